Source: an optimization exercise on an open RTL-to-GDS flow (aim: small area and a short achievable clock period). Production flows keep margins and buffers that such runs may drop.
Only simulation tests tie the RTL to the original design; equivalence was not proved.
Runs are listed by start time; runs that overlapped did not see each other's results, and the first one shown may already differ from the original design.
The series may have gaps, and a smaller design here may also do less where the tests do not look.

==> flow/design.v <==
module custom_isa_extensions (
    input wire clk,
    input wire resetn,
    input wire is_custom_instruction,
    input wire is_vconv_instruction,
    input wire is_relu_instruction,
    input wire is_madd_instruction,
    input wire is_gemm_instruction,
    input wire [31:0] rs1_data,
    input wire [31:0] rs2_data,
    input wire [31:0] rs3_data,
    input wire instruction_valid,
    output reg instruction_ready,
    output reg [31:0] result_data,
    input wire [31:0] mem_addr,
    input wire [31:0] mem_wdata,
    output reg [31:0] mem_rdata,
    input wire [3:0] mem_wstrb,
    input wire mem_valid,
    output reg mem_ready,
    input wire mem_we
);
    typedef enum logic [2:0] {
        IDLE,
        DECODE,
        EXECUTE_VCONV,
        EXECUTE_RELU,
        EXECUTE_MADD,
        EXECUTE_GEMM,
        COMPLETE
    } state_t;
    state_t current_state, next_state;
    reg [7:0] execution_counter;
    reg [31:0] temp_result;
    reg [15:0] vconv_accumulator [0:7];
    reg [3:0] vconv_index;
    reg [31:0] relu_input;
    reg [63:0] madd_product;
    reg [15:0] gemm_accumulator [0:15];
    reg [3:0] gemm_row, gemm_col;
    always @(posedge clk) begin
        if (!resetn) begin
            current_state <= IDLE;
        end else begin
            current_state <= next_state;
        end
    end
    always @(*) begin
        next_state = current_state;
        case (current_state)
            IDLE: begin
                if (instruction_valid && is_custom_instruction) begin
                    next_state = DECODE;
                end
            end
            DECODE: begin
                if (is_vconv_instruction) begin
                    next_state = EXECUTE_VCONV;
                end else if (is_relu_instruction) begin
                    next_state = EXECUTE_RELU;
                end else if (is_madd_instruction) begin
                    next_state = EXECUTE_MADD;
                end else if (is_gemm_instruction) begin
                    next_state = EXECUTE_GEMM;
                end else begin
                    next_state = IDLE;
                end
            end
            EXECUTE_VCONV: begin
                if (execution_counter >= 8'd15) begin  
                    next_state = COMPLETE;
                end
            end
            EXECUTE_RELU: begin
                if (execution_counter >= 8'd3) begin  
                    next_state = COMPLETE;
                end
            end
            EXECUTE_MADD: begin
                if (execution_counter >= 8'd7) begin  
                    next_state = COMPLETE;
                end
            end
            EXECUTE_GEMM: begin
                if (execution_counter >= 8'd31) begin  
                    next_state = COMPLETE;
                end
            end
            COMPLETE: begin
                next_state = IDLE;
            end
            default: begin
                next_state = IDLE;
            end
        endcase
    end
    always @(posedge clk) begin
        if (!resetn) begin
            instruction_ready <= 1'b0;
            result_data <= 32'h0;
            execution_counter <= 8'h0;
            temp_result <= 32'h0;
            for (int i = 0; i < 8; i++) begin
                vconv_accumulator[i] <= 16'h0;
            end
            for (int i = 0; i < 16; i++) begin
                gemm_accumulator[i] <= 16'h0;
            end
            vconv_index <= 4'h0;
            gemm_row <= 4'h0;
            gemm_col <= 4'h0;
        end else begin
            case (current_state)
                IDLE: begin
                    instruction_ready <= 1'b1;
                    execution_counter <= 8'h0;
                    result_data <= 32'h0;
                end
                DECODE: begin
                    instruction_ready <= 1'b0;
                    execution_counter <= 8'h0;
                end
                EXECUTE_VCONV: begin
                    execution_counter <= execution_counter + 1;
                    if (execution_counter < 8) begin
                        if (vconv_index < 4'd8)
                            vconv_accumulator[vconv_index[2:0]] <= vconv_accumulator[vconv_index[2:0]] +
                                                                  rs1_data[15:0] * rs2_data[15:0];
                        vconv_index <= vconv_index + 1;
                    end else begin
                        temp_result <= temp_result + {16'h0, vconv_accumulator[execution_counter - 8]};
                    end
                    if (execution_counter == 8'd15) begin
                        result_data <= temp_result;
                    end
                end
                EXECUTE_RELU: begin
                    execution_counter <= execution_counter + 1;
                    case (execution_counter)
                        8'd0: begin
                            relu_input <= rs1_data;
                        end
                        8'd1: begin
                            if (relu_input[31] == 1'b1) begin
                                temp_result <= 32'h0;  
                            end else begin
                                temp_result <= relu_input;  
                            end
                        end
                        8'd2: begin
                            result_data <= temp_result;
                        end
                        8'd3: begin
                            result_data <= temp_result;
                        end
                    endcase
                end
                EXECUTE_MADD: begin
                    execution_counter <= execution_counter + 1;
                    case (execution_counter)
                        8'd0: begin
                            madd_product <= rs1_data * rs2_data;
                        end
                        8'd1, 8'd2, 8'd3: begin
                            madd_product <= madd_product;
                        end
                        8'd4: begin
                            temp_result <= madd_product[31:0] + rs3_data;
                        end
                        8'd5, 8'd6: begin
                            temp_result <= temp_result;
                        end
                        8'd7: begin
                            result_data <= temp_result;
                        end
                    endcase
                end
                EXECUTE_GEMM: begin
                    execution_counter <= execution_counter + 1;
                    if (execution_counter < 16) begin
                        gemm_accumulator[gemm_row * 4 + gemm_col] <= 
                            gemm_accumulator[gemm_row * 4 + gemm_col] + 
                            rs1_data[15:0] * rs2_data[15:0];
                        if (gemm_col == 3) begin
                            gemm_col <= 0;
                            if (gemm_row == 3) begin
                                gemm_row <= 0;
                            end else begin
                                gemm_row <= gemm_row + 1;
                            end
                        end else begin
                            gemm_col <= gemm_col + 1;
                        end
                    end else begin
                        temp_result <= temp_result + {16'h0, gemm_accumulator[execution_counter - 16]};
                        if (execution_counter == 8'd31) begin
                            result_data <= temp_result;
                        end
                    end
                end
                COMPLETE: begin
                    instruction_ready <= 1'b1;
                end
                default: begin
                    instruction_ready <= 1'b0;
                    result_data <= 32'h0;
                end
            endcase
        end
    end
    always @(posedge clk) begin
        if (!resetn) begin
            mem_ready <= 1'b1;
            mem_rdata <= 32'h0;
        end else begin
            if (mem_valid) begin
                if (mem_we) begin
                    mem_ready <= 1'b1;
                end else begin
                    mem_rdata <= {mem_addr[7:0], mem_addr[15:8], mem_addr[23:16], mem_addr[31:24]};
                    mem_ready <= 1'b1;
                end
            end else begin
                mem_ready <= 1'b1;
            end
        end
    end
endmodule
==> flow/run.sh <==
#!/bin/bash
# synth_recipe.tcl (not shown) runs the flow's synth.tcl, then flattens the netlist and writes it again
# the make line also repeats each setting of config.mk as NAME=value (left out here)
make -C /OpenROAD-flow-scripts/flow DESIGN_CONFIG=/design/flow/config.mk WORK_HOME=/design/flow/orfs CLKGATE_MAP_FILE= SYNTH_SCRIPT=/design/flow/synth_recipe.tcl finish
==> flow/config.mk <==
export PLATFORM = sky130hd
export DESIGN_NAME = custom_isa_extensions
export DESIGN_NICKNAME = custom_isa_extensions
export VERILOG_FILES = /design/flow/design.v
export SDC_FILE = /design/flow/constraint.sdc
export NUM_CORES = 4
export LEC_CHECK = 0
export CAP_MARGIN = 20
export CORE_MARGIN = 2
export CORE_UTILIZATION = 40
export SLEW_MARGIN = 20
==> flow/constraint.sdc <==
create_clock -name core_clock -period 9.0 [get_ports {clk}]
set_input_delay 1.8000 -clock core_clock [delete_from_list [all_inputs] [get_ports {clk}]]
set_output_delay 1.8000 -clock core_clock [all_outputs]
set_load 0.01 [all_outputs]
==> flow_summary.ini, run 1 <==
[run_status]
status = complete, no violations

[route]
via_per_inst = 5.438
dr_total_vias = 35510
drcViolationCount = 0
routed_wl_microns = 147100
drt_iter0_drc = 3226
drtAntennaViolNets = 0
drt-pass1-iter-count = 6
wl_per_cell_microns = 22.53

[timing]
hold_violations = 0
setup_viol_count_final = 0
max_slew.worst_pin.slew_ns = 1.115
slew_headroom = 0.2543
holdWs_ns = 0.4482
max_freq_mhz = 116.9
fin_crit_sh = 0.9504
slew_viol_final = 0
finClkSkew_ns = 0.03822
period_minus_slack_ns = 8.554
rsz0062_at_grt = false

[critical_path]
path_common_cell = fa_1
crit_required_ns = 9.35
r2r_setup_slack_ns = 3.20
cp-end-kind = flop
cp_slowest_stage_delay_ns = 0.63
worstSetupPathType = input pin to flop
critPathLaunchType = input pin
r2r_end = temp_result[31]
slowest_stage = clkdlybuf4s50_1
worstPathArrival_ns = 8.90
crit_chain = clkdlybuf4s50_1, buf_4, and2_1, fa_1, fa_1, fa_1, inv_1, fa_1, inv_1, fa_1, fa_1, fa_1, fa_1, ha_1, a21o_1, a21o_1, a21oi_1, o21ai_0, o2111a_1, nand3_1, a31oi_1, mux2i_1, nand2_1
cp_max_fo = 5
rr_worst_depth = 15

[floorplan]
dieArea_sq_mm = 0.1274
ios = 240
die_x_microns = 356.9
floorplan.rows = 129
fp.dieH_microns = 356.9
design.core.area_sq_mm = 0.1236
start_util = 0.4030

[yosys]
synth.area.top_cells = edfxtp_1 27%, fa_1 20%, mux4_2 10%, ha_1 6.4%, dfxtp_1 5.1%
synth_flop_cell = edfxtp_1
synth_seq_cells = 575
syn_area_sq_mm = 0.04982
netlist_instances = 4606
synth_nets = 5528
synth_edf_count = 448
synth.top_cell.area_share = 0.2700
synth.distinct_cells = 94
synth.largest_area_cell = edfxtp_1
syn_area_per_cell_sq_um = 10.82
ys_warn_count = 1
synth_async_sr_flop_share = 0
yosysSeqAreaShare = 0.3210

[worst_hold_path]
holdCritStartpoint = result_data[9]
hp-class = flop to flop
min_delay_path_depth = 2
min_to = result_data[9]

[global_routing]
grt_overflow = 0
antenna_found_initial = 13
grt_pass1_vias = 36330
grt_start_max_net_pins = 85
grtUsageTotal = 0.2328
grt_first_pass_wirelength_microns = 223800

[cts]
post-cts-setup-buffers = 0
cts_hold_buf = 0
cts_tree = done
clk_root_buffer_cell = clkbuf_16
clk_path_buf_depth = 3
numCtsBuffers = 66
cts_resized = 0
cts_max_level = 3
clk_pin_slew_ns = 0.05
clock_sinks = 575
clock_latency_ns = 0.63

[place]
hpwl_microns = 108300
io_buffer_count = 202
place.gp.congestion = 0.8851
place_inst = 6412
place_area_sq_mm = 0.05491

[cells_and_area]
nets = 5765
fin_util = 0.4612
drive_gt1_frac = 0.1243
postLayoutCellArea_sq_mm = 0.05702
area_delta_synth_final_pct = 14.46
final_cells = 6530

[job]
drv_cap = 0
[placed cells by master, fill, tap and decap left out, types with 16 or more instances in the layout]
| cell type | instances |
|---|---|
| a211oi_1 | 16 |
| a21boi_0 | 41 |
| a21boi_1 | 22 |
| a21o_1 | 39 |
| a21oi_1 | 113 |
| a31oi_1 | 24 |
| and2_1 | 321 |
| and3_1 | 19 |
| buf_12 | 27 |
| buf_4 | 194 |
| clkbuf_16 | 68 |
| clkdlybuf4s50_1 | 201 |
| dfxtp_1 | 123 |
| edfxtp_1 | 448 |
| fa_1 | 492 |
| ha_1 | 255 |
| inv_1 | 595 |
| mux2i_1 | 30 |
| mux4_2 | 224 |
| nand2_1 | 439 |
| nand3_1 | 71 |
| nor2_1 | 488 |
| nor2b_1 | 17 |
| nor3_1 | 33 |
| o21a_1 | 29 |
| o21ai_0 | 83 |
| xnor2_1 | 140 |
| xor2_1 | 48 |
[Yosys cell counts, types with 27 or more instances]
| library cell | n |
|---|---|
| a21boi_0 | 41 |
| a21o_1 | 39 |
| a21oi_1 | 114 |
| and2_1 | 321 |
| buf_1 | 29 |
| buf_2 | 27 |
| clkbuf_1 | 188 |
| dfxtp_1 | 127 |
| edfxtp_1 | 448 |
| fa_1 | 492 |
| ha_1 | 256 |
| inv_1 | 595 |
| mux2i_1 | 30 |
| mux4_2 | 224 |
| nand2_1 | 440 |
| nand3_1 | 71 |
| nor2_1 | 491 |
| nor3_1 | 34 |
| o21a_1 | 29 |
| o21ai_0 | 83 |
| xnor2_1 | 142 |
| xor2_1 | 49 |
[cell type report]
cell class                 instances  area (sq um)
inverter                         597          2241
timing repair buffer             422          4009
clock buffer                      89          1834
tap                             1637          2048
multi-input combinational       3181         30610
antenna                            2         5.005
clock inverter                    27         269.0
fill                           11480         66610
sequential                       575         16010
[worst max-delay path: cells and delay by family]
family,cells,cell delay [ns]
AO/OA/AOI/OAI,6,1.18
adder cells (fa/ha/maj),9,4.34
buffers and inverters,4,1.02
multiplexers,1,0.22
AND/OR/NAND/NOR,3,0.35
[how the worst max path moves through the flow]
stage | from | endpoint | slack (ns)
after floorplan | rs2_data[2] | madd_product[30] | 0.75
after global placement | rs2_data[9] | madd_product[31] | -0.12
after detailed placement | rs2_data[9] | madd_product[30] | -0.19
after CTS | rs2_data[9] | madd_product[27] | 0.45
after global routing | rs2_data[9] | madd_product[27] | 0.1
final | rs1_data[14] | madd_product[30] | 0.45
[sequential cells by signal, summed over array words and instances (netlist names), 3 cells and up, named ones only]
signal	cells
gemm_accumulator	256
current_state	3
madd_product	32
gemm_row	4
vconv_index	4
relu_input	32
vconv_accumulator	128
mem_rdata	32
execution_counter	8
temp_result	32
result_data	32
gemm_col	4
[cell families (layout without fill, tap and decap cells)]
kind of cell / after synthesis / count (layout) / synth area share
mux: 268 / 268 / 0.1104
fa+ha+maj: 748 / 748 / 0.2620
xor+xnor: 195 / 195 / 0.03538
buf+inv: 850 / 1135 / 0.06592
simple gates: 1473 / 1473 / 0.1374
other cells: 1 / 3 / 0.00007527
compound gates: 496 / 496 / 0.06778
flops: 575 / 575 / 0.3210
[per-stage QoR]
stage,worst slack (ns),TNS (ns)
2_1_floorplan,0.7456,0
3_3_place_gp,-0.1168,-0.9691
3_5_place_dp,-0.1928,-2.108
4_1_cts,0.4476,0
5_1_grt,0.09736,0
6_report,0.4464,0
[routing by layer]
layer  wire (microns)  GRT usage
met1            62950     0.3287
met5              116          0
met4             3677    0.05798
met2            67330     0.3692
met3            13020    0.04561
Power of run 1 is not shown: default switching activity piles up to over one toggle a cycle in this logic, so the estimate is an artifact.
==> run 2, diff against run 1 <==
==> flow/design.v (replaced) <==
module custom_isa_extensions (
    input wire clk,
    input wire resetn,
    input wire is_custom_instruction,
    input wire is_vconv_instruction,
    input wire is_relu_instruction,
    input wire is_madd_instruction,
    input wire is_gemm_instruction,
    input wire [31:0] rs1_data,
    input wire [31:0] rs2_data,
    input wire [31:0] rs3_data,
    input wire instruction_valid,
    output reg instruction_ready,
    output reg [31:0] result_data,
    input wire [31:0] mem_addr,
    input wire [31:0] mem_wdata,
    output reg [31:0] mem_rdata,
    input wire [3:0] mem_wstrb,
    input wire mem_valid,
    output wire mem_ready,
    input wire mem_we
);
    reg s_idle, s_dec, s_vc, s_relu, s_madd, s_gemm, s_comp;
    reg [4:0] cnt;               
    reg [31:0] temp;
    reg vph;                     
    reg fresh_v, fresh_g;        
    reg [15:0] vr [0:7];         
    reg [15:0] gr [0:15];        
    reg [15:0] xr, yr;           
    reg [15:0] sr, cr;           
    reg [15:0] hr;               
    wire s_exec    = s_vc | s_relu | s_madd | s_gemm;
    wire vc_last   = s_vc   & (cnt[3:0] == 4'd15);
    wire relu_last = s_relu & (cnt[1:0] == 2'd3);
    wire madd_last = s_madd & (cnt[2:0] == 3'd7);
    wire gemm_last = s_gemm & (cnt == 5'd31);
    wire go        = instruction_valid & is_custom_instruction;
    wire m0 = s_madd & (cnt[2:0] == 3'd0);
    wire m1 = s_madd & (cnt[2:0] == 3'd1);
    wire m2 = s_madd & (cnt[2:0] == 3'd2);
    wire m3 = s_madd & (cnt[2:0] == 3'd3);
    wire m4 = s_madd & (cnt[2:0] == 3'd4);
    wire m5 = s_madd & (cnt[2:0] == 3'd5);
    wire m6 = s_madd & (cnt[2:0] == 3'd6);
    always @(posedge clk) begin
        if (!resetn) begin
            s_idle <= 1'b1;
            s_dec  <= 1'b0;
            s_vc   <= 1'b0;
            s_relu <= 1'b0;
            s_madd <= 1'b0;
            s_gemm <= 1'b0;
            s_comp <= 1'b0;
        end else begin
            s_idle <= (s_idle & ~go) | s_comp |
                      (s_dec & ~(is_vconv_instruction | is_relu_instruction |
                                 is_madd_instruction | is_gemm_instruction));
            s_dec  <= s_idle & go;
            s_vc   <= (s_dec & is_vconv_instruction) | (s_vc & ~vc_last);
            s_relu <= (s_dec & ~is_vconv_instruction & is_relu_instruction) |
                      (s_relu & ~relu_last);
            s_madd <= (s_dec & ~is_vconv_instruction & ~is_relu_instruction &
                       is_madd_instruction) | (s_madd & ~madd_last);
            s_gemm <= (s_dec & ~is_vconv_instruction & ~is_relu_instruction &
                       ~is_madd_instruction & is_gemm_instruction) |
                      (s_gemm & ~gemm_last);
            s_comp <= vc_last | relu_last | madd_last | gemm_last;
        end
    end
    always @(posedge clk) begin
        if (!resetn || !s_exec)
            cnt <= 5'd0;
        else
            cnt <= cnt + 5'd1;
    end
    always @(posedge clk) begin
        if (!(s_madd && cnt != 5'd0)) begin
            xr <= rs1_data[15:0];
            yr <= rs2_data[15:0];
        end
    end
    wire [15:0] ma = m2        ? temp[31:16] :
                     (m3 | m5) ? {8'd0, xr[15:8]} :
                     (m4 | m6) ? {8'd0, xr[7:0]} : xr;
    wire [15:0] mb = m1        ? temp[15:0] :
                     (m3 | m6) ? {8'd0, yr[15:8]} :
                     (m4 | m5) ? {8'd0, yr[7:0]} : yr;
    wire [15:0] cs_s, cs_c;
    wire cs_p0_0 = ma[0] & mb[0];
    wire cs_p0_1 = ma[0] & mb[1];
    wire cs_p0_2 = ma[0] & mb[2];
    wire cs_p0_3 = ma[0] & mb[3];
    wire cs_p0_4 = ma[0] & mb[4];
    wire cs_p0_5 = ma[0] & mb[5];
    wire cs_p0_6 = ma[0] & mb[6];
    wire cs_p0_7 = ma[0] & mb[7];
    wire cs_p0_8 = ma[0] & mb[8];
    wire cs_p0_9 = ma[0] & mb[9];
    wire cs_p0_10 = ma[0] & mb[10];
    wire cs_p0_11 = ma[0] & mb[11];
    wire cs_p0_12 = ma[0] & mb[12];
    wire cs_p0_13 = ma[0] & mb[13];
    wire cs_p0_14 = ma[0] & mb[14];
    wire cs_p0_15 = ma[0] & mb[15];
    wire cs_p1_0 = ma[1] & mb[0];
    wire cs_p1_1 = ma[1] & mb[1];
    wire cs_p1_2 = ma[1] & mb[2];
    wire cs_p1_3 = ma[1] & mb[3];
    wire cs_p1_4 = ma[1] & mb[4];
    wire cs_p1_5 = ma[1] & mb[5];
    wire cs_p1_6 = ma[1] & mb[6];
    wire cs_p1_7 = ma[1] & mb[7];
    wire cs_p1_8 = ma[1] & mb[8];
    wire cs_p1_9 = ma[1] & mb[9];
    wire cs_p1_10 = ma[1] & mb[10];
    wire cs_p1_11 = ma[1] & mb[11];
    wire cs_p1_12 = ma[1] & mb[12];
    wire cs_p1_13 = ma[1] & mb[13];
    wire cs_p1_14 = ma[1] & mb[14];
    wire cs_p2_0 = ma[2] & mb[0];
    wire cs_p2_1 = ma[2] & mb[1];
    wire cs_p2_2 = ma[2] & mb[2];
    wire cs_p2_3 = ma[2] & mb[3];
    wire cs_p2_4 = ma[2] & mb[4];
    wire cs_p2_5 = ma[2] & mb[5];
    wire cs_p2_6 = ma[2] & mb[6];
    wire cs_p2_7 = ma[2] & mb[7];
    wire cs_p2_8 = ma[2] & mb[8];
    wire cs_p2_9 = ma[2] & mb[9];
    wire cs_p2_10 = ma[2] & mb[10];
    wire cs_p2_11 = ma[2] & mb[11];
    wire cs_p2_12 = ma[2] & mb[12];
    wire cs_p2_13 = ma[2] & mb[13];
    wire cs_p3_0 = ma[3] & mb[0];
    wire cs_p3_1 = ma[3] & mb[1];
    wire cs_p3_2 = ma[3] & mb[2];
    wire cs_p3_3 = ma[3] & mb[3];
    wire cs_p3_4 = ma[3] & mb[4];
    wire cs_p3_5 = ma[3] & mb[5];
    wire cs_p3_6 = ma[3] & mb[6];
    wire cs_p3_7 = ma[3] & mb[7];
    wire cs_p3_8 = ma[3] & mb[8];
    wire cs_p3_9 = ma[3] & mb[9];
    wire cs_p3_10 = ma[3] & mb[10];
    wire cs_p3_11 = ma[3] & mb[11];
    wire cs_p3_12 = ma[3] & mb[12];
    wire cs_p4_0 = ma[4] & mb[0];
    wire cs_p4_1 = ma[4] & mb[1];
    wire cs_p4_2 = ma[4] & mb[2];
    wire cs_p4_3 = ma[4] & mb[3];
    wire cs_p4_4 = ma[4] & mb[4];
    wire cs_p4_5 = ma[4] & mb[5];
    wire cs_p4_6 = ma[4] & mb[6];
    wire cs_p4_7 = ma[4] & mb[7];
    wire cs_p4_8 = ma[4] & mb[8];
    wire cs_p4_9 = ma[4] & mb[9];
    wire cs_p4_10 = ma[4] & mb[10];
    wire cs_p4_11 = ma[4] & mb[11];
    wire cs_p5_0 = ma[5] & mb[0];
    wire cs_p5_1 = ma[5] & mb[1];
    wire cs_p5_2 = ma[5] & mb[2];
    wire cs_p5_3 = ma[5] & mb[3];
    wire cs_p5_4 = ma[5] & mb[4];
    wire cs_p5_5 = ma[5] & mb[5];
    wire cs_p5_6 = ma[5] & mb[6];
    wire cs_p5_7 = ma[5] & mb[7];
    wire cs_p5_8 = ma[5] & mb[8];
    wire cs_p5_9 = ma[5] & mb[9];
    wire cs_p5_10 = ma[5] & mb[10];
    wire cs_p6_0 = ma[6] & mb[0];
    wire cs_p6_1 = ma[6] & mb[1];
    wire cs_p6_2 = ma[6] & mb[2];
    wire cs_p6_3 = ma[6] & mb[3];
    wire cs_p6_4 = ma[6] & mb[4];
    wire cs_p6_5 = ma[6] & mb[5];
    wire cs_p6_6 = ma[6] & mb[6];
    wire cs_p6_7 = ma[6] & mb[7];
    wire cs_p6_8 = ma[6] & mb[8];
    wire cs_p6_9 = ma[6] & mb[9];
    wire cs_p7_0 = ma[7] & mb[0];
    wire cs_p7_1 = ma[7] & mb[1];
    wire cs_p7_2 = ma[7] & mb[2];
    wire cs_p7_3 = ma[7] & mb[3];
    wire cs_p7_4 = ma[7] & mb[4];
    wire cs_p7_5 = ma[7] & mb[5];
    wire cs_p7_6 = ma[7] & mb[6];
    wire cs_p7_7 = ma[7] & mb[7];
    wire cs_p7_8 = ma[7] & mb[8];
    wire cs_p8_0 = ma[8] & mb[0];
    wire cs_p8_1 = ma[8] & mb[1];
    wire cs_p8_2 = ma[8] & mb[2];
    wire cs_p8_3 = ma[8] & mb[3];
    wire cs_p8_4 = ma[8] & mb[4];
    wire cs_p8_5 = ma[8] & mb[5];
    wire cs_p8_6 = ma[8] & mb[6];
    wire cs_p8_7 = ma[8] & mb[7];
    wire cs_p9_0 = ma[9] & mb[0];
    wire cs_p9_1 = ma[9] & mb[1];
    wire cs_p9_2 = ma[9] & mb[2];
    wire cs_p9_3 = ma[9] & mb[3];
    wire cs_p9_4 = ma[9] & mb[4];
    wire cs_p9_5 = ma[9] & mb[5];
    wire cs_p9_6 = ma[9] & mb[6];
    wire cs_p10_0 = ma[10] & mb[0];
    wire cs_p10_1 = ma[10] & mb[1];
    wire cs_p10_2 = ma[10] & mb[2];
    wire cs_p10_3 = ma[10] & mb[3];
    wire cs_p10_4 = ma[10] & mb[4];
    wire cs_p10_5 = ma[10] & mb[5];
    wire cs_p11_0 = ma[11] & mb[0];
    wire cs_p11_1 = ma[11] & mb[1];
    wire cs_p11_2 = ma[11] & mb[2];
    wire cs_p11_3 = ma[11] & mb[3];
    wire cs_p11_4 = ma[11] & mb[4];
    wire cs_p12_0 = ma[12] & mb[0];
    wire cs_p12_1 = ma[12] & mb[1];
    wire cs_p12_2 = ma[12] & mb[2];
    wire cs_p12_3 = ma[12] & mb[3];
    wire cs_p13_0 = ma[13] & mb[0];
    wire cs_p13_1 = ma[13] & mb[1];
    wire cs_p13_2 = ma[13] & mb[2];
    wire cs_p14_0 = ma[14] & mb[0];
    wire cs_p14_1 = ma[14] & mb[1];
    wire cs_p15_0 = ma[15] & mb[0];
    wire cs_s0 = cs_p0_13 ^ cs_p1_12;
    wire cs_c0 = cs_p0_13 & cs_p1_12;
    wire cs_s1 = cs_p0_14 ^ cs_p1_13 ^ cs_p2_12;
    wire cs_c1 = (cs_p0_14 & cs_p1_13) | (cs_p0_14 & cs_p2_12) | (cs_p1_13 & cs_p2_12);
    wire cs_s2 = cs_p3_11 ^ cs_p4_10;
    wire cs_c2 = cs_p3_11 & cs_p4_10;
    wire cs_s3 = cs_p0_15 ^ cs_p1_14 ^ cs_p2_13;
    wire cs_s4 = cs_p3_12 ^ cs_p4_11 ^ cs_p5_10;
    wire cs_s5 = cs_p6_9 ^ cs_p7_8;
    wire cs_s6 = cs_p0_9 ^ cs_p1_8;
    wire cs_c6 = cs_p0_9 & cs_p1_8;
    wire cs_s7 = cs_p0_10 ^ cs_p1_9 ^ cs_p2_8;
    wire cs_c7 = (cs_p0_10 & cs_p1_9) | (cs_p0_10 & cs_p2_8) | (cs_p1_9 & cs_p2_8);
    wire cs_s8 = cs_p3_7 ^ cs_p4_6;
    wire cs_c8 = cs_p3_7 & cs_p4_6;
    wire cs_s9 = cs_p0_11 ^ cs_p1_10 ^ cs_p2_9;
    wire cs_c9 = (cs_p0_11 & cs_p1_10) | (cs_p0_11 & cs_p2_9) | (cs_p1_10 & cs_p2_9);
    wire cs_s10 = cs_p3_8 ^ cs_p4_7 ^ cs_p5_6;
    wire cs_c10 = (cs_p3_8 & cs_p4_7) | (cs_p3_8 & cs_p5_6) | (cs_p4_7 & cs_p5_6);
    wire cs_s11 = cs_p6_5 ^ cs_p7_4;
    wire cs_c11 = cs_p6_5 & cs_p7_4;
    wire cs_s12 = cs_p0_12 ^ cs_p1_11 ^ cs_p2_10;
    wire cs_c12 = (cs_p0_12 & cs_p1_11) | (cs_p0_12 & cs_p2_10) | (cs_p1_11 & cs_p2_10);
    wire cs_s13 = cs_p3_9 ^ cs_p4_8 ^ cs_p5_7;
    wire cs_c13 = (cs_p3_9 & cs_p4_8) | (cs_p3_9 & cs_p5_7) | (cs_p4_8 & cs_p5_7);
    wire cs_s14 = cs_p6_6 ^ cs_p7_5 ^ cs_p8_4;
    wire cs_c14 = (cs_p6_6 & cs_p7_5) | (cs_p6_6 & cs_p8_4) | (cs_p7_5 & cs_p8_4);
    wire cs_s15 = cs_p9_3 ^ cs_p10_2;
    wire cs_c15 = cs_p9_3 & cs_p10_2;
    wire cs_s16 = cs_s0 ^ cs_p2_11 ^ cs_p3_10;
    wire cs_c16 = (cs_s0 & cs_p2_11) | (cs_s0 & cs_p3_10) | (cs_p2_11 & cs_p3_10);
    wire cs_s17 = cs_p4_9 ^ cs_p5_8 ^ cs_p6_7;
    wire cs_c17 = (cs_p4_9 & cs_p5_8) | (cs_p4_9 & cs_p6_7) | (cs_p5_8 & cs_p6_7);
    wire cs_s18 = cs_p7_6 ^ cs_p8_5 ^ cs_p9_4;
    wire cs_c18 = (cs_p7_6 & cs_p8_5) | (cs_p7_6 & cs_p9_4) | (cs_p8_5 & cs_p9_4);
    wire cs_s19 = cs_p10_3 ^ cs_p11_2 ^ cs_p12_1;
    wire cs_c19 = (cs_p10_3 & cs_p11_2) | (cs_p10_3 & cs_p12_1) | (cs_p11_2 & cs_p12_1);
    wire cs_s20 = cs_c0 ^ cs_s1 ^ cs_s2;
    wire cs_c20 = (cs_c0 & cs_s1) | (cs_c0 & cs_s2) | (cs_s1 & cs_s2);
    wire cs_s21 = cs_p5_9 ^ cs_p6_8 ^ cs_p7_7;
    wire cs_c21 = (cs_p5_9 & cs_p6_8) | (cs_p5_9 & cs_p7_7) | (cs_p6_8 & cs_p7_7);
    wire cs_s22 = cs_p8_6 ^ cs_p9_5 ^ cs_p10_4;
    wire cs_c22 = (cs_p8_6 & cs_p9_5) | (cs_p8_6 & cs_p10_4) | (cs_p9_5 & cs_p10_4);
    wire cs_s23 = cs_p11_3 ^ cs_p12_2 ^ cs_p13_1;
    wire cs_c23 = (cs_p11_3 & cs_p12_2) | (cs_p11_3 & cs_p13_1) | (cs_p12_2 & cs_p13_1);
    wire cs_s24 = cs_c1 ^ cs_c2 ^ cs_s3;
    wire cs_s25 = cs_s4 ^ cs_s5 ^ cs_p8_7;
    wire cs_s26 = cs_p9_6 ^ cs_p10_5 ^ cs_p11_4;
    wire cs_s27 = cs_p12_3 ^ cs_p13_2 ^ cs_p14_1;
    wire cs_s28 = cs_p0_6 ^ cs_p1_5;
    wire cs_c28 = cs_p0_6 & cs_p1_5;
    wire cs_s29 = cs_p0_7 ^ cs_p1_6 ^ cs_p2_5;
    wire cs_c29 = (cs_p0_7 & cs_p1_6) | (cs_p0_7 & cs_p2_5) | (cs_p1_6 & cs_p2_5);
    wire cs_s30 = cs_p3_4 ^ cs_p4_3;
    wire cs_c30 = cs_p3_4 & cs_p4_3;
    wire cs_s31 = cs_p0_8 ^ cs_p1_7 ^ cs_p2_6;
    wire cs_c31 = (cs_p0_8 & cs_p1_7) | (cs_p0_8 & cs_p2_6) | (cs_p1_7 & cs_p2_6);
    wire cs_s32 = cs_p3_5 ^ cs_p4_4 ^ cs_p5_3;
    wire cs_c32 = (cs_p3_5 & cs_p4_4) | (cs_p3_5 & cs_p5_3) | (cs_p4_4 & cs_p5_3);
    wire cs_s33 = cs_p6_2 ^ cs_p7_1;
    wire cs_c33 = cs_p6_2 & cs_p7_1;
    wire cs_s34 = cs_s6 ^ cs_p2_7 ^ cs_p3_6;
    wire cs_c34 = (cs_s6 & cs_p2_7) | (cs_s6 & cs_p3_6) | (cs_p2_7 & cs_p3_6);
    wire cs_s35 = cs_p4_5 ^ cs_p5_4 ^ cs_p6_3;
    wire cs_c35 = (cs_p4_5 & cs_p5_4) | (cs_p4_5 & cs_p6_3) | (cs_p5_4 & cs_p6_3);
    wire cs_s36 = cs_p7_2 ^ cs_p8_1 ^ cs_p9_0;
    wire cs_c36 = (cs_p7_2 & cs_p8_1) | (cs_p7_2 & cs_p9_0) | (cs_p8_1 & cs_p9_0);
    wire cs_s37 = cs_c6 ^ cs_s7 ^ cs_s8;
    wire cs_c37 = (cs_c6 & cs_s7) | (cs_c6 & cs_s8) | (cs_s7 & cs_s8);
    wire cs_s38 = cs_p5_5 ^ cs_p6_4 ^ cs_p7_3;
    wire cs_c38 = (cs_p5_5 & cs_p6_4) | (cs_p5_5 & cs_p7_3) | (cs_p6_4 & cs_p7_3);
    wire cs_s39 = cs_p8_2 ^ cs_p9_1 ^ cs_p10_0;
    wire cs_c39 = (cs_p8_2 & cs_p9_1) | (cs_p8_2 & cs_p10_0) | (cs_p9_1 & cs_p10_0);
    wire cs_s40 = cs_c7 ^ cs_c8 ^ cs_s9;
    wire cs_c40 = (cs_c7 & cs_c8) | (cs_c7 & cs_s9) | (cs_c8 & cs_s9);
    wire cs_s41 = cs_s10 ^ cs_s11 ^ cs_p8_3;
    wire cs_c41 = (cs_s10 & cs_s11) | (cs_s10 & cs_p8_3) | (cs_s11 & cs_p8_3);
    wire cs_s42 = cs_p9_2 ^ cs_p10_1 ^ cs_p11_0;
    wire cs_c42 = (cs_p9_2 & cs_p10_1) | (cs_p9_2 & cs_p11_0) | (cs_p10_1 & cs_p11_0);
    wire cs_s43 = cs_c9 ^ cs_c10 ^ cs_c11;
    wire cs_c43 = (cs_c9 & cs_c10) | (cs_c9 & cs_c11) | (cs_c10 & cs_c11);
    wire cs_s44 = cs_s12 ^ cs_s13 ^ cs_s14;
    wire cs_c44 = (cs_s12 & cs_s13) | (cs_s12 & cs_s14) | (cs_s13 & cs_s14);
    wire cs_s45 = cs_s15 ^ cs_p11_1 ^ cs_p12_0;
    wire cs_c45 = (cs_s15 & cs_p11_1) | (cs_s15 & cs_p12_0) | (cs_p11_1 & cs_p12_0);
    wire cs_s46 = cs_c12 ^ cs_c13 ^ cs_c14;
    wire cs_c46 = (cs_c12 & cs_c13) | (cs_c12 & cs_c14) | (cs_c13 & cs_c14);
    wire cs_s47 = cs_c15 ^ cs_s16 ^ cs_s17;
    wire cs_c47 = (cs_c15 & cs_s16) | (cs_c15 & cs_s17) | (cs_s16 & cs_s17);
    wire cs_s48 = cs_s18 ^ cs_s19 ^ cs_p13_0;
    wire cs_c48 = (cs_s18 & cs_s19) | (cs_s18 & cs_p13_0) | (cs_s19 & cs_p13_0);
    wire cs_s49 = cs_c16 ^ cs_c17 ^ cs_c18;
    wire cs_c49 = (cs_c16 & cs_c17) | (cs_c16 & cs_c18) | (cs_c17 & cs_c18);
    wire cs_s50 = cs_c19 ^ cs_s20 ^ cs_s21;
    wire cs_c50 = (cs_c19 & cs_s20) | (cs_c19 & cs_s21) | (cs_s20 & cs_s21);
    wire cs_s51 = cs_s22 ^ cs_s23 ^ cs_p14_0;
    wire cs_c51 = (cs_s22 & cs_s23) | (cs_s22 & cs_p14_0) | (cs_s23 & cs_p14_0);
    wire cs_s52 = cs_c20 ^ cs_c21 ^ cs_c22;
    wire cs_s53 = cs_c23 ^ cs_s24 ^ cs_s25;
    wire cs_s54 = cs_s26 ^ cs_s27 ^ cs_p15_0;
    wire cs_s55 = cs_p0_4 ^ cs_p1_3;
    wire cs_c55 = cs_p0_4 & cs_p1_3;
    wire cs_s56 = cs_p0_5 ^ cs_p1_4 ^ cs_p2_3;
    wire cs_c56 = (cs_p0_5 & cs_p1_4) | (cs_p0_5 & cs_p2_3) | (cs_p1_4 & cs_p2_3);
    wire cs_s57 = cs_p3_2 ^ cs_p4_1;
    wire cs_c57 = cs_p3_2 & cs_p4_1;
    wire cs_s58 = cs_s28 ^ cs_p2_4 ^ cs_p3_3;
    wire cs_c58 = (cs_s28 & cs_p2_4) | (cs_s28 & cs_p3_3) | (cs_p2_4 & cs_p3_3);
    wire cs_s59 = cs_p4_2 ^ cs_p5_1 ^ cs_p6_0;
    wire cs_c59 = (cs_p4_2 & cs_p5_1) | (cs_p4_2 & cs_p6_0) | (cs_p5_1 & cs_p6_0);
    wire cs_s60 = cs_c28 ^ cs_s29 ^ cs_s30;
    wire cs_c60 = (cs_c28 & cs_s29) | (cs_c28 & cs_s30) | (cs_s29 & cs_s30);
    wire cs_s61 = cs_p5_2 ^ cs_p6_1 ^ cs_p7_0;
    wire cs_c61 = (cs_p5_2 & cs_p6_1) | (cs_p5_2 & cs_p7_0) | (cs_p6_1 & cs_p7_0);
    wire cs_s62 = cs_c29 ^ cs_c30 ^ cs_s31;
    wire cs_c62 = (cs_c29 & cs_c30) | (cs_c29 & cs_s31) | (cs_c30 & cs_s31);
    wire cs_s63 = cs_s32 ^ cs_s33 ^ cs_p8_0;
    wire cs_c63 = (cs_s32 & cs_s33) | (cs_s32 & cs_p8_0) | (cs_s33 & cs_p8_0);
    wire cs_s64 = cs_c31 ^ cs_c32 ^ cs_c33;
    wire cs_c64 = (cs_c31 & cs_c32) | (cs_c31 & cs_c33) | (cs_c32 & cs_c33);
    wire cs_s65 = cs_s34 ^ cs_s35 ^ cs_s36;
    wire cs_c65 = (cs_s34 & cs_s35) | (cs_s34 & cs_s36) | (cs_s35 & cs_s36);
    wire cs_s66 = cs_c34 ^ cs_c35 ^ cs_c36;
    wire cs_c66 = (cs_c34 & cs_c35) | (cs_c34 & cs_c36) | (cs_c35 & cs_c36);
    wire cs_s67 = cs_s37 ^ cs_s38 ^ cs_s39;
    wire cs_c67 = (cs_s37 & cs_s38) | (cs_s37 & cs_s39) | (cs_s38 & cs_s39);
    wire cs_s68 = cs_c37 ^ cs_c38 ^ cs_c39;
    wire cs_c68 = (cs_c37 & cs_c38) | (cs_c37 & cs_c39) | (cs_c38 & cs_c39);
    wire cs_s69 = cs_s40 ^ cs_s41 ^ cs_s42;
    wire cs_c69 = (cs_s40 & cs_s41) | (cs_s40 & cs_s42) | (cs_s41 & cs_s42);
    wire cs_s70 = cs_c40 ^ cs_c41 ^ cs_c42;
    wire cs_c70 = (cs_c40 & cs_c41) | (cs_c40 & cs_c42) | (cs_c41 & cs_c42);
    wire cs_s71 = cs_s43 ^ cs_s44 ^ cs_s45;
    wire cs_c71 = (cs_s43 & cs_s44) | (cs_s43 & cs_s45) | (cs_s44 & cs_s45);
    wire cs_s72 = cs_c43 ^ cs_c44 ^ cs_c45;
    wire cs_c72 = (cs_c43 & cs_c44) | (cs_c43 & cs_c45) | (cs_c44 & cs_c45);
    wire cs_s73 = cs_s46 ^ cs_s47 ^ cs_s48;
    wire cs_c73 = (cs_s46 & cs_s47) | (cs_s46 & cs_s48) | (cs_s47 & cs_s48);
    wire cs_s74 = cs_c46 ^ cs_c47 ^ cs_c48;
    wire cs_c74 = (cs_c46 & cs_c47) | (cs_c46 & cs_c48) | (cs_c47 & cs_c48);
    wire cs_s75 = cs_s49 ^ cs_s50 ^ cs_s51;
    wire cs_c75 = (cs_s49 & cs_s50) | (cs_s49 & cs_s51) | (cs_s50 & cs_s51);
    wire cs_s76 = cs_c49 ^ cs_c50 ^ cs_c51;
    wire cs_s77 = cs_s52 ^ cs_s53 ^ cs_s54;
    wire cs_s78 = cs_p0_3 ^ cs_p1_2;
    wire cs_c78 = cs_p0_3 & cs_p1_2;
    wire cs_s79 = cs_s55 ^ cs_p2_2 ^ cs_p3_1;
    wire cs_c79 = (cs_s55 & cs_p2_2) | (cs_s55 & cs_p3_1) | (cs_p2_2 & cs_p3_1);
    wire cs_s80 = cs_c55 ^ cs_s56 ^ cs_s57;
    wire cs_c80 = (cs_c55 & cs_s56) | (cs_c55 & cs_s57) | (cs_s56 & cs_s57);
    wire cs_s81 = cs_c56 ^ cs_c57 ^ cs_s58;
    wire cs_c81 = (cs_c56 & cs_c57) | (cs_c56 & cs_s58) | (cs_c57 & cs_s58);
    wire cs_s82 = cs_c58 ^ cs_c59 ^ cs_s60;
    wire cs_c82 = (cs_c58 & cs_c59) | (cs_c58 & cs_s60) | (cs_c59 & cs_s60);
    wire cs_s83 = cs_c60 ^ cs_c61 ^ cs_s62;
    wire cs_c83 = (cs_c60 & cs_c61) | (cs_c60 & cs_s62) | (cs_c61 & cs_s62);
    wire cs_s84 = cs_c62 ^ cs_c63 ^ cs_s64;
    wire cs_c84 = (cs_c62 & cs_c63) | (cs_c62 & cs_s64) | (cs_c63 & cs_s64);
    wire cs_s85 = cs_c64 ^ cs_c65 ^ cs_s66;
    wire cs_c85 = (cs_c64 & cs_c65) | (cs_c64 & cs_s66) | (cs_c65 & cs_s66);
    wire cs_s86 = cs_c66 ^ cs_c67 ^ cs_s68;
    wire cs_c86 = (cs_c66 & cs_c67) | (cs_c66 & cs_s68) | (cs_c67 & cs_s68);
    wire cs_s87 = cs_c68 ^ cs_c69 ^ cs_s70;
    wire cs_c87 = (cs_c68 & cs_c69) | (cs_c68 & cs_s70) | (cs_c69 & cs_s70);
    wire cs_s88 = cs_c70 ^ cs_c71 ^ cs_s72;
    wire cs_c88 = (cs_c70 & cs_c71) | (cs_c70 & cs_s72) | (cs_c71 & cs_s72);
    wire cs_s89 = cs_c72 ^ cs_c73 ^ cs_s74;
    wire cs_c89 = (cs_c72 & cs_c73) | (cs_c72 & cs_s74) | (cs_c73 & cs_s74);
    wire cs_s90 = cs_c74 ^ cs_c75 ^ cs_s76;
    wire cs_s91 = cs_p0_2 ^ cs_p1_1;
    wire cs_c91 = cs_p0_2 & cs_p1_1;
    wire cs_s92 = cs_s78 ^ cs_p2_1 ^ cs_p3_0;
    wire cs_c92 = (cs_s78 & cs_p2_1) | (cs_s78 & cs_p3_0) | (cs_p2_1 & cs_p3_0);
    wire cs_s93 = cs_c78 ^ cs_s79 ^ cs_p4_0;
    wire cs_c93 = (cs_c78 & cs_s79) | (cs_c78 & cs_p4_0) | (cs_s79 & cs_p4_0);
    wire cs_s94 = cs_c79 ^ cs_s80 ^ cs_p5_0;
    wire cs_c94 = (cs_c79 & cs_s80) | (cs_c79 & cs_p5_0) | (cs_s80 & cs_p5_0);
    wire cs_s95 = cs_c80 ^ cs_s81 ^ cs_s59;
    wire cs_c95 = (cs_c80 & cs_s81) | (cs_c80 & cs_s59) | (cs_s81 & cs_s59);
    wire cs_s96 = cs_c81 ^ cs_s82 ^ cs_s61;
    wire cs_c96 = (cs_c81 & cs_s82) | (cs_c81 & cs_s61) | (cs_s82 & cs_s61);
    wire cs_s97 = cs_c82 ^ cs_s83 ^ cs_s63;
    wire cs_c97 = (cs_c82 & cs_s83) | (cs_c82 & cs_s63) | (cs_s83 & cs_s63);
    wire cs_s98 = cs_c83 ^ cs_s84 ^ cs_s65;
    wire cs_c98 = (cs_c83 & cs_s84) | (cs_c83 & cs_s65) | (cs_s84 & cs_s65);
    wire cs_s99 = cs_c84 ^ cs_s85 ^ cs_s67;
    wire cs_c99 = (cs_c84 & cs_s85) | (cs_c84 & cs_s67) | (cs_s85 & cs_s67);
    wire cs_s100 = cs_c85 ^ cs_s86 ^ cs_s69;
    wire cs_c100 = (cs_c85 & cs_s86) | (cs_c85 & cs_s69) | (cs_s86 & cs_s69);
    wire cs_s101 = cs_c86 ^ cs_s87 ^ cs_s71;
    wire cs_c101 = (cs_c86 & cs_s87) | (cs_c86 & cs_s71) | (cs_s87 & cs_s71);
    wire cs_s102 = cs_c87 ^ cs_s88 ^ cs_s73;
    wire cs_c102 = (cs_c87 & cs_s88) | (cs_c87 & cs_s73) | (cs_s88 & cs_s73);
    wire cs_s103 = cs_c88 ^ cs_s89 ^ cs_s75;
    wire cs_c103 = (cs_c88 & cs_s89) | (cs_c88 & cs_s75) | (cs_s89 & cs_s75);
    wire cs_s104 = cs_c89 ^ cs_s90 ^ cs_s77;
    assign cs_s[0] = cs_p0_0;
    assign cs_c[0] = 1'b0;
    assign cs_s[1] = cs_p0_1;
    assign cs_c[1] = cs_p1_0;
    assign cs_s[2] = cs_s91;
    assign cs_c[2] = cs_p2_0;
    assign cs_s[3] = cs_c91;
    assign cs_c[3] = cs_s92;
    assign cs_s[4] = cs_c92;
    assign cs_c[4] = cs_s93;
    assign cs_s[5] = cs_c93;
    assign cs_c[5] = cs_s94;
    assign cs_s[6] = cs_c94;
    assign cs_c[6] = cs_s95;
    assign cs_s[7] = cs_c95;
    assign cs_c[7] = cs_s96;
    assign cs_s[8] = cs_c96;
    assign cs_c[8] = cs_s97;
    assign cs_s[9] = cs_c97;
    assign cs_c[9] = cs_s98;
    assign cs_s[10] = cs_c98;
    assign cs_c[10] = cs_s99;
    assign cs_s[11] = cs_c99;
    assign cs_c[11] = cs_s100;
    assign cs_s[12] = cs_c100;
    assign cs_c[12] = cs_s101;
    assign cs_s[13] = cs_c101;
    assign cs_c[13] = cs_s102;
    assign cs_s[14] = cs_c102;
    assign cs_c[14] = cs_s103;
    assign cs_s[15] = cs_c103;
    assign cs_c[15] = cs_s104;
    always @(posedge clk) begin
        sr <= cs_s;
        cr <= cs_c;
    end
    wire [15:0] vold = fresh_v ? 16'd0 : vr[6];
    wire [15:0] gacc = fresh_g ? 16'd0 : gr[14];
    wire [15:0] s2a  = s_vc ? vold : s_gemm ? gacc : (m3 | m4) ? hr : 16'd0;
    wire [15:0] p16  = s2a + sr + cr;
    wire vwe = s_vc & ~vph & (cnt[3:0] >= 4'd2) & (cnt[3:0] <= 4'd9);
    wire gwe = s_gemm & (cnt >= 5'd2) & (cnt <= 5'd17);
    integer i;
    always @(posedge clk) begin
        if (s_vc) begin
            for (i = 0; i < 7; i = i + 1)
                vr[i] <= vr[i + 1];
            vr[7] <= vr[0];
            vr[5] <= vwe ? p16 : vr[6];
        end
    end
    always @(posedge clk) begin
        if (s_gemm) begin
            for (i = 0; i < 15; i = i + 1)
                gr[i] <= gr[i + 1];
            gr[15] <= gr[0];
            gr[13] <= gwe ? p16 : gr[14];
        end
    end
    always @(posedge clk) begin
        if (!resetn) begin
            vph <= 1'b0;
            fresh_v <= 1'b1;
            fresh_g <= 1'b1;
        end else begin
            if (vc_last) begin
                vph <= ~vph;
                fresh_v <= 1'b0;
            end
            if (gemm_last)
                fresh_g <= 1'b0;
        end
    end
    always @(posedge clk) begin
        if (m2 | m3 | m4)
            hr <= p16;
    end
    wire [31:0] tadd = s_vc   ? {16'd0, vr[0]} :
                       s_gemm ? {16'd0, gr[0]} :
                       m5     ? {hr, p16} : {8'd0, p16, 8'd0};
    wire [31:0] tsum = temp + tadd;
    always @(posedge clk) begin
        if (!resetn)
            temp <= 32'd0;
        else if ((s_vc & cnt[3]) | (s_gemm & cnt[4]) | (s_madd & (cnt[2:0] >= 3'd5)))
            temp <= tsum;
        else if (s_relu & (cnt[1:0] == 2'd0))
            temp <= rs1_data[31] ? 32'd0 : rs1_data;
        else if (m0)
            temp <= {rs1_data[31:16], rs2_data[31:16]};
        else if (m4)
            temp <= rs3_data;
    end
    always @(posedge clk) begin
        if (!resetn)
            instruction_ready <= 1'b0;
        else if (s_idle | s_comp)
            instruction_ready <= 1'b1;
        else if (s_dec)
            instruction_ready <= 1'b0;
    end
    always @(posedge clk) begin
        if (!resetn || s_idle)
            result_data <= 32'd0;
        else if (vc_last | gemm_last | (s_relu & cnt[1]))
            result_data <= temp;
        else if (madd_last)
            result_data <= tsum;
    end
    always @(posedge clk) begin
        if (!resetn)
            mem_rdata <= 32'd0;
        else if (mem_valid && !mem_we)
            mem_rdata <= {mem_addr[7:0], mem_addr[15:8], mem_addr[23:16], mem_addr[31:24]};
    end
    assign mem_ready = 1'b1;
endmodule
==> flow_summary.ini, run 2 <==
[run_status]
status = complete, no violations

[cells_and_area]
layout_commonest_cell = edfxtp_1
drive_gt1_frac = 0.08575
regMostFlops = gr
nets = 2633
top_regs = gr: 256 flops, vr: 128 flops
final_cell_mix = 432 x edfxtp_1, 202 x clkdlybuf4s50_1, 200 x nor2_1, 200 x nand2_1, 148 x a21oi_1
area_delta_synth_final_pct = 19.10
largest_reg_flops = 256

[yosys]
yosysMostFrequentCell = edfxtp_1
synth.largest_area_cell = edfxtp_1
synth_edf_count = 432
synth_flop_cell = edfxtp_1
syn_area_sq_mm = 0.02609
yosysSeqAreaShare = 0.6069
synth_async_sr_flop_share = 0
synth_common_cells = 432 x edfxtp_1, 201 x nor2_1, 200 x nand2_1
synth_seq_cells = 575
synth.area.top_cells = edfxtp_1 50%, dfxtp_1 11%, fa_1 7.2%, ha_1 3.4%, nor2_1 2.9%
synth_nets = 2439
netlist_instances = 2101
synth.top_cell.area_share = 0.4972
syn_area_per_cell_sq_um = 12.42
synth.distinct_cells = 80
ys_warn_count = 3

[timing]
final.setup.tns_ns = 0
hold_violations = 0
slew_viol_final = 0
max_freq_mhz = 124.5
max_slew.worst_pin.slew_ns = 1.061
finClkSkew_ns = 0.02053
slew_headroom = 0.2929
period_minus_slack_ns = 8.035
rsz0062_at_grt = false
setup_viol_count_final = 0
fin_crit_sh = 0.8928

[job]
drv_cap = 0

[cts]
clk_root_buffer_cell = clkbuf_16
cts_hold_buf = 0
clock_sinks = 575
post-cts-setup-buffers = 0
clk_pin_slew_ns = 0.07
numCtsBuffers = 59
clk_path_buf_depth = 3
cts_resized = 0
cts_max_level = 2
clock_latency_ns = 0.63
cts_tree = done

[global_routing]
grt_first_pass_wirelength_microns = 104000
grt_pass1_vias = 16850
grt_overflow = 0
grtUsageTotal = 0.2061
grt_start_max_net_pins = 96
antenna_found_initial = 1

[floorplan]
floorplan.rows = 93
design.core.area_sq_mm = 0.06446
die_x_microns = 259.4
start_util = 0.4047
ios = 240
fp.dieH_microns = 259.4
dieArea_sq_mm = 0.06728

[critical_path]
critical_path_buf_inv_count = 3
rr_worst_depth = 30
r2r_setup_slack_ns = 0.96
cp_max_fo = 11
timing.rr.start = cnt[1]
r2r_end = result_data[24]
slowest_stage = a222oi_1
worstPathArrival_ns = 8.56
crit_family = compound AO/OA/AOI/OAI gates
worstSetupPathType = flop to flop
crit_cells = 30
cp-end-kind = flop
cp_slowest_stage_delay_ns = 0.60
critPathLaunchType = flop
crit_required_ns = 9.52

[worst_hold_path]
min_to = vr[6][14]
min_delay_path_depth = 0
holdCritStartpoint = vr[7][14]
hp-class = flop to flop

[route]
wl_per_cell_microns = 22.14
drt-pass1-iter-count = 8
dr_total_vias = 17250
drcViolationCount = 0
via_per_inst = 5.392
drtAntennaViolNets = 0
routed_wl_microns = 70850
drt_iter0_drc = 1528

[place]
io_buffer_count = 202
place.gp.congestion = 0.9088
hpwl_microns = 50580
-- run 2: cell types whose count changed after synthesis, sizes merged, moves of 41 or more --
cell    change
a21boi     -68
and2      -315
buf        -46
clkbuf    -108
fa        -398
ha        -186
inv       -469
mux4      -224
nand2     -239
nand3      -41
nor2      -293
xnor2      -92
-- run 2: metrics by stage --
stage	setup slack, ns	cell area [sq um]	hold WS (ns)	instances	utilization
floorplan	0.4897	26090	0.4003	2101	-
global placement	1.288	29050	0.4005	3089	0.4507
detailed placement	1.101	29060	0.4045	3089	0.4507
CTS	1.011	31050	0.4147	3199	0.4817
global route	0.4494	31070	0.4153	3199	0.4820
finish	0.9647	31070	0.4070	3200	0.4820
-- run 2: logic make-up after synthesis --
kind of cell    Yosys count  synth area share
flops                   575            0.6069
simple gates            557           0.09352
compound gates          451            0.1118
buf+inv                 226           0.03400
fa+ha+maj               164            0.1057
xor+xnor                 71           0.02494
mux                      56           0.02297
other cells               1         0.0001437
-- run 2: worst max-delay path by stage --
stage	from	end	slack, ns
floorplan	s_vc	result_data[24]	0.49
global placement	cnt[1]	result_data[24]	1.29
detailed placement	cnt[1]	result_data[24]	1.10
CTS	cnt[1]	result_data[24]	1.01
global route	cnt[1]	result_data[24]	0.45
finish	cnt[1]	result_data[24]	0.96
-- run 2: per-layer routing --
layer / up-vias / part of all wire / track usage
met3: 132 / 0.067 / 0.03476
met2: 624 / 0.47 / 0.3365
li1: 7929 / - / -
met5: - / 0 / 0
met1: 8568 / 0.44 / 0.2802
met4: 0 / 0.030 / 0.06721
-- run 2: area by class of cell --
class / instances / area (sq um)
multi-input cells: 1300 / 9429
clock inverters: 41 / 484.2
repair buffers: 232 / 2255
well taps: 855 / 1070
fillers: 5763 / 33390
clock buffers: 69 / 1514
diodes: 1 / 2.502
flip-flops and latches: 575 / 15840
inverters: 127 / 476.7
Power of run 2 is not shown: the default activity estimate is doubtful for this run.
==> run 3, diff against run 2 <==
--- a/flow/design.v
+++ b/flow/design.v
@@ -21,6 +21,7 @@
     input wire mem_we
 );
     reg s_idle, s_dec, s_vc, s_relu, s_madd, s_gemm, s_comp;
+    reg [7:0] mst;               
     reg [4:0] cnt;               
     reg [31:0] temp;
     reg vph;                     
@@ -30,19 +31,14 @@
     reg [15:0] xr, yr;           
     reg [15:0] sr, cr;           
     reg [15:0] hr;               
-    wire s_exec    = s_vc | s_relu | s_madd | s_gemm;
+    reg bm;                      
+    reg vwe, gwe;                
     wire vc_last   = s_vc   & (cnt[3:0] == 4'd15);
     wire relu_last = s_relu & (cnt[1:0] == 2'd3);
-    wire madd_last = s_madd & (cnt[2:0] == 3'd7);
+    wire madd_last = mst[7];
     wire gemm_last = s_gemm & (cnt == 5'd31);
     wire go        = instruction_valid & is_custom_instruction;
-    wire m0 = s_madd & (cnt[2:0] == 3'd0);
-    wire m1 = s_madd & (cnt[2:0] == 3'd1);
-    wire m2 = s_madd & (cnt[2:0] == 3'd2);
-    wire m3 = s_madd & (cnt[2:0] == 3'd3);
-    wire m4 = s_madd & (cnt[2:0] == 3'd4);
-    wire m5 = s_madd & (cnt[2:0] == 3'd5);
-    wire m6 = s_madd & (cnt[2:0] == 3'd6);
+    wire nbm       = ~bm;
     always @(posedge clk) begin
         if (!resetn) begin
             s_idle <= 1'b1;
@@ -52,6 +48,7 @@
             s_madd <= 1'b0;
             s_gemm <= 1'b0;
             s_comp <= 1'b0;
+            mst    <= 8'd0;
         end else begin
             s_idle <= (s_idle & ~go) | s_comp |
                       (s_dec & ~(is_vconv_instruction | is_relu_instruction |
@@ -62,6 +59,8 @@
                       (s_relu & ~relu_last);
             s_madd <= (s_dec & ~is_vconv_instruction & ~is_relu_instruction &
                        is_madd_instruction) | (s_madd & ~madd_last);
+            mst    <= {mst[6:0], s_dec & ~is_vconv_instruction &
+                       ~is_relu_instruction & is_madd_instruction};
             s_gemm <= (s_dec & ~is_vconv_instruction & ~is_relu_instruction &
                        ~is_madd_instruction & is_gemm_instruction) |
                       (s_gemm & ~gemm_last);
@@ -69,160 +68,179 @@
         end
     end
     always @(posedge clk) begin
-        if (!resetn || !s_exec)
+        if (!resetn || !(s_vc | s_relu | s_gemm))
             cnt <= 5'd0;
         else
             cnt <= cnt + 5'd1;
     end
     always @(posedge clk) begin
-        if (!(s_madd && cnt != 5'd0)) begin
+        if (!resetn) begin
+            vwe <= 1'b0;
+            gwe <= 1'b0;
+            bm  <= 1'b0;
+        end else begin
+            vwe <= s_vc & ~vph & (cnt[3:0] >= 4'd1) & (cnt[3:0] <= 4'd8);
+            gwe <= s_gemm & (cnt >= 5'd1) & (cnt <= 5'd16);
+            bm  <= mst[2] | mst[3] | mst[4] | mst[5];
+        end
+    end
+    always @(posedge clk) begin
+        if (mst[0]) begin
+            xr <= rs1_data[15:0];
+            yr <= rs2_data[31:16];
+        end else if (mst[1]) begin
+            xr <= temp[31:16];
+            yr <= temp[15:0];
+        end else if (mst[2]) begin
+            xr <= {temp[23:16], temp[31:24]};
+            yr <= {temp[7:0], temp[15:8]};
+        end else if (mst[3] | mst[5]) begin
+            xr <= {xr[7:0], xr[15:8]};
+            yr <= {yr[7:0], yr[15:8]};
+        end else if (mst[4]) begin
+            yr <= {yr[7:0], yr[15:8]};
+        end else begin
             xr <= rs1_data[15:0];
             yr <= rs2_data[15:0];
         end
     end
-    wire [15:0] ma = m2        ? temp[31:16] :
-                     (m3 | m5) ? {8'd0, xr[15:8]} :
-                     (m4 | m6) ? {8'd0, xr[7:0]} : xr;
-    wire [15:0] mb = m1        ? temp[15:0] :
-                     (m3 | m6) ? {8'd0, yr[15:8]} :
-                     (m4 | m5) ? {8'd0, yr[7:0]} : yr;
     wire [15:0] cs_s, cs_c;
-    wire cs_p0_0 = ma[0] & mb[0];
-    wire cs_p0_1 = ma[0] & mb[1];
-    wire cs_p0_2 = ma[0] & mb[2];
-    wire cs_p0_3 = ma[0] & mb[3];
-    wire cs_p0_4 = ma[0] & mb[4];
-    wire cs_p0_5 = ma[0] & mb[5];
-    wire cs_p0_6 = ma[0] & mb[6];
-    wire cs_p0_7 = ma[0] & mb[7];
-    wire cs_p0_8 = ma[0] & mb[8];
-    wire cs_p0_9 = ma[0] & mb[9];
-    wire cs_p0_10 = ma[0] & mb[10];
-    wire cs_p0_11 = ma[0] & mb[11];
-    wire cs_p0_12 = ma[0] & mb[12];
-    wire cs_p0_13 = ma[0] & mb[13];
-    wire cs_p0_14 = ma[0] & mb[14];
-    wire cs_p0_15 = ma[0] & mb[15];
-    wire cs_p1_0 = ma[1] & mb[0];
-    wire cs_p1_1 = ma[1] & mb[1];
-    wire cs_p1_2 = ma[1] & mb[2];
-    wire cs_p1_3 = ma[1] & mb[3];
-    wire cs_p1_4 = ma[1] & mb[4];
-    wire cs_p1_5 = ma[1] & mb[5];
-    wire cs_p1_6 = ma[1] & mb[6];
-    wire cs_p1_7 = ma[1] & mb[7];
-    wire cs_p1_8 = ma[1] & mb[8];
-    wire cs_p1_9 = ma[1] & mb[9];
-    wire cs_p1_10 = ma[1] & mb[10];
-    wire cs_p1_11 = ma[1] & mb[11];
-    wire cs_p1_12 = ma[1] & mb[12];
-    wire cs_p1_13 = ma[1] & mb[13];
-    wire cs_p1_14 = ma[1] & mb[14];
-    wire cs_p2_0 = ma[2] & mb[0];
-    wire cs_p2_1 = ma[2] & mb[1];
-    wire cs_p2_2 = ma[2] & mb[2];
-    wire cs_p2_3 = ma[2] & mb[3];
-    wire cs_p2_4 = ma[2] & mb[4];
-    wire cs_p2_5 = ma[2] & mb[5];
-    wire cs_p2_6 = ma[2] & mb[6];
-    wire cs_p2_7 = ma[2] & mb[7];
-    wire cs_p2_8 = ma[2] & mb[8];
-    wire cs_p2_9 = ma[2] & mb[9];
-    wire cs_p2_10 = ma[2] & mb[10];
-    wire cs_p2_11 = ma[2] & mb[11];
-    wire cs_p2_12 = ma[2] & mb[12];
-    wire cs_p2_13 = ma[2] & mb[13];
-    wire cs_p3_0 = ma[3] & mb[0];
-    wire cs_p3_1 = ma[3] & mb[1];
-    wire cs_p3_2 = ma[3] & mb[2];
-    wire cs_p3_3 = ma[3] & mb[3];
-    wire cs_p3_4 = ma[3] & mb[4];
-    wire cs_p3_5 = ma[3] & mb[5];
-    wire cs_p3_6 = ma[3] & mb[6];
-    wire cs_p3_7 = ma[3] & mb[7];
-    wire cs_p3_8 = ma[3] & mb[8];
-    wire cs_p3_9 = ma[3] & mb[9];
-    wire cs_p3_10 = ma[3] & mb[10];
-    wire cs_p3_11 = ma[3] & mb[11];
-    wire cs_p3_12 = ma[3] & mb[12];
-    wire cs_p4_0 = ma[4] & mb[0];
-    wire cs_p4_1 = ma[4] & mb[1];
-    wire cs_p4_2 = ma[4] & mb[2];
-    wire cs_p4_3 = ma[4] & mb[3];
-    wire cs_p4_4 = ma[4] & mb[4];
-    wire cs_p4_5 = ma[4] & mb[5];
-    wire cs_p4_6 = ma[4] & mb[6];
-    wire cs_p4_7 = ma[4] & mb[7];
-    wire cs_p4_8 = ma[4] & mb[8];
-    wire cs_p4_9 = ma[4] & mb[9];
-    wire cs_p4_10 = ma[4] & mb[10];
-    wire cs_p4_11 = ma[4] & mb[11];
-    wire cs_p5_0 = ma[5] & mb[0];
-    wire cs_p5_1 = ma[5] & mb[1];
-    wire cs_p5_2 = ma[5] & mb[2];
-    wire cs_p5_3 = ma[5] & mb[3];
-    wire cs_p5_4 = ma[5] & mb[4];
-    wire cs_p5_5 = ma[5] & mb[5];
-    wire cs_p5_6 = ma[5] & mb[6];
-    wire cs_p5_7 = ma[5] & mb[7];
-    wire cs_p5_8 = ma[5] & mb[8];
-    wire cs_p5_9 = ma[5] & mb[9];
-    wire cs_p5_10 = ma[5] & mb[10];
-    wire cs_p6_0 = ma[6] & mb[0];
-    wire cs_p6_1 = ma[6] & mb[1];
-    wire cs_p6_2 = ma[6] & mb[2];
-    wire cs_p6_3 = ma[6] & mb[3];
-    wire cs_p6_4 = ma[6] & mb[4];
-    wire cs_p6_5 = ma[6] & mb[5];
-    wire cs_p6_6 = ma[6] & mb[6];
-    wire cs_p6_7 = ma[6] & mb[7];
-    wire cs_p6_8 = ma[6] & mb[8];
-    wire cs_p6_9 = ma[6] & mb[9];
-    wire cs_p7_0 = ma[7] & mb[0];
-    wire cs_p7_1 = ma[7] & mb[1];
-    wire cs_p7_2 = ma[7] & mb[2];
-    wire cs_p7_3 = ma[7] & mb[3];
-    wire cs_p7_4 = ma[7] & mb[4];
-    wire cs_p7_5 = ma[7] & mb[5];
-    wire cs_p7_6 = ma[7] & mb[6];
-    wire cs_p7_7 = ma[7] & mb[7];
-    wire cs_p7_8 = ma[7] & mb[8];
-    wire cs_p8_0 = ma[8] & mb[0];
-    wire cs_p8_1 = ma[8] & mb[1];
-    wire cs_p8_2 = ma[8] & mb[2];
-    wire cs_p8_3 = ma[8] & mb[3];
-    wire cs_p8_4 = ma[8] & mb[4];
-    wire cs_p8_5 = ma[8] & mb[5];
-    wire cs_p8_6 = ma[8] & mb[6];
-    wire cs_p8_7 = ma[8] & mb[7];
-    wire cs_p9_0 = ma[9] & mb[0];
-    wire cs_p9_1 = ma[9] & mb[1];
-    wire cs_p9_2 = ma[9] & mb[2];
-    wire cs_p9_3 = ma[9] & mb[3];
-    wire cs_p9_4 = ma[9] & mb[4];
-    wire cs_p9_5 = ma[9] & mb[5];
-    wire cs_p9_6 = ma[9] & mb[6];
-    wire cs_p10_0 = ma[10] & mb[0];
-    wire cs_p10_1 = ma[10] & mb[1];
-    wire cs_p10_2 = ma[10] & mb[2];
-    wire cs_p10_3 = ma[10] & mb[3];
-    wire cs_p10_4 = ma[10] & mb[4];
-    wire cs_p10_5 = ma[10] & mb[5];
-    wire cs_p11_0 = ma[11] & mb[0];
-    wire cs_p11_1 = ma[11] & mb[1];
-    wire cs_p11_2 = ma[11] & mb[2];
-    wire cs_p11_3 = ma[11] & mb[3];
-    wire cs_p11_4 = ma[11] & mb[4];
-    wire cs_p12_0 = ma[12] & mb[0];
-    wire cs_p12_1 = ma[12] & mb[1];
-    wire cs_p12_2 = ma[12] & mb[2];
-    wire cs_p12_3 = ma[12] & mb[3];
-    wire cs_p13_0 = ma[13] & mb[0];
-    wire cs_p13_1 = ma[13] & mb[1];
-    wire cs_p13_2 = ma[13] & mb[2];
-    wire cs_p14_0 = ma[14] & mb[0];
-    wire cs_p14_1 = ma[14] & mb[1];
-    wire cs_p15_0 = ma[15] & mb[0];
+    wire cs_p0_0 = xr[0] & yr[0];
+    wire cs_p0_1 = xr[0] & yr[1];
+    wire cs_p0_2 = xr[0] & yr[2];
+    wire cs_p0_3 = xr[0] & yr[3];
+    wire cs_p0_4 = xr[0] & yr[4];
+    wire cs_p0_5 = xr[0] & yr[5];
+    wire cs_p0_6 = xr[0] & yr[6];
+    wire cs_p0_7 = xr[0] & yr[7];
+    wire cs_p0_8 = xr[0] & yr[8] & nbm;
+    wire cs_p0_9 = xr[0] & yr[9] & nbm;
+    wire cs_p0_10 = xr[0] & yr[10] & nbm;
+    wire cs_p0_11 = xr[0] & yr[11] & nbm;
+    wire cs_p0_12 = xr[0] & yr[12] & nbm;
+    wire cs_p0_13 = xr[0] & yr[13] & nbm;
+    wire cs_p0_14 = xr[0] & yr[14] & nbm;
+    wire cs_p0_15 = xr[0] & yr[15] & nbm;
+    wire cs_p1_0 = xr[1] & yr[0];
+    wire cs_p1_1 = xr[1] & yr[1];
+    wire cs_p1_2 = xr[1] & yr[2];
+    wire cs_p1_3 = xr[1] & yr[3];
+    wire cs_p1_4 = xr[1] & yr[4];
+    wire cs_p1_5 = xr[1] & yr[5];
+    wire cs_p1_6 = xr[1] & yr[6];
+    wire cs_p1_7 = xr[1] & yr[7];
+    wire cs_p1_8 = xr[1] & yr[8] & nbm;
+    wire cs_p1_9 = xr[1] & yr[9] & nbm;
+    wire cs_p1_10 = xr[1] & yr[10] & nbm;
+    wire cs_p1_11 = xr[1] & yr[11] & nbm;
+    wire cs_p1_12 = xr[1] & yr[12] & nbm;
+    wire cs_p1_13 = xr[1] & yr[13] & nbm;
+    wire cs_p1_14 = xr[1] & yr[14] & nbm;
+    wire cs_p2_0 = xr[2] & yr[0];
+    wire cs_p2_1 = xr[2] & yr[1];
+    wire cs_p2_2 = xr[2] & yr[2];
+    wire cs_p2_3 = xr[2] & yr[3];
+    wire cs_p2_4 = xr[2] & yr[4];
+    wire cs_p2_5 = xr[2] & yr[5];
+    wire cs_p2_6 = xr[2] & yr[6];
+    wire cs_p2_7 = xr[2] & yr[7];
+    wire cs_p2_8 = xr[2] & yr[8] & nbm;
+    wire cs_p2_9 = xr[2] & yr[9] & nbm;
+    wire cs_p2_10 = xr[2] & yr[10] & nbm;
+    wire cs_p2_11 = xr[2] & yr[11] & nbm;
+    wire cs_p2_12 = xr[2] & yr[12] & nbm;
+    wire cs_p2_13 = xr[2] & yr[13] & nbm;
+    wire cs_p3_0 = xr[3] & yr[0];
+    wire cs_p3_1 = xr[3] & yr[1];
+    wire cs_p3_2 = xr[3] & yr[2];
+    wire cs_p3_3 = xr[3] & yr[3];
+    wire cs_p3_4 = xr[3] & yr[4];
+    wire cs_p3_5 = xr[3] & yr[5];
+    wire cs_p3_6 = xr[3] & yr[6];
+    wire cs_p3_7 = xr[3] & yr[7];
+    wire cs_p3_8 = xr[3] & yr[8] & nbm;
+    wire cs_p3_9 = xr[3] & yr[9] & nbm;
+    wire cs_p3_10 = xr[3] & yr[10] & nbm;
+    wire cs_p3_11 = xr[3] & yr[11] & nbm;
+    wire cs_p3_12 = xr[3] & yr[12] & nbm;
+    wire cs_p4_0 = xr[4] & yr[0];
+    wire cs_p4_1 = xr[4] & yr[1];
+    wire cs_p4_2 = xr[4] & yr[2];
+    wire cs_p4_3 = xr[4] & yr[3];
+    wire cs_p4_4 = xr[4] & yr[4];
+    wire cs_p4_5 = xr[4] & yr[5];
+    wire cs_p4_6 = xr[4] & yr[6];
+    wire cs_p4_7 = xr[4] & yr[7];
+    wire cs_p4_8 = xr[4] & yr[8] & nbm;
+    wire cs_p4_9 = xr[4] & yr[9] & nbm;
+    wire cs_p4_10 = xr[4] & yr[10] & nbm;
+    wire cs_p4_11 = xr[4] & yr[11] & nbm;
+    wire cs_p5_0 = xr[5] & yr[0];
+    wire cs_p5_1 = xr[5] & yr[1];
+    wire cs_p5_2 = xr[5] & yr[2];
+    wire cs_p5_3 = xr[5] & yr[3];
+    wire cs_p5_4 = xr[5] & yr[4];
+    wire cs_p5_5 = xr[5] & yr[5];
+    wire cs_p5_6 = xr[5] & yr[6];
+    wire cs_p5_7 = xr[5] & yr[7];
+    wire cs_p5_8 = xr[5] & yr[8] & nbm;
+    wire cs_p5_9 = xr[5] & yr[9] & nbm;
+    wire cs_p5_10 = xr[5] & yr[10] & nbm;
+    wire cs_p6_0 = xr[6] & yr[0];
+    wire cs_p6_1 = xr[6] & yr[1];
+    wire cs_p6_2 = xr[6] & yr[2];
+    wire cs_p6_3 = xr[6] & yr[3];
+    wire cs_p6_4 = xr[6] & yr[4];
+    wire cs_p6_5 = xr[6] & yr[5];
+    wire cs_p6_6 = xr[6] & yr[6];
+    wire cs_p6_7 = xr[6] & yr[7];
+    wire cs_p6_8 = xr[6] & yr[8] & nbm;
+    wire cs_p6_9 = xr[6] & yr[9] & nbm;
+    wire cs_p7_0 = xr[7] & yr[0];
+    wire cs_p7_1 = xr[7] & yr[1];
+    wire cs_p7_2 = xr[7] & yr[2];
+    wire cs_p7_3 = xr[7] & yr[3];
+    wire cs_p7_4 = xr[7] & yr[4];
+    wire cs_p7_5 = xr[7] & yr[5];
+    wire cs_p7_6 = xr[7] & yr[6];
+    wire cs_p7_7 = xr[7] & yr[7];
+    wire cs_p7_8 = xr[7] & yr[8] & nbm;
+    wire cs_p8_0 = xr[8] & yr[0] & nbm;
+    wire cs_p8_1 = xr[8] & yr[1] & nbm;
+    wire cs_p8_2 = xr[8] & yr[2] & nbm;
+    wire cs_p8_3 = xr[8] & yr[3] & nbm;
+    wire cs_p8_4 = xr[8] & yr[4] & nbm;
+    wire cs_p8_5 = xr[8] & yr[5] & nbm;
+    wire cs_p8_6 = xr[8] & yr[6] & nbm;
+    wire cs_p8_7 = xr[8] & yr[7] & nbm;
+    wire cs_p9_0 = xr[9] & yr[0] & nbm;
+    wire cs_p9_1 = xr[9] & yr[1] & nbm;
+    wire cs_p9_2 = xr[9] & yr[2] & nbm;
+    wire cs_p9_3 = xr[9] & yr[3] & nbm;
+    wire cs_p9_4 = xr[9] & yr[4] & nbm;
+    wire cs_p9_5 = xr[9] & yr[5] & nbm;
+    wire cs_p9_6 = xr[9] & yr[6] & nbm;
+    wire cs_p10_0 = xr[10] & yr[0] & nbm;
+    wire cs_p10_1 = xr[10] & yr[1] & nbm;
+    wire cs_p10_2 = xr[10] & yr[2] & nbm;
+    wire cs_p10_3 = xr[10] & yr[3] & nbm;
+    wire cs_p10_4 = xr[10] & yr[4] & nbm;
+    wire cs_p10_5 = xr[10] & yr[5] & nbm;
+    wire cs_p11_0 = xr[11] & yr[0] & nbm;
+    wire cs_p11_1 = xr[11] & yr[1] & nbm;
+    wire cs_p11_2 = xr[11] & yr[2] & nbm;
+    wire cs_p11_3 = xr[11] & yr[3] & nbm;
+    wire cs_p11_4 = xr[11] & yr[4] & nbm;
+    wire cs_p12_0 = xr[12] & yr[0] & nbm;
+    wire cs_p12_1 = xr[12] & yr[1] & nbm;
+    wire cs_p12_2 = xr[12] & yr[2] & nbm;
+    wire cs_p12_3 = xr[12] & yr[3] & nbm;
+    wire cs_p13_0 = xr[13] & yr[0] & nbm;
+    wire cs_p13_1 = xr[13] & yr[1] & nbm;
+    wire cs_p13_2 = xr[13] & yr[2] & nbm;
+    wire cs_p14_0 = xr[14] & yr[0] & nbm;
+    wire cs_p14_1 = xr[14] & yr[1] & nbm;
+    wire cs_p15_0 = xr[15] & yr[0] & nbm;
     wire cs_s0 = cs_p0_13 ^ cs_p1_12;
     wire cs_c0 = cs_p0_13 & cs_p1_12;
     wire cs_s1 = cs_p0_14 ^ cs_p1_13 ^ cs_p2_12;
@@ -457,10 +475,8 @@
     end
     wire [15:0] vold = fresh_v ? 16'd0 : vr[6];
     wire [15:0] gacc = fresh_g ? 16'd0 : gr[14];
-    wire [15:0] s2a  = s_vc ? vold : s_gemm ? gacc : (m3 | m4) ? hr : 16'd0;
+    wire [15:0] s2a  = s_vc ? vold : s_gemm ? gacc : (mst[3] | mst[4]) ? hr : 16'd0;
     wire [15:0] p16  = s2a + sr + cr;
-    wire vwe = s_vc & ~vph & (cnt[3:0] >= 4'd2) & (cnt[3:0] <= 4'd9);
-    wire gwe = s_gemm & (cnt >= 5'd2) & (cnt <= 5'd17);
     integer i;
     always @(posedge clk) begin
         if (s_vc) begin
@@ -493,23 +509,29 @@
         end
     end
     always @(posedge clk) begin
-        if (m2 | m3 | m4)
+        if (mst[2] | mst[3] | mst[4])
             hr <= p16;
     end
-    wire [31:0] tadd = s_vc   ? {16'd0, vr[0]} :
-                       s_gemm ? {16'd0, gr[0]} :
-                       m5     ? {hr, p16} : {8'd0, p16, 8'd0};
-    wire [31:0] tsum = temp + tadd;
+    wire [31:0] tu = s_vc   ? {16'd0, vr[0]} :
+                     s_gemm ? {16'd0, gr[0]} :
+                     mst[5] ? {hr, sr} : {8'd0, sr, 8'd0};
+    wire [31:0] tv = (s_vc | s_gemm) ? 32'd0 :
+                     mst[5] ? {16'd0, cr} : {8'd0, cr, 8'd0};
+    wire [31:0] t3s = temp ^ tu ^ tv;
+    wire [31:0] t3c = (temp & tu) | (temp & tv) | (tu & tv);
+    wire [31:0] tsum = t3s + {t3c[30:0], 1'b0};
     always @(posedge clk) begin
         if (!resetn)
             temp <= 32'd0;
-        else if ((s_vc & cnt[3]) | (s_gemm & cnt[4]) | (s_madd & (cnt[2:0] >= 3'd5)))
+        else if ((s_vc & cnt[3]) | (s_gemm & cnt[4]) | mst[5] | mst[6] | mst[7])
             temp <= tsum;
         else if (s_relu & (cnt[1:0] == 2'd0))
             temp <= rs1_data[31] ? 32'd0 : rs1_data;
-        else if (m0)
-            temp <= {rs1_data[31:16], rs2_data[31:16]};
-        else if (m4)
+        else if (mst[0])
+            temp <= {rs1_data[31:16], rs2_data[15:0]};
+        else if (mst[1])
+            temp <= {xr, temp[15:0]};
+        else if (mst[4])
             temp <= rs3_data;
     end
     always @(posedge clk) begin
--- a/flow/config.mk
+++ b/flow/config.mk
@@ -8,4 +8,6 @@
 export CAP_MARGIN = 20
 export CORE_MARGIN = 2
 export CORE_UTILIZATION = 40
+export SETUP_SLACK_MARGIN = 5
 export SLEW_MARGIN = 20
+export TNS_END_PERCENT = 100
==> flow_summary.ini, run 3 <==
[cells_and_area]
register_area_sq_mm = 0.01590
final_cell_mix = 416 x edfxtp_1, 267 x nand2_1, 201 x clkdlybuf4s50_1
top_regs = gr: 256 flops, vr: 128 flops
fill_cells = 6059
regMostFlops = gr
drive_gt1_frac = 0.1495
multi_input_area_sq_mm = 0.01167
nets = 2955
layout_commonest_cell = edfxtp_1
largest_reg_flops = 256
area_delta_synth_final_pct = 23.84
antennaDiodeCount = 0

[timing]
setup_ws_ns = 4.827
hold_violations = 0
period_minus_slack_ns = 4.173
setup_viol_count_final = 0
max_freq_mhz = 239.6
max_slew.worst_pin.slew_ns = 1.046
slew_viol_final = 0
slew_headroom = 0.3027
rsz0062_at_grt = true
fin_crit_sh = 0.4637
finClkSkew_ns = 0.07161
final.setup.tns_ns = 0

[route]
wl_per_cell_microns = 22.78
via_per_inst = 5.389
routed_wl_microns = 81410
drtAntennaViolNets = 0
drt_iter0_drc = 1867
dr_total_vias = 19260
drcViolationCount = 0
drt-pass1-iter-count = 5

[yosys]
synth_seq_cells = 585
yosysSeqAreaShare = 0.5696
ys_warn_count = 3
synth_common_cells = 416 x edfxtp_1, 269 x nand2_1, 187 x inv_1
yosysMostFrequentCell = edfxtp_1
synth.area.top_cells = edfxtp_1 45%, dfxtp_1 12%, fa_1 8.4%, nand2_1 3.6%, ha_1 3.1%
synth_flop_cell = edfxtp_1
synth_nets = 2701
syn_area_per_cell_sq_um = 11.91
synth.distinct_cells = 66
synth.top_cell.area_share = 0.4482
synth_async_sr_flop_share = 0
syn_area_sq_mm = 0.02787
synth.largest_area_cell = edfxtp_1
netlist_instances = 2340
synth_edf_count = 416

[floorplan]
ios = 240
design.core.area_sq_mm = 0.06883
floorplan.rows = 96
start_util = 0.4049
die_x_microns = 268.0
dieArea_sq_mm = 0.07180
fp.dieH_microns = 268.0

[global_routing]
grt_first_pass_wirelength_microns = 120100
antenna_found_initial = 3
grt_pass1_vias = 18970
grt_overflow = 0
grt_start_max_net_pins = 79
grtUsageTotal = 0.2239

[place]
hpwl_microns = 56500
place.gp.congestion = 0.9198
io_buffer_count = 202
pre_cts_ws_ns = 3.692

[critical_path]
crit_path_start = mst[5]
cp_slowest_stage_delay_ns = 0.55
rr_worst_depth = 18
slowest_stage = fa_1
worstSetupPathType = flop to flop
timing.rr.start = mst[5]
crit_chain = buf_12, nor2b_4, buf_6, a221o_1, o21ai_4, fa_1, inv_2, ha_4, a211oi_4, o21ai_2, nand4_1, buf_4, a21oi_4, o31ai_4, a21boi_2, a221oi_2, xor2_2, a311oi_1
r2r_end = result_data[30]
cp-end-kind = flop
worstPathArrival_ns = 4.66
critPathLaunchType = flop
r2r_setup_slack_ns = 4.83
crit_required_ns = 9.49
critPathCapture = result_data[30]
cp_max_fo = 8

[worst_hold_path]
min_delay_path_depth = 0
hp-class = flop to flop

[cts]
clk_pin_slew_ns = 0.06
cts_max_level = 2
clk_path_buf_depth = 3
cts_hold_buf = 0
clock_latency_ns = 0.65
numCtsBuffers = 60
clock_sinks = 585
clk_root_buffer_cell = clkbuf_16
cts_tree = done

[job]
drv_cap = 0

[run_status]
status = complete, no violations
-- run 3: cell count changes in the layout (fill, tap and decap cells not counted), sizes merged, moves of 21 or more --
cell	delta
a21boi	+43
a21oi	-33
a221o	+21
and2	+88
buf	+80
dfxtp	+26
fa	+23
inv	+61
nand2	+66
nor2	-90
-- run 3: how the worst min path moves through the flow --
stage                    from        end  slack [ns]
finish              gr[10][2]   gr[9][2]        0.37
global route        gr[10][2]   gr[9][2]        0.37
detailed placement   gr[1][3]   gr[0][3]        0.40
global placement    vr[7][12]  vr[6][12]        0.40
CTS                 gr[10][2]   gr[9][2]        0.37
floorplan            gr[1][0]   gr[0][0]        0.40
-- run 3: final cells by class --
class                           instances  area share
Inverter                              187     0.02045
Sequential cell                       585      0.4605
Timing Repair Buffer                  314     0.09012
Multi-Input combinational cell       1446      0.3380
Clock buffer                           71     0.04470
Clock inverter                         40     0.01243
Tap cell                              931     0.03375
-- run 3: timing repair --
item	in CTS	in global routing
pin swaps	40	78
setup endpoints to repair	97	45
gates cloned	4	1
gates resized for setup	90	86
buffers inserted	53	30
-- run 3: routing by layer --
layer	wire length, microns	GRT usage
met1	35990	0.3187
met3	4902	0.02584
met5	24	0
met2	36630	0.3493
met4	3866	0.09331
-- run 3: cells by family after synthesis --
logic type               share of synthesized area
AND/OR/NAND/NOR                             0.1066
flip-flops                                  0.5696
AO/OA/AOI/OAI                               0.1154
buffers and inverters                      0.04202
adder cells (fa/ha/maj)                     0.1155
multiplexers                               0.02882
XOR/XNOR                                   0.02200
other                                    0.0001346
-- run 3: worst max-delay path: cells and delay by family (launching register included) --
family,cells,cell delay [ns]
AOI/OAI and AO/OA,9,1.59
xor gates and xnor gates,1,0.28
adders and majority gates,2,0.77
buffers and inverters,4,0.49
DFF,1,0.40
and+or+nand+nor,2,0.45
-- run 3: through the flow --
stage | area (sq um) | hold slack, ns | cells | utilization
floorplan | 27990 | 0.4003 | 2340 | -
global placement | 30910 | 0.4002 | 3375 | 0.4492
detailed placement | 30920 | 0.4045 | 3375 | 0.4492
CTS | 33870 | 0.3718 | 3543 | 0.4920
global route | 34520 | 0.3678 | 3574 | 0.5015
finish | 34520 | 0.3711 | 3574 | 0.5015
Power of run 3 is not shown: the default activity estimate is doubtful for this run.
==> run 4, diff against run 3 <==
--- a/flow/config.mk
+++ b/flow/config.mk
@@ -5,9 +5,10 @@
 export SDC_FILE = /design/flow/constraint.sdc
 export NUM_CORES = 4
 export LEC_CHECK = 0
+export ABC_CLOCK_PERIOD_IN_PS = 3000
 export CAP_MARGIN = 20
 export CORE_MARGIN = 2
-export CORE_UTILIZATION = 40
+export CORE_UTILIZATION = 55
 export SETUP_SLACK_MARGIN = 5
 export SLEW_MARGIN = 20
 export TNS_END_PERCENT = 100
==> flow_summary.ini, run 4 <==
[yosys]
synth_common_cells = 416 x edfxtp_1, 269 x nand2_1, 187 x inv_1
synth.largest_area_cell = edfxtp_1
synth_edf_count = 416
syn_area_sq_mm = 0.02787
synth_seq_cells = 585
synth.area.top_cells = edfxtp_1 45%, dfxtp_1 12%, fa_1 8.4%, nand2_1 3.6%, ha_1 3.1%
netlist_instances = 2340
synth_async_sr_flop_share = 0
yosysMostFrequentCell = edfxtp_1
synth.distinct_cells = 66
synth_nets = 2701
synth.top_cell.area_share = 0.4482
yosysSeqAreaShare = 0.5696
syn_area_per_cell_sq_um = 11.91
synth_flop_cell = edfxtp_1
ys_warn_count = 3

[critical_path]
cp_max_fo = 8
timing.rr.start = s_gemm
crit_path_start = s_gemm
cp-end-kind = flop
crit_chain = buf_6, nor2b_4, buf_12, a221o_1, o21ai_2, fa_1, inv_2, ha_4, inv_2, fa_2, nand2b_4, a21oi_4, o21ai_4, o31a_1, o2111ai_2, nand3_2, a21o_1, and3_1, o221a_2
slowest_stage = fa_1
cp_slowest_stage_delay_ns = 0.48
worstPathArrival_ns = 4.58
worstSetupPathType = flop to flop
critPathLaunchType = flop
path_common_cell = inv_2
crit_required_ns = 9.49
critical_path_buf_inv_count = 4
crit_family = compound AO/OA/AOI/OAI gates

[route]
via_per_inst = 5.880
drtAntennaViolNets = 0
wl_per_cell_microns = 24.40
drt_iter0_drc = 1950
drt-pass1-iter-count = 6
dr_total_vias = 19510
drcViolationCount = 0
routed_wl_microns = 80970

[place]
place_inst = 3114
place.gp.congestion = 0.9368
hpwl_microns = 53820
place_area_sq_mm = 0.03058
io_buffer_count = 202

[timing]
slew_headroom = 0.2231
finClkSkew_ns = 0.04022
rsz0062_at_grt = true
max_slew.worst_pin.slew_ns = 1.161
fin_crit_sh = 0.4540
final.setup.tns_ns = 0
slew_viol_final = 0
max_freq_mhz = 244.7
period_minus_slack_ns = 4.086
hold_violations = 0
setup_viol_count_final = 0

[cells_and_area]
layout_commonest_cell = edfxtp_1
antennaDiodeCount = 0
nets = 2962
final_cell_mix = 416 x edfxtp_1, 267 x nand2_1, 201 x clkdlybuf4s50_1
postLayoutCellArea_sq_mm = 0.03463
regMostFlops = gr
area_delta_synth_final_pct = 24.24
drive_gt1_frac = 0.1621
largest_reg_flops = 256
top_regs = gr: 256 flops, vr: 128 flops
final_cells = 3318

[global_routing]
grt_first_pass_wirelength_microns = 119700
grt_pass1_vias = 18920
grt_start_max_net_pins = 90
grtUsageTotal = 0.3044
antenna_found_initial = 2
grt_overflow = 0

[floorplan]
dieArea_sq_mm = 0.05249
die_x_microns = 229.1
start_util = 0.5567
design.core.area_sq_mm = 0.05007
fp.dieH_microns = 229.1
floorplan.rows = 82
ios = 240

[cts]
cts_tree = done
clk_path_buf_depth = 3
cts_max_level = 2
clock_latency_ns = 0.64
numCtsBuffers = 57
clock_sinks = 585
clk_pin_slew_ns = 0.07
clk_root_buffer_cell = clkbuf_16

[worst_hold_path]
holdCritStartpoint = vr[7][8]
hp-class = flop to flop

[run_status]
status = complete, no violations

[job]
drv_cap = 0
## run 4: final timing paths
check / cells after the start / slack, ns / endpoint
max reg2reg: 19 / 4.91 / result_data[25]
min reg2reg: 0 / 0.41 / vr[6][8]
max: 19 / 4.91 / result_data[25]
min: 0 / 0.41 / vr[6][8]
## run 4: cell type report
cell class,instances,area [sq um]
fillers,3620,15440
inverters,187,705.7
clock inverters,35,401.6
well taps,672,840.8
clock buffers,69,1513
repair buffers,324,3383
flip-flops and latches,585,15900
multi-input cells,1446,11880
## run 4: cell families after synthesis
logic type,Yosys count,synth area share
and+or+nand+nor,630,0.1066
DFF,585,0.5696
AOI/OAI and AO/OA,483,0.1154
buffers and inverters,309,0.04202
adders and majority gates,187,0.1155
muxes,75,0.02882
xor gates and xnor gates,70,0.02200
other,1,0.0001346
## run 4: what timing repair did
action	4_1_cts	5_1_grt
endpoints found under the setup margin	108	46
cloned	11	1
resized for setup	116	112
pin swaps	49	84
hold buffers	0	0
setup buffers	51	37
## run 4: layer usage
| layer | share of wire | track usage | vias to the layer above |
|---|---|---|---|
| met4 | 0.043 | 0.1205 | 2 |
| met5 | 0.00014 | 0 | - |
| met3 | 0.068 | 0.04868 | 187 |
| met1 | 0.43 | 0.4310 | 9706 |
| met2 | 0.46 | 0.4741 | 860 |
| li1 | - | - | 8756 |
## run 4: metrics by stage
step	hold WS [ns]	util	worst slack [ns]
detailed placement	0.4045	0.6107	3.361
global route	0.4218	0.6916	4.810
CTS	0.4155	0.6735	4.896
floorplan	0.4003	-	3.225
global placement	0.4003	0.6106	3.470
finish	0.4121	0.6916	4.914
Power of run 4 is not shown: the default activity estimate is doubtful for this run.
==> run 5, diff against run 4 <==
==> flow/flow/run.sh (new file) <==
#!/bin/bash
# Standard layout, with a larger setup repair margin (the SDC and its period are
# unchanged) and regular buffers instead of delay buffers on the ports.
set -euo pipefail
MARGIN=$(cat flow/margin.txt)
bash standard.sh "SETUP_SLACK_MARGIN=$MARGIN" \
  "BUFFER_PORTS_ARGS=-buffer_cell sky130_fd_sc_hd__buf_2" finish > standard_flow.log 2>&1
==> flow/flow/margin.txt (new file) <==
5.8
==> flow/standard.sh (new file) <==
#!/bin/bash
# synth_recipe.tcl (not shown) runs the flow's synth.tcl, then flattens the netlist and writes it again
# the make line also repeats each setting of config.mk as NAME=value (left out here)
make -C /OpenROAD-flow-scripts/flow DESIGN_CONFIG=/design/flow/config.mk WORK_HOME=/design/flow/orfs CLKGATE_MAP_FILE= SYNTH_SCRIPT=/design/flow/synth_recipe.tcl "${@:-finish}"
removed: flow/run.sh
==> flow_summary.ini, run 5 <==
[critical_path]
r2r_setup_slack_ns = 4.88
crit_path_start = s_gemm
cp_slowest_stage_delay_ns = 0.46
worstPathArrival_ns = 4.50
critical_path_buf_inv_count = 3
critPathLaunchType = flop
crit_chain = buf_6, buf_16, nor2_4, buf_6, a22oi_2, o21ai_2, fa_1, ha_2, fa_2, a21o_1, a21o_1, a21oi_2, o21ai_2, a211o_1, a31o_1, a21oi_2, xnor2_2, mux2_4
crit_required_ns = 9.38
slowest_stage = dfxtp_4
cp_max_fo = 9
rr_worst_depth = 18
cp-end-kind = flop
worstSetupPathType = flop to flop
crit_family = compound AO/OA/AOI/OAI gates
r2r_end = gr[13][15]
timing.rr.start = s_gemm

[yosys]
synth_common_cells = 416 x edfxtp_1, 269 x nand2_1, 187 x inv_1
synth_flop_cell = edfxtp_1
netlist_instances = 2340
synth.largest_area_cell = edfxtp_1
syn_area_per_cell_sq_um = 11.91
syn_area_sq_mm = 0.02787
synth_nets = 2701
synth_async_sr_flop_share = 0
synth_edf_count = 416
synth_seq_cells = 585
synth-simple-area-share = 0.1066
synth_top_family_by_area = adder cells
yosysSeqAreaShare = 0.5696
yosysMostFrequentCell = edfxtp_1
synth.top_cell.area_share = 0.4482
synth-compound-area-share = 0.1154
synth.area.top_cells = edfxtp_1 45%, dfxtp_1 12%, fa_1 8.4%, nand2_1 3.6%, ha_1 3.1%
synth.distinct_cells = 66
ys_warn_count = 3
synth_fa_ha_area_frac = 0.1155
synthXorXnorAreaFrac = 0.02200
synth.area.mux_share = 0.02882

[cts]
clk_path_buf_depth = 3
clk_root_buffer_cell = clkbuf_16
clock_latency_ns = 0.63
cts_max_level = 2
numCtsBuffers = 59
clock_sinks = 585
cts_hold_buf = 0
cts_tree = done
clk_pin_slew_ns = 0.06

[cells_and_area]
top_regs = gr: 256 flops, vr: 128 flops
final_cells = 3371
drive_gt1_frac = 0.2812
area_delta_synth_final_pct = 24.53
final_cell_mix = 416 x edfxtp_1, 255 x nand2_1, 203 x buf_2
nets = 3006
regMostFlops = gr
layout_commonest_cell = edfxtp_1
largest_reg_flops = 256

[timing]
holdWs_ns = 0.4141
max_slew.worst_pin.slew_ns = 1.196
setup_viol_count_final = 0
slew_viol_final = 0
final.setup.tns_ns = 0
fin_crit_sh = 0.4582
max_freq_mhz = 242.5
rsz0062_at_grt = true
hold_violations = 0
finClkSkew_ns = 0.01580
slew_headroom = 0.2014
period_minus_slack_ns = 4.124

[floorplan]
start_util = 0.5567
floorplan.rows = 82
fp.dieH_microns = 229.1
design.core.area_sq_mm = 0.05007
ios = 240
dieArea_sq_mm = 0.05249
die_x_microns = 229.1

[run_status]
status = complete, no violations

[place]
hpwl_microns = 53230
io_buffer_count = 202
place.gp.congestion = 0.9392
place_inst = 3119

[worst_hold_path]
hp-class = flop to flop
min_to = gr[14][5]
min_delay_path_depth = 0
holdCritStartpoint = gr[15][5]

[route]
routed_wl_microns = 81640
drcViolationCount = 0
dr_total_vias = 19740
wl_per_cell_microns = 24.22
drt_iter0_drc = 2034
via_per_inst = 5.856
drtAntennaViolNets = 0
drt-pass1-iter-count = 7

[job]
drv_cap = 0

[global_routing]
grt_start_max_net_pins = 90
antenna_found_initial = 4
grt_pass1_vias = 19280
grtUsageTotal = 0.3052
grt_first_pass_wirelength_microns = 119600
grt_overflow = 0
[run 5: cell types whose count changed in the layout (fill, tap and decap cells not counted), moves of 9 or more]
| cell | previous run | this run |
|---|---|---|
| buf_2 | 2 | 203 |
| buf_4 | 88 | 107 |
| buf_6 | 12 | 30 |
| clkdlybuf4s50_1 | 201 | 0 |
| fa_1 | 112 | 94 |
| fa_2 | 5 | 23 |
| inv_1 | 175 | 166 |
| inv_2 | 11 | 20 |
| mux2_2 | 33 | 17 |
| mux2_4 | 9 | 25 |
| nand2_1 | 267 | 255 |
| nand2_2 | 1 | 11 |
| xnor2_1 | 37 | 25 |
[run 5: layer usage]
layer,GRT usage,share of wire
met1,0.4232,0.42
met2,0.4804,0.46
met3,0.04432,0.072
met4,0.1394,0.052
met5,0,0.00013
[run 5: how the worst max path moves through the flow]
| stage | endpoint | cells after the start |
|---|---|---|
| floorplan | gr[13][15] | 18 |
| finish | gr[13][15] | 18 |
| global route | result_data[25] | 18 |
| global placement | result_data[30] | 17 |
| CTS | result_data[25] | 19 |
| detailed placement | gr[13][15] | 17 |
[run 5: area by class of cell]
class,instances,area [sq um]
repair buffers,366,2838
multi-input cells,1446,12340
flip-flops and latches,585,15900
well taps,672,840.8
clock buffers,75,1588
clock inverters,37,488.0
inverters,187,705.7
diodes,3,7.507
fillers,3688,15360
[run 5: logic make-up after synthesis]
logic type	count (synthesis)
AO/OA/AOI/OAI	483
XOR/XNOR	70
adder cells (fa/ha/maj)	187
buffers and inverters	309
flip-flops	585
multiplexers	75
other	1
AND/OR/NAND/NOR	630
[run 5: stage by stage]
step / utilization / setup WS [ns] / instance area [sq um]
floorplan: - / 3.225 / 28040
global placement: 0.5918 / 3.778 / 29630
detailed placement: 0.5918 / 3.704 / 29630
CTS: 0.6770 / 4.863 / 33890
global route: 0.6931 / 4.764 / 34700
finish: 0.6932 / 4.876 / 34710
[run 5: repair_timing]
item                       4_1_cts  5_1_grt
setup buffers                   89       37
hold endpoints to repair         0        0
gates resized for setup        249      116
pin swaps                      104       64
gates cloned                    11        0
setup endpoints to repair      121      108
Power of run 5 is not shown: the default activity estimate is doubtful for this run.
==> run 6, diff against run 5 <==
--- a/flow/design.v
+++ b/flow/design.v
@@ -30,9 +30,11 @@
     reg [15:0] gr [0:15];        
     reg [15:0] xr, yr;           
     reg [15:0] sr, cr;           
-    reg [15:0] hr;               
+    reg [15:0] ar;               
+    reg [15:0] hd;               
     reg bm;                      
-    reg vwe, gwe;                
+    reg tacc;                    
+    reg m67;                     
     wire vc_last   = s_vc   & (cnt[3:0] == 4'd15);
     wire relu_last = s_relu & (cnt[1:0] == 2'd3);
     wire madd_last = mst[7];
@@ -75,15 +77,18 @@
     end
     always @(posedge clk) begin
         if (!resetn) begin
-            vwe <= 1'b0;
-            gwe <= 1'b0;
-            bm  <= 1'b0;
+            bm   <= 1'b0;
+            tacc <= 1'b0;
+            m67  <= 1'b0;
         end else begin
-            vwe <= s_vc & ~vph & (cnt[3:0] >= 4'd1) & (cnt[3:0] <= 4'd8);
-            gwe <= s_gemm & (cnt >= 5'd1) & (cnt <= 5'd16);
-            bm  <= mst[2] | mst[3] | mst[4] | mst[5];
+            bm   <= mst[2] | mst[3] | mst[4] | mst[5];
+            tacc <= (s_vc & (cnt[3:0] >= 4'd7) & (cnt[3:0] <= 4'd14)) |
+                    (s_gemm & (cnt >= 5'd15) & (cnt <= 5'd30)) |
+                    mst[4] | mst[5] | mst[6];
+            m67  <= mst[5] | mst[6];
         end
     end
+    wire use_p = (s_vc & ~vph & ~cnt[3]) | (s_gemm & ~cnt[4]);
     always @(posedge clk) begin
         if (mst[0]) begin
             xr <= rs1_data[15:0];
@@ -101,7 +106,7 @@
             yr <= {yr[7:0], yr[15:8]};
         end else begin
             xr <= rs1_data[15:0];
-            yr <= rs2_data[15:0];
+            yr <= use_p ? rs2_data[15:0] : 16'd0;
         end
     end
     wire [15:0] cs_s, cs_c;
@@ -473,17 +478,27 @@
         sr <= cs_s;
         cr <= cs_c;
     end
-    wire [15:0] vold = fresh_v ? 16'd0 : vr[6];
-    wire [15:0] gacc = fresh_g ? 16'd0 : gr[14];
-    wire [15:0] s2a  = s_vc ? vold : s_gemm ? gacc : (mst[3] | mst[4]) ? hr : 16'd0;
-    wire [15:0] p16  = s2a + sr + cr;
+    wire [15:0] p16 = ar + sr + cr;
+    always @(posedge clk) begin
+        if (s_dec)
+            ar <= is_vconv_instruction ? (fresh_v ? 16'd0 : vr[6])
+                                       : (fresh_g ? 16'd0 : gr[14]);
+        else if (s_vc)
+            ar <= fresh_v ? 16'd0 : vr[7];
+        else if (s_gemm)
+            ar <= fresh_g ? 16'd0 : gr[15];
+        else if (mst[1])
+            ar <= 16'd0;
+        else if (mst[2] | mst[3] | mst[4])
+            ar <= p16;
+    end
     integer i;
     always @(posedge clk) begin
         if (s_vc) begin
             for (i = 0; i < 7; i = i + 1)
                 vr[i] <= vr[i + 1];
             vr[7] <= vr[0];
-            vr[5] <= vwe ? p16 : vr[6];
+            vr[5] <= p16;
         end
     end
     always @(posedge clk) begin
@@ -491,7 +506,7 @@
             for (i = 0; i < 15; i = i + 1)
                 gr[i] <= gr[i + 1];
             gr[15] <= gr[0];
-            gr[13] <= gwe ? p16 : gr[14];
+            gr[13] <= p16;
         end
     end
     always @(posedge clk) begin
@@ -500,30 +515,33 @@
             fresh_v <= 1'b1;
             fresh_g <= 1'b1;
         end else begin
-            if (vc_last) begin
+            if (vc_last)
                 vph <= ~vph;
+            if (s_vc & (cnt[3:0] == 4'd8))
                 fresh_v <= 1'b0;
-            end
-            if (gemm_last)
+            if (s_gemm & (cnt == 5'd16))
                 fresh_g <= 1'b0;
         end
     end
     always @(posedge clk) begin
-        if (mst[2] | mst[3] | mst[4])
-            hr <= p16;
+        if (s_vc & (cnt[3:0] >= 4'd7) & (cnt[3:0] <= 4'd14))
+            hd <= vr[1];
+        else if (s_gemm & (cnt >= 5'd15) & (cnt <= 5'd30))
+            hd <= gr[1];
+        else
+            hd <= 16'd0;
     end
-    wire [31:0] tu = s_vc   ? {16'd0, vr[0]} :
-                     s_gemm ? {16'd0, gr[0]} :
-                     mst[5] ? {hr, sr} : {8'd0, sr, 8'd0};
-    wire [31:0] tv = (s_vc | s_gemm) ? 32'd0 :
-                     mst[5] ? {16'd0, cr} : {8'd0, cr, 8'd0};
-    wire [31:0] t3s = temp ^ tu ^ tv;
-    wire [31:0] t3c = (temp & tu) | (temp & tv) | (tu & tv);
+    wire m5 = mst[5];
+    wire [31:0] tx = {ar & {16{m5}}, hd} | {8'd0, sr & {16{m67}}, 8'd0} |
+                     {16'd0, sr & {16{m5}}};
+    wire [31:0] ty = {8'd0, cr & {16{m67}}, 8'd0} | {16'd0, cr & {16{m5}}};
+    wire [31:0] t3s = temp ^ tx ^ ty;
+    wire [31:0] t3c = (temp & tx) | (temp & ty) | (tx & ty);
     wire [31:0] tsum = t3s + {t3c[30:0], 1'b0};
     always @(posedge clk) begin
         if (!resetn)
             temp <= 32'd0;
-        else if ((s_vc & cnt[3]) | (s_gemm & cnt[4]) | mst[5] | mst[6] | mst[7])
+        else if (tacc)
             temp <= tsum;
         else if (s_relu & (cnt[1:0] == 2'd0))
             temp <= rs1_data[31] ? 32'd0 : rs1_data;
==> flow/flow/margin.txt (replaced) <==
6.0
==> flow_summary.ini, run 6 <==
[timing]
finClkSkew_ns = 0.02523
max_slew.worst_pin.slew_ns = 1.031
max_freq_mhz = 269.8
final.setup.tns_ns = 0
rsz0062_at_grt = true
slew_headroom = 0.3129
slew_viol_final = 0
fin_crit_sh = 0.4118
setup_viol_count_final = 0
hold_violations = 0
period_minus_slack_ns = 3.706

[yosys]
synth.top_cell.area_share = 0.4512
synth_flop_cell = edfxtp_1
syn_area_per_cell_sq_um = 12.04
netlist_instances = 2300
synth_seq_cells = 601
synth_async_sr_flop_share = 0
synth_common_cells = 416 x edfxtp_1, 259 x nand2_1, 185 x dfxtp_1
ys_warn_count = 3
synth.largest_area_cell = edfxtp_1
syn_area_sq_mm = 0.02769
yosysSeqAreaShare = 0.5849
synth.distinct_cells = 58
yosysMostFrequentCell = edfxtp_1
synth.area.top_cells = edfxtp_1 45%, dfxtp_1 13%, fa_1 8.5%, nand2_1 3.5%, ha_1 3.2%
synth_edf_count = 416
synth_nets = 2662

[cts]
clk_root_buffer_cell = clkbuf_16
clk_path_buf_depth = 3
cts_hold_buf = 0
cts_tree = done
clk_pin_slew_ns = 0.06
clock_latency_ns = 0.63
cts_max_level = 2
clock_sinks = 601
numCtsBuffers = 60

[global_routing]
grtUsageTotal = 0.2993
grt_first_pass_wirelength_microns = 117600
antenna_found_initial = 3
grt_pass1_vias = 19250
grt_start_max_net_pins = 81
grt_overflow = 0

[floorplan]
dieArea_sq_mm = 0.05216
die_x_microns = 228.4
ios = 240
floorplan.rows = 82
fp.dieH_microns = 228.4
design.core.area_sq_mm = 0.04997
start_util = 0.5542

[worst_hold_path]
hp-class = flop to flop
min_delay_path_depth = 0
holdCritStartpoint = vr[4][2]

[place]
io_buffer_count = 202
place.gp.congestion = 0.9502
hpwl_microns = 53210

[route]
drt-pass1-iter-count = 8
wl_per_cell_microns = 23.89
routed_wl_microns = 78920
drt_iter0_drc = 1918
dr_total_vias = 19570
drcViolationCount = 0
via_per_inst = 5.926
drtAntennaViolNets = 0

[critical_path]
worstPathArrival_ns = 4.26
worstSetupPathType = flop to flop
cp_max_fo = 2
critPathLaunchType = flop
crit_path_start = xr[1]
path_common_cell = fa_2
cp-end-kind = flop
timing.rr.start = xr[1]
cp_slowest_stage_delay_ns = 0.55
crit_required_ns = 9.56
crit_chain = buf_6, nor2b_4, and2_4, ha_4, fa_2, fa_2, inv_2, fa_2, fa_2, xnor2_2, xnor2_2, xnor2_1, xnor2_1, xnor2_1
rr_worst_depth = 14
slowest_stage = fa_2

[cells_and_area]
drive_gt1_frac = 0.2904
regMostFlops = gr
area_delta_synth_final_pct = 24.03
largest_reg_flops = 256
top_regs = gr: 256 flops, vr: 128 flops
nets = 2944
final_cell_mix = 416 x edfxtp_1, 244 x nand2_1, 201 x buf_2
layout_commonest_cell = edfxtp_1
antennaDiodeCount = 0

[job]
drv_cap = 0

[run_status]
status = complete, no violations
[run 6: worst max-delay path: cells and delay by family, from the launching register on]
kind / cells / cell delay, ns
simple gates: 2 / 0.29
buf+inv: 2 / 0.19
xor+xnor: 5 / 0.86
flops: 1 / 0.37
fa+ha+maj: 5 / 1.94
[run 6: final cells by class]
class	count	area (sq um)
clock buffers	75	1579
clock inverters	36	330.3
fillers	3638	15620
inverters	159	596.8
multi-input cells	1418	12340
flip-flops and latches	601	16250
well taps	672	840.8
repair buffers	342	2405
[run 6: layer usage]
layer  vias to the layer above  routed length [microns]  part of all wire  GRT usage
li1                       8749                        -                 -          -
met1                      9832                    33000              0.42     0.4194
met2                       806                    36350              0.46     0.4675
met3                       185                     6466             0.082    0.05776
met4                         0                     3100             0.039     0.1129
met5                         -                        0                 0          0
[run 6: logic make-up (layout without fill, tap and decap cells)]
family,count (synthesis),in the layout,share of synthesized area
simple gates,612,612,0.1060
compound gates,515,515,0.1204
xor+xnor,74,74,0.02341
buf+inv,281,612,0.03827
mux,28,28,0.01017
other cells,1,1,0.0001354
flops,601,601,0.5849
fa+ha+maj,188,188,0.1167
[run 6: final timing paths]
| kind | to | slack, ns |
|---|---|---|
| max | cr[15] | 5.29 |
| min | vr[3][2] | 0.41 |
| max reg2reg | cr[15] | 5.29 |
| min reg2reg | vr[3][2] | 0.41 |
[run 6: timing repair]
action	in CTS	in global routing
hold endpoints to repair	0	0
pin swaps	129	102
resized for setup	277	120
cloned	3	0
setup endpoints to repair	112	209
setup buffers	79	33
[run 6: per-stage QoR]
step | setup WS [ns] | utilization | instance area, sq um | hold slack (ns) | std cells
final | 5.294 | 0.6873 | 34340 | 0.4128 | 3303
after global routing | 5.158 | 0.6873 | 34340 | 0.4180 | 3303
after CTS | 5.216 | 0.6716 | 33560 | 0.4159 | 3270
after detailed placement | 4.665 | 0.5932 | 29640 | 0.4045 | 3077
after global placement | 4.753 | 0.5932 | 29640 | 0.4007 | 3077
after floorplan | 5.384 | - | 28170 | 0.4003 | 2300
Power of run 6 is not shown: the default activity estimate is doubtful for this run.
==> run 7, diff against run 6 <==
==> flow/run.sh (new file) <==
#!/bin/bash
# synth_recipe.tcl (not shown) runs the flow's synth.tcl, then flattens the netlist and writes it again
# the make line also repeats each setting of config.mk as NAME=value (left out here)
make -C /OpenROAD-flow-scripts/flow DESIGN_CONFIG=/design/flow/config.mk WORK_HOME=/design/flow/orfs CLKGATE_MAP_FILE= SYNTH_SCRIPT=/design/flow/synth_recipe.tcl finish
removed: flow/flow/run.sh
removed: flow/flow/margin.txt
removed: flow/standard.sh
==> flow_summary.ini, run 7 <==
[critical_path]
cp-end-kind = flop
cp_max_fo = 13
worstPathArrival_ns = 4.31
critPathLaunchType = flop
crit_required_ns = 9.46
worstSetupPathType = flop to flop

[place]
io_buffer_count = 202
hpwl_microns = 52830
place.gp.congestion = 0.9635

[cts]
clk_pin_slew_ns = 0.06
cts_max_level = 2
clk_root_buffer_cell = clkbuf_16
cts_tree = done
numCtsBuffers = 59
clock_sinks = 601
clk_path_buf_depth = 3
clock_latency_ns = 0.64

[cells_and_area]
area_delta_synth_final_pct = 17.73
register_area_sq_mm = 0.01622
drive_gt1_frac = 0.06767
largest_reg_flops = 256
nets = 2840
regMostFlops = gr
top_regs = gr: 256 flops, vr: 128 flops
fill_cells = 3795
final_cell_mix = 416 x edfxtp_1, 259 x nand2_1, 202 x clkdlybuf4s50_1
antennaDiodeCount = 0
layout_commonest_cell = edfxtp_1
multi_input_area_sq_mm = 0.01057

[yosys]
synth_common_cells = 416 x edfxtp_1, 259 x nand2_1, 185 x dfxtp_1
synth.distinct_cells = 58
synth_edf_count = 416
ys_warn_count = 3
synth_nets = 2662
synth.largest_area_cell = edfxtp_1
synth.top_cell.area_share = 0.4512
synth_flop_cell = edfxtp_1
netlist_instances = 2300
yosysMostFrequentCell = edfxtp_1
synth_async_sr_flop_share = 0
synth_seq_cells = 601
yosysSeqAreaShare = 0.5849
syn_area_sq_mm = 0.02769
synth.area.top_cells = edfxtp_1 45%, dfxtp_1 13%, fa_1 8.5%, nand2_1 3.5%, ha_1 3.2%
syn_area_per_cell_sq_um = 12.04

[timing]
period_minus_slack_ns = 3.848
fin_crit_sh = 0.4275
finClkSkew_ns = 0.02344
rsz0062_at_grt = false
slew_viol_final = 0
hold_violations = 0
setup_viol_count_final = 0
max_slew.worst_pin.slew_ns = 1.162
max_freq_mhz = 259.9
slew_headroom = 0.2223
final.setup.tns_ns = 0

[global_routing]
grt_pass1_vias = 18420
antenna_found_initial = 2
grtUsageTotal = 0.2833
grt_first_pass_wirelength_microns = 111900
grt_overflow = 0
grt_start_max_net_pins = 201

[floorplan]
ios = 240
fp.dieH_microns = 228.4
dieArea_sq_mm = 0.05216
design.core.area_sq_mm = 0.04997
die_x_microns = 228.4
floorplan.rows = 82
start_util = 0.5542

[job]
drv_cap = 0

[worst_hold_path]
hp-class = flop to flop

[route]
wl_per_cell_microns = 23.18
dr_total_vias = 18680
drt_iter0_drc = 1670
drcViolationCount = 0
via_per_inst = 5.840
drtAntennaViolNets = 0
drt-pass1-iter-count = 5
routed_wl_microns = 74140

[run_status]
status = complete, no violations
run 7: changes by cell type in the layout (fill, tap and decap cells not counted), moves of 29 or more:
cell | before | now
clkdlybuf4s50_1 | 0 | 202
buf_2 | 201 | 0
buf_4 | 91 | 31
a21oi_1 | 105 | 153
buf_6 | 36 | 1
ha_1 | 37 | 70
a21oi_2 | 33 | 1
o21ai_0 | 73 | 102
run 7: metrics by stage:
step | instances | instance area (sq um) | hold WS, ns | setup WS, ns | utilization
after global routing | 3199 | 32600 | 0.4187 | 4.990 | 0.6524
after global placement | 3078 | 30340 | 0.4001 | 4.625 | 0.6072
after detailed placement | 3078 | 30340 | 0.4045 | 4.582 | 0.6073
final | 3199 | 32600 | 0.4098 | 5.152 | 0.6524
after CTS | 3190 | 32390 | 0.4126 | 4.982 | 0.6483
after floorplan | 2300 | 27690 | 0.4003 | 5.062 | -
run 7: layout make-up:
class	count	area share
Clock inverter	29	0.01006
Inverter	159	0.01831
Clock buffer	81	0.05128
Multi-Input combinational cell	1418	0.3243
Sequential cell	601	0.4975
Tap cell	672	0.02579
Timing Repair Buffer	239	0.07274
run 7: cells by family (layout without fill, tap and decap cells):
group,count (synthesis),after routing,share of synthesized area
XOR/XNOR,74,74,0.02341
buffers and inverters,281,508,0.03827
AO/OA/AOI/OAI,515,515,0.1204
multiplexers,28,28,0.01017
AND/OR/NAND/NOR,612,612,0.1060
adder cells (fa/ha/maj),188,188,0.1167
flip-flops,601,601,0.5849
other,1,1,0.0001354
run 7: final timing paths:
path              slack, ns  cells after the start               to       from
setup / recovery       5.15                     16  result_data[31]     mst[5]
hold / removal         0.41                      0        gr[5][10]  gr[6][10]
setup reg to reg       5.15                     16  result_data[31]     mst[5]
hold reg to reg        0.41                      0        gr[5][10]  gr[6][10]
run 7: what timing repair did:
action | CTS | global route
setup buffers | 2 | 7
pin swaps | 5 | 10
setup endpoints to repair | 24 | 19
hold endpoints to repair | 0 | 0
resized for setup | 10 | 21
hold buffers | 0 | 0
gates cloned | 0 | 2
run 7: worst max-delay path, stage by stage, from the launching register on:
cell,delay (ns)
dfxtp_4,0.37
buf_12,0.15
a21oi_1,0.17
fa_1,0.45
inv_1,0.08
ha_1,0.20
inv_1,0.08
fa_1,0.46
nor2b_1,0.15
o31a_1,0.23
o311a_4,0.25
a211oi_4,0.07
buf_4,0.15
o21ai_1,0.31
mux2i_1,0.33
a21o_1,0.15
a21oi_1,0.05
run 7: routing by layer:
| layer | up-vias | wire, microns | global-route usage |
|---|---|---|---|
| li1 | 8557 | - | - |
| met3 | 125 | 5390 | 0.05240 |
| met5 | - | 0 | 0 |
| met1 | 9323 | 32840 | 0.4107 |
| met4 | 0 | 1931 | 0.08313 |
| met2 | 678 | 33980 | 0.4395 |
Power of run 7 is not shown: the default activity estimate is doubtful for this run.
==> run 8, diff against run 7 <==
==> flow/design.v (replaced) <==
module custom_isa_extensions (
    input wire clk,
    input wire resetn,
    input wire is_custom_instruction,
    input wire is_vconv_instruction,
    input wire is_relu_instruction,
    input wire is_madd_instruction,
    input wire is_gemm_instruction,
    input wire [31:0] rs1_data,
    input wire [31:0] rs2_data,
    input wire [31:0] rs3_data,
    input wire instruction_valid,
    output reg instruction_ready,
    output reg [31:0] result_data,
    input wire [31:0] mem_addr,
    input wire [31:0] mem_wdata,
    output reg [31:0] mem_rdata,
    input wire [3:0] mem_wstrb,
    input wire mem_valid,
    output wire mem_ready,
    input wire mem_we
);
    reg s_idle, s_dec, s_vc, s_relu, s_madd, s_gemm, s_comp;
    reg [7:0] mst;               
    reg [4:0] cnt;               
    reg [31:0] temp;
    reg vph;                     
    reg fresh_v, fresh_g;        
    reg [15:0] vr [0:7];         
    reg [15:0] gr [0:15];        
    reg [15:0] xr, yr;           
    reg [15:0] x3r;              
    reg [15:0] sr, cr;           
    reg [15:0] ar;               
    reg [15:0] hd;               
    reg bm;                      
    reg tacc;                    
    reg m67;                     
    wire vc_last   = s_vc   & (cnt[3:0] == 4'd15);
    wire relu_last = s_relu & (cnt[1:0] == 2'd3);
    wire madd_last = mst[7];
    wire gemm_last = s_gemm & (cnt == 5'd31);
    wire go        = instruction_valid & is_custom_instruction;
    wire nbm       = ~bm;
    wire bm_n      = mst[2] | mst[3] | mst[4] | mst[5];   
    always @(posedge clk) begin
        if (!resetn) begin
            s_idle <= 1'b1;
            s_dec  <= 1'b0;
            s_vc   <= 1'b0;
            s_relu <= 1'b0;
            s_madd <= 1'b0;
            s_gemm <= 1'b0;
            s_comp <= 1'b0;
            mst    <= 8'd0;
        end else begin
            s_idle <= (s_idle & ~go) | s_comp |
                      (s_dec & ~(is_vconv_instruction | is_relu_instruction |
                                 is_madd_instruction | is_gemm_instruction));
            s_dec  <= s_idle & go;
            s_vc   <= (s_dec & is_vconv_instruction) | (s_vc & ~vc_last);
            s_relu <= (s_dec & ~is_vconv_instruction & is_relu_instruction) |
                      (s_relu & ~relu_last);
            s_madd <= (s_dec & ~is_vconv_instruction & ~is_relu_instruction &
                       is_madd_instruction) | (s_madd & ~madd_last);
            mst    <= {mst[6:0], s_dec & ~is_vconv_instruction &
                       ~is_relu_instruction & is_madd_instruction};
            s_gemm <= (s_dec & ~is_vconv_instruction & ~is_relu_instruction &
                       ~is_madd_instruction & is_gemm_instruction) |
                      (s_gemm & ~gemm_last);
            s_comp <= vc_last | relu_last | madd_last | gemm_last;
        end
    end
    always @(posedge clk) begin
        if (!resetn || !(s_vc | s_relu | s_gemm))
            cnt <= 5'd0;
        else
            cnt <= cnt + 5'd1;
    end
    always @(posedge clk) begin
        if (!resetn) begin
            bm   <= 1'b0;
            tacc <= 1'b0;
            m67  <= 1'b0;
        end else begin
            bm   <= bm_n;
            tacc <= (s_vc & (cnt[3:0] >= 4'd7) & (cnt[3:0] <= 4'd14)) |
                    (s_gemm & (cnt >= 5'd15) & (cnt <= 5'd30)) |
                    mst[4] | mst[5] | mst[6];
            m67  <= mst[5] | mst[6];
        end
    end
    wire use_p = (s_vc & ~vph & ~cnt[3]) | (s_gemm & ~cnt[4]);
    reg [15:0] xn, yn;
    always @(*) begin
        if (mst[0]) begin
            xn = rs1_data[15:0];
            yn = rs2_data[31:16];
        end else if (mst[1]) begin
            xn = temp[31:16];
            yn = temp[15:0];
        end else if (mst[2]) begin
            xn = {temp[23:16], temp[31:24]};
            yn = {temp[7:0], temp[15:8]};
        end else if (mst[3] | mst[5]) begin
            xn = {xr[7:0], xr[15:8]};
            yn = {yr[7:0], yr[15:8]};
        end else if (mst[4]) begin
            xn = xr;
            yn = {yr[7:0], yr[15:8]};
        end else begin
            xn = rs1_data[15:0];
            yn = use_p ? rs2_data[15:0] : 16'd0;
        end
    end
    wire [15:0] xg = {xn[15:8] & {8{~bm_n}}, xn[7:0]};
    always @(posedge clk) begin
        xr  <= xn;
        yr  <= yn;
        x3r <= xg + {xg[14:0], 1'b0};
    end
    wire [15:0] cs_s, cs_c;
    wire cs_x0 = xr[0];
    wire cs_x1 = xr[1];
    wire cs_x2 = xr[2];
    wire cs_x3 = xr[3];
    wire cs_x4 = xr[4];
    wire cs_x5 = xr[5];
    wire cs_x6 = xr[6];
    wire cs_x7 = xr[7];
    wire cs_x8 = xr[8] & nbm;
    wire cs_x9 = xr[9] & nbm;
    wire cs_x10 = xr[10] & nbm;
    wire cs_x11 = xr[11] & nbm;
    wire cs_x12 = xr[12] & nbm;
    wire cs_x13 = xr[13] & nbm;
    wire cs_x14 = xr[14] & nbm;
    wire cs_x15 = xr[15] & nbm;
    wire cs_d0a = ~yr[1] & yr[0];
    wire cs_d0b = yr[1] & ~yr[0];
    wire cs_d0c = yr[1] & yr[0];
    wire cs_d1a = ~yr[3] & yr[2];
    wire cs_d1b = yr[3] & ~yr[2];
    wire cs_d1c = yr[3] & yr[2];
    wire cs_d2a = ~yr[5] & yr[4];
    wire cs_d2b = yr[5] & ~yr[4];
    wire cs_d2c = yr[5] & yr[4];
    wire cs_d3a = ~yr[7] & yr[6];
    wire cs_d3b = yr[7] & ~yr[6];
    wire cs_d3c = yr[7] & yr[6];
    wire cs_d4a = ~yr[9] & yr[8] & nbm;
    wire cs_d4b = yr[9] & ~yr[8] & nbm;
    wire cs_d4c = yr[9] & yr[8] & nbm;
    wire cs_d5a = ~yr[11] & yr[10] & nbm;
    wire cs_d5b = yr[11] & ~yr[10] & nbm;
    wire cs_d5c = yr[11] & yr[10] & nbm;
    wire cs_d6a = ~yr[13] & yr[12] & nbm;
    wire cs_d6b = yr[13] & ~yr[12] & nbm;
    wire cs_d6c = yr[13] & yr[12] & nbm;
    wire cs_d7a = ~yr[15] & yr[14] & nbm;
    wire cs_d7b = yr[15] & ~yr[14] & nbm;
    wire cs_d7c = yr[15] & yr[14] & nbm;
    wire cs_p0_0 = (cs_d0a & cs_x0) | (cs_d0c & x3r[0]);
    wire cs_p0_1 = (cs_d0a & cs_x1) | (cs_d0c & x3r[1]) | (cs_d0b & cs_x0);
    wire cs_p0_2 = (cs_d0a & cs_x2) | (cs_d0c & x3r[2]) | (cs_d0b & cs_x1);
    wire cs_p0_3 = (cs_d0a & cs_x3) | (cs_d0c & x3r[3]) | (cs_d0b & cs_x2);
    wire cs_p0_4 = (cs_d0a & cs_x4) | (cs_d0c & x3r[4]) | (cs_d0b & cs_x3);
    wire cs_p0_5 = (cs_d0a & cs_x5) | (cs_d0c & x3r[5]) | (cs_d0b & cs_x4);
    wire cs_p0_6 = (cs_d0a & cs_x6) | (cs_d0c & x3r[6]) | (cs_d0b & cs_x5);
    wire cs_p0_7 = (cs_d0a & cs_x7) | (cs_d0c & x3r[7]) | (cs_d0b & cs_x6);
    wire cs_p0_8 = (cs_d0a & cs_x8) | (cs_d0c & x3r[8]) | (cs_d0b & cs_x7);
    wire cs_p0_9 = (cs_d0a & cs_x9) | (cs_d0c & x3r[9]) | (cs_d0b & cs_x8);
    wire cs_p0_10 = (cs_d0a & cs_x10) | (cs_d0c & x3r[10]) | (cs_d0b & cs_x9);
    wire cs_p0_11 = (cs_d0a & cs_x11) | (cs_d0c & x3r[11]) | (cs_d0b & cs_x10);
    wire cs_p0_12 = (cs_d0a & cs_x12) | (cs_d0c & x3r[12]) | (cs_d0b & cs_x11);
    wire cs_p0_13 = (cs_d0a & cs_x13) | (cs_d0c & x3r[13]) | (cs_d0b & cs_x12);
    wire cs_p0_14 = (cs_d0a & cs_x14) | (cs_d0c & x3r[14]) | (cs_d0b & cs_x13);
    wire cs_p0_15 = (cs_d0a & cs_x15) | (cs_d0c & x3r[15]) | (cs_d0b & cs_x14);
    wire cs_p1_0 = (cs_d1a & cs_x0) | (cs_d1c & x3r[0]);
    wire cs_p1_1 = (cs_d1a & cs_x1) | (cs_d1c & x3r[1]) | (cs_d1b & cs_x0);
    wire cs_p1_2 = (cs_d1a & cs_x2) | (cs_d1c & x3r[2]) | (cs_d1b & cs_x1);
    wire cs_p1_3 = (cs_d1a & cs_x3) | (cs_d1c & x3r[3]) | (cs_d1b & cs_x2);
    wire cs_p1_4 = (cs_d1a & cs_x4) | (cs_d1c & x3r[4]) | (cs_d1b & cs_x3);
    wire cs_p1_5 = (cs_d1a & cs_x5) | (cs_d1c & x3r[5]) | (cs_d1b & cs_x4);
    wire cs_p1_6 = (cs_d1a & cs_x6) | (cs_d1c & x3r[6]) | (cs_d1b & cs_x5);
    wire cs_p1_7 = (cs_d1a & cs_x7) | (cs_d1c & x3r[7]) | (cs_d1b & cs_x6);
    wire cs_p1_8 = (cs_d1a & cs_x8) | (cs_d1c & x3r[8]) | (cs_d1b & cs_x7);
    wire cs_p1_9 = (cs_d1a & cs_x9) | (cs_d1c & x3r[9]) | (cs_d1b & cs_x8);
    wire cs_p1_10 = (cs_d1a & cs_x10) | (cs_d1c & x3r[10]) | (cs_d1b & cs_x9);
    wire cs_p1_11 = (cs_d1a & cs_x11) | (cs_d1c & x3r[11]) | (cs_d1b & cs_x10);
    wire cs_p1_12 = (cs_d1a & cs_x12) | (cs_d1c & x3r[12]) | (cs_d1b & cs_x11);
    wire cs_p1_13 = (cs_d1a & cs_x13) | (cs_d1c & x3r[13]) | (cs_d1b & cs_x12);
    wire cs_p2_0 = (cs_d2a & cs_x0) | (cs_d2c & x3r[0]);
    wire cs_p2_1 = (cs_d2a & cs_x1) | (cs_d2c & x3r[1]) | (cs_d2b & cs_x0);
    wire cs_p2_2 = (cs_d2a & cs_x2) | (cs_d2c & x3r[2]) | (cs_d2b & cs_x1);
    wire cs_p2_3 = (cs_d2a & cs_x3) | (cs_d2c & x3r[3]) | (cs_d2b & cs_x2);
    wire cs_p2_4 = (cs_d2a & cs_x4) | (cs_d2c & x3r[4]) | (cs_d2b & cs_x3);
    wire cs_p2_5 = (cs_d2a & cs_x5) | (cs_d2c & x3r[5]) | (cs_d2b & cs_x4);
    wire cs_p2_6 = (cs_d2a & cs_x6) | (cs_d2c & x3r[6]) | (cs_d2b & cs_x5);
    wire cs_p2_7 = (cs_d2a & cs_x7) | (cs_d2c & x3r[7]) | (cs_d2b & cs_x6);
    wire cs_p2_8 = (cs_d2a & cs_x8) | (cs_d2c & x3r[8]) | (cs_d2b & cs_x7);
    wire cs_p2_9 = (cs_d2a & cs_x9) | (cs_d2c & x3r[9]) | (cs_d2b & cs_x8);
    wire cs_p2_10 = (cs_d2a & cs_x10) | (cs_d2c & x3r[10]) | (cs_d2b & cs_x9);
    wire cs_p2_11 = (cs_d2a & cs_x11) | (cs_d2c & x3r[11]) | (cs_d2b & cs_x10);
    wire cs_p3_0 = (cs_d3a & cs_x0) | (cs_d3c & x3r[0]);
    wire cs_p3_1 = (cs_d3a & cs_x1) | (cs_d3c & x3r[1]) | (cs_d3b & cs_x0);
    wire cs_p3_2 = (cs_d3a & cs_x2) | (cs_d3c & x3r[2]) | (cs_d3b & cs_x1);
    wire cs_p3_3 = (cs_d3a & cs_x3) | (cs_d3c & x3r[3]) | (cs_d3b & cs_x2);
    wire cs_p3_4 = (cs_d3a & cs_x4) | (cs_d3c & x3r[4]) | (cs_d3b & cs_x3);
    wire cs_p3_5 = (cs_d3a & cs_x5) | (cs_d3c & x3r[5]) | (cs_d3b & cs_x4);
    wire cs_p3_6 = (cs_d3a & cs_x6) | (cs_d3c & x3r[6]) | (cs_d3b & cs_x5);
    wire cs_p3_7 = (cs_d3a & cs_x7) | (cs_d3c & x3r[7]) | (cs_d3b & cs_x6);
    wire cs_p3_8 = (cs_d3a & cs_x8) | (cs_d3c & x3r[8]) | (cs_d3b & cs_x7);
    wire cs_p3_9 = (cs_d3a & cs_x9) | (cs_d3c & x3r[9]) | (cs_d3b & cs_x8);
    wire cs_p4_0 = (cs_d4a & cs_x0) | (cs_d4c & x3r[0]);
    wire cs_p4_1 = (cs_d4a & cs_x1) | (cs_d4c & x3r[1]) | (cs_d4b & cs_x0);
    wire cs_p4_2 = (cs_d4a & cs_x2) | (cs_d4c & x3r[2]) | (cs_d4b & cs_x1);
    wire cs_p4_3 = (cs_d4a & cs_x3) | (cs_d4c & x3r[3]) | (cs_d4b & cs_x2);
    wire cs_p4_4 = (cs_d4a & cs_x4) | (cs_d4c & x3r[4]) | (cs_d4b & cs_x3);
    wire cs_p4_5 = (cs_d4a & cs_x5) | (cs_d4c & x3r[5]) | (cs_d4b & cs_x4);
    wire cs_p4_6 = (cs_d4a & cs_x6) | (cs_d4c & x3r[6]) | (cs_d4b & cs_x5);
    wire cs_p4_7 = (cs_d4a & cs_x7) | (cs_d4c & x3r[7]) | (cs_d4b & cs_x6);
    wire cs_p5_0 = (cs_d5a & cs_x0) | (cs_d5c & x3r[0]);
    wire cs_p5_1 = (cs_d5a & cs_x1) | (cs_d5c & x3r[1]) | (cs_d5b & cs_x0);
    wire cs_p5_2 = (cs_d5a & cs_x2) | (cs_d5c & x3r[2]) | (cs_d5b & cs_x1);
    wire cs_p5_3 = (cs_d5a & cs_x3) | (cs_d5c & x3r[3]) | (cs_d5b & cs_x2);
    wire cs_p5_4 = (cs_d5a & cs_x4) | (cs_d5c & x3r[4]) | (cs_d5b & cs_x3);
    wire cs_p5_5 = (cs_d5a & cs_x5) | (cs_d5c & x3r[5]) | (cs_d5b & cs_x4);
    wire cs_p6_0 = (cs_d6a & cs_x0) | (cs_d6c & x3r[0]);
    wire cs_p6_1 = (cs_d6a & cs_x1) | (cs_d6c & x3r[1]) | (cs_d6b & cs_x0);
    wire cs_p6_2 = (cs_d6a & cs_x2) | (cs_d6c & x3r[2]) | (cs_d6b & cs_x1);
    wire cs_p6_3 = (cs_d6a & cs_x3) | (cs_d6c & x3r[3]) | (cs_d6b & cs_x2);
    wire cs_p7_0 = (cs_d7a & cs_x0) | (cs_d7c & x3r[0]);
    wire cs_p7_1 = (cs_d7a & cs_x1) | (cs_d7c & x3r[1]) | (cs_d7b & cs_x0);
    wire cs_s0 = cs_p0_12 ^ cs_p1_10;
    wire cs_c0 = cs_p0_12 & cs_p1_10;
    wire cs_s1 = cs_p0_13 ^ cs_p1_11 ^ cs_p2_9;
    wire cs_c1 = (cs_p0_13 & cs_p1_11) | (cs_p0_13 & cs_p2_9) | (cs_p1_11 & cs_p2_9);
    wire cs_s2 = cs_p0_14 ^ cs_p1_12 ^ cs_p2_10;
    wire cs_c2 = (cs_p0_14 & cs_p1_12) | (cs_p0_14 & cs_p2_10) | (cs_p1_12 & cs_p2_10);
    wire cs_s3 = cs_p3_8 ^ cs_p4_6;
    wire cs_c3 = cs_p3_8 & cs_p4_6;
    wire cs_s4 = cs_p0_15 ^ cs_p1_13 ^ cs_p2_11;
    wire cs_s5 = cs_p3_9 ^ cs_p4_7 ^ cs_p5_5;
    wire cs_s6 = cs_p0_8 ^ cs_p1_6;
    wire cs_c6 = cs_p0_8 & cs_p1_6;
    wire cs_s7 = cs_p0_9 ^ cs_p1_7 ^ cs_p2_5;
    wire cs_c7 = (cs_p0_9 & cs_p1_7) | (cs_p0_9 & cs_p2_5) | (cs_p1_7 & cs_p2_5);
    wire cs_s8 = cs_p0_10 ^ cs_p1_8 ^ cs_p2_6;
    wire cs_c8 = (cs_p0_10 & cs_p1_8) | (cs_p0_10 & cs_p2_6) | (cs_p1_8 & cs_p2_6);
    wire cs_s9 = cs_p3_4 ^ cs_p4_2;
    wire cs_c9 = cs_p3_4 & cs_p4_2;
    wire cs_s10 = cs_p0_11 ^ cs_p1_9 ^ cs_p2_7;
    wire cs_c10 = (cs_p0_11 & cs_p1_9) | (cs_p0_11 & cs_p2_7) | (cs_p1_9 & cs_p2_7);
    wire cs_s11 = cs_p3_5 ^ cs_p4_3 ^ cs_p5_1;
    wire cs_c11 = (cs_p3_5 & cs_p4_3) | (cs_p3_5 & cs_p5_1) | (cs_p4_3 & cs_p5_1);
    wire cs_s12 = cs_s0 ^ cs_p2_8 ^ cs_p3_6;
    wire cs_c12 = (cs_s0 & cs_p2_8) | (cs_s0 & cs_p3_6) | (cs_p2_8 & cs_p3_6);
    wire cs_s13 = cs_p4_4 ^ cs_p5_2 ^ cs_p6_0;
    wire cs_c13 = (cs_p4_4 & cs_p5_2) | (cs_p4_4 & cs_p6_0) | (cs_p5_2 & cs_p6_0);
    wire cs_s14 = cs_c0 ^ cs_s1 ^ cs_p3_7;
    wire cs_c14 = (cs_c0 & cs_s1) | (cs_c0 & cs_p3_7) | (cs_s1 & cs_p3_7);
    wire cs_s15 = cs_p4_5 ^ cs_p5_3 ^ cs_p6_1;
    wire cs_c15 = (cs_p4_5 & cs_p5_3) | (cs_p4_5 & cs_p6_1) | (cs_p5_3 & cs_p6_1);
    wire cs_s16 = cs_c1 ^ cs_s2 ^ cs_s3;
    wire cs_c16 = (cs_c1 & cs_s2) | (cs_c1 & cs_s3) | (cs_s2 & cs_s3);
    wire cs_s17 = cs_p5_4 ^ cs_p6_2 ^ cs_p7_0;
    wire cs_c17 = (cs_p5_4 & cs_p6_2) | (cs_p5_4 & cs_p7_0) | (cs_p6_2 & cs_p7_0);
    wire cs_s18 = cs_c2 ^ cs_c3 ^ cs_s4;
    wire cs_s19 = cs_s5 ^ cs_p6_3 ^ cs_p7_1;
    wire cs_s20 = cs_p0_6 ^ cs_p1_4;
    wire cs_c20 = cs_p0_6 & cs_p1_4;
    wire cs_s21 = cs_p0_7 ^ cs_p1_5 ^ cs_p2_3;
    wire cs_c21 = (cs_p0_7 & cs_p1_5) | (cs_p0_7 & cs_p2_3) | (cs_p1_5 & cs_p2_3);
    wire cs_s22 = cs_s6 ^ cs_p2_4 ^ cs_p3_2;
    wire cs_c22 = (cs_s6 & cs_p2_4) | (cs_s6 & cs_p3_2) | (cs_p2_4 & cs_p3_2);
    wire cs_s23 = cs_c6 ^ cs_s7 ^ cs_p3_3;
    wire cs_c23 = (cs_c6 & cs_s7) | (cs_c6 & cs_p3_3) | (cs_s7 & cs_p3_3);
    wire cs_s24 = cs_c7 ^ cs_s8 ^ cs_s9;
    wire cs_c24 = (cs_c7 & cs_s8) | (cs_c7 & cs_s9) | (cs_s8 & cs_s9);
    wire cs_s25 = cs_c8 ^ cs_c9 ^ cs_s10;
    wire cs_c25 = (cs_c8 & cs_c9) | (cs_c8 & cs_s10) | (cs_c9 & cs_s10);
    wire cs_s26 = cs_c10 ^ cs_c11 ^ cs_s12;
    wire cs_c26 = (cs_c10 & cs_c11) | (cs_c10 & cs_s12) | (cs_c11 & cs_s12);
    wire cs_s27 = cs_c12 ^ cs_c13 ^ cs_s14;
    wire cs_c27 = (cs_c12 & cs_c13) | (cs_c12 & cs_s14) | (cs_c13 & cs_s14);
    wire cs_s28 = cs_c14 ^ cs_c15 ^ cs_s16;
    wire cs_c28 = (cs_c14 & cs_c15) | (cs_c14 & cs_s16) | (cs_c15 & cs_s16);
    wire cs_s29 = cs_c16 ^ cs_c17 ^ cs_s18;
    wire cs_s30 = cs_p0_4 ^ cs_p1_2;
    wire cs_c30 = cs_p0_4 & cs_p1_2;
    wire cs_s31 = cs_p0_5 ^ cs_p1_3 ^ cs_p2_1;
    wire cs_c31 = (cs_p0_5 & cs_p1_3) | (cs_p0_5 & cs_p2_1) | (cs_p1_3 & cs_p2_1);
    wire cs_s32 = cs_s20 ^ cs_p2_2 ^ cs_p3_0;
    wire cs_c32 = (cs_s20 & cs_p2_2) | (cs_s20 & cs_p3_0) | (cs_p2_2 & cs_p3_0);
    wire cs_s33 = cs_c20 ^ cs_s21 ^ cs_p3_1;
    wire cs_c33 = (cs_c20 & cs_s21) | (cs_c20 & cs_p3_1) | (cs_s21 & cs_p3_1);
    wire cs_s34 = cs_c21 ^ cs_s22 ^ cs_p4_0;
    wire cs_c34 = (cs_c21 & cs_s22) | (cs_c21 & cs_p4_0) | (cs_s22 & cs_p4_0);
    wire cs_s35 = cs_c22 ^ cs_s23 ^ cs_p4_1;
    wire cs_c35 = (cs_c22 & cs_s23) | (cs_c22 & cs_p4_1) | (cs_s23 & cs_p4_1);
    wire cs_s36 = cs_c23 ^ cs_s24 ^ cs_p5_0;
    wire cs_c36 = (cs_c23 & cs_s24) | (cs_c23 & cs_p5_0) | (cs_s24 & cs_p5_0);
    wire cs_s37 = cs_c24 ^ cs_s25 ^ cs_s11;
    wire cs_c37 = (cs_c24 & cs_s25) | (cs_c24 & cs_s11) | (cs_s25 & cs_s11);
    wire cs_s38 = cs_c25 ^ cs_s26 ^ cs_s13;
    wire cs_c38 = (cs_c25 & cs_s26) | (cs_c25 & cs_s13) | (cs_s26 & cs_s13);
    wire cs_s39 = cs_c26 ^ cs_s27 ^ cs_s15;
    wire cs_c39 = (cs_c26 & cs_s27) | (cs_c26 & cs_s15) | (cs_s27 & cs_s15);
    wire cs_s40 = cs_c27 ^ cs_s28 ^ cs_s17;
    wire cs_c40 = (cs_c27 & cs_s28) | (cs_c27 & cs_s17) | (cs_s28 & cs_s17);
    wire cs_s41 = cs_c28 ^ cs_s29 ^ cs_s19;
    assign cs_s[0] = cs_p0_0;
    assign cs_c[0] = 1'b0;
    assign cs_s[1] = cs_p0_1;
    assign cs_c[1] = 1'b0;
    assign cs_s[2] = cs_p0_2;
    assign cs_c[2] = cs_p1_0;
    assign cs_s[3] = cs_p0_3;
    assign cs_c[3] = cs_p1_1;
    assign cs_s[4] = cs_s30;
    assign cs_c[4] = cs_p2_0;
    assign cs_s[5] = cs_c30;
    assign cs_c[5] = cs_s31;
    assign cs_s[6] = cs_c31;
    assign cs_c[6] = cs_s32;
    assign cs_s[7] = cs_c32;
    assign cs_c[7] = cs_s33;
    assign cs_s[8] = cs_c33;
    assign cs_c[8] = cs_s34;
    assign cs_s[9] = cs_c34;
    assign cs_c[9] = cs_s35;
    assign cs_s[10] = cs_c35;
    assign cs_c[10] = cs_s36;
    assign cs_s[11] = cs_c36;
    assign cs_c[11] = cs_s37;
    assign cs_s[12] = cs_c37;
    assign cs_c[12] = cs_s38;
    assign cs_s[13] = cs_c38;
    assign cs_c[13] = cs_s39;
    assign cs_s[14] = cs_c39;
    assign cs_c[14] = cs_s40;
    assign cs_s[15] = cs_c40;
    assign cs_c[15] = cs_s41;
    always @(posedge clk) begin
        sr <= cs_s;
        cr <= cs_c;
    end
    wire [15:0] p16 = ar + sr + cr;
    always @(posedge clk) begin
        if (s_dec)
            ar <= is_vconv_instruction ? (fresh_v ? 16'd0 : vr[6])
                                       : (fresh_g ? 16'd0 : gr[14]);
        else if (s_vc)
            ar <= fresh_v ? 16'd0 : vr[7];
        else if (s_gemm)
            ar <= fresh_g ? 16'd0 : gr[15];
        else if (mst[1])
            ar <= 16'd0;
        else if (mst[2] | mst[3] | mst[4])
            ar <= p16;
    end
    integer i;
    always @(posedge clk) begin
        if (s_vc) begin
            for (i = 0; i < 7; i = i + 1)
                vr[i] <= vr[i + 1];
            vr[7] <= vr[0];
            vr[5] <= p16;
        end
    end
    always @(posedge clk) begin
        if (s_gemm) begin
            for (i = 0; i < 15; i = i + 1)
                gr[i] <= gr[i + 1];
            gr[15] <= gr[0];
            gr[13] <= p16;
        end
    end
    always @(posedge clk) begin
        if (!resetn) begin
            vph <= 1'b0;
            fresh_v <= 1'b1;
            fresh_g <= 1'b1;
        end else begin
            if (vc_last)
                vph <= ~vph;
            if (s_vc & (cnt[3:0] == 4'd8))
                fresh_v <= 1'b0;
            if (s_gemm & (cnt == 5'd16))
                fresh_g <= 1'b0;
        end
    end
    always @(posedge clk) begin
        if (s_vc & (cnt[3:0] >= 4'd7) & (cnt[3:0] <= 4'd14))
            hd <= vr[1];
        else if (s_gemm & (cnt >= 5'd15) & (cnt <= 5'd30))
            hd <= gr[1];
        else
            hd <= 16'd0;
    end
    wire m5 = mst[5];
    wire [31:0] tx = {ar & {16{m5}}, hd} | {8'd0, sr & {16{m67}}, 8'd0} |
                     {16'd0, sr & {16{m5}}};
    wire [31:0] ty = {8'd0, cr & {16{m67}}, 8'd0} | {16'd0, cr & {16{m5}}};
    wire [31:0] t3s = temp ^ tx ^ ty;
    wire [31:0] t3c = (temp & tx) | (temp & ty) | (tx & ty);
    wire [31:0] tsum = t3s + {t3c[30:0], 1'b0};
    always @(posedge clk) begin
        if (!resetn)
            temp <= 32'd0;
        else if (tacc)
            temp <= tsum;
        else if (s_relu & (cnt[1:0] == 2'd0))
            temp <= rs1_data[31] ? 32'd0 : rs1_data;
        else if (mst[0])
            temp <= {rs1_data[31:16], rs2_data[15:0]};
        else if (mst[1])
            temp <= {xr, temp[15:0]};
        else if (mst[4])
            temp <= rs3_data;
    end
    always @(posedge clk) begin
        if (!resetn)
            instruction_ready <= 1'b0;
        else if (s_idle | s_comp)
            instruction_ready <= 1'b1;
        else if (s_dec)
            instruction_ready <= 1'b0;
    end
    always @(posedge clk) begin
        if (!resetn || s_idle)
            result_data <= 32'd0;
        else if (vc_last | gemm_last | (s_relu & cnt[1]))
            result_data <= temp;
        else if (madd_last)
            result_data <= tsum;
    end
    always @(posedge clk) begin
        if (!resetn)
            mem_rdata <= 32'd0;
        else if (mem_valid && !mem_we)
            mem_rdata <= {mem_addr[7:0], mem_addr[15:8], mem_addr[23:16], mem_addr[31:24]};
    end
    assign mem_ready = 1'b1;
endmodule
==> flow/flow/run.sh (new file) <==
#!/bin/bash
# Standard layout, with a larger setup repair margin (the SDC and its period are
# unchanged) and regular buffers instead of delay buffers on the ports.
set -euo pipefail
MARGIN=$(cat flow/margin.txt)
bash standard.sh "SETUP_SLACK_MARGIN=$MARGIN" \
  "BUFFER_PORTS_ARGS=-buffer_cell sky130_fd_sc_hd__buf_2" finish > standard_flow.log 2>&1
==> flow/flow/margin.txt (new file) <==
6.0
==> flow/standard.sh (new file) <==
#!/bin/bash
# synth_recipe.tcl (not shown) runs the flow's synth.tcl, then flattens the netlist and writes it again
# the make line also repeats each setting of config.mk as NAME=value (left out here)
make -C /OpenROAD-flow-scripts/flow DESIGN_CONFIG=/design/flow/config.mk WORK_HOME=/design/flow/orfs CLKGATE_MAP_FILE= SYNTH_SCRIPT=/design/flow/synth_recipe.tcl "${@:-finish}"
removed: flow/run.sh
==> flow_summary.ini, run 8 <==
[worst_hold_path]
hp-class = flop to flop
min_delay_path_depth = 0

[yosys]
synth_edf_count = 400
synth.top_cell.area_share = 0.4304
synth_nets = 2660
synth.distinct_cells = 66
synth_async_sr_flop_share = 0
syn_area_sq_mm = 0.02791
syn_area_per_cell_sq_um = 11.94
yosysSeqAreaShare = 0.5846
synth.area.top_cells = edfxtp_1 43%, dfxtp_1 15%, fa_1 4.9%, ha_1 3.6%, nand2_1 3.0%
synth_seq_cells = 615
synth.largest_area_cell = edfxtp_1
netlist_instances = 2338
synth_flop_cell = edfxtp_1
yosysMostFrequentCell = edfxtp_1
synth_common_cells = 400 x edfxtp_1, 225 x nand2_1, 215 x dfxtp_1
ys_warn_count = 3

[floorplan]
start_util = 0.5563
fp.dieH_microns = 229.3
design.core.area_sq_mm = 0.05017
ios = 240
dieArea_sq_mm = 0.05256
die_x_microns = 229.3
floorplan.rows = 82

[route]
drt-pass1-iter-count = 6
drt_iter0_drc = 2191
routed_wl_microns = 79750
dr_total_vias = 20130
drtAntennaViolNets = 0
wl_per_cell_microns = 23.96
via_per_inst = 6.050
drcViolationCount = 0

[cells_and_area]
area_delta_synth_final_pct = 23.87
nets = 2926
drive_gt1_frac = 0.3093
top_regs = gr: 256 flops, vr: 128 flops
final_cell_mix = 400 x edfxtp_1, 218 x nand2_1, 199 x buf_2
regMostFlops = gr
largest_reg_flops = 256
layout_commonest_cell = edfxtp_1

[critical_path]
critPathLaunchType = input pin
slowest_stage = a211o_1
crit_family = compound AO/OA/AOI/OAI gates
rr_worst_depth = 15
worstPathArrival_ns = 4.58
crit_required_ns = 9.57
worstSetupPathType = input pin to flop
cp-end-kind = flop
cp_slowest_stage_delay_ns = 0.29
crit_chain = buf_4, mux2i_1, a211oi_1, a21oi_1, nor2_1, a21oi_1, o21a_1, inv_2, ha_4, a21o_1, a21oi_2, o21ai_2, a211o_1, a31oi_4, o21ai_2, a21o_1, a21oi_2, xnor2_1
cp_max_fo = 3
crit_cells = 18
critical_path_buf_inv_count = 2

[cts]
numCtsBuffers = 60
clock_latency_ns = 0.64
clock_sinks = 615
cts_tree = done
clk_pin_slew_ns = 0.06
cts_max_level = 2
clk_path_buf_depth = 3
cts_hold_buf = 0
clk_root_buffer_cell = clkbuf_16

[timing]
setup_viol_count_final = 0
slew_headroom = 0.2450
period_minus_slack_ns = 4.013
fin_crit_sh = 0.4459
hold_violations = 0
finClkSkew_ns = 0.04527
slew_viol_final = 0
final.setup.tns_ns = 0
rsz0062_at_grt = true
max_slew.worst_pin.slew_ns = 1.133
max_freq_mhz = 249.2

[global_routing]
gr-usage-met2 = 0.4489
grt_start_max_net_pins = 199
top_usage_layer = met2
antenna_found_initial = 1
grt_first_pass_wirelength_microns = 117300
grt_pass1_vias = 19100
grt_use_met1 = 0.4202
grt_overflow = 0
use_met3 = 0.04158
grtUsageTotal = 0.2957

[job]
drv_cap = 0

[place]
hpwl_microns = 54490
place.gp.congestion = 0.9787
io_buffer_count = 202

[run_status]
status = complete, no violations
## run 8: changes by cell type in the layout (fill, tap and decap cells not counted), moves of 40 or more
cell / delta
a21oi_1: -53
a22o_1: +44
and2_1: -69
buf_2: +199
buf_4: +73
clkdlybuf4s50_1: -202
fa_1: -58
inv_1: -53
mux2_2: +52
nand2_1: -41
o21ai_0: -40
o21ai_1: +43
## run 8: kinds of logic after synthesis
group / Yosys count / synth area share
compound gates: 631 / 0.1528
buf+inv: 265 / 0.03604
fa+ha+maj: 148 / 0.08464
xor+xnor: 72 / 0.02259
simple gates: 507 / 0.08132
flops: 615 / 0.5846
mux: 99 / 0.03788
other cells: 1 / 0.0001344
## run 8: final timing paths
check,startpoint,to,slack (ns)
max reg2reg,mst[5],temp[29],5.16
min,gr[0][15],gr[15][15],0.39
min reg2reg,gr[0][15],gr[15][15],0.39
max,rs1_data[2],x3r[14],4.99
## run 8: layout make-up
class,count,area (sq um)
sequential,615,16380
fill,3608,15600
multi-input combinational,1458,12430
timing repair buffer,349,2426
clock buffer,76,1622
tap,672,840.8
inverter,120,450.4
clock inverter,36,424.2
antenna,2,5.005
## run 8: stage by stage
step                      utilization  worst slack [ns]  cell area (sq um)  std cells  hold WS [ns]
final                          0.6891             4.987              34570       3328        0.3900
after global routing           0.6891             4.845              34570       3327        0.3914
after CTS                      0.6689             4.968              33560       3287        0.3949
after detailed placement       0.5952             4.133              29860       3089        0.4045
after global placement         0.5952             4.183              29860       3089        0.4004
after floorplan                     -             4.776              28510       2338        0.4003
## run 8: repair_timing
item	in CTS	in global routing
buffers inserted	85	39
cloned	1	0
setup endpoints to repair	114	109
pin swaps	122	103
gates resized for setup	205	137
## run 8: worst reg2reg max path, stage by stage (launching register included)
cell      delay, ns
dfxtp_4        0.37
buf_6          0.12
buf_12         0.14
a221o_1        0.40
fa_1           0.50
ha_4           0.37
a21oi_2        0.07
or3_4          0.33
a31o_4         0.28
a32oi_2        0.27
a31oi_2        0.16
o21ai_2        0.20
a21oi_2        0.08
xor2_1         0.14
buf_4          0.15
a211oi_2       0.17
## run 8: layer usage
layer  wire length, microns  up-vias
met5                      0        -
met2                  35180      953
met4                   4643        0
li1                       -     9064
met1                  34150     9887
met3                   5771      229
Power of run 8 is not shown: the default activity estimate is doubtful for this run.
==> run 9, diff against run 8 <==
==> flow/run.sh (new file) <==
#!/bin/bash
# synth_recipe.tcl (not shown) runs the flow's synth.tcl, then flattens the netlist and writes it again
# the make line also repeats each setting of config.mk as NAME=value (left out here)
make -C /OpenROAD-flow-scripts/flow DESIGN_CONFIG=/design/flow/config.mk WORK_HOME=/design/flow/orfs CLKGATE_MAP_FILE= SYNTH_SCRIPT=/design/flow/synth_recipe.tcl finish
removed: flow/flow/run.sh
removed: flow/flow/margin.txt
removed: flow/standard.sh
==> flow_summary.ini, run 9 <==
[run_status]
status = complete, no violations

[floorplan]
ios = 240
design.core.area_sq_mm = 0.05017
start_util = 0.5563
fp.dieH_microns = 229.3
dieArea_sq_mm = 0.05256
floorplan.rows = 82
die_x_microns = 229.3

[yosys]
synth.area.top_cells = edfxtp_1 43%, dfxtp_1 15%, fa_1 4.9%, ha_1 3.6%, nand2_1 3.0%
synth.distinct_cells = 66
synth_common_cells = 400 x edfxtp_1, 225 x nand2_1, 215 x dfxtp_1
ys_warn_count = 3
synth_seq_cells = 615
yosysSeqAreaShare = 0.5846
synth.largest_area_cell = edfxtp_1
synth_flop_cell = edfxtp_1
synth.area.mux_share = 0.03788
synth-simple-area-share = 0.08132
synth.top_cell.area_share = 0.4304
yosysMostFrequentCell = edfxtp_1
synth-compound-area-share = 0.1528
synth_edf_count = 400
synth_top_family_by_area = compound AO/OA/AOI/OAI gates
syn_area_sq_mm = 0.02791
synthXorXnorAreaFrac = 0.02259
synth_fa_ha_area_frac = 0.08464
syn_area_per_cell_sq_um = 11.94
synth_nets = 2660
netlist_instances = 2338
synth_async_sr_flop_share = 0

[global_routing]
antenna_found_initial = 0
grt_start_max_net_pins = 197
grtUsageTotal = 0.2899
grt_first_pass_wirelength_microns = 114600
grt_pass1_vias = 18330
grt_overflow = 0

[critical_path]
r2r_setup_slack_ns = 5.08
rr_worst_depth = 21
crit_required_ns = 9.53
cp_slowest_stage_delay_ns = 0.31
critPathLaunchType = input pin
worstSetupPathType = input pin to flop
path_common_cell = a21oi_2
cp-end-kind = flop
cp_max_fo = 4
r2r_end = x3r[15]
timing.rr.start = mst[5]
slowest_stage = dlygate4sd2_1
crit_chain = dlygate4sd2_1, mux2i_1, a211oi_1, a21oi_1, nor2_1, a21oi_1, o21ai_2, nor2b_4, ha_1, a21o_1, a21oi_2, inv_1, a21oi_2, o21ai_2, a21o_1, a21oi_2, xnor2_1
worstPathArrival_ns = 4.62

[route]
drtAntennaViolNets = 0
drcViolationCount = 0
wl_per_cell_microns = 24.10
via_per_inst = 6.008
drt_iter0_drc = 2058
routed_wl_microns = 77850
drt-pass1-iter-count = 5
dr_total_vias = 19410

[timing]
rsz0062_at_grt = true
setup_viol_count_final = 0
finClkSkew_ns = 0.05273
max_slew.worst_pin.slew_ns = 1.174
period_minus_slack_ns = 4.085
max_freq_mhz = 244.8
slew_viol_final = 0
hold_violations = 0
final.setup.tns_ns = 0
fin_crit_sh = 0.4538
holdWs_ns = 0.3959
slew_headroom = 0.2176

[worst_hold_path]
min_delay_path_depth = 0
min_to = vr[7][6]
holdCritStartpoint = vr[0][6]
hp-class = flop to flop

[cts]
clk_pin_slew_ns = 0.06
clock_sinks = 615
cts_max_level = 2
cts_tree = done
numCtsBuffers = 58
clk_path_buf_depth = 3
clock_latency_ns = 0.65
clk_root_buffer_cell = clkbuf_16
cts_hold_buf = 0

[cells_and_area]
largest_reg_flops = 256
multi_input_area_sq_mm = 0.01091
nets = 2832
register_area_sq_mm = 0.01634
top_regs = gr: 256 flops, vr: 128 flops
final_cell_mix = 400 x edfxtp_1, 225 x nand2_1, 207 x dfxtp_1
layout_commonest_cell = edfxtp_1
drive_gt1_frac = 0.1134
fill_cells = 3773
regMostFlops = gr
area_delta_synth_final_pct = 18.00

[place]
place.gp.congestion = 0.9853
io_buffer_count = 202
hpwl_microns = 54970

[job]
drv_cap = 0
-- run 9: cell counts after synthesis --
No cell type changed its count.
-- run 9: worst max path at each step --
stage | from | endpoint | slack [ns] | cells past startpoint
after global routing | rs1_data[0] | x3r[15] | 4.80 | 19
after floorplan | rs1_data[1] | x3r[15] | 4.77 | 19
after CTS | rs1_data[1] | x3r[15] | 4.85 | 20
final | rs1_data[8] | x3r[14] | 4.92 | 17
after detailed placement | rs1_data[0] | x3r[15] | 3.57 | 19
after global placement | rs1_data[0] | x3r[15] | 3.57 | 19
-- run 9: kinds of logic (layout without fill, tap and decap cells) --
| logic type | after synthesis | count (layout) |
|---|---|---|
| AOI/OAI and AO/OA | 631 | 631 |
| DFF | 615 | 615 |
| and+or+nand+nor | 507 | 507 |
| buffers and inverters | 265 | 485 |
| adders and majority gates | 148 | 148 |
| muxes | 99 | 99 |
| xor gates and xnor gates | 72 | 72 |
| other | 1 | 2 |
-- run 9: metrics by stage --
stage,cells,area [sq um],worst slack [ns],utilization
after detailed placement,3098,30540,3.566,0.6088
after global placement,3098,30540,3.572,0.6087
final,3231,32930,4.915,0.6564
after floorplan,2338,27950,4.771,-
after CTS,3215,32620,4.846,0.6502
after global routing,3230,32930,4.803,0.6564
-- run 9: layer usage --
| metal | global-route usage | up-vias | wire, microns |
|---|---|---|---|
| met2 | 0.4390 | 833 | 34510 |
| met5 | 0 | - | 0 |
| met1 | 0.4214 | 9519 | 34290 |
| met4 | 0.1187 | 0 | 3633 |
| li1 | - | 8884 | - |
| met3 | 0.04333 | 176 | 5423 |
-- run 9: cell type report --
| class | count | share of cell area |
|---|---|---|
| Antenna cell | 1 | 0.00007598 |
| Clock buffer | 85 | 0.05049 |
| Clock inverter | 23 | 0.007028 |
| Inverter | 120 | 0.01368 |
| Multi-Input combinational cell | 1458 | 0.3313 |
| Sequential cell | 615 | 0.4960 |
| Tap cell | 672 | 0.02553 |
| Timing Repair Buffer | 257 | 0.07591 |
-- run 9: what timing repair did --
action	in CTS	in global routing
setup endpoints to repair	26	25
gates cloned	0	2
pin swaps	24	29
resized for setup	61	41
buffers inserted	9	13
-- run 9: worst max-delay path: cells and delay by family --
kind                     cells  cell delay (ns)
AO/OA/AOI/OAI               10             1.58
XOR/XNOR                     1             0.13
buffers and inverters        2             0.38
multiplexers                 1             0.10
adder cells (fa/ha/maj)      1             0.30
AND/OR/NAND/NOR              2             0.31
Power of run 9 is not shown: the default activity estimate is doubtful for this run.
==> run 10, diff against run 9 <==
--- a/flow/design.v
+++ b/flow/design.v
@@ -11,7 +11,7 @@
     input wire [31:0] rs3_data,
     input wire instruction_valid,
     output reg instruction_ready,
-    output reg [31:0] result_data,
+    output wire [31:0] result_data,
     input wire [31:0] mem_addr,
     input wire [31:0] mem_wdata,
     output reg [31:0] mem_rdata,
@@ -35,6 +35,8 @@
     reg [15:0] hd;               
     reg bm;                      
     reg tacc;                    
+    reg pend_v, pend_g;          
+    reg show;                    
     reg m67;                     
     wire vc_last   = s_vc   & (cnt[3:0] == 4'd15);
     wire relu_last = s_relu & (cnt[1:0] == 2'd3);
@@ -84,8 +86,9 @@
             m67  <= 1'b0;
         end else begin
             bm   <= bm_n;
-            tacc <= (s_vc & (cnt[3:0] >= 4'd7) & (cnt[3:0] <= 4'd14)) |
-                    (s_gemm & (cnt >= 5'd15) & (cnt <= 5'd30)) |
+            tacc <= (s_vc & (cnt[3:0] >= 4'd7) & (cnt[3:0] <= 4'd13)) |
+                    (s_gemm & (cnt >= 5'd15) & (cnt <= 5'd29)) |
+                    (s_comp & (pend_v | pend_g)) |
                     mst[4] | mst[5] | mst[6];
             m67  <= mst[5] | mst[6];
         end
@@ -113,11 +116,15 @@
             yn = use_p ? rs2_data[15:0] : 16'd0;
         end
     end
-    wire [15:0] xg = {xn[15:8] & {8{~bm_n}}, xn[7:0]};
+    wire [15:0] x3i = rs1_data[15:0] + {rs1_data[14:0], 1'b0};
+    wire [15:0] xg  = mst[1]            ? temp[31:16] :
+                      mst[2]            ? {8'd0, temp[31:24]} :
+                      (mst[3] | mst[5]) ? {8'd0, xr[15:8]} : {8'd0, xr[7:0]};
+    wire [15:0] x3g = xg + {xg[14:0], 1'b0};
     always @(posedge clk) begin
         xr  <= xn;
         yr  <= yn;
-        x3r <= xg + {xg[14:0], 1'b0};
+        x3r <= (mst[1] | mst[2] | mst[3] | mst[4] | mst[5]) ? x3g : x3i;
     end
     wire [15:0] cs_s, cs_c;
     wire cs_x0 = xr[0];
@@ -392,10 +399,14 @@
         end
     end
     always @(posedge clk) begin
-        if (s_vc & (cnt[3:0] >= 4'd7) & (cnt[3:0] <= 4'd14))
+        if (s_vc & (cnt[3:0] >= 4'd7) & (cnt[3:0] <= 4'd13))
             hd <= vr[1];
-        else if (s_gemm & (cnt >= 5'd15) & (cnt <= 5'd30))
+        else if (s_gemm & (cnt >= 5'd15) & (cnt <= 5'd29))
             hd <= gr[1];
+        else if (s_comp & pend_v)
+            hd <= vr[7];
+        else if (s_comp & pend_g)
+            hd <= gr[15];
         else
             hd <= 16'd0;
     end
@@ -429,13 +440,17 @@
             instruction_ready <= 1'b0;
     end
     always @(posedge clk) begin
-        if (!resetn || s_idle)
-            result_data <= 32'd0;
-        else if (vc_last | gemm_last | (s_relu & cnt[1]))
-            result_data <= temp;
-        else if (madd_last)
-            result_data <= tsum;
+        if (!resetn) begin
+            show   <= 1'b0;
+            pend_v <= 1'b0;
+            pend_g <= 1'b0;
+        end else begin
+            show   <= (s_relu & cnt[1]) | vc_last | gemm_last | madd_last | s_comp;
+            pend_v <= vc_last;
+            pend_g <= gemm_last;
+        end
     end
+    assign result_data = temp & {32{show}};
     always @(posedge clk) begin
         if (!resetn)
             mem_rdata <= 32'd0;
==> flow/flow/run.sh (new file) <==
#!/bin/bash
# Standard layout, with a larger setup repair margin (the SDC and its period are
# unchanged) and regular buffers instead of delay buffers on the ports.
set -euo pipefail
MARGIN=$(cat flow/margin.txt)
bash standard.sh "SETUP_SLACK_MARGIN=$MARGIN" \
  "BUFFER_PORTS_ARGS=-buffer_cell sky130_fd_sc_hd__buf_2" finish > standard_flow.log 2>&1
==> flow/flow/margin.txt (new file) <==
6.0
==> flow/standard.sh (new file) <==
#!/bin/bash
# synth_recipe.tcl (not shown) runs the flow's synth.tcl, then flattens the netlist and writes it again
# the make line also repeats each setting of config.mk as NAME=value (left out here)
make -C /OpenROAD-flow-scripts/flow DESIGN_CONFIG=/design/flow/config.mk WORK_HOME=/design/flow/orfs CLKGATE_MAP_FILE= SYNTH_SCRIPT=/design/flow/synth_recipe.tcl "${@:-finish}"
removed: flow/run.sh
==> flow_summary.ini, run 10 <==
[run_status]
status = complete, no violations

[global_routing]
grt_overflow = 0
grtUsageTotal = 0.3166
grt_pass1_vias = 20080
antenna_found_initial = 2
grt_first_pass_wirelength_microns = 125400
grt_start_max_net_pins = 94

[cts]
cts_hold_buf = 0
clk_root_buffer_cell = clkbuf_16
cts_max_level = 2
numCtsBuffers = 58
clk_pin_slew_ns = 0.06
clk_path_buf_depth = 3
clock_sinks = 587
cts_tree = done
clock_latency_ns = 0.64

[route]
dr_total_vias = 21070
drt_iter0_drc = 2596
drcViolationCount = 0
drt-pass1-iter-count = 8
wl_per_cell_microns = 25.43
via_per_inst = 6.213
drtAntennaViolNets = 0
routed_wl_microns = 86250

[critical_path]
cp_max_fo = 6
cp-end-kind = flop
crit_required_ns = 9.48
critPathLaunchType = flop
crit_path_start = mst[5]
worstSetupPathType = flop to flop
worstPathArrival_ns = 3.97
timing.rr.start = mst[5]
rr_worst_depth = 17

[floorplan]
start_util = 0.5570
ios = 240
dieArea_sq_mm = 0.05263
die_x_microns = 229.4
design.core.area_sq_mm = 0.05017
fp.dieH_microns = 229.4
floorplan.rows = 82

[cells_and_area]
final_cell_mix = 416 x edfxtp_1, 246 x nand2_1, 169 x buf_2
nets = 3009
area_delta_synth_final_pct = 25.61
largest_reg_flops = 256
fill_cells = 3591
layout_commonest_cell = edfxtp_1
drive_gt1_frac = 0.3228
fin_util = 0.6996
regMostFlops = gr
antennaDiodeCount = 0
top_regs = gr: 256 flops, vr: 128 flops

[yosys]
yosysSeqAreaShare = 0.5695
synth_async_sr_flop_share = 0
synth.area.top_cells = edfxtp_1 45%, dfxtp_1 12%, fa_1 4.9%, ha_1 4.2%, nand2_1 3.5%
synth.largest_area_cell = edfxtp_1
ys_warn_count = 3
synth_flop_cell = edfxtp_1
yosysMostFrequentCell = edfxtp_1
synth_seq_cells = 587
syn_area_sq_mm = 0.02795
synth_edf_count = 416
synth_nets = 2706
synth.top_cell.area_share = 0.4470
netlist_instances = 2369
synth_common_cells = 416 x edfxtp_1, 260 x nand2_1, 172 x a21oi_1
synth.distinct_cells = 76
syn_area_per_cell_sq_um = 11.80

[place]
place.gp.congestion = 0.9813
hpwl_microns = 57350
io_buffer_count = 202
pre_cts_ws_ns = 4.565

[timing]
max_freq_mhz = 286.9
fin_crit_sh = 0.3873
hold_violations = 0
rsz0062_at_grt = true
setup_viol_count_final = 0
setup_ws_ns = 5.515
final.setup.tns_ns = 0
max_slew.worst_pin.slew_ns = 1.087
finClkSkew_ns = 0.03702
slew_headroom = 0.2734
period_minus_slack_ns = 3.485
slew_viol_final = 0

[worst_hold_path]
min_delay_path_depth = 0
hp-class = flop to flop
holdCritStartpoint = vr[3][3]

[job]
drv_cap = 0
[run 10: per-stage QoR]
stage          instances  hold slack (ns)  area, sq um
2_1_floorplan       2369           0.4003        28370
3_3_place_gp        3132           0.4001        29850
3_5_place_dp        3132           0.4045        29860
4_1_cts             3327           0.4138        33630
5_1_grt             3392           0.4192        35100
6_report            3392           0.4082        35100
[run 10: kinds of logic after synthesis]
| kind of cell | Yosys count | share of synthesized area |
|---|---|---|
| flops | 587 | 0.5695 |
| simple gates | 561 | 0.09384 |
| fa+ha+maj | 163 | 0.09152 |
| buf+inv | 229 | 0.03125 |
| compound gates | 676 | 0.1602 |
| other cells | 1 | 0.0001342 |
| xor+xnor | 78 | 0.02445 |
| mux | 74 | 0.02910 |
[run 10: cell type report]
| cell class | count | area [sq um] | share of cell area |
|---|---|---|---|
| clock buffer | 69 | 1524 | 0.04342 |
| clock inverter | 39 | 386.6 | 0.01101 |
| inverter | 92 | 354.1 | 0.01009 |
| multi-input combinational | 1554 | 13070 | 0.3725 |
| sequential | 587 | 15990 | 0.4555 |
| tap | 672 | 840.8 | 0.02395 |
| timing repair buffer | 377 | 2917 | 0.08309 |
| timing repair inverter | 2 | 15.01 | 0.0004277 |
[run 10: what timing repair did]
item	CTS	global route
resized for setup	247	191
pin swaps	73	133
buffers inserted	81	62
cloned	6	3
setup endpoints to repair	251	206
[run 10: routing by layer]
layer	vias up	part of all wire	track usage
met2	1091	0.45	0.4905
met5	-	0	0
met4	0	0.048	0.1197
li1	9394	-	-
met3	214	0.086	0.05727
met1	10380	0.42	0.4469
[run 10: worst max-delay path: stages (launching register included)]
cell and delay, ns:
dfxtp_4 0.41, buf_8 0.15, buf_16 0.14, nor2_4 0.23, buf_6 0.15, a21oi_2 0.05, o31ai_2 0.25, ha_2 0.24
inv_2 0.04, fa_2 0.35, nor2b_2 0.13, o21ai_2 0.07, a21oi_2 0.23, a2111oi_4 0.06, o21bai_1 0.26, a21boi_1 0.12
xor2_1 0.16, o211ai_1 0.30
[run 10: final timing paths]
kind	end	slack, ns
setup / recovery	x3r[13]	5.51
hold / removal	vr[2][3]	0.41
setup reg to reg	x3r[13]	5.51
hold reg to reg	vr[2][3]	0.41
Power of run 10 is not shown: the default activity estimate is doubtful for this run.
==> run 11, diff against run 10 <==
--- a/flow/config.mk
+++ b/flow/config.mk
@@ -5,7 +5,7 @@
 export SDC_FILE = /design/flow/constraint.sdc
 export NUM_CORES = 4
 export LEC_CHECK = 0
-export ABC_CLOCK_PERIOD_IN_PS = 3000
+export ABC_CLOCK_PERIOD_IN_PS = 1500
 export CAP_MARGIN = 20
 export CORE_MARGIN = 2
 export CORE_UTILIZATION = 55
==> flow_summary.ini, run 11 <==
[place]
io_buffer_count = 202
place_inst = 3132
place.gp.congestion = 0.9813
place_area_sq_mm = 0.02986
hpwl_microns = 57350

[timing]
fin_crit_sh = 0.3873
period_minus_slack_ns = 3.485
max_slew.worst_pin.slew_ns = 1.087
setup_viol_count_final = 0
hold_violations = 0
max_freq_mhz = 286.9
finClkSkew_ns = 0.03702
slew_viol_final = 0
slew_headroom = 0.2734
rsz0062_at_grt = true
final.setup.tns_ns = 0

[cells_and_area]
final_cell_mix = 416 x edfxtp_1, 246 x nand2_1, 169 x buf_2
area_delta_synth_final_pct = 25.61
drive_gt1_frac = 0.3228
antennaDiodeCount = 0
regMostFlops = gr
postLayoutCellArea_sq_mm = 0.03510
largest_reg_flops = 256
fill_cells = 3591
layout_commonest_cell = edfxtp_1
top_regs = gr: 256 flops, vr: 128 flops
nets = 3009
final_cells = 3392

[yosys]
netlist_instances = 2369
synth_flop_cell = edfxtp_1
synth.top_cell.area_share = 0.4470
yosysSeqAreaShare = 0.5695
synth.area.top_cells = edfxtp_1 45%, dfxtp_1 12%, fa_1 4.9%, ha_1 4.2%, nand2_1 3.5%
syn_area_sq_mm = 0.02795
synth.distinct_cells = 76
synth_common_cells = 416 x edfxtp_1, 260 x nand2_1, 172 x a21oi_1
synth_edf_count = 416
synth_top_family_by_area = compound AO/OA/AOI/OAI gates
ys_warn_count = 3
synth-simple-area-share = 0.09384
synth.largest_area_cell = edfxtp_1
yosysMostFrequentCell = edfxtp_1
synth_seq_cells = 587
synth.area.mux_share = 0.02910
synth_fa_ha_area_frac = 0.09152
syn_area_per_cell_sq_um = 11.80
synth_async_sr_flop_share = 0
synthXorXnorAreaFrac = 0.02445
synth-compound-area-share = 0.1602
synth_nets = 2706

[global_routing]
grt_pass1_vias = 20080
grt_first_pass_wirelength_microns = 125400
grt_overflow = 0
grt_start_max_net_pins = 94
antenna_found_initial = 2
grtUsageTotal = 0.3166

[cts]
clk_pin_slew_ns = 0.06
clk_path_buf_depth = 3
cts_tree = done
numCtsBuffers = 58
clk_root_buffer_cell = clkbuf_16
cts_max_level = 2
clock_latency_ns = 0.64
clock_sinks = 587

[critical_path]
critPathLaunchType = flop
crit_family = compound AO/OA/AOI/OAI gates
crit_chain = buf_8, buf_16, nor2_4, buf_6, a21oi_2, o31ai_2, ha_2, inv_2, fa_2, nor2b_2, o21ai_2, a21oi_2, a2111oi_4, o21bai_1, a21boi_1, xor2_1, o211ai_1
worstPathArrival_ns = 3.97
cp-end-kind = flop
cp_max_fo = 6
worstSetupPathType = flop to flop
critical_path_buf_inv_count = 4
cp_slowest_stage_delay_ns = 0.41
slowest_stage = dfxtp_4
path_common_cell = a21oi_2
crit_required_ns = 9.48

[floorplan]
dieArea_sq_mm = 0.05263
fp.dieH_microns = 229.4
floorplan.rows = 82
design.core.area_sq_mm = 0.05017
die_x_microns = 229.4
start_util = 0.5570
ios = 240

[route]
drt_iter0_drc = 2596
drtAntennaViolNets = 0
wl_per_cell_microns = 25.43
drcViolationCount = 0
drt-pass1-iter-count = 8
via_per_inst = 6.213
routed_wl_microns = 86250
dr_total_vias = 21070

[run_status]
status = complete, no violations

[worst_hold_path]
hp-class = flop to flop

[job]
drv_cap = 0
[run 11: cell counts after synthesis]
No cell type changed its count.
[run 11: final timing paths]
check / endpoint / start / slack [ns] / depth (start not counted)
worst max-delay path: x3r[13] / mst[5] / 5.51 / 17
worst min-delay path: vr[2][3] / vr[3][3] / 0.41 / 0
worst max register to register: x3r[13] / mst[5] / 5.51 / 17
worst min register to register: vr[2][3] / vr[3][3] / 0.41 / 0
[run 11: layout make-up]
| cell class | instances | area [sq um] | share of cell area |
|---|---|---|---|
| flip-flops and latches | 587 | 15990 | 0.4555 |
| clock inverters | 39 | 386.6 | 0.01101 |
| well taps | 672 | 840.8 | 0.02395 |
| clock buffers | 69 | 1524 | 0.04342 |
| repair inverters | 2 | 15.01 | 0.0004277 |
| repair buffers | 377 | 2917 | 0.08309 |
| inverters | 92 | 354.1 | 0.01009 |
| multi-input cells | 1554 | 13070 | 0.3725 |
[run 11: cells by family after synthesis]
family | Yosys count
compound gates | 676
xor+xnor | 78
fa+ha+maj | 163
buf+inv | 229
flops | 587
mux | 74
other cells | 1
simple gates | 561
[run 11: timing repair]
item | 4_1_cts | 5_1_grt
pin swaps | 73 | 133
cloned | 6 | 3
hold buffers | 0 | 0
setup endpoints to repair | 251 | 206
setup buffers | 81 | 62
resized for setup | 247 | 191
[run 11: per-stage QoR]
step | util | hold slack, ns | setup WS (ns)
after floorplan | - | 0.4003 | 5.594
final | 0.6996 | 0.4082 | 5.515
after global routing | 0.6996 | 0.4192 | 5.417
after detailed placement | 0.5952 | 0.4045 | 4.565
after global placement | 0.5949 | 0.4001 | 4.504
after CTS | 0.6703 | 0.4138 | 5.570
[run 11: layer usage]
| layer | track usage | up-vias | wire length, microns |
|---|---|---|---|
| met1 | 0.4469 | 10380 | 36030 |
| met2 | 0.4905 | 1091 | 38650 |
| met5 | 0 | - | 0 |
| met3 | 0.05727 | 214 | 7387 |
| met4 | 0.1197 | 0 | 4183 |
| li1 | - | 9394 | - |
Power of run 11 is not shown: the default activity estimate is doubtful for this run.
==> run 12, diff against run 11 <==
--- a/flow/config.mk
+++ b/flow/config.mk
@@ -5,10 +5,12 @@
 export SDC_FILE = /design/flow/constraint.sdc
 export NUM_CORES = 4
 export LEC_CHECK = 0
-export ABC_CLOCK_PERIOD_IN_PS = 1500
+export ABC_CLOCK_PERIOD_IN_PS = 3000
 export CAP_MARGIN = 20
 export CORE_MARGIN = 2
-export CORE_UTILIZATION = 55
+export CORE_UTILIZATION = 65
+export CTS_CLUSTER_DIAMETER = 80
+export CTS_CLUSTER_SIZE = 30
 export SETUP_SLACK_MARGIN = 5
 export SLEW_MARGIN = 20
 export TNS_END_PERCENT = 100
==> flow_summary.ini, run 12 <==
[run_status]
status = complete, no violations

[yosys]
syn_area_sq_mm = 0.02795
synth_flop_cell = edfxtp_1
synth_edf_count = 416
synth.area.top_cells = edfxtp_1 45%, dfxtp_1 12%, fa_1 4.9%, ha_1 4.2%, nand2_1 3.5%
yosysSeqAreaShare = 0.5695
syn_area_per_cell_sq_um = 11.80
synth.largest_area_cell = edfxtp_1
synth_seq_cells = 587
synth_nets = 2706
synth_async_sr_flop_share = 0
synth_common_cells = 416 x edfxtp_1, 260 x nand2_1, 172 x a21oi_1
yosysMostFrequentCell = edfxtp_1
synth.top_cell.area_share = 0.4470
ys_warn_count = 3
netlist_instances = 2369
synth.distinct_cells = 76

[place]
place.gp.congestion = 0.9712
hpwl_microns = 55930
io_buffer_count = 202

[critical_path]
critPathCapture = x3r[13]
slowest_stage = edfxtp_1
critical_path_buf_inv_count = 3
worstPathArrival_ns = 3.99
r2r_end = x3r[13]
worstSetupPathType = flop to flop
cp-end-kind = flop
crit_cells = 17
critPathLaunchType = flop
crit_family = compound AO/OA/AOI/OAI gates
rr_worst_depth = 17
r2r_setup_slack_ns = 5.50
cp_max_fo = 4
crit_path_start = xr[8]
timing.rr.start = xr[8]
cp_slowest_stage_delay_ns = 0.59
crit_required_ns = 9.49
crit_chain = buf_6, buf_6, nand2_4, nand2_4, a21oi_4, o31ai_4, ha_2, inv_2, fa_2, nor2b_2, o21ai_2, a21oi_2, a2111oi_4, o21bai_1, a21boi_1, xor2_1, o211ai_1

[timing]
period_minus_slack_ns = 3.496
rsz0062_at_grt = true
finClkSkew_ns = 0.04202
max_freq_mhz = 286.0
final.setup.tns_ns = 0
setup_viol_count_final = 0
fin_crit_sh = 0.3885
slew_viol_final = 0
max_slew.worst_pin.slew_ns = 1.080
slew_headroom = 0.2803
hold_violations = 0

[route]
dr_total_vias = 21640
drtAntennaViolNets = 0
routed_wl_microns = 86680
wl_per_cell_microns = 27.15
drcViolationCount = 0
drt_iter0_drc = 3219
via_per_inst = 6.777
drt-pass1-iter-count = 9

[cts]
clk_root_buffer_cell = clkbuf_16
clk_path_buf_depth = 3
clock_latency_ns = 0.63
cts_max_level = 1
clock_sinks = 587
clk_pin_slew_ns = 0.12
numCtsBuffers = 27
cts_tree = done

[floorplan]
dieArea_sq_mm = 0.04467
start_util = 0.6618
design.core.area_sq_mm = 0.04223
floorplan.rows = 75
ios = 240
fp.dieH_microns = 211.3
die_x_microns = 211.3

[worst_hold_path]
holdCritStartpoint = vr[0][6]
hp-class = flop to flop

[cells_and_area]
top_regs = gr: 256 flops, vr: 128 flops
largest_reg_flops = 256
drive_gt1_frac = 0.3106
area_delta_synth_final_pct = 21.43
layout_commonest_cell = edfxtp_1
final_cell_mix = 416 x edfxtp_1, 249 x nand2_1, 167 x buf_2
fill_cells = 2366
regMostFlops = gr
nets = 2969

[job]
drv_cap = 0

[global_routing]
grtUsageTotal = 0.3719
grt_start_max_net_pins = 203
grt_overflow = 0
grt_pass1_vias = 20320
antenna_found_initial = 3
grt_first_pass_wirelength_microns = 123100
run 12: cell counts after synthesis:
No cell type changed its count.
run 12: cell type report:
cell class / instances / area (sq um) / area share
flip-flops and latches: 587 / 16000 / 0.4715
clock buffers: 40 / 724.4 / 0.02135
inverters: 92 / 350.3 / 0.01032
multi-input cells: 1554 / 13050 / 0.3846
repair buffers: 369 / 2938 / 0.08657
repair inverters: 1 / 7.507 / 0.0002212
diodes: 1 / 2.502 / 0.00007374
clock inverters: 10 / 183.9 / 0.005420
well taps: 539 / 674.4 / 0.01987
run 12: layer usage:
| metal | share of wire | GRT usage |
|---|---|---|
| met5 | 0.00051 | 0 |
| met4 | 0.066 | 0.1872 |
| met3 | 0.12 | 0.07506 |
| met2 | 0.44 | 0.5667 |
| met1 | 0.37 | 0.5137 |
run 12: kinds of logic after synthesis:
| logic type | count (synthesis) | synth area share |
|---|---|---|
| AOI/OAI and AO/OA | 676 | 0.1602 |
| xor gates and xnor gates | 78 | 0.02445 |
| adders and majority gates | 163 | 0.09152 |
| buffers and inverters | 229 | 0.03125 |
| DFF | 587 | 0.5695 |
| muxes | 74 | 0.02910 |
| other | 1 | 0.0001342 |
| and+or+nand+nor | 561 | 0.09384 |
run 12: per-stage QoR:
step / worst slack [ns] / util / instances / hold slack [ns] / instance area, sq um
2_1_floorplan: 5.594 / - / 2369 / 0.4003 / 28370
4_1_cts: 5.644 / 0.7704 / 3156 / 0.4049 / 32530
3_5_place_dp: 4.515 / 0.7026 / 2998 / 0.4045 / 29670
6_report: 5.504 / 0.8036 / 3193 / 0.4010 / 33940
3_3_place_gp: 4.587 / 0.7026 / 2998 / 0.4001 / 29670
5_1_grt: 5.458 / 0.8036 / 3192 / 0.4137 / 33930
run 12: worst reg2reg max path, delay by kind of cell, from the launching register on:
family / cells / cell delay (ns)
simple gates: 3 / 0.28
fa+ha+maj: 2 / 0.61
compound gates: 8 / 1.38
xor+xnor: 1 / 0.16
flops: 1 / 0.59
buf+inv: 3 / 0.32
run 12: worst min-delay path by stage:
| stage | end | slack, ns | cells past startpoint |
|---|---|---|---|
| floorplan | gr[10][0] | 0.40 | 0 |
| global placement | vr[4][1] | 0.40 | 0 |
| detailed placement | gr[11][13] | 0.40 | 0 |
| CTS | gr[10][0] | 0.40 | 0 |
| global route | gr[10][0] | 0.41 | 0 |
| finish | vr[7][6] | 0.40 | 0 |
run 12: repair_timing:
action,4_1_cts,5_1_grt
setup buffers,102,34
pin swaps,95,95
resized for setup,246,215
cloned,6,2
endpoints found under the setup margin,106,101
hold buffers,0,0
Power of run 12 is not shown: the default activity estimate is doubtful for this run.
==> run 13, diff against run 12 <==
--- a/flow/design.v
+++ b/flow/design.v
@@ -32,6 +32,7 @@
     reg [15:0] x3r;              
     reg [15:0] sr, cr;           
     reg [15:0] ar;               
+    reg [15:0] hh;               
     reg [15:0] hd;               
     reg bm;                      
     reg tacc;                    
@@ -117,10 +118,11 @@
         end
     end
     wire [15:0] x3i = rs1_data[15:0] + {rs1_data[14:0], 1'b0};
-    wire [15:0] xg  = mst[1]            ? temp[31:16] :
-                      mst[2]            ? {8'd0, temp[31:24]} :
-                      (mst[3] | mst[5]) ? {8'd0, xr[15:8]} : {8'd0, xr[7:0]};
-    wire [15:0] x3g = xg + {xg[14:0], 1'b0};
+    wire [15:0] x3t = temp[31:16] + {temp[30:16], 1'b0};
+    wire [7:0]  xb  = mst[2]            ? temp[31:24] :
+                      (mst[3] | mst[5]) ? xr[15:8] : xr[7:0];
+    wire [9:0]  x3b = {2'd0, xb} + {1'b0, xb, 1'b0};
+    wire [15:0] x3g = mst[1] ? x3t : {6'd0, x3b};
     always @(posedge clk) begin
         xr  <= xn;
         yr  <= yn;
@@ -364,7 +366,7 @@
             ar <= fresh_g ? 16'd0 : gr[15];
         else if (mst[1])
             ar <= 16'd0;
-        else if (mst[2] | mst[3] | mst[4])
+        else if (mst[2] | mst[3])
             ar <= p16;
     end
     integer i;
@@ -410,8 +412,10 @@
         else
             hd <= 16'd0;
     end
+    always @(posedge clk)
+        hh <= mst[4] ? p16 : 16'd0;
     wire m5 = mst[5];
-    wire [31:0] tx = {ar & {16{m5}}, hd} | {8'd0, sr & {16{m67}}, 8'd0} |
+    wire [31:0] tx = {hh, hd} | {8'd0, sr & {16{m67}}, 8'd0} |
                      {16'd0, sr & {16{m5}}};
     wire [31:0] ty = {8'd0, cr & {16{m67}}, 8'd0} | {16'd0, cr & {16{m5}}};
     wire [31:0] t3s = temp ^ tx ^ ty;
--- a/flow/config.mk
+++ b/flow/config.mk
@@ -8,9 +8,7 @@
 export ABC_CLOCK_PERIOD_IN_PS = 3000
 export CAP_MARGIN = 20
 export CORE_MARGIN = 2
-export CORE_UTILIZATION = 65
-export CTS_CLUSTER_DIAMETER = 80
-export CTS_CLUSTER_SIZE = 30
+export CORE_UTILIZATION = 55
 export SETUP_SLACK_MARGIN = 5
 export SLEW_MARGIN = 20
 export TNS_END_PERCENT = 100
==> flow_summary.ini, run 13 <==
[run_status]
status = complete, no violations

[yosys]
synth_seq_cells = 603
yosysMostFrequentCell = edfxtp_1
synth_edf_count = 416
ys_warn_count = 3
synth.largest_area_cell = edfxtp_1
synth_async_sr_flop_share = 0
synth.area.top_cells = edfxtp_1 43%, dfxtp_1 13%, fa_1 4.9%, ha_1 4.5%, nand2_1 3.6%
synth.distinct_cells = 78
synth_common_cells = 416 x edfxtp_1, 276 x nand2_1, 187 x dfxtp_1
synth_nets = 2801
syn_area_per_cell_sq_um = 11.71
syn_area_sq_mm = 0.02875
synth.top_cell.area_share = 0.4345
netlist_instances = 2454
yosysSeqAreaShare = 0.5648
synth_flop_cell = edfxtp_1

[cells_and_area]
regMostFlops = gr
multi_input_area_sq_mm = 0.01288
top_regs = gr: 256 flops, vr: 128 flops
largest_reg_flops = 256
final_cell_mix = 416 x edfxtp_1, 262 x nand2_1, 183 x buf_2
drive_gt1_frac = 0.2801
fill_cells = 3833
final_cells = 3456
nets = 3070
area_delta_synth_final_pct = 22.40
layout_commonest_cell = edfxtp_1
register_area_sq_mm = 0.01632

[timing]
setup_viol_count_final = 0
rsz0062_at_grt = true
finClkSkew_ns = 0.03027
max_freq_mhz = 275.5
hold_violations = 0
slew_viol_final = 0
max_slew.worst_pin.slew_ns = 1.068
period_minus_slack_ns = 3.630
final.setup.tns_ns = 0
fin_crit_sh = 0.4033
slew_headroom = 0.2881

[global_routing]
antenna_found_initial = 2
grt_start_max_net_pins = 87
grtUsageTotal = 0.3293
grt_pass1_vias = 20480
grt_first_pass_wirelength_microns = 131300
grt_overflow = 0

[floorplan]
ios = 240
die_x_microns = 232.6
start_util = 0.5581
floorplan.rows = 83
dieArea_sq_mm = 0.05411
fp.dieH_microns = 232.6
design.core.area_sq_mm = 0.05151

[place]
place.gp.congestion = 0.9675
hpwl_microns = 60180
io_buffer_count = 202
place_inst = 3239

[critical_path]
rr_worst_depth = 12
critPathLaunchType = flop
r2r_end = temp[28]
critPathCapture = temp[28]
crit_required_ns = 9.52
worstSetupPathType = flop to flop
worstPathArrival_ns = 4.15
cp_max_fo = 4
r2r_setup_slack_ns = 5.37
crit_path_start = mst[5]
cp-end-kind = flop
timing.rr.start = mst[5]

[route]
wl_per_cell_microns = 26.41
drt_iter0_drc = 2252
drt-pass1-iter-count = 9
drcViolationCount = 0
drtAntennaViolNets = 0
via_per_inst = 6.225
routed_wl_microns = 91280
dr_total_vias = 21510

[cts]
clock_latency_ns = 0.65
cts_tree = done
numCtsBuffers = 60
clk_path_buf_depth = 3
clk_pin_slew_ns = 0.07
clk_root_buffer_cell = clkbuf_16
clock_sinks = 603
cts_max_level = 2
cts_hold_buf = 0

[job]
drv_cap = 0

[worst_hold_path]
hp-class = flop to flop
==> run 13: cell types whose count changed in the layout (fill, tap and decap cells not counted), sizes merged, moves of 13 or more <==
| cell | change |
|---|---|
| clkbuf | +34 |
| clkinv | +20 |
| a21oi | +13 |
| nand2 | +16 |
| nor3 | +14 |
| inv | +25 |
| buf | -27 |
| o21ai | -21 |
| dfxtp | +16 |
==> run 13: metrics by stage <==
stage	setup slack, ns	instance area [sq um]	utilization	hold slack (ns)
floorplan	5.318	29180	-	0.4003
global placement	4.771	30720	0.5963	0.4003
detailed placement	4.724	30730	0.5966	0.4045
CTS	5.419	34430	0.6684	0.4101
global route	5.292	35180	0.6830	0.4211
finish	5.370	35190	0.6831	0.4092
==> run 13: routing by layer <==
layer | wire, microns | up-vias | GRT usage
met3 | 7693 | 217 | 0.06140
met2 | 41170 | 1053 | 0.5057
met5 | 16 | - | 0
li1 | - | 9573 | -
met4 | 4206 | 2 | 0.1330
met1 | 38190 | 10670 | 0.4637
==> run 13: logic make-up after synthesis <==
group | after synthesis | synth area share
AOI/OAI and AO/OA | 669 | 0.1581
DFF | 603 | 0.5648
other | 1 | 0.0001304
muxes | 79 | 0.03038
adders and majority gates | 173 | 0.09358
buffers and inverters | 255 | 0.03391
and+or+nand+nor | 599 | 0.09632
xor gates and xnor gates | 75 | 0.02285
==> run 13: critical path, stage by stage, from the launching register on <==
cell and delay, ns:
dfxtp_4 0.39, buf_16 0.15, a221o_1 0.34, fa_2 0.56
ha_4 0.21, a21o_1 0.19, a311o_1 0.38, a21oi_4 0.26
a31oi_4 0.16, or2_4 0.29, a311oi_2 0.28, xor2_1 0.21
o22ai_1 0.09
==> run 13: timing repair <==
action | CTS | global route
setup buffers | 75 | 22
endpoints found under the setup margin | 116 | 169
gates cloned | 3 | 2
pin swaps | 69 | 78
resized for setup | 219 | 116
==> run 13: how the worst min path moves through the flow <==
stage / startpoint / endpoint / depth (start not counted)
after floorplan: gr[11][0] / gr[10][0] / 0
after global placement: gr[11][2] / gr[10][2] / 0
after detailed placement: gr[11][6] / gr[10][6] / 0
after CTS: gr[8][10] / gr[7][10] / 0
after global routing: gr[11][0] / gr[10][0] / 0
final: gr[8][10] / gr[7][10] / 0
==> run 13: layout make-up <==
class / instances / area share
Antenna cell: 2 / 0.0001422
Multi-Input combinational cell: 1596 / 0.3661
Timing Repair Buffer: 341 / 0.07346
Inverter: 121 / 0.01301
Clock buffer: 75 / 0.04630
Sequential cell: 603 / 0.4637
Tap cell: 680 / 0.02418
Clock inverter: 38 / 0.01309
Power of run 13 is not shown: the default activity estimate is doubtful for this run.
==> run 14, diff against run 13 <==
==> flow/flow/margin.txt (replaced) <==
5.5
--- a/flow/config.mk
+++ b/flow/config.mk
@@ -8,7 +8,9 @@
 export ABC_CLOCK_PERIOD_IN_PS = 3000
 export CAP_MARGIN = 20
 export CORE_MARGIN = 2
-export CORE_UTILIZATION = 55
+export CORE_UTILIZATION = 65
+export CTS_CLUSTER_DIAMETER = 80
+export CTS_CLUSTER_SIZE = 30
 export SETUP_SLACK_MARGIN = 5
 export SLEW_MARGIN = 20
 export TNS_END_PERCENT = 100
==> flow_summary.ini, run 14 <==
[run_status]
status = complete, no violations

[cells_and_area]
final_cell_mix = 416 x edfxtp_1, 271 x nand2_1, 202 x buf_2
postLayoutCellArea_sq_mm = 0.03289
top_regs = gr: 256 flops, vr: 128 flops
area_delta_synth_final_pct = 14.40
largest_reg_flops = 256
register_area_sq_mm = 0.01628
nets = 3013
layout_commonest_cell = edfxtp_1
drive_gt1_frac = 0.2137
regMostFlops = gr
multi_input_area_sq_mm = 0.01223
fill_cells = 2782

[floorplan]
start_util = 0.6544
ios = 240
fp.dieH_microns = 214.3
dieArea_sq_mm = 0.04592
die_x_microns = 214.3
floorplan.rows = 77
design.core.area_sq_mm = 0.04393

[global_routing]
grt_first_pass_wirelength_microns = 126100
top_usage_layer = met2
grtUsageTotal = 0.3640
gr-usage-met2 = 0.5740
grt_start_max_net_pins = 95
use_met3 = 0.07262
grt_pass1_vias = 20470
antenna_found_initial = 3
grt_overflow = 0
grt_use_met1 = 0.4880

[yosys]
synth.distinct_cells = 78
yosysSeqAreaShare = 0.5648
ys_warn_count = 3
synth.largest_area_cell = edfxtp_1
synth_edf_count = 416
synth_async_sr_flop_share = 0
synth_common_cells = 416 x edfxtp_1, 276 x nand2_1, 187 x dfxtp_1
synth_seq_cells = 603
synth.area.top_cells = edfxtp_1 43%, dfxtp_1 13%, fa_1 4.9%, ha_1 4.5%, nand2_1 3.6%
netlist_instances = 2454
syn_area_per_cell_sq_um = 11.71
yosysMostFrequentCell = edfxtp_1
synth_nets = 2801
synth.top_cell.area_share = 0.4345
synth_flop_cell = edfxtp_1
syn_area_sq_mm = 0.02875

[critical_path]
worstPathArrival_ns = 4.26
critPathLaunchType = flop
worstSetupPathType = flop to flop
r2r_setup_slack_ns = 5.24
timing.rr.start = mst[5]
r2r_end = temp[30]
rr_worst_depth = 14
critPathCapture = temp[30]
crit_required_ns = 9.50
cp-end-kind = flop
cp_max_fo = 6
crit_path_start = mst[5]

[cts]
clk_pin_slew_ns = 0.11
clk_path_buf_depth = 3
cts_tree = done
clock_sinks = 603
cts_max_level = 1
cts_hold_buf = 0
clock_latency_ns = 0.64
numCtsBuffers = 31
clk_root_buffer_cell = clkbuf_16

[timing]
slew_viol_final = 0
max_freq_mhz = 266.0
max_slew.worst_pin.slew_ns = 1.077
slew_headroom = 0.2769
rsz0062_at_grt = true
hold_violations = 0
period_minus_slack_ns = 3.760
finClkSkew_ns = 0.03638
final.setup.tns_ns = 0
setup_ws_ns = 5.240
setup_viol_count_final = 0
fin_crit_sh = 0.4178

[route]
via_per_inst = 6.682
routed_wl_microns = 89120
drtAntennaViolNets = 0
drt_iter0_drc = 3115
wl_per_cell_microns = 27.13
drcViolationCount = 0
dr_total_vias = 21950
drt-pass1-iter-count = 14

[job]
drv_cap = 0

[worst_hold_path]
hp-class = flop to flop

[place]
place_area_sq_mm = 0.03033
io_buffer_count = 202
pre_cts_ws_ns = 4.542
hpwl_microns = 59020
place.gp.congestion = 1.020
run 14: final cells by class:
| type | count | area share |
|---|---|---|
| antenna | 2 | 0.0001522 |
| clock buffer | 44 | 0.02538 |
| clock inverter | 14 | 0.008826 |
| inverter | 121 | 0.01392 |
| multi-input combinational | 1596 | 0.3717 |
| sequential | 603 | 0.4951 |
| tap | 592 | 0.02252 |
| timing repair buffer | 313 | 0.06236 |
run 14: worst min-delay path by stage:
stage                         start        end  slack (ns)  depth (start not counted)
after floorplan           gr[11][0]  gr[10][0]        0.40                          0
after global placement    vr[3][12]  vr[2][12]        0.40                          0
after detailed placement  gr[4][14]  gr[3][14]        0.40                          0
after CTS                 gr[13][2]  gr[12][2]        0.42                          0
after global routing       gr[9][1]   gr[8][1]        0.43                          0
final                     gr[13][6]  gr[12][6]        0.42                          0
run 14: logic make-up after synthesis:
logic type      after synthesis  synth area share
compound gates              669            0.1581
fa+ha+maj                   173           0.09358
simple gates                599           0.09632
xor+xnor                     75           0.02285
mux                          79           0.03038
other cells                   1         0.0001304
buf+inv                     255           0.03391
flops                       603            0.5648
run 14: metal layers:
layer / share of wire / up-vias / wire length (microns)
li1: - / 9426 / -
met1: 0.36 / 10640 / 32300
met2: 0.46 / 1522 / 41080
met3: 0.12 / 365 / 10340
met4: 0.060 / 2 / 5369
met5: 0.00035 / - / 31
run 14: repair_timing:
action	CTS	global route
setup endpoints to repair	70	36
hold endpoints to repair	0	0
pin swaps	5	56
resized for setup	38	136
gates cloned	0	4
setup buffers	6	67
run 14: critical path, stage by stage (launching register included):
cell and delay [ns]:
dfxtp_4 0.42, clkbuf_16 0.17, buf_8 0.12, buf_12 0.14, a221oi_4 0.32, fa_1 0.49, inv_2 0.09, ha_4 0.16
and4_1 0.18, nand4_1 0.24, a31oi_4 0.39, nor4_4 0.09, or2_4 0.27, o311ai_1 0.36, o311ai_2 0.17
run 14: metrics by stage:
| stage | util | hold slack (ns) | std cells |
|---|---|---|---|
| floorplan | - | 0.4003 | 2454 |
| global placement | 0.6904 | 0.4001 | 3147 |
| detailed placement | 0.6904 | 0.4045 | 3147 |
| CTS | 0.7205 | 0.4242 | 3211 |
| global route | 0.7485 | 0.4292 | 3284 |
| finish | 0.7486 | 0.4226 | 3285 |
Power of run 14 is not shown: the default activity estimate is doubtful for this run.
==> run 15, diff against run 14 <==
--- a/flow/design.v
+++ b/flow/design.v
@@ -32,7 +32,6 @@
     reg [15:0] x3r;              
     reg [15:0] sr, cr;           
     reg [15:0] ar;               
-    reg [15:0] hh;               
     reg [15:0] hd;               
     reg bm;                      
     reg tacc;                    
@@ -118,11 +117,10 @@
         end
     end
     wire [15:0] x3i = rs1_data[15:0] + {rs1_data[14:0], 1'b0};
-    wire [15:0] x3t = temp[31:16] + {temp[30:16], 1'b0};
-    wire [7:0]  xb  = mst[2]            ? temp[31:24] :
-                      (mst[3] | mst[5]) ? xr[15:8] : xr[7:0];
-    wire [9:0]  x3b = {2'd0, xb} + {1'b0, xb, 1'b0};
-    wire [15:0] x3g = mst[1] ? x3t : {6'd0, x3b};
+    wire [15:0] xg  = mst[1]            ? temp[31:16] :
+                      mst[2]            ? {8'd0, temp[31:24]} :
+                      (mst[3] | mst[5]) ? {8'd0, xr[15:8]} : {8'd0, xr[7:0]};
+    wire [15:0] x3g = xg + {xg[14:0], 1'b0};
     always @(posedge clk) begin
         xr  <= xn;
         yr  <= yn;
@@ -366,7 +364,7 @@
             ar <= fresh_g ? 16'd0 : gr[15];
         else if (mst[1])
             ar <= 16'd0;
-        else if (mst[2] | mst[3])
+        else if (mst[2] | mst[3] | mst[4])
             ar <= p16;
     end
     integer i;
@@ -412,10 +410,8 @@
         else
             hd <= 16'd0;
     end
-    always @(posedge clk)
-        hh <= mst[4] ? p16 : 16'd0;
     wire m5 = mst[5];
-    wire [31:0] tx = {hh, hd} | {8'd0, sr & {16{m67}}, 8'd0} |
+    wire [31:0] tx = {ar & {16{m5}}, hd} | {8'd0, sr & {16{m67}}, 8'd0} |
                      {16'd0, sr & {16{m5}}};
     wire [31:0] ty = {8'd0, cr & {16{m67}}, 8'd0} | {16'd0, cr & {16{m5}}};
     wire [31:0] t3s = temp ^ tx ^ ty;
==> flow/flow/margin.txt (replaced) <==
5.6
==> flow/config.mk (replaced) <==
export PLATFORM = sky130hd
export DESIGN_NAME = custom_isa_extensions
export DESIGN_NICKNAME = custom_isa_extensions
export VERILOG_FILES = /design/flow/design.v
export SDC_FILE = /design/flow/constraint.sdc
export NUM_CORES = 4
export LEC_CHECK = 0
export CAP_MARGIN = 20
export CORE_MARGIN = 2
export CORE_UTILIZATION = 70
export CTS_CLUSTER_DIAMETER = 80
export CTS_CLUSTER_SIZE = 25
export SETUP_SLACK_MARGIN = 5
export SLEW_MARGIN = 20
export TNS_END_PERCENT = 100
==> flow_summary.ini, run 15 <==
[timing]
max_slew.worst_pin.slew_ns = 1.291
setup_ws_ns = 5.263
slew_headroom = 0.1373
rsz0062_at_grt = true
finClkSkew_ns = 0.02353
setup_viol_count_final = 0
final.setup.tns_ns = 0
hold_violations = 0
fin_crit_sh = 0.4152
max_freq_mhz = 267.6
slew_viol_final = 0
period_minus_slack_ns = 3.737

[yosys]
synth.largest_area_cell = edfxtp_1
synth_seq_cells = 587
synth_common_cells = 416 x edfxtp_1, 260 x nand2_1, 172 x a21oi_1
synth_nets = 2706
synth.distinct_cells = 76
synth.top_cell.area_share = 0.4470
synth_edf_count = 416
synth_async_sr_flop_share = 0
yosysSeqAreaShare = 0.5695
ys_warn_count = 3
synth_flop_cell = edfxtp_1
synth.area.top_cells = edfxtp_1 45%, dfxtp_1 12%, fa_1 4.9%, ha_1 4.2%, nand2_1 3.5%
syn_area_per_cell_sq_um = 11.80
yosysMostFrequentCell = edfxtp_1
netlist_instances = 2369
syn_area_sq_mm = 0.02795

[job]
drv_cap = 0

[route]
wl_per_cell_microns = 30.01
drt_iter0_drc = 3982
drcViolationCount = 0
routed_wl_microns = 94100
drt-pass1-iter-count = 11
dr_total_vias = 22680
via_per_inst = 7.233
drtAntennaViolNets = 0

[place]
hpwl_microns = 57220
io_buffer_count = 202
place.gp.congestion = 1.016
pre_cts_ws_ns = 4.378

[critical_path]
worstPathArrival_ns = 4.22
cp-end-kind = flop
rr_worst_depth = 13
critPathCapture = cr[15]
timing.rr.start = xr[8]
worstSetupPathType = flop to flop
crit_required_ns = 9.48
r2r_end = cr[15]
r2r_setup_slack_ns = 5.26
cp_max_fo = 3
critPathLaunchType = flop
crit_path_start = xr[8]

[worst_hold_path]
holdCritStartpoint = gr[0][12]
hp-class = flop to flop

[global_routing]
grt_use_met1 = 0.5473
grt_first_pass_wirelength_microns = 128000
grt_pass1_vias = 20550
grt_overflow = 0
top_usage_layer = met2
grt_start_max_net_pins = 83
grtUsageTotal = 0.4185
antenna_found_initial = 6
use_met3 = 0.1071
gr-usage-met2 = 0.6388

[floorplan]
die_x_microns = 203.8
floorplan.rows = 73
ios = 240
start_util = 0.7066
design.core.area_sq_mm = 0.03955
fp.dieH_microns = 203.8
dieArea_sq_mm = 0.04154

[cts]
clk_path_buf_depth = 3
clk_root_buffer_cell = clkbuf_16
clock_sinks = 587
numCtsBuffers = 34
cts_tree = done
clk_pin_slew_ns = 0.10
cts_max_level = 2
clock_latency_ns = 0.60

[cells_and_area]
top_regs = gr: 256 flops, vr: 128 flops
largest_reg_flops = 256
layout_commonest_cell = edfxtp_1
final_cell_mix = 416 x edfxtp_1, 255 x nand2_1, 201 x buf_2
drive_gt1_frac = 0.2356
nets = 2917
regMostFlops = gr
area_delta_synth_final_pct = 15.38

[run_status]
status = complete, no violations
==> run 15: area by class of cell <==
class / instances / area [sq um]
fillers: 2060 / 7306
repair buffers: 310 / 2026
multi-input cells: 1554 / 12120
well taps: 525 / 656.9
flip-flops and latches: 587 / 15970
inverters: 92 / 356.6
clock buffers: 48 / 903.4
clock inverters: 14 / 195.2
diodes: 4 / 10.01
repair inverters: 1 / 7.507
==> run 15: critical path, cell delays in order (launching register included) <==
cell      delay [ns]
edfxtp_1        0.56
buf_6           0.20
a22o_1          0.18
a22o_1          0.25
fa_2            0.56
inv_2           0.04
fa_2            0.38
fa_2            0.45
xnor2_4         0.18
xnor2_2         0.25
xnor2_1         0.17
xnor2_1         0.15
xnor2_1         0.16
xnor2_1         0.09
==> run 15: cells by family after synthesis <==
logic type | Yosys count | synth area share
xor gates and xnor gates | 78 | 0.02445
muxes | 74 | 0.02910
AOI/OAI and AO/OA | 676 | 0.1602
and+or+nand+nor | 561 | 0.09384
buffers and inverters | 229 | 0.03125
other | 1 | 0.0001342
DFF | 587 | 0.5695
adders and majority gates | 163 | 0.09152
==> run 15: stage by stage <==
stage                     utilization  cell area (sq um)  instances  hold WS (ns)
after floorplan                     -              28030       2369        0.4003
after CTS                      0.7917              31310       3088        0.4227
after global placement         0.7416              29330       2977        0.4005
after detailed placement       0.7418              29340       2978        0.4045
final                          0.8153              32240       3135        0.4212
after global routing           0.8151              32240       3132        0.4277
==> run 15: worst min-delay path by stage <==
stage	endpoint	slack (ns)	cells past startpoint
after floorplan	gr[10][0]	0.40	0
after global placement	vr[4][15]	0.40	0
after detailed placement	gr[15][6]	0.40	0
after CTS	vr[2][6]	0.42	0
after global routing	gr[11][3]	0.43	0
final	gr[15][12]	0.42	0
==> run 15: repair_timing <==
action	in CTS	in global routing
buffers inserted	42	40
gates cloned	6	2
pin swaps	29	71
setup endpoints to repair	85	52
endpoints found under the hold margin	0	0
gates resized for setup	104	110
hold buffers	0	0
==> run 15: per-layer routing <==
metal / part of all wire / up-vias / routed length, microns
li1: - / 9162 / -
met1: 0.33 / 10630 / 31390
met2: 0.43 / 2210 / 40310
met3: 0.15 / 669 / 14030
met4: 0.089 / 2 / 8358
met5: 0.00019 / - / 18
Power of run 15 is not shown: the default activity estimate is doubtful for this run.
==> run 16, diff against run 15 <==
--- a/flow/design.v
+++ b/flow/design.v
@@ -32,6 +32,7 @@
     reg [15:0] x3r;              
     reg [15:0] sr, cr;           
     reg [15:0] ar;               
+    reg [15:0] hh;               
     reg [15:0] hd;               
     reg bm;                      
     reg tacc;                    
@@ -117,10 +118,11 @@
         end
     end
     wire [15:0] x3i = rs1_data[15:0] + {rs1_data[14:0], 1'b0};
-    wire [15:0] xg  = mst[1]            ? temp[31:16] :
-                      mst[2]            ? {8'd0, temp[31:24]} :
-                      (mst[3] | mst[5]) ? {8'd0, xr[15:8]} : {8'd0, xr[7:0]};
-    wire [15:0] x3g = xg + {xg[14:0], 1'b0};
+    wire [15:0] x3t = temp[31:16] + {temp[30:16], 1'b0};
+    wire [7:0]  xb  = mst[2]            ? temp[31:24] :
+                      (mst[3] | mst[5]) ? xr[15:8] : xr[7:0];
+    wire [9:0]  x3b = {2'd0, xb} + {1'b0, xb, 1'b0};
+    wire [15:0] x3g = mst[1] ? x3t : {6'd0, x3b};
     always @(posedge clk) begin
         xr  <= xn;
         yr  <= yn;
@@ -364,7 +366,7 @@
             ar <= fresh_g ? 16'd0 : gr[15];
         else if (mst[1])
             ar <= 16'd0;
-        else if (mst[2] | mst[3] | mst[4])
+        else if (mst[2] | mst[3])
             ar <= p16;
     end
     integer i;
@@ -410,8 +412,10 @@
         else
             hd <= 16'd0;
     end
+    always @(posedge clk)
+        hh <= mst[4] ? p16 : 16'd0;
     wire m5 = mst[5];
-    wire [31:0] tx = {ar & {16{m5}}, hd} | {8'd0, sr & {16{m67}}, 8'd0} |
+    wire [31:0] tx = {hh, hd} | {8'd0, sr & {16{m67}}, 8'd0} |
                      {16'd0, sr & {16{m5}}};
     wire [31:0] ty = {8'd0, cr & {16{m67}}, 8'd0} | {16'd0, cr & {16{m5}}};
     wire [31:0] t3s = temp ^ tx ^ ty;
==> flow/flow/margin.txt (replaced) <==
6.0
--- a/flow/config.mk
+++ b/flow/config.mk
@@ -5,11 +5,12 @@
 export SDC_FILE = /design/flow/constraint.sdc
 export NUM_CORES = 4
 export LEC_CHECK = 0
+export ABC_CLOCK_PERIOD_IN_PS = 3000
 export CAP_MARGIN = 20
 export CORE_MARGIN = 2
-export CORE_UTILIZATION = 70
+export CORE_UTILIZATION = 65
 export CTS_CLUSTER_DIAMETER = 80
-export CTS_CLUSTER_SIZE = 25
+export CTS_CLUSTER_SIZE = 30
 export SETUP_SLACK_MARGIN = 5
 export SLEW_MARGIN = 20
 export TNS_END_PERCENT = 100
==> flow_summary.ini, run 16 <==
[critical_path]
crit_required_ns = 9.53
worstSetupPathType = flop to flop
cp_max_fo = 15
critPathLaunchType = flop
r2r_setup_slack_ns = 5.40
cp-end-kind = flop
crit_chain = buf_12, buf_4, a21oi_4, fa_1, buf_4, buf_4, fa_2, nand2b_4, a21oi_4, o21ai_4, a21oi_4, o31a_1, nor3_1, nand3b_1, a221oi_2
critical_path_buf_inv_count = 4
worstPathArrival_ns = 4.13
cp_slowest_stage_delay_ns = 0.46
rr_worst_depth = 15
crit_cells = 15
crit_family = compound AO/OA/AOI/OAI gates
slowest_stage = fa_1

[cells_and_area]
drive_gt1_frac = 0.2742
antennaDiodeCount = 0
largest_reg_flops = 256
layout_commonest_cell = edfxtp_1
final_cell_mix = 416 x edfxtp_1, 266 x nand2_1, 166 x buf_2
multi_input_area_sq_mm = 0.01291
register_area_sq_mm = 0.01631
regMostFlops = gr
fill_cells = 2761
nets = 3037
top_regs = gr: 256 flops, vr: 128 flops
area_delta_synth_final_pct = 18.72

[global_routing]
antenna_found_initial = 3
grtUsageTotal = 0.3689
grt_start_max_net_pins = 90
grt_first_pass_wirelength_microns = 128200
grt_overflow = 0
grt_pass1_vias = 20920

[place]
pre_cts_ws_ns = 4.617
place.gp.congestion = 1.021
hpwl_microns = 58020
io_buffer_count = 202

[floorplan]
fp.dieH_microns = 214.3
floorplan.rows = 77
design.core.area_sq_mm = 0.04393
start_util = 0.6544
dieArea_sq_mm = 0.04592
ios = 240
die_x_microns = 214.3

[timing]
max_freq_mhz = 277.8
final.setup.tns_ns = 0
slew_viol_final = 0
setup_viol_count_final = 0
finClkSkew_ns = 0.02566
max_slew.worst_pin.slew_ns = 1.024
rsz0062_at_grt = true
hold_violations = 0
setup_ws_ns = 5.400
period_minus_slack_ns = 3.600
slew_headroom = 0.3175
fin_crit_sh = 0.4000

[yosys]
synth_seq_cells = 603
synth.area.top_cells = edfxtp_1 43%, dfxtp_1 13%, fa_1 4.9%, ha_1 4.5%, nand2_1 3.6%
yosysSeqAreaShare = 0.5648
synth_edf_count = 416
ys_warn_count = 3
synth.largest_area_cell = edfxtp_1
synth_async_sr_flop_share = 0
synth_nets = 2801
synth.top_cell.area_share = 0.4345
syn_area_per_cell_sq_um = 11.71
synth_flop_cell = edfxtp_1
synth_common_cells = 416 x edfxtp_1, 276 x nand2_1, 187 x dfxtp_1
yosysMostFrequentCell = edfxtp_1
netlist_instances = 2454
syn_area_sq_mm = 0.02875
synth.distinct_cells = 78

[cts]
cts_tree = done
clk_pin_slew_ns = 0.11
clk_root_buffer_cell = clkbuf_16
clk_path_buf_depth = 3
clock_sinks = 603
cts_max_level = 1
numCtsBuffers = 29
clock_latency_ns = 0.64

[worst_hold_path]
min_delay_path_depth = 0
hp-class = flop to flop

[route]
drt-pass1-iter-count = 9
drt_iter0_drc = 3292
drtAntennaViolNets = 0
routed_wl_microns = 87720
dr_total_vias = 21950
drcViolationCount = 0
wl_per_cell_microns = 26.54
via_per_inst = 6.640

[run_status]
status = complete, no violations

[job]
drv_cap = 0
-- run 16: cell count changes in the layout (fill, tap and decap cells not counted), moves of 13 or more --
cell     delta
o21ai_1    +15
a22oi_1    -21
buf_6      +40
and2_1     -39
buf_2      -35
inv_1      +22
buf_12     +13
and2_4     +31
ha_1       +13
dfxtp_2    +17
o21ai_0    -41
-- run 16: layout make-up --
| class | instances | area share |
|---|---|---|
| Sequential cell | 603 | 0.4778 |
| Multi-Input combinational cell | 1596 | 0.3783 |
| Timing Repair Buffer | 339 | 0.07930 |
| Clock buffer | 42 | 0.02269 |
| Tap cell | 592 | 0.02170 |
| Inverter | 121 | 0.01353 |
| Clock inverter | 12 | 0.006709 |
-- run 16: final timing paths --
path / startpoint / to
setup reg to reg: mst[5] / temp[17]
hold / removal: vr[3][9] / vr[2][9]
hold reg to reg: vr[3][9] / vr[2][9]
setup / recovery: mst[5] / temp[17]
-- run 16: worst reg2reg max path, delay by kind of cell, from the launching register on --
| kind | cells | cell delay [ns] |
|---|---|---|
| AOI/OAI and AO/OA | 6 | 1.24 |
| adders and majority gates | 2 | 0.82 |
| buffers and inverters | 4 | 0.59 |
| and+or+nand+nor | 3 | 0.46 |
| DFF | 1 | 0.38 |
-- run 16: cells by family (layout without fill, tap and decap cells) --
family,after synthesis,in the layout,synth area share
AO/OA/AOI/OAI,669,669,0.1581
flip-flops,603,603,0.5648
AND/OR/NAND/NOR,599,599,0.09632
XOR/XNOR,75,75,0.02285
buffers and inverters,255,514,0.03391
other,1,1,0.0001304
adder cells (fa/ha/maj),173,173,0.09358
multiplexers,79,79,0.03038
-- run 16: layer usage --
metal	vias up	share of wire	global-route usage
li1	9478	-	-
met1	10690	0.37	0.4916
met2	1470	0.45	0.5705
met3	308	0.13	0.09957
met4	0	0.054	0.1690
met5	-	0	0
-- run 16: what timing repair did --
action	in CTS	in global routing
gates resized for setup	244	109
endpoints found under the setup margin	114	110
hold buffers	0	0
setup buffers	67	31
pin swaps	59	66
gates cloned	5	2
-- run 16: metrics by stage --
| stage | hold WS (ns) | cells | instance area [sq um] | util |
|---|---|---|---|---|
| finish | 0.4117 | 3305 | 34130 | 0.7769 |
| CTS | 0.4238 | 3269 | 33350 | 0.7590 |
| global route | 0.4304 | 3305 | 34130 | 0.7769 |
| detailed placement | 0.4045 | 3143 | 30550 | 0.6954 |
| global placement | 0.4002 | 3143 | 30550 | 0.6954 |
| floorplan | 0.4003 | 2454 | 29180 | - |
Power of run 16 is not shown: the default activity estimate is doubtful for this run.
==> run 17, diff against run 16 <==
--- a/flow/design.v
+++ b/flow/design.v
@@ -32,7 +32,6 @@
     reg [15:0] x3r;              
     reg [15:0] sr, cr;           
     reg [15:0] ar;               
-    reg [15:0] hh;               
     reg [15:0] hd;               
     reg bm;                      
     reg tacc;                    
@@ -118,11 +117,10 @@
         end
     end
     wire [15:0] x3i = rs1_data[15:0] + {rs1_data[14:0], 1'b0};
-    wire [15:0] x3t = temp[31:16] + {temp[30:16], 1'b0};
-    wire [7:0]  xb  = mst[2]            ? temp[31:24] :
-                      (mst[3] | mst[5]) ? xr[15:8] : xr[7:0];
-    wire [9:0]  x3b = {2'd0, xb} + {1'b0, xb, 1'b0};
-    wire [15:0] x3g = mst[1] ? x3t : {6'd0, x3b};
+    wire [15:0] xg  = mst[1]            ? temp[31:16] :
+                      mst[2]            ? {8'd0, temp[31:24]} :
+                      (mst[3] | mst[5]) ? {8'd0, xr[15:8]} : {8'd0, xr[7:0]};
+    wire [15:0] x3g = xg + {xg[14:0], 1'b0};
     always @(posedge clk) begin
         xr  <= xn;
         yr  <= yn;
@@ -366,7 +364,7 @@
             ar <= fresh_g ? 16'd0 : gr[15];
         else if (mst[1])
             ar <= 16'd0;
-        else if (mst[2] | mst[3])
+        else if (mst[2] | mst[3] | mst[4])
             ar <= p16;
     end
     integer i;
@@ -412,10 +410,8 @@
         else
             hd <= 16'd0;
     end
-    always @(posedge clk)
-        hh <= mst[4] ? p16 : 16'd0;
     wire m5 = mst[5];
-    wire [31:0] tx = {hh, hd} | {8'd0, sr & {16{m67}}, 8'd0} |
+    wire [31:0] tx = {ar & {16{m5}}, hd} | {8'd0, sr & {16{m67}}, 8'd0} |
                      {16'd0, sr & {16{m5}}};
     wire [31:0] ty = {8'd0, cr & {16{m67}}, 8'd0} | {16'd0, cr & {16{m5}}};
     wire [31:0] t3s = temp ^ tx ^ ty;
==> flow/flow/margin.txt (replaced) <==
5.8
==> flow/config.mk (replaced) <==
export PLATFORM = sky130hd
export DESIGN_NAME = custom_isa_extensions
export DESIGN_NICKNAME = custom_isa_extensions
export VERILOG_FILES = /design/flow/design.v
export SDC_FILE = /design/flow/constraint.sdc
export NUM_CORES = 4
export LEC_CHECK = 0
export CAP_MARGIN = 20
export CORE_MARGIN = 2
export CORE_UTILIZATION = 60
export CTS_CLUSTER_DIAMETER = 80
export CTS_CLUSTER_SIZE = 28
export SETUP_SLACK_MARGIN = 5
export SLEW_MARGIN = 20
export TNS_END_PERCENT = 100
==> flow_summary.ini, run 17 <==
[global_routing]
grt_use_met1 = 0.4547
antenna_found_initial = 2
grtUsageTotal = 0.3394
grt_start_max_net_pins = 209
grt_first_pass_wirelength_microns = 121600
gr-usage-met2 = 0.5269
use_met3 = 0.06584
grt_overflow = 0
grt_pass1_vias = 19600
top_usage_layer = met2

[yosys]
synth.distinct_cells = 76
syn_area_sq_mm = 0.02795
synth_top_family_by_area = compound AO/OA/AOI/OAI gates
synth_async_sr_flop_share = 0
synth_nets = 2706
synth_flop_cell = edfxtp_1
ys_warn_count = 3
synth-compound-area-share = 0.1602
synth.area.mux_share = 0.02910
yosysSeqAreaShare = 0.5695
synthXorXnorAreaFrac = 0.02445
synth.largest_area_cell = edfxtp_1
netlist_instances = 2369
synth.top_cell.area_share = 0.4470
synth_fa_ha_area_frac = 0.09152
yosysMostFrequentCell = edfxtp_1
synth.area.top_cells = edfxtp_1 45%, dfxtp_1 12%, fa_1 4.9%, ha_1 4.2%, nand2_1 3.5%
synth-simple-area-share = 0.09384
syn_area_per_cell_sq_um = 11.80
synth_seq_cells = 587
synth_common_cells = 416 x edfxtp_1, 260 x nand2_1, 172 x a21oi_1
synth_edf_count = 416

[route]
drt_iter0_drc = 2426
wl_per_cell_microns = 26.19
drt-pass1-iter-count = 10
drcViolationCount = 0
via_per_inst = 6.433
drtAntennaViolNets = 0
routed_wl_microns = 84040
dr_total_vias = 20640

[critical_path]
crit_required_ns = 9.52
r2r_setup_slack_ns = 5.45
rr_worst_depth = 13
worstSetupPathType = flop to flop
cp_slowest_stage_delay_ns = 0.57
crit_path_start = yr[1]
cp-end-kind = flop
path_common_cell = xnor2_1
timing.rr.start = yr[1]
cp_max_fo = 18
slowest_stage = fa_1
crit_chain = buf_8, nor2b_4, nor2b_4, a22oi_2, fa_1, fa_1, fa_2, xnor2_2, xnor2_1, xnor2_1, xnor2_1, xnor2_1, xnor2_1
worstPathArrival_ns = 4.07
critPathLaunchType = flop
r2r_end = cr[15]

[timing]
fin_crit_sh = 0.3944
period_minus_slack_ns = 3.549
hold_violations = 0
finClkSkew_ns = 0.05103
rsz0062_at_grt = true
max_slew.worst_pin.slew_ns = 1.046
slew_viol_final = 0
setup_viol_count_final = 0
max_freq_mhz = 281.7
slew_headroom = 0.3025
final.setup.tns_ns = 0

[cells_and_area]
regMostFlops = gr
area_delta_synth_final_pct = 18.92
antennaDiodeCount = 0
top_regs = gr: 256 flops, vr: 128 flops
nets = 2916
register_area_sq_mm = 0.01598
largest_reg_flops = 256
multi_input_area_sq_mm = 0.01263
fill_cells = 3182
layout_commonest_cell = edfxtp_1
final_cell_mix = 416 x edfxtp_1, 252 x nand2_1, 170 x buf_2
drive_gt1_frac = 0.2709

[place]
io_buffer_count = 202
hpwl_microns = 56460
place.gp.congestion = 0.9743

[floorplan]
ios = 240
start_util = 0.6041
design.core.area_sq_mm = 0.04626
dieArea_sq_mm = 0.04832
die_x_microns = 219.8
fp.dieH_microns = 219.8
floorplan.rows = 79

[run_status]
status = complete, no violations

[worst_hold_path]
min_delay_path_depth = 0
holdCritStartpoint = gr[7][6]
min_to = gr[6][6]
hp-class = flop to flop

[job]
drv_cap = 0

[cts]
clk_root_buffer_cell = clkbuf_16
clk_path_buf_depth = 3
clock_latency_ns = 0.64
clk_pin_slew_ns = 0.11
numCtsBuffers = 30
clock_sinks = 587
cts_max_level = 1
cts_tree = done
[run 17: cell families after synthesis]
| group | after synthesis |
|---|---|
| buffers and inverters | 229 |
| AOI/OAI and AO/OA | 676 |
| muxes | 74 |
| DFF | 587 |
| xor gates and xnor gates | 78 |
| other | 1 |
| adders and majority gates | 163 |
| and+or+nand+nor | 561 |
[run 17: per-stage QoR]
stage / instances / cell area, sq um / setup slack (ns) / hold slack (ns) / util
global route: 3209 / 33230 / 5.329 / 0.4296 / 0.7184
global placement: 3069 / 29660 / 4.430 / 0.4004 / 0.6411
CTS: 3181 / 32420 / 5.438 / 0.4212 / 0.7008
floorplan: 2369 / 28210 / 5.594 / 0.4003 / -
detailed placement: 3069 / 29660 / 4.374 / 0.4045 / 0.6411
finish: 3209 / 33230 / 5.451 / 0.4145 / 0.7184
[run 17: worst max path at each step]
stage | slack [ns] | cells past startpoint | to
6_report | 5.45 | 13 | cr[15]
5_1_grt | 5.33 | 13 | cr[15]
4_1_cts | 5.44 | 15 | cr[15]
3_5_place_dp | 4.37 | 14 | x3r[15]
3_3_place_gp | 4.43 | 14 | x3r[15]
2_1_floorplan | 5.59 | 16 | cr[15]
[run 17: critical path: cells and delay by family (launching register included)]
family                   cells  cell delay [ns]
XOR/XNOR                     6             0.97
AO/OA/AOI/OAI                1             0.12
AND/OR/NAND/NOR              2             0.40
buffers and inverters        1             0.18
adder cells (fa/ha/maj)      3             1.45
flip-flops                   1             0.34
[run 17: metal layers]
| metal | share of wire | wire length (microns) |
|---|---|---|
| met1 | 0.40 | 33340 |
| met2 | 0.45 | 37780 |
| met3 | 0.088 | 7368 |
| met4 | 0.066 | 5543 |
| met5 | 0 | 0 |
[run 17: area by class of cell]
cell class	instances	area share
flip-flops and latches	587	0.4808
multi-input cells	1554	0.3800
repair buffers	313	0.07511
clock buffers	41	0.02383
well taps	607	0.02285
inverters	92	0.01050
clock inverters	14	0.006664
repair inverters	1	0.0002259
[run 17: timing repair]
item | CTS | global route
hold buffers | 0 | 0
pin swaps | 59 | 61
buffers inserted | 51 | 23
resized for setup | 255 | 114
gates cloned | 6 | 3
setup endpoints to repair | 101 | 77
Power of run 17 is not shown: the default activity estimate is doubtful for this run.
==> run 18, diff against run 17 <==
--- a/flow/design.v
+++ b/flow/design.v
@@ -109,7 +109,7 @@
             xn = {xr[7:0], xr[15:8]};
             yn = {yr[7:0], yr[15:8]};
         end else if (mst[4]) begin
-            xn = xr;
+            xn = temp[31:16];            
             yn = {yr[7:0], yr[15:8]};
         end else begin
             xn = rs1_data[15:0];
@@ -117,10 +117,11 @@
         end
     end
     wire [15:0] x3i = rs1_data[15:0] + {rs1_data[14:0], 1'b0};
-    wire [15:0] xg  = mst[1]            ? temp[31:16] :
-                      mst[2]            ? {8'd0, temp[31:24]} :
-                      (mst[3] | mst[5]) ? {8'd0, xr[15:8]} : {8'd0, xr[7:0]};
-    wire [15:0] x3g = xg + {xg[14:0], 1'b0};
+    wire [15:0] x3t = temp[31:16] + {temp[30:16], 1'b0};
+    wire [7:0]  xb  = mst[2]            ? temp[31:24] :
+                      (mst[3] | mst[5]) ? xr[15:8] : temp[23:16];
+    wire [9:0]  x3b = {2'd0, xb} + {1'b0, xb, 1'b0};
+    wire [15:0] x3g = mst[1] ? x3t : {6'd0, x3b};
     always @(posedge clk) begin
         xr  <= xn;
         yr  <= yn;
@@ -247,76 +248,72 @@
     wire cs_c2 = (cs_p0_14 & cs_p1_12) | (cs_p0_14 & cs_p2_10) | (cs_p1_12 & cs_p2_10);
     wire cs_s3 = cs_p3_8 ^ cs_p4_6;
     wire cs_c3 = cs_p3_8 & cs_p4_6;
-    wire cs_s4 = cs_p0_15 ^ cs_p1_13 ^ cs_p2_11;
-    wire cs_s5 = cs_p3_9 ^ cs_p4_7 ^ cs_p5_5;
-    wire cs_s6 = cs_p0_8 ^ cs_p1_6;
-    wire cs_c6 = cs_p0_8 & cs_p1_6;
-    wire cs_s7 = cs_p0_9 ^ cs_p1_7 ^ cs_p2_5;
-    wire cs_c7 = (cs_p0_9 & cs_p1_7) | (cs_p0_9 & cs_p2_5) | (cs_p1_7 & cs_p2_5);
-    wire cs_s8 = cs_p0_10 ^ cs_p1_8 ^ cs_p2_6;
-    wire cs_c8 = (cs_p0_10 & cs_p1_8) | (cs_p0_10 & cs_p2_6) | (cs_p1_8 & cs_p2_6);
-    wire cs_s9 = cs_p3_4 ^ cs_p4_2;
-    wire cs_c9 = cs_p3_4 & cs_p4_2;
-    wire cs_s10 = cs_p0_11 ^ cs_p1_9 ^ cs_p2_7;
-    wire cs_c10 = (cs_p0_11 & cs_p1_9) | (cs_p0_11 & cs_p2_7) | (cs_p1_9 & cs_p2_7);
-    wire cs_s11 = cs_p3_5 ^ cs_p4_3 ^ cs_p5_1;
-    wire cs_c11 = (cs_p3_5 & cs_p4_3) | (cs_p3_5 & cs_p5_1) | (cs_p4_3 & cs_p5_1);
-    wire cs_s12 = cs_s0 ^ cs_p2_8 ^ cs_p3_6;
-    wire cs_c12 = (cs_s0 & cs_p2_8) | (cs_s0 & cs_p3_6) | (cs_p2_8 & cs_p3_6);
-    wire cs_s13 = cs_p4_4 ^ cs_p5_2 ^ cs_p6_0;
-    wire cs_c13 = (cs_p4_4 & cs_p5_2) | (cs_p4_4 & cs_p6_0) | (cs_p5_2 & cs_p6_0);
-    wire cs_s14 = cs_c0 ^ cs_s1 ^ cs_p3_7;
-    wire cs_c14 = (cs_c0 & cs_s1) | (cs_c0 & cs_p3_7) | (cs_s1 & cs_p3_7);
-    wire cs_s15 = cs_p4_5 ^ cs_p5_3 ^ cs_p6_1;
-    wire cs_c15 = (cs_p4_5 & cs_p5_3) | (cs_p4_5 & cs_p6_1) | (cs_p5_3 & cs_p6_1);
-    wire cs_s16 = cs_c1 ^ cs_s2 ^ cs_s3;
-    wire cs_c16 = (cs_c1 & cs_s2) | (cs_c1 & cs_s3) | (cs_s2 & cs_s3);
-    wire cs_s17 = cs_p5_4 ^ cs_p6_2 ^ cs_p7_0;
-    wire cs_c17 = (cs_p5_4 & cs_p6_2) | (cs_p5_4 & cs_p7_0) | (cs_p6_2 & cs_p7_0);
-    wire cs_s18 = cs_c2 ^ cs_c3 ^ cs_s4;
-    wire cs_s19 = cs_s5 ^ cs_p6_3 ^ cs_p7_1;
-    wire cs_s20 = cs_p0_6 ^ cs_p1_4;
-    wire cs_c20 = cs_p0_6 & cs_p1_4;
-    wire cs_s21 = cs_p0_7 ^ cs_p1_5 ^ cs_p2_3;
-    wire cs_c21 = (cs_p0_7 & cs_p1_5) | (cs_p0_7 & cs_p2_3) | (cs_p1_5 & cs_p2_3);
-    wire cs_s22 = cs_s6 ^ cs_p2_4 ^ cs_p3_2;
-    wire cs_c22 = (cs_s6 & cs_p2_4) | (cs_s6 & cs_p3_2) | (cs_p2_4 & cs_p3_2);
-    wire cs_s23 = cs_c6 ^ cs_s7 ^ cs_p3_3;
-    wire cs_c23 = (cs_c6 & cs_s7) | (cs_c6 & cs_p3_3) | (cs_s7 & cs_p3_3);
-    wire cs_s24 = cs_c7 ^ cs_s8 ^ cs_s9;
-    wire cs_c24 = (cs_c7 & cs_s8) | (cs_c7 & cs_s9) | (cs_s8 & cs_s9);
-    wire cs_s25 = cs_c8 ^ cs_c9 ^ cs_s10;
-    wire cs_c25 = (cs_c8 & cs_c9) | (cs_c8 & cs_s10) | (cs_c9 & cs_s10);
-    wire cs_s26 = cs_c10 ^ cs_c11 ^ cs_s12;
-    wire cs_c26 = (cs_c10 & cs_c11) | (cs_c10 & cs_s12) | (cs_c11 & cs_s12);
-    wire cs_s27 = cs_c12 ^ cs_c13 ^ cs_s14;
-    wire cs_c27 = (cs_c12 & cs_c13) | (cs_c12 & cs_s14) | (cs_c13 & cs_s14);
-    wire cs_s28 = cs_c14 ^ cs_c15 ^ cs_s16;
-    wire cs_c28 = (cs_c14 & cs_c15) | (cs_c14 & cs_s16) | (cs_c15 & cs_s16);
-    wire cs_s29 = cs_c16 ^ cs_c17 ^ cs_s18;
-    wire cs_s30 = cs_p0_4 ^ cs_p1_2;
-    wire cs_c30 = cs_p0_4 & cs_p1_2;
-    wire cs_s31 = cs_p0_5 ^ cs_p1_3 ^ cs_p2_1;
-    wire cs_c31 = (cs_p0_5 & cs_p1_3) | (cs_p0_5 & cs_p2_1) | (cs_p1_3 & cs_p2_1);
-    wire cs_s32 = cs_s20 ^ cs_p2_2 ^ cs_p3_0;
-    wire cs_c32 = (cs_s20 & cs_p2_2) | (cs_s20 & cs_p3_0) | (cs_p2_2 & cs_p3_0);
-    wire cs_s33 = cs_c20 ^ cs_s21 ^ cs_p3_1;
-    wire cs_c33 = (cs_c20 & cs_s21) | (cs_c20 & cs_p3_1) | (cs_s21 & cs_p3_1);
-    wire cs_s34 = cs_c21 ^ cs_s22 ^ cs_p4_0;
-    wire cs_c34 = (cs_c21 & cs_s22) | (cs_c21 & cs_p4_0) | (cs_s22 & cs_p4_0);
-    wire cs_s35 = cs_c22 ^ cs_s23 ^ cs_p4_1;
-    wire cs_c35 = (cs_c22 & cs_s23) | (cs_c22 & cs_p4_1) | (cs_s23 & cs_p4_1);
-    wire cs_s36 = cs_c23 ^ cs_s24 ^ cs_p5_0;
-    wire cs_c36 = (cs_c23 & cs_s24) | (cs_c23 & cs_p5_0) | (cs_s24 & cs_p5_0);
-    wire cs_s37 = cs_c24 ^ cs_s25 ^ cs_s11;
-    wire cs_c37 = (cs_c24 & cs_s25) | (cs_c24 & cs_s11) | (cs_s25 & cs_s11);
-    wire cs_s38 = cs_c25 ^ cs_s26 ^ cs_s13;
-    wire cs_c38 = (cs_c25 & cs_s26) | (cs_c25 & cs_s13) | (cs_s26 & cs_s13);
-    wire cs_s39 = cs_c26 ^ cs_s27 ^ cs_s15;
-    wire cs_c39 = (cs_c26 & cs_s27) | (cs_c26 & cs_s15) | (cs_s27 & cs_s15);
-    wire cs_s40 = cs_c27 ^ cs_s28 ^ cs_s17;
-    wire cs_c40 = (cs_c27 & cs_s28) | (cs_c27 & cs_s17) | (cs_s28 & cs_s17);
-    wire cs_s41 = cs_c28 ^ cs_s29 ^ cs_s19;
+    wire cs_s4 = cs_p0_8 ^ cs_p1_6;
+    wire cs_c4 = cs_p0_8 & cs_p1_6;
+    wire cs_s5 = cs_p0_9 ^ cs_p1_7 ^ cs_p2_5;
+    wire cs_c5 = (cs_p0_9 & cs_p1_7) | (cs_p0_9 & cs_p2_5) | (cs_p1_7 & cs_p2_5);
+    wire cs_s6 = cs_p0_10 ^ cs_p1_8 ^ cs_p2_6;
+    wire cs_c6 = (cs_p0_10 & cs_p1_8) | (cs_p0_10 & cs_p2_6) | (cs_p1_8 & cs_p2_6);
+    wire cs_s7 = cs_p3_4 ^ cs_p4_2;
+    wire cs_c7 = cs_p3_4 & cs_p4_2;
+    wire cs_s8 = cs_p0_11 ^ cs_p1_9 ^ cs_p2_7;
+    wire cs_c8 = (cs_p0_11 & cs_p1_9) | (cs_p0_11 & cs_p2_7) | (cs_p1_9 & cs_p2_7);
+    wire cs_s9 = cs_p3_5 ^ cs_p4_3 ^ cs_p5_1;
+    wire cs_c9 = (cs_p3_5 & cs_p4_3) | (cs_p3_5 & cs_p5_1) | (cs_p4_3 & cs_p5_1);
+    wire cs_s10 = cs_s0 ^ cs_p2_8 ^ cs_p3_6;
+    wire cs_c10 = (cs_s0 & cs_p2_8) | (cs_s0 & cs_p3_6) | (cs_p2_8 & cs_p3_6);
+    wire cs_s11 = cs_p4_4 ^ cs_p5_2 ^ cs_p6_0;
+    wire cs_c11 = (cs_p4_4 & cs_p5_2) | (cs_p4_4 & cs_p6_0) | (cs_p5_2 & cs_p6_0);
+    wire cs_s12 = cs_c0 ^ cs_s1 ^ cs_p3_7;
+    wire cs_c12 = (cs_c0 & cs_s1) | (cs_c0 & cs_p3_7) | (cs_s1 & cs_p3_7);
+    wire cs_s13 = cs_p4_5 ^ cs_p5_3 ^ cs_p6_1;
+    wire cs_c13 = (cs_p4_5 & cs_p5_3) | (cs_p4_5 & cs_p6_1) | (cs_p5_3 & cs_p6_1);
+    wire cs_s14 = cs_c1 ^ cs_s2 ^ cs_s3;
+    wire cs_c14 = (cs_c1 & cs_s2) | (cs_c1 & cs_s3) | (cs_s2 & cs_s3);
+    wire cs_s15 = cs_p5_4 ^ cs_p6_2 ^ cs_p7_0;
+    wire cs_c15 = (cs_p5_4 & cs_p6_2) | (cs_p5_4 & cs_p7_0) | (cs_p6_2 & cs_p7_0);
+    wire cs_s16 = cs_p0_6 ^ cs_p1_4;
+    wire cs_c16 = cs_p0_6 & cs_p1_4;
+    wire cs_s17 = cs_p0_7 ^ cs_p1_5 ^ cs_p2_3;
+    wire cs_c17 = (cs_p0_7 & cs_p1_5) | (cs_p0_7 & cs_p2_3) | (cs_p1_5 & cs_p2_3);
+    wire cs_s18 = cs_s4 ^ cs_p2_4 ^ cs_p3_2;
+    wire cs_c18 = (cs_s4 & cs_p2_4) | (cs_s4 & cs_p3_2) | (cs_p2_4 & cs_p3_2);
+    wire cs_s19 = cs_c4 ^ cs_s5 ^ cs_p3_3;
+    wire cs_c19 = (cs_c4 & cs_s5) | (cs_c4 & cs_p3_3) | (cs_s5 & cs_p3_3);
+    wire cs_s20 = cs_c5 ^ cs_s6 ^ cs_s7;
+    wire cs_c20 = (cs_c5 & cs_s6) | (cs_c5 & cs_s7) | (cs_s6 & cs_s7);
+    wire cs_s21 = cs_c6 ^ cs_c7 ^ cs_s8;
+    wire cs_c21 = (cs_c6 & cs_c7) | (cs_c6 & cs_s8) | (cs_c7 & cs_s8);
+    wire cs_s22 = cs_c8 ^ cs_c9 ^ cs_s10;
+    wire cs_c22 = (cs_c8 & cs_c9) | (cs_c8 & cs_s10) | (cs_c9 & cs_s10);
+    wire cs_s23 = cs_c10 ^ cs_c11 ^ cs_s12;
+    wire cs_c23 = (cs_c10 & cs_c11) | (cs_c10 & cs_s12) | (cs_c11 & cs_s12);
+    wire cs_s24 = cs_c12 ^ cs_c13 ^ cs_s14;
+    wire cs_c24 = (cs_c12 & cs_c13) | (cs_c12 & cs_s14) | (cs_c13 & cs_s14);
+    wire cs_s25 = cs_p0_4 ^ cs_p1_2;
+    wire cs_c25 = cs_p0_4 & cs_p1_2;
+    wire cs_s26 = cs_p0_5 ^ cs_p1_3 ^ cs_p2_1;
+    wire cs_c26 = (cs_p0_5 & cs_p1_3) | (cs_p0_5 & cs_p2_1) | (cs_p1_3 & cs_p2_1);
+    wire cs_s27 = cs_s16 ^ cs_p2_2 ^ cs_p3_0;
+    wire cs_c27 = (cs_s16 & cs_p2_2) | (cs_s16 & cs_p3_0) | (cs_p2_2 & cs_p3_0);
+    wire cs_s28 = cs_c16 ^ cs_s17 ^ cs_p3_1;
+    wire cs_c28 = (cs_c16 & cs_s17) | (cs_c16 & cs_p3_1) | (cs_s17 & cs_p3_1);
+    wire cs_s29 = cs_c17 ^ cs_s18 ^ cs_p4_0;
+    wire cs_c29 = (cs_c17 & cs_s18) | (cs_c17 & cs_p4_0) | (cs_s18 & cs_p4_0);
+    wire cs_s30 = cs_c18 ^ cs_s19 ^ cs_p4_1;
+    wire cs_c30 = (cs_c18 & cs_s19) | (cs_c18 & cs_p4_1) | (cs_s19 & cs_p4_1);
+    wire cs_s31 = cs_c19 ^ cs_s20 ^ cs_p5_0;
+    wire cs_c31 = (cs_c19 & cs_s20) | (cs_c19 & cs_p5_0) | (cs_s20 & cs_p5_0);
+    wire cs_s32 = cs_c20 ^ cs_s21 ^ cs_s9;
+    wire cs_c32 = (cs_c20 & cs_s21) | (cs_c20 & cs_s9) | (cs_s21 & cs_s9);
+    wire cs_s33 = cs_c21 ^ cs_s22 ^ cs_s11;
+    wire cs_c33 = (cs_c21 & cs_s22) | (cs_c21 & cs_s11) | (cs_s22 & cs_s11);
+    wire cs_s34 = cs_c22 ^ cs_s23 ^ cs_s13;
+    wire cs_c34 = (cs_c22 & cs_s23) | (cs_c22 & cs_s13) | (cs_s23 & cs_s13);
+    wire cs_s35 = cs_c23 ^ cs_s24 ^ cs_s15;
+    wire cs_c35 = (cs_c23 & cs_s24) | (cs_c23 & cs_s15) | (cs_s24 & cs_s15);
+    assign cs_s[15] = cs_p0_15 ^ cs_p1_13 ^ cs_p2_11 ^ cs_p3_9 ^ cs_p4_7 ^ cs_p5_5 ^ cs_p6_3 ^ cs_p7_1;
+    assign cs_c[15] = cs_c35 ^ cs_c24 ^ cs_c14 ^ cs_c15 ^ cs_c2 ^ cs_c3;
     assign cs_s[0] = cs_p0_0;
     assign cs_c[0] = 1'b0;
     assign cs_s[1] = cs_p0_1;
@@ -325,30 +322,28 @@
     assign cs_c[2] = cs_p1_0;
     assign cs_s[3] = cs_p0_3;
     assign cs_c[3] = cs_p1_1;
-    assign cs_s[4] = cs_s30;
+    assign cs_s[4] = cs_s25;
     assign cs_c[4] = cs_p2_0;
-    assign cs_s[5] = cs_c30;
-    assign cs_c[5] = cs_s31;
-    assign cs_s[6] = cs_c31;
-    assign cs_c[6] = cs_s32;
-    assign cs_s[7] = cs_c32;
-    assign cs_c[7] = cs_s33;
-    assign cs_s[8] = cs_c33;
-    assign cs_c[8] = cs_s34;
-    assign cs_s[9] = cs_c34;
-    assign cs_c[9] = cs_s35;
-    assign cs_s[10] = cs_c35;
-    assign cs_c[10] = cs_s36;
-    assign cs_s[11] = cs_c36;
-    assign cs_c[11] = cs_s37;
-    assign cs_s[12] = cs_c37;
-    assign cs_c[12] = cs_s38;
-    assign cs_s[13] = cs_c38;
-    assign cs_c[13] = cs_s39;
-    assign cs_s[14] = cs_c39;
-    assign cs_c[14] = cs_s40;
-    assign cs_s[15] = cs_c40;
-    assign cs_c[15] = cs_s41;
+    assign cs_s[5] = cs_c25;
+    assign cs_c[5] = cs_s26;
+    assign cs_s[6] = cs_c26;
+    assign cs_c[6] = cs_s27;
+    assign cs_s[7] = cs_c27;
+    assign cs_c[7] = cs_s28;
+    assign cs_s[8] = cs_c28;
+    assign cs_c[8] = cs_s29;
+    assign cs_s[9] = cs_c29;
+    assign cs_c[9] = cs_s30;
+    assign cs_s[10] = cs_c30;
+    assign cs_c[10] = cs_s31;
+    assign cs_s[11] = cs_c31;
+    assign cs_c[11] = cs_s32;
+    assign cs_s[12] = cs_c32;
+    assign cs_c[12] = cs_s33;
+    assign cs_s[13] = cs_c33;
+    assign cs_c[13] = cs_s34;
+    assign cs_s[14] = cs_c34;
+    assign cs_c[14] = cs_s35;
     always @(posedge clk) begin
         sr <= cs_s;
         cr <= cs_c;
@@ -364,7 +359,7 @@
             ar <= fresh_g ? 16'd0 : gr[15];
         else if (mst[1])
             ar <= 16'd0;
-        else if (mst[2] | mst[3] | mst[4])
+        else                             
             ar <= p16;
     end
     integer i;
==> flow_summary.ini, run 18 <==
[critical_path]
cp_max_fo = 8
crit_family = flip-flops
critPathLaunchType = flop
critical_path_buf_inv_count = 2
worstSetupPathType = flop to primary output
crit_required_ns = 7.20
slowest_stage = dfxtp_4
cp_slowest_stage_delay_ns = 0.46
crit_chain = clkbuf_16, and2_4, buf_6
worstPathArrival_ns = 1.55
cp-end-kind = primary output

[yosys]
synth_nets = 2838
synth_common_cells = 384 x edfxtp_1, 247 x nand2_1, 203 x dfxtp_1
synth.area.top_cells = edfxtp_1 40%, dfxtp_1 14%, fa_1 4.9%, ha_1 4.5%, nand2_1 3.3%
synth.largest_area_cell = edfxtp_1
synth_edf_count = 384
synth_async_sr_flop_share = 0
synth.distinct_cells = 78
synth_flop_cell = edfxtp_1
syn_area_sq_mm = 0.02852
synth.top_cell.area_share = 0.4044
yosysSeqAreaShare = 0.5469
syn_area_per_cell_sq_um = 11.45
synth_seq_cells = 587
ys_warn_count = 3
yosysMostFrequentCell = edfxtp_1
netlist_instances = 2491

[route]
routed_wl_microns = 83750
drt_iter0_drc = 2323
dr_total_vias = 21150
drt-pass1-iter-count = 6
drcViolationCount = 0
drtAntennaViolNets = 0
via_per_inst = 6.367
wl_per_cell_microns = 25.21

[timing]
max_freq_mhz = 298.7
slew_viol_final = 0
rsz0062_at_grt = true
max_slew.worst_pin.slew_ns = 1.119
final.setup.tns_ns = 0
setup_ws_ns = 5.652
fin_crit_sh = 0.3720
finClkSkew_ns = 0.02997
hold_violations = 0
period_minus_slack_ns = 3.348
slew_headroom = 0.2539
setup_viol_count_final = 0

[floorplan]
ios = 240
floorplan.rows = 79
die_x_microns = 222.0
dieArea_sq_mm = 0.04929
start_util = 0.6099
fp.dieH_microns = 222.0
design.core.area_sq_mm = 0.04675

[cells_and_area]
largest_reg_flops = 256
multi_input_area_sq_mm = 0.01299
drive_gt1_frac = 0.2395
register_area_sq_mm = 0.01568
final_cell_mix = 384 x edfxtp_1, 245 x nand2_1, 165 x dfxtp_1, 165 x buf_2, 159 x a21oi_1
nets = 3036
postLayoutCellArea_sq_mm = 0.03335
layout_commonest_cell = edfxtp_1
top_regs = gr: 256 flops, vr: 128 flops
area_delta_synth_final_pct = 16.94
fill_cells = 3298
regMostFlops = gr

[place]
io_buffer_count = 202
hpwl_microns = 56600
pre_cts_ws_ns = 4.675
place_area_sq_mm = 0.03012
place.gp.congestion = 1.013

[worst_hold_path]
hp-class = flop to flop

[cts]
clk_path_buf_depth = 3
cts_max_level = 1
clock_sinks = 587
clk_root_buffer_cell = clkbuf_16
numCtsBuffers = 31
cts_tree = done
cts_hold_buf = 0
clk_pin_slew_ns = 0.11
clock_latency_ns = 0.65

[global_routing]
grt_pass1_vias = 20190
antenna_found_initial = 1
grtUsageTotal = 0.3293
grt_first_pass_wirelength_microns = 122700
grt_overflow = 0
grt_start_max_net_pins = 204

[job]
drv_cap = 0

[run_status]
status = complete, no violations
run 18: cell types whose count changed in the layout (fill, tap and decap cells not counted), sizes merged, moves of 13 or more:
cell,delta
mux2i,+30
edfxtp,-32
dfxtp,+32
a211oi,+22
nand2,-13
a22oi,-20
run 18: per-layer routing:
layer  share of wire  wire length [microns]  GRT usage
met1            0.40                  33800     0.4377
met2            0.46                  38240     0.5233
met3           0.080                   6702    0.06003
met4           0.060                   5014     0.1650
met5               0                      0          0
run 18: path summary, 6_finish.rpt:
| path | startpoint | endpoint | slack (ns) | cells past startpoint |
|---|---|---|---|---|
| worst min register to register | gr[9][3] | gr[8][3] | 0.41 | 0 |
| worst min-delay path | gr[9][3] | gr[8][3] | 0.41 | 0 |
| worst max-delay path | show | result_data[14] | 5.65 | 3 |
| worst max register to register | mst[5] | temp[25] | 5.67 | 13 |
run 18: cells by family after synthesis:
logic type      after synthesis  synth area share
fa+ha+maj                   173           0.09433
xor+xnor                     71           0.02181
compound gates              722            0.1684
buf+inv                     252           0.03449
other cells                   1         0.0001315
simple gates                587           0.09727
mux                          98           0.03668
flops                       587            0.5469
run 18: timing repair:
| action | CTS | global route |
|---|---|---|
| resized for setup | 159 | 172 |
| endpoints found under the setup margin | 84 | 81 |
| pin swaps | 23 | 66 |
| cloned | 5 | 5 |
| setup buffers | 31 | 33 |
run 18: layout make-up:
| type | count | area share |
|---|---|---|
| inverters | 101 | 0.01144 |
| well taps | 607 | 0.02278 |
| multi-input cells | 1652 | 0.3894 |
| flip-flops and latches | 587 | 0.4702 |
| repair buffers | 316 | 0.07418 |
| diodes | 1 | 0.00007504 |
| clock inverters | 14 | 0.007204 |
| clock buffers | 44 | 0.02473 |
run 18: metrics by stage:
step | utilization | std cells | hold WS [ns]
3_5_place_dp | 0.6442 | 3189 | 0.4045
6_report | 0.7133 | 3322 | 0.4088
5_1_grt | 0.7133 | 3322 | 0.4229
4_1_cts | 0.6880 | 3283 | 0.4110
3_3_place_gp | 0.6442 | 3189 | 0.4005
2_1_floorplan | - | 2491 | 0.4003
Power of run 18 is not shown: the default activity estimate is doubtful for this run.
==> run 19, diff against run 18 <==
--- a/flow/design.v
+++ b/flow/design.v
@@ -38,6 +38,8 @@
     reg pend_v, pend_g;          
     reg show;                    
     reg m67;                     
+    reg m5y, m67y;               
+    reg noshow;                  
     wire vc_last   = s_vc   & (cnt[3:0] == 4'd15);
     wire relu_last = s_relu & (cnt[1:0] == 2'd3);
     wire madd_last = mst[7];
@@ -405,10 +407,14 @@
         else
             hd <= 16'd0;
     end
+    always @(posedge clk) begin
+        m5y  <= mst[4];
+        m67y <= mst[5] | mst[6];
+    end
     wire m5 = mst[5];
-    wire [31:0] tx = {ar & {16{m5}}, hd} | {8'd0, sr & {16{m67}}, 8'd0} |
+    wire [31:0] tx = {ar & {16{m5y}}, hd} | {8'd0, sr & {16{m67}}, 8'd0} |
                      {16'd0, sr & {16{m5}}};
-    wire [31:0] ty = {8'd0, cr & {16{m67}}, 8'd0} | {16'd0, cr & {16{m5}}};
+    wire [31:0] ty = {8'd0, cr & {16{m67y}}, 8'd0} | {16'd0, cr & {16{m5y}}};
     wire [31:0] t3s = temp ^ tx ^ ty;
     wire [31:0] t3c = (temp & tx) | (temp & ty) | (tx & ty);
     wire [31:0] tsum = t3s + {t3c[30:0], 1'b0};
@@ -437,15 +443,17 @@
     always @(posedge clk) begin
         if (!resetn) begin
             show   <= 1'b0;
+            noshow <= 1'b1;
             pend_v <= 1'b0;
             pend_g <= 1'b0;
         end else begin
             show   <= (s_relu & cnt[1]) | vc_last | gemm_last | madd_last | s_comp;
+            noshow <= ~((s_relu & cnt[1]) | vc_last | gemm_last | madd_last | s_comp);
             pend_v <= vc_last;
             pend_g <= gemm_last;
         end
     end
-    assign result_data = temp & {32{show}};
+    assign result_data = {temp[31:16] & {16{~noshow}}, temp[15:0] & {16{show}}};
     always @(posedge clk) begin
         if (!resetn)
             mem_rdata <= 32'd0;
==> flow_summary.ini, run 19 <==
[yosys]
synth_nets = 2770
synth.top_cell.area_share = 0.4083
synth_flop_cell = edfxtp_1
netlist_instances = 2423
synth_top_family_by_area = compound AO/OA/AOI/OAI gates
synth.distinct_cells = 74
synth.area.top_cells = edfxtp_1 41%, dfxtp_1 15%, fa_1 5.0%, ha_1 4.6%, nand2_1 3.0%
synthXorXnorAreaFrac = 0.02760
synth_seq_cells = 590
synth-simple-area-share = 0.09047
syn_area_per_cell_sq_um = 11.66
yosysMostFrequentCell = edfxtp_1
synth_common_cells = 384 x edfxtp_1, 225 x nand2_1, 206 x dfxtp_1
synth.largest_area_cell = edfxtp_1
synth_async_sr_flop_share = 0
synth_edf_count = 384
synth_fa_ha_area_frac = 0.09525
synth-compound-area-share = 0.1672
synth.area.mux_share = 0.03172
yosysSeqAreaShare = 0.5543
ys_warn_count = 3
syn_area_sq_mm = 0.02824

[place]
place.gp.congestion = 1.004
place_area_sq_mm = 0.02994
pre_cts_ws_ns = 4.696
io_buffer_count = 202
hpwl_microns = 57130

[cts]
cts_tree = done
clk_path_buf_depth = 3
cts_max_level = 1
clk_root_buffer_cell = clkbuf_16
clock_sinks = 590
clk_pin_slew_ns = 0.11
numCtsBuffers = 30
clock_latency_ns = 0.66
cts_hold_buf = 0

[cells_and_area]
final_cell_mix = 384 x edfxtp_1, 217 x nand2_1, 181 x buf_2
largest_reg_flops = 256
fin_util = 0.7289
area_delta_synth_final_pct = 19.91
fill_cells = 3121
regMostFlops = gr
top_regs = gr: 256 flops, vr: 128 flops
layout_commonest_cell = edfxtp_1
nets = 3031
postLayoutCellArea_sq_mm = 0.03386
drive_gt1_frac = 0.2877

[route]
drt-pass1-iter-count = 7
drcViolationCount = 0
drtAntennaViolNets = 0
via_per_inst = 6.436
drt_iter0_drc = 2554
dr_total_vias = 21350
routed_wl_microns = 84750
wl_per_cell_microns = 25.55

[global_routing]
antenna_found_initial = 3
grt_overflow = 0
grtUsageTotal = 0.3302
grt_pass1_vias = 19880
grt_start_max_net_pins = 90
grt_first_pass_wirelength_microns = 123300

[floorplan]
fp.dieH_microns = 221.0
die_x_microns = 221.0
dieArea_sq_mm = 0.04882
floorplan.rows = 79
design.core.area_sq_mm = 0.04646
ios = 240
start_util = 0.6079

[run_status]
status = complete, no violations

[critical_path]
crit_required_ns = 9.50
cp_max_fo = 6
worstPathArrival_ns = 4.06
worstSetupPathType = flop to flop
critPathLaunchType = flop
cp-end-kind = flop
crit_chain = buf_6, a21o_1, ha_1, ha_2, fa_2, a21o_1, a21oi_2, o21ai_2, nand4_1, a31oi_4, a221o_1, a21o_1, a311oi_2, xor2_1, o21ai_1
cp_slowest_stage_delay_ns = 0.42
path_common_cell = a21o_1
slowest_stage = dfxtp_4

[timing]
max_freq_mhz = 280.4
rsz0062_at_grt = true
hold_violations = 0
finClkSkew_ns = 0.05495
final.setup.tns_ns = 0
period_minus_slack_ns = 3.566
slew_viol_final = 0
max_slew.worst_pin.slew_ns = 1.089
setup_ws_ns = 5.434
setup_viol_count_final = 0
slew_headroom = 0.2743
fin_crit_sh = 0.3962

[worst_hold_path]
hp-class = flop to flop

[job]
drv_cap = 0
==> run 19: layer usage <==
| layer | vias up | track usage | wire length [microns] | part of all wire |
|---|---|---|---|---|
| met5 | - | 0 | 0 | 0 |
| met3 | 251 | 0.04501 | 7451 | 0.088 |
| met2 | 1246 | 0.5176 | 38690 | 0.46 |
| met1 | 10460 | 0.4690 | 34240 | 0.40 |
| li1 | 9392 | - | - | - |
| met4 | 0 | 0.1334 | 4371 | 0.052 |
==> run 19: path summary, 6_finish.rpt <==
check             start         end  slack [ns]  cells past startpoint
max              mst[5]    temp[25]        5.43                     15
min          gr[11][13]  gr[10][13]        0.41                      0
max reg2reg      mst[5]    temp[25]        5.43                     15
min reg2reg  gr[11][13]  gr[10][13]        0.41                      0
==> run 19: area by class of cell <==
cell class / instances / area [sq um] / share of cell area
inverters: 101 / 379.1 / 0.01120
well taps: 607 / 759.5 / 0.02243
clock inverters: 12 / 270.3 / 0.007981
diodes: 2 / 5.005 / 0.0001478
repair buffers: 377 / 2743 / 0.08099
clock buffers: 44 / 803.3 / 0.02372
flip-flops and latches: 590 / 15790 / 0.4663
multi-input cells: 1584 / 13110 / 0.3872
==> run 19: worst max-delay path: cells and delay by family, from the launching register on <==
| family | cells | cell delay, ns |
|---|---|---|
| AOI/OAI and AO/OA | 9 | 1.65 |
| xor gates and xnor gates | 1 | 0.17 |
| adders and majority gates | 3 | 0.86 |
| buffers and inverters | 1 | 0.13 |
| DFF | 1 | 0.42 |
| and+or+nand+nor | 1 | 0.18 |
==> run 19: cells by family (layout without fill, tap and decap cells) <==
group / after synthesis / after routing
adder cells (fa/ha/maj): 173 / 173
buffers and inverters: 249 / 534
flip-flops: 590 / 590
XOR/XNOR: 89 / 89
multiplexers: 83 / 83
AO/OA/AOI/OAI: 694 / 694
AND/OR/NAND/NOR: 544 / 544
other: 1 / 3
==> run 19: repair_timing <==
item	4_1_cts	5_1_grt
pin swaps	71	88
gates cloned	1	2
hold endpoints to repair	0	0
setup endpoints to repair	91	80
resized for setup	248	173
setup buffers	79	57
==> run 19: metrics by stage <==
stage / cells / hold slack (ns)
6_report: 3317 / 0.4129
5_1_grt: 3317 / 0.4283
4_1_cts: 3256 / 0.4176
3_5_place_dp: 3120 / 0.4045
3_3_place_gp: 3120 / 0.4003
2_1_floorplan: 2423 / 0.3289
Power of run 19 is not shown: the default activity estimate is doubtful for this run.
==> run 20, diff against run 19 <==
--- a/flow/design.v
+++ b/flow/design.v
@@ -38,8 +38,6 @@
     reg pend_v, pend_g;          
     reg show;                    
     reg m67;                     
-    reg m5y, m67y;               
-    reg noshow;                  
     wire vc_last   = s_vc   & (cnt[3:0] == 4'd15);
     wire relu_last = s_relu & (cnt[1:0] == 2'd3);
     wire madd_last = mst[7];
@@ -407,14 +405,10 @@
         else
             hd <= 16'd0;
     end
-    always @(posedge clk) begin
-        m5y  <= mst[4];
-        m67y <= mst[5] | mst[6];
-    end
     wire m5 = mst[5];
-    wire [31:0] tx = {ar & {16{m5y}}, hd} | {8'd0, sr & {16{m67}}, 8'd0} |
+    wire [31:0] tx = {ar & {16{m5}}, hd} | {8'd0, sr & {16{m67}}, 8'd0} |
                      {16'd0, sr & {16{m5}}};
-    wire [31:0] ty = {8'd0, cr & {16{m67y}}, 8'd0} | {16'd0, cr & {16{m5y}}};
+    wire [31:0] ty = {8'd0, cr & {16{m67}}, 8'd0} | {16'd0, cr & {16{m5}}};
     wire [31:0] t3s = temp ^ tx ^ ty;
     wire [31:0] t3c = (temp & tx) | (temp & ty) | (tx & ty);
     wire [31:0] tsum = t3s + {t3c[30:0], 1'b0};
@@ -443,17 +437,15 @@
     always @(posedge clk) begin
         if (!resetn) begin
             show   <= 1'b0;
-            noshow <= 1'b1;
             pend_v <= 1'b0;
             pend_g <= 1'b0;
         end else begin
             show   <= (s_relu & cnt[1]) | vc_last | gemm_last | madd_last | s_comp;
-            noshow <= ~((s_relu & cnt[1]) | vc_last | gemm_last | madd_last | s_comp);
             pend_v <= vc_last;
             pend_g <= gemm_last;
         end
     end
-    assign result_data = {temp[31:16] & {16{~noshow}}, temp[15:0] & {16{show}}};
+    assign result_data = temp & {32{show}};
     always @(posedge clk) begin
         if (!resetn)
             mem_rdata <= 32'd0;
--- a/flow/config.mk
+++ b/flow/config.mk
@@ -7,9 +7,9 @@
 export LEC_CHECK = 0
 export CAP_MARGIN = 20
 export CORE_MARGIN = 2
-export CORE_UTILIZATION = 60
+export CORE_UTILIZATION = 65
 export CTS_CLUSTER_DIAMETER = 80
-export CTS_CLUSTER_SIZE = 28
+export CTS_CLUSTER_SIZE = 26
 export SETUP_SLACK_MARGIN = 5
 export SLEW_MARGIN = 20
 export TNS_END_PERCENT = 100
==> flow_summary.ini, run 20 <==
[run_status]
status = complete, no violations

[route]
drcViolationCount = 0
drt_iter0_drc = 2873
wl_per_cell_microns = 27.73
dr_total_vias = 22120
drtAntennaViolNets = 0
routed_wl_microns = 91070
via_per_inst = 6.735
drt-pass1-iter-count = 9

[critical_path]
cp_slowest_stage_delay_ns = 0.56
r2r_setup_slack_ns = 5.62
slowest_stage = a2111o_1
worstSetupPathType = flop to flop
worstPathArrival_ns = 3.91
critPathCapture = temp[22]
rr_worst_depth = 12
r2r_end = temp[22]
crit_path_start = mst[5]
cp_max_fo = 6
critPathLaunchType = flop
crit_chain = buf_6, buf_16, a221o_1, fa_1, ha_4, nand3_1, nor2_1, nand4_1, a2111o_1, nor2b_4, xnor2_2, o21a_1
timing.rr.start = mst[5]
crit_required_ns = 9.53
cp-end-kind = flop

[cells_and_area]
register_area_sq_mm = 0.01568
final_cell_mix = 384 x edfxtp_1, 242 x nand2_1, 165 x buf_2
largest_reg_flops = 256
regMostFlops = gr
drive_gt1_frac = 0.2439
fill_cells = 2614
nets = 3020
top_regs = gr: 256 flops, vr: 128 flops
layout_commonest_cell = edfxtp_1
area_delta_synth_final_pct = 16.66
multi_input_area_sq_mm = 0.01312

[timing]
setup_viol_count_final = 0
rsz0062_at_grt = true
final.setup.tns_ns = 0
finClkSkew_ns = 0.05770
period_minus_slack_ns = 3.381
max_freq_mhz = 295.8
slew_viol_final = 0
fin_crit_sh = 0.3756
max_slew.worst_pin.slew_ns = 1.114
slew_headroom = 0.2557
hold_violations = 0

[yosys]
synth_flop_cell = edfxtp_1
synth_seq_cells = 587
synth.largest_area_cell = edfxtp_1
synth_async_sr_flop_share = 0
yosysSeqAreaShare = 0.5469
yosysMostFrequentCell = edfxtp_1
synth_nets = 2838
ys_warn_count = 3
netlist_instances = 2491
synth_common_cells = 384 x edfxtp_1, 247 x nand2_1, 203 x dfxtp_1
syn_area_sq_mm = 0.02852
synth.area.top_cells = edfxtp_1 40%, dfxtp_1 14%, fa_1 4.9%, ha_1 4.5%, nand2_1 3.3%
syn_area_per_cell_sq_um = 11.45
synth.distinct_cells = 78
synth_edf_count = 384
synth.top_cell.area_share = 0.4044

[floorplan]
design.core.area_sq_mm = 0.04317
die_x_microns = 213.5
start_util = 0.6606
dieArea_sq_mm = 0.04557
ios = 240
fp.dieH_microns = 213.5
floorplan.rows = 76

[cts]
clk_path_buf_depth = 3
clock_sinks = 587
cts_tree = done
cts_max_level = 1
clk_root_buffer_cell = clkbuf_16
clock_latency_ns = 0.66
cts_hold_buf = 0
clk_pin_slew_ns = 0.11
numCtsBuffers = 31

[global_routing]
grt_start_max_net_pins = 201
grt_overflow = 0
grt_first_pass_wirelength_microns = 132400
grt_pass1_vias = 21130
grtUsageTotal = 0.3946
antenna_found_initial = 2

[worst_hold_path]
hp-class = flop to flop

[place]
place.gp.congestion = 1.040
io_buffer_count = 202
hpwl_microns = 58820

[job]
drv_cap = 0
[run 20: cell count changes after synthesis, moves of 10 or more]
cell      delta
nand2_1     +22
mux2i_1     +15
a211oi_1    +12
and2_1      +17
nor3_1      +12
a21boi_0    -34
o21ai_0     -12
a21o_1      +10
nor2b_1     -22
a21oi_1     +58
[run 20: layout make-up]
type | count | area share
antenna | 1 | 0.00007522
sequential | 587 | 0.4714
clock buffer | 46 | 0.02501
tap | 585 | 0.02200
clock inverter | 12 | 0.006769
timing repair buffer | 300 | 0.06905
inverter | 101 | 0.01147
multi-input combinational | 1652 | 0.3942
[run 20: repair_timing]
action	in CTS	in global routing
cloned	6	2
pin swaps	60	57
setup endpoints to repair	94	130
setup buffers	39	20
hold endpoints to repair	0	0
gates resized for setup	194	159
[run 20: logic make-up (layout without fill, tap and decap cells)]
group / Yosys count / in the layout / synth area share
buf+inv: 252 / 459 / 0.03449
simple gates: 587 / 587 / 0.09727
compound gates: 722 / 722 / 0.1684
fa+ha+maj: 173 / 173 / 0.09433
mux: 98 / 98 / 0.03668
flops: 587 / 587 / 0.5469
other cells: 1 / 2 / 0.0001315
xor+xnor: 71 / 71 / 0.02181
[run 20: worst max-delay path: cells and delay by family, from the launching register on]
family	cells	cell delay, ns
flip-flops	1	0.39
buffers and inverters	2	0.26
AND/OR/NAND/NOR	4	0.56
XOR/XNOR	1	0.16
AO/OA/AOI/OAI	3	1.13
adder cells (fa/ha/maj)	2	0.82
[run 20: routing by layer]
layer  vias to the layer above  track usage  share of wire
li1                       9516            -              -
met3                       335      0.07411           0.11
met5                         -            0        0.00011
met2                      1548       0.6350           0.46
met1                     10720       0.5164           0.37
met4                         2       0.2009          0.066
[run 20: per-stage QoR]
| stage | hold slack [ns] | cells | worst slack (ns) | cell area (sq um) | util |
|---|---|---|---|---|---|
| after floorplan | 0.4003 | 2491 | 5.463 | 28660 | - |
| after global placement | 0.4005 | 3158 | 4.638 | 30020 | 0.6954 |
| after detailed placement | 0.4045 | 3158 | 4.640 | 30020 | 0.6954 |
| after CTS | 0.4072 | 3261 | 5.590 | 32300 | 0.7483 |
| after global routing | 0.4304 | 3284 | 5.565 | 33270 | 0.7706 |
| final | 0.3888 | 3284 | 5.619 | 33270 | 0.7706 |
[run 20: worst min path at each step]
stage,end,startpoint,slack (ns),cells after the start
2_1_floorplan,gr[10][0],gr[11][0],0.40,0
5_1_grt,gr[4][15],gr[5][15],0.43,0
6_report,gr[15][8],gr[0][8],0.39,0
3_5_place_dp,gr[10][10],gr[11][10],0.40,0
3_3_place_gp,gr[6][1],gr[7][1],0.40,0
4_1_cts,gr[15][8],gr[0][8],0.41,0
Power of run 20 is not shown: the default activity estimate is doubtful for this run.
==> run 21, diff against run 20 <==
==> flow/flow/margin.txt (replaced) <==
6.0
--- a/flow/config.mk
+++ b/flow/config.mk
@@ -7,9 +7,9 @@
 export LEC_CHECK = 0
 export CAP_MARGIN = 20
 export CORE_MARGIN = 2
-export CORE_UTILIZATION = 65
+export CORE_UTILIZATION = 60
 export CTS_CLUSTER_DIAMETER = 80
-export CTS_CLUSTER_SIZE = 26
+export CTS_CLUSTER_SIZE = 28
 export SETUP_SLACK_MARGIN = 5
 export SLEW_MARGIN = 20
 export TNS_END_PERCENT = 100
==> flow_summary.ini, run 21 <==
[yosys]
synth.distinct_cells = 78
netlist_instances = 2491
synth.top_cell.area_share = 0.4044
synth_common_cells = 384 x edfxtp_1, 247 x nand2_1, 203 x dfxtp_1
synth_nets = 2838
synth.largest_area_cell = edfxtp_1
synth_seq_cells = 587
yosysMostFrequentCell = edfxtp_1
ys_warn_count = 3
syn_area_sq_mm = 0.02852
yosysSeqAreaShare = 0.5469
synth_flop_cell = edfxtp_1
synth_edf_count = 384
synth.area.top_cells = edfxtp_1 40%, dfxtp_1 14%, fa_1 4.9%, ha_1 4.5%, nand2_1 3.3%
syn_area_per_cell_sq_um = 11.45
synth_async_sr_flop_share = 0

[cts]
clk_path_buf_depth = 3
clk_pin_slew_ns = 0.10
clock_sinks = 587
cts_hold_buf = 0
clock_latency_ns = 0.65
numCtsBuffers = 30
clk_root_buffer_cell = clkbuf_16
cts_max_level = 1
cts_tree = done

[place]
pre_cts_ws_ns = 4.665
place_inst = 3186
io_buffer_count = 202
place.gp.congestion = 0.9731
hpwl_microns = 60590

[floorplan]
ios = 240
floorplan.rows = 79
fp.dieH_microns = 222.0
start_util = 0.6099
design.core.area_sq_mm = 0.04675
dieArea_sq_mm = 0.04929
die_x_microns = 222.0

[route]
wl_per_cell_microns = 26.50
routed_wl_microns = 88670
drt-met1-wl_microns = 35940
drtAntennaViolNets = 0
met2WireLength_microns = 40130
drt_iter0_drc = 2797
drt-pass1-iter-count = 6
routed.top_layer = met4
route.met3.wl_microns = 8403
drcViolationCount = 0
via_per_inst = 6.483
dr_total_vias = 21690

[timing]
holdWs_ns = 0.4203
max_freq_mhz = 291.8
fin_crit_sh = 0.3808
rsz0062_at_grt = true
max_slew.worst_pin.slew_ns = 1.125
finClkSkew_ns = 0.03174
slew_viol_final = 0
period_minus_slack_ns = 3.428
hold_violations = 0
final.setup.tns_ns = 0
setup_viol_count_final = 0
setup_ws_ns = 5.572
slew_headroom = 0.2474

[worst_hold_path]
hp-class = flop to flop

[global_routing]
grt_first_pass_wirelength_microns = 129300
grt_pass1_vias = 20800
grt_overflow = 0
antenna_found_initial = 2
grt_start_max_net_pins = 87
grtUsageTotal = 0.3478

[cells_and_area]
area_delta_synth_final_pct = 18.98
drive_gt1_frac = 0.2706
top_regs = gr: 256 flops, vr: 128 flops
layout_commonest_cell = edfxtp_1
final_cells = 3346
largest_reg_flops = 256
final_cell_mix = 384 x edfxtp_1, 243 x nand2_1, 162 x buf_2
regMostFlops = gr
nets = 3061

[critical_path]
worstPathArrival_ns = 1.63
cp_max_fo = 4
critPathLaunchType = flop
crit_required_ns = 7.20
worstSetupPathType = flop to primary output
cp-end-kind = primary output

[run_status]
status = complete, no violations

[job]
drv_cap = 0
-- run 21: cell types whose count changed in the layout (fill, tap and decap cells not counted), sizes merged --
cell	change
buf	+41
bufbuf	+1
clkbuf	-3
clkinv	-2
inv	+3
-- run 21: timing repair --
item	CTS	global route
gates cloned	7	2
buffers inserted	67	26
pin swaps	71	72
resized for setup	244	156
setup endpoints to repair	106	175
-- run 21: final timing paths --
path	from	to	slack, ns	cells after the start
max	show	result_data[1]	5.57	4
min	vr[2][4]	vr[1][4]	0.42	0
max reg2reg	mst[5]	temp[28]	5.61	10
min reg2reg	vr[2][4]	vr[1][4]	0.42	0
-- run 21: layout make-up --
| cell class | instances | area, sq um |
|---|---|---|
| Multi-Input combinational cell | 1652 | 13310 |
| Antenna cell | 1 | 2.502 |
| Inverter | 101 | 379.1 |
| Clock inverter | 13 | 245.2 |
| Clock buffer | 43 | 809.5 |
| Timing Repair Buffer | 342 | 2741 |
| Sequential cell | 587 | 15680 |
| Fill cell | 3168 | 12820 |
| Tap cell | 607 | 759.5 |
-- run 21: logic make-up after synthesis --
group / after synthesis / share of synthesized area
fa+ha+maj: 173 / 0.09433
mux: 98 / 0.03668
compound gates: 722 / 0.1684
other cells: 1 / 0.0001315
xor+xnor: 71 / 0.02181
buf+inv: 252 / 0.03449
simple gates: 587 / 0.09727
flops: 587 / 0.5469
-- run 21: worst max-delay path: stages (launching register included) --
cell     delay, ns
dfxtp_4       0.44
buf_12        0.15
buf_12        0.12
and2_4        0.17
buf_6         0.10
-- run 21: routing by layer --
| metal | track usage | vias to the layer above |
|---|---|---|
| met3 | 0.05341 | 236 |
| met5 | 0 | - |
| met2 | 0.5435 | 1173 |
| met1 | 0.4894 | 10680 |
| met4 | 0.1439 | 0 |
| li1 | - | 9601 |
-- run 21: stage by stage --
step / utilization / area, sq um
after floorplan: - / 28870
after global placement: 0.6465 / 30230
after detailed placement: 0.6467 / 30230
after CTS: 0.7052 / 32970
after global routing: 0.7257 / 33930
final: 0.7257 / 33930
Power of run 21 is not shown: the default activity estimate is doubtful for this run.
==> run 22, diff against run 21 <==
--- a/flow/design.v
+++ b/flow/design.v
@@ -28,7 +28,8 @@
     reg fresh_v, fresh_g;        
     reg [15:0] vr [0:7];         
     reg [15:0] gr [0:15];        
-    reg [15:0] xr, yr;           
+    reg [15:0] xr;               
+    reg [23:0] yd;               
     reg [15:0] x3r;              
     reg [15:0] sr, cr;           
     reg [15:0] ar;               
@@ -107,15 +108,24 @@
             yn = {temp[7:0], temp[15:8]};
         end else if (mst[3] | mst[5]) begin
             xn = {xr[7:0], xr[15:8]};
-            yn = {yr[7:0], yr[15:8]};
+            yn = 16'd0;                  
         end else if (mst[4]) begin
             xn = temp[31:16];            
-            yn = {yr[7:0], yr[15:8]};
+            yn = 16'd0;
         end else begin
             xn = rs1_data[15:0];
             yn = use_p ? rs2_data[15:0] : 16'd0;
         end
     end
+    wire [23:0] ydn;
+    genvar gk;
+    generate
+        for (gk = 0; gk < 8; gk = gk + 1) begin : ydec
+            assign ydn[3*gk]   = ~yn[2*gk+1] &  yn[2*gk];
+            assign ydn[3*gk+1] =  yn[2*gk+1] & ~yn[2*gk];
+            assign ydn[3*gk+2] =  yn[2*gk+1] &  yn[2*gk];
+        end
+    endgenerate
     wire [15:0] x3i = rs1_data[15:0] + {rs1_data[14:0], 1'b0};
     wire [15:0] x3t = temp[31:16] + {temp[30:16], 1'b0};
     wire [7:0]  xb  = mst[2]            ? temp[31:24] :
@@ -124,7 +134,7 @@
     wire [15:0] x3g = mst[1] ? x3t : {6'd0, x3b};
     always @(posedge clk) begin
         xr  <= xn;
-        yr  <= yn;
+        yd  <= (mst[3] | mst[4] | mst[5]) ? {yd[11:0], yd[23:12]} : ydn;
         x3r <= (mst[1] | mst[2] | mst[3] | mst[4] | mst[5]) ? x3g : x3i;
     end
     wire [15:0] cs_s, cs_c;
@@ -144,30 +154,30 @@
     wire cs_x13 = xr[13] & nbm;
     wire cs_x14 = xr[14] & nbm;
     wire cs_x15 = xr[15] & nbm;
-    wire cs_d0a = ~yr[1] & yr[0];
-    wire cs_d0b = yr[1] & ~yr[0];
-    wire cs_d0c = yr[1] & yr[0];
-    wire cs_d1a = ~yr[3] & yr[2];
-    wire cs_d1b = yr[3] & ~yr[2];
-    wire cs_d1c = yr[3] & yr[2];
-    wire cs_d2a = ~yr[5] & yr[4];
-    wire cs_d2b = yr[5] & ~yr[4];
-    wire cs_d2c = yr[5] & yr[4];
-    wire cs_d3a = ~yr[7] & yr[6];
-    wire cs_d3b = yr[7] & ~yr[6];
-    wire cs_d3c = yr[7] & yr[6];
-    wire cs_d4a = ~yr[9] & yr[8] & nbm;
-    wire cs_d4b = yr[9] & ~yr[8] & nbm;
-    wire cs_d4c = yr[9] & yr[8] & nbm;
-    wire cs_d5a = ~yr[11] & yr[10] & nbm;
-    wire cs_d5b = yr[11] & ~yr[10] & nbm;
-    wire cs_d5c = yr[11] & yr[10] & nbm;
-    wire cs_d6a = ~yr[13] & yr[12] & nbm;
-    wire cs_d6b = yr[13] & ~yr[12] & nbm;
-    wire cs_d6c = yr[13] & yr[12] & nbm;
-    wire cs_d7a = ~yr[15] & yr[14] & nbm;
-    wire cs_d7b = yr[15] & ~yr[14] & nbm;
-    wire cs_d7c = yr[15] & yr[14] & nbm;
+    wire cs_d0a = yd[0];
+    wire cs_d0b = yd[1];
+    wire cs_d0c = yd[2];
+    wire cs_d1a = yd[3];
+    wire cs_d1b = yd[4];
+    wire cs_d1c = yd[5];
+    wire cs_d2a = yd[6];
+    wire cs_d2b = yd[7];
+    wire cs_d2c = yd[8];
+    wire cs_d3a = yd[9];
+    wire cs_d3b = yd[10];
+    wire cs_d3c = yd[11];
+    wire cs_d4a = yd[12] & nbm;
+    wire cs_d4b = yd[13] & nbm;
+    wire cs_d4c = yd[14] & nbm;
+    wire cs_d5a = yd[15] & nbm;
+    wire cs_d5b = yd[16] & nbm;
+    wire cs_d5c = yd[17] & nbm;
+    wire cs_d6a = yd[18] & nbm;
+    wire cs_d6b = yd[19] & nbm;
+    wire cs_d6c = yd[20] & nbm;
+    wire cs_d7a = yd[21] & nbm;
+    wire cs_d7b = yd[22] & nbm;
+    wire cs_d7c = yd[23] & nbm;
     wire cs_p0_0 = (cs_d0a & cs_x0) | (cs_d0c & x3r[0]);
     wire cs_p0_1 = (cs_d0a & cs_x1) | (cs_d0c & x3r[1]) | (cs_d0b & cs_x0);
     wire cs_p0_2 = (cs_d0a & cs_x2) | (cs_d0c & x3r[2]) | (cs_d0b & cs_x1);
==> flow/flow/margin.txt (replaced) <==
5.8
--- a/flow/config.mk
+++ b/flow/config.mk
@@ -7,9 +7,9 @@
 export LEC_CHECK = 0
 export CAP_MARGIN = 20
 export CORE_MARGIN = 2
-export CORE_UTILIZATION = 60
+export CORE_UTILIZATION = 65
 export CTS_CLUSTER_DIAMETER = 80
-export CTS_CLUSTER_SIZE = 28
+export CTS_CLUSTER_SIZE = 26
 export SETUP_SLACK_MARGIN = 5
 export SLEW_MARGIN = 20
 export TNS_END_PERCENT = 100
==> flow_summary.ini, run 22 <==
[run_status]
status = complete, no violations

[cells_and_area]
nets = 2987
largest_reg_flops = 256
antennaDiodeCount = 0
top_regs = gr: 256 flops, vr: 128 flops
final_cell_mix = 384 x edfxtp_1, 254 x nand2_1, 198 x buf_2
regMostFlops = gr
drive_gt1_frac = 0.2066
area_delta_synth_final_pct = 13.62
layout_commonest_cell = edfxtp_1

[timing]
rsz0062_at_grt = true
slew_viol_final = 0
finClkSkew_ns = 0.04097
max_freq_mhz = 296.1
hold_violations = 0
setup_viol_count_final = 0
max_slew.worst_pin.slew_ns = 1.056
slew_headroom = 0.2906
fin_crit_sh = 0.3753
period_minus_slack_ns = 3.377
final.setup.tns_ns = 0

[route]
drt_iter0_drc = 3255
routed_wl_microns = 89070
via_per_inst = 6.844
wl_per_cell_microns = 27.43
drcViolationCount = 0
dr_total_vias = 22220
drtAntennaViolNets = 0
drt-pass1-iter-count = 10

[yosys]
synth.largest_area_cell = edfxtp_1
syn_area_per_cell_sq_um = 11.47
synth_edf_count = 384
synth_async_sr_flop_share = 0
synth.distinct_cells = 83
ys_warn_count = 3
syn_area_sq_mm = 0.02840
synth_seq_cells = 595
yosysSeqAreaShare = 0.5548
yosysMostFrequentCell = edfxtp_1
synth_nets = 2823
synth_common_cells = 384 x edfxtp_1, 258 x nand2_1, 211 x dfxtp_1
synth.top_cell.area_share = 0.4061
netlist_instances = 2476
synth_flop_cell = edfxtp_1
synth.area.top_cells = edfxtp_1 41%, dfxtp_1 15%, fa_1 4.9%, ha_1 4.5%, nand2_1 3.4%

[job]
drv_cap = 0

[cts]
clk_path_buf_depth = 3
numCtsBuffers = 29
clk_root_buffer_cell = clkbuf_16
clk_pin_slew_ns = 0.11
clock_sinks = 595
cts_hold_buf = 0
cts_max_level = 1
clock_latency_ns = 0.64
cts_tree = done

[place]
io_buffer_count = 202
hpwl_microns = 58470
place.gp.congestion = 1.036

[floorplan]
ios = 240
die_x_microns = 213.0
dieArea_sq_mm = 0.04538
start_util = 0.6592
floorplan.rows = 76
design.core.area_sq_mm = 0.04308
fp.dieH_microns = 213.0

[critical_path]
crit_required_ns = 9.53
rr_worst_depth = 11
slowest_stage = fa_1
crit_path_start = xr[8]
cp-end-kind = flop
r2r_end = cr[15]
cp_slowest_stage_delay_ns = 0.56
critPathLaunchType = flop
timing.rr.start = xr[8]
critPathCapture = cr[15]
worstPathArrival_ns = 3.91
r2r_setup_slack_ns = 5.62
worstSetupPathType = flop to flop
cp_max_fo = 8
crit_chain = nor2b_2, a222oi_1, inv_1, fa_1, inv_2, fa_2, fa_1, inv_2, fa_2, xor2_1, xnor2_1

[global_routing]
grt_first_pass_wirelength_microns = 127200
grtUsageTotal = 0.3801
antenna_found_initial = 1
grt_pass1_vias = 20710
grt_overflow = 0
grt_start_max_net_pins = 86

[worst_hold_path]
hp-class = flop to flop
==> run 22: cell types whose count changed in the layout (fill, tap and decap cells not counted), moves of 35 or more <==
cell      previous run  this run
a222oi_1             3        54
and2_1              28        66
buf_2              162       198
buf_4              107        62
buf_6               43         8
mux2_2              52         6
==> run 22: how the worst min path moves through the flow <==
stage | startpoint | end | slack [ns] | depth (start not counted)
floorplan | gr[11][0] | gr[10][0] | 0.40 | 0
global placement | vr[5][1] | vr[4][1] | 0.40 | 0
detailed placement | gr[11][8] | gr[10][8] | 0.40 | 0
CTS | vr[2][2] | vr[1][2] | 0.42 | 0
global route | gr[6][6] | gr[5][6] | 0.43 | 0
finish | gr[6][6] | gr[5][6] | 0.41 | 0
==> run 22: what timing repair did <==
item	4_1_cts	5_1_grt
resized for setup	156	99
setup endpoints to repair	93	85
gates cloned	5	1
buffers inserted	26	22
pin swaps	51	52
==> run 22: worst max-delay path, delay by kind of cell (launching register included) <==
family	cells	cell delay [ns]
adders and majority gates	4	1.82
DFF	1	0.43
AOI/OAI and AO/OA	1	0.28
xor gates and xnor gates	2	0.27
and+or+nand+nor	1	0.26
buffers and inverters	3	0.20
==> run 22: layer usage <==
metal / GRT usage / vias up / part of all wire
li1: - / 9545 / -
met1: 0.4926 / 10680 / 0.37
met2: 0.6036 / 1603 / 0.45
met3: 0.07781 / 393 / 0.11
met4: 0.2086 / 0 / 0.072
met5: 0 / - / 0
==> run 22: stage by stage <==
step                      hold WS [ns]  std cells  cell area [sq um]  setup WS (ns)    util
after floorplan                 0.4003       2476              28550          5.465       -
after global placement          0.4005       3140              29890          4.904  0.6940
after detailed placement        0.4045       3140              29900          4.855  0.6940
after CTS                       0.4165       3224              31670          5.552  0.7351
after global routing            0.4252       3247              32260          5.534  0.7490
final                           0.4137       3247              32260          5.623  0.7490
==> run 22: cell type report <==
| type | count | area [sq um] |
|---|---|---|
| clock inverter | 8 | 112.6 |
| sequential | 595 | 15860 |
| inverter | 95 | 356.6 |
| tap | 585 | 732.0 |
| multi-input combinational | 1637 | 12540 |
| clock buffer | 45 | 795.8 |
| timing repair buffer | 282 | 1864 |
| fill | 2783 | 10810 |
==> run 22: logic make-up (layout without fill, tap and decap cells) <==
family,count (synthesis),after routing,share of synthesized area
adders and majority gates,173,173,0.09473
AOI/OAI and AO/OA,744,744,0.1798
xor gates and xnor gates,69,69,0.02128
muxes,43,43,0.01542
DFF,595,595,0.5548
and+or+nand+nor,607,607,0.1004
other,1,1,0.0001321
buffers and inverters,244,430,0.03344
Power of run 22 is not shown: the default activity estimate is doubtful for this run.
==> run 23, diff against run 22 <==
==> flow/flow/margin.txt (replaced) <==
5.9
==> flow_summary.ini, run 23 <==
[global_routing]
grtUsageTotal = 0.4016
grt_overflow = 0
antenna_found_initial = 2
grt_pass1_vias = 21780
grt_start_max_net_pins = 187
grt_first_pass_wirelength_microns = 134200

[route]
routed_wl_microns = 94320
wl_per_cell_microns = 28.77
drtAntennaViolNets = 0
routed.top_layer = met4
drt_iter0_drc = 3446
met2WireLength_microns = 42010
route.met3.wl_microns = 11380
via_per_inst = 6.943
drt-pass1-iter-count = 12
drcViolationCount = 0
drt-met1-wl_microns = 32840
dr_total_vias = 22760

[critical_path]
worstPathArrival_ns = 4.03
crit_required_ns = 9.53
cp_max_fo = 13
critPathLaunchType = flop
worstSetupPathType = flop to flop
cp-end-kind = flop

[timing]
setup_ws_ns = 5.504
hold_violations = 0
max_slew.worst_pin.slew_ns = 1.125
finClkSkew_ns = 0.03547
slew_headroom = 0.2499
final.setup.tns_ns = 0
rsz0062_at_grt = true
holdWs_ns = 0.4159
period_minus_slack_ns = 3.496
setup_viol_count_final = 0
max_freq_mhz = 286.1
slew_viol_final = 0
fin_crit_sh = 0.3884

[cts]
clock_latency_ns = 0.64
clk_path_buf_depth = 3
cts_tree = done
clk_root_buffer_cell = clkbuf_16
cts_max_level = 1
clock_sinks = 595
cts_hold_buf = 0
numCtsBuffers = 29
clk_pin_slew_ns = 0.10

[yosys]
yosysSeqAreaShare = 0.5548
synth_common_cells = 384 x edfxtp_1, 258 x nand2_1, 211 x dfxtp_1
syn_area_sq_mm = 0.02840
synth.area.top_cells = edfxtp_1 41%, dfxtp_1 15%, fa_1 4.9%, ha_1 4.5%, nand2_1 3.4%
synth_flop_cell = edfxtp_1
synth.top_cell.area_share = 0.4061
yosysMostFrequentCell = edfxtp_1
netlist_instances = 2476
syn_area_per_cell_sq_um = 11.47
synth_edf_count = 384
ys_warn_count = 3
synth.largest_area_cell = edfxtp_1
synth.distinct_cells = 83
synth_async_sr_flop_share = 0
synth_nets = 2823
synth_seq_cells = 595

[cells_and_area]
regMostFlops = gr
nets = 3015
top_regs = gr: 256 flops, vr: 128 flops
largest_reg_flops = 256
layout_commonest_cell = edfxtp_1
final_cells = 3278
area_delta_synth_final_pct = 17.12
final_cell_mix = 384 x edfxtp_1, 252 x nand2_1, 180 x buf_2
drive_gt1_frac = 0.2386
fill_cells = 2521

[place]
place_inst = 3141
io_buffer_count = 202
hpwl_microns = 59080
place.gp.congestion = 1.042
pre_cts_ws_ns = 4.901

[job]
drv_cap = 0

[run_status]
status = complete, no violations

[floorplan]
floorplan.rows = 76
die_x_microns = 213.0
fp.dieH_microns = 213.0
dieArea_sq_mm = 0.04538
design.core.area_sq_mm = 0.04308
ios = 240
start_util = 0.6592

[worst_hold_path]
hp-class = flop to flop
[run 23: changes by cell type in the layout (fill, tap and decap cells not counted), sizes merged]
cell   before  now
diode       0    2
buf       277  305
inv        97   98
[run 23: final timing paths]
kind	slack [ns]	startpoint	end	cells past startpoint
setup / recovery	5.50	yd[6]	cr[15]	8
hold / removal	0.42	vr[0][8]	vr[7][8]	0
setup reg to reg	5.50	yd[6]	cr[15]	8
hold reg to reg	0.42	vr[0][8]	vr[7][8]	0
[run 23: layout make-up]
type | count | area, sq um | area share
inverters | 95 | 356.6 | 0.01072
flip-flops and latches | 595 | 15860 | 0.4768
repair buffers | 310 | 2313 | 0.06956
clock buffers | 45 | 810.8 | 0.02438
multi-input cells | 1637 | 13080 | 0.3934
well taps | 585 | 732.0 | 0.02201
diodes | 2 | 5.005 | 0.0001505
clock inverters | 9 | 100.1 | 0.003010
[run 23: cell families (layout without fill, tap and decap cells)]
logic type      after synthesis  in the layout  share of synthesized area
compound gates              744            744                     0.1798
xor+xnor                     69             69                    0.02128
fa+ha+maj                   173            173                    0.09473
buf+inv                     244            459                    0.03344
flops                       595            595                     0.5548
mux                          43             43                    0.01542
other cells                   1              3                  0.0001321
simple gates                607            607                     0.1004
[run 23: what timing repair did]
action,CTS,global route
buffers inserted,43,32
pin swaps,96,96
setup endpoints to repair,84,94
gates resized for setup,244,141
cloned,6,0
[run 23: layer usage]
layer | GRT usage | vias to the layer above
met3 | 0.09251 | 530
met1 | 0.5079 | 10770
met5 | 0 | -
met2 | 0.6217 | 1863
li1 | - | 9594
met4 | 0.2677 | 0
[run 23: worst max-delay path, cell delays in order (launching register included)]
cell,delay (ns)
dfxtp_1,0.51
a222oi_1,0.49
fa_1,0.53
fa_1,0.50
fa_1,0.52
inv_2,0.04
fa_2,0.34
xor2_2,0.17
xnor2_2,0.29
[run 23: stage by stage]
step / util / area [sq um]
final: 0.7721 / 33260
after detailed placement: 0.6957 / 29970
after global placement: 0.6957 / 29970
after global routing: 0.7720 / 33250
after CTS: 0.7527 / 32420
after floorplan: - / 28680
Power of run 23 is not shown: the default activity estimate is doubtful for this run.
==> run 24, diff against run 23 <==
==> flow/run.sh (new file) <==
#!/bin/bash
# synth_recipe.tcl (not shown) runs the flow's synth.tcl, then flattens the netlist and writes it again
# the make line also repeats each setting of config.mk as NAME=value (left out here)
make -C /OpenROAD-flow-scripts/flow DESIGN_CONFIG=/design/flow/config.mk WORK_HOME=/design/flow/orfs CLKGATE_MAP_FILE= SYNTH_SCRIPT=/design/flow/synth_recipe.tcl finish
removed: flow/flow/run.sh
removed: flow/flow/margin.txt
removed: flow/standard.sh
==> flow_summary.ini, run 24 <==
[yosys]
synth_fa_ha_area_frac = 0.09473
synth.area.mux_share = 0.01542
syn_area_per_cell_sq_um = 11.47
synth-compound-area-share = 0.1798
yosysMostFrequentCell = edfxtp_1
synth_top_family_by_area = compound AO/OA/AOI/OAI gates
syn_area_sq_mm = 0.02840
synth_async_sr_flop_share = 0
synth.largest_area_cell = edfxtp_1
synth.top_cell.area_share = 0.4061
synth.area.top_cells = edfxtp_1 41%, dfxtp_1 15%, fa_1 4.9%, ha_1 4.5%, nand2_1 3.4%
netlist_instances = 2476
synth_edf_count = 384
synth_seq_cells = 595
synth_common_cells = 384 x edfxtp_1, 258 x nand2_1, 211 x dfxtp_1
ys_warn_count = 3
yosysSeqAreaShare = 0.5548
synthXorXnorAreaFrac = 0.02128
synth-simple-area-share = 0.1004
synth.distinct_cells = 83
synth_flop_cell = edfxtp_1
synth_nets = 2823

[cts]
post-cts-setup-buffers = 0
clock_sinks = 595
clk_pin_slew_ns = 0.11
clk_path_buf_depth = 3
clk_root_buffer_cell = clkbuf_16
clock_latency_ns = 0.64
cts_max_level = 1
numCtsBuffers = 31
cts_tree = done

[cells_and_area]
fin_util = 0.7406
final_cells = 3203
layout_commonest_cell = edfxtp_1
drive_gt1_frac = 0.04966
final_cell_mix = 384 x edfxtp_1, 258 x nand2_1, 201 x dfxtp_1
top_regs = gr: 256 flops, vr: 128 flops
nets = 2940
antennaDiodeCount = 0
largest_reg_flops = 256
area_delta_synth_final_pct = 12.35
regMostFlops = gr

[route]
drcViolationCount = 0
routed_wl_microns = 93110
drt_iter0_drc = 4003
dr_total_vias = 22450
drtAntennaViolNets = 0
wl_per_cell_microns = 29.07
drt-pass1-iter-count = 15
via_per_inst = 7.010

[global_routing]
use_met3 = 0.09398
antenna_found_initial = 0
grtUsageTotal = 0.4064
top_usage_layer = met2
grt_overflow = 0
gr-usage-met2 = 0.6430
grt_first_pass_wirelength_microns = 135300
grt_start_max_net_pins = 94
grt_pass1_vias = 21740
grt_use_met1 = 0.5112

[timing]
rsz0062_at_grt = true
final.setup.tns_ns = 0
setup_viol_count_final = 0
hold_violations = 0
period_minus_slack_ns = 3.982
fin_crit_sh = 0.4424
max_slew.worst_pin.slew_ns = 1.083
slew_viol_final = 0
max_freq_mhz = 251.1
setup_ws_ns = 5.018
finClkSkew_ns = 0.02563
slew_headroom = 0.2779

[place]
io_buffer_count = 202
pre_cts_ws_ns = 4.328
place_inst = 3145
hpwl_microns = 61770
place.gp.congestion = 0.9877

[run_status]
status = complete, no violations

[critical_path]
rr_worst_depth = 8
crit_required_ns = 7.20
cp_max_fo = 9
critPathLaunchType = flop
worstSetupPathType = flop to primary output
cp-end-kind = primary output
worstPathArrival_ns = 2.18
r2r_end = gr[13][13]
timing.rr.start = ar[5]
r2r_setup_slack_ns = 5.11

[floorplan]
floorplan.rows = 76
die_x_microns = 213.0
dieArea_sq_mm = 0.04538
fp.dieH_microns = 213.0
design.core.area_sq_mm = 0.04308
ios = 240
start_util = 0.6592

[worst_hold_path]
min_to = vr[1][15]
hp-class = flop to flop
min_delay_path_depth = 0
holdCritStartpoint = vr[2][15]

[job]
drv_cap = 0
[run 24: cell counts after synthesis]
Identical to the previous run, type by type.
[run 24: area by class of cell]
class                   instances  area (sq um)
clock inverters                12         188.9
multi-input cells            1637         11760
fillers                      2626         11170
repair buffers                233          2262
clock buffers                  46         832.0
flip-flops and latches        595         15780
well taps                     585         732.0
inverters                      95         356.6
[run 24: repair_timing]
| item | CTS | global route |
|---|---|---|
| resized for setup | 5 | 11 |
| hold buffers | 0 | 0 |
| pin swaps | 0 | 0 |
| hold endpoints to repair | 0 | 0 |
| endpoints found under the setup margin | 36 | 43 |
[run 24: logic make-up (layout without fill, tap and decap cells)]
kind of cell,after synthesis,in the layout
XOR/XNOR,69,69
AO/OA/AOI/OAI,744,744
buffers and inverters,244,386
multiplexers,43,43
other,1,1
AND/OR/NAND/NOR,607,607
adder cells (fa/ha/maj),173,173
flip-flops,595,595
[run 24: metal layers]
| metal | share of wire | up-vias |
|---|---|---|
| met2 | 0.45 | 1896 |
| met3 | 0.12 | 500 |
| met4 | 0.076 | 0 |
| met5 | 0 | - |
| li1 | - | 9461 |
| met1 | 0.35 | 10600 |
[run 24: metrics by stage]
step | cell area, sq um | hold WS, ns
after floorplan | 28400 | 0.4003
after global placement | 30830 | 0.4010
after detailed placement | 30830 | 0.4045
after CTS | 31850 | 0.4179
after global routing | 31900 | 0.4261
final | 31900 | 0.4138
[run 24: worst max-delay path: stages, from the launching register on]
cell	delay, ns
dfxtp_1	0.76
and2_1	0.25
clkdlybuf4s50_1	0.54
[run 24: worst max path at each step]
stage	endpoint	slack [ns]	from	cells after the start
floorplan	x3r[14]	5.27	rs1_data[6]	8
global placement	x3r[14]	4.37	rs1_data[7]	9
detailed placement	x3r[14]	4.33	rs1_data[6]	9
CTS	temp[25]	4.81	m67	10
global route	temp[25]	4.96	mst[5]	12
finish	result_data[22]	5.02	temp[22]	2
Power of run 24 is not shown: the default activity estimate is doubtful for this run.
==> run 25, diff against run 24 <==
==> flow/flow/run.sh (new file) <==
#!/bin/bash
# Standard layout, with a larger setup repair margin (the SDC and its period are
# unchanged) and regular buffers instead of delay buffers on the ports.
set -euo pipefail
MARGIN=$(cat flow/margin.txt)
bash standard.sh "SETUP_SLACK_MARGIN=$MARGIN" \
  "BUFFER_PORTS_ARGS=-buffer_cell sky130_fd_sc_hd__buf_2" finish > standard_flow.log 2>&1
==> flow/flow/margin.txt (new file) <==
5.7
==> flow/standard.sh (new file) <==
#!/bin/bash
# synth_recipe.tcl (not shown) runs the flow's synth.tcl, then flattens the netlist and writes it again
# the make line also repeats each setting of config.mk as NAME=value (left out here)
make -C /OpenROAD-flow-scripts/flow DESIGN_CONFIG=/design/flow/config.mk WORK_HOME=/design/flow/orfs CLKGATE_MAP_FILE= SYNTH_SCRIPT=/design/flow/synth_recipe.tcl "${@:-finish}"
removed: flow/run.sh
==> flow_summary.ini, run 25 <==
[global_routing]
grt_overflow = 0
grt_first_pass_wirelength_microns = 126900
grtUsageTotal = 0.3771
grt_start_max_net_pins = 95
grt_pass1_vias = 20790
antenna_found_initial = 1

[yosys]
synth_nets = 2823
synth_common_cells = 384 x edfxtp_1, 258 x nand2_1, 211 x dfxtp_1
synth_async_sr_flop_share = 0
synth.area.top_cells = edfxtp_1 41%, dfxtp_1 15%, fa_1 4.9%, ha_1 4.5%, nand2_1 3.4%
synth_seq_cells = 595
synth-compound-area-share = 0.1798
yosysSeqAreaShare = 0.5548
ys_warn_count = 3
syn_area_sq_mm = 0.02840
synth-simple-area-share = 0.1004
synth.area.mux_share = 0.01542
synth_top_family_by_area = compound AO/OA/AOI/OAI gates
yosysMostFrequentCell = edfxtp_1
synth_flop_cell = edfxtp_1
synth_fa_ha_area_frac = 0.09473
synth.largest_area_cell = edfxtp_1
synth_edf_count = 384
syn_area_per_cell_sq_um = 11.47
synth.top_cell.area_share = 0.4061
netlist_instances = 2476
synthXorXnorAreaFrac = 0.02128
synth.distinct_cells = 83

[timing]
max_freq_mhz = 294.7
holdWs_ns = 0.4119
period_minus_slack_ns = 3.393
slew_headroom = 0.2608
slew_viol_final = 0
rsz0062_at_grt = true
fin_crit_sh = 0.3770
max_slew.worst_pin.slew_ns = 1.109
setup_viol_count_final = 0
final.setup.tns_ns = 0
hold_violations = 0
finClkSkew_ns = 0.04511

[floorplan]
fp.dieH_microns = 213.0
floorplan.rows = 76
design.core.area_sq_mm = 0.04308
die_x_microns = 213.0
start_util = 0.6592
dieArea_sq_mm = 0.04538
ios = 240

[cts]
clk_pin_slew_ns = 0.10
numCtsBuffers = 31
clock_sinks = 595
clk_root_buffer_cell = clkbuf_16
cts_tree = done
cts_hold_buf = 0
cts_max_level = 1
clock_latency_ns = 0.65
clk_path_buf_depth = 3

[route]
drtAntennaViolNets = 0
drcViolationCount = 0
via_per_inst = 6.840
drt-pass1-iter-count = 11
drt_iter0_drc = 3550
dr_total_vias = 22030
routed_wl_microns = 87330
wl_per_cell_microns = 27.11

[cells_and_area]
top_regs = gr: 256 flops, vr: 128 flops
layout_commonest_cell = edfxtp_1
fill_cells = 2796
nets = 2957
final_cells = 3221
area_delta_synth_final_pct = 11.94
postLayoutCellArea_sq_mm = 0.03179
largest_reg_flops = 256
regMostFlops = gr
drive_gt1_frac = 0.1796
final_cell_mix = 384 x edfxtp_1, 258 x nand2_1, 185 x buf_2

[critical_path]
slowest_stage = fa_1
crit_required_ns = 9.52
cp_slowest_stage_delay_ns = 0.51
worstPathArrival_ns = 3.91
crit_chain = buf_12, a221o_1, fa_1, ha_4, nand3_1, nor2_2, a211oi_4, buf_4, a211oi_1, a21bo_2, xnor2_1, o21a_1
cp-end-kind = flop
crit_family = compound AO/OA/AOI/OAI gates
worstSetupPathType = flop to flop
critPathLaunchType = flop
cp_max_fo = 24
critical_path_buf_inv_count = 2

[worst_hold_path]
hp-class = flop to flop

[job]
drv_cap = 0

[place]
hpwl_microns = 58520
place.gp.congestion = 1.014
place_area_sq_mm = 0.02987
place_inst = 3140
io_buffer_count = 202

[run_status]
status = complete, no violations
-- run 25: worst paths after layout --
path,startpoint,cells after the start,to,slack (ns)
worst max-delay path,mst[5],12,temp[22],5.61
worst min-delay path,gr[8][7],0,gr[7][7],0.41
worst max register to register,mst[5],12,temp[22],5.61
worst min register to register,gr[8][7],0,gr[7][7],0.41
-- run 25: layout make-up --
| class | instances | area, sq um | area share |
|---|---|---|---|
| Clock buffer | 47 | 835.8 | 0.02629 |
| Tap cell | 585 | 732.0 | 0.02303 |
| Timing Repair Buffer | 250 | 1600 | 0.05034 |
| Clock inverter | 10 | 168.9 | 0.005314 |
| Sequential cell | 595 | 15840 | 0.4983 |
| Inverter | 95 | 356.6 | 0.01122 |
| Multi-Input combinational cell | 1637 | 12250 | 0.3853 |
| Antenna cell | 2 | 5.005 | 0.0001574 |
-- run 25: per-layer routing --
layer	up-vias	GRT usage	wire length (microns)
li1	9477	-	-
met1	10570	0.4998	32500
met2	1600	0.6010	39550
met3	385	0.06001	9252
met4	0	0.2042	6021
met5	-	0	0
-- run 25: timing repair --
| action | 4_1_cts | 5_1_grt |
|---|---|---|
| setup buffers | 11 | 8 |
| setup endpoints to repair | 73 | 63 |
| pin swaps | 20 | 21 |
| resized for setup | 100 | 88 |
| gates cloned | 1 | 2 |
-- run 25: through the flow --
stage | setup slack [ns] | util
6_report | 5.607 | 0.7380
5_1_grt | 5.505 | 0.7379
4_1_cts | 5.665 | 0.7266
3_5_place_dp | 4.984 | 0.6935
3_3_place_gp | 5.032 | 0.6935
2_1_floorplan | 5.465 | -
-- run 25: logic make-up after synthesis --
logic type                 after synthesis
AOI/OAI and AO/OA                      744
adders and majority gates              173
xor gates and xnor gates                69
buffers and inverters                  244
and+or+nand+nor                        607
DFF                                    595
other                                    1
muxes                                   43
Power of run 25 is not shown: the default activity estimate is doubtful for this run.

## static timing again, ports no longer ideal
The results above use ideal ports. As a check the final layouts listed here were re-extracted and re-timed, cells and wires unchanged. Step 1 assumes that a clkbuf_16 drives the clock port and a buf_2 every other input. Step 2 times the ports against the registers' clock, not the clock port: input delays grow and output delays shrink by t, the midpoint of the rising clock arrivals with the driver on. a / b / c = ideal ports / drivers / drivers and shift; a / b = the first two.
run | t, ns | setup slack, ns | hold WS [ns] | worst setup path at the end | worst slew at a driven data input, ns
run 1 | 0.680 | 0.446 / 0.399 / -0.281 | 0.448 / 0.448 / 0.448 | input to register | 0.19
run 2 | 0.682 | 0.965 / 0.965 / 0.965 | 0.407 / 0.407 / 0.407 | register to register | 0.07
run 3 | 0.669 | 4.827 / 4.827 / 4.809 | 0.371 / 0.371 / 0.371 | input to register | 0.06
run 4 | 0.680 | 4.914 / 4.914 / 4.803 | 0.412 / 0.412 / 0.412 | input to register | 0.07
run 5 | 0.684 | 4.876 / 4.876 / 4.876 | 0.414 / 0.414 / 0.414 | register to register | 0.07
run 6 | 0.676 | 5.294 / 5.294 / 5.294 | 0.413 / 0.413 / 0.413 | register to register | 0.06
run 7 | 0.682 | 5.152 / 5.152 / 4.583 | 0.410 / 0.410 / 0.410 | input to register | 0.05
run 8 | 0.677 | 4.987 / 5.017 / 4.339 | 0.390 / 0.390 / 0.390 | input to register | 0.06
run 9 | 0.690 | 4.915 / 4.946 / 4.256 | 0.396 / 0.396 / 0.396 | input to register | 0.06
run 10 | 0.677 | 5.515 / 5.515 / 5.121 | 0.408 / 0.408 / 0.408 | input to register | 0.06
run 11 | 0.677 | 5.515 / 5.515 / 5.121 | 0.408 / 0.408 / 0.408 | input to register | 0.06
run 12 | 0.670 | 5.504 / 5.504 / 5.098 | 0.401 / 0.401 / 0.401 | input to register | 0.06
run 13 | 0.699 | 5.370 / 5.370 / 4.980 | 0.409 / 0.409 / 0.409 | input to register | 0.09
run 14 | 0.683 | 5.240 / 5.240 / 4.948 | 0.423 / 0.423 / 0.423 | input to register | 0.07
run 15 | 0.647 | 5.263 / 5.263 / 5.025 | 0.421 / 0.421 / 0.421 | input to register | 0.06
run 16 | 0.690 | 5.400 / 5.400 / 4.965 | 0.412 / 0.412 / 0.412 | input to register | 0.07
run 17 | 0.677 | 5.451 / 5.451 / 4.914 | 0.415 / 0.415 / 0.415 | input to register | 0.04
run 18 | 0.696 | 5.652 / 5.591 / 5.097 | 0.409 / 0.409 / 0.409 | input to register | 0.12
run 19 | 0.693 | 5.434 / 5.434 / 4.962 | 0.413 / 0.413 / 0.413 | input to register | 0.06
run 20 | 0.689 | 5.619 / 5.592 / 5.087 | 0.389 / 0.389 / 0.389 | input to register | 0.12
run 21 | 0.695 | 5.572 / 5.510 / 5.267 | 0.420 / 0.420 / 0.420 | input to register | 0.09
run 22 | 0.676 | 5.623 / 5.623 / 5.112 | 0.414 / 0.414 / 0.414 | input to register | 0.07
run 23 | 0.674 | 5.504 / 5.504 / 5.166 | 0.416 / 0.416 / 0.416 | input to register | 0.07
run 24 | 0.690 | 5.018 / 4.957 / 4.512 | 0.414 / 0.414 / 0.414 | input to register | 0.06
run 25 | 0.689 | 5.607 / 5.551 / 5.007 | 0.412 / 0.412 / 0.412 | input to register | 0.10
With both steps, setup timing fails in run 1, where it was met with ideal ports. The setup slack of run 1, which loses most, moves by -0.047 ns with the drivers and by -0.727 ns with both steps.
